Background: an optimization exercise with open tools, aiming at small area, a short achievable clock period and few clock cycles. Do not read the settings as production practice.
RTL that was checked went through simulation tests only; none was proved equivalent to the original.
The runs stand in the order in which they began. Some may have run side by side, so a run need not build on the results above it, and the first need not be the original design.
The series may have gaps, and a smaller design here may also do less where the tests do not look.
Function not checked in runs 3 to 14, 17, 20, 21 and 35: the RTL went through the layout flow alone.

**design/flow/design.v**
```verilog
 module GCD(
	input clk, 
	input rst,
	input start,
	input [7:0] A,
	input [7:0] B,
	output reg [7:0] gcd_result,
	output reg ready
);
reg [7:0] a;
reg [7:0] b;
reg [1:0] state;
always @(posedge clk)
begin
	if(rst)
	begin
		state <= 0;
		ready <= 0;
		gcd_result <= 0;
	end
	else
	begin
	if(state == 0)
	begin
		gcd_result <= 0;
		ready <= 0;
		if(start) 
		begin
			if(A[7]) a <= -A;
			else a <= A ;
			if(B[7]) b <= -B;
			else b <= B ;
			state <= 1;
		end		
	end
	else if(state == 1)
	begin 	
		if(a == 0) 
		begin		
			gcd_result <= b;
			state <= 2;
		end
		else if(b == 0) 
		begin		
			gcd_result <= a;
			state <= 2;
		end
		else if(a >= b) 
		begin
			a <= a - b;
			state <= 1;
		end
		else if(b > a)
		begin
			b <= b - a;
			state <= 1;
		end
	end
	if(state == 2)
	begin		
		ready <= 1;
		if(ready) state <= 0;
	end
	end
end
endmodule
```
**design/flow/run.sh**
```bash
#!/bin/bash
# synth_recipe.tcl (not shown) runs the flow's synth.tcl, then flattens the netlist and writes it again
# the make line also repeats each setting of config.mk as NAME=value (left out here)
make -C /OpenROAD-flow-scripts/flow DESIGN_CONFIG=/design/flow/config.mk WORK_HOME=/design/flow/orfs CLKGATE_MAP_FILE= SYNTH_SCRIPT=/design/flow/synth_recipe.tcl finish
```
**design/flow/config.mk**
```make
export PLATFORM = sky130hd
export DESIGN_NAME = GCD
export DESIGN_NICKNAME = GCD
export VERILOG_FILES = /design/flow/design.v
export SDC_FILE = /design/flow/constraint.sdc
export NUM_CORES = 4
export LEC_CHECK = 0
export CAP_MARGIN = 20
export CORE_MARGIN = 2
export CORE_UTILIZATION = 40
export SLEW_MARGIN = 20
```
**design/flow/constraint.sdc**
```tcl
create_clock -name core_clock -period 4.0 [get_ports {clk}]
set_input_delay 0.8000 -clock core_clock [delete_from_list [all_inputs] [get_ports {clk}]]
set_output_delay 0.8000 -clock core_clock [all_outputs]
set_load 0.01 [all_outputs]
```
==> qor.csv, run 1 <==
metric,value,unit
n_diodes,0,
path depth of the worst reg2reg path,7,
CTS sink cnt,27,
r2r setup slk,1.37,ns
Clock transition at path regs,0.10,ns
FP Rows,27,
drt pass-1 iters,4,
"FFs w/ async S/R, synth",0,%
syn_area_per_cell,8.298,sq um
IO buf count,27,
Post-Syn Area,2232,sq um
CTS H-tree depth,1,
Post-synth EDFFs,16,
dpl ws,1.315,ns
per-cell routed wire length,15.61,um
DR iter-0 viols,110,
Netlist cell types,47,
main flop type after synthesis,edfxtp_1,
CP required,3.94,ns
Area Overhead vs Synth,16.26,%
Setup Buffers After CTS,0,
post-synth top area cell,edfxtp_1,
status,finished clean,
clock buffer depth,2,
HPWL Detailed,4407,um
Hold Path Class,reg -> reg,
final period utilization,65.81,%
vias in the first global route,1847,
final setup vio count,0,
RSZ-0062 raised after global routing,no,
slew at the pin closest to its max-slew limit,0.6657,ns
initial core utilization,41.04,%
CP Class,reg -> reg,
Final Hold Viols,0,
cell count after synthesis,269,
RePlAce Congestion,0.8681,
critical path endpoint category,flop,
Achievable Freq,0.3799,GHz
post-route antenna net violation count,0,
DRC Markers,0,
clock latency on the worst-skew pair,0.28,ns
RR Endpoint,b[3]$_DFFE_PP_,
first-pass GRT wire length,9321,um
Final min period,2.633,ns
"count leader, synth",a21oi_1,
Critical Path Fanout Max,8,
I/O Pins,28,
layout cells sized above 1,5.172,%
number of max-cap violations,0,
YS warnings,1,
setup TNS,0,ns
critical path arrival,2.58,ns
hold endpoint,ready$_SDFFE_PP0P_,
Post-Syn Nets,308,
hold_buf cts,0,
core area,5439,sq um
CTS buffer count,3,
CTS tree,done,
Hold Path Cell Cnt,2,
synth cell count leaders,"a21oi_1 (28), inv_1 (27), nand2_1 (24), nor2_1 (24), ha_1 (18)",
post-synthesis sequential area ratio,31.39,%
worst reg2reg path startpoint,a[0]$_DFFE_PP_,
Die Y,78.70,um
hold path startpoint,ready$_SDFFE_PP0P_,
ranking of synthesized cells by area,"edfxtp_1 (22%), ha_1 (10%), dfxtp_1 (9.9%), a21oi_1 (6.3%), inv_1 (4.5%)",
Die Wd,78.70,um
Overall Global Routing Usage,19.42,%
die area,6194,sq um
clock root cell,clkbuf_8,
Post-CTS Resized,0,
final max-slew violation count,0,
Synth Register Bits,27,
GRT overflow,0,
vias per inst,5.483,
final WL,5650,um
Fin Clk Skew,0.004409,ns
final-stage net count,330,
largest net degree at the start of global routing,26,
Via Count,1985,
Rel. slew slack,55.57,%
post-synth top area share,21.52,%
final setup margin,1.367,ns
crit start category,flop,
initial antenna violation count,0,
-- metrics by stage --
stage,hold WS [ns],util (%),cells,instance area (sq um)
after CTS,0.4810,47.67,362,2592
after floorplan,0.4852,-,269,2232
final,0.4729,47.71,362,2595
after global routing,0.5116,47.71,362,2595
after detailed placement,0.4629,46.84,358,2547
after global placement,0.4615,46.84,358,2547
-- layout by cell type, fill, tap and decap left out, types with 3 or more instances in the layout --
cell type and instances:
a211oi_1 8, a21oi_1 28, a31oi_1 3, clkbuf_8 3
clkdlybuf4s50_1 27, dfxtp_1 11, edfxtp_1 16, ha_1 18
inv_1 27, mux2i_1 3, nand2_1 24, nand2b_1 4
nand3_1 4, nor2_1 23, nor2b_1 7, nor3_1 7
nor4_1 7, o21ai_0 12, o22ai_1 4, or3_1 3
xnor2_1 5, xor2_1 6
-- cells by family after synthesis --
logic type               after synthesis  share of synthesized area [%]
AND/OR/NAND/NOR                       94                          21.52
XOR/XNOR                              11                          4.316
flip-flops                            27                          31.39
multiplexers                           4                          1.850
AO/OA/AOI/OAI                         75                          22.14
buffers and inverters                 38                          6.895
adder cells (fa/ha/maj)               20                          11.88
-- state kept, by name, summed over array words and instances, names as in the netlist --
signal	flops
a	8
b	8
gcd_result	8
ready	1
state	2
-- metal layers --
| layer | track usage, % | up-vias | wire length, um |
|---|---|---|---|
| met4 | 4.737 | 0 | 97 |
| met1 | 26.90 | 896 | 2612 |
| met3 | 2.500 | 10 | 329 |
| met2 | 32.14 | 81 | 2611 |
| met5 | 0 | - | 0 |
| li1 | - | 998 | - |
-- worst max path at each step --
stage | start | endpoint | slack, ns | cells after the start
4_1_cts | a[0]$_DFFE_PP_ | b[3]$_DFFE_PP_ | 1.38 | 7
6_report | a[0]$_DFFE_PP_ | b[3]$_DFFE_PP_ | 1.37 | 7
3_3_place_gp | A[0] | a[6]$_DFFE_PP_ | 1.33 | 7
5_1_grt | a[0]$_DFFE_PP_ | a[4]$_DFFE_PP_ | 1.21 | 9
2_1_floorplan | b[0]$_DFFE_PP_ | a[0]$_DFFE_PP_ | 1.16 | 7
3_5_place_dp | B[0] | b[5]$_DFFE_PP_ | 1.32 | 6
-- critical path, cell delays in order, from the launching register on --
cell      delay (ns)
edfxtp_1        0.46
ha_1            0.26
fa_1            0.37
nand2b_1        0.19
a21oi_1         0.29
a21oi_1         0.11
and3b_1         0.22
a32o_1          0.39
-- final cells by class --
class                           instances  area [sq um]
Fill cell                             548          2844
Multi-Input combinational cell        204          1380
Sequential cell                        27         700.7
Timing Repair Buffer                   28         277.8
Inverter                               27         101.3
Tap cell                               72         90.09
Clock buffer                            4         45.04
Testbench counts, summed over its fixed seeds: cycles 157,427.
Power of run 1 is not shown: the default activity estimate is doubtful for this run.
==> run 2: changes to the inputs <==
==> design/flow/design.v (replaced) <==
module GCD(
	input clk,
	input rst,
	input start,
	input [7:0] A,
	input [7:0] B,
	output [7:0] gcd_result,
	output ready
);
reg [5:0] a_h;
reg [5:0] b_h;
reg       a0;
reg [2:0] k;
reg       busy;
function [2:0] ctz8(input [7:0] v);
	casez (v)
		8'b???????1: ctz8 = 3'd0;
		8'b??????10: ctz8 = 3'd1;
		8'b?????100: ctz8 = 3'd2;
		8'b????1000: ctz8 = 3'd3;
		8'b???10000: ctz8 = 3'd4;
		8'b??100000: ctz8 = 3'd5;
		8'b?1000000: ctz8 = 3'd6;
		default:     ctz8 = 3'd7;
	endcase
endfunction
function [5:0] oddhi(input [7:0] v);
	reg [7:0] x;
	reg [7:0] sh;
	begin
		x = v ^ {8{v[7]}};
		sh = x >> ctz8(v);
		oddhi = sh[6:1];
	end
endfunction
wire       za = (A == 8'd0);
wire       zb = (B == 8'd0);
wire [5:0] ha = oddhi(A);
wire [5:0] hb = oddhi(B);
wire [5:0] a_init = za ? hb : ha;
wire [5:0] b_init = zb ? ha : hb;
wire [2:0] k_init = ctz8(A | B);
wire       a0_init = ~(za & zb);
wire [6:0] d = {1'b0, a_h} - {1'b0, b_h};
wire       s = d[6];                  
wire [5:0] m = d[5:0] ^ {6{s}};
wire [5:0] u = a_h ^ b_h;
function [2:0] ctz6(input [5:0] v);
	casez (v)
		6'b?????1: ctz6 = 3'd0;
		6'b????10: ctz6 = 3'd1;
		6'b???100: ctz6 = 3'd2;
		6'b??1000: ctz6 = 3'd3;
		6'b?10000: ctz6 = 3'd4;
		default:   ctz6 = 3'd5;
	endcase
endfunction
wire [5:0] b_step = m >> (ctz6(u) + 3'd1);
wire [5:0] a_step = s ? a_h : b_h;
wire eq = (u == 6'd0);
always @(posedge clk) begin
	if (start) begin
		a_h <= a_init;
		b_h <= b_init;
		k   <= k_init;
		a0  <= a0_init;
	end else begin
		a_h <= a_step;
		b_h <= b_step;
	end
end
always @(posedge clk) begin
	if (rst)
		busy <= 1'b0;
	else if (start)
		busy <= 1'b1;
	else if (eq)
		busy <= 1'b0;
end
assign ready = busy & eq;
assign gcd_result = {a_h, a0} << k;
endmodule
==> run 2 against run 1 <==
Compared with the run above: critical path depth unchanged; utilization decreased by 0.11 points; largest cell class unchanged; register-to-register slack got worse by 0.21 ns; non-clock buffer count increased by 2; highest routed layer unchanged; clock skew is 0.00097 ns lower; synthesized cell count up 16%; cell count rose by 9.1%; global-route usage about the same; die area increased by 2.2%; maximum frequency down 15%.
==> qor.csv, run 2 <==
metric,value,unit,change
most frequent cells in the layout,"nor2_1 (34), clkdlybuf4s50_1 (27), o21ai_0 (26)",,
Sequential cell area,440.4,sq um,-37%
Post-Syn Nets,340,,+10%
Hold Path Class,reg -> reg,,
Buf/Inv on CP,2,,+2
"commonest non-fill, non-tap cell in the layout",nor2_1,,
Fin Clk Skew,0.003435,ns,-0.0009746 ns
ranking of synthesized cells by area,"edfxtp_1 (13%), dfxtp_1 (6.1%), o21ai_0 (5.7%), nor2_1 (5.6%), ha_1 (4.9%)",,
post-route antenna net violation count,0,,unchanged
die area,6332,sq um,+2.2%
synth cell count leaders,"nor2_1 (34), o21ai_0 (26), nand2_1 (25)",,
initial antenna violation count,0,,unchanged
"count leader, synth",nor2_1,,
cell count after synthesis,311,,+16%
"FFs w/ async S/R, synth",0,%,unchanged
RSZ-0062 raised after global routing,no,,
HPWL Detailed,4631,um,+5.1%
clock latency on the worst-skew pair,0.26,ns,-0.02 ns
Die Wd,79.58,um,+1.1%
final max-slew violation count,0,,unchanged
Post-CTS Resized,0,,unchanged
final setup vio count,0,,unchanged
CP Class,in -> reg,,
CTS H-tree depth,1,,unchanged
global route hottest layer,met2,,
post-synth top area share,13.14,%,-8.4 points
Clock transition at path regs,0.07,ns,-0.03 ns
final period utilization,77.48,%,+12 points
Post-synth EDFFs,10,,-6
critical path depth,7,,unchanged
Hold Path Cell Cnt,2,,unchanged
Die Y,79.58,um,+1.1%
IO buf count,27,,unchanged
Overall Global Routing Usage,19.41,%,about the same
critical path arrival,3.25,ns,+0.67 ns
main flop type after synthesis,edfxtp_1,,
CTS tree,done,,
Netlist cell types,69,,+47%
YS warnings,1,,unchanged
slowest CP cell,clkdlybuf4s50_1,,
Synth Register Bits,17,,-37%
Area Overhead vs Synth,14.73,%,
setup TNS,0,ns,unchanged
Achievable Freq,0.3227,GHz,-15%
DRC Markers,0,,unchanged
final-stage net count,353,,+7.0%
path depth of the worst reg2reg path,9,,+2
"Largest delay share family, worst path",buffers and inverters,,
crit start category,primary input,,
post-synthesis sequential area ratio,19.28,%,-12 points
largest net degree at the start of global routing,17,,-35%
final setup margin,0.9008,ns,-0.4667 ns
post-synth top area cell,edfxtp_1,,
met3 usage,1.584,%,-0.92 points
per-cell routed wire length,15.07,um,-3.5%
worst reg2reg path startpoint,a_h[2]$_DFFE_PP_,,
dpl ws,0.6019,ns,-0.7131 ns
Post-Syn Area,2285,sq um,+2.4%
CTS sink cnt,17,,-37%
n_diodes,0,,unchanged
CTS buffer count,3,,unchanged
Rel. slew slack,67.88,%,+12 points
vias per inst,5.722,,+4.3%
M2 GR Usage,34.03,%,+1.9 points
Multi-input gate area,1673,sq um,+21%
GRT overflow,0,,unchanged
critical path endpoint category,flop,,
DR iter-0 viols,186,,+69%
placed cells,391,,+9.2%
status,finished clean,,
drt pass-1 iters,5,,+1
CP required,4.15,ns,+0.21 ns
Final Hold Viols,0,,unchanged
I/O Pins,28,,unchanged
layout cells sized above 1,6.502,%,+1.3 points
Via Count,2260,,+14%
vias in the first global route,2092,,+13%
CP Launch Point,A[7],,
hold path startpoint,busy$_SDFFE_PP0P_,,
syn_area_per_cell,7.346,sq um,-11%
slew at the pin closest to its max-slew limit,0.4803,ns,-0.1855 ns
met1 usage,25.16,%,-1.7 points
clock root cell,clkbuf_8,,
Critical Path Fanout Max,8,,unchanged
initial core utilization,41.49,%,+0.45 points
Final Non-Filler Cells,395,,+9.1%
Top Registers,"a_h: 6 flops, b_h: 6 flops, k: 3 flops",,
Final min period,3.099,ns,+0.4667 ns
crit path cell chain,"clkdlybuf4s50_1, clkinv_1, ha_1, mux2_2, a211oi_1, o21ai_0, or3_1",,
fill count,589,,+7.5%
clock buffer depth,2,,unchanged
first-pass GRT wire length,9949,um,+6.7%
FP Rows,27,,unchanged
CP max stage delay,0.64,ns,+0.18 ns
number of max-cap violations,0,,unchanged
RePlAce Congestion,0.9807,,+13%
hold_buf cts,0,,unchanged
core area,5507,sq um,+1.2%
Setup Buffers After CTS,0,,unchanged
final WL,5952,um,+5.3%
Hold Slack,0.4743,ns,+0.001485 ns
==> run 2: changes by cell type after synthesis, moves of 4 or more <==
cell	previous run	this run
dfxtp_1	11	7
o21ai_0	12	26
nor3_1	7	16
o211ai_1	2	6
nor4_1	7	1
xnor2_1	5	12
a21oi_1	28	20
edfxtp_1	16	10
inv_1	27	20
clkbuf_1	7	15
ha_1	18	9
nor2_1	24	34
mux2i_1	3	9
==> run 2: per-stage QoR <==
stage | cell area [sq um] | utilization [%]
2_1_floorplan | 2285 | -
3_3_place_gp | 2575 | 46.76
3_5_place_dp | 2575 | 46.76
4_1_cts | 2621 | 47.60
5_1_grt | 2621 | 47.60
6_report | 2621 | 47.60
==> run 2: per-layer routing <==
metal | up-vias | share of wire [%]
li1 | 1161 | -
met1 | 1043 | 47
met2 | 46 | 49
met3 | 10 | 2.4
met4 | 0 | 1.6
met5 | - | 0
==> run 2: cell type report <==
cell class	count	share of cell area [%]
Inverter	21	3.007
Sequential cell	17	16.80
Tap cell	72	3.437
Multi-Input combinational cell	251	63.82
Clock inverter	1	0.1909
Clock buffer	3	1.575
Timing Repair Buffer	30	11.17
==> run 2: logic make-up (layout without fill, tap and decap cells) <==
group | count (synthesis) | after routing | synth area share [%]
buffers and inverters | 43 | 55 | 7.502
XOR/XNOR | 16 | 16 | 6.463
adder cells (fa/ha/maj) | 10 | 10 | 5.805
AND/OR/NAND/NOR | 114 | 114 | 24.97
AO/OA/AOI/OAI | 97 | 97 | 29.41
multiplexers | 14 | 14 | 6.572
flip-flops | 17 | 17 | 19.28
==> run 2: path summary, 6_finish.rpt <==
check,endpoint,slack [ns]
worst max register to register,b_h[2]$_DFF_P_,1.16
worst min-delay path,busy$_SDFFE_PP0P_,0.47
worst max-delay path,b_h[2]$_DFF_P_,0.90
worst min register to register,busy$_SDFFE_PP0P_,0.47
==> run 2: worst reg2reg max path: stages, from the launching register on <==
cell	delay, ns
edfxtp_1	0.47
ha_1	0.43
or2b_1	0.27
nand3_2	0.18
inv_1	0.13
ha_1	0.23
xnor2_1	0.32
or3_1	0.24
o21ai_0	0.15
or3_1	0.32
Testbench counts for the RTL of run 2, summed over its fixed seeds: cycles 43,530.
Power of run 2 is not shown: the default activity estimate is doubtful for this run.
==> run 3: changes to the inputs <==
--- a/design/flow/design.v
+++ b/design/flow/design.v
@@ -57,7 +57,7 @@
 endfunction
 wire [5:0] b_step = m >> (ctz6(u) + 3'd1);
 wire [5:0] a_step = s ? a_h : b_h;
-wire eq = (u == 6'd0);
+wire eq = (u == 6'd0) | (a_h == 6'd0) | (b_h == 6'd0);    
 always @(posedge clk) begin
 	if (start) begin
 		a_h <= a_init;
@@ -78,5 +78,5 @@
 		busy <= 1'b0;
 end
 assign ready = busy & eq;
-assign gcd_result = {a_h, a0} << k;
+assign gcd_result = {a_h & b_h, a0} << k;
 endmodule
==> run 3 against run 2 <==
Compared with the run above: still clean on timing, DRC and antenna; count of clock-buffer cells in the layout up 1; non-clock buffer count down 2; wire length down 4.9%; critical path type is now reg -> out; largest cell class unchanged.
==> qor.csv, run 3 <==
metric,value,unit,change
core area,5608,sq um,+1.8%
Netlist cell types,61,,-12%
number of max-cap violations,0,,unchanged
initial antenna violation count,0,,unchanged
Post-CTS Resized,0,,unchanged
DR iter-0 viols,186,,unchanged
I/O Pins,28,,unchanged
"commonest non-fill, non-tap cell in the layout",nor2_1,,
IO buf count,27,,unchanged
post-route antenna net violation count,0,,unchanged
CTS buffer count,3,,unchanged
ranking of synthesized cells by area,"edfxtp_1 (13%), ha_1 (8.0%), dfxtp_1 (6.0%), nor2_1 (5.6%), a21oi_1 (4.9%)",,
clock root cell,clkbuf_8,,
Final Hold Viols,0,,unchanged
main flop type after synthesis,edfxtp_1,,
CTS sink cnt,17,,unchanged
CP Class,reg -> out,,
first-pass GRT wire length,9687,um,-2.6%
Hold Path Class,reg -> reg,,
synth cell count leaders,"nor2_1 (35), nand2_1 (30), a21oi_1 (23)",,
Rel. slew slack,56.60,%,-11 points
Post-Syn Area,2351,sq um,+2.9%
critical path arrival,2.25,ns,-1.00 ns
status,finished clean,,
initial core utilization,41.92,%,+0.43 points
Fin Clk Skew,0.006124,ns,+0.002689 ns
final-stage net count,369,,+4.5%
"Largest delay share family, worst path",buffers and inverters,,
DRC Markers,0,,unchanged
drt pass-1 iters,5,,unchanged
Die Y,80.67,um,+1.4%
vias per inst,5.649,,-1.3%
largest net degree at the start of global routing,27,,+10
per-cell routed wire length,13.97,um,-7.3%
CTS tree,done,,
Achievable Freq,0.3278,GHz,+1.6%
"FFs w/ async S/R, synth",0,%,unchanged
crit start category,flop,,
cell count after synthesis,321,,+3.2%
clock buffer depth,2,,unchanged
CP required,3.20,ns,-0.95 ns
final setup vio count,0,,unchanged
Final min period,3.050,ns,-0.04876 ns
Buf/Inv on CP,1,,-1
clock latency on the worst-skew pair,0.25,ns,about the same
CTS H-tree depth,1,,unchanged
Clock transition at path regs,0.07,ns,about the same
FP Rows,27,,unchanged
n_diodes,0,,unchanged
final period utilization,76.26,%,-1.2 points
final WL,5659,um,-4.9%
Overall Global Routing Usage,18.45,%,-0.96 points
"count leader, synth",nor2_1,,
Synth Register Bits,17,,unchanged
hold_buf cts,0,,unchanged
slowest CP cell,clkdlybuf4s50_1,,
layout cells sized above 1,5.706,%,-0.80 points
vias in the first global route,2032,,-2.9%
Setup Buffers After CTS,0,,unchanged
Top Registers,"a_h: 6 flops, b_h: 6 flops, k: 3 flops",,
RePlAce Congestion,0.9345,,-4.7%
Area Overhead vs Synth,14.37,%,
critical path endpoint category,primary output,,
HPWL Detailed,4436,um,-4.2%
Via Count,2288,,+1.2%
Post-Syn Nets,356,,+4.7%
RSZ-0062 raised after global routing,no,,
GRT overflow,0,,unchanged
CP max stage delay,0.55,ns,-0.09 ns
Die Wd,80.67,um,+1.4%
setup TNS,0,ns,unchanged
die area,6507,sq um,+2.8%
final max-slew violation count,0,,unchanged
Critical Path Fanout Max,8,,unchanged
slew at the pin closest to its max-slew limit,0.6450,ns,+0.1647 ns
post-synth top area cell,edfxtp_1,,
post-synth top area share,12.77,%,-0.37 points
Post-synth EDFFs,10,,unchanged
YS warnings,1,,unchanged
crit path cell chain,"ha_1, nand2_1, nor2_1, nand3_1, a31oi_1, clkdlybuf4s50_1",,
syn_area_per_cell,7.324,sq um,-0.30%
post-synthesis sequential area ratio,18.73,%,-0.54 points
most frequent cells in the layout,"nor2_1 (35), nand2_1 (30), clkdlybuf4s50_1 (27)",,
run 3: changes by cell type after synthesis, moves of 6 or more:
cell | previous run | this run
o21ai_0 | 26 | 15
ha_1 | 9 | 15
nor3_1 | 16 | 7
o21ai_1 | 1 | 7
o221ai_1 | 1 | 7
run 3: worst paths after layout:
path / from / end / slack, ns / cells past startpoint
max: a_h[2]$_DFFE_PP_ / ready / 0.95 / 6
min: busy$_SDFFE_PP0P_ / busy$_SDFFE_PP0P_ / 0.56 / 2
max reg2reg: a_h[0]$_DFFE_PP_ / b_h[1]$_DFF_P_ / 1.36 / 10
min reg2reg: busy$_SDFFE_PP0P_ / busy$_SDFFE_PP0P_ / 0.56 / 2
run 3: layout make-up:
cell class / instances / area, sq um
clock buffers: 4 / 45.04
inverters: 23 / 88.84
well taps: 72 / 90.09
multi-input cells: 261 / 1747
flip-flops and latches: 17 / 440.4
fillers: 560 / 2919
repair buffers: 28 / 277.8
run 3: per-layer routing:
layer / global-route usage (%) / wire length (um)
met3: 1.011 / 219
met1: 27.05 / 2840
met5: 0 / 0
met2: 30.17 / 2585
met4: 3.051 / 14
run 3: tightest hold or removal path, cell delays in order, from the launching register on:
cell and delay, ns:
dfxtp_1 0.31, a41oi_1 0.15, nor2_1 0.05
run 3: logic make-up (layout without fill, tap and decap cells):
family                   count (synthesis)  count (layout)  share of synthesized area, %
XOR/XNOR                                15              15                         5.588
multiplexers                            17              17                         7.557
adder cells (fa/ha/maj)                 16              16                         8.835
AO/OA/AOI/OAI                          103             103                         30.07
flip-flops                              17              17                         18.73
buffers and inverters                   43              55                         6.972
AND/OR/NAND/NOR                        110             110                         22.25
run 3: through the flow:
stage	util (%)	setup slack, ns	area [sq um]	instances	hold WS (ns)
after floorplan	-	1.299	2351	321	0.5011
after global placement	47.14	0.6231	2644	401	0.5270
after detailed placement	47.14	0.7232	2644	401	0.5556
after CTS	47.95	0.9429	2689	405	0.5661
after global routing	47.95	0.7134	2689	405	0.6061
final	47.95	0.9495	2689	405	0.5564
Power of run 3 is not shown: the default activity estimate is doubtful for this run.
==> run 4: changes to the inputs <==
--- a/design/flow/config.mk
+++ b/design/flow/config.mk
@@ -8,4 +8,5 @@
 export CAP_MARGIN = 20
 export CORE_MARGIN = 2
 export CORE_UTILIZATION = 40
+export SETUP_SLACK_MARGIN = 1.5
 export SLEW_MARGIN = 20
==> run 4 against run 3 <==
Compared with the run above: still clean on timing, DRC and antenna; maximum frequency is 17% higher; register-to-register slack gained 0.17 ns; sequential share of layout area down 3.2 points; final area is 26% higher; cell count rose by 9.6%; utilization up 13 points; worst setup slack improved by 0.45 ns; sequential cell count stayed put; highest routed layer unchanged.
==> qor.csv, run 4 <==
metric,value,unit,change
"commonest non-fill, non-tap cell in the layout",buf_4,,
GRT overflow,0,,unchanged
RSZ-0062 raised after global routing,yes,,
HPWL Detailed,4634,um,+4.5%
syn_area_per_cell,7.324,sq um,unchanged
CP required,3.20,ns,about the same
Top Registers,"a_h: 6 flops, b_h: 6 flops, k: 3 flops",,
Multi-input gate area,2145,sq um,+23%
YS warnings,1,,unchanged
vias per inst,5.867,,+3.9%
CP Class,reg -> out,,
post-synth top area share,12.77,%,unchanged
main flop type after synthesis,edfxtp_1,,
final-stage net count,408,,+11%
Hold Path Class,reg -> reg,,
Critical Path Fanout Max,2,,-6
critical path endpoint category,primary output,,
n_diodes,0,,unchanged
number of max-cap violations,0,,unchanged
"FFs w/ async S/R, synth",0,%,unchanged
Area Overhead vs Synth,44.23,%,
clock latency on the worst-skew pair,0.26,ns,about the same
DR iter-0 viols,144,,-23%
Fin Clk Skew,0.01578,ns,+0.009653 ns
setup TNS,0,ns,unchanged
Via Count,2605,,+14%
clock buffer depth,2,,unchanged
most frequent cells in the layout,"buf_4 (32), nor2_1 (31), nand2_1 (28)",,
critical path arrival,1.80,ns,-0.45 ns
RePlAce Congestion,0.9126,,-2.3%
initial antenna violation count,0,,unchanged
Post-Syn Area,2351,sq um,unchanged
DRC Markers,0,,unchanged
RR Endpoint,b_h[1]$_DFF_P_,,
drt pass-1 iters,5,,unchanged
Sequential cell area,445.4,sq um,+1.1%
hold endpoint,busy$_SDFFE_PP0P_,,
final WL,7087,um,+25%
final setup vio count,0,,unchanged
cell count after synthesis,321,,unchanged
die area,6507,sq um,unchanged
largest net degree at the start of global routing,18,,-33%
fill count,509,,-9.1%
Final min period,2.605,ns,-0.4455 ns
slew at the pin closest to its max-slew limit,0.5621,ns,-0.08286 ns
CTS tree,done,,
Post-Syn Nets,356,,unchanged
crit start category,flop,,
initial core utilization,41.92,%,unchanged
post-route antenna net violation count,0,,unchanged
r2r setup slk,1.53,ns,+0.17 ns
layout cells sized above 1,34.14,%,+28 points
CTS buffer count,3,,unchanged
path depth of the worst reg2reg path,10,,unchanged
core area,5608,sq um,unchanged
first-pass GRT wire length,10720,um,+11%
Rel. slew slack,62.41,%,+5.8 points
clock root cell,clkbuf_8,,
worst reg2reg path startpoint,a_h[1]$_DFFE_PP_,,
Final Hold Viols,0,,unchanged
CTS H-tree depth,1,,unchanged
per-cell routed wire length,15.96,um,+14%
final max-slew violation count,0,,unchanged
CTS sink cnt,17,,unchanged
ranking of synthesized cells by area,"edfxtp_1 (13%), ha_1 (8.0%), dfxtp_1 (6.0%), nor2_1 (5.6%), a21oi_1 (4.9%)",,
post-synth top area cell,edfxtp_1,,
Clock transition at path regs,0.08,ns,about the same
I/O Pins,28,,unchanged
synth cell count leaders,"nor2_1 (35), nand2_1 (30), a21oi_1 (23)",,
final period utilization,65.12,%,-11 points
Overall Global Routing Usage,20.30,%,+1.8 points
Netlist cell types,61,,unchanged
FP Rows,27,,unchanged
hold path startpoint,busy$_SDFFE_PP0P_,,
vias in the first global route,2256,,+11%
Die Y,80.67,um,unchanged
Synth Register Bits,17,,unchanged
hold_buf cts,0,,unchanged
Post-synth EDFFs,10,,unchanged
"count leader, synth",nor2_1,,
status,finished clean,,
IO buf count,27,,unchanged
Die Wd,80.67,um,unchanged
Hold Path Cell Cnt,2,,unchanged
Achievable Freq,0.3839,GHz,+17%
post-synthesis sequential area ratio,18.73,%,unchanged
## run 4: final cells by class
type	count	area share, %
Sequential cell	17	13.14
Timing Repair Buffer	67	16.86
Tap cell	72	2.657
Clock inverter	1	0.1845
Clock buffer	3	1.218
Multi-Input combinational cell	261	63.25
Inverter	23	2.694
## run 4: cell families (layout without fill, tap and decap cells)
group | after synthesis | count (layout) | synth area share (%)
AO/OA/AOI/OAI | 103 | 103 | 30.07
XOR/XNOR | 15 | 15 | 5.588
adder cells (fa/ha/maj) | 16 | 16 | 8.835
buffers and inverters | 43 | 94 | 6.972
flip-flops | 17 | 17 | 18.73
multiplexers | 17 | 17 | 7.557
AND/OR/NAND/NOR | 110 | 110 | 22.25
## run 4: layer usage
metal | track usage [%] | share of wire [%] | vias to the layer above
met5 | 0 | 0 | -
met4 | 1.864 | 0.54 | 0
met3 | 1.011 | 4.4 | 4
met2 | 36.92 | 51 | 69
met1 | 27.33 | 44 | 1251
li1 | - | - | 1281
## run 4: through the flow
stage                     cell area (sq um)  setup WS [ns]  hold slack [ns]  cells  utilization [%]
after global placement                 2674         0.7990           0.5193    405            47.68
after global routing                   3391          1.355           0.5842    444            60.46
after detailed placement               2674         0.7509           0.5308    405            47.68
after CTS                              3017          1.411           0.5463    427            53.79
after floorplan                        2354          1.472           0.5011    321                -
final                                  3391          1.395           0.5427    444            60.46
## run 4: worst max-delay path by stage
stage | start | to | slack [ns]
floorplan | A[7] | b_h[1]$_DFF_P_ | 1.47
global placement | A[7] | b_h[1]$_DFF_P_ | 0.80
detailed placement | A[7] | b_h[1]$_DFF_P_ | 0.75
CTS | A[6] | b_h[1]$_DFF_P_ | 1.41
global route | a_h[3]$_DFFE_PP_ | gcd_result[6] | 1.35
finish | a_h[3]$_DFFE_PP_ | gcd_result[6] | 1.40
## run 4: timing repair
action	CTS	global route
pin swaps	6	28
gates resized for setup	67	74
gates cloned	0	1
setup endpoints to repair	21	20
buffers inserted	18	16
## run 4: worst max-delay path, stage by stage (launching register included)
cell	delay (ns)
edfxtp_1	0.43
buf_6	0.15
ha_4	0.15
mux2_4	0.29
nor2_4	0.11
a21oi_2	0.03
mux2_4	0.27
buf_6	0.12
Power of run 4 is not shown: the default activity estimate is doubtful for this run.
==> run 5: changes to the inputs <==
--- a/design/flow/config.mk
+++ b/design/flow/config.mk
@@ -8,5 +8,5 @@
 export CAP_MARGIN = 20
 export CORE_MARGIN = 2
 export CORE_UTILIZATION = 40
-export SETUP_SLACK_MARGIN = 1.5
+export SETUP_SLACK_MARGIN = 1.2
 export SLEW_MARGIN = 20
==> run 5 against run 4 <==
Compared with the run above: still clean on timing, DRC and antenna; final area shrank 17%; global-route usage is 1.6 points lower; clock skew down 0.0086 ns; area after synthesis unchanged; sequential share of layout area rose by 2.6 points; critical path depth decreased by 3; wire length down 18%; utilization down 10 points; via count down 9.6%; cell count fell by 7.4%; critical path type unchanged; largest cell class unchanged.
==> qor.csv, run 5 <==
metric,value,unit,change
final-stage net count,375,,-8.1%
Clock transition at path regs,0.07,ns,about the same
initial core utilization,41.92,%,unchanged
largest net degree at the start of global routing,27,,+9
DR iter-0 viols,201,,+40%
cell count after synthesis,321,,unchanged
HPWL Detailed,4436,um,-4.3%
Critical Path Fanout Max,11,,+9
Die Wd,80.67,um,unchanged
CP required,3.20,ns,about the same
Post-Syn Area,2351,sq um,unchanged
post-route antenna net violation count,0,,unchanged
Post-synth EDFFs,10,,unchanged
status,finished clean,,
initial antenna violation count,0,,unchanged
Overall Global Routing Usage,18.71,%,-1.6 points
Post-Syn Nets,356,,unchanged
final period utilization,68.09,%,+3.0 points
IO buf count,27,,unchanged
syn_area_per_cell,7.324,sq um,unchanged
final WL,5826,um,-18%
clock buffer depth,2,,unchanged
Synth Register Bits,17,,unchanged
critical path endpoint category,primary output,,
CP Class,reg -> out,,
synth cell count leaders,"nor2_1 (35), nand2_1 (30), a21oi_1 (23)",,
CTS buffer count,3,,unchanged
post-synthesis sequential area ratio,18.73,%,unchanged
most frequent cells in the layout,"nor2_1 (34), nand2_1 (30), a21oi_1 (23)",,
FP Rows,27,,unchanged
Achievable Freq,0.3671,GHz,-4.4%
"Cell Area, Placed",2644,sq um,-1.1%
ranking of synthesized cells by area,"edfxtp_1 (13%), ha_1 (8.0%), dfxtp_1 (6.0%), nor2_1 (5.6%), a21oi_1 (4.9%)",,
Top Registers,"a_h: 6 flops, b_h: 6 flops, k: 3 flops",,
Buf/Inv on CP,1,,-1
Fin Clk Skew,0.007139,ns,-0.008638 ns
die area,6507,sq um,unchanged
Area Overhead vs Synth,19.53,%,
Die Y,80.67,um,unchanged
RePlAce Congestion,0.9345,,+2.4%
CP max stage delay,0.55,ns,+0.12 ns
post-synth top area share,12.77,%,unchanged
clock root cell,clkbuf_8,,
Hold Path Class,reg -> reg,,
vias per inst,5.727,,-2.4%
post-route cell area,2810,sq um,-17%
slowest CP cell,edfxtp_1,,
crit start category,flop,,
drt pass-1 iters,4,,-1
DRC Markers,0,,unchanged
CTS sink cnt,17,,unchanged
slew at the pin closest to its max-slew limit,0.5278,ns,-0.03436 ns
clock latency on the worst-skew pair,0.25,ns,about the same
number of max-cap violations,0,,unchanged
post-synth top area cell,edfxtp_1,,
YS warnings,1,,unchanged
Final min period,2.724,ns,+0.1188 ns
n_diodes,0,,unchanged
per-cell routed wire length,14.18,um,-11%
CTS H-tree depth,1,,unchanged
layout cells sized above 1,11.50,%,-23 points
Netlist cell types,61,,unchanged
"Largest delay share family, worst path",flip-flops,,
"commonest non-fill, non-tap cell in the layout",nor2_1,,
RSZ-0062 raised after global routing,yes,,
crit path cell chain,"mux2i_1, o22a_1, o22ai_1, clkdlybuf4s50_1",,
final setup vio count,0,,unchanged
Final Hold Viols,0,,unchanged
first-pass GRT wire length,9818,um,-8.4%
I/O Pins,28,,unchanged
"count leader, synth",nor2_1,,
"FFs w/ async S/R, synth",0,%,unchanged
Via Count,2354,,-9.6%
GRT overflow,0,,unchanged
critical path arrival,1.92,ns,+0.12 ns
final max-slew violation count,0,,unchanged
CTS tree,done,,
vias in the first global route,2062,,-8.6%
Rel. slew slack,64.81,%,+2.4 points
main flop type after synthesis,edfxtp_1,,
core area,5608,sq um,unchanged
setup TNS,0,ns,unchanged
fill count,549,,+7.9%
[run 5: cell counts after synthesis]
No cell type changed its count.
[run 5: routing by layer]
layer  routed length (um)  vias to the layer above  global-route usage [%]  part of all wire [%]
li1                     -                     1207                       -                     -
met1                 2760                     1066                   26.98                    47
met2                 2709                       77                   30.75                    46
met3                  316                        4                   1.573                   5.4
met4                   39                        0                   3.051                  0.67
met5                    0                        -                       0                     0
[run 5: final timing paths]
kind / start / to / slack [ns] / cells after the start
worst max-delay path: k[2]$_DFFE_PP_ / gcd_result[4] / 1.28 / 4
worst min-delay path: busy$_SDFFE_PP0P_ / busy$_SDFFE_PP0P_ / 0.58 / 2
worst max register to register: a_h[0]$_DFFE_PP_ / b_h[1]$_DFF_P_ / 1.35 / 10
worst min register to register: busy$_SDFFE_PP0P_ / busy$_SDFFE_PP0P_ / 0.58 / 2
[run 5: metrics by stage]
stage / hold WS (ns) / setup slack [ns] / util [%] / std cells
global route: 0.6255 / 1.169 / 50.11 / 411
floorplan: 0.5011 / 1.299 / - / 321
detailed placement: 0.5556 / 0.7232 / 47.14 / 401
CTS: 0.5661 / 1.206 / 48.95 / 409
global placement: 0.5270 / 0.6231 / 47.14 / 401
finish: 0.5779 / 1.276 / 50.11 / 411
[run 5: cell families (layout without fill, tap and decap cells)]
family | Yosys count | in the layout | synth area share [%]
xor+xnor | 15 | 15 | 5.588
buf+inv | 43 | 61 | 6.972
mux | 17 | 17 | 7.557
compound gates | 103 | 103 | 30.07
flops | 17 | 17 | 18.73
fa+ha+maj | 16 | 16 | 8.835
simple gates | 110 | 110 | 22.25
[run 5: final cells by class]
type | instances | area (sq um) | area share (%)
clock buffers | 4 | 45.04 | 1.603
inverters | 23 | 88.84 | 3.161
multi-input cells | 261 | 1819 | 64.74
flip-flops and latches | 17 | 441.7 | 15.72
well taps | 72 | 90.09 | 3.206
repair buffers | 34 | 325.3 | 11.58
[run 5: worst register-to-register path, delay by kind of cell (launching register included)]
| family | cells | cell delay, ns |
|---|---|---|
| AOI/OAI and AO/OA | 5 | 0.76 |
| and+or+nand+nor | 2 | 0.71 |
| adders and majority gates | 2 | 0.66 |
| DFF | 1 | 0.37 |
| buffers and inverters | 1 | 0.07 |
[run 5: timing repair]
action                     in CTS  in global routing
pin swaps                       0                  1
hold buffers                    0                  0
gates resized for setup        14                 19
buffers inserted                4                  2
setup endpoints to repair      10                 12
Power of run 5 is not shown: the default activity estimate is doubtful for this run.
==> run 6: changes to the inputs <==
--- a/design/flow/config.mk
+++ b/design/flow/config.mk
@@ -8,5 +8,5 @@
 export CAP_MARGIN = 20
 export CORE_MARGIN = 2
 export CORE_UTILIZATION = 40
-export SETUP_SLACK_MARGIN = 1.2
+export SETUP_SLACK_MARGIN = 1.0
 export SLEW_MARGIN = 20
==> run 6 against run 5 <==
Compared with the run above: still clean; cell count shrank 0.73%; first-iteration DRC count shrank 11%; register-to-register slack improved by 0.02 ns; global-route usage decreased by 0.19 points; area after synthesis stayed put; clock skew about the same; maximum frequency decreased by 6.0%; synthesized cell count did not move; final area is 1.5% lower; hold slack worse by 0.020 ns.
==> qor.csv, run 6 <==
metric,value,unit,change
HPWL Detailed,4436,um,unchanged
Post-synth EDFFs,10,,unchanged
GRT overflow,0,,unchanged
Compound-Gate Fraction of Synth Area,30.07,%,unchanged
main flop type after synthesis,edfxtp_1,,
Sequential cell area,441.7,sq um,unchanged
XOR/XNOR share of the synthesized area,5.588,%,unchanged
layout cells sized above 1,8.631,%,-2.9 points
syn_area_per_cell,7.324,sq um,unchanged
YS warnings,1,,unchanged
clock buffer depth,2,,unchanged
r2r setup slk,1.37,ns,+0.02 ns
fin util,49.38,%,-0.74 points
mux contribution to synthesized area,7.557,%,unchanged
initial antenna violation count,0,,unchanged
initial core utilization,41.92,%,unchanged
Clock transition at path regs,0.07,ns,about the same
Post-Syn Nets,356,,unchanged
status,finished clean,,
clock root cell,clkbuf_8,,
Area Overhead vs Synth,17.78,%,
DRC Markers,0,,unchanged
post-synth top area cell,edfxtp_1,,
CTS sink cnt,17,,unchanged
Post-Syn Area,2351,sq um,unchanged
Hold Path Class,reg -> reg,,
I/O Pins,28,,unchanged
setup TNS,0,ns,unchanged
Overall Global Routing Usage,18.52,%,-0.19 points
post-synth top area share,12.77,%,unchanged
RePlAce Congestion,0.9345,,unchanged
CP Class,reg -> out,,
critical path arrival,2.10,ns,+0.18 ns
adder-cell area share of the yosys netlist,8.834,%,unchanged
combinational family with the most area after synthesis,compound AO/OA/AOI/OAI gates,,
RSZ-0062 raised after global routing,no,,
IO buf count,27,,unchanged
synth cell count leaders,"nor2_1 (35), nand2_1 (30), a21oi_1 (23)",,
vias per inst,5.689,,-0.68%
Die Y,80.67,um,unchanged
Final Hold Viols,0,,unchanged
post-route antenna net violation count,0,,unchanged
most frequent cells in the layout,"nor2_1 (34), nand2_1 (30), a21oi_1 (23)",,
CTS tree,done,,
ranking of synthesized cells by area,"edfxtp_1 (13%), ha_1 (8.0%), dfxtp_1 (6.0%), nor2_1 (5.6%), a21oi_1 (4.9%)",,
vias in the first global route,2045,,-0.82%
n_diodes,0,,unchanged
FP Rows,27,,unchanged
clock latency on the worst-skew pair,0.25,ns,about the same
drt pass-1 iters,4,,unchanged
"FFs w/ async S/R, synth",0,%,unchanged
core area,5608,sq um,unchanged
crit start category,flop,,
Rel. slew slack,63.10,%,-1.7 points
Via Count,2321,,-1.4%
final setup vio count,0,,unchanged
slew at the pin closest to its max-slew limit,0.5527,ns,+0.02488 ns
simple-gate share of the synthesized area,22.25,%,unchanged
fill count,551,,+0.36%
number of max-cap violations,0,,unchanged
final WL,5704,um,-2.1%
Fin Clk Skew,0.006757,ns,-0.0003819 ns
cell count after synthesis,321,,unchanged
Die Wd,80.67,um,unchanged
largest net degree at the start of global routing,27,,unchanged
Critical Path Fanout Max,3,,-8
"count leader, synth",nor2_1,,
die area,6507,sq um,unchanged
post-synthesis sequential area ratio,18.73,%,unchanged
"commonest non-fill, non-tap cell in the layout",nor2_1,,
Netlist cell types,61,,unchanged
final-stage net count,372,,-0.80%
Top Registers,"a_h: 6 flops, b_h: 6 flops, k: 3 flops",,
final max-slew violation count,0,,unchanged
Final min period,2.897,ns,+0.1729 ns
CTS buffer count,3,,unchanged
Multi-input gate area,1790,sq um,-1.6%
CTS H-tree depth,1,,unchanged
CP required,3.20,ns,about the same
critical path endpoint category,primary output,,
final period utilization,72.42,%,+4.3 points
DR iter-0 viols,179,,-11%
Achievable Freq,0.3452,GHz,-6.0%
first-pass GRT wire length,9722,um,-0.98%
per-cell routed wire length,13.98,um,-1.4%
Synth Register Bits,17,,unchanged
run 6: per-stage QoR:
step	hold WS, ns	worst slack (ns)	area [sq um]	std cells
floorplan	0.5011	1.299	2351	321
global placement	0.5270	0.6231	2644	401
detailed placement	0.5556	0.7232	2644	401
CTS	0.5661	0.9668	2701	405
global route	0.6061	1.018	2769	408
finish	0.5581	1.103	2769	408
run 6: area by class of cell:
class / instances / area share, %
flip-flops and latches: 17 / 15.95
clock buffers: 4 / 1.627
well taps: 72 / 3.253
multi-input cells: 261 / 64.66
repair buffers: 31 / 11.30
inverters: 23 / 3.208
run 6: worst paths after layout:
check                                         end  cells after the start         startpoint
worst min-delay path            busy$_SDFFE_PP0P_                      2  busy$_SDFFE_PP0P_
worst max register to register     b_h[1]$_DFF_P_                     10   a_h[0]$_DFFE_PP_
worst min register to register  busy$_SDFFE_PP0P_                      2  busy$_SDFFE_PP0P_
worst max-delay path                gcd_result[6]                      6   a_h[3]$_DFFE_PP_
run 6: per-layer routing:
metal / up-vias / routed length (um) / global-route usage (%)
met5: - / 0 / 0
met4: 0 / 39 / 3.220
met3: 4 / 247 / 1.011
met1: 1056 / 2792 / 26.98
met2: 57 / 2625 / 30.42
li1: 1204 / - / -
run 6: cell families after synthesis:
family                   Yosys count
AO/OA/AOI/OAI                    103
XOR/XNOR                          15
adder cells (fa/ha/maj)           16
buffers and inverters             43
flip-flops                        17
multiplexers                      17
AND/OR/NAND/NOR                  110
run 6: worst max-delay path, cell delays in order (launching register included):
cell and delay (ns):
edfxtp_1 0.43, ha_1 0.25, mux2_2 0.28, nor2_1 0.09, a21oi_1 0.05, mux2_2 0.28, clkdlybuf4s50_1 0.47
run 6: what timing repair did:
action | CTS | global route
buffers inserted | 0 | 3
setup endpoints to repair | 2 | 8
gates resized for setup | 4 | 11
hold buffers | 0 | 0
Power of run 6 is not shown: the default activity estimate is doubtful for this run.
==> run 7: changes to the inputs <==
==> design/flow/flow/run.sh (new file) <==
#!/bin/bash
set -euo pipefail
bash standard.sh 'BUFFER_PORTS_ARGS=-buffer_cell sky130_fd_sc_hd__buf_2' finish > standard_flow.log 2>&1
==> design/flow/standard.sh (new file) <==
#!/bin/bash
# synth_recipe.tcl (not shown) runs the flow's synth.tcl, then flattens the netlist and writes it again
# the make line also repeats each setting of config.mk as NAME=value (left out here)
make -C /OpenROAD-flow-scripts/flow DESIGN_CONFIG=/design/flow/config.mk WORK_HOME=/design/flow/orfs CLKGATE_MAP_FILE= SYNTH_SCRIPT=/design/flow/synth_recipe.tcl "${@:-finish}"
removed: design/flow/run.sh
==> run 7 against run 6 <==
Compared with the run above: sequential share of layout area increased by 1.3 points; sequential cell count unchanged; hold slack got worse by 0.015 ns; first-iteration DRC count increased by 5.0%; count of clock-buffer cells in the layout decreased by 1; via count about the same; non-clock buffer count decreased by 4; maximum frequency increased by 7.4%; wire length increased by 2.0%; utilization decreased by 3.9 points; critical path type is now in -> reg; largest cell class unchanged.
==> qor.csv, run 7 <==
metric,value,unit,change
Final min period,2.698,ns,-0.1983 ns
initial core utilization,41.92,%,unchanged
Die Y,80.67,um,unchanged
critical path arrival,2.89,ns,+0.79 ns
post-route antenna net violation count,0,,unchanged
Setup Buffers After CTS,0,,unchanged
die area,6507,sq um,unchanged
status,finished clean,,
FP Rows,27,,unchanged
main flop type after synthesis,edfxtp_1,,
hold path startpoint,busy$_SDFFE_PP0P_,,
core area,5608,sq um,unchanged
Compound-Gate Fraction of Synth Area,30.07,%,unchanged
placed cells,400,,-0.25%
final max-slew violation count,0,,unchanged
fill count,591,,+7.3%
adder-cell area share of the yosys netlist,8.834,%,unchanged
CP Class,in -> reg,,
"count leader, synth",nor2_1,,
"FFs w/ async S/R, synth",0,%,unchanged
CTS tree,done,,
final WL,5820,um,+2.0%
I/O Pins,28,,unchanged
slowest CP cell,nor4_1,,
Post-Syn Area,2351,sq um,unchanged
synth cell count leaders,"nor2_1 (35), nand2_1 (30), a21oi_1 (23)",,
cell count after synthesis,321,,unchanged
Area Overhead vs Synth,8.409,%,
Post-synth EDFFs,10,,unchanged
drt pass-1 iters,4,,unchanged
Hold Path Class,reg -> reg,,
Netlist cell types,61,,unchanged
Sequential cell area,440.4,sq um,-0.28%
Buf/Inv on CP,1,,unchanged
ranking of synthesized cells by area,"edfxtp_1 (13%), ha_1 (8.0%), dfxtp_1 (6.0%), nor2_1 (5.6%), a21oi_1 (4.9%)",,
vias in the first global route,1977,,-3.3%
critical path endpoint category,flop,,
Post-Syn Nets,356,,unchanged
Top Registers,"a_h: 6 flops, b_h: 6 flops, k: 3 flops",,
Overall Global Routing Usage,18.24,%,-0.28 points
final period utilization,67.46,%,-5.0 points
Post-CTS Resized,0,,-4
slew at the pin closest to its max-slew limit,0.6428,ns,+0.09017 ns
worst reg2reg path startpoint,a_h[0]$_DFFE_PP_,,
CTS sink cnt,17,,unchanged
syn_area_per_cell,7.324,sq um,unchanged
RSZ-0062 raised after global routing,no,,
DR iter-0 viols,188,,+5.0%
Die Wd,80.67,um,unchanged
per-cell routed wire length,14.41,um,+3.0%
crit start category,primary input,,
GRT overflow,0,,unchanged
post-synth top area cell,edfxtp_1,,
Clock transition at path regs,0.08,ns,about the same
Rel. slew slack,56.75,%,-6.3 points
Synth Register Bits,17,,unchanged
simple-gate share of the synthesized area,22.25,%,unchanged
YS warnings,1,,unchanged
DRC Markers,0,,unchanged
Via Count,2320,,-0.043%
CTS H-tree depth,1,,unchanged
first-pass GRT wire length,9446,um,-2.8%
layout cells sized above 1,13.86,%,+5.2 points
HPWL Detailed,4530,um,+2.1%
post-synth top area share,12.77,%,unchanged
CP required,4.20,ns,+1.00 ns
CTS buffer count,3,,unchanged
clock root cell,clkbuf_8,,
"commonest non-fill, non-tap cell in the layout",nor2_1,,
largest net degree at the start of global routing,27,,unchanged
Achievable Freq,0.3706,GHz,+7.4%
"Largest delay share family, worst path",simple AND/OR/NAND/NOR gates,,
IO buf count,27,,unchanged
Multi-input gate area,1747,sq um,-2.4%
setup TNS,0,ns,unchanged
clock latency on the worst-skew pair,0.26,ns,about the same
XOR/XNOR share of the synthesized area,5.588,%,unchanged
CP max stage delay,0.61,ns,+0.14 ns
vias per inst,5.743,,+0.95%
clock buffer depth,2,,unchanged
crit path cell chain,"buf_2, nor4_1, nand3_1, a2111oi_0, o21ai_0, o21ai_1",,
mux contribution to synthesized area,7.557,%,unchanged
CP Launch Point,B[0],,
RePlAce Congestion,0.9409,,+0.68%
most frequent cells in the layout,"nor2_1 (35), nand2_1 (30), buf_2 (27)",,
Final Hold Viols,0,,unchanged
final-stage net count,368,,-1.1%
number of max-cap violations,0,,unchanged
Final Non-Filler Cells,404,,-0.98%
post-synthesis sequential area ratio,18.73,%,unchanged
combinational family with the most area after synthesis,compound AO/OA/AOI/OAI gates,,
Fin Clk Skew,0.01500,ns,+0.008246 ns
n_diodes,0,,unchanged
final setup vio count,0,,unchanged
hold_buf cts,0,,unchanged
initial antenna violation count,0,,unchanged
Critical Path Fanout Max,14,,+11
-- run 7: worst reg2reg max path, stage by stage, from the launching register on --
cell and delay [ns]:
edfxtp_1 0.39, inv_1 0.08, ha_1 0.24, fa_1 0.42
nand2b_1 0.26, a21oi_2 0.28, a2111oi_0 0.14, a21oi_1 0.18
xnor2_1 0.10, o22ai_1 0.30, o221ai_1 0.17
-- run 7: cell type report --
cell class / count / area share [%]
inverter: 23 / 3.486
clock buffer: 3 / 1.620
clock inverter: 1 / 0.2455
tap: 72 / 3.535
timing repair buffer: 27 / 5.302
multi-input combinational: 261 / 68.53
sequential: 17 / 17.28
-- run 7: cell families after synthesis --
group | count (synthesis)
AOI/OAI and AO/OA | 103
xor gates and xnor gates | 15
adders and majority gates | 16
buffers and inverters | 43
DFF | 17
muxes | 17
and+or+nand+nor | 110
-- run 7: final timing paths --
check	end	slack, ns	cells past startpoint
worst max-delay path	b_h[4]$_DFF_P_	1.30	6
worst min-delay path	busy$_SDFFE_PP0P_	0.54	2
worst min register to register	busy$_SDFFE_PP0P_	0.54	2
worst max register to register	b_h[0]$_DFF_P_	1.30	10
-- run 7: per-layer routing --
layer / up-vias / part of all wire (%) / global-route usage, %
li1: 1202 / - / -
met1: 1056 / 50 / 25.92
met2: 60 / 46 / 30.00
met3: 2 / 3.8 / 1.685
met4: 0 / 0.33 / 3.559
met5: - / 0 / 0
-- run 7: through the flow --
stage / setup WS (ns) / hold slack, ns / cell area [sq um] / utilization, %
after floorplan: 1.299 / 0.5011 / 2351 / -
after global placement: 0.9663 / 0.5286 / 2501 / 44.60
after detailed placement: 1.062 / 0.5350 / 2501 / 44.60
after CTS: 1.340 / 0.5524 / 2549 / 45.45
after global routing: 1.107 / 0.5807 / 2549 / 45.45
final: 1.302 / 0.5430 / 2549 / 45.45
Power of run 7 is not shown: the default activity estimate is doubtful for this run.
==> run 8: changes to the inputs <==
--- a/design/flow/config.mk
+++ b/design/flow/config.mk
@@ -8,5 +8,4 @@
 export CAP_MARGIN = 20
 export CORE_MARGIN = 2
 export CORE_UTILIZATION = 40
-export SETUP_SLACK_MARGIN = 1.0
 export SLEW_MARGIN = 20
==> run 8 against run 7 <==
Compared with the run above: wire length unchanged; utilization unchanged; hold slack is the same; cell count did not move; non-clock buffer count is the same; register-to-register slack hardly changed; still clean on timing, DRC and antenna; maximum frequency is the same; count of clock-buffer cells in the layout is the same; die area stayed put; first-iteration DRC count stayed put; largest cell class unchanged; critical endpoint unchanged.
==> qor.csv, run 8 <==
metric,value,unit,change
Buf/Inv on CP,1,,unchanged
per-cell routed wire length,14.41,um,unchanged
Area Overhead vs Synth,8.409,%,unchanged
"FFs w/ async S/R, synth",0,%,unchanged
I/O Pins,28,,unchanged
CTS H-tree depth,1,,unchanged
Netlist cell types,61,,unchanged
critical path arrival,2.89,ns,about the same
cell count after synthesis,321,,unchanged
status,finished clean,,
YS warnings,1,,unchanged
Die Y,80.67,um,unchanged
hold_buf cts,0,,unchanged
crit path cell chain,"buf_2, nor4_1, nand3_1, a2111oi_0, o21ai_0, o21ai_1",,
Final min period,2.698,ns,unchanged
Rel. slew slack,56.75,%,unchanged
Top Registers,"a_h: 6 flops, b_h: 6 flops, k: 3 flops",,
ranking of synthesized cells by area,"edfxtp_1 (13%), ha_1 (8.0%), dfxtp_1 (6.0%), nor2_1 (5.6%), a21oi_1 (4.9%)",,
Synth Register Bits,17,,unchanged
CP Class,in -> reg,,
CP required,4.20,ns,about the same
RePlAce Congestion,0.9409,,unchanged
largest net degree at the start of global routing,27,,unchanged
fin util,45.45,%,unchanged
"count leader, synth",nor2_1,,
first-pass GRT wire length,9446,um,unchanged
FP Rows,27,,unchanged
DRC Markers,0,,unchanged
core area,5608,sq um,unchanged
post-synth top area share,12.77,%,unchanged
clock latency on the worst-skew pair,0.26,ns,about the same
DR iter-0 viols,188,,unchanged
IO buf count,27,,unchanged
drt pass-1 iters,4,,unchanged
initial antenna violation count,0,,unchanged
Hold Path Class,reg -> reg,,
CP max stage delay,0.61,ns,about the same
synth cell count leaders,"nor2_1 (35), nand2_1 (30), a21oi_1 (23)",,
Via Count,2320,,unchanged
slowest CP cell,nor4_1,,
n_diodes,0,,unchanged
Post-CTS Resized,0,,unchanged
CTS sink cnt,17,,unchanged
die area,6507,sq um,unchanged
Clock transition at path regs,0.08,ns,about the same
Hold Path Cell Cnt,2,,unchanged
initial core utilization,41.92,%,unchanged
number of max-cap violations,0,,unchanged
RR Endpoint,b_h[0]$_DFF_P_,,
final-stage net count,368,,unchanged
post-synth top area cell,edfxtp_1,,
final max-slew violation count,0,,unchanged
critical path endpoint category,flop,,
"Largest delay share family, worst path",simple AND/OR/NAND/NOR gates,,
hold endpoint,busy$_SDFFE_PP0P_,,
slew at the pin closest to its max-slew limit,0.6428,ns,unchanged
most frequent cells in the layout,"nor2_1 (35), nand2_1 (30), buf_2 (27)",,
hold path startpoint,busy$_SDFFE_PP0P_,,
Fin Clk Skew,0.01500,ns,unchanged
Final Hold Viols,0,,unchanged
vias per inst,5.743,,unchanged
crit start category,primary input,,
main flop type after synthesis,edfxtp_1,,
Die Wd,80.67,um,unchanged
clock buffer depth,2,,unchanged
final WL,5820,um,unchanged
final setup vio count,0,,unchanged
syn_area_per_cell,7.324,sq um,unchanged
HPWL Detailed,4530,um,unchanged
path depth of the worst reg2reg path,10,,unchanged
Post-Syn Area,2351,sq um,unchanged
setup TNS,0,ns,unchanged
"commonest non-fill, non-tap cell in the layout",nor2_1,,
worst reg2reg path startpoint,a_h[0]$_DFFE_PP_,,
post-route antenna net violation count,0,,unchanged
post-synthesis sequential area ratio,18.73,%,unchanged
Post-Syn Nets,356,,unchanged
Achievable Freq,0.3706,GHz,unchanged
CTS tree,done,,
RSZ-0062 raised after global routing,no,,
CTS buffer count,3,,unchanged
Overall Global Routing Usage,18.24,%,unchanged
clock root cell,clkbuf_8,,
final period utilization,67.46,%,unchanged
Setup Buffers After CTS,0,,unchanged
Critical Path Fanout Max,14,,unchanged
Post-synth EDFFs,10,,unchanged
layout cells sized above 1,13.86,%,unchanged
vias in the first global route,1977,,unchanged
GRT overflow,0,,unchanged
r2r setup slk,1.30,ns,about the same
-- run 8: final cells by class --
class,instances,area [sq um]
clock inverters,1,6.256
repair buffers,27,135.1
well taps,72,90.09
multi-input cells,261,1747
flip-flops and latches,17,440.4
fillers,591,3059
inverters,23,88.84
clock buffers,3,41.29
-- run 8: cell families (layout without fill, tap and decap cells) --
logic type / Yosys count / in the layout / synth area share (%)
and+or+nand+nor: 110 / 110 / 22.25
AOI/OAI and AO/OA: 103 / 103 / 30.07
buffers and inverters: 43 / 54 / 6.972
muxes: 17 / 17 / 7.557
DFF: 17 / 17 / 18.73
adders and majority gates: 16 / 16 / 8.835
xor gates and xnor gates: 15 / 15 / 5.588
-- run 8: layer usage --
layer  GRT usage [%]  vias to the layer above  share of wire (%)
li1                -                     1202                  -
met1           25.92                     1056                 50
met2           30.00                       60                 46
met3           1.685                        2                3.8
met5               0                        -                  0
met4           3.559                        0               0.33
-- run 8: worst max path at each step --
stage / from / endpoint / slack, ns / cells past startpoint
2_1_floorplan: A[7] / b_h[1]$_DFF_P_ / 1.30 / 9
3_3_place_gp: B[0] / b_h[4]$_DFF_P_ / 0.97 / 6
3_5_place_dp: B[0] / b_h[4]$_DFF_P_ / 1.06 / 6
4_1_cts: B[0] / b_h[4]$_DFF_P_ / 1.34 / 6
5_1_grt: a_h[0]$_DFFE_PP_ / b_h[0]$_DFF_P_ / 1.11 / 10
6_report: B[0] / b_h[4]$_DFF_P_ / 1.30 / 6
-- run 8: stage by stage --
| stage | cells | setup WS (ns) | hold WS [ns] | area, sq um |
|---|---|---|---|---|
| 6_report | 404 | 1.302 | 0.5430 | 2549 |
| 5_1_grt | 404 | 1.107 | 0.5807 | 2549 |
| 4_1_cts | 404 | 1.340 | 0.5524 | 2549 |
| 3_5_place_dp | 400 | 1.062 | 0.5350 | 2501 |
| 3_3_place_gp | 400 | 0.9663 | 0.5286 | 2501 |
| 2_1_floorplan | 321 | 1.299 | 0.5011 | 2351 |
-- run 8: tightest hold or removal path, cell delays in order, from the launching register on --
cell     delay [ns]
dfxtp_1        0.33
a41oi_1        0.09
nor2_1         0.09
Power of run 8 is not shown: the default activity estimate is doubtful for this run.
==> run 9: changes to the inputs <==
--- a/design/flow/config.mk
+++ b/design/flow/config.mk
@@ -8,4 +8,5 @@
 export CAP_MARGIN = 20
 export CORE_MARGIN = 2
 export CORE_UTILIZATION = 40
+export SETUP_SLACK_MARGIN = 1.6
 export SLEW_MARGIN = 20
==> run 9 against run 8 <==
Compared with the run above: still clean on timing, DRC and antenna; global-route usage is 1.4 points higher; maximum frequency is 5.6% higher; worst setup slack better by 0.14 ns; die area stayed put; synthesized cell count stayed put; utilization is 7.6 points higher; count of clock-buffer cells in the layout stayed put; sequential cell count stayed put.
==> qor.csv, run 9 <==
metric,value,unit,change
status,finished clean,,
Critical Path Fanout Max,5,,-9
CP Class,reg -> out,,
slew at the pin closest to its max-slew limit,0.5045,ns,-0.1383 ns
Overall Global Routing Usage,19.62,%,+1.4 points
layout cells sized above 1,29.91,%,+16 points
YS warnings,1,,unchanged
post-synth top area cell,edfxtp_1,,
"count leader, synth",nor2_1,,
per-cell routed wire length,15.11,um,+4.9%
final period utilization,63.89,%,-3.6 points
Final Hold Viols,0,,unchanged
post-synthesis sequential area ratio,18.73,%,unchanged
first-pass GRT wire length,10210,um,+8.1%
Final Non-Filler Cells,423,,+4.7%
largest net degree at the start of global routing,27,,unchanged
Die Y,80.67,um,unchanged
CP required,3.20,ns,-1.00 ns
CTS tree,done,,
IO buf count,27,,unchanged
syn_area_per_cell,7.324,sq um,unchanged
final WL,6390,um,+9.8%
final setup vio count,0,,unchanged
vias in the first global route,2175,,+10%
Fin Clk Skew,0.01352,ns,-0.001478 ns
clock latency on the worst-skew pair,0.26,ns,about the same
synth cell count leaders,"nor2_1 (35), nand2_1 (30), a21oi_1 (23)",,
Synth Register Bits,17,,unchanged
Multi-input gate area,1994,sq um,+14%
DRC Markers,0,,unchanged
crit start category,flop,,
Hold Path Class,reg -> reg,,
clock buffer depth,2,,unchanged
FP Rows,27,,unchanged
Post-Syn Area,2351,sq um,unchanged
die area,6507,sq um,unchanged
hold_buf cts,0,,unchanged
Via Count,2457,,+5.9%
I/O Pins,28,,unchanged
number of max-cap violations,0,,unchanged
Sequential cell area,447.9,sq um,+1.7%
most frequent cells in the layout,"nor2_1 (32), nand2_1 (28), buf_2 (25)",,
RSZ-0062 raised after global routing,yes,,
cell count after synthesis,321,,unchanged
post-route cell area,2975,sq um,+17%
core area,5608,sq um,unchanged
critical path arrival,1.76,ns,-1.13 ns
RePlAce Congestion,0.9513,,+1.1%
post-route antenna net violation count,0,,unchanged
fill count,546,,-7.6%
initial core utilization,41.92,%,unchanged
Final min period,2.556,ns,-0.1427 ns
Achievable Freq,0.3913,GHz,+5.6%
ranking of synthesized cells by area,"edfxtp_1 (13%), ha_1 (8.0%), dfxtp_1 (6.0%), nor2_1 (5.6%), a21oi_1 (4.9%)",,
Rel. slew slack,66.12,%,+9.4 points
Top Registers,"a_h: 6 flops, b_h: 6 flops, k: 3 flops",,
Area Overhead vs Synth,26.56,%,
placed cells,400,,unchanged
CTS buffer count,3,,unchanged
Post-Syn Nets,356,,unchanged
"commonest non-fill, non-tap cell in the layout",nor2_1,,
final-stage net count,387,,+5.2%
"Cell Area, Placed",2520,sq um,+0.75%
n_diodes,0,,unchanged
post-synth top area share,12.77,%,unchanged
Die Wd,80.67,um,unchanged
clock root cell,clkbuf_8,,
setup TNS,0,ns,unchanged
"FFs w/ async S/R, synth",0,%,unchanged
Netlist cell types,61,,unchanged
initial antenna violation count,0,,unchanged
critical path endpoint category,primary output,,
Hold Slack,0.5840,ns,+0.04095 ns
CTS sink cnt,17,,unchanged
CTS H-tree depth,1,,unchanged
drt pass-1 iters,4,,unchanged
GRT overflow,0,,unchanged
Clock transition at path regs,0.08,ns,about the same
final max-slew violation count,0,,unchanged
vias per inst,5.809,,+1.1%
Post-synth EDFFs,10,,unchanged
HPWL Detailed,4631,um,+2.2%
DR iter-0 viols,150,,-20%
main flop type after synthesis,edfxtp_1,,
run 9: changes by cell type in the layout (fill, tap and decap cells not counted), sizes merged:
cell,before,now
buf,27,45
clkbuf,3,4
run 9: logic make-up after synthesis:
| group | synth area share [%] |
|---|---|
| multiplexers | 7.557 |
| adder cells (fa/ha/maj) | 8.835 |
| flip-flops | 18.73 |
| buffers and inverters | 6.972 |
| AND/OR/NAND/NOR | 22.25 |
| AO/OA/AOI/OAI | 30.07 |
| XOR/XNOR | 5.588 |
run 9: what timing repair did:
action	in CTS	in global routing
resized for setup	19	39
setup endpoints to repair	18	14
buffers inserted	7	12
pin swaps	4	12
run 9: path summary, 6_finish.rpt:
kind	from	to	slack, ns	cells past startpoint
worst max-delay path	a_h[3]$_DFFE_PP_	ready	1.44	7
worst min-delay path	busy$_SDFFE_PP0P_	busy$_SDFFE_PP0P_	0.58	2
worst max register to register	a_h[0]$_DFFE_PP_	b_h[1]$_DFF_P_	1.61	10
worst min register to register	busy$_SDFFE_PP0P_	busy$_SDFFE_PP0P_	0.58	2
run 9: worst max-delay path, cell delays in order, from the launching register on:
cell,delay (ns)
edfxtp_1,0.44
buf_4,0.17
ha_4,0.29
nand2_2,0.08
nor2_4,0.11
nand3_2,0.10
a31oi_1,0.16
buf_2,0.15
run 9: per-stage QoR:
step / setup WS [ns] / utilization, %
global placement: 1.133 / 44.94
finish: 1.444 / 53.06
CTS: 1.433 / 48.17
global route: 1.372 / 53.06
detailed placement: 1.193 / 44.94
floorplan: 1.587 / -
run 9: layout make-up:
type	instances	share of cell area [%]
multi-input cells	261	67.03
clock inverters	1	0.2103
flip-flops and latches	17	15.05
well taps	72	3.028
clock buffers	3	1.388
repair buffers	46	10.30
inverters	23	2.986
run 9: per-layer routing:
| layer | vias to the layer above | GRT usage (%) | share of wire (%) |
|---|---|---|---|
| met5 | - | 0 | 0 |
| met2 | 53 | 33.75 | 50 |
| met4 | 0 | 2.542 | 0.25 |
| met3 | 2 | 1.685 | 4.2 |
| li1 | 1238 | - | - |
| met1 | 1164 | 27.29 | 46 |
Power of run 9 is not shown: the default activity estimate is doubtful for this run.
==> run 10: changes to the inputs <==
--- a/design/flow/config.mk
+++ b/design/flow/config.mk
@@ -8,5 +8,5 @@
 export CAP_MARGIN = 20
 export CORE_MARGIN = 2
 export CORE_UTILIZATION = 40
-export SETUP_SLACK_MARGIN = 1.6
+export SETUP_SLACK_MARGIN = 2.0
 export SLEW_MARGIN = 20
==> run 10 against run 9 <==
Compared with the run above: still clean on timing, DRC and antenna; sequential cell count unchanged; final area up 18%; utilization increased by 9.3 points; critical path type unchanged.
==> qor.csv, run 10 <==
metric,value,unit,change
clock root cell,clkbuf_8,,
worst reg2reg path startpoint,a_h[0]$_DFFE_PP_,,
dpl ws,1.448,ns,+0.2549 ns
main flop type after synthesis,edfxtp_1,,
core area,5608,sq um,unchanged
hold path startpoint,busy$_SDFFE_PP0P_,,
FP Rows,27,,unchanged
final setup margin,1.521,ns,+0.07633 ns
initial core utilization,41.92,%,unchanged
DR iter-0 viols,147,,-2.0%
DRC Markers,0,,unchanged
final max-slew violation count,0,,unchanged
Clock transition at path regs,0.07,ns,about the same
CP required,3.20,ns,about the same
CTS H-tree depth,1,,unchanged
post-synthesis sequential area ratio,18.73,%,unchanged
setup TNS,0,ns,unchanged
clock latency on the worst-skew pair,0.26,ns,about the same
Area Overhead vs Synth,48.75,%,
number of max-cap violations,0,,unchanged
Fin Clk Skew,0.007988,ns,-0.005537 ns
critical path arrival,1.68,ns,-0.08 ns
final WL,7098,um,+11%
vias per inst,5.875,,+1.1%
Post-Syn Area,2351,sq um,unchanged
CTS sink cnt,17,,unchanged
Achievable Freq,0.4033,GHz,+3.1%
largest net degree at the start of global routing,27,,unchanged
"FFs w/ async S/R, synth",0,%,unchanged
RSZ-0062 raised after global routing,yes,,
Overall Global Routing Usage,21.99,%,+2.4 points
vias in the first global route,2454,,+13%
post-synth top area share,12.77,%,unchanged
hold_buf cts,0,,unchanged
Synth Register Bits,17,,unchanged
ranking of synthesized cells by area,"edfxtp_1 (13%), ha_1 (8.0%), dfxtp_1 (6.0%), nor2_1 (5.6%), a21oi_1 (4.9%)",,
Post-Syn Nets,356,,unchanged
fin util,62.36,%,+9.3 points
synth cell count leaders,"nor2_1 (35), nand2_1 (30), a21oi_1 (23)",,
GRT overflow,0,,unchanged
final period utilization,61.98,%,-1.9 points
layout cells sized above 1,42.93,%,+13 points
critical path endpoint category,primary output,,
syn_area_per_cell,7.324,sq um,unchanged
Final Hold Viols,0,,unchanged
CTS tree,done,,
most frequent cells in the layout,"nor2_1 (28), buf_4 (27), nand2_1 (26)",,
final setup vio count,0,,unchanged
Die Y,80.67,um,unchanged
I/O Pins,28,,unchanged
clock buffer depth,2,,unchanged
RePlAce Congestion,0.8784,,-7.7%
Rel. slew slack,70.07,%,+3.9 points
final-stage net count,404,,+4.4%
initial antenna violation count,0,,unchanged
"commonest non-fill, non-tap cell in the layout",nor2_1,,
CP Class,reg -> out,,
CP Launch Point,a_h[3]$_DFFE_PP_,,
HPWL Detailed,4674,um,+0.92%
crit start category,flop,,
post-route antenna net violation count,0,,unchanged
Post-synth EDFFs,10,,unchanged
YS warnings,1,,unchanged
IO buf count,27,,unchanged
Hold Path Class,reg -> reg,,
Critical Path Fanout Max,2,,-3
"count leader, synth",nor2_1,,
status,finished clean,,
post-synth top area cell,edfxtp_1,,
die area,6507,sq um,unchanged
per-cell routed wire length,16.13,um,+6.8%
cell count after synthesis,321,,unchanged
n_diodes,0,,unchanged
Final min period,2.479,ns,-0.07633 ns
Top Registers,"a_h: 6 flops, b_h: 6 flops, k: 3 flops",,
Via Count,2585,,+5.2%
first-pass GRT wire length,11480,um,+12%
Die Wd,80.67,um,unchanged
CTS buffer count,3,,unchanged
Netlist cell types,61,,unchanged
drt pass-1 iters,4,,unchanged
slew at the pin closest to its max-slew limit,0.4489,ns,-0.05563 ns
run 10: path summary, 6_finish.rpt:
check / end / slack, ns / cells past startpoint
max reg2reg: b_h[3]$_DFF_P_ / 1.55 / 10
min: busy$_SDFFE_PP0P_ / 0.56 / 2
max: ready / 1.52 / 7
min reg2reg: busy$_SDFFE_PP0P_ / 0.56 / 2
run 10: logic make-up (layout without fill, tap and decap cells):
family                   after synthesis  after routing  synth area share, %
flip-flops                            17             17                18.73
AND/OR/NAND/NOR                      110            110                22.25
AO/OA/AOI/OAI                        103            103                30.07
XOR/XNOR                              15             15                5.588
buffers and inverters                 43             90                6.972
adder cells (fa/ha/maj)               16             16                8.835
multiplexers                          17             17                7.557
run 10: cell type report:
cell class              instances  area, sq um
inverters                      23        98.84
fillers                       472         2111
repair buffers                 63        540.5
multi-input cells             261         2278
well taps                      72        90.09
flip-flops and latches         17        444.2
clock buffers                   4        45.04
run 10: timing repair:
item | in CTS | in global routing
setup buffers | 31 | 5
endpoints found under the setup margin | 26 | 27
resized for setup | 61 | 43
pin swaps | 33 | 23
run 10: routing by layer:
layer / global-route usage (%) / routed length (um) / up-vias
met3: 1.461 / 265 / 9
met1: 29.93 / 3153 / 1245
li1: - / - / 1270
met4: 4.068 / 76 / 0
met2: 38.33 / 3602 / 61
met5: 0 / 0 / -
run 10: stage by stage:
| stage | instance area [sq um] | hold WS, ns | std cells |
|---|---|---|---|
| finish | 3497 | 0.5646 | 440 |
| global route | 3497 | 0.5873 | 440 |
| CTS | 3274 | 0.5719 | 435 |
| detailed placement | 2718 | 0.5594 | 400 |
| global placement | 2718 | 0.5389 | 400 |
| floorplan | 2649 | 0.5011 | 321 |
run 10: worst max-delay path, stage by stage (launching register included):
cell	delay, ns
edfxtp_1	0.42
buf_6	0.15
ha_4	0.27
nand2_4	0.06
nor2_4	0.14
nand3_4	0.09
a31oi_4	0.17
buf_6	0.12
Power of run 10 is not shown: the default activity estimate is doubtful for this run.
==> run 11: changes to the inputs <==
==> design/flow/design.v (replaced) <==
module GCD(
	input clk,
	input rst,
	input start,
	input [7:0] A,
	input [7:0] B,
	output [7:0] gcd_result,
	output ready
);
reg [5:0] a_h;
reg [5:0] b_h;
reg [2:0] k;
reg       z;      
reg       nz;     
reg       busy;
function [2:0] ctz8(input [7:0] v);
	casez (v)
		8'b???????1: ctz8 = 3'd0;
		8'b??????10: ctz8 = 3'd1;
		8'b?????100: ctz8 = 3'd2;
		8'b????1000: ctz8 = 3'd3;
		8'b???10000: ctz8 = 3'd4;
		8'b??100000: ctz8 = 3'd5;
		8'b?1000000: ctz8 = 3'd6;
		default:     ctz8 = 3'd7;
	endcase
endfunction
function [5:0] oddhi(input [7:0] v);
	reg [7:0] x;
	reg [7:0] p;     
	reg       seen;
	integer   i, t;
	begin
		x = v ^ {8{v[7]}};
		seen = 1'b0;
		for (i = 0; i < 8; i = i + 1) begin
			p[i] = v[i] & ~seen;
			seen = seen | v[i];
		end
		for (i = 0; i < 6; i = i + 1) begin
			oddhi[i] = 1'b0;
			for (t = 0; t + i + 1 < 7; t = t + 1)
				oddhi[i] = oddhi[i] | (p[t] & x[i + 1 + t]);
		end
	end
endfunction
wire za = (A == 8'd0);
wire zb = (B == 8'd0);
function [2:0] ctz6(input [5:0] v);
	casez (v)
		6'b?????1: ctz6 = 3'd0;
		6'b????10: ctz6 = 3'd1;
		6'b???100: ctz6 = 3'd2;
		6'b??1000: ctz6 = 3'd3;
		6'b?10000: ctz6 = 3'd4;
		default:   ctz6 = 3'd5;
	endcase
endfunction
wire [6:0] d = {1'b0, a_h} - {1'b0, b_h};
wire       s = d[6];                  
wire [5:0] m = d[5:0] ^ {6{s}};
wire [5:0] u = a_h ^ b_h;
wire [5:0] b_step = m >> (ctz6(u) + 3'd1);
wire [5:0] a_step = s ? a_h : b_h;
wire done = (u == 6'd0) | (a_h == 6'd0) | (b_h == 6'd0);
always @(posedge clk) begin
	if (start) begin
		a_h <= oddhi(A);
		b_h <= oddhi(B);
		k   <= ctz8(A | B);
	end else begin
		a_h <= a_step;
		b_h <= b_step;
	end
	z  <= start & (za | zb);
	nz <= ~(start & za & zb);
end
always @(posedge clk) begin
	if (rst)
		busy <= 1'b0;
	else if (start)
		busy <= 1'b1;
	else if (done)
		busy <= 1'b0;
end
assign ready = busy & done;
assign gcd_result = {(a_h & b_h) | ({6{z}} & (a_h | b_h)), nz} << k;
endmodule
--- a/design/flow/config.mk
+++ b/design/flow/config.mk
@@ -5,8 +5,8 @@
 export SDC_FILE = /design/flow/constraint.sdc
 export NUM_CORES = 4
 export LEC_CHECK = 0
+export ABC_AREA = 1
 export CAP_MARGIN = 20
 export CORE_MARGIN = 2
 export CORE_UTILIZATION = 40
-export SETUP_SLACK_MARGIN = 2.0
 export SLEW_MARGIN = 20
==> run 11 against run 10 <==
Compared with the run above: count of clock-buffer cells in the layout unchanged; die area decreased by 2.5%; global-route usage shrank 4.4 points; clock skew decreased by 0.0047 ns; final area fell by 27%; area after synthesis shrank 2.6%; non-clock buffer count fell by 36; first-iteration DRC count is 22% lower; hold slack worse by 0.079 ns; worst setup slack worse by 0.13 ns; wire length decreased by 24%; critical endpoint is now gcd_result[5].
==> qor.csv, run 11 <==
metric,value,unit,change
status,finished clean,,
met2 WL,2417,um,-33%
CTS H-tree depth,1,,unchanged
CTS tree,done,,
Final Non-Filler Cells,451,,+2.5%
vias per inst,4.980,,-15%
RSZ-0062 raised after global routing,no,,
"count leader, synth",nand2_1,,
Netlist cell types,41,,-33%
metal3 WL,153,um,-42%
final max-slew violation count,0,,unchanged
CP required,3.20,ns,about the same
DRC Markers,0,,unchanged
clock buffer depth,2,,unchanged
CP max stage delay,0.44,ns,+0.02 ns
"commonest non-fill, non-tap cell in the layout",nand2_1,,
post-synth top area cell,edfxtp_1,,
Die Y,79.66,um,-1.2%
Final Hold Viols,0,,unchanged
Via Count,2246,,-13%
initial antenna violation count,0,,unchanged
first-pass GRT wire length,9032,um,-21%
final setup vio count,0,,unchanged
RePlAce Congestion,0.8835,,+0.58%
Buf/Inv on CP,2,,unchanged
Overall Global Routing Usage,17.55,%,-4.4 points
cell count after synthesis,355,,+11%
CP Class,reg -> out,,
Post-Syn Area,2290,sq um,-2.6%
per-cell routed wire length,11.92,um,-26%
post-synth top area share,11.80,%,-0.97 points
HPWL Detailed,4626,um,-1.0%
DR iter-0 viols,114,,-22%
Post-Syn Nets,396,,+11%
Synth Register Bits,18,,+1
clock root cell,clkbuf_8,,
GRT overflow,0,,unchanged
Fin Clk Skew,0.003271,ns,-0.004717 ns
clock latency on the worst-skew pair,0.25,ns,about the same
drt pass-1 iters,4,,unchanged
Top Layer Used,met4,,
Clock transition at path regs,0.06,ns,about the same
critical path arrival,1.81,ns,+0.13 ns
initial core utilization,41.58,%,-0.34 points
YS warnings,1,,unchanged
Top Registers,"a_h: 6 flops, b_h: 6 flops, k: 3 flops",,
crit path cell chain,"inv_1, ha_1, nor2_1, nor2_1, nand2_1, o21ai_0, or2_2, o21ai_0, buf_2",,
critical path depth,9,,+2
setup TNS,0,ns,unchanged
"Largest delay share family, worst path",simple AND/OR/NAND/NOR gates,,
syn_area_per_cell,6.450,sq um,-12%
CTS buffer count,3,,unchanged
"FFs w/ async S/R, synth",0,%,unchanged
Area Overhead vs Synth,10.87,%,
final WL,5375,um,-24%
Critical Path Fanout Max,5,,+3
placed cells,447,,+12%
RR Endpoint,b_h[0]$_DFF_P_,,
n_diodes,0,,unchanged
crit start category,flop,,
FP Rows,27,,unchanged
IO buf count,27,,unchanged
Rel. slew slack,68.30,%,-1.8 points
Achievable Freq,0.3829,GHz,-5.1%
Final min period,2.611,ns,+0.1321 ns
Post-CTS Resized,0,,-100%
core area,5507,sq um,-1.8%
Die Wd,79.66,um,-1.2%
I/O Pins,28,,unchanged
worst reg2reg path startpoint,a_h[1]$_DFFE_PP_,,
Setup Buffers After CTS,0,,-100%
final period utilization,65.28,%,+3.3 points
final-stage net count,421,,+4.2%
vias in the first global route,1985,,-19%
post-synthesis sequential area ratio,19.67,%,+0.94 points
capture point of the worst path,gcd_result[5],,
number of max-cap violations,0,,unchanged
DRT met1 WL,2737,um,-13%
slew at the pin closest to its max-slew limit,0.4696,ns,+0.02068 ns
layout cells sized above 1,16.62,%,-26 points
CP Launch Point,b_h[0]$_DFF_P_,,
path depth of the worst reg2reg path,12,,+2
most frequent cells in the layout,"nand2_1 (70), inv_1 (57), nor2_1 (37)",,
Hold Path Class,reg -> reg,,
synth cell count leaders,"nand2_1 (70), inv_1 (57), nor2_1 (37)",,
r2r setup slk,1.64,ns,+0.09 ns
largest net degree at the start of global routing,21,,-22%
post-route antenna net violation count,0,,unchanged
main flop type after synthesis,edfxtp_1,,
hold_buf cts,0,,unchanged
CTS sink cnt,18,,+1
die area,6346,sq um,-2.5%
Post-synth EDFFs,9,,-1
slowest CP cell,dfxtp_1,,
critical path endpoint category,primary output,,
ranking of synthesized cells by area,"edfxtp_1 (12%), ha_1 (11%), nand2_1 (11%), inv_1 (9.3%), dfxtp_1 (7.9%)",,
run 11: changes by cell type after synthesis, sizes merged, moves of 11 or more:
cell	delta
nand2	+50
clkbuf	-16
inv	+40
mux2i	-11
nand3	+30
run 11: how the worst min path moves through the flow:
stage | start | to | slack (ns) | depth (start not counted)
floorplan | busy$_SDFFE_PP0P_ | busy$_SDFFE_PP0P_ | 0.46 | 2
global placement | busy$_SDFFE_PP0P_ | busy$_SDFFE_PP0P_ | 0.48 | 2
detailed placement | busy$_SDFFE_PP0P_ | busy$_SDFFE_PP0P_ | 0.48 | 2
CTS | busy$_SDFFE_PP0P_ | busy$_SDFFE_PP0P_ | 0.49 | 2
global route | busy$_SDFFE_PP0P_ | busy$_SDFFE_PP0P_ | 0.51 | 2
finish | busy$_SDFFE_PP0P_ | busy$_SDFFE_PP0P_ | 0.49 | 2
run 11: cell families (layout without fill, tap and decap cells):
kind of cell,Yosys count,after routing,share of synthesized area (%)
and+or+nand+nor,174,174,36.23
buffers and inverters,72,96,12.24
AOI/OAI and AO/OA,61,61,16.12
adders and majority gates,22,22,12.35
DFF,18,18,19.67
xor gates and xnor gates,8,8,3.388
run 11: cell type report:
class / instances / area, sq um
Clock buffer: 4 / 55.05
Fill cell: 575 / 2968
Inverter: 65 / 249.0
Multi-Input combinational cell: 265 / 1559
Sequential cell: 18 / 450.4
Tap cell: 72 / 90.09
Timing Repair Buffer: 27 / 135.1
run 11: worst min-delay path: stages (launching register included):
cell	delay, ns
dfxtp_1	0.31
nand4_1	0.08
a21oi_1	0.05
run 11: routing by layer:
layer	GRT usage (%)	vias up
li1	-	1220
met1	24.48	978
met2	29.58	42
met3	1.244	6
met4	3.793	0
met5	0	-
run 11: metrics by stage:
step                      hold slack (ns)  instance area, sq um  setup slack [ns]  util [%]
after floorplan                    0.4613                  2290             1.797         -
after global placement             0.4783                  2484             1.620     45.10
after detailed placement           0.4799                  2484             1.649     45.10
after CTS                          0.4901                  2539             1.375     46.10
after global routing               0.5109                  2539             1.180     46.10
final                              0.4857                  2539             1.389     46.10
Power of run 11 is not shown: the default activity estimate is doubtful for this run.
==> run 12: changes to the inputs <==
==> design/flow/design.v (replaced) <==
module GCD(
	input clk,
	input rst,
	input start,
	input [7:0] A,
	input [7:0] B,
	output [7:0] gcd_result,
	output ready
);
reg [5:0] a_h;
reg [5:0] b_h;
reg       a0;
reg [2:0] k;
reg       busy;
function [2:0] ctz8(input [7:0] v);
	casez (v)
		8'b???????1: ctz8 = 3'd0;
		8'b??????10: ctz8 = 3'd1;
		8'b?????100: ctz8 = 3'd2;
		8'b????1000: ctz8 = 3'd3;
		8'b???10000: ctz8 = 3'd4;
		8'b??100000: ctz8 = 3'd5;
		8'b?1000000: ctz8 = 3'd6;
		default:     ctz8 = 3'd7;
	endcase
endfunction
function [5:0] oddhi(input [7:0] v);
	reg [7:0] x;
	reg [7:0] sh;
	begin
		x = v ^ {8{v[7]}};
		sh = x >> ctz8(v);
		oddhi = sh[6:1];
	end
endfunction
wire       za = (A == 8'd0);
wire       zb = (B == 8'd0);
wire [5:0] ha = oddhi(A);
wire [5:0] hb = oddhi(B);
wire [5:0] a_init = za ? hb : ha;
wire [5:0] b_init = zb ? ha : hb;
wire [2:0] k_init = ctz8(A | B);
wire       a0_init = ~(za & zb);
wire [6:0] d = {1'b0, a_h} - {1'b0, b_h};
wire       s = d[6];                  
wire [5:0] m = d[5:0] ^ {6{s}};
wire [5:0] u = a_h ^ b_h;
function [2:0] ctz6(input [5:0] v);
	casez (v)
		6'b?????1: ctz6 = 3'd0;
		6'b????10: ctz6 = 3'd1;
		6'b???100: ctz6 = 3'd2;
		6'b??1000: ctz6 = 3'd3;
		6'b?10000: ctz6 = 3'd4;
		default:   ctz6 = 3'd5;
	endcase
endfunction
wire [5:0] b_step = m >> (ctz6(u) + 3'd1);
wire [5:0] a_step = s ? a_h : b_h;
wire eq = (u == 6'd0) | (a_h == 6'd0) | (b_h == 6'd0);    
always @(posedge clk) begin
	if (start) begin
		a_h <= a_init;
		b_h <= b_init;
		k   <= k_init;
		a0  <= a0_init;
	end else begin
		a_h <= a_step;
		b_h <= b_step;
	end
end
always @(posedge clk) begin
	if (rst)
		busy <= 1'b0;
	else if (start)
		busy <= 1'b1;
	else if (eq)
		busy <= 1'b0;
end
assign ready = busy & eq;
assign gcd_result = {a_h & b_h, a0} << k;
endmodule
==> run 12 against run 11 <==
Compared with the run above: hold slack improved by 0.017 ns; area after synthesis increased by 1.6%; utilization about the same; global-route usage increased by 1.4 points; register-to-register slack about the same; first-iteration DRC count increased by 2.6%; sequential cell count decreased by 1; critical path depth unchanged; sequential share of layout area decreased by 0.61 points; worst setup slack got worse by 0.027 ns; die area increased by 1.5%; maximum frequency decreased by 1.0%.
==> qor.csv, run 12 <==
metric,value,unit,change
die area,6441,sq um,+1.5%
Final Hold Viols,0,,unchanged
FP Rows,27,,unchanged
Sequential cell area,440.4,sq um,-2.2%
clock root cell,clkbuf_8,,
Overall Global Routing Usage,18.93,%,+1.4 points
"commonest non-fill, non-tap cell in the layout",nand2_1,,
CP required,3.20,ns,about the same
hold_buf cts,0,,unchanged
post-route antenna net violation count,0,,unchanged
cell count after synthesis,382,,+7.6%
Critical Path Fanout Max,4,,-1
final WL,5835,um,+8.6%
initial antenna violation count,0,,unchanged
Post-synth EDFFs,10,,+1
post-synth top area cell,nand2_1,,
final setup vio count,0,,unchanged
syn_area_per_cell,6.089,sq um,-5.6%
YS warnings,1,,unchanged
slew at the pin closest to its max-slew limit,0.3841,ns,-0.08544 ns
CTS buffer count,3,,unchanged
IO buf count,27,,unchanged
ranking of synthesized cells by area,"nand2_1 (19%), nand3_1 (14%), edfxtp_1 (13%), ha_1 (8.1%), inv_1 (7.3%)",,
CTS sink cnt,17,,-1
I/O Pins,28,,unchanged
most frequent cells in the layout,"nand2_1 (117), nand3_1 (66), inv_1 (45)",,
fill count,628,,+9.2%
setup TNS,0,ns,unchanged
crit start category,flop,,
RSZ-0062 raised after global routing,no,,
per-cell routed wire length,12.18,um,+2.2%
synth cell count leaders,"nand2_1 (117), nand3_1 (66), inv_1 (45)",,
critical path arrival,1.84,ns,+0.03 ns
Fin Clk Skew,0.007806,ns,+0.004536 ns
HPWL Detailed,4896,um,+5.8%
Netlist cell types,35,,-15%
"count leader, synth",nand2_1,,
CP Class,reg -> out,,
Area Overhead vs Synth,10.54,%,
clock latency on the worst-skew pair,0.26,ns,about the same
layout cells sized above 1,14.25,%,-2.4 points
DRC Markers,0,,unchanged
Achievable Freq,0.3791,GHz,-1.0%
Via Count,2442,,+8.7%
final-stage net count,443,,+5.2%
Top Registers,"a_h: 6 flops, b_h: 6 flops, k: 3 flops",,
drt pass-1 iters,4,,unchanged
Clock transition at path regs,0.08,ns,+0.02 ns
CTS H-tree depth,1,,unchanged
Setup Buffers After CTS,0,,unchanged
Rel. slew slack,74.30,%,+6.0 points
vias per inst,5.098,,+2.4%
post-synthesis sequential area ratio,18.93,%,-0.74 points
initial core utilization,41.73,%,+0.15 points
Synth Register Bits,17,,-1
largest net degree at the start of global routing,22,,+4.8%
CTS tree,done,,
Final min period,2.638,ns,+0.02682 ns
vias in the first global route,2229,,+12%
critical path endpoint category,primary output,,
GRT overflow,0,,unchanged
Post-Syn Nets,417,,+5.3%
Hold Path Class,reg -> reg,,
clock buffer depth,2,,unchanged
n_diodes,0,,unchanged
Post-CTS Resized,0,,unchanged
status,finished clean,,
DR iter-0 viols,117,,+2.6%
RePlAce Congestion,0.8958,,+1.4%
number of max-cap violations,0,,unchanged
first-pass GRT wire length,9873,um,+9.3%
Post-Syn Area,2326,sq um,+1.6%
post-synth top area share,18.88,%,+7.1 points
main flop type after synthesis,edfxtp_1,,
final period utilization,65.95,%,+0.67 points
final max-slew violation count,0,,unchanged
Multi-input gate area,1662,sq um,+6.6%
"FFs w/ async S/R, synth",0,%,unchanged
core area,5574,sq um,+1.2%
Die Wd,80.26,um,+0.75%
Die Y,80.26,um,+0.75%
==> run 12: cell count changes in the layout (fill, tap and decap cells not counted), moves of 6 or more <==
cell and delta:
nand2_1 +47, nand3_1 +34, nor2_1 -16, inv_1 -12
ha_1 -6
==> run 12: stage by stage <==
stage | util (%) | setup WS (ns) | instance area, sq um | cells | hold slack, ns
3_5_place_dp | 45.25 | 1.608 | 2522 | 475 | 0.4882
4_1_cts | 46.13 | 1.356 | 2571 | 479 | 0.5018
3_3_place_gp | 45.25 | 1.607 | 2522 | 475 | 0.4768
5_1_grt | 46.13 | 1.165 | 2571 | 479 | 0.5415
2_1_floorplan | - | 1.912 | 2326 | 382 | 0.4613
6_report | 46.13 | 1.362 | 2571 | 479 | 0.5029
==> run 12: final timing paths <==
check,start,to,slack [ns],cells after the start
max,b_h[1]$_DFF_P_,ready,1.36,9
min,busy$_SDFFE_PP0P_,busy$_SDFFE_PP0P_,0.50,2
max reg2reg,b_h[1]$_DFF_P_,b_h[2]$_DFF_P_,1.65,11
min reg2reg,busy$_SDFFE_PP0P_,busy$_SDFFE_PP0P_,0.50,2
==> run 12: critical path: stages (launching register included) <==
cell and delay (ns):
dfxtp_1 0.46, inv_1 0.10, ha_1 0.34, nand2_1 0.09
nor2_2 0.19, nand2_1 0.11, nand3_1 0.10, nand2_1 0.05
inv_1 0.04, buf_2 0.11
==> run 12: kinds of logic (layout without fill, tap and decap cells) <==
family | Yosys count | in the layout | share of synthesized area [%]
xor+xnor | 13 | 13 | 4.895
flops | 17 | 17 | 18.93
mux | 2 | 2 | 0.8607
buf+inv | 58 | 83 | 9.629
simple gates | 234 | 234 | 46.48
fa+ha+maj | 16 | 16 | 8.930
compound gates | 42 | 42 | 10.27
==> run 12: area by class of cell <==
cell class              instances  area share (%)
clock buffers                   3           1.606
clock inverters                 1          0.2920
inverters                      52           7.591
multi-input cells             307           64.62
flip-flops and latches         17           17.13
well taps                      72           3.504
repair buffers                 27           5.255
==> run 12: per-layer routing <==
metal,global-route usage (%),share of wire [%]
met2,32.67,46
met1,25.56,50
met5,0,0
met3,2.135,3.4
met4,3.390,1.1
Power of run 12 is not shown: the default activity estimate is doubtful for this run.
==> run 13: changes to the inputs <==
==> design/flow/design.v (replaced) <==
module GCD(
	input clk,
	input rst,
	input start,
	input [7:0] A,
	input [7:0] B,
	output [7:0] gcd_result,
	output ready
);
reg [5:0] a_h;
reg [5:0] b_h;
reg [2:0] k;
reg       z;      
reg       nz;     
reg       busy;
function [2:0] ctz8(input [7:0] v);
	casez (v)
		8'b???????1: ctz8 = 3'd0;
		8'b??????10: ctz8 = 3'd1;
		8'b?????100: ctz8 = 3'd2;
		8'b????1000: ctz8 = 3'd3;
		8'b???10000: ctz8 = 3'd4;
		8'b??100000: ctz8 = 3'd5;
		8'b?1000000: ctz8 = 3'd6;
		default:     ctz8 = 3'd7;
	endcase
endfunction
function [5:0] oddhi(input [7:0] v);
	reg [7:0] x;
	reg [7:0] p;     
	reg       seen;
	integer   i, t;
	begin
		x = v ^ {8{v[7]}};
		seen = 1'b0;
		for (i = 0; i < 8; i = i + 1) begin
			p[i] = v[i] & ~seen;
			seen = seen | v[i];
		end
		for (i = 0; i < 6; i = i + 1) begin
			oddhi[i] = 1'b0;
			for (t = 0; t + i + 1 < 7; t = t + 1)
				oddhi[i] = oddhi[i] | (p[t] & x[i + 1 + t]);
		end
	end
endfunction
wire za = (A == 8'd0);
wire zb = (B == 8'd0);
function [2:0] ctz6(input [5:0] v);
	casez (v)
		6'b?????1: ctz6 = 3'd0;
		6'b????10: ctz6 = 3'd1;
		6'b???100: ctz6 = 3'd2;
		6'b??1000: ctz6 = 3'd3;
		6'b?10000: ctz6 = 3'd4;
		default:   ctz6 = 3'd5;
	endcase
endfunction
wire [6:0] d = {1'b0, a_h} - {1'b0, b_h};
wire       s = d[6];                  
wire [5:0] m = d[5:0] ^ {6{s}};
wire [5:0] u = a_h ^ b_h;
wire [5:0] b_step = m >> (ctz6(u) + 3'd1);
wire [5:0] a_step = s ? a_h : b_h;
wire done = (u == 6'd0) | (a_h == 6'd0) | (b_h == 6'd0);
always @(posedge clk) begin
	if (start) begin
		a_h <= oddhi(A);
		b_h <= oddhi(B);
		k   <= ctz8(A | B);
	end else begin
		a_h <= a_step;
		b_h <= b_step;
	end
	z  <= start & (za | zb);
	nz <= ~(start & za & zb);
end
always @(posedge clk) begin
	if (rst)
		busy <= 1'b0;
	else if (start)
		busy <= 1'b1;
	else if (done)
		busy <= 1'b0;
end
assign ready = busy & done;
assign gcd_result = {(a_h & b_h) | ({6{z}} & (a_h | b_h)), nz} << k;
endmodule
--- a/design/flow/config.mk
+++ b/design/flow/config.mk
@@ -9,4 +9,7 @@
 export CAP_MARGIN = 20
 export CORE_MARGIN = 2
 export CORE_UTILIZATION = 40
+export CTS_BUF_LIST = sky130_fd_sc_hd__clkbuf_16
+export CTS_CLUSTER_DIAMETER = 100
+export CTS_CLUSTER_SIZE = 30
 export SLEW_MARGIN = 20
==> run 13 against run 12 <==
Compared with the run above: utilization increased by 0.41 points; critical endpoint is now gcd_result[5]; via count decreased by 7.7%; worst setup slack improved by 0.040 ns; critical path type unchanged.
==> qor.csv, run 13 <==
metric,value,unit,change
status,finished clean,,
Synth Register Bits,18,,+1
clock buffer depth,2,,unchanged
critical path endpoint category,primary output,,
Post-CTS Resized,0,,unchanged
"FFs w/ async S/R, synth",0,%,unchanged
Final min period,2.598,ns,-0.04047 ns
post-synthesis sequential area ratio,19.67,%,+0.74 points
final period utilization,64.94,%,-1.0 points
DR iter-0 viols,115,,-1.7%
r2r setup slk,1.66,ns,about the same
most frequent cells in the layout,"nand2_1 (70), inv_1 (57), nor2_1 (37)",,
Sequential cell area,450.4,sq um,+2.3%
Fin Clk Skew,0.004328,ns,-0.003478 ns
Achievable Freq,0.3850,GHz,+1.6%
hold_buf cts,0,,unchanged
Top Registers,"a_h: 6 flops, b_h: 6 flops, k: 3 flops",,
final-stage net count,421,,-5.0%
clock root cell,clkbuf_16,,
post-synth top area share,11.80,%,-7.1 points
Buf/Inv on CP,2,,-1
layout cells sized above 1,16.36,%,+2.1 points
slowest CP cell,dfxtp_1,,
DRC Markers,0,,unchanged
slew at the pin closest to its max-slew limit,0.4607,ns,+0.07659 ns
die area,6346,sq um,-1.5%
core area,5507,sq um,-1.2%
"Largest delay share family, worst path",simple AND/OR/NAND/NOR gates,,
hold endpoint,busy$_SDFFE_PP0P_,,
post-route antenna net violation count,0,,unchanged
CP required,3.20,ns,about the same
initial antenna violation count,0,,unchanged
post-synth top area cell,edfxtp_1,,
Die Wd,79.66,um,-0.74%
critical path arrival,1.80,ns,-0.04 ns
IO buf count,27,,unchanged
initial core utilization,41.58,%,-0.15 points
"commonest non-fill, non-tap cell in the layout",nand2_1,,
number of max-cap violations,0,,unchanged
synth cell count leaders,"nand2_1 (70), inv_1 (57), nor2_1 (37)",,
setup TNS,0,ns,unchanged
drt pass-1 iters,4,,unchanged
Post-Syn Nets,396,,-5.0%
syn_area_per_cell,6.450,sq um,+5.9%
per-cell routed wire length,11.97,um,-1.8%
main flop type after synthesis,edfxtp_1,,
Via Count,2253,,-7.7%
RR Endpoint,b_h[0]$_DFF_P_,,
"count leader, synth",nand2_1,,
CTS sink cnt,18,,+1
Die Y,79.66,um,-0.74%
hold path startpoint,busy$_SDFFE_PP0P_,,
n_diodes,0,,unchanged
Hold Path Cell Cnt,2,,unchanged
CTS tree,done,,
Overall Global Routing Usage,17.81,%,-1.1 points
I/O Pins,28,,unchanged
Hold Slack,0.4839,ns,-0.01901 ns
FP Rows,27,,unchanged
CTS H-tree depth,1,,unchanged
final max-slew violation count,0,,unchanged
first-pass GRT wire length,9080,um,-8.0%
Setup Buffers After CTS,0,,unchanged
Hold Path Class,reg -> reg,,
crit path cell chain,"inv_1, ha_1, nor2_1, nor2_1, nand2_1, o21ai_0, or2_2, o21ai_0, buf_2",,
placed cells,447,,-5.9%
Netlist cell types,41,,+17%
clock latency on the worst-skew pair,0.25,ns,about the same
Critical Path Fanout Max,5,,+1
RSZ-0062 raised after global routing,no,,
final setup vio count,0,,unchanged
worst reg2reg path startpoint,a_h[1]$_DFFE_PP_,,
Final Non-Filler Cells,451,,-5.8%
Multi-input gate area,1559,sq um,-6.2%
vias per inst,4.996,,-2.0%
Final Hold Viols,0,,unchanged
fill count,574,,-8.6%
crit start category,flop,,
cell count after synthesis,355,,-7.1%
RePlAce Congestion,0.8835,,-1.4%
largest net degree at the start of global routing,21,,-4.5%
Clock transition at path regs,0.05,ns,-0.03 ns
Post-synth EDFFs,9,,-1
ranking of synthesized cells by area,"edfxtp_1 (12%), ha_1 (11%), nand2_1 (11%), inv_1 (9.3%), dfxtp_1 (7.9%)",,
CTS buffer count,3,,unchanged
HPWL Detailed,4626,um,-5.5%
CP max stage delay,0.43,ns,-0.03 ns
Post-Syn Area,2290,sq um,-1.6%
GRT overflow,0,,unchanged
Rel. slew slack,68.90,%,-5.4 points
YS warnings,1,,unchanged
CP Class,reg -> out,,
Area Overhead vs Synth,11.91,%,
vias in the first global route,1981,,-11%
path depth of the worst reg2reg path,12,,+1
final WL,5397,um,-7.5%
[run 13: cell count changes in the layout (fill, tap and decap cells not counted), moves of 6 or more]
cell and delta:
ha_1 +6, nor2_1 +16, nand2_1 -47, inv_1 +12, nand3_1 -34
[run 13: per-stage QoR]
step                      area (sq um)  util, %  setup WS [ns]
after floorplan                   2290        -          1.797
after global placement            2484    45.10          1.620
after detailed placement          2484    45.10          1.649
after CTS                         2562    46.53          1.382
after global routing              2562    46.53          1.187
final                             2562    46.53          1.402
[run 13: logic make-up after synthesis]
kind of cell | Yosys count | share of synthesized area [%]
buf+inv | 72 | 12.24
fa+ha+maj | 22 | 12.35
xor+xnor | 8 | 3.388
simple gates | 174 | 36.23
compound gates | 61 | 16.12
flops | 18 | 19.67
[run 13: how the worst max path moves through the flow]
stage / start / end / slack (ns) / cells after the start
6_report: b_h[0]$_DFF_P_ / gcd_result[5] / 1.40 / 9
5_1_grt: a_h[1]$_DFFE_PP_ / gcd_result[7] / 1.19 / 8
4_1_cts: b_h[0]$_DFF_P_ / gcd_result[5] / 1.38 / 9
3_5_place_dp: b_h[0]$_DFF_P_ / gcd_result[5] / 1.65 / 9
3_3_place_gp: b_h[0]$_DFF_P_ / gcd_result[5] / 1.62 / 9
2_1_floorplan: a_h[0]$_DFFE_PP_ / gcd_result[5] / 1.80 / 8
[run 13: layout make-up]
type                            count  area share [%]
Multi-Input combinational cell    265           60.84
Sequential cell                    18           17.58
Inverter                           65           9.717
Timing Repair Buffer               27           5.273
Tap cell                           72           3.516
Clock buffer                        3           2.930
Clock inverter                      1          0.1465
[run 13: tightest hold or removal path: stages (launching register included)]
cell,delay (ns)
dfxtp_1,0.31
nand4_1,0.08
a21oi_1,0.05
[run 13: layer usage]
layer | vias to the layer above | GRT usage [%] | wire length (um)
li1 | 1220 | - | -
met1 | 974 | 24.69 | 2711
met2 | 52 | 29.83 | 2425
met3 | 7 | 1.471 | 189
met4 | 0 | 4.310 | 72
met5 | - | 0 | 0
Power of run 13 is not shown: the default activity estimate is doubtful for this run.
==> run 14: changes to the inputs <==
--- a/design/flow/config.mk
+++ b/design/flow/config.mk
@@ -9,7 +9,6 @@
 export CAP_MARGIN = 20
 export CORE_MARGIN = 2
 export CORE_UTILIZATION = 40
-export CTS_BUF_LIST = sky130_fd_sc_hd__clkbuf_16
 export CTS_CLUSTER_DIAMETER = 100
 export CTS_CLUSTER_SIZE = 30
 export SLEW_MARGIN = 20
==> run 14 against run 13 <==
Compared with the run above: sequential cell count unchanged; area after synthesis unchanged; worst setup slack worse by 0.014 ns; hold slack better by 0.0018 ns; final area down 0.93%; cell count unchanged; die area unchanged; wire length down 0.41%; critical path depth unchanged; non-clock buffer count unchanged; via count down 0.31%.
==> qor.csv, run 14 <==
metric,value,unit,change
status,finished clean,,
Top Registers,"a_h: 6 flops, b_h: 6 flops, k: 3 flops",,
I/O Pins,28,,unchanged
drt pass-1 iters,4,,unchanged
Hold Path Class,reg -> reg,,
RePlAce Congestion,0.8835,,unchanged
Die Y,79.66,um,unchanged
post-synth top area share,11.80,%,unchanged
DR iter-0 viols,114,,-0.87%
"FFs w/ async S/R, synth",0,%,unchanged
CP max stage delay,0.44,ns,about the same
crit start category,flop,,
post-synth top area cell,edfxtp_1,,
CTS buffer count,3,,unchanged
number of max-cap violations,0,,unchanged
die area,6346,sq um,unchanged
vias in the first global route,1985,,+0.20%
clock root cell,clkbuf_8,,
Rel. slew slack,68.30,%,-0.60 points
Final Non-Filler Cells,451,,unchanged
Clock transition at path regs,0.06,ns,about the same
Final min period,2.611,ns,+0.01365 ns
layout cells sized above 1,16.62,%,+0.26 points
per-cell routed wire length,11.92,um,-0.41%
placed cells,447,,unchanged
Achievable Freq,0.3829,GHz,-0.52%
Area Overhead vs Synth,10.87,%,
final-stage net count,421,,unchanged
HPWL Detailed,4626,um,unchanged
slowest CP cell,dfxtp_1,,
clock latency on the worst-skew pair,0.25,ns,about the same
Via Count,2246,,-0.31%
post-synthesis sequential area ratio,19.67,%,unchanged
Critical Path Fanout Max,5,,unchanged
CP Class,reg -> out,,
CTS tree,done,,
first-pass GRT wire length,9032,um,-0.53%
Overall Global Routing Usage,17.55,%,-0.26 points
hold_buf cts,0,,unchanged
cell count after synthesis,355,,unchanged
CP required,3.20,ns,about the same
Netlist cell types,41,,unchanged
DRC Markers,0,,unchanged
"commonest non-fill, non-tap cell in the layout",nand2_1,,
Setup Buffers After CTS,0,,unchanged
CTS sink cnt,18,,unchanged
Post-Syn Area,2290,sq um,unchanged
YS warnings,1,,unchanged
crit path cell chain,"inv_1, ha_1, nor2_1, nor2_1, nand2_1, o21ai_0, or2_2, o21ai_0, buf_2",,
post-route antenna net violation count,0,,unchanged
initial core utilization,41.58,%,unchanged
critical path endpoint category,primary output,,
IO buf count,27,,unchanged
Final Hold Viols,0,,unchanged
final WL,5375,um,-0.41%
vias per inst,4.980,,-0.31%
final setup vio count,0,,unchanged
Synth Register Bits,18,,unchanged
setup TNS,0,ns,unchanged
largest net degree at the start of global routing,21,,unchanged
core area,5507,sq um,unchanged
r2r setup slk,1.64,ns,-0.02 ns
critical path arrival,1.81,ns,about the same
Post-CTS Resized,0,,unchanged
GRT overflow,0,,unchanged
syn_area_per_cell,6.450,sq um,unchanged
CTS H-tree depth,1,,unchanged
Hold Slack,0.4857,ns,+0.001841 ns
ranking of synthesized cells by area,"edfxtp_1 (12%), ha_1 (11%), nand2_1 (11%), inv_1 (9.3%), dfxtp_1 (7.9%)",,
Post-Syn Nets,396,,unchanged
synth cell count leaders,"nand2_1 (70), inv_1 (57), nor2_1 (37)",,
slew at the pin closest to its max-slew limit,0.4696,ns,+0.008855 ns
initial antenna violation count,0,,unchanged
RSZ-0062 raised after global routing,no,,
clock buffer depth,2,,unchanged
n_diodes,0,,unchanged
"count leader, synth",nand2_1,,
Die Wd,79.66,um,unchanged
Post-synth EDFFs,9,,unchanged
main flop type after synthesis,edfxtp_1,,
most frequent cells in the layout,"nand2_1 (70), inv_1 (57), nor2_1 (37)",,
FP Rows,27,,unchanged
final max-slew violation count,0,,unchanged
final period utilization,65.28,%,+0.34 points
Fin Clk Skew,0.003271,ns,-0.001058 ns
==> run 14: logic make-up (layout without fill, tap and decap cells) <==
group / count (synthesis) / in the layout / share of synthesized area, %
and+or+nand+nor: 174 / 174 / 36.23
buffers and inverters: 72 / 96 / 12.24
AOI/OAI and AO/OA: 61 / 61 / 16.12
adders and majority gates: 22 / 22 / 12.35
DFF: 18 / 18 / 19.67
xor gates and xnor gates: 8 / 8 / 3.388
==> run 14: final timing paths <==
check / startpoint / end / depth (start not counted)
worst max-delay path: b_h[0]$_DFF_P_ / gcd_result[5] / 9
worst min-delay path: busy$_SDFFE_PP0P_ / busy$_SDFFE_PP0P_ / 2
worst max register to register: a_h[1]$_DFFE_PP_ / b_h[0]$_DFF_P_ / 12
worst min register to register: busy$_SDFFE_PP0P_ / busy$_SDFFE_PP0P_ / 2
==> run 14: cell type report <==
type                            count  area, sq um
Clock buffer                        4        55.05
Fill cell                         575         2968
Inverter                           65        249.0
Multi-Input combinational cell    265         1559
Sequential cell                    18        450.4
Tap cell                           72        90.09
Timing Repair Buffer               27        135.1
==> run 14: worst max-delay path: cells and delay by family, from the launching register on <==
family	cells	cell delay [ns]
AO/OA/AOI/OAI	2	0.23
adder cells (fa/ha/maj)	1	0.18
flip-flops	1	0.44
AND/OR/NAND/NOR	4	0.50
buffers and inverters	2	0.22
==> run 14: through the flow <==
step | utilization [%] | area [sq um] | setup WS [ns]
3_3_place_gp | 45.10 | 2484 | 1.620
2_1_floorplan | - | 2290 | 1.797
5_1_grt | 46.10 | 2539 | 1.180
4_1_cts | 46.10 | 2539 | 1.375
6_report | 46.10 | 2539 | 1.389
3_5_place_dp | 45.10 | 2484 | 1.649
==> run 14: routing by layer <==
layer | track usage (%) | routed length (um) | share of wire [%]
met1 | 24.48 | 2737 | 51
met2 | 29.58 | 2417 | 45
met3 | 1.244 | 153 | 2.8
met4 | 3.793 | 67 | 1.2
met5 | 0 | 0 | 0
Power of run 14 is not shown: the default activity estimate is doubtful for this run.
==> run 15: changes to the inputs <==
==> design/flow/design.v (replaced) <==
module GCD(
	input clk,
	input rst,
	input start,
	input [7:0] A,
	input [7:0] B,
	output [7:0] gcd_result,
	output ready
);
reg [5:0] a_h;
reg [5:0] b_h;
reg [2:0] k;
reg       a0;     
reg       busy;
function [7:0] lowbit8(input [7:0] v);
	reg seen;
	integer i;
	begin
		seen = 1'b0;
		for (i = 0; i < 8; i = i + 1) begin
			lowbit8[i] = v[i] & ~seen;
			seen = seen | v[i];
		end
	end
endfunction
function [5:0] oddhi(input [7:0] v);
	reg [7:0] x;
	reg [7:0] p;
	integer   i, t;
	begin
		x = v ^ {8{v[7]}};
		p = lowbit8(v);
		for (i = 0; i < 6; i = i + 1) begin
			oddhi[i] = 1'b0;
			for (t = 0; t + i + 1 < 7; t = t + 1)
				oddhi[i] = oddhi[i] | (p[t] & x[i + 1 + t]);
		end
	end
endfunction
function [2:0] enc8(input [7:0] p);    
	enc8 = {p[4] | p[5] | p[6] | p[7], p[2] | p[3] | p[6] | p[7], p[1] | p[3] | p[5] | p[7]};
endfunction
wire       za = (A == 8'd0);
wire       zb = (B == 8'd0);
wire [5:0] ha = oddhi(A);
wire [5:0] hb = oddhi(B);
function [2:0] ctz6(input [5:0] v);
	casez (v)
		6'b?????1: ctz6 = 3'd0;
		6'b????10: ctz6 = 3'd1;
		6'b???100: ctz6 = 3'd2;
		6'b??1000: ctz6 = 3'd3;
		6'b?10000: ctz6 = 3'd4;
		default:   ctz6 = 3'd5;
	endcase
endfunction
wire [6:0] d = {1'b0, a_h} - {1'b0, b_h};
wire       s = d[6];                  
wire [5:0] m = d[5:0] ^ {6{s}};
wire [5:0] u = a_h ^ b_h;
wire [5:0] b_step = m >> (ctz6(u) + 3'd1);
wire [5:0] a_step = s ? a_h : b_h;
wire done = (u == 6'd0) | (a_h == 6'd0) | (b_h == 6'd0);
always @(posedge clk) begin
	if (start) begin
		a_h <= za ? hb : ha;
		b_h <= zb ? ha : hb;
		k   <= enc8(lowbit8(A | B));
	end else begin
		a_h <= a_step;
		b_h <= b_step;
	end
	a0 <= ~(start & za & zb);
end
always @(posedge clk) begin
	if (rst)
		busy <= 1'b0;
	else if (start)
		busy <= 1'b1;
	else if (done)
		busy <= 1'b0;
end
assign ready = busy & done;
wire [6:0] g = {a_h & b_h, a0};
wire [7:0] kd = 8'd1 << k;
reg  [7:0] res;
integer i, j;
always @* begin
	for (i = 0; i < 8; i = i + 1) begin
		res[i] = 1'b0;
		for (j = 0; j <= i && j < 8; j = j + 1)
			if (i - j < 7) res[i] = res[i] | (kd[j] & g[i - j]);
	end
end
assign gcd_result = res;
endmodule
==> design/flow/flow/run.sh (replaced) <==
#!/bin/bash
set -euo pipefail
bash standard.sh 'BUFFER_PORTS_ARGS=-buffer_cell sky130_fd_sc_hd__buf_2' \
  'SETUP_MOVE_SEQUENCE=sizeup,swap' SKIP_GATE_CLONING=1 SKIP_LAST_GASP=1 \
  finish > standard_flow.log 2>&1
--- a/design/flow/config.mk
+++ b/design/flow/config.mk
@@ -9,6 +9,5 @@
 export CAP_MARGIN = 20
 export CORE_MARGIN = 2
 export CORE_UTILIZATION = 40
-export CTS_CLUSTER_DIAMETER = 100
-export CTS_CLUSTER_SIZE = 30
+export SETUP_SLACK_MARGIN = 1.8
 export SLEW_MARGIN = 20
==> run 15 against run 14 <==
Compared with the run above: still clean; global-route usage increased by 4.1 points; critical path depth decreased by 3; sequential cell count decreased by 1; non-clock buffer count unchanged; critical path type unchanged; highest routed layer unchanged.
==> qor.csv, run 15 <==
metric,value,unit,change
I/O Pins,28,,unchanged
Synth Register Bits,17,,-1
clock buffer depth,2,,unchanged
Final min period,2.460,ns,-0.1518 ns
Achievable Freq,0.4066,GHz,+6.2%
"FFs w/ async S/R, synth",0,%,unchanged
Die Y,79.93,um,+0.33%
die area,6388,sq um,+0.67%
Rel. slew slack,76.13,%,+7.8 points
initial antenna violation count,0,,unchanged
post-synth top area cell,nand2_1,,
"count leader, synth",nand2_1,,
Top Registers,"a_h: 6 flops, b_h: 6 flops, k: 3 flops",,
Die Wd,79.93,um,+0.33%
Post-Syn Area,2306,sq um,+0.71%
global route hottest layer,met2,,
cell count after synthesis,380,,+7.0%
"Largest delay share family, worst path",flip-flops,,
clock latency on the worst-skew pair,0.26,ns,about the same
Final Hold Viols,0,,unchanged
critical path endpoint category,primary output,,
CTS buffer count,3,,unchanged
Clock transition at path regs,0.07,ns,about the same
HPWL Detailed,5283,um,+14%
number of max-cap violations,0,,unchanged
slowest CP cell,edfxtp_1,,
CTS H-tree depth,1,,unchanged
YS warnings,1,,unchanged
syn_area_per_cell,6.068,sq um,-5.9%
hold_buf cts,0,,unchanged
largest net degree at the start of global routing,17,,-19%
n_diodes,0,,unchanged
GRT overflow,0,,unchanged
most frequent cells in the layout,"nand2_1 (109), inv_1 (49), nand3_1 (42)",,
ranking of synthesized cells by area,"nand2_1 (18%), edfxtp_1 (12%), nand3_1 (9.3%), inv_1 (9.0%), ha_1 (8.1%)",,
status,finished clean,,
"Cell Area, Placed",2515,sq um,+1.3%
M2 GR Usage,36.75,%,+7.2 points
IO buf count,27,,unchanged
critical path arrival,1.66,ns,-0.15 ns
per-cell routed wire length,13.82,um,+16%
CP required,3.20,ns,about the same
clock root cell,clkbuf_8,,
final WL,6634,um,+23%
slew at the pin closest to its max-slew limit,0.3554,ns,-0.1141 ns
crit path cell chain,"ha_2, inv_2, o22ai_1, a221oi_1, o211ai_1, buf_2",,
initial core utilization,41.62,%,about the same
CP max stage delay,0.47,ns,+0.03 ns
final period utilization,61.49,%,-3.8 points
RePlAce Congestion,0.9014,,+2.0%
Hold Path Class,reg -> reg,,
synth cell count leaders,"nand2_1 (113), inv_1 (55), nand3_1 (43)",,
FP Rows,27,,unchanged
core area,5540,sq um,+0.61%
Critical Path Fanout Max,3,,-2
first-pass GRT wire length,11180,um,+24%
CP Class,reg -> out,,
Overall Global Routing Usage,21.66,%,+4.1 points
final setup vio count,0,,unchanged
crit start category,flop,,
setup TNS,0,ns,unchanged
Buf/Inv on CP,2,,unchanged
final max-slew violation count,0,,unchanged
DR iter-0 viols,211,,+85%
vias in the first global route,2430,,+22%
vias per inst,5.463,,+9.7%
r2r setup slk,1.81,ns,+0.17 ns
final-stage net count,444,,+5.5%
Fin Clk Skew,0.009603,ns,+0.006332 ns
met1 usage,30.09,%,+5.6 points
post-synth top area share,18.39,%,+6.6 points
Netlist cell types,41,,unchanged
post-route antenna net violation count,0,,unchanged
main flop type after synthesis,edfxtp_1,,
Post-Syn Nets,415,,+4.8%
"commonest non-fill, non-tap cell in the layout",nand2_1,,
Hold Slack,0.5077,ns,+0.02204 ns
Area Overhead vs Synth,16.98,%,
CTS tree,done,,
Via Count,2622,,+17%
RSZ-0062 raised after global routing,yes,,
CTS sink cnt,17,,-1
post-synthesis sequential area ratio,18.67,%,-1.0 points
DRC Markers,0,,unchanged
post-route cell area,2698,sq um,+6.3%
layout cells sized above 1,21.08,%,+4.5 points
met3 usage,1.810,%,+0.57 points
drt pass-1 iters,5,,+1
Post-synth EDFFs,9,,unchanged
[run 15: changes by cell type in the layout (fill, tap and decap cells not counted), sizes merged, moves of 3 or more]
cell / delta
a31oi: -5
ha: -6
o221ai: +3
nand2: +39
xnor2: -4
nand3: +9
o21ai: -15
o211ai: +3
nor2: -5
o22ai: +7
nand4: +5
[run 15: cells by family after synthesis]
group | after synthesis | share of synthesized area (%)
DFF | 17 | 18.67
adders and majority gates | 16 | 9.007
xor gates and xnor gates | 4 | 1.520
AOI/OAI and AO/OA | 51 | 14.43
buffers and inverters | 64 | 10.74
and+or+nand+nor | 228 | 45.63
[run 15: per-layer routing]
layer	routed length [um]	vias to the layer above
met2	3113	100
met1	3060	1176
met5	0	-
met4	70	0
li1	-	1336
met3	390	10
[run 15: through the flow]
step | cells | utilization (%) | worst slack [ns]
floorplan | 380 | - | 1.860
global placement | 476 | 45.39 | 1.648
detailed placement | 476 | 45.39 | 1.669
CTS | 480 | 47.97 | 1.541
global route | 480 | 48.69 | 1.461
finish | 480 | 48.69 | 1.540
[run 15: layout make-up]
class	count	area, sq um
inverters	61	234.0
multi-input cells	299	1757
flip-flops and latches	17	436.7
repair buffers	27	135.1
fillers	580	2843
clock buffers	4	45.04
well taps	72	90.09
[run 15: what timing repair did]
| action | in CTS | in global routing |
|---|---|---|
| endpoints found under the setup margin | 13 | 21 |
| buffers inserted | 0 | 0 |
| gates cloned | 0 | 0 |
| gates resized for setup | 23 | 15 |
| pin swaps | 6 | 11 |
[run 15: worst reg2reg max path, cell delays in order, from the launching register on]
cell      delay (ns)
edfxtp_1        0.47
ha_4            0.36
nand2_4         0.08
nor2_4          0.14
nand2_2         0.09
nand2_4         0.14
ha_2            0.19
xnor2_1         0.15
and2_4          0.20
inv_1           0.07
a21oi_1         0.11
nand2_1         0.06
nand3_1         0.08
[run 15: path summary, 6_finish.rpt]
kind,cells past startpoint,to,startpoint
setup / recovery,6,gcd_result[6],a_h[2]$_DFFE_PP_
hold / removal,2,busy$_SDFFE_PP0P_,busy$_SDFFE_PP0P_
setup reg to reg,12,b_h[0]$_DFF_P_,a_h[2]$_DFFE_PP_
hold reg to reg,2,busy$_SDFFE_PP0P_,busy$_SDFFE_PP0P_
Testbench counts for the RTL of run 15, summed over its fixed seeds: cycles 32,500.
Power of run 15 is not shown: the default activity estimate is doubtful for this run.
==> run 16: changes to the inputs <==
==> design/flow/flow/run.sh (replaced) <==
#!/bin/bash
set -euo pipefail
bash standard.sh 'BUFFER_PORTS_ARGS=-buffer_cell sky130_fd_sc_hd__buf_2' finish > standard_flow.log 2>&1
--- a/design/flow/config.mk
+++ b/design/flow/config.mk
@@ -9,5 +9,4 @@
 export CAP_MARGIN = 20
 export CORE_MARGIN = 2
 export CORE_UTILIZATION = 40
-export SETUP_SLACK_MARGIN = 1.8
 export SLEW_MARGIN = 20
==> run 16 against run 15 <==
Compared with the run above: still clean on timing, DRC and antenna; wire length is 3.0% lower; hold slack worse by 0.0040 ns; worst setup slack worse by 0.12 ns; synthesized cell count stayed put; final area is 5.1% lower; cell count stayed put; non-clock buffer count stayed put; area after synthesis stayed put; largest cell class unchanged.
==> qor.csv, run 16 <==
metric,value,unit,change
final period utilization,64.37,%,+2.9 points
capture point of the worst path,ready,,
Post-Syn Nets,415,,unchanged
worst reg2reg path startpoint,b_h[1]$_DFF_P_,,
I/O Pins,28,,unchanged
"count leader, synth",nand2_1,,
Final min period,2.575,ns,+0.1153 ns
ranking of synthesized cells by area,"nand2_1 (18%), edfxtp_1 (12%), nand3_1 (9.3%), inv_1 (9.0%), ha_1 (8.1%)",,
CP required,3.20,ns,about the same
DR iter-0 viols,211,,unchanged
initial antenna violation count,0,,unchanged
post-synth top area cell,nand2_1,,
hold_buf cts,0,,unchanged
RePlAce Congestion,0.9014,,unchanged
most frequent cells in the layout,"nand2_1 (113), inv_1 (55), nand3_1 (43)",,
final setup vio count,0,,unchanged
Setup Buffers After CTS,0,,unchanged
Buf/Inv on CP,3,,+1
Post-Syn Area,2306,sq um,unchanged
crit start category,flop,,
FP Rows,27,,unchanged
setup TNS,0,ns,unchanged
critical path depth,9,,+3
Post-CTS Resized,0,,-100%
CP max stage delay,0.41,ns,-0.06 ns
slew at the pin closest to its max-slew limit,0.4044,ns,+0.04891 ns
per-cell routed wire length,13.41,um,-3.0%
first-pass GRT wire length,10920,um,-2.3%
final WL,6436,um,-3.0%
status,finished clean,,
Via Count,2632,,+0.38%
main flop type after synthesis,edfxtp_1,,
YS warnings,1,,unchanged
CTS tree,done,,
post-route antenna net violation count,0,,unchanged
clock latency on the worst-skew pair,0.26,ns,about the same
n_diodes,0,,unchanged
Hold Path Class,reg -> reg,,
crit path cell chain,"inv_1, ha_1, nand2_1, nor2_4, nand2_1, nand3_1, nand2_1, inv_1, buf_2",,
Netlist cell types,41,,unchanged
CP Class,reg -> out,,
CTS H-tree depth,1,,unchanged
syn_area_per_cell,6.068,sq um,unchanged
r2r setup slk,1.72,ns,-0.09 ns
die area,6388,sq um,unchanged
Die Wd,79.93,um,unchanged
path depth of the worst reg2reg path,11,,-1
Synth Register Bits,17,,unchanged
Hold Slack,0.5038,ns,-0.003964 ns
Worst path most repeated cell,nand2_1,,
final-stage net count,444,,unchanged
Critical Path Fanout Max,4,,+1
placed cells,476,,unchanged
slowest CP cell,dfxtp_1,,
clock root cell,clkbuf_8,,
drt pass-1 iters,6,,+1
"commonest non-fill, non-tap cell in the layout",nand2_1,,
number of max-cap violations,0,,unchanged
Fin Clk Skew,0.009258,ns,-0.0003447 ns
initial core utilization,41.62,%,unchanged
final max-slew violation count,0,,unchanged
vias per inst,5.483,,+0.38%
IO buf count,27,,unchanged
DRC Markers,0,,unchanged
"Largest delay share family, worst path",simple AND/OR/NAND/NOR gates,,
Multi-input gate area,1628,sq um,-7.3%
Final Non-Filler Cells,480,,unchanged
Overall Global Routing Usage,21.09,%,-0.57 points
post-synth top area share,18.39,%,unchanged
Final Hold Viols,0,,unchanged
Rel. slew slack,72.94,%,-3.2 points
Area Overhead vs Synth,11.01,%,
CP Launch Point,b_h[1]$_DFF_P_,,
Post-synth EDFFs,9,,unchanged
critical path endpoint category,primary output,,
layout cells sized above 1,13.48,%,-7.6 points
synth cell count leaders,"nand2_1 (113), inv_1 (55), nand3_1 (43)",,
RSZ-0062 raised after global routing,no,,
CTS sink cnt,17,,unchanged
post-synthesis sequential area ratio,18.67,%,unchanged
clock buffer depth,2,,unchanged
GRT overflow,0,,unchanged
"FFs w/ async S/R, synth",0,%,unchanged
vias in the first global route,2403,,-1.1%
Die Y,79.93,um,unchanged
fill count,596,,+2.8%
RR Endpoint,b_h[1]$_DFF_P_,,
Sequential cell area,430.4,sq um,-1.4%
critical path arrival,1.77,ns,+0.11 ns
cell count after synthesis,380,,unchanged
HPWL Detailed,5283,um,unchanged
Clock transition at path regs,0.07,ns,about the same
core area,5540,sq um,unchanged
Achievable Freq,0.3884,GHz,-4.5%
Top Registers,"a_h: 6 flops, b_h: 6 flops, k: 3 flops",,
largest net degree at the start of global routing,17,,unchanged
CTS buffer count,3,,unchanged
==> run 16: area by class of cell <==
class	count	area share, %
multi-input cells	299	63.59
flip-flops and latches	17	16.81
repair buffers	27	5.279
inverters	61	9.042
well taps	72	3.519
clock buffers	4	1.760
==> run 16: worst min path at each step <==
stage,from,end,slack (ns),depth (start not counted)
floorplan,busy$_SDFFE_PP0P_,busy$_SDFFE_PP0P_,0.46,2
global placement,busy$_SDFFE_PP0P_,busy$_SDFFE_PP0P_,0.48,2
detailed placement,busy$_SDFFE_PP0P_,busy$_SDFFE_PP0P_,0.50,2
CTS,busy$_SDFFE_PP0P_,busy$_SDFFE_PP0P_,0.51,2
global route,busy$_SDFFE_PP0P_,busy$_SDFFE_PP0P_,0.55,2
finish,busy$_SDFFE_PP0P_,busy$_SDFFE_PP0P_,0.50,2
==> run 16: logic make-up (layout without fill, tap and decap cells) <==
family,count (synthesis),in the layout,synth area share [%]
AO/OA/AOI/OAI,51,51,14.43
XOR/XNOR,4,4,1.520
adder cells (fa/ha/maj),16,16,9.007
buffers and inverters,64,92,10.74
flip-flops,17,17,18.67
AND/OR/NAND/NOR,228,228,45.63
==> run 16: per-layer routing <==
layer / share of wire, % / up-vias / track usage, %
li1: - / 1337 / -
met1: 47 / 1180 / 29.47
met2: 47 / 109 / 35.50
met3: 5.8 / 6 / 1.810
met4: 0.64 / 0 / 3.898
met5: 0 / - / 0
==> run 16: worst min-delay path, stage by stage (launching register included) <==
cell and delay, ns:
dfxtp_1 0.32, nand4_1 0.08, a21oi_1 0.06
==> run 16: metrics by stage <==
stage,cell area [sq um],util (%),worst slack (ns)
3_3_place_gp,2515,45.39,1.648
4_1_cts,2560,46.21,1.419
3_5_place_dp,2515,45.39,1.669
5_1_grt,2560,46.21,1.281
6_report,2560,46.21,1.425
2_1_floorplan,2306,-,1.860
Power of run 16 is not shown: the default activity estimate is doubtful for this run.
==> run 17: changes to the inputs <==
--- a/design/flow/design.v
+++ b/design/flow/design.v
@@ -12,6 +12,7 @@
 reg [2:0] k;
 reg       a0;     
 reg       busy;
+reg       one;    
 function [7:0] lowbit8(input [7:0] v);
 	reg seen;
 	integer i;
@@ -60,7 +61,21 @@
 wire [5:0] u = a_h ^ b_h;
 wire [5:0] b_step = m >> (ctz6(u) + 3'd1);
 wire [5:0] a_step = s ? a_h : b_h;
-wire done = (u == 6'd0) | (a_h == 6'd0) | (b_h == 6'd0);
+reg [5:0] below;    
+integer q;
+always @* begin
+	below[0] = 1'b0;
+	for (q = 1; q < 6; q = q + 1) below[q] = below[q - 1] | u[q - 1];
+end
+wire b_step_one = ~|(m & below);
+function pow2s(input [7:0] v);
+	reg [7:0] x;
+	begin
+		x = v ^ {8{v[7]}};            
+		pow2s = v[7] ? ((x & (x + 8'd1)) == 8'd0) : ((v & (v - 8'd1)) == 8'd0);
+	end
+endfunction
+wire done = (u == 6'd0) | one;
 always @(posedge clk) begin
 	if (start) begin
 		a_h <= za ? hb : ha;
@@ -71,6 +86,7 @@
 		b_h <= b_step;
 	end
 	a0 <= ~(start & za & zb);
+	one <= start ? ((pow2s(A) & ~za) | (pow2s(B) & ~zb)) : b_step_one;
 end
 always @(posedge clk) begin
 	if (rst)
==> run 17 against run 16 <==
Compared with the run above: global-route usage is 1.0 points lower; sequential share of layout area decreased by 1.2 points; area after synthesis grew 14%; cell count increased by 15%; critical endpoint unchanged; wire length up 7.9%; clock skew down 0.00089 ns; utilization down 0.83 points; worst setup slack got worse by 0.040 ns; critical path depth down 3; first-iteration DRC count fell by 20%; hold slack lost 0.041 ns; maximum frequency down 1.5%.
==> qor.csv, run 17 <==
metric,value,unit,change
Worst path most repeated cell,nor2_1,,
CTS tree,done,,
DR iter-0 viols,168,,-20%
Area Overhead vs Synth,9.458,%,
CTS sink cnt,18,,+1
CP max stage delay,0.45,ns,+0.04 ns
Netlist cell types,41,,unchanged
synth cell count leaders,"nand2_1 (154), inv_1 (71), nand3_1 (37)",,
clock root cell,clkbuf_8,,
initial core utilization,41.46,%,-0.16 points
CP Class,reg -> out,,
post-synthesis sequential area ratio,17.11,%,-1.6 points
Die Wd,85.13,um,+6.5%
fin util,45.38,%,-0.83 points
Post-CTS Resized,0,,unchanged
clock buffer depth,2,,unchanged
CTS H-tree depth,1,,unchanged
vias in the first global route,2731,,+14%
Final min period,2.615,ns,+0.03971 ns
vias per inst,5.212,,-4.9%
post-route cell area,2882,sq um,+13%
slowest CP cell,edfxtp_1,,
post-synth top area share,21.96,%,+3.6 points
FP Rows,29,,+7.4%
cell count after synthesis,449,,+18%
largest net degree at the start of global routing,15,,-2
placed cells,548,,+15%
final max-slew violation count,0,,unchanged
"Cell Area, Placed",2836,sq um,+13%
post-route antenna net violation count,0,,unchanged
layout cells sized above 1,13.68,%,+0.20 points
"Largest delay share family, worst path",flip-flops,,
Overall Global Routing Usage,20.05,%,-1.0 points
final WL,6942,um,+7.9%
HPWL Detailed,5766,um,+9.1%
setup TNS,0,ns,unchanged
post-synth top area cell,nand2_1,,
final setup vio count,0,,unchanged
"count leader, synth",nand2_1,,
Final Non-Filler Cells,552,,+15%
Post-Syn Nets,484,,+17%
Fin Clk Skew,0.008371,ns,-0.0008875 ns
ranking of synthesized cells by area,"nand2_1 (22%), edfxtp_1 (10%), inv_1 (10%), ha_1 (7.1%), nand3_1 (7.0%)",,
I/O Pins,28,,unchanged
clock latency on the worst-skew pair,0.26,ns,about the same
critical path endpoint category,primary output,,
Buf/Inv on CP,1,,-2
final period utilization,65.36,%,+0.99 points
Via Count,2877,,+9.3%
IO buf count,27,,unchanged
hold_buf cts,0,,unchanged
Setup Buffers After CTS,0,,unchanged
slew at the pin closest to its max-slew limit,0.5005,ns,+0.09616 ns
GRT overflow,0,,unchanged
Die Y,85.13,um,+6.5%
CP required,3.20,ns,about the same
crit path cell chain,"ha_1, nand2_1, nor2_1, a21oi_1, nor2_1, buf_2",,
YS warnings,1,,unchanged
Rel. slew slack,66.60,%,-6.3 points
CTS buffer count,3,,unchanged
RSZ-0062 raised after global routing,no,,
initial antenna violation count,0,,unchanged
Critical Path Fanout Max,5,,+1
DRC Markers,0,,unchanged
drt pass-1 iters,5,,-1
final-stage net count,511,,+15%
crit start category,flop,,
status,finished clean,,
most frequent cells in the layout,"nand2_1 (154), inv_1 (71), nand3_1 (37)",,
Post-synth EDFFs,9,,unchanged
number of max-cap violations,0,,unchanged
n_diodes,0,,unchanged
per-cell routed wire length,12.58,um,-6.2%
"commonest non-fill, non-tap cell in the layout",nand2_1,,
Synth Register Bits,18,,+1
"FFs w/ async S/R, synth",0,%,unchanged
RePlAce Congestion,0.9246,,+2.6%
core area,6350,sq um,+15%
critical path arrival,1.81,ns,+0.04 ns
Post-Syn Area,2633,sq um,+14%
die area,7246,sq um,+13%
first-pass GRT wire length,12030,um,+10%
Final Hold Viols,0,,unchanged
Hold Path Class,reg -> reg,,
Top Registers,"a_h: 6 flops, b_h: 6 flops, k: 3 flops",,
Clock transition at path regs,0.07,ns,about the same
Achievable Freq,0.3825,GHz,-1.5%
syn_area_per_cell,5.863,sq um,-3.4%
main flop type after synthesis,edfxtp_1,,
[run 17: cell count changes after synthesis, moves of 6 or more]
cell     previous run  this run
inv_1              55        71
nand2_1           113       154
nand3_1            43        37
o21ai_0             6        14
[run 17: logic make-up (layout without fill, tap and decap cells)]
logic type / Yosys count / after routing / share of synthesized area [%]
AOI/OAI and AO/OA: 65 / 65 / 15.78
xor gates and xnor gates: 2 / 2 / 0.6655
adders and majority gates: 16 / 16 / 7.890
buffers and inverters: 83 / 109 / 12.26
DFF: 18 / 18 / 17.11
and+or+nand+nor: 265 / 265 / 46.29
[run 17: through the flow]
step | setup slack [ns] | hold slack (ns)
after global routing | 1.245 | 0.4958
after detailed placement | 1.668 | 0.4597
after global placement | 1.695 | 0.4452
final | 1.385 | 0.4627
after CTS | 1.377 | 0.4703
after floorplan | 1.855 | 0.4329
[run 17: worst paths after layout]
path,from,slack (ns),depth (start not counted),endpoint
max reg2reg,a_h[0]$_DFFE_PP_,1.84,12,one$_DFF_P_
min,busy$_SDFFE_PP0P_,0.46,2,busy$_SDFFE_PP0P_
max,a_h[1]$_DFFE_PP_,1.39,6,ready
min reg2reg,busy$_SDFFE_PP0P_,0.46,2,busy$_SDFFE_PP0P_
[run 17: final cells by class]
| type | instances | area, sq um |
|---|---|---|
| sequential | 18 | 450.4 |
| fill | 698 | 3468 |
| clock buffer | 3 | 41.29 |
| multi-input combinational | 348 | 1859 |
| timing repair buffer | 27 | 135.1 |
| clock inverter | 1 | 3.754 |
| tap | 77 | 96.34 |
| inverter | 78 | 295.3 |
[run 17: worst register-to-register path: cells and delay by family, from the launching register on]
| family | cells | cell delay (ns) |
|---|---|---|
| buffers and inverters | 2 | 0.14 |
| flip-flops | 1 | 0.40 |
| adder cells (fa/ha/maj) | 2 | 0.59 |
| XOR/XNOR | 1 | 0.26 |
| AO/OA/AOI/OAI | 1 | 0.07 |
| AND/OR/NAND/NOR | 6 | 0.60 |
[run 17: metal layers]
layer | routed length, um | part of all wire [%] | vias up | GRT usage [%]
li1 | - | - | 1520 | -
met1 | 3188 | 46 | 1265 | 26.33
met2 | 3237 | 47 | 78 | 34.38
met3 | 341 | 4.9 | 14 | 1.459
met4 | 175 | 2.5 | 0 | 7.504
met5 | 0 | 0 | - | 0
Power of run 17 is not shown: the default activity estimate is doubtful for this run.
==> run 18: changes to the inputs <==
--- a/design/flow/design.v
+++ b/design/flow/design.v
@@ -12,7 +12,6 @@
 reg [2:0] k;
 reg       a0;     
 reg       busy;
-reg       one;    
 function [7:0] lowbit8(input [7:0] v);
 	reg seen;
 	integer i;
@@ -61,21 +60,7 @@
 wire [5:0] u = a_h ^ b_h;
 wire [5:0] b_step = m >> (ctz6(u) + 3'd1);
 wire [5:0] a_step = s ? a_h : b_h;
-reg [5:0] below;    
-integer q;
-always @* begin
-	below[0] = 1'b0;
-	for (q = 1; q < 6; q = q + 1) below[q] = below[q - 1] | u[q - 1];
-end
-wire b_step_one = ~|(m & below);
-function pow2s(input [7:0] v);
-	reg [7:0] x;
-	begin
-		x = v ^ {8{v[7]}};            
-		pow2s = v[7] ? ((x & (x + 8'd1)) == 8'd0) : ((v & (v - 8'd1)) == 8'd0);
-	end
-endfunction
-wire done = (u == 6'd0) | one;
+wire done = (u == 6'd0) | (a_h == 6'd0) | (b_h == 6'd0);
 always @(posedge clk) begin
 	if (start) begin
 		a_h <= za ? hb : ha;
@@ -86,7 +71,6 @@
 		b_h <= b_step;
 	end
 	a0 <= ~(start & za & zb);
-	one <= start ? ((pow2s(A) & ~za) | (pow2s(B) & ~zb)) : b_step_one;
 end
 always @(posedge clk) begin
 	if (rst)
==> design/flow/flow/run.sh (replaced) <==
#!/bin/bash
set -euo pipefail
bash standard.sh 'BUFFER_PORTS_ARGS=-buffer_cell sky130_fd_sc_hd__buf_2' \
  'SETUP_MOVE_SEQUENCE=sizeup,swap' SKIP_GATE_CLONING=1 SKIP_LAST_GASP=1 \
  finish > standard_flow.log 2>&1
--- a/design/flow/config.mk
+++ b/design/flow/config.mk
@@ -9,4 +9,5 @@
 export CAP_MARGIN = 20
 export CORE_MARGIN = 2
 export CORE_UTILIZATION = 40
+export SETUP_SLACK_MARGIN = 1.55
 export SLEW_MARGIN = 20
==> run 18 against run 17 <==
Compared with the run above: utilization is 2.5 points higher; hold slack better by 0.045 ns; cell count is 13% lower; synthesized cell count is 15% lower; sequential share of layout area is 0.74 points higher; worst setup slack better by 0.12 ns; final area is 8.0% lower; area after synthesis is 12% lower; global-route usage is 1.4 points higher.
==> qor.csv, run 18 <==
metric,value,unit,change
"count leader, synth",nand2_1,,
mux contribution to synthesized area,0,%,unchanged
combinational family with the most area after synthesis,simple AND/OR/NAND/NOR gates,,
path depth of the worst reg2reg path,10,,-2
Post-Syn Area,2306,sq um,-12%
number of max-cap violations,0,,unchanged
post-route antenna net violation count,0,,unchanged
Clock transition at path regs,0.07,ns,about the same
Rel. slew slack,74.39,%,+7.8 points
core area,5540,sq um,-13%
layout cells sized above 1,18.38,%,+4.7 points
final setup vio count,0,,unchanged
HPWL Detailed,5283,um,-8.4%
Compound-Gate Fraction of Synth Area,14.43,%,-1.3 points
synth cell count leaders,"nand2_1 (113), inv_1 (55), nand3_1 (43)",,
CTS H-tree depth,1,,unchanged
Hold Slack,0.5075,ns,+0.04477 ns
largest net degree at the start of global routing,17,,+2
CTS sink cnt,17,,-1
status,finished clean,,
first-pass GRT wire length,11090,um,-7.8%
CP required,3.20,ns,about the same
XOR/XNOR share of the synthesized area,1.519,%,+0.85 points
hold path startpoint,busy$_SDFFE_PP0P_,,
main flop type after synthesis,edfxtp_1,,
clock latency on the worst-skew pair,0.26,ns,about the same
DR iter-0 viols,165,,-1.8%
final max-slew violation count,0,,unchanged
CP Class,reg -> out,,
worst reg2reg path startpoint,a_h[2]$_DFFE_PP_,,
cell count after synthesis,380,,-15%
syn_area_per_cell,6.068,sq um,+3.5%
hold endpoint,busy$_SDFFE_PP0P_,,
clock root cell,clkbuf_8,,
I/O Pins,28,,unchanged
r2r setup slk,1.80,ns,-0.04 ns
RR Endpoint,b_h[3]$_DFF_P_,,
Post-synth EDFFs,9,,unchanged
Final min period,2.494,ns,-0.1206 ns
Top Registers,"a_h: 6 flops, b_h: 6 flops, k: 3 flops",,
initial antenna violation count,0,,unchanged
critical path arrival,1.69,ns,-0.12 ns
post-synth top area share,18.39,%,-3.6 points
Final Hold Viols,0,,unchanged
Hold Path Class,reg -> reg,,
IO buf count,27,,unchanged
Achievable Freq,0.4010,GHz,+4.8%
die area,6388,sq um,-12%
Via Count,2622,,-8.9%
GRT overflow,0,,unchanged
YS warnings,1,,unchanged
Area Overhead vs Synth,14.98,%,
critical path endpoint category,primary output,,
per-cell routed wire length,13.74,um,+9.3%
Synth Register Bits,17,,-1
vias per inst,5.463,,+4.8%
n_diodes,0,,unchanged
clock buffer depth,2,,unchanged
crit start category,flop,,
setup TNS,0,ns,unchanged
Post-Syn Nets,415,,-14%
RSZ-0062 raised after global routing,yes,,
CTS tree,done,,
Die Y,79.93,um,-6.1%
Setup Buffers After CTS,0,,unchanged
DRC Markers,0,,unchanged
initial core utilization,41.62,%,+0.16 points
post-synthesis sequential area ratio,18.67,%,+1.6 points
CTS buffer count,3,,unchanged
Fin Clk Skew,0.007692,ns,-0.0006788 ns
slew at the pin closest to its max-slew limit,0.3841,ns,-0.1164 ns
Overall Global Routing Usage,21.47,%,+1.4 points
simple-gate share of the synthesized area,45.63,%,-0.66 points
final period utilization,62.35,%,-3.0 points
adder-cell area share of the yosys netlist,9.007,%,+1.1 points
"commonest non-fill, non-tap cell in the layout",nand2_1,,
drt pass-1 iters,5,,unchanged
post-route cell area,2651,sq um,-8.0%
FP Rows,27,,-6.9%
RePlAce Congestion,0.9014,,-2.5%
most frequent cells in the layout,"nand2_1 (110), inv_1 (52), nand3_1 (42)",,
final WL,6597,um,-5.0%
hold_buf cts,0,,unchanged
"FFs w/ async S/R, synth",0,%,unchanged
Die Wd,79.93,um,-6.1%
Netlist cell types,41,,unchanged
Critical Path Fanout Max,3,,-2
Hold Path Cell Cnt,2,,unchanged
vias in the first global route,2416,,-12%
ranking of synthesized cells by area,"nand2_1 (18%), edfxtp_1 (12%), nand3_1 (9.3%), inv_1 (9.0%), ha_1 (8.1%)",,
final-stage net count,444,,-13%
post-synth top area cell,nand2_1,,
"Cell Area, Placed",2515,sq um,-11%
run 18: changes by cell type after synthesis, moves of 4 or more:
cell and change:
nand3_1 +6, nand3_2 -5, inv_1 -16, o21ai_0 -8
nand2_1 -41, a21oi_1 -5, nor2_1 -4, o22ai_1 +5
nand4_1 +4
run 18: layout make-up:
cell class	instances	area, sq um
tap	72	90.09
sequential	17	434.2
inverter	61	231.5
fill	589	2889
multi-input combinational	299	1715
timing repair buffer	27	135.1
clock buffer	4	45.04
run 18: critical path, cell delays in order (launching register included):
cell      delay (ns)
edfxtp_1        0.47
ha_2            0.26
inv_2           0.07
o22ai_1         0.08
a221oi_1        0.26
o211ai_1        0.14
buf_2           0.16
run 18: worst max-delay path by stage:
stage | startpoint | endpoint | slack (ns) | depth (start not counted)
final | a_h[2]$_DFFE_PP_ | gcd_result[6] | 1.51 | 6
after global routing | k[2]$_DFFE_PP_ | gcd_result[6] | 1.47 | 6
after CTS | a_h[2]$_DFFE_PP_ | gcd_result[6] | 1.54 | 6
after detailed placement | B[7] | a_h[2]$_DFFE_PP_ | 1.67 | 9
after global placement | B[7] | a_h[2]$_DFFE_PP_ | 1.65 | 9
after floorplan | B[7] | a_h[2]$_DFFE_PP_ | 1.86 | 9
run 18: per-layer routing:
metal  vias up  wire length (um)  track usage (%)
met3        10               324            1.810
met4         0                65            3.898
li1       1333                 -                -
met1      1190              3126            29.95
met2        89              3080            36.25
met5         -                 0                0
run 18: metrics by stage:
stage | util [%] | std cells | setup slack, ns
final | 47.85 | 480 | 1.506
after global placement | 45.39 | 476 | 1.648
after CTS | 47.38 | 480 | 1.541
after detailed placement | 45.39 | 476 | 1.669
after floorplan | - | 380 | 1.860
after global routing | 47.85 | 480 | 1.465
run 18: kinds of logic (layout without fill, tap and decap cells):
| logic type | Yosys count | in the layout |
|---|---|---|
| DFF | 17 | 17 |
| AOI/OAI and AO/OA | 51 | 51 |
| xor gates and xnor gates | 4 | 4 |
| and+or+nand+nor | 228 | 228 |
| buffers and inverters | 64 | 92 |
| adders and majority gates | 16 | 16 |
run 18: repair_timing:
action	in CTS	in global routing
resized for setup	14	11
setup endpoints to repair	2	8
pin swaps	5	9
gates cloned	0	0
Testbench counts for the RTL of run 18, summed over its fixed seeds: cycles 32,500.
Power of run 18 is not shown: the default activity estimate is doubtful for this run.
==> run 19: changes to the inputs <==
==> design/flow/flow/run.sh (replaced) <==
#!/bin/bash
set -euo pipefail
bash standard.sh 'BUFFER_PORTS_ARGS=-buffer_cell sky130_fd_sc_hd__buf_2' ADDER_MAP_FILE= \
  finish > standard_flow.log 2>&1
--- a/design/flow/config.mk
+++ b/design/flow/config.mk
@@ -9,5 +9,4 @@
 export CAP_MARGIN = 20
 export CORE_MARGIN = 2
 export CORE_UTILIZATION = 40
-export SETUP_SLACK_MARGIN = 1.55
 export SLEW_MARGIN = 20
==> run 19 against run 18 <==
Compared with the run above: still clean on timing, DRC and antenna; clock skew fell by 0.0053 ns; final area is 6.8% lower; count of clock-buffer cells in the layout is 1 lower; synthesized cell count increased by 2.9%; sequential share of layout area up 1.1 points; critical path type unchanged; highest routed layer unchanged.
==> qor.csv, run 19 <==
metric,value,unit,change
status,finished clean,,
Synth Register Bits,17,,unchanged
main flop type after synthesis,edfxtp_1,,
vias in the first global route,2418,,+0.083%
"FFs w/ async S/R, synth",0,%,unchanged
crit path cell chain,"inv_1, nor2_1, inv_1, nor2_1, inv_1, o22ai_1, a221oi_1, o221ai_1, buf_2",,
CP Class,reg -> out,,
CTS sink cnt,17,,unchanged
ranking of synthesized cells by area,"nand2_1 (18%), edfxtp_1 (12%), inv_1 (9.5%), nor2_1 (8.3%), dfxtp_1 (7.2%)",,
critical path arrival,1.83,ns,+0.14 ns
DRC Markers,0,,unchanged
M2 GR Usage,37.86,%,+1.6 points
clock latency on the worst-skew pair,0.25,ns,about the same
Post-Syn Area,2223,sq um,-3.6%
Achievable Freq,0.3804,GHz,-5.1%
first-pass GRT wire length,10690,um,-3.6%
RePlAce Congestion,0.8985,,-0.32%
post-route antenna net violation count,0,,unchanged
CP required,3.20,ns,about the same
slowest CP cell,edfxtp_1,,
YS warnings,1,,unchanged
layout cells sized above 1,14.42,%,-4.0 points
CTS tree,done,,
CTS buffer count,3,,unchanged
IO buf count,27,,unchanged
I/O Pins,28,,unchanged
clock buffer depth,2,,unchanged
most frequent cells in the layout,"nand2_1 (109), inv_1 (56), nor2_1 (49)",,
initial core utilization,40.88,%,-0.74 points
Final min period,2.629,ns,+0.1350 ns
"Largest delay share family, worst path",compound AO/OA/AOI/OAI gates,,
Worst path most repeated cell,inv_1,,
Via Count,2596,,-0.99%
number of max-cap violations,0,,unchanged
n_diodes,0,,unchanged
vias per inst,5.320,,-2.6%
FP Rows,27,,unchanged
final setup vio count,0,,unchanged
post-synth top area cell,nand2_1,,
CTS H-tree depth,1,,unchanged
largest net degree at the start of global routing,15,,-2
drt pass-1 iters,5,,unchanged
Critical Path Fanout Max,3,,unchanged
met1 usage,26.82,%,-3.1 points
hold_buf cts,0,,unchanged
GRT overflow,0,,unchanged
"commonest non-fill, non-tap cell in the layout",nand2_1,,
met3 usage,2.759,%,+0.95 points
global route hottest layer,met2,,
critical path endpoint category,primary output,,
core area,5439,sq um,-1.8%
HPWL Detailed,5226,um,-1.1%
post-route cell area,2470,sq um,-6.8%
die area,6171,sq um,-3.4%
Final Hold Viols,0,,unchanged
Rel. slew slack,71.49,%,-2.9 points
clock root cell,clkbuf_8,,
Post-Syn Nets,410,,-1.2%
cell count after synthesis,391,,+2.9%
RSZ-0062 raised after global routing,no,,
Fin Clk Skew,0.002376,ns,-0.005316 ns
final WL,6216,um,-5.8%
synth cell count leaders,"nand2_1 (109), inv_1 (56), nor2_1 (49)",,
final max-slew violation count,0,,unchanged
crit start category,flop,,
DR iter-0 viols,206,,+25%
per-cell routed wire length,12.74,um,-7.3%
fill count,614,,+4.2%
fin util,45.41,%,-2.4 points
Die Y,78.56,um,-1.7%
CP max stage delay,0.43,ns,-0.04 ns
Netlist cell types,38,,-7.3%
Buf/Inv on CP,4,,+2
Clock transition at path regs,0.07,ns,about the same
final period utilization,65.72,%,+3.4 points
"Cell Area, Placed",2421,sq um,-3.7%
slew at the pin closest to its max-slew limit,0.4272,ns,+0.04309 ns
Die Wd,78.56,um,-1.7%
Setup Buffers After CTS,0,,unchanged
syn_area_per_cell,5.686,sq um,-6.3%
Overall Global Routing Usage,21.26,%,-0.21 points
final-stage net count,436,,-1.8%
Top Registers,"a_h: 6 flops, b_h: 6 flops, k: 3 flops",,
initial antenna violation count,0,,unchanged
"count leader, synth",nand2_1,,
Post-CTS Resized,0,,-14
Post-synth EDFFs,9,,unchanged
post-synthesis sequential area ratio,19.36,%,+0.69 points
setup TNS,0,ns,unchanged
post-synth top area share,18.40,%,about the same
Area Overhead vs Synth,11.09,%,
Hold Path Class,reg -> reg,,
==> run 19: cell types whose count changed after synthesis, moves of 4 or more <==
cell | before | now
a21oi_1 | 12 | 21
a31oi_1 | 0 | 6
buf_2 | 0 | 4
ha_1 | 15 | 0
nand2_1 | 113 | 109
nand2_2 | 4 | 10
nand3_1 | 43 | 32
nand4_1 | 12 | 6
nor2_1 | 31 | 49
o221ai_1 | 3 | 8
==> run 19: worst paths after layout <==
kind / from / to / slack [ns] / cells past startpoint
setup reg to reg: b_h[4]$_DFF_P_ / b_h[0]$_DFF_P_ / 2.06 / 13
hold reg to reg: busy$_SDFFE_PP0P_ / busy$_SDFFE_PP0P_ / 0.45 / 2
setup / recovery: k[0]$_DFFE_PP_ / gcd_result[5] / 1.37 / 9
hold / removal: busy$_SDFFE_PP0P_ / busy$_SDFFE_PP0P_ / 0.45 / 2
==> run 19: kinds of logic after synthesis <==
kind of cell	count (synthesis)	share of synthesized area, %
AO/OA/AOI/OAI	73	21.16
XOR/XNOR	6	2.364
buffers and inverters	69	11.87
flip-flops	17	19.36
AND/OR/NAND/NOR	226	45.25
==> run 19: tightest hold or removal path, stage by stage (launching register included) <==
cell	delay, ns
dfxtp_1	0.31
nand2_1	0.06
a21oi_1	0.05
==> run 19: per-layer routing <==
metal	wire, um	part of all wire [%]
met1	2888	46
met2	2915	47
met3	303	4.9
met4	108	1.7
met5	0	0
==> run 19: through the flow <==
stage,std cells,setup slack (ns),hold slack (ns)
3_5_place_dp,484,1.613,0.4461
3_3_place_gp,484,1.679,0.4407
4_1_cts,488,1.389,0.4566
5_1_grt,488,1.184,0.5012
2_1_floorplan,391,1.917,0.4329
6_report,488,1.371,0.4538
==> run 19: area by class of cell <==
type / count / area, sq um / area share, %
timing repair buffer: 27 / 135.1 / 5.471
clock buffer: 3 / 41.29 / 1.672
clock inverter: 1 / 7.507 / 0.3040
multi-input combinational: 305 / 1529 / 61.90
inverter: 63 / 236.5 / 9.574
sequential: 17 / 430.4 / 17.43
tap: 72 / 90.09 / 3.647
Power of run 19 is not shown: the default activity estimate is doubtful for this run.
==> run 20: changes to the inputs <==
--- a/design/flow/design.v
+++ b/design/flow/design.v
@@ -9,7 +9,7 @@
 );
 reg [5:0] a_h;
 reg [5:0] b_h;
-reg [2:0] k;
+reg [7:0] kh;    
 reg       a0;     
 reg       busy;
 function [7:0] lowbit8(input [7:0] v);
@@ -37,9 +37,6 @@
 		end
 	end
 endfunction
-function [2:0] enc8(input [7:0] p);    
-	enc8 = {p[4] | p[5] | p[6] | p[7], p[2] | p[3] | p[6] | p[7], p[1] | p[3] | p[5] | p[7]};
-endfunction
 wire       za = (A == 8'd0);
 wire       zb = (B == 8'd0);
 wire [5:0] ha = oddhi(A);
@@ -65,7 +62,7 @@
 	if (start) begin
 		a_h <= za ? hb : ha;
 		b_h <= zb ? ha : hb;
-		k   <= enc8(lowbit8(A | B));
+		kh  <= lowbit8(A | B);
 	end else begin
 		a_h <= a_step;
 		b_h <= b_step;
@@ -82,7 +79,7 @@
 end
 assign ready = busy & done;
 wire [6:0] g = {a_h & b_h, a0};
-wire [7:0] kd = 8'd1 << k;
+wire [7:0] kd = kh;
 reg  [7:0] res;
 integer i, j;
 always @* begin
==> run 20 against run 19 <==
Compared with the run above: die area up 6.7%; register-to-register slack better by 0.12 ns; clock skew up 0.0031 ns; wire length up 1.7%; hold slack better by 0.0031 ns; cell count down 2.0%; global-route usage down 1.1 points; utilization down 0.41 points; critical path depth down 2; area after synthesis up 7.1%; first-iteration DRC count down 16%.
==> qor.csv, run 20 <==
metric,value,unit,change
"FFs w/ async S/R, synth",0,%,unchanged
layout cells sized above 1,18.36,%,+3.9 points
Synth Register Bits,22,,+5
slew at the pin closest to its max-slew limit,0.4335,ns,+0.006324 ns
placed cells,474,,-2.1%
CP Class,reg -> out,,
main flop type after synthesis,edfxtp_1,,
Setup Buffers After CTS,0,,unchanged
CTS tree,done,,
clock latency on the worst-skew pair,0.25,ns,about the same
cell count after synthesis,377,,-3.6%
fill count,617,,+0.49%
CP max stage delay,0.49,ns,+0.06 ns
Sequential cell area,580.6,sq um,+35%
Netlist cell types,40,,+5.3%
"count leader, synth",nand2_1,,
RSZ-0062 raised after global routing,no,,
per-cell routed wire length,13.22,um,+3.8%
Clock transition at path regs,0.07,ns,about the same
setup TNS,0,ns,unchanged
most frequent cells in the layout,"nand2_1 (108), inv_1 (46), nand3_1 (35)",,
CP required,3.20,ns,about the same
crit path cell chain,"nand2_2, clkinv_4, nor2_8, nor2_1, a31oi_1, nor2_1, buf_2",,
largest net degree at the start of global routing,20,,+5
Final Non-Filler Cells,478,,-2.0%
Largest Register,kh,,
YS warnings,1,,unchanged
status,finished clean,,
CTS H-tree depth,1,,unchanged
Post-CTS Resized,0,,unchanged
fin util,45.00,%,-0.41 points
syn_area_per_cell,6.316,sq um,+11%
Die Wd,81.15,um,+3.3%
final setup vio count,0,,unchanged
worst reg2reg path startpoint,a_h[2]$_DFFE_PP_,,
post-synth top area share,17.66,%,-0.75 points
Final min period,2.589,ns,-0.03961 ns
r2r setup slk,2.18,ns,+0.12 ns
Area Overhead vs Synth,10.56,%,
HPWL Detailed,5233,um,+0.13%
initial core utilization,40.70,%,-0.18 points
Top Registers,"kh: 8 flops, a_h: 6 flops, b_h: 6 flops",,
Critical Path Fanout Max,6,,+3
Post-Syn Area,2381,sq um,+7.1%
capture point of the worst path,ready,,
Hold Path Class,reg -> reg,,
Rel. slew slack,70.89,%,-0.60 points
Worst path most repeated cell,nor2_1,,
I/O Pins,28,,unchanged
first-pass GRT wire length,10370,um,-3.0%
Die Y,81.15,um,+3.3%
Multi-input gate area,1554,sq um,+1.6%
crit start category,flop,,
ranking of synthesized cells by area,"edfxtp_1 (18%), nand2_1 (17%), nand3_1 (7.4%), inv_1 (7.3%), dfxtp_1 (6.7%)",,
synth cell count leaders,"nand2_1 (108), inv_1 (46), nand3_1 (35)",,
critical path arrival,1.79,ns,-0.04 ns
post-synth top area cell,edfxtp_1,,
hold_buf cts,0,,unchanged
clock buffer depth,2,,unchanged
clock root cell,clkbuf_8,,
slowest CP cell,edfxtp_1,,
RePlAce Congestion,0.9013,,+0.31%
die area,6585,sq um,+6.7%
vias in the first global route,2272,,-6.0%
post-synthesis sequential area ratio,24.38,%,+5.0 points
DR iter-0 viols,174,,-16%
CTS buffer count,3,,unchanged
critical path endpoint category,primary output,,
Overall Global Routing Usage,20.18,%,-1.1 points
post-route cell area,2633,sq um,+6.6%
CTS sink cnt,22,,+5
"Cell Area, Placed",2587,sq um,+6.9%
"commonest non-fill, non-tap cell in the layout",nand2_1,,
Post-Syn Nets,396,,-3.4%
RR Endpoint,b_h[1]$_DFF_P_,,
Via Count,2519,,-3.0%
initial antenna violation count,0,,unchanged
post-route antenna net violation count,0,,unchanged
FP Rows,28,,+3.7%
final-stage net count,423,,-3.0%
path depth of the worst reg2reg path,12,,-1
vias per inst,5.270,,-0.94%
final max-slew violation count,0,,unchanged
CP Launch Point,a_h[2]$_DFFE_PP_,,
Final Hold Viols,0,,unchanged
n_diodes,0,,unchanged
Achievable Freq,0.3862,GHz,+1.5%
core area,5851,sq um,+7.6%
final WL,6319,um,+1.7%
Post-synth EDFFs,14,,+5
drt pass-1 iters,4,,-1
max FFs per register,8,,
Fin Clk Skew,0.005496,ns,+0.003120 ns
number of max-cap violations,0,,unchanged
IO buf count,27,,unchanged
GRT overflow,0,,unchanged
DRC Markers,0,,unchanged
final period utilization,64.73,%,-0.99 points
==> run 20: cell types whose count changed in the layout (fill, tap and decap cells not counted), sizes merged, moves of 4 or more <==
cell,delta
inv,-8
nand3,+4
edfxtp,+5
o21ai,+9
a21oi,-6
nor2,-15
==> run 20: critical path, delay by kind of cell, from the launching register on <==
| kind | cells | cell delay (ns) |
|---|---|---|
| and+or+nand+nor | 4 | 0.49 |
| buffers and inverters | 2 | 0.25 |
| AOI/OAI and AO/OA | 1 | 0.31 |
| DFF | 1 | 0.49 |
==> run 20: cell type report <==
cell class | count | share of cell area (%)
Multi-Input combinational cell | 293 | 59.03
Sequential cell | 22 | 22.05
Inverter | 57 | 8.508
Timing Repair Buffer | 27 | 5.133
Tap cell | 75 | 3.565
Clock buffer | 3 | 1.568
Clock inverter | 1 | 0.1426
==> run 20: routing by layer <==
layer	GRT usage [%]	wire, um	vias to the layer above
li1	-	-	1324
met1	28.80	3043	1122
met2	33.88	2931	65
met3	1.333	280	8
met4	3.559	63	0
met5	0	0	-
==> run 20: how the worst min path moves through the flow <==
stage	end	cells past startpoint	start
5_1_grt	busy$_SDFFE_PP0P_	2	busy$_SDFFE_PP0P_
3_5_place_dp	busy$_SDFFE_PP0P_	2	busy$_SDFFE_PP0P_
2_1_floorplan	busy$_SDFFE_PP0P_	2	busy$_SDFFE_PP0P_
4_1_cts	busy$_SDFFE_PP0P_	2	busy$_SDFFE_PP0P_
3_3_place_gp	busy$_SDFFE_PP0P_	2	busy$_SDFFE_PP0P_
6_report	busy$_SDFFE_PP0P_	2	busy$_SDFFE_PP0P_
==> run 20: cells by family after synthesis <==
logic type | count (synthesis) | synth area share (%)
compound gates | 67 | 18.13
flops | 22 | 24.38
buf+inv | 62 | 10.35
simple gates | 223 | 46.03
xor+xnor | 3 | 1.104
==> run 20: per-stage QoR <==
stage	setup slack [ns]	hold WS [ns]
6_report	1.411	0.4570
5_1_grt	1.269	0.5013
4_1_cts	1.407	0.4632
3_5_place_dp	1.542	0.4521
3_3_place_gp	1.623	0.4452
2_1_floorplan	1.910	0.4329
Power of run 20 is not shown: the default activity estimate is doubtful for this run.
==> run 21: changes to the inputs <==
--- a/design/flow/design.v
+++ b/design/flow/design.v
@@ -9,9 +9,12 @@
 );
 reg [5:0] a_h;
 reg [5:0] b_h;
-reg [7:0] kh;    
-reg       a0;     
+reg [2:0] k;
+reg       zf;     
+reg       nz;     
 reg       busy;
+reg       rdy;
+reg [7:0] res;
 function [7:0] lowbit8(input [7:0] v);
 	reg seen;
 	integer i;
@@ -37,6 +40,9 @@
 		end
 	end
 endfunction
+function [2:0] enc8(input [7:0] p);    
+	enc8 = {p[4] | p[5] | p[6] | p[7], p[2] | p[3] | p[6] | p[7], p[1] | p[3] | p[5] | p[7]};
+endfunction
 wire       za = (A == 8'd0);
 wire       zb = (B == 8'd0);
 wire [5:0] ha = oddhi(A);
@@ -55,39 +61,54 @@
 wire       s = d[6];                  
 wire [5:0] m = d[5:0] ^ {6{s}};
 wire [5:0] u = a_h ^ b_h;
+wire       eq = (u == 6'd0);          
+reg  [5:0] above;                     
+integer q;
+always @* begin
+	above[0] = 1'b0;
+	for (q = 1; q < 6; q = q + 1) above[q] = above[q - 1] | u[q - 1];
+end
+wire one_next = ~|(m & above);
+wire one_now  = (a_h == 6'd0) | (b_h == 6'd0);
+wire found = eq | one_now | one_next;
 wire [5:0] b_step = m >> (ctz6(u) + 3'd1);
 wire [5:0] a_step = s ? a_h : b_h;
-wire done = (u == 6'd0) | (a_h == 6'd0) | (b_h == 6'd0);
+wire [6:0] g = {(a_h & {6{eq}}) | ((a_h | b_h) & {6{zf}}), nz};
+wire [7:0] kd = 8'd1 << k;
+reg  [7:0] res_step;
+integer i, j;
+always @* begin
+	for (i = 0; i < 8; i = i + 1) begin
+		res_step[i] = 1'b0;
+		for (j = 0; j <= i && j < 8; j = j + 1)
+			if (i - j < 7) res_step[i] = res_step[i] | (kd[j] & g[i - j]);
+	end
+end
 always @(posedge clk) begin
 	if (start) begin
-		a_h <= za ? hb : ha;
-		b_h <= zb ? ha : hb;
-		kh  <= lowbit8(A | B);
+		a_h <= ha;
+		b_h <= hb;
+		k   <= enc8(lowbit8(A | B));
 	end else begin
 		a_h <= a_step;
 		b_h <= b_step;
 	end
-	a0 <= ~(start & za & zb);
+	res <= res_step;
+	zf  <= start & (za | zb);
+	nz  <= ~(start & za & zb);
 end
 always @(posedge clk) begin
-	if (rst)
+	if (rst) begin
 		busy <= 1'b0;
-	else if (start)
+		rdy  <= 1'b0;
+	end else if (start) begin
 		busy <= 1'b1;
-	else if (done)
-		busy <= 1'b0;
-end
-assign ready = busy & done;
-wire [6:0] g = {a_h & b_h, a0};
-wire [7:0] kd = kh;
-reg  [7:0] res;
-integer i, j;
-always @* begin
-	for (i = 0; i < 8; i = i + 1) begin
-		res[i] = 1'b0;
-		for (j = 0; j <= i && j < 8; j = j + 1)
-			if (i - j < 7) res[i] = res[i] | (kd[j] & g[i - j]);
+		rdy  <= 1'b0;
+	end else begin
+		busy <= busy & ~found;
+		rdy  <= busy & found;
 	end
 end
+assign ready = rdy;
 assign gcd_result = res;
 endmodule
==> run 21 against run 20 <==
Compared with the run above: sequential share of layout area up 0.88 points; worst setup slack gained 0.52 ns; maximum frequency is 25% higher; via count is 8.1% higher; global-route usage about the same.
==> qor.csv, run 21 <==
metric,value,unit,change
hold_buf cts,0,,unchanged
Final Hold Viols,0,,unchanged
synth cell count leaders,"nand2_1 (94), inv_1 (55), nor2_1 (39)",,
CP max stage delay,0.38,ns,-0.11 ns
Post-synth EDFFs,9,,-5
drt pass-1 iters,5,,+1
"commonest non-fill, non-tap cell in the layout",nand2_1,,
Die Wd,82.94,um,+2.2%
Overall Global Routing Usage,20.17,%,about the same
IO buf count,27,,unchanged
CP Class,reg -> reg,,
RePlAce Congestion,0.9313,,+3.3%
n_diodes,0,,unchanged
slowest CP cell,dfxtp_1,,
vias per inst,5.433,,+3.1%
"FFs w/ async S/R, synth",0,%,unchanged
final period utilization,51.70,%,-13 points
cell count after synthesis,400,,+6.1%
Final min period,2.068,ns,-0.5212 ns
clock root cell,clkbuf_8,,
Area Overhead vs Synth,10.34,%,
RSZ-0062 raised after global routing,no,,
most frequent cells in the layout,"nand2_1 (94), inv_1 (55), nor2_1 (39)",,
max FFs per register,8,,unchanged
critical path arrival,2.22,ns,+0.43 ns
syn_area_per_cell,6.231,sq um,-1.3%
main flop type after synthesis,dfxtp_1,,
number of max-cap violations,0,,unchanged
Netlist cell types,42,,+5.0%
clock buffer depth,2,,unchanged
Achievable Freq,0.4835,GHz,+25%
Post-Syn Area,2492,sq um,+4.7%
setup TNS,0,ns,unchanged
crit path cell chain,"inv_1, nand2_1, nand2_4, nor2_4, nand2_1, nor2_1, nor2_1, nand3_1, nand2_1, nand2_1, nand3_1, nand3_1, nand2_1, a21oi_2",,
initial antenna violation count,0,,unchanged
Clock transition at path regs,0.09,ns,+0.02 ns
Post-Syn Nets,419,,+5.8%
DR iter-0 viols,197,,+13%
per-cell routed wire length,13.67,um,+3.4%
HPWL Detailed,5624,um,+7.5%
CTS sink cnt,27,,+23%
CTS buffer count,3,,unchanged
Setup Buffers After CTS,0,,unchanged
post-synth top area share,14.46,%,-3.2 points
fill count,663,,+7.5%
largest net degree at the start of global routing,18,,-10%
final setup vio count,0,,unchanged
post-synthesis sequential area ratio,25.30,%,+0.92 points
status,finished clean,,
Largest Register,res,,
slew at the pin closest to its max-slew limit,0.7097,ns,+0.2762 ns
"count leader, synth",nand2_1,,
first-pass GRT wire length,11790,um,+14%
Hold Path Class,reg -> reg,,
Via Count,2722,,+8.1%
Synth Register Bits,27,,+23%
final-stage net count,446,,+5.4%
vias in the first global route,2515,,+11%
Top Registers,"res: 8 flops, a_h: 6 flops, b_h: 6 flops",,
CTS tree,done,,
Rel. slew slack,52.32,%,-19 points
Post-CTS Resized,0,,unchanged
post-synth top area cell,dfxtp_1,,
crit start category,flop,,
CP required,4.15,ns,+0.95 ns
layout cells sized above 1,18.78,%,+0.42 points
final max-slew violation count,0,,unchanged
core area,5956,sq um,+1.8%
critical path endpoint category,flop,,
YS warnings,1,,unchanged
final WL,6847,um,+8.4%
CTS H-tree depth,1,,unchanged
post-route antenna net violation count,0,,unchanged
clock latency on the worst-skew pair,0.28,ns,+0.03 ns
I/O Pins,28,,unchanged
Critical Path Fanout Max,7,,+1
Worst path most repeated cell,nand2_1,,
Fin Clk Skew,0.004554,ns,-0.0009420 ns
GRT overflow,0,,unchanged
ranking of synthesized cells by area,"dfxtp_1 (14%), nand2_1 (14%), edfxtp_1 (11%), inv_1 (8.3%), nand3_1 (6.0%)",,
DRC Markers,0,,unchanged
Die Y,82.94,um,+2.2%
FP Rows,28,,unchanged
die area,6878,sq um,+4.4%
initial core utilization,41.85,%,+1.2 points
-- run 21: changes by cell type after synthesis, moves of 5 or more --
cell      previous run  this run
a21oi_1             15        21
nand3_1             35        30
nor2_1              29        39
dfxtp_1              8        18
edfxtp_1            14         9
nand2_1            108        94
inv_1               46        55
-- run 21: final cells by class --
cell class	count	area [sq um]	share of cell area, %
inverters	69	261.5	9.509
well taps	75	93.84	3.412
multi-input cells	299	1580	57.46
flip-flops and latches	27	630.6	22.93
repair buffers	27	135.1	4.914
clock buffers	3	41.29	1.501
clock inverters	1	7.507	0.2730
-- run 21: through the flow --
step | setup slack, ns | hold slack, ns | util (%) | cell area (sq um) | instances
after floorplan | 1.943 | 0.4194 | - | 2492 | 400
after global placement | 1.754 | 0.4263 | 45.36 | 2701 | 497
after detailed placement | 1.706 | 0.4356 | 45.36 | 2701 | 497
after CTS | 1.951 | 0.4424 | 46.18 | 2750 | 501
after global routing | 1.677 | 0.4523 | 46.18 | 2750 | 501
final | 1.932 | 0.4446 | 46.18 | 2750 | 501
-- run 21: layer usage --
layer  wire (um)  share of wire (%)  up-vias  global-route usage (%)
li1            -                  -     1389                       -
met1        3168                 46     1235                   26.75
met2        3225                 47       85                   34.02
met3         304                4.4       13                   2.584
met4         149                2.2        0                   6.259
met5           0                  0        -                       0
-- run 21: worst max-delay path: cells and delay by family, from the launching register on --
kind,cells,cell delay (ns)
AOI/OAI and AO/OA,1,0.05
buffers and inverters,1,0.17
and+or+nand+nor,12,1.33
DFF,1,0.38
-- run 21: final timing paths --
kind                   startpoint              to  slack, ns  cells past startpoint
setup / recovery   b_h[2]$_DFF_P_  b_h[1]$_DFF_P_       1.93                     14
hold / removal    busy$_SDFF_PP0_  rdy$_SDFF_PP0_       0.44                      2
setup reg to reg   b_h[2]$_DFF_P_  b_h[1]$_DFF_P_       1.93                     14
hold reg to reg   busy$_SDFF_PP0_  rdy$_SDFF_PP0_       0.44                      2
-- run 21: cell families after synthesis --
kind of cell / count (synthesis) / share of synthesized area [%]
AOI/OAI and AO/OA: 78 / 19.73
buffers and inverters: 74 / 11.30
and+or+nand+nor: 216 / 41.92
xor gates and xnor gates: 5 / 1.757
DFF: 27 / 25.30
Power of run 21 is not shown: the default activity estimate is doubtful for this run.
==> run 22: changes to the inputs <==
--- a/design/flow/design.v
+++ b/design/flow/design.v
@@ -9,9 +9,8 @@
 );
 reg [5:0] a_h;
 reg [5:0] b_h;
-reg [2:0] k;
+reg [7:0] kh;     
 reg       zf;     
-reg       nz;     
 reg       busy;
 reg       rdy;
 reg [7:0] res;
@@ -39,9 +38,6 @@
 				oddhi[i] = oddhi[i] | (p[t] & x[i + 1 + t]);
 		end
 	end
-endfunction
-function [2:0] enc8(input [7:0] p);    
-	enc8 = {p[4] | p[5] | p[6] | p[7], p[2] | p[3] | p[6] | p[7], p[1] | p[3] | p[5] | p[7]};
 endfunction
 wire       za = (A == 8'd0);
 wire       zb = (B == 8'd0);
@@ -73,29 +69,27 @@
 wire found = eq | one_now | one_next;
 wire [5:0] b_step = m >> (ctz6(u) + 3'd1);
 wire [5:0] a_step = s ? a_h : b_h;
-wire [6:0] g = {(a_h & {6{eq}}) | ((a_h | b_h) & {6{zf}}), nz};
-wire [7:0] kd = 8'd1 << k;
+wire [6:0] g = {(a_h & {6{eq}}) | ((a_h | b_h) & {6{zf}}), 1'b1};
 reg  [7:0] res_step;
 integer i, j;
 always @* begin
 	for (i = 0; i < 8; i = i + 1) begin
 		res_step[i] = 1'b0;
 		for (j = 0; j <= i && j < 8; j = j + 1)
-			if (i - j < 7) res_step[i] = res_step[i] | (kd[j] & g[i - j]);
+			if (i - j < 7) res_step[i] = res_step[i] | (kh[j] & g[i - j]);
 	end
 end
 always @(posedge clk) begin
 	if (start) begin
 		a_h <= ha;
 		b_h <= hb;
-		k   <= enc8(lowbit8(A | B));
+		kh  <= lowbit8(A | B);
 	end else begin
 		a_h <= a_step;
 		b_h <= b_step;
 	end
 	res <= res_step;
 	zf  <= start & (za | zb);
-	nz  <= ~(start & za & zb);
 end
 always @(posedge clk) begin
 	if (rst) begin
==> run 22 against run 21 <==
Compared with the run above: register-to-register slack better by 0.12 ns; worst setup slack better by 0.087 ns; still clean; utilization up 0.80 points; clock skew up 0.0030 ns; via count down 6.7%.
==> qor.csv, run 22 <==
metric,value,unit,change
fin util,46.97,%,+0.80 points
Final min period,1.981,ns,-0.08672 ns
final setup vio count,0,,unchanged
CTS sink cnt,31,,+15%
Hold Path Class,reg -> reg,,
"FFs w/ async S/R, synth",0,%,unchanged
"count leader, synth",nand2_1,,
post-synth top area cell,edfxtp_1,,
Post-Syn Area,2509,sq um,+0.65%
CTS tree,done,,
clock latency on the worst-skew pair,0.28,ns,about the same
setup TNS,0,ns,unchanged
Final Non-Filler Cells,487,,-2.8%
final max-slew violation count,0,,unchanged
Via Count,2539,,-6.7%
DRC Markers,0,,unchanged
CP required,4.15,ns,about the same
RSZ-0062 raised after global routing,no,,
Sequential cell area,760.7,sq um,+21%
GRT overflow,0,,unchanged
clock buffer depth,2,,unchanged
Post-Syn Nets,400,,-4.5%
r2r setup slk,2.05,ns,+0.12 ns
CTS H-tree depth,2,,+1
Netlist cell types,42,,unchanged
status,finished clean,,
Multi-input gate area,1455,sq um,-7.9%
hold endpoint,res[0]$_DFF_P_,,
final WL,6490,um,-5.2%
Die Wd,83.20,um,+0.31%
synth cell count leaders,"nand2_1 (88), inv_1 (64), nor2_1 (40)",,
IO buf count,27,,unchanged
Clock transition at path regs,0.07,ns,-0.02 ns
vias per inst,5.214,,-4.0%
post-synth top area share,16.76,%,+2.3 points
FP Rows,28,,unchanged
initial core utilization,41.88,%,about the same
post-route cell area,2814,sq um,+2.3%
Rel. slew slack,58.17,%,+5.8 points
vias in the first global route,2411,,-4.1%
CP Class,in -> reg,,
first-pass GRT wire length,11140,um,-5.5%
Critical Path Fanout Max,21,,+14
n_diodes,0,,unchanged
Setup Buffers After CTS,0,,unchanged
critical path arrival,2.13,ns,-0.09 ns
clock root cell,clkbuf_8,,
Die Y,83.20,um,+0.31%
"Cell Area, Placed",2721,sq um,+0.74%
Fin Clk Skew,0.007571,ns,+0.003017 ns
Overall Global Routing Usage,19.70,%,-0.47 points
Area Overhead vs Synth,12.17,%,
CTS buffer count,5,,+2
Synth Register Bits,31,,+15%
hold_buf cts,0,,unchanged
fill count,659,,-0.60%
YS warnings,1,,unchanged
hold path startpoint,kh[0]$_DFFE_PP_,,
worst reg2reg path startpoint,a_h[4]$_DFFE_PP_,,
post-route antenna net violation count,0,,unchanged
final period utilization,49.53,%,-2.2 points
I/O Pins,28,,unchanged
Post-CTS Resized,0,,unchanged
"commonest non-fill, non-tap cell in the layout",nand2_1,,
slew at the pin closest to its max-slew limit,0.6117,ns,-0.09804 ns
per-cell routed wire length,13.33,um,-2.5%
main flop type after synthesis,dfxtp_1,,
initial antenna violation count,0,,unchanged
post-synthesis sequential area ratio,30.32,%,+5.0 points
number of max-cap violations,0,,unchanged
DR iter-0 viols,213,,+8.1%
core area,5991,sq um,+0.59%
crit start category,primary input,,
path depth of the worst reg2reg path,14,,unchanged
final-stage net count,430,,-3.6%
Post-synth EDFFs,14,,+5
RePlAce Congestion,0.9552,,+2.6%
drt pass-1 iters,4,,-1
most frequent cells in the layout,"nand2_1 (88), inv_1 (64), nor2_1 (40)",,
die area,6921,sq um,+0.63%
layout cells sized above 1,17.72,%,-1.1 points
Final Hold Viols,0,,unchanged
cell count after synthesis,381,,-4.8%
ranking of synthesized cells by area,"edfxtp_1 (17%), dfxtp_1 (14%), nand2_1 (13%), inv_1 (9.6%), nor2_1 (6.0%)",,
HPWL Detailed,5348,um,-4.9%
largest net degree at the start of global routing,22,,+4
placed cells,479,,-3.6%
Achievable Freq,0.5047,GHz,+4.4%
Top Registers,"kh: 8 flops, res: 8 flops",,
syn_area_per_cell,6.584,sq um,+5.7%
Hold Path Cell Cnt,0,,-2
critical path endpoint category,flop,,
RR Endpoint,busy$_SDFF_PP0_,,
[run 22: cell types whose count changed in the layout (fill, tap and decap cells not counted), moves of 6 or more]
cell,before,now
inv_1,55,64
inv_2,13,7
nand2_1,94,88
o21ai_0,19,13
[run 22: cell families after synthesis]
family,synth area share [%]
xor gates and xnor gates,2.045
DFF,30.32
buffers and inverters,11.67
AOI/OAI and AO/OA,19.80
and+or+nand+nor,36.16
[run 22: routing by layer]
metal  vias to the layer above  part of all wire, %  GRT usage [%]
li1                       1323                    -              -
met1                      1124                   47          25.97
met2                        76                   45          30.50
met3                        16                  4.4          3.380
met4                         0                  3.0          10.88
met5                         -                    0              0
[run 22: cell type report]
type / count / share of cell area (%)
inverter: 73 / 9.827
clock inverter: 3 / 0.8448
tap: 75 / 3.335
clock buffer: 5 / 2.446
sequential: 31 / 27.03
multi-input combinational: 273 / 51.71
timing repair buffer: 27 / 4.802
[run 22: worst max-delay path, stage by stage]
cell	delay (ns)
buf_2	0.32
inv_1	0.30
a2111oi_0	0.65
a21oi_2	0.05
[run 22: worst max path at each step]
stage,slack (ns),cells past startpoint,from,endpoint
3_5_place_dp,1.77,4,start,b_h[1]$_DFF_P_
2_1_floorplan,2.01,8,B[7],b_h[1]$_DFF_P_
3_3_place_gp,1.81,4,start,b_h[1]$_DFF_P_
6_report,2.02,4,start,b_h[1]$_DFF_P_
5_1_grt,1.81,4,start,b_h[1]$_DFF_P_
4_1_cts,2.04,4,start,b_h[1]$_DFF_P_
[run 22: through the flow]
step | hold slack [ns] | setup slack, ns
after global placement | 0.4031 | 1.806
after detailed placement | 0.4022 | 1.775
final | 0.4237 | 2.019
after floorplan | 0.3702 | 2.010
after global routing | 0.4505 | 1.810
after CTS | 0.4200 | 2.041
Testbench counts for the RTL of run 22, summed over its fixed seeds: cycles 34,956.
Power of run 22 is not shown: the default activity estimate is doubtful for this run.
==> run 23: changes to the inputs <==
--- a/design/flow/design.v
+++ b/design/flow/design.v
@@ -9,7 +9,6 @@
 );
 reg [5:0] a_h;
 reg [5:0] b_h;
-reg [7:0] kh;     
 reg       zf;     
 reg       busy;
 reg       rdy;
@@ -39,10 +38,8 @@
 		end
 	end
 endfunction
-wire       za = (A == 8'd0);
-wire       zb = (B == 8'd0);
-wire [5:0] ha = oddhi(A);
-wire [5:0] hb = oddhi(B);
+wire za = (A == 8'd0);
+wire zb = (B == 8'd0);
 function [2:0] ctz6(input [5:0] v);
 	casez (v)
 		6'b?????1: ctz6 = 3'd0;
@@ -69,27 +66,28 @@
 wire found = eq | one_now | one_next;
 wire [5:0] b_step = m >> (ctz6(u) + 3'd1);
 wire [5:0] a_step = s ? a_h : b_h;
-wire [6:0] g = {(a_h & {6{eq}}) | ((a_h | b_h) & {6{zf}}), 1'b1};
-reg  [7:0] res_step;
+wire [6:0] g = {a_h | b_h, 1'b1};
+reg  [7:0] res_shift;
 integer i, j;
 always @* begin
 	for (i = 0; i < 8; i = i + 1) begin
-		res_step[i] = 1'b0;
-		for (j = 0; j <= i && j < 8; j = j + 1)
-			if (i - j < 7) res_step[i] = res_step[i] | (kh[j] & g[i - j]);
+		res_shift[i] = 1'b0;
+		for (j = 0; j <= i; j = j + 1)
+			if (i - j < 7) res_shift[i] = res_shift[i] | (res[j] & g[i - j]);
 	end
 end
 always @(posedge clk) begin
 	if (start) begin
-		a_h <= ha;
-		b_h <= hb;
-		kh  <= lowbit8(A | B);
+		a_h <= oddhi(A);
+		b_h <= oddhi(B);
+		res <= lowbit8(A | B);
 	end else begin
 		a_h <= a_step;
 		b_h <= b_step;
+		if (busy & (eq | zf))
+			res <= res_shift;
 	end
-	res <= res_step;
-	zf  <= start & (za | zb);
+	zf <= start & (za | zb);
 end
 always @(posedge clk) begin
 	if (rst) begin
==> run 23 against run 22 <==
Compared with the run above: first-iteration DRC count down 8.0%; critical path depth up 4; maximum frequency down 9.0%; count of clock-buffer cells in the layout down 1; sequential share of layout area down 4.2 points; clock skew down 0.0047 ns; largest cell class unchanged; area after synthesis down 5.2%; synthesized cell count down 2.4%; still clean on timing, DRC and antenna; cell count down 3.1%; worst setup slack worse by 0.19 ns; register-to-register slack about the same; non-clock buffer count unchanged.
==> qor.csv, run 23 <==
metric,value,unit,change
status,finished clean,,
post-synth top area share,17.68,%,+0.93 points
Overall Global Routing Usage,22.12,%,+2.4 points
CP required,4.04,ns,-0.11 ns
Fin Clk Skew,0.002863,ns,-0.004708 ns
placed cells,468,,-2.3%
n_diodes,0,,unchanged
I/O Pins,28,,unchanged
Hold Path Class,reg -> reg,,
drt pass-1 iters,5,,+1
Final min period,2.176,ns,+0.1950 ns
DR iter-0 viols,196,,-8.0%
largest net degree at the start of global routing,25,,+14%
Setup Buffers After CTS,0,,unchanged
post-route antenna net violation count,0,,unchanged
Synth Register Bits,23,,-26%
Netlist cell types,40,,-4.8%
Via Count,2552,,+0.51%
synth cell count leaders,"nand2_1 (70), inv_1 (56), nor2_1 (34)",,
clock buffer depth,2,,unchanged
per-cell routed wire length,14.31,um,+7.4%
number of max-cap violations,0,,unchanged
initial core utilization,40.88,%,-1.0 points
CTS tree,done,,
vias in the first global route,2413,,+0.083%
clock latency on the worst-skew pair,0.26,ns,-0.02 ns
CTS H-tree depth,1,,-1
core area,5816,sq um,-2.9%
"FFs w/ async S/R, synth",0,%,unchanged
hold_buf cts,0,,unchanged
final setup vio count,0,,unchanged
Area Overhead vs Synth,10.58,%,
main flop type after synthesis,edfxtp_1,,
Post-CTS Resized,0,,unchanged
Die Y,81.09,um,-2.5%
Sequential cell area,600.6,sq um,-21%
slew at the pin closest to its max-slew limit,0.7300,ns,+0.1183 ns
RePlAce Congestion,0.9599,,+0.49%
clock root cell,clkbuf_8,,
Die Wd,81.09,um,-2.5%
HPWL Detailed,5559,um,+3.9%
final WL,6754,um,+4.1%
critical path endpoint category,flop,,
max FFs per register,8,,
vias per inst,5.407,,+3.7%
cell count after synthesis,372,,-2.4%
IO buf count,27,,unchanged
"count leader, synth",nand2_1,,
layout cells sized above 1,21.66,%,+3.9 points
crit start category,primary input,,
Hold Slack,0.4833,ns,+0.05955 ns
CP Class,in -> reg,,
Post-synth EDFFs,14,,unchanged
final max-slew violation count,0,,unchanged
Achievable Freq,0.4595,GHz,-9.0%
final period utilization,54.41,%,+4.9 points
Top Registers,"res: 8 flops, a_h: 6 flops, b_h: 6 flops",,
fill count,647,,-1.8%
YS warnings,1,,unchanged
path depth of the worst reg2reg path,9,,-5
"commonest non-fill, non-tap cell in the layout",nand2_1,,
post-synth top area cell,edfxtp_1,,
Post-Syn Nets,391,,-2.3%
ranking of synthesized cells by area,"edfxtp_1 (18%), nand2_1 (11%), inv_1 (8.8%), dfxtp_1 (7.6%), nand3_1 (6.1%)",,
syn_area_per_cell,6.391,sq um,-2.9%
most frequent cells in the layout,"nand2_1 (70), inv_1 (56), nor2_1 (34)",,
CTS sink cnt,23,,-26%
initial antenna violation count,0,,unchanged
final-stage net count,417,,-3.0%
Rel. slew slack,51.28,%,-6.9 points
setup TNS,0,ns,unchanged
critical path arrival,2.22,ns,+0.09 ns
DRC Markers,0,,unchanged
Largest Register,res,,
Hold Path Cell Cnt,2,,+2
FP Rows,28,,unchanged
die area,6576,sq um,-5.0%
GRT overflow,0,,unchanged
RSZ-0062 raised after global routing,no,,
Critical Path Fanout Max,4,,-81%
Final Hold Viols,0,,unchanged
Clock transition at path regs,0.08,ns,about the same
Multi-input gate area,1479,sq um,+1.6%
Post-Syn Area,2377,sq um,-5.2%
post-synthesis sequential area ratio,25.26,%,-5.1 points
Final Non-Filler Cells,472,,-3.1%
first-pass GRT wire length,11360,um,+2.0%
CTS buffer count,3,,-2
run 23: cell count changes after synthesis, sizes merged, moves of 4 or more:
cell,before,now
dfxtp,17,9
nand2,104,97
nor2,47,38
o221ai,2,6
o22ai,10,15
xnor2,1,6
xor2,4,0
run 23: final timing paths:
check / from / end / slack, ns
worst max-delay path: B[0] / res[5]$_DFFE_PP_ / 1.82
worst min-delay path: busy$_SDFF_PP0_ / rdy$_SDFF_PP0_ / 0.48
worst max register to register: a_h[0]$_DFFE_PP_ / res[4]$_DFFE_PP_ / 2.05
worst min register to register: busy$_SDFF_PP0_ / rdy$_SDFF_PP0_ / 0.48
run 23: kinds of logic (layout without fill, tap and decap cells):
kind of cell	Yosys count	count (layout)	synth area share, %
AOI/OAI and AO/OA	81	81	21.63
xor gates and xnor gates	6	6	2.211
buffers and inverters	79	104	12.53
DFF	23	23	25.26
and+or+nand+nor	183	183	38.37
run 23: cell type report:
class | instances | area share, %
sequential | 23 | 22.85
clock buffer | 4 | 1.713
tap | 75 | 3.570
multi-input combinational | 270 | 56.26
inverter | 73 | 10.47
timing repair buffer | 27 | 5.140
run 23: critical path, cell delays in order:
cell	delay (ns)
buf_2	0.12
nor2_1	0.19
inv_1	0.10
nor2_1	0.09
inv_1	0.10
nor2_1	0.24
nand2_1	0.16
o41ai_1	0.41
run 23: stage by stage:
stage          worst slack [ns]  instance area [sq um]  utilization, %
5_1_grt                   1.708                   2629           45.20
2_1_floorplan             1.964                   2377               -
3_5_place_dp              1.559                   2584           44.43
6_report                  1.824                   2629           45.20
4_1_cts                   1.817                   2629           45.20
3_3_place_gp              1.530                   2584           44.43
run 23: metal layers:
| metal | track usage, % | vias up | wire length [um] | share of wire, % |
|---|---|---|---|---|
| li1 | - | 1303 | - | - |
| met3 | 1.222 | 8 | 335 | 5.0 |
| met4 | 6.610 | 0 | 93 | 1.4 |
| met2 | 38.26 | 82 | 3312 | 49 |
| met5 | 0 | - | 0 | 0 |
| met1 | 29.67 | 1159 | 3013 | 45 |
Testbench counts for the RTL of run 23, summed over its fixed seeds: cycles 34,956.
Power of run 23 is not shown: the default activity estimate is doubtful for this run.
==> run 24: changes to the inputs <==
--- a/design/flow/design.v
+++ b/design/flow/design.v
@@ -9,6 +9,7 @@
 );
 reg [5:0] a_h;
 reg [5:0] b_h;
+reg [7:0] kh;     
 reg       zf;     
 reg       busy;
 reg       rdy;
@@ -38,8 +39,10 @@
 		end
 	end
 endfunction
-wire za = (A == 8'd0);
-wire zb = (B == 8'd0);
+wire       za = (A == 8'd0);
+wire       zb = (B == 8'd0);
+wire [5:0] ha = oddhi(A);
+wire [5:0] hb = oddhi(B);
 function [2:0] ctz6(input [5:0] v);
 	casez (v)
 		6'b?????1: ctz6 = 3'd0;
@@ -66,28 +69,27 @@
 wire found = eq | one_now | one_next;
 wire [5:0] b_step = m >> (ctz6(u) + 3'd1);
 wire [5:0] a_step = s ? a_h : b_h;
-wire [6:0] g = {a_h | b_h, 1'b1};
-reg  [7:0] res_shift;
+wire [6:0] g = {(a_h & {6{eq}}) | ((a_h | b_h) & {6{zf}}), 1'b1};
+reg  [7:0] res_step;
 integer i, j;
 always @* begin
 	for (i = 0; i < 8; i = i + 1) begin
-		res_shift[i] = 1'b0;
-		for (j = 0; j <= i; j = j + 1)
-			if (i - j < 7) res_shift[i] = res_shift[i] | (res[j] & g[i - j]);
+		res_step[i] = 1'b0;
+		for (j = 0; j <= i && j < 8; j = j + 1)
+			if (i - j < 7) res_step[i] = res_step[i] | (kh[j] & g[i - j]);
 	end
 end
 always @(posedge clk) begin
 	if (start) begin
-		a_h <= oddhi(A);
-		b_h <= oddhi(B);
-		res <= lowbit8(A | B);
+		a_h <= ha;
+		b_h <= hb;
+		kh  <= lowbit8(A | B);
 	end else begin
 		a_h <= a_step;
 		b_h <= b_step;
-		if (busy & (eq | zf))
-			res <= res_shift;
 	end
-	zf <= start & (za | zb);
+	res <= res_step;
+	zf  <= start & (za | zb);
 end
 always @(posedge clk) begin
 	if (rst) begin
==> design/flow/flow/run.sh (replaced) <==
#!/bin/bash
set -euo pipefail
bash standard.sh 'BUFFER_PORTS_ARGS=-buffer_cell sky130_fd_sc_hd__buf_2' ADDER_MAP_FILE= \
  'SETUP_MOVE_SEQUENCE=sizeup,swap' SKIP_GATE_CLONING=1 SKIP_LAST_GASP=1 \
  finish > standard_flow.log 2>&1
--- a/design/flow/config.mk
+++ b/design/flow/config.mk
@@ -9,4 +9,5 @@
 export CAP_MARGIN = 20
 export CORE_MARGIN = 2
 export CORE_UTILIZATION = 40
+export SETUP_SLACK_MARGIN = 2.15
 export SLEW_MARGIN = 20
==> run 24 against run 23 <==
Compared with the run above: die area grew 5.3%; sequential share of layout area grew 2.9 points; first-iteration DRC count shrank 4.6%; worst setup slack gained 0.25 ns; utilization grew 4.4 points; synthesized cell count grew 2.4%; wire length shrank 4.0%; sequential cell count grew 8.
==> qor.csv, run 24 <==
metric,value,unit,change
die area,6921,sq um,+5.3%
Synth Register Bits,31,,+35%
slew at the pin closest to its max-slew limit,0.4249,ns,-0.3050 ns
Die Y,83.20,um,+2.6%
CTS H-tree depth,2,,+1
clock latency on the worst-skew pair,0.28,ns,+0.02 ns
Area Overhead vs Synth,18.45,%,
hold_buf cts,0,,unchanged
Setup Buffers After CTS,0,,unchanged
Top Registers,"kh: 8 flops, res: 8 flops",,
Critical Path Fanout Max,6,,+2
Final Non-Filler Cells,487,,+3.2%
final max-slew violation count,0,,unchanged
per-cell routed wire length,13.32,um,-6.9%
Die Wd,83.20,um,+2.6%
clock buffer depth,2,,unchanged
HPWL Detailed,5279,um,-5.0%
initial antenna violation count,0,,unchanged
drt pass-1 iters,5,,unchanged
"FFs w/ async S/R, synth",0,%,unchanged
final period utilization,48.23,%,-6.2 points
first-pass GRT wire length,10580,um,-6.9%
crit start category,flop,,
post-route antenna net violation count,0,,unchanged
main flop type after synthesis,dfxtp_1,,
post-synthesis sequential area ratio,30.32,%,+5.1 points
I/O Pins,28,,unchanged
"count leader, synth",nand2_1,,
final setup vio count,0,,unchanged
critical path arrival,2.07,ns,-0.15 ns
vias in the first global route,2316,,-4.0%
Netlist cell types,42,,+5.0%
Post-Syn Nets,400,,+2.3%
Rel. slew slack,71.60,%,+20 points
DR iter-0 viols,187,,-4.6%
IO buf count,27,,unchanged
initial core utilization,41.88,%,+1.0 points
Hold Path Class,reg -> reg,,
placed cells,479,,+2.4%
post-synth top area cell,edfxtp_1,,
clock root cell,clkbuf_8,,
Overall Global Routing Usage,18.48,%,-3.6 points
CTS sink cnt,31,,+35%
post-synth top area share,16.76,%,-0.93 points
CP Class,reg -> reg,,
syn_area_per_cell,6.584,sq um,+3.0%
RSZ-0062 raised after global routing,yes,,
Clock transition at path regs,0.07,ns,about the same
layout cells sized above 1,27.43,%,+5.8 points
RePlAce Congestion,1.008,,+5.0%
YS warnings,1,,unchanged
GRT overflow,0,,unchanged
Final Hold Viols,0,,unchanged
critical path endpoint category,flop,,
cell count after synthesis,381,,+2.4%
status,finished clean,,
final WL,6487,um,-4.0%
CTS buffer count,5,,+2
post-route cell area,2972,sq um,+13%
Post-synth EDFFs,14,,unchanged
vias per inst,5.267,,-2.6%
n_diodes,0,,unchanged
CTS tree,done,,
ranking of synthesized cells by area,"edfxtp_1 (17%), dfxtp_1 (14%), nand2_1 (13%), inv_1 (9.6%), nor2_1 (6.0%)",,
core area,5991,sq um,+3.0%
final-stage net count,430,,+3.1%
Fin Clk Skew,0.01014,ns,+0.007278 ns
Post-Syn Area,2509,sq um,+5.5%
FP Rows,28,,unchanged
DRC Markers,0,,unchanged
"commonest non-fill, non-tap cell in the layout",nand2_1,,
Achievable Freq,0.5183,GHz,+13%
setup TNS,0,ns,unchanged
Final min period,1.929,ns,-0.2471 ns
largest net degree at the start of global routing,22,,-12%
most frequent cells in the layout,"nand2_1 (80), inv_1 (57), nor2_1 (30)",,
CP required,4.15,ns,+0.11 ns
number of max-cap violations,0,,unchanged
Via Count,2565,,+0.51%
synth cell count leaders,"nand2_1 (88), inv_1 (64), nor2_1 (40)",,
"Cell Area, Placed",2743,sq um,+6.2%
==> run 24: changes by cell type in the layout (fill, tap and decap cells not counted), sizes merged, moves of 5 or more <==
| cell | change |
|---|---|
| nor2 | +9 |
| dfxtp | +8 |
| o22ai | -5 |
| xnor2 | -5 |
| nand2 | +7 |
==> run 24: final timing paths <==
check	slack, ns	from	end	cells past startpoint
max	2.07	a_h[1]$_DFFE_PP_	res[7]$_DFF_P_	10
min	0.44	busy$_SDFF_PP0_	rdy$_SDFF_PP0_	2
max reg2reg	2.07	a_h[1]$_DFFE_PP_	res[7]$_DFF_P_	10
min reg2reg	0.44	busy$_SDFF_PP0_	rdy$_SDFF_PP0_	2
==> run 24: worst max-delay path, cell delays in order (launching register included) <==
cell	delay, ns
edfxtp_1	0.53
nand2_2	0.15
inv_2	0.05
nor2_4	0.12
nor2_4	0.08
nand2_4	0.11
nor2_4	0.08
a21oi_2	0.31
o22ai_1	0.13
a21oi_1	0.12
o2111ai_1	0.12
==> run 24: layer usage <==
| layer | up-vias | routed length [um] | track usage [%] |
|---|---|---|---|
| met4 | 0 | 111 | 7.154 |
| met1 | 1148 | 2997 | 24.98 |
| li1 | 1317 | - | - |
| met2 | 88 | 3060 | 29.69 |
| met5 | - | 0 | 0 |
| met3 | 12 | 317 | 2.783 |
==> run 24: final cells by class <==
cell class / instances / area [sq um]
clock inverters: 3 / 23.77
inverters: 73 / 280.3
clock buffers: 5 / 68.82
well taps: 75 / 93.84
fillers: 620 / 3019
flip-flops and latches: 31 / 764.5
repair buffers: 27 / 143.9
multi-input cells: 273 / 1597
==> run 24: kinds of logic after synthesis <==
kind of cell / count (synthesis) / synth area share (%)
AND/OR/NAND/NOR: 191 / 36.16
AO/OA/AOI/OAI: 77 / 19.80
buffers and inverters: 77 / 11.67
flip-flops: 31 / 30.32
XOR/XNOR: 5 / 2.045
==> run 24: timing repair <==
item / in CTS / in global routing
setup endpoints to repair: 16 / 27
gates resized for setup: 6 / 39
pin swaps: 0 / 5
==> run 24: stage by stage <==
stage	util (%)	hold slack [ns]	setup slack [ns]
global placement	45.78	0.4170	1.858
CTS	47.62	0.4425	2.124
finish	49.60	0.4417	2.071
floorplan	-	0.3702	2.148
global route	49.60	0.4610	1.975
detailed placement	45.78	0.4330	1.850
Testbench counts for the RTL of run 24, summed over its fixed seeds: cycles 34,956.
Power of run 24 is not shown: the default activity estimate is doubtful for this run.
==> run 25: changes to the inputs <==
--- a/design/flow/design.v
+++ b/design/flow/design.v
@@ -9,7 +9,6 @@
 );
 reg [5:0] a_h;
 reg [5:0] b_h;
-reg [7:0] kh;     
 reg       zf;     
 reg       busy;
 reg       rdy;
@@ -39,10 +38,8 @@
 		end
 	end
 endfunction
-wire       za = (A == 8'd0);
-wire       zb = (B == 8'd0);
-wire [5:0] ha = oddhi(A);
-wire [5:0] hb = oddhi(B);
+wire za = (A == 8'd0);
+wire zb = (B == 8'd0);
 function [2:0] ctz6(input [5:0] v);
 	casez (v)
 		6'b?????1: ctz6 = 3'd0;
@@ -69,27 +66,28 @@
 wire found = eq | one_now | one_next;
 wire [5:0] b_step = m >> (ctz6(u) + 3'd1);
 wire [5:0] a_step = s ? a_h : b_h;
-wire [6:0] g = {(a_h & {6{eq}}) | ((a_h | b_h) & {6{zf}}), 1'b1};
-reg  [7:0] res_step;
+wire [6:0] g = {a_h | b_h, 1'b1};
+reg  [7:0] res_shift;
 integer i, j;
 always @* begin
 	for (i = 0; i < 8; i = i + 1) begin
-		res_step[i] = 1'b0;
-		for (j = 0; j <= i && j < 8; j = j + 1)
-			if (i - j < 7) res_step[i] = res_step[i] | (kh[j] & g[i - j]);
+		res_shift[i] = 1'b0;
+		for (j = 0; j <= i; j = j + 1)
+			if (i - j < 7) res_shift[i] = res_shift[i] | (res[j] & g[i - j]);
 	end
 end
 always @(posedge clk) begin
 	if (start) begin
-		a_h <= ha;
-		b_h <= hb;
-		kh  <= lowbit8(A | B);
+		a_h <= oddhi(A);
+		b_h <= oddhi(B);
+		res <= lowbit8(A | B);
 	end else begin
 		a_h <= a_step;
 		b_h <= b_step;
+		if (busy & (eq | zf))
+			res <= res_shift;
 	end
-	res <= res_step;
-	zf  <= start & (za | zb);
+	zf <= start & (za | zb);
 end
 always @(posedge clk) begin
 	if (rst) begin
==> run 25 against run 24 <==
Compared with the run above: synthesized cell count shrank 2.4%; largest cell class unchanged; hold slack gained 0.040 ns; critical path depth shrank 4; cell count shrank 3.1%; count of clock-buffer cells in the layout shrank 2; sequential share of layout area shrank 5.3 points; critical path type is now in -> reg; highest routed layer unchanged; register-to-register slack gained 0.07 ns; worst setup slack lost 0.0098 ns; maximum frequency shrank 0.50%; still clean on timing, DRC and antenna.
==> qor.csv, run 25 <==
metric,value,unit,change
largest net degree at the start of global routing,25,,+14%
Die Wd,81.09,um,-2.5%
layout cells sized above 1,36.52,%,+9.1 points
YS warnings,1,,unchanged
Top Registers,"res: 8 flops, a_h: 6 flops, b_h: 6 flops",,
Final min period,1.939,ns,+0.009770 ns
hold_buf cts,0,,unchanged
critical path arrival,1.96,ns,-0.11 ns
Hold Path Class,reg -> reg,,
main flop type after synthesis,edfxtp_1,,
Netlist cell types,40,,-4.8%
post-synthesis sequential area ratio,25.26,%,-5.1 points
status,finished clean,,
per-cell routed wire length,14.47,um,+8.7%
metal3 WL,308,um,-2.8%
clock latency on the worst-skew pair,0.27,ns,about the same
slew at the pin closest to its max-slew limit,0.4154,ns,-0.009559 ns
ranking of synthesized cells by area,"edfxtp_1 (18%), nand2_1 (11%), inv_1 (8.8%), dfxtp_1 (7.6%), nand3_1 (6.1%)",,
post-synth top area share,17.68,%,+0.93 points
Hold Slack,0.4816,ns,+0.03996 ns
final WL,6832,um,+5.3%
CP max stage delay,0.36,ns,-0.17 ns
"count leader, synth",nand2_1,,
Setup Buffers After CTS,0,,unchanged
n_diodes,0,,unchanged
Largest Register,res,,
final-stage net count,417,,-3.0%
IO buf count,27,,unchanged
crit start category,primary input,,
CTS sink cnt,23,,-26%
CTS tree,done,,
Fin Clk Skew,0.001261,ns,-0.008879 ns
"commonest non-fill, non-tap cell in the layout",inv_1,,
Buf/Inv on CP,3,,+2
vias per inst,5.390,,+2.3%
slowest CP cell,clkinvlp_4,,
post-synth top area cell,edfxtp_1,,
critical path endpoint category,flop,,
Post-synth EDFFs,14,,unchanged
syn_area_per_cell,6.391,sq um,-2.9%
"Largest delay share family, worst path",buffers and inverters,,
DR iter-0 viols,216,,+16%
vias in the first global route,2283,,-1.4%
setup TNS,0,ns,unchanged
drt pass-1 iters,5,,unchanged
met2 WL,3393,um,+11%
number of max-cap violations,0,,unchanged
die area,6576,sq um,-5.0%
RePlAce Congestion,0.9324,,-7.5%
Die Y,81.09,um,-2.5%
cell count after synthesis,372,,-2.4%
first-pass GRT wire length,11040,um,+4.4%
placed cells,468,,-2.3%
final setup vio count,0,,unchanged
"FFs w/ async S/R, synth",0,%,unchanged
initial antenna violation count,0,,unchanged
Final Hold Viols,0,,unchanged
initial core utilization,40.88,%,-1.0 points
most frequent cells in the layout,"inv_1 (50), nand2_1 (49), nand2_2 (29)",,
core area,5816,sq um,-2.9%
CTS buffer count,3,,-2
FP Rows,28,,unchanged
Synth Register Bits,23,,-26%
Top Layer Used,met4,,
Via Count,2544,,-0.82%
post-route antenna net violation count,0,,unchanged
Final Non-Filler Cells,472,,-3.1%
I/O Pins,28,,unchanged
clock root cell,clkbuf_8,,
max FFs per register,8,,
synth cell count leaders,"nand2_1 (70), inv_1 (56), nor2_1 (34)",,
CP Class,in -> reg,,
CTS H-tree depth,1,,-1
Area Overhead vs Synth,24.74,%,
GRT overflow,0,,unchanged
clock buffer depth,2,,unchanged
Critical Path Fanout Max,24,,+18
Rel. slew slack,72.25,%,+0.65 points
HPWL Detailed,5453,um,+3.3%
CP required,4.03,ns,-0.12 ns
crit path cell chain,"buf_12, clkinvlp_4, nor2_1, o2111ai_1, o32ai_2, inv_1",,
Overall Global Routing Usage,21.64,%,+3.2 points
Post-Syn Area,2377,sq um,-5.2%
final period utilization,48.48,%,+0.24 points
Post-Syn Nets,391,,-2.3%
Achievable Freq,0.5157,GHz,-0.50%
RSZ-0062 raised after global routing,yes,,
DRT met1 WL,3030,um,+1.1%
Clock transition at path regs,0.08,ns,about the same
DRC Markers,0,,unchanged
final max-slew violation count,0,,unchanged
==> run 25: changes by cell type after synthesis, sizes merged, moves of 5 or more <==
cell   delta
o22ai     +5
nand2     -7
dfxtp     -8
xnor2     +5
nor2      -9
==> run 25: worst register-to-register path: stages (launching register included) <==
cell,delay [ns]
edfxtp_1,0.43
inv_2,0.12
nand2_4,0.08
nand2_2,0.13
nand2_8,0.08
nor2_4,0.18
inv_2,0.06
o21ai_2,0.14
nor2_2,0.09
a21oi_1,0.11
o21ai_0,0.11
nand3_1,0.12
nand3b_1,0.09
==> run 25: stage by stage <==
stage | util, % | setup slack, ns | area [sq um]
3_3_place_gp | 45.09 | 1.621 | 2623
3_5_place_dp | 45.09 | 1.538 | 2623
2_1_floorplan | - | 2.097 | 2442
4_1_cts | 47.29 | 2.023 | 2750
6_report | 50.99 | 2.061 | 2965
5_1_grt | 50.99 | 2.009 | 2965
==> run 25: layout make-up <==
class / instances / area, sq um
Clock buffer: 3 / 41.29
Clock inverter: 1 / 5.005
Fill cell: 595 / 2850
Inverter: 73 / 281.5
Multi-Input combinational cell: 270 / 1772
Sequential cell: 23 / 605.6
Tap cell: 75 / 93.84
Timing Repair Buffer: 27 / 166.4
==> run 25: cell families after synthesis <==
family | share of synthesized area, %
buf+inv | 12.53
xor+xnor | 2.211
flops | 25.26
simple gates | 38.37
compound gates | 21.63
==> run 25: routing by layer <==
metal	vias up	global-route usage, %
met5	-	0
met4	0	6.780
met3	6	0.8889
met2	77	36.94
met1	1157	29.53
li1	1304	-
==> run 25: final timing paths <==
check | startpoint | end | slack, ns | cells past startpoint
worst min register to register | busy$_SDFF_PP0_ | rdy$_SDFF_PP0_ | 0.48 | 2
worst max register to register | a_h[2]$_DFFE_PP_ | b_h[0]$_DFF_P_ | 2.14 | 12
worst min-delay path | busy$_SDFF_PP0_ | rdy$_SDFF_PP0_ | 0.48 | 2
worst max-delay path | start | a_h[0]$_DFFE_PP_ | 2.06 | 6
==> run 25: timing repair <==
item	4_1_cts	5_1_grt
pin swaps	9	31
endpoints found under the setup margin	21	18
resized for setup	26	56
Testbench counts for the RTL of run 25, summed over its fixed seeds: cycles 34,956.
Power of run 25 is not shown: the default activity estimate is doubtful for this run.
==> run 26: changes to the inputs <==
--- a/design/flow/design.v
+++ b/design/flow/design.v
@@ -9,6 +9,7 @@
 );
 reg [5:0] a_h;
 reg [5:0] b_h;
+reg [7:0] kh;     
 reg       zf;     
 reg       busy;
 reg       rdy;
@@ -38,8 +39,10 @@
 		end
 	end
 endfunction
-wire za = (A == 8'd0);
-wire zb = (B == 8'd0);
+wire       za = (A == 8'd0);
+wire       zb = (B == 8'd0);
+wire [5:0] ha = oddhi(A);
+wire [5:0] hb = oddhi(B);
 function [2:0] ctz6(input [5:0] v);
 	casez (v)
 		6'b?????1: ctz6 = 3'd0;
@@ -66,28 +69,27 @@
 wire found = eq | one_now | one_next;
 wire [5:0] b_step = m >> (ctz6(u) + 3'd1);
 wire [5:0] a_step = s ? a_h : b_h;
-wire [6:0] g = {a_h | b_h, 1'b1};
-reg  [7:0] res_shift;
+wire [6:0] g = {(a_h & {6{eq}}) | ((a_h | b_h) & {6{zf}}), 1'b1};
+reg  [7:0] res_step;
 integer i, j;
 always @* begin
 	for (i = 0; i < 8; i = i + 1) begin
-		res_shift[i] = 1'b0;
-		for (j = 0; j <= i; j = j + 1)
-			if (i - j < 7) res_shift[i] = res_shift[i] | (res[j] & g[i - j]);
+		res_step[i] = 1'b0;
+		for (j = 0; j <= i && j < 8; j = j + 1)
+			if (i - j < 7) res_step[i] = res_step[i] | (kh[j] & g[i - j]);
 	end
 end
 always @(posedge clk) begin
 	if (start) begin
-		a_h <= oddhi(A);
-		b_h <= oddhi(B);
-		res <= lowbit8(A | B);
+		a_h <= ha;
+		b_h <= hb;
+		kh  <= lowbit8(A | B);
 	end else begin
 		a_h <= a_step;
 		b_h <= b_step;
-		if (busy & (eq | zf))
-			res <= res_shift;
 	end
-	zf <= start & (za | zb);
+	res <= res_step;
+	zf  <= start & (za | zb);
 end
 always @(posedge clk) begin
 	if (rst) begin
==> design/flow/flow/run.sh (replaced) <==
#!/bin/bash
set -euo pipefail
bash standard.sh 'BUFFER_PORTS_ARGS=-buffer_cell sky130_fd_sc_hd__buf_2' ADDER_MAP_FILE= \
  finish > standard_flow.log 2>&1
--- a/design/flow/config.mk
+++ b/design/flow/config.mk
@@ -8,6 +8,5 @@
 export ABC_AREA = 1
 export CAP_MARGIN = 20
 export CORE_MARGIN = 2
-export CORE_UTILIZATION = 40
-export SETUP_SLACK_MARGIN = 2.15
+export CORE_UTILIZATION = 65
 export SLEW_MARGIN = 20
==> run 26 against run 25 <==
Compared with the run above: still clean on timing, DRC and antenna; register-to-register slack got worse by 0.13 ns; via count rose by 2.5%; maximum frequency fell by 2.5%; first-iteration DRC count is 9.7% higher; count of clock-buffer cells in the layout up 3; clock skew up 0.0073 ns; worst setup slack got worse by 0.050 ns; critical path depth rose by 6; highest routed layer unchanged.
==> qor.csv, run 26 <==
metric,value,unit,change
status,finished clean,,
Post-Syn Area,2509,sq um,+5.5%
post-synth top area share,16.76,%,-0.93 points
final max-slew violation count,0,,unchanged
dpl ws,1.827,ns,+0.2889 ns
final setup vio count,0,,unchanged
Post-synth EDFFs,14,,unchanged
final-stage net count,430,,+3.1%
synth cell count leaders,"nand2_1 (88), inv_1 (64), nor2_1 (40)",,
CTS sink cnt,31,,+35%
placed cells,452,,-3.4%
post-route cell area,2773,sq um,-6.5%
Final min period,1.989,ns,+0.05034 ns
cell count after synthesis,381,,+2.4%
first-pass GRT wire length,10260,um,-7.1%
Synth Register Bits,31,,+35%
YS warnings,1,,unchanged
Area Overhead vs Synth,10.52,%,
IO buf count,27,,unchanged
Critical Path Fanout Max,6,,-75%
HPWL Detailed,4974,um,-8.8%
Hold Path Cell Cnt,0,,-2
die area,4373,sq um,-34%
FP Rows,22,,-21%
per-cell routed wire length,13.42,um,-7.3%
post-synthesis sequential area ratio,30.32,%,+5.1 points
critical path arrival,2.13,ns,+0.17 ns
initial antenna violation count,0,,unchanged
"Cell Area, Placed",2688,sq um,+2.5%
"commonest non-fill, non-tap cell in the layout",nand2_1,,
setup TNS,0,ns,unchanged
Overall Global Routing Usage,30.80,%,+9.2 points
clock root cell,clkbuf_8,,
Final Hold Viols,0,,unchanged
RePlAce Congestion,0.9676,,+3.8%
vias per inst,5.670,,+5.2%
I/O Pins,28,,unchanged
Top Registers,"kh: 8 flops, res: 8 flops",,
DR iter-0 viols,237,,+9.7%
vias in the first global route,2298,,+0.66%
drt pass-1 iters,7,,+2
number of max-cap violations,0,,unchanged
Die Y,66.13,um,-18%
Die Wd,66.13,um,-18%
layout cells sized above 1,17.48,%,-19 points
Achievable Freq,0.5027,GHz,-2.5%
"FFs w/ async S/R, synth",0,%,unchanged
syn_area_per_cell,6.584,sq um,+3.0%
Netlist cell types,42,,+5.0%
initial core utilization,68.01,%,+27 points
Rel. slew slack,65.12,%,-7.1 points
GRT overflow,0,,unchanged
path depth of the worst reg2reg path,12,,unchanged
critical path endpoint category,flop,,
most frequent cells in the layout,"nand2_1 (88), inv_1 (64), nor2_1 (40)",,
CTS tree,done,,
final WL,6175,um,-9.6%
hold_buf cts,0,,unchanged
slew at the pin closest to its max-slew limit,0.5100,ns,+0.09464 ns
RSZ-0062 raised after global routing,no,,
final period utilization,49.73,%,+1.3 points
Fin Clk Skew,0.008594,ns,+0.007333 ns
Setup Buffers After CTS,0,,unchanged
clock latency on the worst-skew pair,0.27,ns,about the same
main flop type after synthesis,dfxtp_1,,
ranking of synthesized cells by area,"edfxtp_1 (17%), dfxtp_1 (14%), nand2_1 (13%), inv_1 (9.6%), nor2_1 (6.0%)",,
Via Count,2608,,+2.5%
post-synth top area cell,edfxtp_1,,
n_diodes,0,,unchanged
Post-CTS Resized,0,,-100%
Hold Path Class,reg -> reg,,
"count leader, synth",nand2_1,,
post-route antenna net violation count,0,,unchanged
largest net degree at the start of global routing,22,,-12%
Final Non-Filler Cells,460,,-2.5%
Post-Syn Nets,400,,+2.3%
CP required,4.14,ns,+0.11 ns
final setup margin,2.011,ns,-0.05034 ns
CTS buffer count,5,,+2
clock buffer depth,2,,unchanged
CP Class,reg -> reg,,
core area,3689,sq um,-37%
crit start category,flop,,
CTS H-tree depth,2,,+1
Clock transition at path regs,0.07,ns,about the same
DRC Markers,0,,unchanged
-- run 26: cell types whose count changed after synthesis, moves of 5 or more --
cell and change:
dfxtp_1 +8, inv_1 +8, inv_2 -9, nand2_1 +18
nand2_2 -8, nor2_1 +6, o21ai_0 -8, o21ai_1 +6
o22ai_1 -5, xnor2_1 -5
-- run 26: path summary, 6_finish.rpt --
kind                         start        endpoint  slack, ns
hold / removal     kh[0]$_DFFE_PP_  res[0]$_DFF_P_       0.40
setup reg to reg  a_h[1]$_DFFE_PP_  b_h[1]$_DFF_P_       2.01
hold reg to reg    kh[0]$_DFFE_PP_  res[0]$_DFF_P_       0.40
setup / recovery  a_h[1]$_DFFE_PP_  b_h[1]$_DFF_P_       2.01
-- run 26: area by class of cell --
type | count | area (sq um)
Multi-Input combinational cell | 273 | 1455
Fill cell | 338 | 915.9
Sequential cell | 31 | 760.7
Inverter | 73 | 276.5
Timing Repair Buffer | 27 | 135.1
Clock buffer | 6 | 72.57
Tap cell | 48 | 60.06
Clock inverter | 2 | 12.51
-- run 26: layer usage --
| layer | part of all wire (%) | wire length [um] | global-route usage, % |
|---|---|---|---|
| met1 | 43 | 2656 | 41.81 |
| met2 | 47 | 2929 | 51.88 |
| met3 | 8.6 | 533 | 4.940 |
| met4 | 0.91 | 56 | 6.122 |
| met5 | 0 | 0 | 0 |
-- run 26: through the flow --
stage,hold slack [ns],util (%)
floorplan,0.3702,-
global placement,0.3907,72.86
detailed placement,0.3989,72.86
CTS,0.4034,75.17
global route,0.4132,75.17
finish,0.4022,75.17
-- run 26: logic make-up (layout without fill, tap and decap cells) --
kind of cell           after synthesis  count (layout)  synth area share (%)
AO/OA/AOI/OAI                       77              77                 19.80
XOR/XNOR                             5               5                 2.045
buffers and inverters               77             108                 11.67
flip-flops                          31              31                 30.32
AND/OR/NAND/NOR                    191             191                 36.16
-- run 26: critical path, cell delays in order (launching register included) --
cell	delay (ns)
edfxtp_1	0.51
nor2_1	0.23
nor2_2	0.11
nor2_4	0.18
nand2_4	0.11
nor2_2	0.13
inv_2	0.08
nand2_4	0.09
inv_4	0.05
nand3_1	0.10
nand3_1	0.08
nand3_1	0.12
a21oi_2	0.07
Testbench counts for the RTL of run 26, summed over its fixed seeds: cycles 34,956.
Power of run 26 is not shown: the default activity estimate is doubtful for this run.
==> run 27: changes to the inputs <==
--- a/design/flow/design.v
+++ b/design/flow/design.v
@@ -9,7 +9,6 @@
 );
 reg [5:0] a_h;
 reg [5:0] b_h;
-reg [7:0] kh;     
 reg       zf;     
 reg       busy;
 reg       rdy;
@@ -39,10 +38,8 @@
 		end
 	end
 endfunction
-wire       za = (A == 8'd0);
-wire       zb = (B == 8'd0);
-wire [5:0] ha = oddhi(A);
-wire [5:0] hb = oddhi(B);
+wire za = (A == 8'd0);
+wire zb = (B == 8'd0);
 function [2:0] ctz6(input [5:0] v);
 	casez (v)
 		6'b?????1: ctz6 = 3'd0;
@@ -69,27 +66,28 @@
 wire found = eq | one_now | one_next;
 wire [5:0] b_step = m >> (ctz6(u) + 3'd1);
 wire [5:0] a_step = s ? a_h : b_h;
-wire [6:0] g = {(a_h & {6{eq}}) | ((a_h | b_h) & {6{zf}}), 1'b1};
-reg  [7:0] res_step;
+wire [6:0] g = {a_h | b_h, 1'b1};
+reg  [7:0] res_shift;
 integer i, j;
 always @* begin
 	for (i = 0; i < 8; i = i + 1) begin
-		res_step[i] = 1'b0;
-		for (j = 0; j <= i && j < 8; j = j + 1)
-			if (i - j < 7) res_step[i] = res_step[i] | (kh[j] & g[i - j]);
+		res_shift[i] = 1'b0;
+		for (j = 0; j <= i; j = j + 1)
+			if (i - j < 7) res_shift[i] = res_shift[i] | (res[j] & g[i - j]);
 	end
 end
 always @(posedge clk) begin
 	if (start) begin
-		a_h <= ha;
-		b_h <= hb;
-		kh  <= lowbit8(A | B);
+		a_h <= oddhi(A);
+		b_h <= oddhi(B);
+		res <= lowbit8(A | B);
 	end else begin
 		a_h <= a_step;
 		b_h <= b_step;
+		if (busy & (eq | zf))
+			res <= res_shift;
 	end
-	res <= res_step;
-	zf  <= start & (za | zb);
+	zf <= start & (za | zb);
 end
 always @(posedge clk) begin
 	if (rst) begin
==> run 27 against run 26 <==
Compared with the run above: still clean; via count up 1.5%; maximum frequency down 3.1%; utilization up 0.21 points; worst setup slack worse by 0.063 ns; global-route usage up 1.2 points; sequential cell count down 8.
==> qor.csv, run 27 <==
metric,value,unit,change
Worst path most repeated cell,inv_1,,
post-synth top area share,17.68,%,+0.93 points
Final Hold Viols,0,,unchanged
YS warnings,1,,unchanged
CP required,4.07,ns,-0.07 ns
Area Overhead vs Synth,8.316,%,
critical path endpoint category,flop,,
Die Wd,64.48,um,-2.5%
GRT overflow,0,,unchanged
die area,4157,sq um,-4.9%
n_diodes,0,,unchanged
synth cell count leaders,"nand2_1 (70), inv_1 (56), nor2_1 (34)",,
initial antenna violation count,0,,unchanged
Critical Path Fanout Max,24,,+18
syn_area_per_cell,6.391,sq um,-2.9%
fin util,75.38,%,+0.21 points
final period utilization,51.31,%,+1.6 points
Achievable Freq,0.4873,GHz,-3.1%
critical path depth,6,,-6
RR Endpoint,busy$_SDFF_PP0_,,
post-synthesis sequential area ratio,25.26,%,-5.1 points
max FFs per register,8,,
slowest CP cell,inv_1,,
CP Launch Point,start,,
Post-Syn Area,2377,sq um,-5.2%
Die Y,64.48,um,-2.5%
Via Count,2646,,+1.5%
Final Non-Filler Cells,443,,-3.7%
FP Rows,21,,-4.5%
Clock transition at path regs,0.12,ns,+0.05 ns
ranking of synthesized cells by area,"edfxtp_1 (18%), nand2_1 (11%), inv_1 (8.8%), dfxtp_1 (7.6%), nand3_1 (6.1%)",,
fill count,310,,-8.3%
Overall Global Routing Usage,32.04,%,+1.2 points
cell count after synthesis,372,,-2.4%
most frequent cells in the layout,"nand2_1 (70), inv_1 (56), nor2_1 (34)",,
final setup vio count,0,,unchanged
first-pass GRT wire length,10650,um,+3.8%
Top Registers,"res: 8 flops, a_h: 6 flops, b_h: 6 flops",,
RePlAce Congestion,0.9543,,-1.4%
CTS H-tree depth,1,,-1
post-synth top area cell,edfxtp_1,,
r2r setup slk,1.98,ns,-0.03 ns
"FFs w/ async S/R, synth",0,%,unchanged
Largest Register,res,,
crit start category,primary input,,
setup TNS,0,ns,unchanged
clock latency on the worst-skew pair,0.31,ns,+0.04 ns
hold path startpoint,busy$_SDFF_PP0_,,
status,finished clean,,
Hold Path Cell Cnt,2,,+2
"commonest non-fill, non-tap cell in the layout",nand2_1,,
"Cell Area, Placed",2547,sq um,-5.2%
"count leader, synth",nand2_1,,
largest net degree at the start of global routing,25,,+14%
number of max-cap violations,0,,unchanged
CTS sink cnt,23,,-26%
Post-Syn Nets,391,,-2.3%
"Largest delay share family, worst path",buffers and inverters,,
Synth Register Bits,23,,-26%
CTS tree,done,,
Post-CTS Resized,0,,unchanged
Final min period,2.052,ns,+0.06283 ns
layout cells sized above 1,21.91,%,+4.4 points
RSZ-0062 raised after global routing,no,,
path depth of the worst reg2reg path,12,,unchanged
core area,3416,sq um,-7.4%
HPWL Detailed,5199,um,+4.5%
initial core utilization,69.60,%,+1.6 points
Rel. slew slack,53.76,%,-11 points
crit path cell chain,"buf_2, inv_1, nor2_1, o2111ai_1, o32ai_1, inv_1",,
final max-slew violation count,0,,unchanged
post-route cell area,2575,sq um,-7.1%
clock buffer depth,2,,unchanged
Hold Path Class,reg -> reg,,
Buf/Inv on CP,3,,+1
drt pass-1 iters,6,,-1
main flop type after synthesis,edfxtp_1,,
final-stage net count,417,,-3.0%
hold_buf cts,0,,unchanged
vias in the first global route,2375,,+3.4%
placed cells,439,,-2.9%
Netlist cell types,40,,-4.8%
capture point of the worst path,a_h[0]$_DFFE_PP_,,
final WL,6319,um,+2.3%
clock root cell,clkbuf_4,,
post-route antenna net violation count,0,,unchanged
CP Class,in -> reg,,
worst reg2reg path startpoint,a_h[0]$_DFFE_PP_,,
per-cell routed wire length,14.26,um,+6.3%
CTS buffer count,3,,-2
DR iter-0 viols,284,,+20%
Setup Buffers After CTS,0,,unchanged
Post-synth EDFFs,14,,unchanged
slew at the pin closest to its max-slew limit,0.6929,ns,+0.1829 ns
vias per inst,5.973,,+5.4%
CP max stage delay,0.41,ns,-0.10 ns
critical path arrival,2.12,ns,about the same
IO buf count,27,,unchanged
I/O Pins,28,,unchanged
Fin Clk Skew,0.007362,ns,-0.001232 ns
DRC Markers,0,,unchanged
run 27: cell types whose count changed after synthesis, sizes merged, moves of 3 or more:
cell / before / now
nor2: 47 / 38
xor2: 4 / 0
dfxtp: 17 / 9
o211ai: 5 / 2
clkbuf: 3 / 6
nand2: 104 / 97
o22ai: 10 / 15
o221ai: 2 / 6
xnor2: 1 / 6
nor3: 5 / 8
a32oi: 4 / 1
run 27: worst min-delay path by stage:
| stage | endpoint | slack [ns] |
|---|---|---|
| 2_1_floorplan | rdy$_SDFF_PP0_ | 0.44 |
| 3_3_place_gp | rdy$_SDFF_PP0_ | 0.46 |
| 3_5_place_dp | busy$_SDFF_PP0_ | 0.48 |
| 4_1_cts | busy$_SDFF_PP0_ | 0.50 |
| 5_1_grt | rdy$_SDFF_PP0_ | 0.51 |
| 6_report | busy$_SDFF_PP0_ | 0.50 |
run 27: cell families (layout without fill, tap and decap cells):
group / Yosys count / count (layout) / synth area share [%]
buf+inv: 79 / 104 / 12.53
simple gates: 183 / 183 / 38.37
flops: 23 / 23 / 25.26
compound gates: 81 / 81 / 21.63
xor+xnor: 6 / 6 / 2.211
run 27: worst min-delay path: cells and delay by family (launching register included):
kind            cells  cell delay [ns]
simple gates        1             0.08
compound gates      1             0.04
flops               1             0.35
run 27: layout make-up:
cell class                 instances  area [sq um]  area share (%)
timing repair buffer              27         135.1           5.248
sequential                        23         600.6           23.32
inverter                          73         275.3           10.69
tap                               46         57.56           2.235
clock buffer                       3         22.52          0.8746
multi-input combinational        270          1479           57.43
clock inverter                     1         5.005          0.1944
run 27: metal layers:
metal / share of wire [%] / global-route usage (%) / vias to the layer above
met4: 1.9 / 7.979 / 0
met2: 45 / 50.26 / 125
met5: 0 / 0 / -
met1: 44 / 47.31 / 1199
li1: - / - / 1305
met3: 9.4 / 3.299 / 17
run 27: stage by stage:
stage          hold slack (ns)  worst slack [ns]
3_3_place_gp            0.4557             1.694
2_1_floorplan           0.4409             1.964
6_report                0.5004             1.948
4_1_cts                 0.4980             1.987
5_1_grt                 0.5088             1.772
3_5_place_dp            0.4808             1.648
Testbench counts for the RTL of run 27, summed over its fixed seeds: cycles 34,956.
Power of run 27 is not shown: the default activity estimate is doubtful for this run.
==> run 28: changes to the inputs <==
--- a/design/flow/design.v
+++ b/design/flow/design.v
@@ -40,16 +40,6 @@
 endfunction
 wire za = (A == 8'd0);
 wire zb = (B == 8'd0);
-function [2:0] ctz6(input [5:0] v);
-	casez (v)
-		6'b?????1: ctz6 = 3'd0;
-		6'b????10: ctz6 = 3'd1;
-		6'b???100: ctz6 = 3'd2;
-		6'b??1000: ctz6 = 3'd3;
-		6'b?10000: ctz6 = 3'd4;
-		default:   ctz6 = 3'd5;
-	endcase
-endfunction
 wire [6:0] d = {1'b0, a_h} - {1'b0, b_h};
 wire       s = d[6];                  
 wire [5:0] m = d[5:0] ^ {6{s}};
@@ -64,7 +54,16 @@
 wire one_next = ~|(m & above);
 wire one_now  = (a_h == 6'd0) | (b_h == 6'd0);
 wire found = eq | one_now | one_next;
-wire [5:0] b_step = m >> (ctz6(u) + 3'd1);
+wire [5:0] pu = u & ~above;
+reg  [5:0] b_step;
+integer bi, bt;
+always @* begin
+	for (bi = 0; bi < 6; bi = bi + 1) begin
+		b_step[bi] = 1'b0;
+		for (bt = 0; bt + bi + 1 < 6; bt = bt + 1)
+			b_step[bi] = b_step[bi] | (pu[bt] & m[bi + bt + 1]);
+	end
+end
 wire [5:0] a_step = s ? a_h : b_h;
 wire [6:0] g = {a_h | b_h, 1'b1};
 reg  [7:0] res_shift;
--- a/design/flow/config.mk
+++ b/design/flow/config.mk
@@ -9,4 +9,5 @@
 export CAP_MARGIN = 20
 export CORE_MARGIN = 2
 export CORE_UTILIZATION = 65
+export CTS_BUF_LIST = sky130_fd_sc_hd__clkbuf_8
 export SLEW_MARGIN = 20
==> run 28 against run 27 <==
Compared with the run above: sequential cell count stayed put; via count is 7.8% lower; non-clock buffer count stayed put; still clean on timing, DRC and antenna; sequential share of layout area is 1.0 points higher; critical path depth is 3 higher.
==> qor.csv, run 28 <==
metric,value,unit,change
path depth of the worst reg2reg path,9,,-3
synth cell count leaders,"nand2_1 (77), inv_1 (52), nor2_1 (40)",,
YS warnings,1,,unchanged
"count leader, synth",nand2_1,,
die area,3956,sq um,-4.8%
post-synth top area cell,edfxtp_1,,
Fin Clk Skew,0.001820,ns,-0.005543 ns
number of max-cap violations,0,,unchanged
Critical Path Fanout Max,7,,-71%
drt pass-1 iters,5,,-1
DR iter-0 viols,321,,+13%
final setup margin,1.761,ns,-0.1866 ns
status,finished clean,,
cell count after synthesis,351,,-5.6%
max FFs per register,8,,unchanged
n_diodes,0,,unchanged
main flop type after synthesis,edfxtp_1,,
Post-CTS Resized,0,,unchanged
crit path cell chain,"nor2_4, inv_2, nand2_1, nand2_1, nor2_1, nand2_1, nor2_1, o21ai_0, nand2_1",,
Rel. slew slack,50.31,%,-3.4 points
Synth Register Bits,23,,unchanged
syn_area_per_cell,6.424,sq um,+0.52%
DRC Markers,0,,unchanged
Top Registers,"res: 8 flops, a_h: 6 flops, b_h: 6 flops",,
hold_buf cts,0,,unchanged
ranking of synthesized cells by area,"edfxtp_1 (19%), nand2_1 (13%), inv_1 (8.7%), dfxtp_1 (8.0%), nor2_1 (6.7%)",,
"commonest non-fill, non-tap cell in the layout",nand2_1,,
final-stage net count,395,,-5.3%
Worst path most repeated cell,nand2_1,,
Area Overhead vs Synth,9.490,%,
IO buf count,27,,unchanged
CP max stage delay,0.51,ns,+0.10 ns
Die Y,62.90,um,-2.5%
Hold Path Cell Cnt,2,,unchanged
most frequent cells in the layout,"nand2_1 (77), inv_1 (52), nor2_1 (40)",,
CP Class,reg -> reg,,
Netlist cell types,37,,-7.5%
Final min period,2.239,ns,+0.1866 ns
RR Endpoint,res[1]$_DFFE_PP_,,
CTS buffer count,3,,unchanged
Final Non-Filler Cells,421,,-5.0%
Setup Buffers After CTS,0,,unchanged
Via Count,2440,,-7.8%
critical path arrival,2.17,ns,+0.05 ns
Post-Syn Area,2255,sq um,-5.2%
final WL,6049,um,-4.3%
slowest CP cell,edfxtp_1,,
Post-Syn Nets,370,,-5.4%
initial core utilization,67.57,%,-2.0 points
post-synth top area share,18.65,%,+0.96 points
vias per inst,5.796,,-3.0%
hold endpoint,rdy$_SDFF_PP0_,,
clock root cell,clkbuf_8,,
"Largest delay share family, worst path",simple AND/OR/NAND/NOR gates,,
GRT overflow,0,,unchanged
Hold Slack,0.4736,ns,-0.02678 ns
setup TNS,0,ns,unchanged
crit start category,flop,,
post-synthesis sequential area ratio,26.64,%,+1.4 points
CP required,3.93,ns,-0.14 ns
clock buffer depth,2,,unchanged
first-pass GRT wire length,10340,um,-3.0%
CTS tree,done,,
layout cells sized above 1,21.33,%,-0.58 points
dpl ws,1.659,ns,+0.01108 ns
CTS sink cnt,23,,unchanged
Post-synth EDFFs,14,,unchanged
I/O Pins,28,,unchanged
Clock transition at path regs,0.08,ns,-0.04 ns
Hold Path Class,reg -> reg,,
largest net degree at the start of global routing,26,,+4.0%
r2r setup slk,1.76,ns,-0.22 ns
FP Rows,21,,unchanged
placed cells,417,,-5.0%
CTS H-tree depth,1,,unchanged
Largest Register,res,,
core area,3337,sq um,-2.3%
HPWL Detailed,4892,um,-5.9%
initial antenna violation count,0,,unchanged
Buf/Inv on CP,1,,-2
Overall Global Routing Usage,32.53,%,+0.49 points
final period utilization,55.97,%,+4.7 points
hold path startpoint,busy$_SDFF_PP0_,,
per-cell routed wire length,14.37,um,+0.73%
critical path endpoint category,flop,,
"FFs w/ async S/R, synth",0,%,unchanged
final setup vio count,0,,unchanged
slew at the pin closest to its max-slew limit,0.7445,ns,+0.05161 ns
clock latency on the worst-skew pair,0.26,ns,-0.05 ns
Final Hold Viols,0,,unchanged
post-route antenna net violation count,0,,unchanged
vias in the first global route,2329,,-1.9%
RePlAce Congestion,0.9669,,+1.3%
final max-slew violation count,0,,unchanged
RSZ-0062 raised after global routing,no,,
Achievable Freq,0.4467,GHz,-8.3%
Die Wd,62.90,um,-2.5%
worst reg2reg path startpoint,a_h[1]$_DFFE_PP_,,
==> run 28: changes by cell type in the layout (fill, tap and decap cells not counted), sizes merged, moves of 3 or more <==
cell	change
o2111ai	-3
nand3	-3
xor2	+4
nor3	-4
nor2	+8
o22ai	-8
o31ai	+3
nand2	-3
inv	-9
a21oi	-5
==> run 28: worst max-delay path by stage <==
stage                           startpoint               end  slack, ns  cells past startpoint
final                     a_h[1]$_DFFE_PP_  res[1]$_DFFE_PP_       1.76                      9
after global routing      a_h[1]$_DFFE_PP_  res[1]$_DFFE_PP_       1.68                      9
after CTS                 a_h[1]$_DFFE_PP_  res[1]$_DFFE_PP_       1.85                      9
after detailed placement             start  res[1]$_DFFE_PP_       1.66                      3
after global placement               start  res[6]$_DFFE_PP_       1.74                      3
after floorplan                       A[7]  a_h[1]$_DFFE_PP_       2.00                      6
==> run 28: worst reg2reg max path: cells and delay by family, from the launching register on <==
family          cells  cell delay (ns)
compound gates      1             0.16
buf+inv             1             0.07
flops               1             0.51
simple gates        7             1.18
==> run 28: cell families after synthesis <==
family | synth area share, %
XOR/XNOR | 3.107
buffers and inverters | 11.71
flip-flops | 26.64
AND/OR/NAND/NOR | 38.07
AO/OA/AOI/OAI | 20.48
==> run 28: cell type report <==
class / count / area (sq um)
Clock buffer: 3 / 41.29
Clock inverter: 1 / 7.507
Fill cell: 308 / 868.3
Inverter: 63 / 236.5
Multi-Input combinational cell: 258 / 1390
Sequential cell: 23 / 600.6
Tap cell: 46 / 57.56
Timing Repair Buffer: 27 / 135.1
==> run 28: routing by layer <==
metal	GRT usage (%)	wire (um)	up-vias
met5	0	0	-
met4	11.67	163	0
met3	3.063	458	21
met2	54.79	2752	128
met1	43.33	2674	1076
li1	-	-	1215
==> run 28: stage by stage <==
| stage | util, % | instance area, sq um |
|---|---|---|
| after global routing | 73.98 | 2469 |
| after global placement | 72.52 | 2420 |
| final | 73.98 | 2469 |
| after floorplan | - | 2255 |
| after CTS | 73.98 | 2469 |
| after detailed placement | 72.52 | 2420 |
Testbench counts for the RTL of run 28, summed over its fixed seeds: cycles 34,956.
Power of run 28 is not shown: the default activity estimate is doubtful for this run.
==> run 29: changes to the inputs <==
==> design/flow/flow/run.sh (replaced) <==
#!/bin/bash
set -euo pipefail
bash standard.sh 'BUFFER_PORTS_ARGS=-buffer_cell sky130_fd_sc_hd__buf_2' ADDER_MAP_FILE= \
  'SETUP_MOVE_SEQUENCE=sizeup,swap' SKIP_GATE_CLONING=1 SKIP_LAST_GASP=1 \
  finish > standard_flow.log 2>&1
--- a/design/flow/config.mk
+++ b/design/flow/config.mk
@@ -10,4 +10,5 @@
 export CORE_MARGIN = 2
 export CORE_UTILIZATION = 65
 export CTS_BUF_LIST = sky130_fd_sc_hd__clkbuf_8
+export SETUP_SLACK_MARGIN = 1.9
 export SLEW_MARGIN = 20
==> run 29 against run 28 <==
Compared with the run above: die area unchanged; maximum frequency up 12%; hold slack better by 0.0037 ns; register-to-register slack better by 0.25 ns; highest routed layer unchanged; first-iteration DRC count down 0.62%; global-route usage unchanged; final area up 1.7%; area after synthesis unchanged; sequential share of layout area down 0.40 points.
==> qor.csv, run 29 <==
metric,value,unit,change
cell count after synthesis,351,,unchanged
Via Count,2454,,+0.57%
per-cell routed wire length,14.48,um,+0.74%
setup TNS,0,ns,unchanged
Hold Slack,0.4773,ns,+0.003730 ns
Die Y,62.90,um,unchanged
vias in the first global route,2330,,+0.043%
CP required,4.02,ns,+0.09 ns
final max-slew violation count,0,,unchanged
Post-Syn Nets,370,,unchanged
clock latency on the worst-skew pair,0.26,ns,about the same
"Cell Area, Placed",2420,sq um,unchanged
final setup vio count,0,,unchanged
Die Wd,62.90,um,unchanged
final period utilization,49.88,%,-6.1 points
Post-Syn Area,2255,sq um,unchanged
crit path cell chain,"clkbuf_4, clkinvlp_4, a21oi_1, nand3_1, o21ai_0, inv_1",,
DRC Markers,0,,unchanged
most frequent cells in the layout,"nand2_1 (73), inv_1 (51), nor2_1 (37)",,
core area,3337,sq um,unchanged
RePlAce Congestion,0.9669,,unchanged
CTS buffer count,3,,unchanged
first-pass GRT wire length,10350,um,+0.14%
Final min period,1.995,ns,-0.2437 ns
initial core utilization,67.57,%,unchanged
post-synth top area share,18.65,%,unchanged
Achievable Freq,0.5012,GHz,+12%
clock root cell,clkbuf_8,,
"count leader, synth",nand2_1,,
Sequential cell area,600.6,sq um,unchanged
Setup Buffers After CTS,0,,unchanged
largest net degree at the start of global routing,26,,unchanged
Top Registers,"res: 8 flops, a_h: 6 flops, b_h: 6 flops",,
Post-synth EDFFs,14,,unchanged
CP max stage delay,0.44,ns,-0.07 ns
Largest Register,res,,
CP Class,in -> reg,,
Critical Path Fanout Max,25,,+18
final-stage net count,395,,unchanged
max FFs per register,8,,unchanged
syn_area_per_cell,6.424,sq um,unchanged
RSZ-0062 raised after global routing,yes,,
CTS sink cnt,23,,unchanged
"commonest non-fill, non-tap cell in the layout",nand2_1,,
Netlist cell types,37,,unchanged
clock buffer depth,2,,unchanged
ranking of synthesized cells by area,"edfxtp_1 (19%), nand2_1 (13%), inv_1 (8.7%), dfxtp_1 (8.0%), nor2_1 (6.7%)",,
Fin Clk Skew,0.001375,ns,-0.0004445 ns
initial antenna violation count,0,,unchanged
status,finished clean,,
critical path arrival,2.02,ns,-0.15 ns
Hold Path Class,reg -> reg,,
Overall Global Routing Usage,32.53,%,unchanged
HPWL Detailed,4892,um,unchanged
CTS H-tree depth,1,,unchanged
"FFs w/ async S/R, synth",0,%,unchanged
n_diodes,0,,unchanged
I/O Pins,28,,unchanged
Synth Register Bits,23,,unchanged
Clock transition at path regs,0.08,ns,about the same
critical path endpoint category,flop,,
placed cells,417,,unchanged
Final Hold Viols,0,,unchanged
Area Overhead vs Synth,11.32,%,
GRT overflow,0,,unchanged
synth cell count leaders,"nand2_1 (77), inv_1 (52), nor2_1 (40)",,
post-synth top area cell,edfxtp_1,,
layout cells sized above 1,24.27,%,+2.9 points
slew at the pin closest to its max-slew limit,0.5176,ns,-0.2269 ns
post-route cell area,2510,sq um,+1.7%
drt pass-1 iters,5,,unchanged
main flop type after synthesis,edfxtp_1,,
Rel. slew slack,65.23,%,+15 points
CTS tree,done,,
number of max-cap violations,0,,unchanged
Final Non-Filler Cells,421,,unchanged
vias per inst,5.829,,+0.57%
IO buf count,27,,unchanged
post-synthesis sequential area ratio,26.64,%,unchanged
die area,3956,sq um,unchanged
fill count,301,,-2.3%
Multi-input gate area,1425,sq um,+2.5%
slowest CP cell,clkinvlp_4,,
FP Rows,21,,unchanged
crit start category,primary input,,
hold_buf cts,0,,unchanged
DR iter-0 viols,319,,-0.62%
YS warnings,1,,unchanged
final WL,6094,um,+0.74%
post-route antenna net violation count,0,,unchanged
-- run 29: changes by cell type in the layout (fill, tap and decap cells not counted), moves of 2 or more --
cell	change
nand2_1	-4
nand2_2	+4
nor2_1	-3
nor2_2	+3
o31ai_1	-2
o31ai_2	+2
-- run 29: logic make-up after synthesis --
| kind of cell | after synthesis | share of synthesized area [%] |
|---|---|---|
| and+or+nand+nor | 182 | 38.07 |
| DFF | 23 | 26.64 |
| buffers and inverters | 70 | 11.71 |
| xor gates and xnor gates | 8 | 3.107 |
| AOI/OAI and AO/OA | 68 | 20.48 |
-- run 29: worst paths after layout --
path	startpoint	end	slack, ns	cells past startpoint
worst max-delay path	start	a_h[1]$_DFFE_PP_	2.00	6
worst min-delay path	busy$_SDFF_PP0_	rdy$_SDFF_PP0_	0.48	2
worst max register to register	a_h[1]$_DFFE_PP_	res[1]$_DFFE_PP_	2.01	9
worst min register to register	busy$_SDFF_PP0_	rdy$_SDFF_PP0_	0.48	2
-- run 29: cell type report --
cell class / count / area share (%)
clock inverter: 1 / 0.2991
tap: 46 / 2.293
inverter: 63 / 9.571
clock buffer: 3 / 1.645
multi-input combinational: 258 / 56.78
sequential: 23 / 23.93
timing repair buffer: 27 / 5.484
-- run 29: routing by layer --
metal / vias up / wire length (um) / global-route usage, %
met4: 0 / 109 / 11.67
met5: - / 0 / 0
met2: 140 / 2866 / 54.79
met3: 12 / 469 / 3.063
met1: 1089 / 2648 / 43.33
li1: 1213 / - / -
-- run 29: worst max-delay path: cells and delay by family --
kind	cells	cell delay, ns
buffers and inverters	3	0.76
AO/OA/AOI/OAI	2	0.35
AND/OR/NAND/NOR	1	0.10
-- run 29: through the flow --
| stage | util [%] | setup WS, ns |
|---|---|---|
| 2_1_floorplan | - | 2.005 |
| 6_report | 75.22 | 2.005 |
| 3_3_place_gp | 72.52 | 1.736 |
| 5_1_grt | 75.22 | 1.902 |
| 3_5_place_dp | 72.52 | 1.659 |
| 4_1_cts | 74.05 | 1.929 |
-- run 29: repair_timing --
| action | 4_1_cts | 5_1_grt |
|---|---|---|
| gates resized for setup | 1 | 12 |
| endpoints found under the setup margin | 7 | 13 |
| pin swaps | 0 | 3 |
| gates cloned | 0 | 0 |
Power of run 29 is not shown: the default activity estimate is doubtful for this run.
==> run 30: changes to the inputs <==
--- a/design/flow/config.mk
+++ b/design/flow/config.mk
@@ -10,5 +10,5 @@
 export CORE_MARGIN = 2
 export CORE_UTILIZATION = 65
 export CTS_BUF_LIST = sky130_fd_sc_hd__clkbuf_8
-export SETUP_SLACK_MARGIN = 1.9
+export SETUP_SLACK_MARGIN = 2.1
 export SLEW_MARGIN = 20
==> run 30 against run 29 <==
Compared with the run above: via count rose by 5.3%; global-route usage is 1.7 points higher; sequential share of layout area decreased by 1.6 points; sequential cell count did not move.
==> qor.csv, run 30 <==
metric,value,unit,change
final WL,6918,um,+14%
number of max-cap violations,0,,unchanged
critical path endpoint category,flop,,
final-stage net count,395,,unchanged
core area,3337,sq um,unchanged
Compound-Gate Fraction of Synth Area,20.48,%,unchanged
mux contribution to synthesized area,0,%,unchanged
combinational family with the most area after synthesis,simple AND/OR/NAND/NOR gates,,
post-synthesis sequential area ratio,26.64,%,unchanged
final max-slew violation count,0,,unchanged
Post-Syn Area,2255,sq um,unchanged
CTS buffer count,3,,unchanged
crit path cell chain,"inv_2, nand2_1, nand2_2, nand2_2, nand2_4, inv_2, nand2_2, nand2_4, nand2_1, nand2_2, nand3_1, nand2_1, nor2_2, nand2_2, nand3_2, a21oi_2",,
clock root cell,clkbuf_8,,
vias in the first global route,2372,,+1.8%
synth cell count leaders,"nand2_1 (77), inv_1 (52), nor2_1 (40)",,
Largest Register,res,,
HPWL Detailed,5121,um,+4.7%
Die Y,62.90,um,unchanged
CTS H-tree depth,1,,unchanged
Final Non-Filler Cells,421,,unchanged
CP Class,reg -> reg,,
Hold Path Class,reg -> reg,,
largest net degree at the start of global routing,26,,unchanged
status,finished clean,,
crit start category,flop,,
Synth Register Bits,23,,unchanged
CP required,4.14,ns,+0.12 ns
critical path arrival,2.09,ns,+0.07 ns
final setup margin,2.056,ns,+0.05135 ns
post-synth top area share,18.65,%,unchanged
layout cells sized above 1,33.60,%,+9.3 points
Via Count,2584,,+5.3%
FP Rows,21,,unchanged
slew at the pin closest to its max-slew limit,0.5376,ns,+0.02002 ns
I/O Pins,28,,unchanged
Area Overhead vs Synth,20.31,%,
post-route antenna net violation count,0,,unchanged
max FFs per register,8,,unchanged
Overall Global Routing Usage,34.19,%,+1.7 points
Final Hold Viols,0,,unchanged
ranking of synthesized cells by area,"edfxtp_1 (19%), nand2_1 (13%), inv_1 (8.7%), dfxtp_1 (8.0%), nor2_1 (6.7%)",,
hold_buf cts,0,,unchanged
setup TNS,0,ns,unchanged
Die Wd,62.90,um,unchanged
drt pass-1 iters,5,,unchanged
XOR/XNOR share of the synthesized area,3.108,%,unchanged
Final min period,1.944,ns,-0.05135 ns
syn_area_per_cell,6.424,sq um,unchanged
"FFs w/ async S/R, synth",0,%,unchanged
Post-Syn Nets,370,,unchanged
Clock transition at path regs,0.08,ns,about the same
DRC Markers,0,,unchanged
post-synth top area cell,edfxtp_1,,
adder-cell area share of the yosys netlist,0,%,unchanged
most frequent cells in the layout,"nand2_1 (59), inv_1 (46), nor2_1 (31)",,
per-cell routed wire length,16.43,um,+14%
"count leader, synth",nand2_1,,
simple-gate share of the synthesized area,38.07,%,unchanged
cell count after synthesis,351,,unchanged
Fin Clk Skew,0.005625,ns,+0.004249 ns
clock latency on the worst-skew pair,0.26,ns,about the same
CP max stage delay,0.50,ns,+0.06 ns
Critical Path Fanout Max,5,,-80%
Hold Slack,0.5030,ns,+0.02572 ns
n_diodes,0,,unchanged
Worst path most repeated cell,nand2_2,,
initial core utilization,67.57,%,unchanged
GRT overflow,0,,unchanged
main flop type after synthesis,edfxtp_1,,
CTS tree,done,,
IO buf count,27,,unchanged
Netlist cell types,37,,unchanged
slowest CP cell,edfxtp_1,,
DR iter-0 viols,355,,+11%
RSZ-0062 raised after global routing,yes,,
"commonest non-fill, non-tap cell in the layout",nand2_1,,
die area,3956,sq um,unchanged
initial antenna violation count,0,,unchanged
Achievable Freq,0.5145,GHz,+2.6%
fill count,242,,-20%
placed cells,417,,unchanged
vias per inst,6.138,,+5.3%
Rel. slew slack,63.89,%,-1.3 points
Setup Buffers After CTS,0,,unchanged
final period utilization,48.59,%,-1.3 points
YS warnings,1,,unchanged
final setup vio count,0,,unchanged
Post-synth EDFFs,14,,unchanged
first-pass GRT wire length,10900,um,+5.3%
clock buffer depth,2,,unchanged
Top Registers,"res: 8 flops, a_h: 6 flops, b_h: 6 flops",,
CTS sink cnt,23,,unchanged
dpl ws,1.690,ns,+0.03147 ns
RePlAce Congestion,0.9825,,+1.6%
run 30: cell types whose count changed in the layout (fill, tap and decap cells not counted), moves of 5 or more:
cell / previous run / this run
nand2_4: 2 / 9
nand2_2: 19 / 26
inv_1: 51 / 46
nand2_1: 73 / 59
nor2_1: 37 / 31
nor2_4: 2 / 8
inv_2: 11 / 16
run 30: stage by stage:
step                      utilization [%]  instance area [sq um]
after global placement              72.74                   2427
after CTS                           76.00                   2536
after detailed placement            72.74                   2427
after global routing                81.29                   2713
final                               81.29                   2713
after floorplan                         -                   2267
run 30: worst paths after layout:
check | start | to | slack (ns) | cells past startpoint
worst max-delay path | a_h[3]$_DFFE_PP_ | busy$_SDFF_PP0_ | 2.06 | 16
worst max register to register | a_h[3]$_DFFE_PP_ | busy$_SDFF_PP0_ | 2.06 | 16
worst min-delay path | busy$_SDFF_PP0_ | busy$_SDFF_PP0_ | 0.50 | 2
worst min register to register | busy$_SDFF_PP0_ | busy$_SDFF_PP0_ | 0.50 | 2
run 30: kinds of logic after synthesis:
family / Yosys count
AND/OR/NAND/NOR: 182
AO/OA/AOI/OAI: 68
buffers and inverters: 70
flip-flops: 23
XOR/XNOR: 8
run 30: layer usage:
layer	share of wire, %	wire, um	track usage [%]
met3	8.5	590	4.505
met5	0	0	0
met4	4.2	288	11.67
met1	41	2816	46.76
met2	47	3222	55.45
run 30: worst max-delay path, delay by kind of cell, from the launching register on:
family	cells	cell delay [ns]
DFF	1	0.50
and+or+nand+nor	13	1.14
AOI/OAI and AO/OA	1	0.05
buffers and inverters	2	0.14
run 30: cell type report:
| cell class | instances | area (sq um) | share of cell area (%) |
|---|---|---|---|
| multi-input combinational | 258 | 1597 | 58.86 |
| sequential | 23 | 605.6 | 22.32 |
| inverter | 63 | 240.2 | 8.856 |
| timing repair buffer | 27 | 166.4 | 6.135 |
| tap | 46 | 57.56 | 2.122 |
| clock buffer | 3 | 41.29 | 1.522 |
| clock inverter | 1 | 5.005 | 0.1845 |
run 30: repair_timing:
action                     in CTS  in global routing
setup endpoints to repair      25                 30
resized for setup              21                 52
pin swaps                       8                 26
Power of run 30 is not shown: the default activity estimate is doubtful for this run.
==> run 31: changes to the inputs <==
--- a/design/flow/config.mk
+++ b/design/flow/config.mk
@@ -10,5 +10,5 @@
 export CORE_MARGIN = 2
 export CORE_UTILIZATION = 65
 export CTS_BUF_LIST = sky130_fd_sc_hd__clkbuf_8
-export SETUP_SLACK_MARGIN = 2.1
+export SETUP_SLACK_MARGIN = 1.7
 export SLEW_MARGIN = 20
==> run 31 against run 30 <==
Compared with the run above: utilization fell by 7.2 points; hold slack got worse by 0.030 ns; worst setup slack got worse by 0.20 ns; non-clock buffer count did not move; sequential cell count did not move; die area did not move; area after synthesis did not move; largest cell class unchanged.
==> qor.csv, run 31 <==
metric,value,unit,change
Top Registers,"res: 8 flops, a_h: 6 flops, b_h: 6 flops",,
clock latency on the worst-skew pair,0.26,ns,about the same
ranking of synthesized cells by area,"edfxtp_1 (19%), nand2_1 (13%), inv_1 (8.7%), dfxtp_1 (8.0%), nor2_1 (6.7%)",,
largest net degree at the start of global routing,26,,unchanged
final WL,6072,um,-12%
synth cell count leaders,"nand2_1 (77), inv_1 (52), nor2_1 (40)",,
Clock transition at path regs,0.08,ns,about the same
Post-Syn Nets,370,,unchanged
max FFs per register,8,,unchanged
Netlist cell types,37,,unchanged
clock buffer depth,2,,unchanged
Die Wd,62.90,um,unchanged
Hold Path Cell Cnt,2,,unchanged
post-synthesis sequential area ratio,26.64,%,unchanged
"Cell Area, Placed",2420,sq um,-0.31%
Largest Register,res,,
hold_buf cts,0,,unchanged
initial antenna violation count,0,,unchanged
Via Count,2418,,-6.4%
crit start category,flop,,
Synth Register Bits,23,,unchanged
Die Y,62.90,um,unchanged
main flop type after synthesis,edfxtp_1,,
final-stage net count,395,,unchanged
slew at the pin closest to its max-slew limit,0.7542,ns,+0.2166 ns
final max-slew violation count,0,,unchanged
Rel. slew slack,49.67,%,-14 points
core area,3337,sq um,unchanged
first-pass GRT wire length,10340,um,-5.1%
"commonest non-fill, non-tap cell in the layout",nand2_1,,
layout cells sized above 1,21.60,%,-12 points
Post-CTS Resized,0,,-100%
RSZ-0062 raised after global routing,no,,
post-synth top area share,18.65,%,unchanged
Fin Clk Skew,0.001383,ns,-0.004242 ns
post-route antenna net violation count,0,,unchanged
critical path endpoint category,flop,,
path depth of the worst reg2reg path,9,,-7
YS warnings,1,,unchanged
Final Hold Viols,0,,unchanged
GRT overflow,0,,unchanged
CTS sink cnt,23,,unchanged
Area Overhead vs Synth,9.600,%,
IO buf count,27,,unchanged
XOR/XNOR share of the synthesized area,3.108,%,unchanged
RePlAce Congestion,0.9669,,-1.6%
n_diodes,0,,unchanged
setup TNS,0,ns,unchanged
CP Class,reg -> reg,,
status,finished clean,,
Hold Path Class,reg -> reg,,
CP required,3.96,ns,-0.18 ns
dpl ws,1.659,ns,-0.03147 ns
Post-Syn Area,2255,sq um,unchanged
final period utilization,53.54,%,+4.9 points
Setup Buffers After CTS,0,,unchanged
DR iter-0 viols,313,,-12%
critical path arrival,2.10,ns,about the same
DRC Markers,0,,unchanged
drt pass-1 iters,6,,+1
combinational family with the most area after synthesis,simple AND/OR/NAND/NOR gates,,
die area,3956,sq um,unchanged
post-synth top area cell,edfxtp_1,,
Achievable Freq,0.4669,GHz,-9.2%
clock root cell,clkbuf_8,,
Post-synth EDFFs,14,,unchanged
vias per inst,5.743,,-6.4%
final setup vio count,0,,unchanged
Overall Global Routing Usage,32.53,%,-1.7 points
post-route cell area,2471,sq um,-8.9%
mux contribution to synthesized area,0,%,unchanged
per-cell routed wire length,14.42,um,-12%
final setup margin,1.858,ns,-0.1980 ns
CTS buffer count,3,,unchanged
"count leader, synth",nand2_1,,
Critical Path Fanout Max,7,,+2
CTS tree,done,,
simple-gate share of the synthesized area,38.07,%,unchanged
"FFs w/ async S/R, synth",0,%,unchanged
Final min period,2.142,ns,+0.1980 ns
syn_area_per_cell,6.424,sq um,unchanged
HPWL Detailed,4892,um,-4.5%
most frequent cells in the layout,"nand2_1 (76), inv_1 (52), nor2_1 (40)",,
vias in the first global route,2329,,-1.8%
initial core utilization,67.57,%,unchanged
number of max-cap violations,0,,unchanged
FP Rows,21,,unchanged
I/O Pins,28,,unchanged
Compound-Gate Fraction of Synth Area,20.48,%,unchanged
cell count after synthesis,351,,unchanged
CTS H-tree depth,1,,unchanged
adder-cell area share of the yosys netlist,0,%,unchanged
[run 31: cell count changes in the layout (fill, tap and decap cells not counted), moves of 5 or more]
cell | previous run | this run
nand2_1 | 59 | 76
nand2_2 | 26 | 16
nor2_1 | 31 | 40
nand2_4 | 9 | 2
inv_1 | 46 | 52
nor2_4 | 8 | 2
inv_2 | 16 | 11
[run 31: area by class of cell]
cell class                 instances  area (sq um)
clock buffer                       3         41.29
clock inverter                     1         7.507
tap                               46         57.56
sequential                        23         600.6
inverter                          63         236.5
multi-input combinational        258          1393
fill                             308         865.8
timing repair buffer              27         135.1
[run 31: worst max-delay path: stages, from the launching register on]
cell,delay [ns]
edfxtp_1,0.51
nor2_4,0.19
inv_2,0.07
nand2_1,0.12
nand2_1,0.10
nor2_1,0.14
nand2_1,0.15
nor2_1,0.16
o21ai_0,0.17
nand2_2,0.22
[run 31: worst paths after layout]
kind	to	slack, ns	from
worst max-delay path	res[1]$_DFFE_PP_	1.86	a_h[1]$_DFFE_PP_
worst min register to register	rdy$_SDFF_PP0_	0.47	busy$_SDFF_PP0_
worst min-delay path	rdy$_SDFF_PP0_	0.47	busy$_SDFF_PP0_
worst max register to register	res[1]$_DFFE_PP_	1.86	a_h[1]$_DFFE_PP_
[run 31: metal layers]
| layer | vias to the layer above | global-route usage, % | routed length (um) |
|---|---|---|---|
| met1 | 1065 | 43.33 | 2718 |
| li1 | 1214 | - | - |
| met5 | - | 0 | 0 |
| met4 | 0 | 11.67 | 153 |
| met2 | 122 | 54.79 | 2762 |
| met3 | 17 | 3.063 | 438 |
[run 31: kinds of logic after synthesis]
group | after synthesis
simple gates | 182
buf+inv | 70
compound gates | 68
flops | 23
xor+xnor | 8
[run 31: metrics by stage]
stage / hold slack, ns / instances / utilization, %
floorplan: 0.4409 / 351 / -
global placement: 0.4583 / 417 / 72.52
detailed placement: 0.4648 / 417 / 72.52
CTS: 0.4755 / 421 / 73.98
global route: 0.5192 / 421 / 74.05
finish: 0.4734 / 421 / 74.05
Power of run 31 is not shown: the default activity estimate is doubtful for this run.
==> run 32: changes to the inputs <==
--- a/design/flow/config.mk
+++ b/design/flow/config.mk
@@ -10,5 +10,5 @@
 export CORE_MARGIN = 2
 export CORE_UTILIZATION = 65
 export CTS_BUF_LIST = sky130_fd_sc_hd__clkbuf_8
-export SETUP_SLACK_MARGIN = 1.7
+export SETUP_SLACK_MARGIN = 1.85
 export SLEW_MARGIN = 20
==> run 32 against run 31 <==
Compared with the run above: still clean; global-route usage unchanged; count of clock-buffer cells in the layout unchanged; wire length increased by 0.86%; die area unchanged; sequential share of layout area decreased by 0.26 points; hold slack improved by 0.0018 ns; synthesized cell count unchanged; worst setup slack improved by 0.11 ns; first-iteration DRC count decreased by 14%; clock skew increased by 0.00052 ns; utilization increased by 0.79 points.
==> qor.csv, run 32 <==
metric,value,unit,change
final WL,6124,um,+0.86%
"FFs w/ async S/R, synth",0,%,unchanged
Clock transition at path regs,0.08,ns,about the same
"commonest non-fill, non-tap cell in the layout",nand2_1,,
RePlAce Congestion,0.9669,,unchanged
clock root cell,clkbuf_8,,
clock latency on the worst-skew pair,0.26,ns,about the same
critical path endpoint category,flop,,
Achievable Freq,0.4925,GHz,+5.5%
per-cell routed wire length,14.55,um,+0.86%
post-route antenna net violation count,0,,unchanged
layout cells sized above 1,23.47,%,+1.9 points
CTS tree,done,,
"count leader, synth",nand2_1,,
Final Non-Filler Cells,421,,unchanged
post-synth top area cell,edfxtp_1,,
final setup vio count,0,,unchanged
first-pass GRT wire length,10350,um,+0.14%
DR iter-0 viols,269,,-14%
Die Y,62.90,um,unchanged
Post-Syn Area,2255,sq um,unchanged
Final min period,2.030,ns,-0.1114 ns
placed cells,417,,unchanged
largest net degree at the start of global routing,26,,unchanged
XOR/XNOR share of the synthesized area,3.108,%,unchanged
max FFs per register,8,,unchanged
FP Rows,21,,unchanged
vias in the first global route,2330,,+0.043%
Fin Clk Skew,0.001898,ns,+0.0005155 ns
Synth Register Bits,23,,unchanged
CTS H-tree depth,1,,unchanged
Netlist cell types,37,,unchanged
CP Class,reg -> reg,,
CP required,3.96,ns,about the same
syn_area_per_cell,6.424,sq um,unchanged
die area,3956,sq um,unchanged
final-stage net count,395,,unchanged
post-synth top area share,18.65,%,unchanged
critical path arrival,1.99,ns,-0.11 ns
Overall Global Routing Usage,32.53,%,unchanged
initial antenna violation count,0,,unchanged
most frequent cells in the layout,"nand2_1 (74), inv_1 (51), nor2_1 (38)",,
I/O Pins,28,,unchanged
CTS buffer count,3,,unchanged
fin util,74.84,%,+0.79 points
adder-cell area share of the yosys netlist,0,%,unchanged
Largest Register,res,,
core area,3337,sq um,unchanged
initial core utilization,67.57,%,unchanged
HPWL Detailed,4892,um,unchanged
vias per inst,5.812,,+1.2%
synth cell count leaders,"nand2_1 (77), inv_1 (52), nor2_1 (40)",,
Post-synth EDFFs,14,,unchanged
Die Wd,62.90,um,unchanged
crit start category,flop,,
simple-gate share of the synthesized area,38.07,%,unchanged
Final Hold Viols,0,,unchanged
status,finished clean,,
CTS sink cnt,23,,unchanged
n_diodes,0,,unchanged
ranking of synthesized cells by area,"edfxtp_1 (19%), nand2_1 (13%), inv_1 (8.7%), dfxtp_1 (8.0%), nor2_1 (6.7%)",,
hold_buf cts,0,,unchanged
final max-slew violation count,0,,unchanged
RSZ-0062 raised after global routing,yes,,
number of max-cap violations,0,,unchanged
cell count after synthesis,351,,unchanged
mux contribution to synthesized area,0,%,unchanged
Top Registers,"res: 8 flops, a_h: 6 flops, b_h: 6 flops",,
main flop type after synthesis,edfxtp_1,,
Via Count,2447,,+1.2%
post-synthesis sequential area ratio,26.64,%,unchanged
IO buf count,27,,unchanged
Area Overhead vs Synth,10.77,%,
fill count,306,,-0.65%
setup TNS,0,ns,unchanged
slew at the pin closest to its max-slew limit,0.5261,ns,-0.2281 ns
Hold Path Class,reg -> reg,,
YS warnings,1,,unchanged
drt pass-1 iters,6,,unchanged
Compound-Gate Fraction of Synth Area,20.48,%,unchanged
GRT overflow,0,,unchanged
DRC Markers,0,,unchanged
Rel. slew slack,64.66,%,+15 points
combinational family with the most area after synthesis,simple AND/OR/NAND/NOR gates,,
Post-Syn Nets,370,,unchanged
final period utilization,50.76,%,-2.8 points
clock buffer depth,2,,unchanged
Critical Path Fanout Max,7,,unchanged
[run 32: critical path, stage by stage (launching register included)]
cell and delay (ns):
edfxtp_1 0.51, nor2_4 0.22, inv_2 0.07, nand2_1 0.12, nand2_1 0.11, nor2_2 0.14
nand2_2 0.10, nor2_1 0.14, o21ai_1 0.12, nand2_2 0.19
[run 32: layout make-up]
type                       instances  area (sq um)  share of cell area [%]
clock buffer                       3         41.29                   1.653
clock inverter                     1         7.507                  0.3006
inverter                          63         240.2                   9.619
multi-input combinational        258          1413                   56.56
sequential                        23         600.6                   24.05
tap                               46         57.56                   2.305
timing repair buffer              27         137.6                   5.511
[run 32: what timing repair did]
item                                   in CTS  in global routing
gates resized for setup                     1                  9
setup endpoints to repair                   7                 10
endpoints found under the hold margin       0                  0
buffers inserted                            0                  0
pin swaps                                   0                  3
[run 32: stage by stage]
stage	hold WS [ns]	setup slack [ns]	area, sq um
after floorplan	0.4409	2.005	2255
after global placement	0.4583	1.736	2420
after detailed placement	0.4648	1.659	2420
after CTS	0.4755	1.929	2471
after global routing	0.5210	1.860	2497
final	0.4752	1.970	2497
[run 32: worst paths after layout]
path | startpoint | to | slack, ns | cells after the start
max | a_h[1]$_DFFE_PP_ | res[1]$_DFFE_PP_ | 1.97 | 9
min | busy$_SDFF_PP0_ | rdy$_SDFF_PP0_ | 0.48 | 2
min reg2reg | busy$_SDFF_PP0_ | rdy$_SDFF_PP0_ | 0.48 | 2
max reg2reg | a_h[1]$_DFFE_PP_ | res[1]$_DFFE_PP_ | 1.97 | 9
[run 32: logic make-up (layout without fill, tap and decap cells)]
logic type / after synthesis / count (layout)
xor gates and xnor gates: 8 / 8
and+or+nand+nor: 182 / 182
DFF: 23 / 23
buffers and inverters: 70 / 94
AOI/OAI and AO/OA: 68 / 68
[run 32: routing by layer]
metal | GRT usage, % | part of all wire, %
met5 | 0 | 0
met4 | 11.67 | 3.0
met3 | 3.063 | 8.1
met2 | 54.79 | 46
met1 | 43.33 | 43
Power of run 32 is not shown: the default activity estimate is doubtful for this run.
==> run 33: changes to the inputs <==
--- a/design/flow/config.mk
+++ b/design/flow/config.mk
@@ -10,5 +10,5 @@
 export CORE_MARGIN = 2
 export CORE_UTILIZATION = 65
 export CTS_BUF_LIST = sky130_fd_sc_hd__clkbuf_8
-export SETUP_SLACK_MARGIN = 1.85
+export SETUP_SLACK_MARGIN = 2.0
 export SLEW_MARGIN = 20
==> run 33 against run 32 <==
Compared with the run above: critical path depth stayed put; utilization increased by 2.7 points; critical endpoint unchanged; hold slack gained 0.0055 ns.
==> qor.csv, run 33 <==
metric,value,unit,change
final WL,6481,um,+5.8%
Final min period,1.941,ns,-0.08918 ns
per-cell routed wire length,15.39,um,+5.8%
Clock transition at path regs,0.08,ns,about the same
post-route antenna net violation count,0,,unchanged
Largest Register,res,,
initial core utilization,67.57,%,unchanged
drt pass-1 iters,6,,unchanged
Post-Syn Area,2255,sq um,unchanged
Buf/Inv on CP,1,,unchanged
Synth Register Bits,23,,unchanged
RSZ-0062 raised after global routing,yes,,
post-route cell area,2586,sq um,+3.6%
CTS H-tree depth,1,,unchanged
crit start category,flop,,
Achievable Freq,0.5152,GHz,+4.6%
synth cell count leaders,"nand2_1 (77), inv_1 (52), nor2_1 (40)",,
Post-Syn Nets,370,,unchanged
ranking of synthesized cells by area,"edfxtp_1 (19%), nand2_1 (13%), inv_1 (8.7%), dfxtp_1 (8.0%), nor2_1 (6.7%)",,
clock latency on the worst-skew pair,0.26,ns,about the same
Sequential cell area,604.3,sq um,+0.63%
n_diodes,0,,unchanged
Final Hold Viols,0,,unchanged
CTS sink cnt,23,,unchanged
Fin Clk Skew,0.003015,ns,+0.001117 ns
slew at the pin closest to its max-slew limit,0.5806,ns,+0.05448 ns
Via Count,2514,,+2.7%
Hold Path Class,reg -> reg,,
syn_area_per_cell,6.424,sq um,unchanged
HPWL Detailed,4892,um,unchanged
Critical Path Fanout Max,7,,unchanged
"Largest delay share family, worst path",simple AND/OR/NAND/NOR gates,,
first-pass GRT wire length,10380,um,+0.33%
GRT overflow,0,,unchanged
CTS tree,done,,
Setup Buffers After CTS,0,,unchanged
max FFs per register,8,,unchanged
YS warnings,1,,unchanged
fill count,277,,-9.5%
DR iter-0 viols,299,,+11%
Multi-input gate area,1494,sq um,+5.8%
crit path cell chain,"nor2_4, inv_2, nand2_2, nand2_2, nor2_4, nand2_2, nor2_2, o21ai_1, nand2_2",,
"Cell Area, Placed",2420,sq um,unchanged
FP Rows,21,,unchanged
vias in the first global route,2334,,+0.17%
final period utilization,48.53,%,-2.2 points
status,finished clean,,
"count leader, synth",nand2_1,,
largest net degree at the start of global routing,26,,unchanged
initial antenna violation count,0,,unchanged
critical path arrival,1.90,ns,-0.09 ns
clock buffer depth,2,,unchanged
post-synth top area share,18.65,%,unchanged
layout cells sized above 1,27.73,%,+4.3 points
setup TNS,0,ns,unchanged
Rel. slew slack,61.00,%,-3.7 points
critical path endpoint category,flop,,
DRC Markers,0,,unchanged
"FFs w/ async S/R, synth",0,%,unchanged
core area,3337,sq um,unchanged
hold_buf cts,0,,unchanged
Post-synth EDFFs,14,,unchanged
Worst path most repeated cell,nand2_2,,
I/O Pins,28,,unchanged
main flop type after synthesis,edfxtp_1,,
CP required,3.96,ns,about the same
Die Y,62.90,um,unchanged
CTS buffer count,3,,unchanged
post-synth top area cell,edfxtp_1,,
most frequent cells in the layout,"nand2_1 (71), inv_1 (49), nor2_1 (33)",,
clock root cell,clkbuf_8,,
Area Overhead vs Synth,14.71,%,
IO buf count,27,,unchanged
Top Registers,"res: 8 flops, a_h: 6 flops, b_h: 6 flops",,
"commonest non-fill, non-tap cell in the layout",nand2_1,,
final setup vio count,0,,unchanged
RePlAce Congestion,0.9669,,unchanged
final max-slew violation count,0,,unchanged
CP max stage delay,0.51,ns,about the same
CP Class,reg -> reg,,
final-stage net count,395,,unchanged
Die Wd,62.90,um,unchanged
die area,3956,sq um,unchanged
number of max-cap violations,0,,unchanged
Netlist cell types,37,,unchanged
slowest CP cell,edfxtp_1,,
vias per inst,5.971,,+2.7%
cell count after synthesis,351,,unchanged
Overall Global Routing Usage,32.65,%,+0.11 points
post-synthesis sequential area ratio,26.64,%,unchanged
-- run 33: cell counts after synthesis --
No cell type changed its count.
-- run 33: worst paths after layout --
kind               startpoint  cells past startpoint  slack (ns)               end
max reg2reg  a_h[1]$_DFFE_PP_                      9        2.06  res[1]$_DFFE_PP_
min reg2reg   busy$_SDFF_PP0_                      2        0.48    rdy$_SDFF_PP0_
min           busy$_SDFF_PP0_                      2        0.48    rdy$_SDFF_PP0_
max          a_h[1]$_DFFE_PP_                      9        2.06  res[1]$_DFFE_PP_
-- run 33: final cells by class --
cell class	instances	area share [%]
multi-input cells	258	57.76
flip-flops and latches	23	23.37
inverters	63	9.289
repair buffers	27	5.467
well taps	46	2.225
clock buffers	3	1.597
clock inverters	1	0.2903
-- run 33: cell families after synthesis --
logic type / synth area share (%)
AOI/OAI and AO/OA: 20.48
and+or+nand+nor: 38.07
buffers and inverters: 11.71
DFF: 26.64
xor gates and xnor gates: 3.107
-- run 33: metal layers --
layer | global-route usage, % | share of wire (%) | vias up
met2 | 55.19 | 48 | 150
li1 | - | - | 1220
met5 | 0 | 0 | -
met3 | 3.063 | 8.1 | 20
met4 | 11.67 | 2.7 | 0
met1 | 43.33 | 42 | 1124
-- run 33: worst register-to-register path: stages (launching register included) --
cell and delay, ns:
edfxtp_1 0.51, nor2_4 0.19, inv_2 0.08, nand2_2 0.11, nand2_2 0.10, nor2_4 0.13, nand2_2 0.10, nor2_2 0.12
o21ai_1 0.11, nand2_2 0.18
-- run 33: metrics by stage --
step / utilization, % / hold slack, ns / setup slack, ns / instances
detailed placement: 72.52 / 0.4648 / 1.659 / 417
global placement: 72.52 / 0.4583 / 1.736 / 417
global route: 77.50 / 0.5213 / 1.928 / 421
finish: 77.50 / 0.4808 / 2.059 / 421
CTS: 74.39 / 0.4774 / 2.013 / 421
floorplan: - / 0.4409 / 2.005 / 351
-- run 33: repair_timing --
item / 4_1_cts / 5_1_grt
setup endpoints to repair: 8 / 15
resized for setup: 6 / 30
pin swaps: 1 / 8
Power of run 33 is not shown: the default activity estimate is doubtful for this run.
==> run 34: changes to the inputs <==
--- a/design/flow/config.mk
+++ b/design/flow/config.mk
@@ -8,7 +8,7 @@
 export ABC_AREA = 1
 export CAP_MARGIN = 20
 export CORE_MARGIN = 2
-export CORE_UTILIZATION = 65
+export CORE_UTILIZATION = 80
 export CTS_BUF_LIST = sky130_fd_sc_hd__clkbuf_8
 export SETUP_SLACK_MARGIN = 2.0
 export SLEW_MARGIN = 20
==> run 34 against run 33 <==
Compared with the run above: the run now fails in global placement; area after synthesis did not move; synthesized cell count did not move.
==> qor.csv, run 34 <==
metric,value,unit,change
FP Rows,19,,-9.5%
"FFs w/ async S/R, synth",0,%,unchanged
Log Error,[ERROR GPL-0301] Utilization 100.891 % exceeds 100%.,,
Synth Register Bits,23,,unchanged
Post-Syn Nets,370,,unchanged
IO buf count,27,,unchanged
Die Y,57.09,um,-9.2%
post-synth top area share,18.65,%,unchanged
post-synth top area cell,edfxtp_1,,
Netlist cell types,37,,unchanged
YS warnings,1,,unchanged
Post-Syn Area,2255,sq um,unchanged
Stopped at,global placement,,
initial core utilization,83.19,%,+16 points
main flop type after synthesis,edfxtp_1,,
Post-synth EDFFs,14,,unchanged
synth cell count leaders,"nand2_1 (77), inv_1 (52), nor2_1 (40)",,
Die Wd,57.09,um,-9.2%
"count leader, synth",nand2_1,,
post-synthesis sequential area ratio,26.64,%,unchanged
ranking of synthesized cells by area,"edfxtp_1 (19%), nand2_1 (13%), inv_1 (8.7%), dfxtp_1 (8.0%), nor2_1 (6.7%)",,
cell count after synthesis,351,,unchanged
status,stopped before the end,,
I/O Pins,28,,unchanged
syn_area_per_cell,6.424,sq um,unchanged
==> run 34: cell counts after synthesis <==
Identical to the previous run, type by type.
==> run 34: kinds of logic after synthesis <==
| family | count (synthesis) | share of synthesized area (%) |
|---|---|---|
| AND/OR/NAND/NOR | 182 | 38.07 |
| buffers and inverters | 70 | 11.71 |
| AO/OA/AOI/OAI | 68 | 20.48 |
| flip-flops | 23 | 26.64 |
| XOR/XNOR | 8 | 3.107 |
==> run 35: changes to the inputs <==
--- a/design/flow/design.v
+++ b/design/flow/design.v
@@ -38,8 +38,11 @@
 		end
 	end
 endfunction
-wire za = (A == 8'd0);
-wire zb = (B == 8'd0);
+wire       za = (A == 8'd0);
+wire       zb = (B == 8'd0);
+wire [5:0] ha = oddhi(A);
+wire [5:0] hb = oddhi(B);
+wire       one_init = ((ha == 6'd0) & ~za) | ((hb == 6'd0) & ~zb);
 wire [6:0] d = {1'b0, a_h} - {1'b0, b_h};
 wire       s = d[6];                  
 wire [5:0] m = d[5:0] ^ {6{s}};
@@ -77,8 +80,8 @@
 end
 always @(posedge clk) begin
 	if (start) begin
-		a_h <= oddhi(A);
-		b_h <= oddhi(B);
+		a_h <= ha;
+		b_h <= hb;
 		res <= lowbit8(A | B);
 	end else begin
 		a_h <= a_step;
@@ -93,8 +96,8 @@
 		busy <= 1'b0;
 		rdy  <= 1'b0;
 	end else if (start) begin
-		busy <= 1'b1;
-		rdy  <= 1'b0;
+		busy <= ~one_init;
+		rdy  <= one_init;
 	end else begin
 		busy <= busy & ~found;
 		rdy  <= busy & found;
--- a/design/flow/config.mk
+++ b/design/flow/config.mk
@@ -8,7 +8,7 @@
 export ABC_AREA = 1
 export CAP_MARGIN = 20
 export CORE_MARGIN = 2
-export CORE_UTILIZATION = 80
+export CORE_UTILIZATION = 65
 export CTS_BUF_LIST = sky130_fd_sc_hd__clkbuf_8
 export SETUP_SLACK_MARGIN = 2.0
 export SLEW_MARGIN = 20
==> run 35 against run 34 <==
Compared with the run above: the run now finishes clean; area after synthesis rose by 2.0%; synthesized cell count rose by 5.1%.
==> qor.csv, run 35 <==
metric,value,unit,change
status,finished clean,,
GRT overflow,0,,
final period utilization,49.51,%,
CP required,4.13,ns,
Top Registers,"res: 8 flops, a_h: 6 flops, b_h: 6 flops",,
IO buf count,27,,unchanged
initial core utilization,68.38,%,-15 points
Achievable Freq,0.5049,GHz,
DR iter-0 viols,240,,
capture point of the worst path,b_h[1]$_DFF_P_,,
clock buffer depth,2,,
CTS tree,done,,
hold path startpoint,busy$_SDFF_PP0_,,
"FFs w/ async S/R, synth",0,%,unchanged
Clock transition at path regs,0.08,ns,
number of max-cap violations,0,,
Synth Register Bits,23,,unchanged
Post-synth EDFFs,14,,unchanged
post-route antenna net violation count,0,,
Post-Syn Nets,388,,+4.9%
slew at the pin closest to its max-slew limit,0.3190,ns,
RR Endpoint,b_h[1]$_DFF_P_,,
cell count after synthesis,369,,+5.1%
"Largest delay share family, worst path",simple AND/OR/NAND/NOR gates,,
max FFs per register,8,,
Worst path most repeated cell,nand2_1,,
YS warnings,1,,unchanged
FP Rows,21,,+2
"count leader, synth",nand2_1,,
final setup vio count,0,,
n_diodes,0,,
main flop type after synthesis,edfxtp_1,,
post-route cell area,2743,sq um,
clock latency on the worst-skew pair,0.25,ns,
Hold Slack,0.5043,ns,
final-stage net count,413,,
Final Hold Viols,0,,
setup TNS,0,ns,
RePlAce Congestion,0.9096,,
ranking of synthesized cells by area,"edfxtp_1 (18%), nand2_1 (16%), inv_1 (8.0%), dfxtp_1 (7.8%), nor2_1 (6.5%)",,
Die Y,63.48,um,+11%
first-pass GRT wire length,10150,um,
crit start category,flop,,
Sequential cell area,601.8,sq um,
Setup Buffers After CTS,0,,
Die Wd,63.48,um,+11%
CP max stage delay,0.44,ns,
Fin Clk Skew,0.002891,ns,
HPWL Detailed,4688,um,
Final min period,1.980,ns,
critical path arrival,2.11,ns,
per-cell routed wire length,14.43,um,
most frequent cells in the layout,"nand2_1 (77), inv_1 (43), nor2_1 (29)",,
"Cell Area, Placed",2460,sq um,
CTS buffer count,3,,
post-synth top area share,18.28,%,-0.37 points
core area,3363,sq um,
DRC Markers,0,,
vias in the first global route,2276,,
fill count,253,,
CP Launch Point,a_h[2]$_DFFE_PP_,,
CTS H-tree depth,1,,
Overall Global Routing Usage,31.37,%,
vias per inst,5.829,,
die area,4030,sq um,
Hold Path Class,reg -> reg,,
Via Count,2559,,
RSZ-0062 raised after global routing,yes,,
Rel. slew slack,78.55,%,
Post-Syn Area,2300,sq um,+2.0%
critical path depth,13,,
path depth of the worst reg2reg path,13,,
critical path endpoint category,flop,,
initial antenna violation count,0,,
CP Class,reg -> reg,,
synth cell count leaders,"nand2_1 (96), inv_1 (49), nor2_1 (40)",,
final WL,6334,um,
Critical Path Fanout Max,5,,
syn_area_per_cell,6.232,sq um,-3.0%
CTS sink cnt,23,,
Multi-input gate area,1657,sq um,
Buf/Inv on CP,1,,
layout cells sized above 1,31.55,%,
crit path cell chain,"inv_2, nand2_1, nand2_1, nand3_2, nand2_1, nand2_1, nand2_1, nand2_1, and2_1, nand2_1, nand3_1, a21oi_2, o21ai_1",,
Largest Register,res,,
post-synthesis sequential area ratio,26.12,%,-0.52 points
Area Overhead vs Synth,19.26,%,
drt pass-1 iters,5,,
"commonest non-fill, non-tap cell in the layout",nand2_1,,
worst reg2reg path startpoint,a_h[2]$_DFFE_PP_,,
I/O Pins,28,,unchanged
post-synth top area cell,edfxtp_1,,
final max-slew violation count,0,,
Netlist cell types,40,,+8.1%
r2r setup slk,2.02,ns,
slowest CP cell,edfxtp_1,,
largest net degree at the start of global routing,28,,
clock root cell,clkbuf_8,,
==> run 35: cell types whose count changed after synthesis, moves of 4 or more <==
cell     previous run  this run
nand3_1            22        29
nand2_2            15        11
xnor2_1             4         0
nand2_1            77        96
a22oi_1             0         5
==> run 35: how the worst min path moves through the flow <==
stage / end / slack, ns / cells past startpoint
after floorplan: rdy$_SDFF_PP0_ / 0.46 / 2
after global placement: rdy$_SDFF_PP0_ / 0.49 / 2
after detailed placement: rdy$_SDFF_PP0_ / 0.49 / 2
after CTS: rdy$_SDFF_PP0_ / 0.50 / 2
after global routing: rdy$_SDFF_PP0_ / 0.54 / 2
final: rdy$_SDFF_PP0_ / 0.50 / 2
==> run 35: metrics by stage <==
stage	setup slack [ns]	cells	utilization, %
6_report	2.020	439	81.55
3_5_place_dp	1.449	435	73.14
4_1_cts	2.021	439	75.30
5_1_grt	1.947	439	81.55
2_1_floorplan	2.000	369	-
3_3_place_gp	1.512	435	73.14
==> run 35: what timing repair did <==
action                                  4_1_cts  5_1_grt
endpoints found under the setup margin       21       18
hold buffers                                  0        0
pin swaps                                     0       22
resized for setup                             7       66
==> run 35: routing by layer <==
metal / share of wire, % / track usage [%] / up-vias
li1: - / - / 1263
met1: 45 / 42.74 / 1173
met2: 48 / 51.97 / 103
met3: 4.5 / 3.036 / 20
met4: 2.6 / 10.60 / 0
met5: 0 / 0 / -
==> run 35: area by class of cell <==
class / count / share of cell area [%]
timing repair buffer: 27 / 5.109
clock inverter: 1 / 0.1825
inverter: 62 / 8.759
clock buffer: 3 / 1.505
sequential: 23 / 21.94
multi-input combinational: 277 / 60.40
tap: 46 / 2.099
==> run 35: cell families after synthesis <==
kind of cell | share of synthesized area (%)
AOI/OAI and AO/OA | 17.63
buffers and inverters | 11.86
xor gates and xnor gates | 2.666
and+or+nand+nor | 41.73
DFF | 26.12
==> run 35: worst register-to-register path: stages, from the launching register on <==
cell and delay (ns):
edfxtp_1 0.44, inv_2 0.11, nand2_1 0.17, nand2_1 0.18
nand3_2 0.09, nand2_1 0.06, nand2_1 0.04, nand2_1 0.08
nand2_1 0.09, and2_1 0.21, nand2_1 0.07, nand3_1 0.08
a21oi_2 0.16, o21ai_1 0.07
Power of run 35 is not shown: the default activity estimate is doubtful for this run.
==> run 36: changes to the inputs <==
--- a/design/flow/design.v
+++ b/design/flow/design.v
@@ -38,11 +38,8 @@
 		end
 	end
 endfunction
-wire       za = (A == 8'd0);
-wire       zb = (B == 8'd0);
-wire [5:0] ha = oddhi(A);
-wire [5:0] hb = oddhi(B);
-wire       one_init = ((ha == 6'd0) & ~za) | ((hb == 6'd0) & ~zb);
+wire za = (A == 8'd0);
+wire zb = (B == 8'd0);
 wire [6:0] d = {1'b0, a_h} - {1'b0, b_h};
 wire       s = d[6];                  
 wire [5:0] m = d[5:0] ^ {6{s}};
@@ -80,8 +77,8 @@
 end
 always @(posedge clk) begin
 	if (start) begin
-		a_h <= ha;
-		b_h <= hb;
+		a_h <= oddhi(A);
+		b_h <= oddhi(B);
 		res <= lowbit8(A | B);
 	end else begin
 		a_h <= a_step;
@@ -96,8 +93,8 @@
 		busy <= 1'b0;
 		rdy  <= 1'b0;
 	end else if (start) begin
-		busy <= ~one_init;
-		rdy  <= one_init;
+		busy <= 1'b1;
+		rdy  <= 1'b0;
 	end else begin
 		busy <= busy & ~found;
 		rdy  <= busy & found;
==> design/flow/flow/run.sh (replaced) <==
#!/bin/bash
set -euo pipefail
bash standard.sh 'BUFFER_PORTS_ARGS=-buffer_cell sky130_fd_sc_hd__buf_1' ADDER_MAP_FILE= \
  'SETUP_MOVE_SEQUENCE=sizeup,swap' SKIP_GATE_CLONING=1 SKIP_LAST_GASP=1 \
  finish > standard_flow.log 2>&1
==> run 36 against run 35 <==
Compared with the run above: still clean; hold slack lost 0.025 ns; utilization shrank 5.8 points; sequential cell count stayed put; global-route usage increased by 0.77 points; area after synthesis shrank 2.0%; final area decreased by 7.8%; critical path depth fell by 6; worst setup slack improved by 0.014 ns; sequential share of layout area is 2.0 points higher; synthesized cell count fell by 4.9%; cell count shrank 3.9%; critical endpoint is now a_h[1]$_DFFE_PP_; highest routed layer unchanged.
==> qor.csv, run 36 <==
metric,value,unit,change
Area Overhead vs Synth,12.15,%,
layout cells sized above 1,21.28,%,-10 points
post-synth top area cell,edfxtp_1,,
CTS H-tree depth,1,,unchanged
CP max stage delay,0.41,ns,-0.03 ns
drt pass-1 iters,5,,unchanged
Hold Path Cell Cnt,2,,unchanged
GRT overflow,0,,unchanged
Top Registers,"res: 8 flops, a_h: 6 flops, b_h: 6 flops",,
CP required,4.03,ns,-0.10 ns
status,finished clean,,
slowest CP cell,clkinvlp_4,,
final WL,6165,um,-2.7%
Post-synth EDFFs,14,,unchanged
number of max-cap violations,0,,unchanged
YS warnings,1,,unchanged
post-route antenna net violation count,0,,unchanged
first-pass GRT wire length,10270,um,+1.2%
critical path arrival,2.00,ns,-0.11 ns
DRC Markers,0,,unchanged
FP Rows,21,,unchanged
met3 usage,2.883,%,-0.15 points
largest net degree at the start of global routing,26,,-7.1%
"count leader, synth",nand2_1,,
Hold Slack,0.4796,ns,-0.02470 ns
"commonest non-fill, non-tap cell in the layout",nand2_1,,
main flop type after synthesis,edfxtp_1,,
Rel. slew slack,63.54,%,-15 points
Post-Syn Nets,370,,-4.6%
Setup Buffers After CTS,0,,unchanged
Post-Syn Area,2255,sq um,-2.0%
final max-slew violation count,0,,unchanged
met1 usage,45.40,%,+2.7 points
final setup vio count,0,,unchanged
Via Count,2466,,-3.6%
DR iter-0 viols,352,,+47%
Fin Clk Skew,0.009097,ns,+0.006205 ns
"Largest delay share family, worst path",buffers and inverters,,
Die Wd,62.90,um,-0.92%
final-stage net count,396,,-4.1%
initial core utilization,67.57,%,-0.81 points
"FFs w/ async S/R, synth",0,%,unchanged
CTS sink cnt,23,,unchanged
slew at the pin closest to its max-slew limit,0.5427,ns,+0.2238 ns
CTS tree,done,,
fin util,75.78,%,-5.8 points
ranking of synthesized cells by area,"edfxtp_1 (19%), nand2_1 (13%), inv_1 (8.7%), dfxtp_1 (8.0%), nor2_1 (6.7%)",,
critical path endpoint category,flop,,
syn_area_per_cell,6.424,sq um,+3.1%
placed cells,418,,-3.9%
clock buffer depth,2,,unchanged
Achievable Freq,0.5086,GHz,+0.71%
Final min period,1.966,ns,-0.01404 ns
RSZ-0062 raised after global routing,yes,,
synth cell count leaders,"nand2_1 (77), inv_1 (52), nor2_1 (40)",,
M2 GR Usage,52.26,%,+0.29 points
Synth Register Bits,23,,unchanged
die area,3956,sq um,-1.8%
most frequent cells in the layout,"nand2_1 (71), inv_1 (50), nor2_1 (32)",,
setup TNS,0,ns,unchanged
vias per inst,5.844,,+0.25%
Hold Path Class,reg -> reg,,
critical path depth,7,,-6
Final Non-Filler Cells,422,,-3.9%
Final Hold Viols,0,,unchanged
Overall Global Routing Usage,32.14,%,+0.77 points
per-cell routed wire length,14.61,um,+1.3%
crit path cell chain,"buf_1, buf_6, clkinvlp_4, a21oi_2, nand3_1, o21ai_1, inv_1",,
post-synth top area share,18.65,%,+0.37 points
Buf/Inv on CP,4,,+3
HPWL Detailed,4883,um,+4.2%
RePlAce Congestion,0.9540,,+4.9%
path depth of the worst reg2reg path,9,,-4
Largest Register,res,,
clock latency on the worst-skew pair,0.26,ns,about the same
IO buf count,27,,unchanged
global route hottest layer,met2,,
Die Y,62.90,um,-0.92%
n_diodes,0,,unchanged
clock root cell,clkbuf_8,,
fill count,296,,+17%
core area,3337,sq um,-0.78%
cell count after synthesis,351,,-4.9%
Netlist cell types,37,,-7.5%
initial antenna violation count,0,,unchanged
vias in the first global route,2282,,+0.26%
CP Class,in -> reg,,
Critical Path Fanout Max,25,,+20
final period utilization,49.16,%,-0.35 points
crit start category,primary input,,
CTS buffer count,3,,unchanged
post-synthesis sequential area ratio,26.64,%,+0.52 points
max FFs per register,8,,unchanged
I/O Pins,28,,unchanged
Clock transition at path regs,0.09,ns,about the same
run 36: tightest hold or removal path: cells and delay by family (launching register included):
family	cells	cell delay, ns
simple gates	1	0.07
flops	1	0.34
compound gates	1	0.04
run 36: per-stage QoR:
step                worst slack, ns  area [sq um]
floorplan                     2.005          2255
global placement              1.642          2394
detailed placement            1.639          2394
CTS                           1.993          2459
global route                  1.942          2529
finish                        2.034          2529
run 36: final cells by class:
cell class / count / area [sq um] / area share, %
clock buffer: 3 / 41.29 / 1.633
inverter: 63 / 240.2 / 9.500
sequential: 23 / 604.3 / 23.90
timing repair buffer: 28 / 116.4 / 4.602
multi-input combinational: 258 / 1461 / 57.79
clock inverter: 1 / 7.507 / 0.2969
tap: 46 / 57.56 / 2.276
run 36: timing repair:
action,4_1_cts,5_1_grt
pin swaps,3,4
hold buffers,0,0
resized for setup,7,26
setup endpoints to repair,10,25
run 36: logic make-up (layout without fill, tap and decap cells):
| family | Yosys count | after routing | share of synthesized area [%] |
|---|---|---|---|
| compound gates | 68 | 68 | 20.48 |
| simple gates | 182 | 182 | 38.07 |
| flops | 23 | 23 | 26.64 |
| buf+inv | 70 | 95 | 11.71 |
| xor+xnor | 8 | 8 | 3.107 |
run 36: layer usage:
layer,part of all wire (%),vias to the layer above
met3,7.3,18
met1,45,1106
met2,45,130
li1,-,1212
met5,0,-
met4,2.2,0
run 36: worst paths after layout:
path | startpoint | to | slack, ns
worst min register to register | busy$_SDFF_PP0_ | rdy$_SDFF_PP0_ | 0.48
worst max register to register | a_h[1]$_DFFE_PP_ | res[1]$_DFFE_PP_ | 2.09
worst min-delay path | busy$_SDFF_PP0_ | rdy$_SDFF_PP0_ | 0.48
worst max-delay path | start | a_h[1]$_DFFE_PP_ | 2.03
Testbench counts for the RTL of run 36, summed over its fixed seeds: cycles 34,956.
Power of run 36 is not shown: the default activity estimate is doubtful for this run.
==> run 37: changes to the inputs <==
==> design/flow/flow/run.sh (replaced) <==
#!/bin/bash
set -euo pipefail
bash standard.sh 'BUFFER_PORTS_ARGS=-buffer_cell sky130_fd_sc_hd__buf_2' ADDER_MAP_FILE= \
  'SETUP_MOVE_SEQUENCE=sizeup,swap' SKIP_GATE_CLONING=1 SKIP_LAST_GASP=1 \
  finish > standard_flow.log 2>&1
--- a/design/flow/config.mk
+++ b/design/flow/config.mk
@@ -8,7 +8,7 @@
 export ABC_AREA = 1
 export CAP_MARGIN = 20
 export CORE_MARGIN = 2
-export CORE_UTILIZATION = 65
+export CORE_UTILIZATION = 50
 export CTS_BUF_LIST = sky130_fd_sc_hd__clkbuf_8
 export SETUP_SLACK_MARGIN = 2.0
 export SLEW_MARGIN = 20
==> run 37 against run 36 <==
Compared with the run above: wire length rose by 2.3%; global-route usage fell by 6.3 points; area after synthesis did not move; cell count rose by 1.2%; register-to-register slack barely moved; sequential share of layout area fell by 0.55 points; die area rose by 28%; non-clock buffer count fell by 1; utilization fell by 16 points; synthesized cell count did not move; critical endpoint is now res[7]$_DFFE_PP_.
==> qor.csv, run 37 <==
metric,value,unit,change
initial antenna violation count,0,,unchanged
final max-slew violation count,0,,unchanged
Multi-input gate area,1486,sq um,+1.7%
slowest CP cell,o31ai_1,,
n_diodes,0,,unchanged
vias in the first global route,2244,,-1.7%
DR iter-0 viols,223,,-37%
"commonest non-fill, non-tap cell in the layout",nand2_1,,
Post-Syn Area,2255,sq um,unchanged
Area Overhead vs Synth,14.82,%,
met3 usage,1.709,%,-1.2 points
Rel. slew slack,63.03,%,-0.51 points
Sequential cell area,604.3,sq um,unchanged
"FFs w/ async S/R, synth",0,%,unchanged
CP max stage delay,0.28,ns,-0.13 ns
HPWL Detailed,5114,um,+4.7%
number of max-cap violations,0,,unchanged
post-synth top area share,18.65,%,unchanged
Hold Path Class,reg -> reg,,
initial core utilization,51.78,%,-16 points
Achievable Freq,0.5205,GHz,+2.3%
CP Class,in -> reg,,
RePlAce Congestion,0.9276,,-2.8%
Final min period,1.921,ns,-0.04511 ns
Netlist cell types,37,,unchanged
IO buf count,27,,unchanged
Top Registers,"res: 8 flops, a_h: 6 flops, b_h: 6 flops",,
max FFs per register,8,,unchanged
per-cell routed wire length,14.77,um,+1.1%
Final Hold Viols,0,,unchanged
Clock transition at path regs,0.08,ns,about the same
Post-Syn Nets,370,,unchanged
crit start category,primary input,,
Die Y,71.15,um,+13%
setup TNS,0,ns,unchanged
post-route antenna net violation count,0,,unchanged
critical path arrival,2.02,ns,+0.02 ns
Critical Path Fanout Max,7,,-72%
placed cells,423,,+1.2%
I/O Pins,28,,unchanged
CP required,4.09,ns,+0.06 ns
core area,4354,sq um,+30%
die area,5062,sq um,+28%
most frequent cells in the layout,"nand2_1 (70), inv_1 (48), nor2_1 (34)",,
post-synth top area cell,edfxtp_1,,
final WL,6305,um,+2.3%
Via Count,2415,,-2.1%
Post-synth EDFFs,14,,unchanged
synth cell count leaders,"nand2_1 (77), inv_1 (52), nor2_1 (40)",,
final period utilization,48.03,%,-1.1 points
DRC Markers,0,,unchanged
crit path cell chain,"clkbuf_4, nor2_4, inv_2, nor2_4, inv_1, nor2_2, nand2_2, inv_2, nand4_1, o31ai_1",,
critical path endpoint category,flop,,
vias per inst,5.656,,-3.2%
main flop type after synthesis,edfxtp_1,,
final setup vio count,0,,unchanged
YS warnings,1,,unchanged
ranking of synthesized cells by area,"edfxtp_1 (19%), nand2_1 (13%), inv_1 (8.7%), dfxtp_1 (8.0%), nor2_1 (6.7%)",,
CTS H-tree depth,1,,unchanged
GRT overflow,0,,unchanged
Fin Clk Skew,0.003041,ns,-0.006056 ns
Final Non-Filler Cells,427,,+1.2%
syn_area_per_cell,6.424,sq um,unchanged
global route hottest layer,met2,,
cell count after synthesis,351,,unchanged
first-pass GRT wire length,10440,um,+1.7%
Largest Register,res,,
hold_buf cts,0,,unchanged
clock latency on the worst-skew pair,0.26,ns,about the same
final-stage net count,395,,-0.25%
clock root cell,clkbuf_8,,
"count leader, synth",nand2_1,,
RSZ-0062 raised after global routing,yes,,
met1 usage,38.24,%,-7.2 points
slew at the pin closest to its max-slew limit,0.5503,ns,+0.007585 ns
FP Rows,24,,+14%
layout cells sized above 1,27.20,%,+5.9 points
status,finished clean,,
fill count,418,,+41%
Die Wd,71.15,um,+13%
CTS sink cnt,23,,unchanged
clock buffer depth,2,,unchanged
CTS buffer count,3,,unchanged
Synth Register Bits,23,,unchanged
largest net degree at the start of global routing,26,,unchanged
Overall Global Routing Usage,25.79,%,-6.3 points
post-synthesis sequential area ratio,26.64,%,unchanged
M2 GR Usage,40.64,%,-12 points
CTS tree,done,,
drt pass-1 iters,5,,unchanged
-- run 37: worst max-delay path: cells and delay by family --
kind / cells / cell delay [ns]
and+or+nand+nor: 5 / 0.59
buffers and inverters: 4 / 0.36
AOI/OAI and AO/OA: 1 / 0.28
-- run 37: per-layer routing --
| layer | share of wire, % | wire length, um |
|---|---|---|
| met1 | 48 | 3054 |
| met3 | 4.9 | 309 |
| met2 | 45 | 2840 |
| met5 | 0 | 0 |
| met4 | 1.6 | 100 |
-- run 37: area by class of cell --
| type | count | area share, % |
|---|---|---|
| multi-input cells | 258 | 57.42 |
| clock inverters | 1 | 0.2900 |
| flip-flops and latches | 23 | 23.34 |
| well taps | 52 | 2.513 |
| inverters | 63 | 9.280 |
| clock buffers | 3 | 1.595 |
| repair buffers | 27 | 5.558 |
-- run 37: kinds of logic after synthesis --
kind of cell,after synthesis,share of synthesized area [%]
buf+inv,70,11.71
simple gates,182,38.07
xor+xnor,8,3.107
flops,23,26.64
compound gates,68,20.48
-- run 37: final timing paths --
path,from,endpoint,slack [ns],depth (start not counted)
worst max-delay path,B[0],res[7]$_DFFE_PP_,2.08,10
worst min-delay path,busy$_SDFF_PP0_,rdy$_SDFF_PP0_,0.48,2
worst max register to register,a_h[1]$_DFFE_PP_,res[1]$_DFFE_PP_,2.09,9
worst min register to register,busy$_SDFF_PP0_,rdy$_SDFF_PP0_,0.48,2
-- run 37: timing repair --
action,4_1_cts,5_1_grt
gates resized for setup,6,30
setup buffers,0,0
endpoints found under the hold margin,0,0
endpoints found under the setup margin,15,15
pin swaps,2,10
-- run 37: metrics by stage --
stage               worst slack, ns  utilization, %  cell area, sq um  hold slack [ns]
floorplan                     2.005               -              2255           0.4409
global placement              1.692           55.75              2427           0.4792
detailed placement            1.655           55.75              2427           0.4725
CTS                           2.006           57.18              2490           0.4853
global route                  1.982           59.45              2589           0.5163
finish                        2.079           59.45              2589           0.4811
Power of run 37 is not shown: the default activity estimate is doubtful for this run.
==> run 38: changes to the inputs <==
==> design/flow/flow/run.sh (replaced) <==
#!/bin/bash
set -euo pipefail
bash standard.sh 'BUFFER_PORTS_ARGS=-buffer_cell sky130_fd_sc_hd__buf_1' ADDER_MAP_FILE= \
  'SETUP_MOVE_SEQUENCE=sizeup,swap' SKIP_GATE_CLONING=1 SKIP_LAST_GASP=1 \
  finish > standard_flow.log 2>&1
--- a/design/flow/config.mk
+++ b/design/flow/config.mk
@@ -8,7 +8,7 @@
 export ABC_AREA = 1
 export CAP_MARGIN = 20
 export CORE_MARGIN = 2
-export CORE_UTILIZATION = 50
+export CORE_UTILIZATION = 55
 export CTS_BUF_LIST = sky130_fd_sc_hd__clkbuf_8
 export SETUP_SLACK_MARGIN = 2.0
 export SLEW_MARGIN = 20
==> run 38 against run 37 <==
Compared with the run above: still clean on timing, DRC and antenna; hold slack worse by 0.0065 ns; critical path depth is 1 lower; clock skew is 0.0040 ns higher; utilization is 5.0 points higher; synthesized cell count stayed put; critical path type is now reg -> reg; largest cell class unchanged.
==> qor.csv, run 38 <==
metric,value,unit,change
status,finished clean,,
initial core utilization,56.77,%,+5.0 points
Largest Register,res,,
syn_area_per_cell,6.424,sq um,unchanged
Sequential cell area,601.8,sq um,-0.41%
crit start category,flop,,
RR Endpoint,res[1]$_DFFE_PP_,,
final max-slew violation count,0,,unchanged
r2r setup slk,2.06,ns,-0.03 ns
critical path endpoint category,flop,,
clock latency on the worst-skew pair,0.27,ns,about the same
vias in the first global route,2221,,-1.0%
CTS buffer count,3,,unchanged
layout cells sized above 1,20.48,%,-6.7 points
main flop type after synthesis,edfxtp_1,,
DR iter-0 viols,223,,unchanged
number of max-cap violations,0,,unchanged
I/O Pins,28,,unchanged
slew at the pin closest to its max-slew limit,0.5313,ns,-0.01901 ns
metal3 WL,466,um,+51%
n_diodes,0,,unchanged
synth cell count leaders,"nand2_1 (77), inv_1 (52), nor2_1 (40)",,
Clock transition at path regs,0.09,ns,about the same
Rel. slew slack,64.31,%,+1.3 points
DRT met1 WL,2930,um,-4.1%
GRT overflow,0,,unchanged
Achievable Freq,0.5150,GHz,-1.0%
CP Class,reg -> reg,,
Post-synth EDFFs,14,,unchanged
Overall Global Routing Usage,29.18,%,+3.4 points
capture point of the worst path,res[1]$_DFFE_PP_,,
Final min period,1.942,ns,+0.02037 ns
final setup vio count,0,,unchanged
"commonest non-fill, non-tap cell in the layout",nand2_1,,
post-synth top area share,18.65,%,unchanged
die area,4627,sq um,-8.6%
Die Y,68.03,um,-4.4%
final WL,6274,um,-0.49%
clock buffer depth,2,,unchanged
met2 WL,2789,um,-1.8%
setup TNS,0,ns,unchanged
CTS sink cnt,23,,unchanged
most frequent cells in the layout,"nand2_1 (71), inv_1 (51), nor2_1 (33)",,
ranking of synthesized cells by area,"edfxtp_1 (19%), nand2_1 (13%), inv_1 (8.7%), dfxtp_1 (8.0%), nor2_1 (6.7%)",,
HPWL Detailed,5029,um,-1.7%
Fin Clk Skew,0.007053,ns,+0.004012 ns
critical path arrival,1.91,ns,-0.11 ns
Multi-input gate area,1474,sq um,-0.84%
post-synthesis sequential area ratio,26.64,%,unchanged
max FFs per register,8,,unchanged
Critical Path Fanout Max,7,,unchanged
Area Overhead vs Synth,13.54,%,
final period utilization,48.54,%,+0.51 points
"FFs w/ async S/R, synth",0,%,unchanged
path depth of the worst reg2reg path,9,,unchanged
CTS H-tree depth,1,,unchanged
DRC Markers,0,,unchanged
Setup Buffers After CTS,0,,unchanged
first-pass GRT wire length,10190,um,-2.4%
vias per inst,5.798,,+2.5%
Final Hold Viols,0,,unchanged
IO buf count,27,,unchanged
initial antenna violation count,0,,unchanged
YS warnings,1,,unchanged
drt pass-1 iters,5,,unchanged
cell count after synthesis,351,,unchanged
RSZ-0062 raised after global routing,yes,,
worst reg2reg path startpoint,a_h[1]$_DFFE_PP_,,
Hold Path Class,reg -> reg,,
"count leader, synth",nand2_1,,
CP Launch Point,a_h[1]$_DFFE_PP_,,
CTS tree,done,,
FP Rows,23,,-4.2%
hold_buf cts,0,,unchanged
Synth Register Bits,23,,unchanged
largest net degree at the start of global routing,26,,unchanged
clock root cell,clkbuf_8,,
Post-Syn Area,2255,sq um,unchanged
Top Layer Used,met4,,
RePlAce Congestion,0.9045,,-2.5%
post-synth top area cell,edfxtp_1,,
post-route antenna net violation count,0,,unchanged
fill count,397,,-5.0%
Die Wd,68.03,um,-4.4%
Netlist cell types,37,,unchanged
Top Registers,"res: 8 flops, a_h: 6 flops, b_h: 6 flops",,
per-cell routed wire length,14.73,um,-0.26%
CP required,3.97,ns,-0.12 ns
final-stage net count,396,,+0.25%
Via Count,2470,,+2.3%
core area,3971,sq um,-8.8%
Post-Syn Nets,370,,unchanged
-- run 38: how the worst min path moves through the flow --
stage                          startpoint        endpoint  slack [ns]  depth (start not counted)
final                     busy$_SDFF_PP0_  rdy$_SDFF_PP0_        0.47                          2
after global routing      busy$_SDFF_PP0_  rdy$_SDFF_PP0_        0.49                          2
after CTS                 busy$_SDFF_PP0_  rdy$_SDFF_PP0_        0.48                          2
after detailed placement  busy$_SDFF_PP0_  rdy$_SDFF_PP0_        0.46                          2
after global placement    busy$_SDFF_PP0_  rdy$_SDFF_PP0_        0.46                          2
after floorplan           busy$_SDFF_PP0_  rdy$_SDFF_PP0_        0.44                          2
-- run 38: logic make-up (layout without fill, tap and decap cells) --
family	Yosys count	count (layout)	synth area share, %
AND/OR/NAND/NOR	182	182	38.07
XOR/XNOR	8	8	3.107
AO/OA/AOI/OAI	68	68	20.48
flip-flops	23	23	26.64
buffers and inverters	70	95	11.71
-- run 38: worst max-delay path, cell delays in order, from the launching register on --
cell and delay (ns):
edfxtp_1 0.51, nor2_4 0.22, inv_2 0.09, nand2_4 0.09, nand2_2 0.09, nor2_4 0.13, nand2_2 0.10, nor2_2 0.12
o21ai_1 0.11, nand2_2 0.19
-- run 38: through the flow --
step	std cells	instance area (sq um)	setup slack, ns	hold WS, ns	utilization [%]
3_3_place_gp	422	2399	1.629	0.4634	60.40
6_report	426	2560	2.058	0.4745	64.46
2_1_floorplan	351	2255	2.005	0.4409	-
4_1_cts	426	2462	1.960	0.4777	62.00
5_1_grt	426	2560	1.976	0.4935	64.46
3_5_place_dp	422	2399	1.618	0.4646	60.40
-- run 38: area by class of cell --
cell class	count	area share (%)
multi-input cells	258	57.58
flip-flops and latches	23	23.51
inverters	63	9.384
well taps	50	2.444
repair buffers	28	5.181
clock buffers	3	1.613
clock inverters	1	0.2933
-- run 38: timing repair --
action / 4_1_cts / 5_1_grt
pin swaps: 4 / 8
setup endpoints to repair: 15 / 28
resized for setup: 7 / 28
endpoints found under the hold margin: 0 / 0
-- run 38: layer usage --
metal,vias up,global-route usage (%)
met5,-,0
met4,0,7.000
met3,8,1.974
met2,116,46.36
met1,1128,43.09
li1,1218,-
Power of run 38 is not shown: the default activity estimate is doubtful for this run.
==> run 39: changes to the inputs <==
==> design/flow/flow/run.sh (replaced) <==
#!/bin/bash
set -euo pipefail
bash standard.sh 'BUFFER_PORTS_ARGS=-buffer_cell sky130_fd_sc_hd__buf_2' ADDER_MAP_FILE= \
  'SETUP_MOVE_SEQUENCE=sizeup,swap' SKIP_GATE_CLONING=1 SKIP_LAST_GASP=1 \
  finish > standard_flow.log 2>&1
==> run 39 against run 38 <==
Compared with the run above: still clean; count of clock-buffer cells in the layout is the same; critical path type is now in -> reg; worst setup slack gained 0.036 ns; via count shrank 1.7%; non-clock buffer count shrank 1; critical endpoint is now res[7]$_DFFE_PP_; largest cell class unchanged; area after synthesis is the same; register-to-register slack gained 0.04 ns; maximum frequency grew 1.9%; highest routed layer unchanged; first-iteration DRC count shrank 3.6%; synthesized cell count is the same; cell count shrank 0.23%; final area shrank 0.34%.
==> qor.csv, run 39 <==
metric,value,unit,change
Netlist cell types,37,,unchanged
Hold Slack,0.4980,ns,+0.02343 ns
Die Y,68.03,um,unchanged
RSZ-0062 raised after global routing,yes,,
CTS sink cnt,23,,unchanged
largest net degree at the start of global routing,26,,unchanged
final setup vio count,0,,unchanged
max FFs per register,8,,unchanged
CP required,4.11,ns,+0.14 ns
syn_area_per_cell,6.424,sq um,unchanged
Top Layer Used,met4,,
DRT met1 WL,2991,um,+2.1%
Die Wd,68.03,um,unchanged
cell count after synthesis,351,,unchanged
I/O Pins,28,,unchanged
DRC Markers,0,,unchanged
fill count,395,,-0.50%
initial antenna violation count,0,,unchanged
CP Class,in -> reg,,
final period utilization,47.63,%,-0.91 points
worst reg2reg path startpoint,a_h[1]$_DFFE_PP_,,
vias in the first global route,2213,,-0.36%
Largest Register,res,,
first-pass GRT wire length,10010,um,-1.8%
synth cell count leaders,"nand2_1 (77), inv_1 (52), nor2_1 (40)",,
final WL,6292,um,+0.29%
GRT overflow,0,,unchanged
critical path endpoint category,flop,,
CTS buffer count,3,,unchanged
Rel. slew slack,62.39,%,-1.9 points
DR iter-0 viols,215,,-3.6%
Post-Syn Area,2255,sq um,unchanged
HPWL Detailed,5141,um,+2.2%
final max-slew violation count,0,,unchanged
post-synthesis sequential area ratio,26.64,%,unchanged
Setup Buffers After CTS,0,,unchanged
drt pass-1 iters,5,,unchanged
clock buffer depth,2,,unchanged
metal3 WL,381,um,-18%
main flop type after synthesis,edfxtp_1,,
hold path startpoint,busy$_SDFF_PP0_,,
crit start category,primary input,,
Sequential cell area,601.8,sq um,unchanged
Overall Global Routing Usage,28.93,%,-0.25 points
most frequent cells in the layout,"nand2_1 (70), inv_1 (50), nor2_1 (33)",,
clock root cell,clkbuf_8,,
n_diodes,0,,unchanged
IO buf count,27,,unchanged
crit path cell chain,"buf_2, nor2_4, inv_2, nor2_2, inv_1, nor2_2, nand2_2, inv_1, nand4_1, o31ai_1",,
Final Hold Viols,0,,unchanged
core area,3971,sq um,unchanged
Post-Syn Nets,370,,unchanged
setup TNS,0,ns,unchanged
ranking of synthesized cells by area,"edfxtp_1 (19%), nand2_1 (13%), inv_1 (8.7%), dfxtp_1 (8.0%), nor2_1 (6.7%)",,
slew at the pin closest to its max-slew limit,0.5599,ns,+0.02857 ns
CP max stage delay,0.26,ns,-0.25 ns
Synth Register Bits,23,,unchanged
Area Overhead vs Synth,13.15,%,
Via Count,2428,,-1.7%
Achievable Freq,0.5248,GHz,+1.9%
layout cells sized above 1,26.67,%,+6.2 points
per-cell routed wire length,14.80,um,+0.52%
post-synth top area cell,edfxtp_1,,
die area,4627,sq um,unchanged
clock latency on the worst-skew pair,0.27,ns,about the same
"commonest non-fill, non-tap cell in the layout",nand2_1,,
"FFs w/ async S/R, synth",0,%,unchanged
FP Rows,23,,unchanged
Clock transition at path regs,0.09,ns,about the same
number of max-cap violations,0,,unchanged
CTS tree,done,,
initial core utilization,56.77,%,unchanged
Fin Clk Skew,0.004849,ns,-0.002204 ns
CP Launch Point,B[0],,
vias per inst,5.713,,-1.5%
slowest CP cell,o31ai_1,,
CTS H-tree depth,1,,unchanged
Top Registers,"res: 8 flops, a_h: 6 flops, b_h: 6 flops",,
Post-synth EDFFs,14,,unchanged
critical path arrival,2.01,ns,+0.10 ns
post-route antenna net violation count,0,,unchanged
RePlAce Congestion,0.9144,,+1.1%
Critical Path Fanout Max,7,,unchanged
final-stage net count,395,,-0.25%
status,finished clean,,
Multi-input gate area,1456,sq um,-1.2%
Final min period,1.905,ns,-0.03629 ns
YS warnings,1,,unchanged
met2 WL,2817,um,+1.0%
Hold Path Class,reg -> reg,,
post-synth top area share,18.65,%,unchanged
"count leader, synth",nand2_1,,
==> run 39: cell counts after synthesis <==
Identical to the previous run, type by type.
==> run 39: worst paths after layout <==
path	cells past startpoint	endpoint	slack, ns
worst min register to register	2	rdy$_SDFF_PP0_	0.50
worst min-delay path	2	rdy$_SDFF_PP0_	0.50
worst max-delay path	10	res[7]$_DFFE_PP_	2.09
worst max register to register	9	res[7]$_DFFE_PP_	2.10
==> run 39: critical path, delay by kind of cell <==
kind,cells,cell delay [ns]
and+or+nand+nor,5,0.59
buffers and inverters,4,0.36
AOI/OAI and AO/OA,1,0.26
==> run 39: repair_timing <==
action                                  CTS  global route
pin swaps                                 1             7
gates resized for setup                   6            20
hold buffers                              0             0
endpoints found under the setup margin   13            19
==> run 39: logic make-up (layout without fill, tap and decap cells) <==
| kind of cell | after synthesis | after routing | synth area share (%) |
|---|---|---|---|
| simple gates | 182 | 182 | 38.07 |
| buf+inv | 70 | 94 | 11.71 |
| xor+xnor | 8 | 8 | 3.107 |
| flops | 23 | 23 | 26.64 |
| compound gates | 68 | 68 | 20.48 |
==> run 39: metal layers <==
metal	GRT usage [%]	up-vias
met5	0	-
met4	7.500	0
met3	2.303	11
met2	47.09	120
li1	-	1215
met1	41.28	1082
==> run 39: area by class of cell <==
cell class / count / area share (%)
multi-input cells: 258 / 57.09
inverters: 63 / 9.416
clock buffers: 3 / 1.618
well taps: 50 / 2.452
clock inverters: 1 / 0.2943
repair buffers: 27 / 5.542
flip-flops and latches: 23 / 23.59
==> run 39: per-stage QoR <==
| stage | util, % | setup slack (ns) | cells | instance area (sq um) |
|---|---|---|---|---|
| 2_1_floorplan | - | 2.005 | 351 | 2255 |
| 3_3_place_gp | 61.06 | 1.711 | 421 | 2425 |
| 4_1_cts | 62.63 | 2.013 | 425 | 2487 |
| 3_5_place_dp | 61.06 | 1.626 | 421 | 2425 |
| 6_report | 64.24 | 2.095 | 425 | 2551 |
| 5_1_grt | 64.24 | 1.986 | 425 | 2551 |
Power of run 39 is not shown: the default activity estimate is doubtful for this run.
==> run 40: changes to the inputs <==
--- a/design/flow/design.v
+++ b/design/flow/design.v
@@ -51,9 +51,9 @@
 	above[0] = 1'b0;
 	for (q = 1; q < 6; q = q + 1) above[q] = above[q - 1] | u[q - 1];
 end
-wire one_next = ~|(m & above);
+wire one_next = ~|(m & above);       
 wire one_now  = (a_h == 6'd0) | (b_h == 6'd0);
-wire found = eq | one_now | one_next;
+wire found = one_now | one_next;
 wire [5:0] pu = u & ~above;
 reg  [5:0] b_step;
 integer bi, bt;
@@ -83,7 +83,7 @@
 	end else begin
 		a_h <= a_step;
 		b_h <= b_step;
-		if (busy & (eq | zf))
+		if (eq | zf)                  
 			res <= res_shift;
 	end
 	zf <= start & (za | zb);
==> run 40 against run 39 <==
Compared with the run above: register-to-register slack is essentially flat; first-iteration DRC count shrank 36%; clock skew is essentially flat; utilization grew 1.9 points.
==> qor.csv, run 40 <==
metric,value,unit,change
adder-cell area share of the yosys netlist,0,%,unchanged
clock buffer depth,2,,unchanged
drt pass-1 iters,5,,unchanged
RR Endpoint,busy$_SDFF_PP0_,,
worst reg2reg path startpoint,a_h[3]$_DFFE_PP_,,
per-cell routed wire length,14.03,um,-5.2%
Critical Path Fanout Max,4,,-3
path depth of the worst reg2reg path,14,,+5
largest net degree at the start of global routing,27,,+3.8%
Largest Register,res,,
Final min period,1.908,ns,+0.002560 ns
initial core utilization,57.71,%,+0.94 points
YS warnings,1,,unchanged
post-synthesis sequential area ratio,28.00,%,+1.4 points
Final Hold Viols,0,,unchanged
final setup vio count,0,,unchanged
XOR/XNOR share of the synthesized area,2.859,%,-0.25 points
Fin Clk Skew,0.005054,ns,+0.0002049 ns
vias per inst,5.620,,-1.6%
Hold Path Class,reg -> reg,,
final max-slew violation count,0,,unchanged
Setup Buffers After CTS,0,,unchanged
hold_buf cts,0,,unchanged
mux contribution to synthesized area,0,%,unchanged
CTS sink cnt,23,,unchanged
ranking of synthesized cells by area,"edfxtp_1 (20%), nand2_1 (14%), inv_1 (10%), dfxtp_1 (8.4%), nor2_1 (6.8%)",,
"count leader, synth",nand2_1,,
"commonest non-fill, non-tap cell in the layout",nand2_1,,
GRT overflow,0,,unchanged
Overall Global Routing Usage,29.08,%,+0.15 points
"FFs w/ async S/R, synth",0,%,unchanged
RePlAce Congestion,0.8866,,-3.0%
simple-gate share of the synthesized area,35.12,%,-2.9 points
Top Registers,"res: 8 flops, a_h: 6 flops, b_h: 6 flops",,
Netlist cell types,36,,-2.7%
DR iter-0 viols,138,,-36%
IO buf count,27,,unchanged
CP required,4.15,ns,+0.04 ns
CTS buffer count,3,,unchanged
clock latency on the worst-skew pair,0.27,ns,about the same
Area Overhead vs Synth,14.53,%,
combinational family with the most area after synthesis,simple AND/OR/NAND/NOR gates,,
capture point of the worst path,busy$_SDFF_PP0_,,
vias in the first global route,2091,,-5.5%
Synth Register Bits,23,,unchanged
syn_area_per_cell,6.198,sq um,-3.5%
n_diodes,0,,unchanged
Post-synth EDFFs,14,,unchanged
Post-Syn Area,2145,sq um,-4.9%
Clock transition at path regs,0.08,ns,about the same
post-synth top area share,19.60,%,+0.96 points
slew at the pin closest to its max-slew limit,0.5351,ns,-0.02475 ns
I/O Pins,28,,unchanged
Die Y,66.45,um,-2.3%
status,finished clean,,
final period utilization,47.70,%,+0.064 points
fill count,355,,-10%
post-synth top area cell,edfxtp_1,,
RSZ-0062 raised after global routing,yes,,
CP Launch Point,a_h[3]$_DFFE_PP_,,
layout cells sized above 1,21.08,%,-5.6 points
HPWL Detailed,4673,um,-9.1%
CTS H-tree depth,1,,unchanged
Via Count,2349,,-3.3%
main flop type after synthesis,edfxtp_1,,
FP Rows,22,,-4.3%
post-route antenna net violation count,0,,unchanged
Rel. slew slack,64.23,%,+1.8 points
Compound-Gate Fraction of Synth Area,21.59,%,+1.1 points
Die Wd,66.45,um,-2.3%
max FFs per register,8,,unchanged
core area,3716,sq um,-6.4%
cell count after synthesis,346,,-1.4%
most frequent cells in the layout,"nand2_1 (75), inv_1 (56), nor2_1 (32)",,
r2r setup slk,2.09,ns,about the same
setup TNS,0,ns,unchanged
final WL,5866,um,-6.8%
initial antenna violation count,0,,unchanged
Hold Path Cell Cnt,2,,unchanged
Achievable Freq,0.5241,GHz,-0.13%
final-stage net count,390,,-1.3%
DRC Markers,0,,unchanged
number of max-cap violations,0,,unchanged
crit start category,flop,,
clock root cell,clkbuf_8,,
synth cell count leaders,"nand2_1 (80), inv_1 (59), nor2_1 (39)",,
critical path arrival,2.06,ns,+0.05 ns
CTS tree,done,,
critical path endpoint category,flop,,
die area,4415,sq um,-4.6%
Post-Syn Nets,365,,-1.4%
CP Class,reg -> reg,,
first-pass GRT wire length,9660,um,-3.4%
[run 40: changes by cell type in the layout (fill, tap and decap cells not counted), sizes merged, moves of 2 or more]
cell / change
nor3: +2
clkinvlp: -2
a211oi: +2
nand3: -2
inv: +2
o22ai: +4
a21oi: +2
nand2: -5
nor2: -5
[run 40: critical path, cell delays in order, from the launching register on]
cell and delay (ns):
edfxtp_1 0.49, nand2_2 0.14, inv_2 0.05, nor2_4 0.16
nor2_4 0.06, nand3_2 0.10, inv_1 0.05, nor2_2 0.16
nand2_1 0.12, nand3_1 0.09, nand2_1 0.05, nor2_1 0.12
nand2_2 0.07, nand3_1 0.08, a21oi_2 0.05
[run 40: logic make-up after synthesis]
family / count (synthesis)
simple gates: 173
compound gates: 72
buf+inv: 71
flops: 23
xor+xnor: 7
[run 40: cell type report]
type                            count  area, sq um  share of cell area (%)
Sequential cell                    23        604.3                   24.61
Inverter                           64        242.7                   9.883
Clock inverter                      1        5.005                  0.2038
Tap cell                           48        60.06                   2.445
Clock buffer                        3        41.29                   1.681
Timing Repair Buffer               27        135.1                   5.502
Multi-Input combinational cell    252         1368                   55.68
[run 40: per-layer routing]
metal / vias to the layer above / global-route usage [%] / share of wire [%]
li1: 1206 / - / -
met1: 1059 / 42.62 / 49
met2: 75 / 45.00 / 44
met3: 9 / 3.237 / 5.6
met4: 0 / 7.908 / 1.5
met5: - / 0 / 0
[run 40: repair_timing]
action                     4_1_cts  5_1_grt
gates resized for setup          2       31
pin swaps                        0        8
setup endpoints to repair       23       19
[run 40: stage by stage]
stage                     std cells  hold WS (ns)  setup slack [ns]  cell area [sq um]  util, %
after detailed placement        414        0.4350             1.492               2313    62.26
after floorplan                 346        0.4194             2.005               2146        -
after global routing            418        0.4788             1.975               2456    66.09
after CTS                       418        0.4458             2.032               2365    63.64
final                           418        0.4419             2.092               2456    66.09
after global placement          414        0.4316             1.523               2313    62.26
[run 40: how the worst min path moves through the flow]
| stage | from | to | slack [ns] |
|---|---|---|---|
| detailed placement | busy$_SDFF_PP0_ | rdy$_SDFF_PP0_ | 0.43 |
| finish | busy$_SDFF_PP0_ | rdy$_SDFF_PP0_ | 0.44 |
| global placement | busy$_SDFF_PP0_ | rdy$_SDFF_PP0_ | 0.43 |
| floorplan | busy$_SDFF_PP0_ | rdy$_SDFF_PP0_ | 0.42 |
| CTS | busy$_SDFF_PP0_ | rdy$_SDFF_PP0_ | 0.45 |
| global route | busy$_SDFF_PP0_ | rdy$_SDFF_PP0_ | 0.48 |
Testbench counts for the RTL of run 40, summed over its fixed seeds: cycles 34,956.
Power of run 40 is not shown: the default activity estimate is doubtful for this run.
==> run 41: changes to the inputs <==
--- a/design/flow/config.mk
+++ b/design/flow/config.mk
@@ -10,5 +10,5 @@
 export CORE_MARGIN = 2
 export CORE_UTILIZATION = 55
 export CTS_BUF_LIST = sky130_fd_sc_hd__clkbuf_8
-export SETUP_SLACK_MARGIN = 2.0
+export SETUP_SLACK_MARGIN = 2.1
 export SLEW_MARGIN = 20
==> run 41 against run 40 <==
Compared with the run above: sequential cell count is the same; highest routed layer unchanged; non-clock buffer count is the same; clock skew barely moved; largest cell class unchanged; register-to-register slack got worse by 0.03 ns; utilization grew 4.7 points; first-iteration DRC count is 59% higher; count of clock-buffer cells in the layout stayed put; area after synthesis unchanged.
==> qor.csv, run 41 <==
metric,value,unit,change
Fin Clk Skew,0.005282,ns,+0.0002281 ns
n_diodes,0,,unchanged
slew at the pin closest to its max-slew limit,0.4919,ns,-0.04321 ns
initial antenna violation count,0,,unchanged
post-synthesis sequential area ratio,28.00,%,unchanged
Netlist cell types,36,,unchanged
Post-synth EDFFs,14,,unchanged
CP max stage delay,0.46,ns,-0.03 ns
final period utilization,48.51,%,+0.81 points
Hold Slack,0.4737,ns,+0.03178 ns
first-pass GRT wire length,9791,um,+1.4%
vias in the first global route,2156,,+3.1%
ranking of synthesized cells by area,"edfxtp_1 (20%), nand2_1 (14%), inv_1 (10%), dfxtp_1 (8.4%), nor2_1 (6.8%)",,
clock root cell,clkbuf_8,,
Overall Global Routing Usage,29.32,%,+0.24 points
final setup margin,2.060,ns,-0.03255 ns
max FFs per register,8,,unchanged
post-route antenna net violation count,0,,unchanged
"commonest non-fill, non-tap cell in the layout",nand2_1,,
Die Y,66.45,um,unchanged
adder-cell area share of the yosys netlist,0,%,unchanged
final setup vio count,0,,unchanged
Setup Buffers After CTS,0,,unchanged
clock latency on the worst-skew pair,0.27,ns,about the same
CTS tree,done,,
post-synth top area share,19.60,%,unchanged
RR Endpoint,res[7]$_DFFE_PP_,,
core area,3716,sq um,unchanged
YS warnings,1,,unchanged
number of max-cap violations,0,,unchanged
Synth Register Bits,23,,unchanged
CP Class,reg -> reg,,
Hold Path Class,reg -> reg,,
vias per inst,5.799,,+3.2%
FP Rows,22,,unchanged
RePlAce Congestion,0.8705,,-1.8%
CTS buffer count,3,,unchanged
I/O Pins,28,,unchanged
"FFs w/ async S/R, synth",0,%,unchanged
die area,4415,sq um,unchanged
critical path arrival,1.95,ns,-0.11 ns
IO buf count,27,,unchanged
status,finished clean,,
dpl ws,1.751,ns,+0.2586 ns
crit path cell chain,"inv_2, nand2_2, nand2_1, o21ai_0, a221oi_1, o221ai_1, o21ai_0, o41ai_2",,
syn_area_per_cell,6.198,sq um,unchanged
Achievable Freq,0.5153,GHz,-1.7%
path depth of the worst reg2reg path,8,,-6
worst reg2reg path startpoint,a_h[5]$_DFFE_PP_,,
HPWL Detailed,4792,um,+2.5%
fin util,70.77,%,+4.7 points
GRT overflow,0,,unchanged
DRC Markers,0,,unchanged
drt pass-1 iters,5,,unchanged
hold path startpoint,busy$_SDFF_PP0_,,
"count leader, synth",nand2_1,,
cell count after synthesis,346,,unchanged
largest net degree at the start of global routing,27,,unchanged
capture point of the worst path,res[7]$_DFFE_PP_,,
final max-slew violation count,0,,unchanged
synth cell count leaders,"nand2_1 (80), inv_1 (59), nor2_1 (39)",,
Via Count,2424,,+3.2%
most frequent cells in the layout,"nand2_1 (59), inv_1 (52), nor2_1 (29)",,
RSZ-0062 raised after global routing,yes,,
Area Overhead vs Synth,22.64,%,
Top Registers,"res: 8 flops, a_h: 6 flops, b_h: 6 flops",,
crit start category,flop,,
XOR/XNOR share of the synthesized area,2.859,%,unchanged
CP Launch Point,a_h[5]$_DFFE_PP_,,
Worst path most repeated cell,o21ai_0,,
simple-gate share of the synthesized area,35.12,%,unchanged
Final min period,1.940,ns,+0.03255 ns
post-synth top area cell,edfxtp_1,,
r2r setup slk,2.06,ns,-0.03 ns
DR iter-0 viols,220,,+59%
CTS sink cnt,23,,unchanged
setup TNS,0,ns,unchanged
Compound-Gate Fraction of Synth Area,21.59,%,unchanged
mux contribution to synthesized area,0,%,unchanged
main flop type after synthesis,edfxtp_1,,
Final Hold Viols,0,,unchanged
clock buffer depth,2,,unchanged
per-cell routed wire length,15.08,um,+7.4%
Critical Path Fanout Max,4,,unchanged
Rel. slew slack,67.12,%,+2.9 points
layout cells sized above 1,30.27,%,+9.2 points
slowest CP cell,edfxtp_1,,
CP required,4.01,ns,-0.14 ns
CTS H-tree depth,1,,unchanged
Largest Register,res,,
combinational family with the most area after synthesis,simple AND/OR/NAND/NOR gates,,
final-stage net count,390,,unchanged
initial core utilization,57.71,%,unchanged
Clock transition at path regs,0.08,ns,about the same
critical path endpoint category,flop,,
Die Wd,66.45,um,unchanged
Post-Syn Nets,365,,unchanged
final WL,6302,um,+7.4%
Post-Syn Area,2145,sq um,unchanged
-- run 41: worst min path at each step --
stage	endpoint	slack (ns)	cells after the start
2_1_floorplan	rdy$_SDFF_PP0_	0.42	2
3_3_place_gp	rdy$_SDFF_PP0_	0.44	2
3_5_place_dp	rdy$_SDFF_PP0_	0.44	2
4_1_cts	rdy$_SDFF_PP0_	0.45	2
5_1_grt	busy$_SDFF_PP0_	0.48	2
6_report	rdy$_SDFF_PP0_	0.47	2
-- run 41: cells by family (layout without fill, tap and decap cells) --
kind of cell,after synthesis,after routing
DFF,23,23
xor gates and xnor gates,7,7
buffers and inverters,71,95
and+or+nand+nor,173,173
AOI/OAI and AO/OA,72,72
-- run 41: per-stage QoR --
| stage | std cells | instance area, sq um |
|---|---|---|
| after floorplan | 346 | 2163 |
| after global placement | 414 | 2318 |
| after detailed placement | 414 | 2318 |
| after CTS | 418 | 2392 |
| after global routing | 418 | 2630 |
| final | 418 | 2630 |
-- run 41: what timing repair did --
item	4_1_cts	5_1_grt
setup endpoints to repair	13	28
resized for setup	7	76
pin swaps	1	16
hold buffers	0	0
-- run 41: area by class of cell --
cell class,count,area [sq um]
Multi-Input combinational cell,252,1524
Fill cell,345,1086
Sequential cell,23,605.6
Inverter,64,242.7
Timing Repair Buffer,27,151.4
Tap cell,48,60.06
Clock buffer,3,41.29
Clock inverter,1,5.005
-- run 41: worst max-delay path, delay by kind of cell (launching register included) --
family                 cells  cell delay (ns)
AO/OA/AOI/OAI              5             0.92
buffers and inverters      1             0.11
flip-flops                 1             0.46
AND/OR/NAND/NOR            2             0.19
-- run 41: metal layers --
metal | track usage (%) | part of all wire (%) | vias to the layer above
met5 | 0 | 0 | -
met4 | 8.929 | 3.6 | 0
met3 | 4.259 | 7.2 | 23
met2 | 48.88 | 46 | 117
met1 | 39.08 | 44 | 1075
li1 | - | - | 1209
Power of run 41 is not shown: the default activity estimate is doubtful for this run.
==> run 42: changes to the inputs <==
--- a/design/flow/config.mk
+++ b/design/flow/config.mk
@@ -10,5 +10,5 @@
 export CORE_MARGIN = 2
 export CORE_UTILIZATION = 55
 export CTS_BUF_LIST = sky130_fd_sc_hd__clkbuf_8
-export SETUP_SLACK_MARGIN = 2.1
+export SETUP_SLACK_MARGIN = 1.9
 export SLEW_MARGIN = 20
==> run 42 against run 41 <==
Compared with the run above: sequential share of layout area is 2.1 points higher; sequential cell count is the same; via count decreased by 2.1%; synthesized cell count stayed put; clock skew grew 0.0036 ns; non-clock buffer count up 1; register-to-register slack about the same; die area is the same; critical endpoint is now res[5]$_DFFE_PP_.
==> qor.csv, run 42 <==
metric,value,unit,change
status,finished clean,,
final max-slew violation count,0,,unchanged
"commonest non-fill, non-tap cell in the layout",nand2_1,,
syn_area_per_cell,6.198,sq um,unchanged
Top Registers,"res: 8 flops, a_h: 6 flops, b_h: 6 flops",,
layout cells sized above 1,16.98,%,-13 points
DRC Markers,0,,unchanged
max FFs per register,8,,unchanged
Sequential cell area,600.6,sq um,-0.83%
Largest Register,res,,
n_diodes,0,,unchanged
most frequent cells in the layout,"nand2_1 (79), inv_1 (57), nor2_1 (35)",,
slew at the pin closest to its max-slew limit,0.5892,ns,+0.09724 ns
YS warnings,1,,unchanged
Final min period,1.935,ns,-0.005600 ns
critical path endpoint category,flop,,
Multi-input gate area,1297,sq um,-15%
Final Non-Filler Cells,419,,+0.24%
crit start category,primary input,,
Netlist cell types,36,,unchanged
vias in the first global route,2004,,-7.1%
ranking of synthesized cells by area,"edfxtp_1 (20%), nand2_1 (14%), inv_1 (10%), dfxtp_1 (8.4%), nor2_1 (6.8%)",,
clock buffer depth,2,,unchanged
hold path startpoint,busy$_SDFF_PP0_,,
RSZ-0062 raised after global routing,no,,
DR iter-0 viols,236,,+7.3%
main flop type after synthesis,edfxtp_1,,
CTS buffer count,3,,unchanged
CP Class,in -> reg,,
Overall Global Routing Usage,27.83,%,-1.5 points
drt pass-1 iters,5,,unchanged
Via Count,2374,,-2.1%
fill count,369,,+7.0%
final-stage net count,391,,+0.26%
Post-synth EDFFs,14,,unchanged
initial core utilization,57.71,%,unchanged
GRT overflow,0,,unchanged
Fin Clk Skew,0.008910,ns,+0.003627 ns
IO buf count,27,,unchanged
post-synthesis sequential area ratio,28.00,%,unchanged
CP required,4.06,ns,+0.05 ns
critical path arrival,1.99,ns,+0.04 ns
Rel. slew slack,59.71,%,-7.4 points
vias per inst,5.666,,-2.3%
Synth Register Bits,23,,unchanged
crit path cell chain,"buf_2, clkinv_2, o41ai_1",,
FP Rows,22,,unchanged
final WL,5732,um,-9.0%
post-synth top area cell,edfxtp_1,,
core area,3716,sq um,unchanged
per-cell routed wire length,13.68,um,-9.3%
"Largest delay share family, worst path",buffers and inverters,,
HPWL Detailed,4633,um,-3.3%
setup TNS,0,ns,unchanged
clock latency on the worst-skew pair,0.27,ns,about the same
largest net degree at the start of global routing,27,,unchanged
Critical Path Fanout Max,26,,+22
"FFs w/ async S/R, synth",0,%,unchanged
Clock transition at path regs,0.09,ns,about the same
final setup vio count,0,,unchanged
slowest CP cell,o41ai_1,,
Post-Syn Nets,365,,unchanged
RePlAce Congestion,0.8869,,+1.9%
CP Launch Point,start,,
initial antenna violation count,0,,unchanged
"count leader, synth",nand2_1,,
placed cells,415,,+0.24%
Die Wd,66.45,um,unchanged
worst reg2reg path startpoint,a_h[3]$_DFFE_PP_,,
post-route antenna net violation count,0,,unchanged
Post-Syn Area,2145,sq um,unchanged
CTS tree,done,,
post-synth top area share,19.60,%,unchanged
Hold Path Class,reg -> reg,,
clock root cell,clkbuf_8,,
CTS H-tree depth,1,,unchanged
number of max-cap violations,0,,unchanged
Final Hold Viols,0,,unchanged
CTS sink cnt,23,,unchanged
synth cell count leaders,"nand2_1 (80), inv_1 (59), nor2_1 (39)",,
first-pass GRT wire length,9315,um,-4.9%
CP max stage delay,0.50,ns,+0.04 ns
cell count after synthesis,346,,unchanged
Die Y,66.45,um,unchanged
Buf/Inv on CP,2,,+1
final period utilization,48.37,%,-0.14 points
die area,4415,sq um,unchanged
Achievable Freq,0.5168,GHz,+0.29%
Area Overhead vs Synth,11.49,%,
I/O Pins,28,,unchanged
fin util,64.34,%,-6.4 points
-- run 42: cell counts after synthesis --
No cell type changed its count.
-- run 42: layout make-up --
type	count	share of cell area, %
clock buffers	3	1.727
multi-input cells	252	54.26
well taps	48	2.512
clock inverters	1	0.3140
inverters	64	10.10
repair buffers	28	5.965
flip-flops and latches	23	25.12
-- run 42: path summary, 6_finish.rpt --
path,to,slack [ns],cells past startpoint
worst max-delay path,res[5]$_DFFE_PP_,2.07,3
worst min-delay path,rdy$_SDFF_PP0_,0.44,2
worst max register to register,b_h[2]$_DFF_P_,2.07,11
worst min register to register,rdy$_SDFF_PP0_,0.44,2
-- run 42: timing repair --
action                                 in CTS  in global routing
setup buffers                               0                  0
endpoints found under the hold margin       0                  0
gates resized for setup                     1                  8
setup endpoints to repair                  12                 10
pin swaps                                   0                  0
hold buffers                                0                  0
-- run 42: logic make-up after synthesis --
logic type / after synthesis / synth area share, %
compound gates: 72 / 21.59
xor+xnor: 7 / 2.859
buf+inv: 71 / 12.43
flops: 23 / 28.00
simple gates: 173 / 35.12
-- run 42: stage by stage --
| stage | hold slack [ns] | setup slack [ns] | cell area [sq um] |
|---|---|---|---|
| 2_1_floorplan | 0.4194 | 1.963 | 2145 |
| 3_3_place_gp | 0.4356 | 1.540 | 2321 |
| 3_5_place_dp | 0.4391 | 1.484 | 2321 |
| 4_1_cts | 0.4509 | 2.012 | 2371 |
| 5_1_grt | 0.4738 | 1.915 | 2391 |
| 6_report | 0.4433 | 2.065 | 2391 |
-- run 42: tightest hold or removal path: stages (launching register included) --
cell and delay (ns):
dfxtp_1 0.31, nand2_1 0.06, a21oi_1 0.03
-- run 42: routing by layer --
layer | wire (um) | global-route usage [%] | up-vias | share of wire, %
li1 | - | - | 1205 | -
met1 | 2839 | 42.09 | 1079 | 50
met2 | 2468 | 42.63 | 86 | 43
met3 | 387 | 3.578 | 4 | 6.8
met4 | 36 | 4.592 | 0 | 0.63
met5 | 0 | 0 | - | 0
Power of run 42 is not shown: the default activity estimate is doubtful for this run.

==> afterwards: timing with drivers on the ports <==
In the flow no input, the clock included, has a driving cell. The finished layouts below were timed again as built, in two steps. Step 1 (the two cells are an assumption about what drives the block):
set clk [get_ports {clk}]
set_driving_cell -lib_cell sky130_fd_sc_hd__clkbuf_16 $clk
set_driving_cell -lib_cell sky130_fd_sc_hd__buf_2 [delete_from_list [all_inputs] $clk]
Step 2 adds t to the input delays and takes it off the output delays; t is the mean of the earliest and latest rising clock arrival at the registers after step 1. Input paths then give back, and output paths get back, about the clock's delay inside the block. a / b / c = ideal / step 1 / step 2; a / b = the first two.
run	t, ns	setup WS [ns]	hold WS [ns]	worst slew at a driven data input, ns	pins driven straight from the clock port
run 1	0.309	1.367 / 1.367 / 1.316	0.473 / 0.473 / 0.473	0.03	1
run 2	0.284	0.901 / 0.903 / 0.619	0.474 / 0.474 / 0.474	0.03	1
run 3	0.267	0.950 / 0.927 / 0.688	0.556 / 0.556 / 0.556	0.03	1
run 4	0.271	1.395 / 1.373 / 1.286	0.543 / 0.543 / 0.543	0.03	1
run 5	0.271	1.276 / 1.252 / 1.077	0.578 / 0.578 / 0.578	0.03	1
run 6	0.271	1.103 / 1.078 / 0.933	0.558 / 0.558 / 0.558	0.03	1
run 7	0.275	1.302 / 1.305 / 1.033	0.543 / 0.543 / 0.543	0.03	1
run 8	0.275	1.302 / 1.305 / 1.033	0.543 / 0.543 / 0.543	0.03	1
run 9	0.276	1.444 / 1.420 / 1.405	0.584 / 0.584 / 0.584	0.03	1
run 10	0.278	1.521 / 1.495 / 1.554	0.565 / 0.565 / 0.565	0.06	1
run 11	0.269	1.389 / 1.366 / 1.635	0.486 / 0.486 / 0.486	0.03	1
run 12	0.278	1.362 / 1.337 / 1.610	0.503 / 0.503 / 0.503	0.03	1
run 13	0.275	1.402 / 1.375 / 1.649	0.484 / 0.484 / 0.484	0.03	1
run 14	0.269	1.389 / 1.366 / 1.635	0.486 / 0.486 / 0.486	0.03	1
run 15	0.277	1.540 / 1.515 / 1.632	0.508 / 0.508 / 0.508	0.03	1
run 16	0.277	1.425 / 1.400 / 1.633	0.504 / 0.504 / 0.504	0.03	1
run 17	0.278	1.385 / 1.358 / 1.636	0.463 / 0.463 / 0.463	0.03	1
run 18	0.278	1.506 / 1.480 / 1.638	0.507 / 0.507 / 0.507	0.03	1
run 19	0.280	1.371 / 1.343 / 1.581	0.454 / 0.454 / 0.454	0.03	1
run 20	0.273	1.411 / 1.385 / 1.509	0.457 / 0.457 / 0.457	0.03	1
run 21	0.307	1.932 / 1.932 / 1.687	0.445 / 0.445 / 0.445	0.04	1
run 22	0.305	2.019 / 2.025 / 1.720	0.424 / 0.424 / 0.424	0.03	1
run 23	0.287	1.824 / 1.831 / 1.544	0.483 / 0.483 / 0.483	0.03	1
run 24	0.301	2.071 / 2.071 / 1.950	0.442 / 0.442 / 0.442	0.04	1
run 25	0.291	2.061 / 2.019 / 1.727	0.482 / 0.482 / 0.482	0.07	1
run 26	0.298	2.011 / 2.011 / 1.766	0.402 / 0.402 / 0.402	0.03	1
run 27	0.330	1.948 / 1.950 / 1.620	0.500 / 0.500 / 0.500	0.03	1
run 28	0.282	1.761 / 1.761 / 1.628	0.474 / 0.474 / 0.474	0.03	1
run 29	0.284	2.005 / 2.004 / 1.720	0.477 / 0.477 / 0.477	0.03	1
run 30	0.285	2.056 / 2.056 / 1.867	0.503 / 0.503 / 0.503	0.06	1
run 31	0.284	1.858 / 1.858 / 1.683	0.473 / 0.473 / 0.473	0.03	1
run 32	0.284	1.970 / 1.970 / 1.695	0.475 / 0.475 / 0.475	0.03	1
run 33	0.281	2.059 / 2.059 / 1.823	0.481 / 0.481 / 0.481	0.04	1
run 35	0.277	2.020 / 2.020 / 1.818	0.504 / 0.504 / 0.504	0.03	1
run 36	0.285	2.034 / 2.034 / 1.749	0.480 / 0.480 / 0.480	0.03	1
run 37	0.285	2.079 / 2.084 / 1.799	0.481 / 0.481 / 0.481	0.04	1
run 38	0.289	2.058 / 2.052 / 1.763	0.475 / 0.475 / 0.475	0.04	1
run 39	0.297	2.095 / 2.103 / 1.809	0.498 / 0.498 / 0.498	0.04	1
run 40	0.293	2.092 / 2.092 / 1.827	0.442 / 0.442 / 0.442	0.03	1
run 41	0.289	2.060 / 2.060 / 1.822	0.474 / 0.474 / 0.474	0.05	1
run 42	0.294	2.065 / 2.066 / 1.777	0.443 / 0.443 / 0.443	0.03	1
After both steps setup and hold are still met in every run listed. For run 25, which loses most, drivers alone change the setup slack by -0.042 ns; drivers and shift together by -0.334 ns.
